Background: an optimization exercise with open tools, aiming at small area and a short achievable clock period. Do not read the settings as production practice. RTL that was checked went through simulation tests only; none was proved equivalent to the original. The runs stand in the order in which they began. Some may have run side by side, so a run need not build on the results above it, and the first need not be the original design. The series may have gaps, and a smaller design here may also do less where the tests do not look. Function not checked in runs 6, 7, 11, 12, 14, 16 to 18, 23, 28, 30, 35 and 40: the RTL went through the layout flow alone. Power figures rest on the tool's default switching activity, not on a simulated workload.

--- run.sh ---
#!/bin/bash
# synth_recipe.tcl (not shown) runs the flow's synth.tcl, then flattens the netlist and writes it again
# the make line also repeats each setting of config.mk as NAME=value (left out here)
make -C /OpenROAD-flow-scripts/flow DESIGN_CONFIG=/design/flow/config.mk WORK_HOME=/design/flow/orfs CLKGATE_MAP_FILE= SYNTH_SCRIPT=/design/flow/synth_recipe.tcl finish
--- config.mk ---
export PLATFORM = sky130hd
export DESIGN_NAME = System
export DESIGN_NICKNAME = System
export VERILOG_FILES = /design/flow/design.v
export SDC_FILE = /design/flow/constraint.sdc
export NUM_CORES = 4
export LEC_CHECK = 0
export CAP_MARGIN = 20
export CORE_MARGIN = 2
export CORE_UTILIZATION = 40
export SLEW_MARGIN = 20
--- constraint.sdc ---
create_clock -name core_clock -period 17.0 [get_ports {CLK}]
set_input_delay 3.4000 -clock core_clock [delete_from_list [all_inputs] [get_ports {CLK}]]
set_output_delay 3.4000 -clock core_clock [all_outputs]
set_load 0.01 [all_outputs]
--- design.v ---
`timescale 1ns / 1ps
module Counter(RESET, CLK, COUNTUP, INIT, END, OUT);
	parameter integer len = 3;
	input RESET;
	input CLK;
	input COUNTUP;
	input [len*8-1:0] INIT;
	output END;
	output [len*8-1:0] OUT;
	reg [len*8-1:0] cnt;
	assign OUT=cnt;
	wire [len*8-1:0] added;
	wire [len:0] carry;
	assign carry [0] = COUNTUP;
	assign END = carry[len];
	generate
		genvar i;
		for(i=0;i<len;i=i+1) begin: loop
			wire [7:0] total = carry[i]+cnt[i*8+7:i*8];
			wire overflow = total == 95;
			assign carry [i+1] = overflow ? 1'b1 : 1'b0;
			assign added [i*8+7:i*8] = overflow ? 8'b0 : total;
		end
	endgenerate
	always @ (posedge CLK) begin
		cnt <=
			RESET ? INIT :
			END ? cnt :
			added;
	end
endmodule
module CharDec(chr1, chr2, decoded);
	parameter [7:0] j=0;
	input [7:0] chr1;
	input [7:0] chr2;
	output [7:0] decoded;
	wire [7:0] total = chr1+j;
	wire flag = chr2 < total;
	wire [7:0] base = total - chr2;
	wire [7:0] nbase =
		base <= (95*1) ? 95 :
		base <= (95*2) ? (95*2) : 95*3;
	wire [7:0] baseK = flag ? nbase : 0;
	assign decoded = baseK + chr2 - total;
endmodule
module Decoder(RESET, CLK, ENC_TAIL, PASSWD_INIT, FOUND, END, PASSWD_OUT);
	parameter integer ENQLEN=10;
	parameter integer PASSLEN=5;
	input RESET;
	input CLK;
	input [0:8*PASSLEN-1] ENC_TAIL;
	input [0:8*PASSLEN-1] PASSWD_INIT;
    output FOUND;
	output END;
    output [0:8*PASSLEN-1] PASSWD_OUT;
	wire [0:8*PASSLEN-1] passwd;
	Counter #(PASSLEN) counter(RESET, CLK, !FOUND, PASSWD_INIT, END, passwd);
	wire [0:8*PASSLEN-1] decoded;
	generate
		genvar i;
		for(i=0;i<PASSLEN;i=i+1) begin: len
			parameter j = PASSLEN-1-((ENQLEN-PASSLEN + i)%PASSLEN);
			CharDec #(.j(j))
				dev(passwd[j*8:j*8+7], ENC_TAIL[i*8:i*8+7], decoded[i*8:i*8+7]);
		end
	endgenerate
	assign FOUND = decoded == passwd;
	assign PASSWD_OUT = passwd;
endmodule
module Serial(RESET, CLK, START, END, SIGNAL, BUFFER);
	parameter integer BUFFLEN=5;
	parameter integer CLOCK=26; 
	input RESET;
	input CLK;
	input START;
	output reg END;
	output SIGNAL;
	input [0:8*BUFFLEN-1] BUFFER;
	reg [9:0] slckcount;
	wire slckp;
	wire [9:0] next_slckcount;
	assign slckp = slckcount == CLOCK;
	assign next_slckcount = slckp ? 10'd0 : slckcount + 10'd1;
	reg [3:0] bitwidecount;
	wire bitwide;
	wire [3:0] next_bitwidecount;
	assign bitwide = bitwidecount == 15;
	assign next_bitwidecount =
		slckp ? ( bitwide ? 4'd0 : bitwidecount + 4'd1 ) :
		bitwidecount;
	reg [3:0] framecount;
	wire framelast;
	wire [3:0] next_framecount;
	assign next_framecount =
		slckp && bitwide ? (framelast ? 4'd0 : framecount + 4'd1 ):
		framecount;
	wire framefirst;
	wire framestart;
	assign framelast = framecount == 4'd10;
	assign framefirst = framecount == 4'd0;
	assign framestart = framecount == 4'd1;
	reg [7:0] charcount;
	wire [7:0] next_charcount;
	assign next_charcount =
		(slckp && bitwide && framelast) ? (END ? 8'd0 : charcount + 8'd1) :
		charcount;
	assign SIGNAL =
		((!sending) || END || framefirst || framelast) ? 1'b1 :  
		framestart ? 1'b0 :  
		charcount == 0 ? 1'b1 :
		BUFFER[8*(charcount-1)+9-framecount];
	reg sending;
	always @(posedge CLK) begin
		if (RESET) begin
			sending <= 0;
			slckcount <= 0;
			bitwidecount <= 0;
			framecount <= 0;
			charcount <= 0;
			END <= 0;
		end else if (END && !START) begin
			END <= 0;
			sending <= 0;
		end else if (!END && START && !sending) begin
			sending <= 1;
			slckcount <= 0;
			bitwidecount <= 0;
			framecount <= 0;
			charcount <= 0;
		end else if (sending) begin
			slckcount <= next_slckcount;
			bitwidecount <= next_bitwidecount;
			framecount <= next_framecount;
			charcount <= next_charcount;
			END <= next_charcount ==  (BUFFLEN+1);
			sending <= next_charcount != (BUFFLEN+1);
		end
	end
endmodule
module System(RESET, CLK, ENCRYPTED, PASSWD_INIT, FLAG, FOUND, TXD);
	parameter integer ENQLEN=17;
	parameter integer PASSLEN=5;
	input RESET;
	input CLK;
	input [0:8*PASSLEN-1] ENCRYPTED;
	input [0:8*PASSLEN-1] PASSWD_INIT;
	output FLAG;
	output FOUND;
	output TXD;
	wire [0:8*PASSLEN-1] PASSWD_OUT;
	wire SerEND;
	wire DecoderEND;
	wire SerSEND = FOUND | DecoderEND;
	reg [0:8*PASSLEN-1] ENC_REG;
	reg [15:0] DecoderCount;
	assign FLAG=DecoderEND ? 1'b1 : DecoderCount[15];
	Decoder #(ENQLEN, PASSLEN) dec(RESET, CLK, ENC_REG, PASSWD_INIT, FOUND, DecoderEND, PASSWD_OUT);
	Serial #(PASSLEN) ser(RESET, CLK, SerSEND, SerEND, TXD, PASSWD_OUT);
	always @(posedge CLK) begin
		DecoderCount <= RESET ? 16'd0 : DecoderCount+16'd1;
	end
	always @(posedge CLK) begin
		if (RESET) ENC_REG <= ENCRYPTED;
	end
endmodule
==> summary.txt, run 1 <==
min-delay worst type=flip-flop to flip-flop; Yosys reg bits=124; Data required, critical path=13.60 ns; fill count=2942; via count=10.5k; Post-Route WL=32.1 mm; number of synthesized flops with an enable pin=80; crit path to=FLAG; I/O pin cnt=85; R2R cell count=66; final instance area=0.0147 sq mm; setup slack, reg-to-reg=3.61 ns; clk slew on worst S/H paths=0.08 ns; overall power=1.68 mW; Startpoint Class=flip-flop; syn_area_per_cell=8.76 sq um; H-tree levels=4; post-DP HPWL=24.2 mm; Post-DP Area=0.0136 sq mm; Synth warnings=3; Fin. Hold Viols=0; pre-CTS setup slack=0.235 ns; die height=180 um; share of cells above drive strength 1=10.9%; Finished Core Util=48.1%; grt ovf=0; ys flop type=edfxtp_1; Vias/cell=5.49; Critical Path Max Stage Delay=0.56 ns; Nets=1739; initial core utilization=40.5%; P per Cell Area=115 mW/mm^2; Async SR Flop Fraction=0%; type of element capturing the critical path=output port; CTS Buf Count=17; Antenna Violating Nets Remaining=0; status=complete, no violations; Pins Over Slew Limit=0; routed length per instance=16.8 um; clk sink count=124; VDD IR-drop max=0.0757 mV; max cap viols=0; Area Growth Syn to Fin=18.6%; Final period util=95.0%; Max Fanout on Critical Path=6; CTS Root Cell=clkbuf_16; first-pass GRT wire length=51.5 mm; syn nets=1646; synthesized area=0.0124 sq mm; Seq/Total Area, Yosys=26.6%; GRT Total Usage=19.7%; Clock Skew=0.0200 ns; largest net degree at the start of global routing=91; die area=0.0323 sq mm; Static Leakage=5.98 nW; Reg-to-Reg Start=dec.counter.cnt[10]; Die X=180 um; CP Launch Point=dec.counter.cnt[10]; WP depth=62; Post-Synthesis Cells=1411; TritonCTS clock tree=done; hold buffers post-CTS=0; num rows=64; Finish-stage setup viols=0; gpl congestion=0.860; clock tree buffer depth=2; core box area=0.0305 sq mm; fin crit period=16.15 ns; clock latency (worst-skew pair)=0.44 ns; slowest cell on the critical path=or4_4; Netlist cell types=88; Slew HR=28.4%; Worst Hold Slack=0.478 ns; Arr. time, crit path=12.75 ns; Top cell by count, worst path=ha_2; Critical path buffers and inverters=8; initial DRC count=678; Max Freq=61.9 MHz; IO buf count=84; vias in the first global route=10.1k; family with the most delay on the worst path=simple AND/OR/NAND/NOR gates; Final Worst Setup Slack=0.853 ns; critical path class=flip-flop to output port; reg-to-reg critical path endpoint=ser.charcount[0]; slew of the pin with the lowest slew margin=1.07 ns; DRC Markers=0; diodes inserted=0; antenna violations before repair=0; Pre-antenna DRT Iters=5
[stage by stage]
stage          cells  TNS (ns)
2_1_floorplan   1411         0
3_3_place_gp    1848         0
3_5_place_dp    1848         0
4_1_cts         1885         0
5_1_grt         1913    -0.106
6_report        1913         0
[cell type report]
cell class	count	area, sq um	share of cell area, %
Clock buffer	18	450	3.07
Timing Repair Buffer	130	1180	8.03
Multi-Input combinational cell	1095	8610	58.7
Inverter	136	510	3.48
Clock inverter	14	143	0.972
Sequential cell	124	3280	22.4
Tap cell	396	495	3.38
[metal layers]
layer | track usage [%] | part of all wire (%) | vias up
met2 | 33.3 | 48 | 241
met1 | 26.2 | 47 | 5015
li1 | - | - | 5223
met3 | 3.16 | 4.3 | 31
met4 | 5.11 | 1.4 | 0
met5 | 0 | 0 | -
[report_power, final]
group / leakage [nW] / switching, mW / internal (mW)
logic: 4.50 / 0.520 / 0.414
clock network: 0.293 / 0.173 / 0.204
registers: 1.18 / 0.0280 / 0.342
total: 5.98 / 0.721 / 0.960
[worst reg2reg max path, delay by kind of cell (launching register included)]
family	cells	cell delay [ns]
DFF	1	0.46
buffers and inverters	8	1.04
and+or+nand+nor	33	6.36
adders and majority gates	13	3.10
xor gates and xnor gates	5	0.89
AOI/OAI and AO/OA	7	1.38
[flip-flops by register name, indices dropped and copies added (netlist names)]
register	cells
ENC_REG	40
dec.counter.cnt	40
DecoderCount	16
ser.slckcount	10
ser.charcount	8
ser.bitwidecount	4
ser.framecount	4
ser.END	1
ser.sending	1
[cells by family after synthesis]
logic type      share of synthesized area (%)
mux                                      2.95
compound gates                           16.0
fa+ha+maj                                18.0
xor+xnor                                 11.5
flops                                    26.6
simple gates                             19.1
buf+inv                                  5.92
[cell usage in the layout (no fill, tap or decap), types with 8 or more instances in the layout]
master	synthesis	layout
o21a_1	10	10
buf_4	0	47
o31ai_1	21	21
o21ai_0	63	59
dfxtp_1	44	44
nand2_1	133	131
nor2_1	103	103
o2111ai_1	9	9
clkbuf_16	0	18
nand3_1	49	49
nor2b_1	19	18
a31oi_1	8	8
nor4_1	15	14
a21o_1	25	25
nand3b_1	9	9
nand2b_1	15	15
nand4_1	32	32
ha_2	0	10
xor2_1	65	63
and3_1	19	18
ha_1	113	98
fa_1	40	40
clkdlybuf4s50_1	0	82
inv_1	136	134
or3_1	8	8
mux4_2	11	11
a211oi_1	11	9
a21oi_1	49	47
edfxtp_1	80	80
nor3_1	26	24
xnor2_1	97	90
and2_1	10	10
[what timing repair did]
action                                  4_1_cts  5_1_grt
setup buffers                                 5       28
gates cloned                                  0        0
endpoints found under the setup margin        1        1
pin swaps                                     0       22
resized for setup                             8       53
[synth_stat cells (5+ instances only)]
master / instances / share of area [%]
a2111oi_0: 7 / 0.50
a211o_1: 6 / 0.42
a211oi_1: 11 / 0.67
a21o_1: 25 / 1.5
a21oi_1: 49 / 2.0
a311oi_1: 5 / 0.35
a31oi_1: 8 / 0.40
and2_1: 10 / 0.51
and3_1: 19 / 0.96
buf_2: 9 / 0.36
clkbuf_1: 45 / 1.4
dfxtp_1: 44 / 7.1
edfxtp_1: 80 / 19
fa_1: 40 / 6.5
ha_1: 113 / 11
inv_1: 136 / 4.1
mux2_2: 6 / 0.55
mux2i_1: 5 / 0.40
mux4_2: 11 / 2.0
nand2_1: 133 / 4.0
nand2b_1: 15 / 0.76
nand3_1: 49 / 2.0
nand3b_1: 9 / 0.55
nand4_1: 32 / 1.6
nor2_1: 103 / 3.1
nor2b_1: 19 / 0.96
nor3_1: 26 / 1.1
nor3b_1: 7 / 0.42
nor4_1: 15 / 0.76
o2111ai_1: 9 / 0.64
o211ai_1: 7 / 0.42
o21a_1: 10 / 0.61
o21ai_0: 63 / 2.5
o22ai_1: 5 / 0.25
o31ai_1: 21 / 1.3
or2_2: 6 / 0.30
or3_1: 8 / 0.40
or4_1: 5 / 0.30
xnor2_1: 97 / 6.9
xor2_1: 65 / 4.6
[worst min-delay path by stage]
stage                           to  cells after the start  slack [ns]           startpoint
2_1_floorplan      DecoderCount[0]                      1        0.43      DecoderCount[0]
3_3_place_gp       DecoderCount[0]                      1        0.45      DecoderCount[0]
3_5_place_dp   ser.bitwidecount[1]                      2        0.47  ser.bitwidecount[1]
4_1_cts            DecoderCount[0]                      1        0.49      DecoderCount[0]
5_1_grt            DecoderCount[0]                      1        0.53      DecoderCount[0]
6_report           DecoderCount[0]                      1        0.48      DecoderCount[0]
==> run 2: changes to the inputs <==
==> design.v (replaced) <==
`timescale 1ns / 1ps
module System(RESET, CLK, ENCRYPTED, PASSWD_INIT, FLAG, FOUND, TXD);
	input RESET;
	input CLK;
	input [0:39] ENCRYPTED;
	input [0:39] PASSWD_INIT;
	output FLAG;
	output FOUND;
	output TXD;
	wire [6:0] e0 = ENCRYPTED[1:7];
	wire [6:0] e1 = ENCRYPTED[9:15];
	wire [6:0] e2 = ENCRYPTED[17:23];
	wire [6:0] e3 = ENCRYPTED[25:31];
	wire [6:0] e4 = ENCRYPTED[33:39];
	reg [6:0] p0, p1, p2, p3, p4;
	reg found;
	reg [15:0] hb;
	wire top = (p0 == 7'd94) & (p1 == 7'd94) & (p2 == 7'd94) & (p3 == 7'd94) & (p4 == 7'd94);
	wire stop = found | top;
	wire w4 = p4 == 7'd94;
	wire w3 = p3 == 7'd94;
	wire w2 = p2 == 7'd94;
	wire w1 = p1 == 7'd94;
	wire c4 = !stop;
	wire c3 = c4 & w4;
	wire c2 = c3 & w3;
	wire c1 = c2 & w2;
	wire c0 = c1 & w1;
	wire [6:0] i4 = c4 ? (w4 ? 7'd0 : p4 + 7'd1) : p4;
	wire [6:0] i3 = c3 ? (w3 ? 7'd0 : p3 + 7'd1) : p3;
	wire [6:0] i2 = c2 ? (w2 ? 7'd0 : p2 + 7'd1) : p2;
	wire [6:0] i1 = c1 ? (w1 ? 7'd0 : p1 + 7'd1) : p1;
	wire [6:0] i0 = c0 ? p0 + 7'd1 : p0;
	wire [6:0] n0 = RESET ? PASSWD_INIT[1:7]   : i0;
	wire [6:0] n1 = RESET ? PASSWD_INIT[9:15]  : i1;
	wire [6:0] n2 = RESET ? PASSWD_INIT[17:23] : i2;
	wire [6:0] n3 = RESET ? PASSWD_INIT[25:31] : i3;
	wire [6:0] n4 = RESET ? PASSWD_INIT[33:39] : i4;
	wire [7:0] s02 = n0 + n2;
	wire [7:0] m02 = (s02 >= 8'd95) ? s02 - 8'd95 : s02;
	wire [7:0] s34 = n3 + n4 + 8'd3;
	wire [7:0] m34 = (s34 >= 8'd190) ? s34 - 8'd190 : (s34 >= 8'd95) ? s34 - 8'd95 : s34;
	wire [6:0] h1 = e1[0] ? {1'b0, e1[6:1]} : {1'b0, e1[6:1]} + 7'd47;
	wire [7:0] e2p = e2 + 8'd2;
	wire [7:0] e4p = e4 + 8'd1;
	wire v0 = (e2p == {1'b0, e0}) | (e2p == {1'b0, e0} + 8'd95);
	wire v3 = (e4p == {1'b0, e3}) | (e4p == {1'b0, e3} + 8'd95);
	wire pass = v0 & v3 & (m02 == {1'b0, e2}) & (m34 == {1'b0, e4}) & (n1 == h1);
	always @(posedge CLK) begin
		p0 <= n0; p1 <= n1; p2 <= n2; p3 <= n3; p4 <= n4;
		found <= pass;
		hb <= RESET ? 16'd0 : hb + 16'd1;
	end
	assign FOUND = found;
	assign FLAG = (top & !found) | hb[15];
	reg [8:0] ph;
	reg [3:0] j;
	reg [2:0] b;
	reg txd;
	wire slot_end = ph == 9'd431;
	wire done = b == 3'd6;
	always @(posedge CLK) begin
		if (RESET) begin
			ph <= 9'd0;
			j <= 4'd6;
			b <= 3'd0;
		end else if (stop) begin
			ph <= slot_end ? 9'd0 : ph + 9'd1;
			if (slot_end) begin
				j <= (j == 4'd0) ? 4'd6 : j + 4'd1;
				if (j == 4'd0 && !done) b <= b + 3'd1;
			end
		end
	end
	reg dbit;
	always @(*) begin
		case (b)
			3'd1: dbit = j[2:0] == 3'd7 ? 1'b0 : p0[j[2:0]];
			3'd2: dbit = j[2:0] == 3'd7 ? 1'b0 : p1[j[2:0]];
			3'd3: dbit = j[2:0] == 3'd7 ? 1'b0 : p2[j[2:0]];
			3'd4: dbit = j[2:0] == 3'd7 ? 1'b0 : p3[j[2:0]];
			3'd5: dbit = j[2:0] == 3'd7 ? 1'b0 : p4[j[2:0]];
			default: dbit = 1'b1;
		endcase
	end
	wire low = !done & ((j == 4'd7) | (j[3] & !dbit));
	always @(posedge CLK) txd <= RESET | !low;
	assign TXD = txd;
endmodule
==> run 2 against run 1 <==
Effect of this change:
- largest cell class unchanged
- non-clock buffer count is 54 lower
- clock skew is 0.014 ns lower
- critical path depth is 40 lower
- sequential cell count is 55 lower
- still clean
- die area is 45% lower
- final cell count is 41% lower
- clock-buffer cell count is 5 lower
- clock power is 56% lower
- routed wire length is 49% lower
- register-to-register slack better by 6.6 ns
- combinational power is about 70% lower
- highest routed layer unchanged
==> summary.txt, run 2 <==
Final period util=50.6% (-44 points); VDD IR-drop max=0.0403 mV (-47%); Post-Synthesis Cells=849 (-40%); CTS Buf Count=9 (-8); first-pass GRT wire length=27.8 mm (-46%); Arr. time, crit path=8.85 ns (-3.90 ns); I/O pin cnt=85 (unchanged); fin crit period=8.61 ns (-7.54 ns); Met1 Routed Length=7.97 mm (-47%); Finished Core Util=47.7% (-0.41 points); Netlist cell types=90 (+2.3%); clk sink count=69 (-44%); post-CTS sizing=0 (-8); diodes inserted=0 (unchanged); Seq/Total Area, Yosys=20.9% (-5.6 points); antenna violations before repair=0 (unchanged); Biggest register=hb; top layer in use=met4; slew of the pin with the lowest slew margin=1.08 ns (+0.00472 ns); Slew HR=27.6% (-0.77 points); initial DRC count=284 (-58%); commonest non-fill, non-tap cells in the layout=nor2_1 (88), nand2_1 (80), clkdlybuf4s50_1 (73); Max Fanout on Critical Path=52 (+46); Finish-stage setup viols=0 (unchanged); Max Freq=116 MHz (+88%); type of element capturing the critical path=flip-flop; Top cell by count, worst path=inv_1; WL met2=7.55 mm (-51%); sw power=0.236 mW (-67%); clock tree buffer depth=2 (unchanged); number of synthesized flops with an enable pin=2 (-98%); Comb power frac=44.7% (-11 points); most common cell after layout, fill and taps aside=nor2_1; max cap viols=0 (unchanged); Yosys top cell area share=20.0% (+0.60 points); vias in the first global route=5710 (-44%); max reg flops=16; Synth warnings=1 (-2); die area=0.0178 sq mm (-45%); GRT Total Usage=18.9% (-0.78 points); CP Launch Point=RESET; Area contributors post-synth=dfxtp_1 (20%), ha_1 (9.2%), xnor2_1 (8.4%); Die X=133 um (-26%); Pre-antenna DRT Iters=5 (unchanged); core box area=0.0165 sq mm (-46%); Area Growth Syn to Fin=17.2%; Regs by FF count=hb (16), ph (9); internal power=0.393 mW (-59%); TNS Setup=0 ns (unchanged); RSZ-0062 raised after global routing=false; status=complete, no violations; Critical Path Max Stage Delay=0.58 ns (+0.02 ns); Vias/cell=5.46 (-0.55%); syn nets=982 (-40%); syn_area_per_cell=7.89 sq um (-10%); P per Cell Area=80.1 mW/mm^2 (-30%); ys flop type=dfxtp_1; largest net degree at the start of global routing=53 (-42%); clock latency (worst-skew pair)=0.33 ns (-0.11 ns); Async SR Flop Fraction=0% (unchanged); Antenna Violating Nets Remaining=0 (unchanged); Cell Chain, Critical Path=buf_2 > buf_4 > nor2_1 > a22o_1 > inv_1 > ha_1 > inv_1 > ha_1 > inv_1 > fa_1 > nor2b_1 > o22ai_1 > xor2_1 > o21ai_0 > a211o_1 > a211oi_1 > a31oi_1 > xor2_1 > a2111o_1 > a2111oi_2 > o2111ai_1 > nor4_2; Post-Route WL=16.3 mm (-49%); overall power=0.629 mW (-63%); Data required, critical path=17.25 ns (+3.65 ns); switching fraction of total power=37.5% (-5.4 points); routed length per instance=14.4 um (-14%); family with the most delay on the worst path=compound AO/OA/AOI/OAI gates; initial core utilization=40.7% (+0.14 points); hold path startpoint=hb[0]; most frequent cell after synthesis=nor2_1; most frequent cells after synthesis=nor2_1 (88), nand2_1 (80), dfxtp_1 (67), xnor2_1 (64), ha_1 (49); Pins Over Slew Limit=0 (unchanged); synthesized area=0.00670 sq mm (-46%); final instance area=0.00785 sq mm (-46%); Yosys reg bits=69 (-44%); min-delay worst type=flip-flop to flip-flop; Nets=1038 (-40%); grt ovf=0 (unchanged); die height=133 um (-26%); post-DP HPWL=12.8 mm (-47%); Critical path buffers and inverters=5 (-3); Startpoint Class=input pin; hold buffers post-CTS=0 (unchanged); clock power share=26.0% (+3.6 points); clk slew on worst S/H paths=0.05 ns (-0.03 ns); TritonCTS clock tree=done; Synth area leader=dfxtp_1; Static Leakage=3.03 nW (-49%); share of cells above drive strength 1=5.60% (-5.3 points); IO buf count=74 (-12%); gpl congestion=0.839 (-2.4%); number of setup buffers added after CTS=0 (-5); num rows=47 (-27%); Fin. Hold Viols=0 (unchanged); Clock Skew=0.00646 ns (-0.0136 ns); slowest cell on the critical path=buf_4; Reg-to-Reg Start=p0[0]; via count=6174 (-41%); register share of total power=29.3% (+7.3 points); met3 wire length=617 um (-55%); critical path class=input pin to flip-flop; H-tree levels=3 (-1); DRC Markers=0 (unchanged); Final Non-Filler Cells=1130 (-41%); placed insts=1114 (-40%); CTS Root Cell=clkbuf_16; Post-DP Area=0.00760 sq mm (-44%)
## run 2: cell count changes in the layout (fill, tap and decap cells not counted), sizes merged, moves of 13 or more
cell    previous run  this run
a21o              25         5
dfxtp             44        67
xor2              65        46
o21ai             66        44
nor2             104        88
fa                40         2
nand2            134        81
o31ai             22         9
xnor2             97        66
buf               47         3
ha               113        49
inv              145        42
edfxtp            80         2
## run 2: worst paths after layout
kind / end / slack, ns / cells after the start
setup / recovery: found / 8.39 / 22
hold / removal: hb[0] / 0.44 / 1
setup reg to reg: found / 10.17 / 24
hold reg to reg: hb[0] / 0.44 / 1
## run 2: stage by stage
| step | hold slack [ns] | setup WS [ns] |
|---|---|---|
| 6_report | 0.438 | 8.39 |
| 5_1_grt | 0.493 | 7.82 |
| 4_1_cts | 0.432 | 8.39 |
| 3_5_place_dp | 0.418 | 8.06 |
| 3_3_place_gp | 0.413 | 8.08 |
| 2_1_floorplan | 0.398 | 8.76 |
## run 2: cell families (layout without fill, tap and decap cells)
logic type | Yosys count | count (layout) | share of synthesized area [%]
multiplexers | 24 | 24 | 4.62
AO/OA/AOI/OAI | 183 | 183 | 19.5
adder cells (fa/ha/maj) | 51 | 51 | 9.75
buffers and inverters | 73 | 134 | 4.22
XOR/XNOR | 113 | 113 | 15.4
flip-flops | 69 | 69 | 20.9
AND/OR/NAND/NOR | 336 | 336 | 25.6
## run 2: worst reg2reg max path, cell delays in order (launching register included)
cell	delay, ns
dfxtp_1	0.39
inv_1	0.10
ha_1	0.19
and4b_1	0.19
nand3_1	0.27
nor3_1	0.18
a21o_1	0.32
nor3_1	0.86
nand4_1	0.23
xnor2_1	0.17
a22o_1	0.22
ha_1	0.29
ha_1	0.25
or2_2	0.32
o22ai_1	0.23
xor2_1	0.36
o21ai_0	0.22
a211o_1	0.39
a211oi_1	0.26
a31oi_1	0.09
xor2_1	0.17
a2111o_1	0.31
a2111oi_2	0.28
o2111ai_1	0.19
nor4_2	0.29
## run 2: layout make-up
cell class              instances  area [sq um]
well taps                     220           275
clock inverters                 3          12.5
fillers                      1698          8620
clock buffers                  13           240
multi-input cells             707          5010
inverters                      42           158
repair buffers                 76           751
flip-flops and latches         69          1400
## run 2: power by group through the flow
stage	combinational (mW)	sequential (mW)	clock [mW]
2_1_floorplan	0.214	0.184	0
3_3_place_gp	0.278	0.188	0
3_5_place_dp	0.279	0.188	0
4_1_cts	0.281	0.184	0.168
5_1_grt	0.314	0.186	0.175
6_report	0.281	0.185	0.164
## run 2: routing by layer
metal	GRT usage (%)	vias to the layer above
li1	-	3181
met4	5.02	0
met3	2.85	14
met2	30.5	118
met5	0	-
met1	26.4	2861
==> run 3: changes to the inputs <==
==> design.v (replaced) <==
`timescale 1ns / 1ps
module System(RESET, CLK, ENCRYPTED, PASSWD_INIT, FLAG, FOUND, TXD);
	input RESET;
	input CLK;
	input [0:39] ENCRYPTED;
	input [0:39] PASSWD_INIT;
	output FLAG;
	output FOUND;
	output TXD;
	function eqsum8;
		input [7:0] x, y, z;
		reg [7:0] k;
		begin
			k = (x & y) | ((x ^ y) & ~z);
			eqsum8 = (x ^ y ^ z) == {k[6:0], 1'b0};
		end
	endfunction
	function eqsum3;
		input [7:0] x, y, c, z;
		reg [7:0] s, k;
		begin
			s = x ^ y ^ c;
			k = (x & y) | (x & c) | (y & c);
			eqsum3 = eqsum8(s, {k[6:0], 1'b0}, z);
		end
	endfunction
	function [6:0] mod95;
		input [7:0] s;
		mod95 = (s >= 8'd95) ? s - 8'd95 : s[6:0];
	endfunction
	wire [6:0] e0 = ENCRYPTED[1:7];
	wire [6:0] e1 = ENCRYPTED[9:15];
	wire [6:0] e2 = ENCRYPTED[17:23];
	wire [6:0] e3 = ENCRYPTED[25:31];
	wire [6:0] e4 = ENCRYPTED[33:39];
	wire [6:0] I0 = PASSWD_INIT[1:7];
	wire [6:0] I1 = PASSWD_INIT[9:15];
	wire [6:0] I2 = PASSWD_INIT[17:23];
	wire [6:0] I3 = PASSWD_INIT[25:31];
	wire [6:0] I4 = PASSWD_INIT[33:39];
	reg rst_q;
	always @(posedge CLK) rst_q <= RESET;
	reg [6:0] p0, p1, p2, p3, p4;
	reg fv, f1, f02, f34;
	wire found = fv & f1 & f02 & f34;
	wire w4 = p4 == 7'd94;
	wire w3 = p3 == 7'd94;
	wire w2 = p2 == 7'd94;
	wire w1 = p1 == 7'd94;
	wire top = w4 & w3 & w2 & w1 & (p0 == 7'd94);
	wire stop = found | top;
	wire c4 = !stop;
	wire c3 = c4 & w4;
	wire c2 = c3 & w3;
	wire c1 = c2 & w2;
	wire c0 = c1 & w1;
	wire [6:0] i4 = c4 ? (w4 ? 7'd0 : p4 + 7'd1) : p4;
	wire [6:0] i3 = c3 ? (w3 ? 7'd0 : p3 + 7'd1) : p3;
	wire [6:0] i2 = c2 ? (w2 ? 7'd0 : p2 + 7'd1) : p2;
	wire [6:0] i1 = c1 ? (w1 ? 7'd0 : p1 + 7'd1) : p1;
	wire [6:0] i0 = c0 ? p0 + 7'd1 : p0;
	wire topn = (i0 == 7'd94) & (i1 == 7'd94) & (i2 == 7'd94) & (i3 == 7'd94) & (i4 == 7'd94);
	wire [7:0] e2p = e2 + 8'd2;
	wire [7:0] e4p = e4 + 8'd1;
	wire v = (e0 == mod95(e2p)) & (e3 == mod95(e4p));
	wire [6:0] h1 = e1[0] ? {1'b0, e1[6:1]} : {1'b0, e1[6:1]} + 7'd47;
	wire ptop = (e0 == 7'd0) & (e1 == 7'd94) & (e2 == 7'd93) & (e3 == 7'd2) & (e4 == 7'd1);
	wire r02 = eqsum8({1'b0, I0}, {1'b0, I2}, {1'b0, e2}) | eqsum3({1'b0, I0}, {1'b0, I2}, 8'd161, {1'b0, e2});
	wire r34 = eqsum3({1'b0, I3}, {1'b0, I4}, 8'd3, {1'b0, e4}) | eqsum3({1'b0, I3}, {1'b0, I4}, 8'd164, {1'b0, e4}) |
		((e4 == 7'd0) & (((I3 == 7'd93) & (I4 == 7'd94)) | ((I3 == 7'd94) & (I4 == 7'd93)))) |
		((e4 == 7'd1) & (I3 == 7'd94) & (I4 == 7'd94));
	wire topI = (I0 == 7'd94) & (I1 == 7'd94) & (I2 == 7'd94) & (I3 == 7'd94) & (I4 == 7'd94);
	wire [7:0] s02 = i0 + i2;
	wire [7:0] s34 = i3 + i4 + 8'd3;
	wire [6:0] w02 = mod95(s02);
	wire [6:0] w34 = (s34 >= 8'd190) ? s34 - 8'd190 : mod95(s34);
	reg [15:0] hb;    
	reg fl;
	always @(posedge CLK) begin
		if (RESET) begin
			p0 <= I0; p1 <= I1; p2 <= I2; p3 <= I3; p4 <= I4;
		end else begin
			p0 <= i0; p1 <= i1; p2 <= i2; p3 <= i3; p4 <= i4;
		end
		fv <= v;
		f1 <= (RESET ? I1 : i1) == h1;
		f02 <= RESET ? r02 : (w02 == e2);
		f34 <= RESET ? r34 : (w34 == e4);
		hb <= rst_q ? 16'd2 : hb + 16'd1;
		fl <= ((RESET ? topI : topn) & !ptop) | (hb[15] & !rst_q & !RESET);
	end
	assign FOUND = found;
	assign FLAG = fl;
	reg [8:0] ph;
	reg [3:0] j;
	reg [2:0] b;
	reg txd;
	wire [8:0] phe = rst_q ? 9'd0 : ph;
	wire slot_end = ph == 9'd431;
	wire done = b == 3'd6;
	always @(posedge CLK) begin
		ph <= stop ? ((phe == 9'd431) ? 9'd0 : phe + 9'd1) : 9'd0;
		if (rst_q) begin
			j <= 4'd6;
			b <= 3'd0;
		end else if (stop && slot_end) begin
			j <= (j == 4'd0) ? 4'd6 : j + 4'd1;
			if (j == 4'd0 && !done) b <= b + 3'd1;
		end
	end
	reg dbit;
	always @(*) begin
		case (b)
			3'd1: dbit = j[2:0] == 3'd7 ? 1'b0 : p0[j[2:0]];
			3'd2: dbit = j[2:0] == 3'd7 ? 1'b0 : p1[j[2:0]];
			3'd3: dbit = j[2:0] == 3'd7 ? 1'b0 : p2[j[2:0]];
			3'd4: dbit = j[2:0] == 3'd7 ? 1'b0 : p3[j[2:0]];
			3'd5: dbit = j[2:0] == 3'd7 ? 1'b0 : p4[j[2:0]];
			default: dbit = 1'b1;
		endcase
	end
	wire low = !done & ((j == 4'd7) | (j[3] & !dbit));
	always @(posedge CLK) txd <= RESET | rst_q | !low;
	assign TXD = txd;
endmodule
==> run 3 against run 2 <==
Effect of this change:
- still clean
- worst setup slack improved by 1.9 ns
- final area up 16%
- area after synthesis grew 16%
- critical path type unchanged
- largest power group unchanged
==> summary.txt, run 3 <==
status=complete, no violations; number of synthesized flops with an enable pin=1 (-1); type of element capturing the critical path=flip-flop; number of setup buffers added after CTS=0 (unchanged); H-tree levels=3 (unchanged); Max Freq=149 MHz (+28%); Antenna Violating Nets Remaining=0 (unchanged); Cell Chain, Critical Path=clkdlybuf4s50_1 > inv_1 > ha_1 > or4b_2 > a21oi_1 > a31oi_1 > nand2b_1 > nor3b_1 > a211oi_1 > a211oi_1 > a21oi_1 > a2111oi_0; hold buffers post-CTS=0 (unchanged); commonest non-fill, non-tap cells in the layout=inv_1 (89), xnor2_1 (89), nand2_1 (83); clk sink count=74 (+7.2%); clock tree buffer depth=2 (unchanged); min-delay worst type=flip-flop to flip-flop; Yosys reg bits=74 (+7.2%); num rows=51 (+8.5%); Biggest register=hb; Post-DP Area=0.00876 sq mm (+15%); Critical Path Max Stage Delay=0.68 ns (+0.10 ns); grt ovf=0 (unchanged); Synth area leader=dfxtp_1; clk slew on worst S/H paths=0.06 ns (about the same); Vias/cell=5.31 (-2.8%); first-pass GRT wire length=33.3 mm (+20%); syn nets=1137 (+16%); Die X=144 um (+7.6%); Area Growth Syn to Fin=16.5%; max cap viols=0 (unchanged); Pre-antenna DRT Iters=4 (-1); die height=144 um (+7.6%); initial core utilization=40.4% (-0.25 points); Regs by FF count=hb (16), ph (9); Finish-stage setup viols=0 (unchanged); Startpoint Class=input pin; Post-Synthesis Cells=954 (+12%); routed length per instance=15.8 um (+9.2%); fin crit period=6.70 ns (-1.90 ns); RSZ-0062 raised after global routing=false; die area=0.0206 sq mm (+16%); Max Fanout on Critical Path=6 (-88%); max reg flops=16 (unchanged); syn_area_per_cell=8.16 sq um (+3.5%); antenna violations before repair=0 (unchanged); TNS Setup=0 ns (unchanged); clock latency (worst-skew pair)=0.34 ns (about the same); Netlist cell types=76 (-16%); pre-CTS setup slack=10.01 ns (+1.96 ns); DRC Markers=0 (unchanged); Post-Route WL=20.2 mm (+24%); gpl congestion=0.914 (+8.9%); Data required, critical path=17.20 ns (-0.05 ns); CTS Buf Count=9 (unchanged); via count=6811 (+10%); Final Worst Setup Slack=10.30 ns (+1.90 ns); final instance area=0.00907 sq mm (+16%); slowest cell on the critical path=or4b_2; post-CTS sizing=0 (unchanged); Fin. Hold Viols=0 (unchanged); most frequent cells after synthesis=inv_1 (89), xnor2_1 (89), nand2_1 (83), nor2_1 (79), ha_1 (75); overall power=0.727 mW (+16%); CTS Root Cell=clkbuf_16; Final period util=39.4% (-11 points); Seq/Total Area, Yosys=19.1% (-1.8 points); P per Cell Area=80.1 mW/mm^2 (about the same); Pins Over Slew Limit=0 (unchanged); Nets=1196 (+15%); Synth warnings=1 (unchanged); critical path class=input pin to flip-flop; post-DP HPWL=16.2 mm (+27%); Slew HR=33.3% (+5.7 points); diodes inserted=0 (unchanged); Static Leakage=3.66 nW (+21%); GRT Total Usage=20.3% (+1.4 points); share of cells above drive strength 1=5.11% (-0.50 points); Async SR Flop Fraction=0% (unchanged); Clock Skew=0.0101 ns (+0.00367 ns); IO buf count=74 (unchanged); VDD IR-drop max=0.0411 mV (+1.9%); initial DRC count=354 (+25%); slew of the pin with the lowest slew margin=0.999 ns (-0.0784 ns); Worst Hold Slack=0.442 ns (+0.00355 ns); ys flop type=dfxtp_1; I/O pin cnt=85 (unchanged); vias in the first global route=6541 (+15%); Area contributors post-synth=dfxtp_1 (19%), ha_1 (12%), xnor2_1 (10%); largest net degree at the start of global routing=69 (+30%); TritonCTS clock tree=done; synthesized area=0.00779 sq mm (+16%); Arr. time, crit path=6.90 ns (-1.95 ns); Yosys top cell area share=18.8% (-1.3 points); core box area=0.0193 sq mm (+17%)
==> run 3: final cells by class <==
cell class	instances	area, sq um
flip-flops and latches	74	1490
multi-input cells	763	5860
fillers	1991	10200
clock inverters	2	35.0
repair buffers	76	751
well taps	265	332
inverters	89	334
clock buffers	14	264
==> run 3: final timing paths <==
| path | slack (ns) | end | startpoint | cells past startpoint |
|---|---|---|---|---|
| worst min register to register | 0.44 | hb[0] | hb[0] | 1 |
| worst max-delay path | 10.30 | fv | ENCRYPTED[22] | 12 |
| worst min-delay path | 0.44 | hb[0] | hb[0] | 1 |
| worst max register to register | 11.54 | f34 | p1[0] | 22 |
==> run 3: metal layers <==
metal	vias to the layer above	track usage [%]	part of all wire (%)
li1	3441	-	-
met1	3218	28.4	49
met2	125	33.1	46
met3	27	2.37	3.2
met4	0	5.57	1.7
met5	-	0	0
==> run 3: power by group <==
part | internal [mW] | switching, mW | total (mW) | leakage (nW)
clock | 0.122 | 0.0706 | 0.192 | 0.147
combinational | 0.155 | 0.179 | 0.333 | 2.90
sequential | 0.184 | 0.0169 | 0.201 | 0.612
total | 0.460 | 0.266 | 0.727 | 3.66
==> run 3: kinds of logic after synthesis <==
logic type / Yosys count / share of synthesized area (%)
buffers and inverters: 117 / 5.80
and+or+nand+nor: 353 / 23.4
adders and majority gates: 101 / 18.7
muxes: 35 / 5.56
DFF: 74 / 19.1
xor gates and xnor gates: 135 / 15.6
AOI/OAI and AO/OA: 139 / 11.7
==> run 3: worst max-delay path, delay by kind of cell <==
| family | cells | cell delay (ns) |
|---|---|---|
| adders and majority gates | 1 | 0.39 |
| buffers and inverters | 2 | 0.82 |
| AOI/OAI and AO/OA | 6 | 1.08 |
| and+or+nand+nor | 3 | 1.19 |
==> run 3: through the flow <==
stage	std cells	util, %
floorplan	954	-
global placement	1267	45.5
detailed placement	1267	45.5
CTS	1283	47.0
global route	1283	47.1
finish	1283	47.1
==> run 4: changes to the inputs <==
--- a/config.mk
+++ b/config.mk
@@ -7,5 +7,5 @@
 export LEC_CHECK = 0
-export CAP_MARGIN = 20
+export CAP_MARGIN = 60
 export CORE_MARGIN = 2
 export CORE_UTILIZATION = 40
-export SLEW_MARGIN = 20
+export SLEW_MARGIN = 80
==> run 4 against run 3 <==
Effect of this change:
- still clean on timing, DRC and antenna
- critical path depth unchanged
- area after synthesis did not move
- clock-buffer cell count shrank 1
- sequential power is essentially flat
- largest power group unchanged
==> summary.txt, run 4 <==
status=complete, no violations; first-pass GRT wire length=34.0 mm (+2.2%); Post-Synthesis Cells=954 (unchanged); Regs by FF count=hb (16), ph (9); most frequent cells after synthesis=inv_1 (89), xnor2_1 (89), nand2_1 (83), nor2_1 (79), ha_1 (75); fin crit period=5.84 ns (-0.864 ns); type of element capturing the critical path=flip-flop; pre-CTS setup slack=10.32 ns (+0.309 ns); clock power share=22.9% (-3.5 points); RSZ-0062 raised after global routing=false; initial core utilization=40.4% (unchanged); commonest non-fill, non-tap cells in the layout=inv_1 (84), nand2_1 (82), xnor2_1 (74); Seq/Total Area, Yosys=19.1% (unchanged); Yosys reg bits=74 (unchanged); P per Cell Area=77.3 mW/mm^2 (-3.6%); Async SR Flop Fraction=0% (unchanged); Max Freq=171 MHz (+15%); post-CTS sizing=0 (unchanged); Area Growth Syn to Fin=26.1%; clk sink count=74 (unchanged); most common cell after layout, fill and taps aside=inv_1; Pins Over Slew Limit=0 (unchanged); clock tree buffer depth=2 (unchanged); TritonCTS clock tree=done; die height=144 um (unchanged); Data required, critical path=17.25 ns (+0.05 ns); Slew HR=78.8% (+46 points); VDD IR-drop max=0.0456 mV (+11%); sw power=0.293 mW (+10%); clk slew on worst S/H paths=0.06 ns (about the same); hold buffers post-CTS=0 (unchanged); Final Worst Setup Slack=11.16 ns (+0.864 ns); H-tree levels=3 (unchanged); CTS Buf Count=9 (unchanged); Post-Route WL=21.1 mm (+4.3%); post-DP HPWL=16.9 mm (+4.3%); largest net degree at the start of global routing=25 (-64%); max cap viols=0 (unchanged); ys flop type=dfxtp_1; Clock Skew=0.00642 ns (-0.00371 ns); IO buf count=74 (unchanged); switching fraction of total power=38.6% (+2.0 points); vias in the first global route=6714 (+2.6%); antenna violations before repair=0 (unchanged); internal power=0.466 mW (+1.1%); Max Fanout on Critical Path=6 (unchanged); Biggest register=hb; core box area=0.0193 sq mm (unchanged); Comb power frac=50.5% (+4.6 points); Area contributors post-synth=dfxtp_1 (19%), ha_1 (12%), xnor2_1 (10%); Finish-stage setup viols=0 (unchanged); Die X=144 um (unchanged); num rows=51 (unchanged); Antenna Violating Nets Remaining=0 (unchanged); max reg flops=16 (unchanged); Yosys top cell area share=18.8% (unchanged); grt ovf=0 (unchanged); Synth warnings=1 (unchanged); Arr. time, crit path=6.08 ns (-0.82 ns); min-delay worst type=flip-flop to flip-flop; DRC Markers=0 (unchanged); critical path class=input pin to flip-flop; Synth area leader=dfxtp_1; Netlist cell types=76 (unchanged); slew of the pin with the lowest slew margin=0.317 ns (-0.683 ns); register share of total power=26.6% (-1.1 points); routed length per instance=16.2 um (+2.4%); die area=0.0206 sq mm (unchanged); initial DRC count=334 (-5.6%); CTS Root Cell=clkbuf_16; GRT Total Usage=21.0% (+0.65 points); Startpoint Class=input pin; Pre-antenna DRT Iters=4 (unchanged); gpl congestion=0.914 (unchanged); Static Leakage=3.85 nW (+5.4%); clock latency (worst-skew pair)=0.35 ns (about the same); fill count=1903 (-4.4%); syn_area_per_cell=8.16 sq um (unchanged); Final period util=34.3% (-5.1 points); diodes inserted=0 (unchanged); Nets=1219 (+1.9%); number of synthesized flops with an enable pin=1 (unchanged); syn nets=1137 (unchanged); TNS Setup=0 ns (unchanged); via count=6939 (+1.9%); number of setup buffers added after CTS=0 (unchanged); Vias/cell=5.31 (about the same); I/O pin cnt=85 (unchanged); share of cells above drive strength 1=15.4% (+10 points); synthesized area=0.00779 sq mm (unchanged); Fin. Hold Viols=0 (unchanged)
## run 4: cell types whose count changed in the layout (fill, tap and decap cells not counted), sizes merged
cell           before  now
bufinv              1    0
buf                 3   36
clkdlybuf4s25       0    1
inv                89   87
clkdlybuf4s50      73   61
clkinv              1    5
## run 4: stage by stage
| stage | area [sq um] | power (mW) | instances | util (%) | hold slack (ns) |
|---|---|---|---|---|---|
| floorplan | 7790 | 0.454 | 954 | - | 0.413 |
| global route | 9820 | 0.811 | 1306 | 51.0 | 0.477 |
| CTS | 9580 | 0.747 | 1305 | 49.7 | 0.441 |
| finish | 9820 | 0.759 | 1306 | 51.0 | 0.440 |
| global placement | 8760 | 0.533 | 1267 | 45.5 | 0.426 |
| detailed placement | 9320 | 0.571 | 1289 | 48.3 | 0.433 |
## run 4: path summary, 6_finish.rpt
path | start | to | slack [ns] | cells past startpoint
hold / removal | hb[0] | hb[0] | 0.44 | 1
setup / recovery | ENCRYPTED[22] | fv | 11.16 | 12
hold reg to reg | hb[0] | hb[0] | 0.44 | 1
setup reg to reg | p1[0] | f34 | 11.41 | 25
## run 4: power by group through the flow
stage                     Sequential, mW  Combinational [mW]  Clock (mW)
after floorplan                    0.197               0.257           0
after global placement             0.204               0.329           0
after detailed placement           0.205               0.366           0
after CTS                          0.201               0.370       0.177
after global routing               0.203               0.422       0.186
final                              0.202               0.383       0.174
## run 4: routing by layer
layer	global-route usage, %	vias to the layer above	part of all wire [%]
li1	-	3490	-
met1	28.8	3248	47
met2	33.4	168	47
met3	3.40	33	3.8
met4	7.17	0	2.0
met5	0	-	0
## run 4: layout make-up
type	instances	area [sq um]	area share, %
Sequential cell	74	1510	15.4
Tap cell	265	332	3.38
Clock inverter	3	15.0	0.153
Clock buffer	13	250	2.55
Inverter	89	334	3.40
Timing Repair Buffer	99	860	8.75
Multi-Input combinational cell	763	6520	66.3
## run 4: kinds of logic (layout without fill, tap and decap cells)
logic type      count (synthesis)  count (layout)  synth area share [%]
buf+inv                       117             204                  5.80
simple gates                  353             353                  23.4
fa+ha+maj                     101             101                  18.7
mux                            35              35                  5.56
flops                          74              74                  19.1
xor+xnor                      135             135                  15.6
compound gates                139             139                  11.7
## run 4: worst max-delay path, cell delays in order
cell       delay [ns]
buf_2            0.16
inv_2            0.11
ha_1             0.37
or4b_2           0.71
a21oi_2          0.24
a31oi_4          0.08
nand2b_1         0.24
nor3b_1          0.23
a211oi_1         0.08
a211oi_1         0.17
a21oi_1          0.09
a2111oi_4        0.20
==> run 5: changes to the inputs <==
==> flow/run.sh (new file) <==
#!/bin/bash
export BUFFER_PORTS_ARGS="-buffer_cell sky130_fd_sc_hd__buf_2"
bash standard.sh > standard.log 2>&1
==> standard.sh (new file) <==
#!/bin/bash
# synth_recipe.tcl (not shown) runs the flow's synth.tcl, then flattens the netlist and writes it again
# the make line also repeats each setting of config.mk as NAME=value (left out here)
make -C /OpenROAD-flow-scripts/flow DESIGN_CONFIG=/design/flow/config.mk WORK_HOME=/design/flow/orfs CLKGATE_MAP_FILE= SYNTH_SCRIPT=/design/flow/synth_recipe.tcl "${@:-finish}"
--- a/config.mk
+++ b/config.mk
@@ -7,5 +7,5 @@
 export LEC_CHECK = 0
-export CAP_MARGIN = 60
+export CAP_MARGIN = 20
 export CORE_MARGIN = 2
 export CORE_UTILIZATION = 40
-export SLEW_MARGIN = 80
+export SLEW_MARGIN = 20
removed: run.sh
==> run 5 against run 4 <==
Effect of this change:
- still clean on timing, DRC and antenna
- first-iteration DRC count rose by 25%
- register-to-register slack got worse by 0.29 ns
- global-route usage fell by 1.2 points
- hold slack improved by 0.0043 ns
- largest power group unchanged
- highest routed layer unchanged
==> summary.txt, run 5 <==
status=complete, no violations; Yosys top cell area share=18.8% (unchanged); syn_area_per_cell=8.16 sq um (unchanged); Post-Synth XOR/XNOR Area=15.6% (unchanged); clock latency (worst-skew pair)=0.34 ns (about the same); complex-gate fraction of the synthesized area=11.7% (unchanged); Seq/Total Area, Yosys=19.1% (unchanged); TNS Setup=0 ns (unchanged); core box area=0.0193 sq mm (unchanged); P per Cell Area=81.0 mW/mm^2 (+4.8%); largest net degree at the start of global routing=69 (+180%); Area contributors post-synth=dfxtp_1 (19%), ha_1 (12%), xnor2_1 (10%); DRC Markers=0 (unchanged); post-CTS sizing=0 (unchanged); IO buf count=74 (unchanged); H-tree levels=3 (unchanged); Post-Synth Simple-Gate Area=23.4% (unchanged); CTS Root Cell=clkbuf_16; grt ovf=0 (unchanged); critical path class=input pin to flip-flop; Hold Crit Depth=1 (unchanged); largest family of logic cells by synthesized area=simple AND/OR/NAND/NOR gates; Pre-antenna DRT Iters=4 (unchanged); vias in the first global route=6459 (-3.8%); RSZ-0062 raised after global routing=false; Die X=144 um (unchanged); syn nets=1137 (unchanged); R2R cell count=22 (-12%); Finished Core Util=45.0% (-5.9 points); Finish-stage setup viols=0 (unchanged); Yosys reg bits=74 (unchanged); share of cells above drive strength 1=12.5% (-2.9 points); via count=6717 (-3.2%); slew of the pin with the lowest slew margin=1.14 ns (+0.827 ns); synthesized area=0.00779 sq mm (unchanged); GR Layer Usage met3=2.73% (-0.67 points); Fin. Hold Viols=0 (unchanged); number of synthesized flops with an enable pin=1 (unchanged); die area=0.0206 sq mm (unchanged); min-delay worst type=flip-flop to flip-flop; hold path startpoint=hb[0]; gr busiest metal=met2; VDD IR-drop max=0.0445 mV (-2.5%); grt met1 use=27.9% (-0.87 points); Startpoint Class=input pin; post-DP HPWL=15.8 mm (-6.8%); Post-Synthesis Cells=954 (unchanged); type of element capturing the critical path=flip-flop; CTS Buf Count=9 (unchanged); hold buffers post-CTS=0 (unchanged); gpl congestion=0.893 (-2.3%); commonest non-fill, non-tap cells in the layout=inv_1 (89), xnor2_1 (89), nand2_1 (83); num rows=51 (unchanged); most frequent cells after synthesis=inv_1 (89), xnor2_1 (89), nand2_1 (83), nor2_1 (79), ha_1 (75); Reg-to-Reg Start=p1[0]; Static Leakage=3.65 nW (-5.2%); Antenna Violating Nets Remaining=0 (unchanged); Nets=1196 (-1.9%); number of setup buffers added after CTS=0 (unchanged); ys flop type=dfxtp_1; Clock Skew=0.00658 ns (+0.000156 ns); clock tree buffer depth=2 (unchanged); Synth area leader=dfxtp_1; fin crit period=6.22 ns (+0.385 ns); clk slew on worst S/H paths=0.06 ns (about the same); I/O pin cnt=85 (unchanged); Max Fanout on Critical Path=6 (unchanged); GRT Total Usage=19.8% (-1.2 points); max reg flops=16 (unchanged); antenna violations before repair=0 (unchanged); Max Freq=161 MHz (-6.2%); Post-Route WL=19.6 mm (-7.3%); CP Launch Point=ENCRYPTED[22]; post-synthesis mux area share=5.56% (unchanged); Synth warnings=1 (unchanged); Netlist cell types=76 (unchanged); met2 usage=31.6% (-1.8 points); Data required, critical path=17.18 ns (-0.07 ns); clk sink count=74 (unchanged); Slew HR=23.6% (-55 points); Async SR Flop Fraction=0% (unchanged); first-pass GRT wire length=32.8 mm (-3.6%); initial core utilization=40.4% (unchanged); TritonCTS clock tree=done; Vias/cell=5.24 (-1.5%); initial DRC count=416 (+25%); diodes inserted=0 (unchanged); Final period util=36.6% (+2.3 points); Biggest register=hb; Pins Over Slew Limit=0 (unchanged); Arr. time, crit path=6.40 ns (+0.32 ns); Regs by FF count=hb (16), ph (9); routed length per instance=15.3 um (-5.6%); Area Growth Syn to Fin=11.4%; max cap viols=0 (unchanged); die height=144 um (unchanged); Synth Area in Adders=18.7% (unchanged)
==> run 5: final timing paths <==
check	to	slack, ns
hold / removal	hb[0]	0.44
setup reg to reg	f34	11.12
hold reg to reg	hb[0]	0.44
setup / recovery	fv	10.78
==> run 5: worst max-delay path, cell delays in order <==
cell and delay, ns:
buf_2 0.15, inv_1 0.16, ha_1 0.37, or4b_2 0.67, a21oi_1 0.21, a31oi_1 0.15, nand2b_1 0.29, nor3b_1 0.23
a211oi_1 0.07, a211oi_1 0.17, a21oi_1 0.07, a2111oi_0 0.45
==> run 5: metal layers <==
layer,vias to the layer above,part of all wire [%]
li1,3429,-
met2,137,46
met1,3126,49
met5,-,0
met3,25,3.6
met4,0,1.6
==> run 5: power breakdown <==
part           switching (mW)  internal (mW)  leakage, nW  total, mW
Clock                  0.0726          0.106        0.139      0.179
Combinational           0.178          0.146         2.90      0.324
Sequential             0.0155          0.184        0.612      0.200
==> run 5: final cells by class <==
| cell class | instances | area, sq um |
|---|---|---|
| multi-input cells | 763 | 5850 |
| inverters | 89 | 334 |
| repair buffers | 76 | 385 |
| clock buffers | 12 | 256 |
| fillers | 1975 | 10600 |
| clock inverters | 4 | 26.3 |
| well taps | 265 | 332 |
| flip-flops and latches | 74 | 1490 |
==> run 5: kinds of logic (layout without fill, tap and decap cells) <==
kind of cell,after synthesis,count (layout)
flops,74,74
xor+xnor,135,135
mux,35,35
simple gates,353,353
buf+inv,117,181
compound gates,139,139
fa+ha+maj,101,101
==> run 5: metrics by stage <==
stage,std cells,hold slack [ns],cell area (sq um),power [mW],setup slack [ns]
finish,1283,0.445,8680,0.703,10.78
global route,1283,0.467,8680,0.758,10.56
CTS,1283,0.451,8680,0.705,10.83
detailed placement,1267,0.440,8390,0.524,10.48
global placement,1267,0.427,8390,0.523,10.54
floorplan,954,0.413,7790,0.454,11.13
==> run 6: changes to the inputs <==
--- a/design.v
+++ b/design.v
@@ -9,2 +9,15 @@
 	output TXD;
+	function [7:0] add8;
+		input [7:0] x, y;
+		input ci;
+		integer k;
+		reg c;
+		begin
+			c = ci;
+			for (k = 0; k < 8; k = k + 1) begin
+				add8[k] = x[k] ^ y[k] ^ c;
+				c = (x[k] & y[k]) | (c & (x[k] ^ y[k]));
+			end
+		end
+	endfunction
 	function eqsum8;
@@ -26,5 +39,14 @@
 	endfunction
-	function [6:0] mod95;
-		input [7:0] s;
-		mod95 = (s >= 8'd95) ? s - 8'd95 : s[6:0];
+	function [6:0] inc7;
+		input [6:0] x;
+		input c;
+		integer k;
+		reg t;
+		begin
+			t = c;
+			for (k = 0; k < 7; k = k + 1) begin
+				inc7[k] = x[k] ^ t;
+				t = t & x[k];
+			end
+		end
 	endfunction
@@ -56,13 +78,12 @@
 	wire c0 = c1 & w1;
-	wire [6:0] i4 = c4 ? (w4 ? 7'd0 : p4 + 7'd1) : p4;
-	wire [6:0] i3 = c3 ? (w3 ? 7'd0 : p3 + 7'd1) : p3;
-	wire [6:0] i2 = c2 ? (w2 ? 7'd0 : p2 + 7'd1) : p2;
-	wire [6:0] i1 = c1 ? (w1 ? 7'd0 : p1 + 7'd1) : p1;
-	wire [6:0] i0 = c0 ? p0 + 7'd1 : p0;
-	wire topn = (i0 == 7'd94) & (i1 == 7'd94) & (i2 == 7'd94) & (i3 == 7'd94) & (i4 == 7'd94);
-	wire [7:0] e2p = e2 + 8'd2;
-	wire [7:0] e4p = e4 + 8'd1;
-	wire v = (e0 == mod95(e2p)) & (e3 == mod95(e4p));
-	wire [6:0] h1 = e1[0] ? {1'b0, e1[6:1]} : {1'b0, e1[6:1]} + 7'd47;
+	wire [6:0] i4 = (c3) ? 7'd0 : inc7(p4, c4);
+	wire [6:0] i3 = (c2) ? 7'd0 : inc7(p3, c3);
+	wire [6:0] i2 = (c1) ? 7'd0 : inc7(p2, c2);
+	wire [6:0] i1 = (c0) ? 7'd0 : inc7(p1, c1);
+	wire [6:0] i0 = inc7(p0, c0);
+	wire topn = top | (c4 & (p4 == 7'd93) & w3 & w2 & w1 & (p0 == 7'd94));
+	wire v = (eqsum8({1'b0, e2}, 8'd2, {1'b0, e0}) | eqsum8({1'b0, e2}, 8'd163, {1'b0, e0})) &
+	         (eqsum8({1'b0, e4}, 8'd1, {1'b0, e3}) | eqsum8({1'b0, e4}, 8'd162, {1'b0, e3}));
 	wire ptop = (e0 == 7'd0) & (e1 == 7'd94) & (e2 == 7'd93) & (e3 == 7'd2) & (e4 == 7'd1);
+	wire r1 = ((I1 == e1[6:1]) & e1[0]) | eqsum8({I1, 1'b1}, 8'd161, {1'b0, e1});
 	wire r02 = eqsum8({1'b0, I0}, {1'b0, I2}, {1'b0, e2}) | eqsum3({1'b0, I0}, {1'b0, I2}, 8'd161, {1'b0, e2});
@@ -72,7 +93,15 @@
 	wire topI = (I0 == 7'd94) & (I1 == 7'd94) & (I2 == 7'd94) & (I3 == 7'd94) & (I4 == 7'd94);
-	wire [7:0] s02 = i0 + i2;
-	wire [7:0] s34 = i3 + i4 + 8'd3;
-	wire [6:0] w02 = mod95(s02);
-	wire [6:0] w34 = (s34 >= 8'd190) ? s34 - 8'd190 : mod95(s34);
-	reg [15:0] hb;    
+	wire [7:0] u1 = add8({i1, 1'b1}, 8'd161, 1'b0);
+	wire q1 = ((i1 == e1[6:1]) & e1[0]) | (u1 == {1'b0, e1});
+	wire [7:0] s02 = add8({1'b0, i0}, {1'b0, i2}, 1'b0);
+	wire [7:0] s02b = add8(s02, 8'd161, 1'b0);
+	wire q02 = (s02 == {1'b0, e2}) | (s02b == {1'b0, e2});
+	wire [7:0] s34 = add8({1'b0, i3}, {1'b0, i4}, 1'b1);    
+	wire [7:0] s34a = add8(s34, 8'd2, 1'b0);               
+	wire [7:0] s34b = add8(s34, 8'd163, 1'b0);             
+	wire q34 = (s34a == {1'b0, e4}) | (s34b == {1'b0, e4}) |
+		((e4 == 7'd0) & (s34a == 8'd190)) | ((e4 == 7'd1) & (s34a == 8'd191));
+	reg [14:0] hx;
+	reg hb15;
+	wire hz = hx[13:0] == 14'd0;
 	reg fl;
@@ -85,7 +114,8 @@
 		fv <= v;
-		f1 <= (RESET ? I1 : i1) == h1;
-		f02 <= RESET ? r02 : (w02 == e2);
-		f34 <= RESET ? r34 : (w34 == e4);
-		hb <= rst_q ? 16'd2 : hb + 16'd1;
-		fl <= ((RESET ? topI : topn) & !ptop) | (hb[15] & !rst_q & !RESET);
+		f1 <= RESET ? r1 : q1;
+		f02 <= RESET ? r02 : q02;
+		f34 <= RESET ? r34 : q34;
+		hx <= rst_q ? 15'd4 : {hx[13:0], hx[14] ^ hx[13] ^ hz};
+		hb15 <= rst_q ? 1'b0 : hb15 ^ (hz & !hx[14]);
+		fl <= ((RESET ? topI : topn) & !ptop) | (hb15 & !rst_q & !RESET);
 	end
@@ -101,3 +131,3 @@
 	always @(posedge CLK) begin
-		ph <= stop ? ((phe == 9'd431) ? 9'd0 : phe + 9'd1) : 9'd0;
+		ph <= (stop && phe != 9'd431) ? {phe[8:1] ^ {(&phe[7:0]), (&phe[6:0]), (&phe[5:0]), (&phe[4:0]), (&phe[3:0]), (&phe[2:0]), (&phe[1:0]), phe[0]}, ~phe[0]} : 9'd0;
 		if (rst_q) begin
@@ -106,4 +136,4 @@
 		end else if (stop && slot_end) begin
-			j <= (j == 4'd0) ? 4'd6 : j + 4'd1;
-			if (j == 4'd0 && !done) b <= b + 3'd1;
+			j <= (j == 4'd0) ? 4'd6 : {j[3] ^ (&j[2:0]), j[2] ^ (&j[1:0]), j[1] ^ j[0], ~j[0]};
+			if (j == 4'd0 && !done) b <= {b[2] ^ (&b[1:0]), b[1] ^ b[0], ~b[0]};
 		end
==> run 6 against run 5 <==
Effect of this change:
- clock power up about 30%
- worst setup slack got worse by 0.22 ns
- synthesized cell count is 17% lower
- clock-buffer cell count decreased by 1
- non-clock buffer count stayed put
- final cell count is 15% lower
- sequential share of layout area up 1.2 points
- die area down 8.5%
- first-iteration DRC count fell by 31%
- utilization rose by 1.3 points
- routed wire length fell by 15%
- critical path type is now flip-flop to flip-flop
- largest cell class unchanged
==> summary.txt, run 6 <==
Final Worst Setup Slack=10.55 ns (-0.224 ns); WP depth=22 (+10); first-pass GRT wire length=27.9 mm (-15%); reg-to-reg critical path endpoint=f02; share of cells above drive strength 1=13.9% (+1.4 points); slew of the pin with the lowest slew margin=0.743 ns (-0.401 ns); Post-DP Area=0.00768 sq mm (-8.5%); Post-Synth XOR/XNOR Area=12.2% (-3.4 points); max cap viols=0 (unchanged); Max Fanout on Critical Path=8 (+2); CP Launch Point=p1[5]; TNS Setup=0 ns (unchanged); vias in the first global route=5535 (-14%); post-CTS sizing=0 (unchanged); VDD IR-drop max=0.0634 mV (+43%); syn nets=1023 (-10%); DRC Markers=0 (unchanged); TritonCTS clock tree=done; Data required, critical path=17.18 ns (about the same); Final period util=37.9% (+1.3 points); via count=5542 (-17%); Critical Path Max Stage Delay=0.63 ns (-0.04 ns); R2R cell count=22 (unchanged); Arr. time, crit path=6.63 ns (+0.23 ns); Pre-antenna DRT Iters=5 (+1); largest net degree at the start of global routing=74 (+7.2%); slowest cell on the critical path=or4_4; hold buffers post-CTS=0 (unchanged); Max Freq=155 MHz (-3.5%); crit path to=f02; setup slack, reg-to-reg=10.55 ns (-0.57 ns); critical path class=flip-flop to flip-flop; Synth warnings=1 (unchanged); H-tree levels=3 (unchanged); Vias/cell=5.08 (-3.0%); fin crit period=6.45 ns (+0.224 ns); Die X=137 um (-4.3%); Clock Skew=0.00666 ns (+0.0000812 ns); Startpoint Class=flip-flop; number of setup buffers added after CTS=0 (unchanged); diodes inserted=0 (unchanged); Post-Synthesis Cells=793 (-17%); P per Cell Area=83.1 mW/mm^2 (+2.6%); Slew HR=50.4% (+27 points); die area=0.0189 sq mm (-8.5%); routed length per instance=15.3 um (+0.13%); largest family of logic cells by synthesized area=adder cells; initial core utilization=41.0% (+0.55 points); Synth area leader=dfxtp_1; Reg-to-Reg Start=p1[5]; Antenna Violating Nets Remaining=0 (unchanged); gpl congestion=0.864 (-3.2%); GRT Total Usage=19.0% (-0.78 points); final instance area=0.00805 sq mm (-7.3%); Yosys reg bits=74 (unchanged); Area Growth Syn to Fin=13.1%; number of synthesized flops with an enable pin=0 (-1); post-DP HPWL=13.8 mm (-13%); Critical path buffers and inverters=3 (+1); complex-gate fraction of the synthesized area=7.36% (-4.4 points); post-synthesis mux area share=3.98% (-1.6 points); clock latency (worst-skew pair)=0.34 ns (about the same); Static Leakage=3.75 nW (+2.7%); clock tree buffer depth=2 (unchanged); clk slew on worst S/H paths=0.06 ns (about the same); Top cell by count, worst path=fa_1; family with the most delay on the worst path=adder cells; Async SR Flop Fraction=0% (unchanged); CTS Root Cell=clkbuf_16; Biggest register=hx; Synth Area in Adders=29.8% (+11 points); Post-Route WL=16.7 mm (-15%); Finish-stage setup viols=0 (unchanged); syn_area_per_cell=8.97 sq um (+9.8%); Fin. Hold Viols=0 (unchanged); Seq/Total Area, Yosys=20.8% (+1.7 points); Post-Synth Simple-Gate Area=18.5% (-4.9 points); most common cell after layout, fill and taps aside=ha_1; CTS Buf Count=9 (unchanged); Netlist cell types=63 (-17%); max reg flops=15 (-1); num rows=48 (-5.9%); most frequent cells after synthesis=ha_1 (112), inv_1 (110), dfxtp_1 (74), nand2_1 (63), xnor2_1 (58); Area contributors post-synth=dfxtp_1 (21%), ha_1 (20%), fa_1 (10%); Regs by FF count=hx (15), ph (9); Finished Core Util=46.4% (+1.3 points); die height=137 um (-4.3%); IO buf count=74 (unchanged); Yosys top cell area share=20.8% (+2.1 points); grt ovf=0 (unchanged); Pins Over Slew Limit=0 (unchanged); core box area=0.0174 sq mm (-9.9%); RSZ-0062 raised after global routing=false; status=complete, no violations; min-delay worst type=flip-flop to flip-flop; most frequent cell after synthesis=ha_1; clk sink count=74 (unchanged); I/O pin cnt=85 (unchanged); pre-CTS setup slack=10.57 ns (+0.0878 ns); Cell Chain, Critical Path=nand4bb_1 > or4_4 > o21bai_4 > or3_1 > inv_2 > ha_1 > and2_1 > ha_1 > inv_1 > fa_1 > fa_1 > fa_1 > fa_1 > fa_1 > fa_1 > inv_1 > ha_1 > xnor2_1 > nand4_1 > nor2_1 > nor3_1 > a31oi_1; synthesized area=0.00711 sq mm (-8.7%); initial DRC count=288 (-31%); type of element capturing the critical path=flip-flop; commonest non-fill, non-tap cells in the layout=ha_1 (112), inv_1 (110), dfxtp_1 (74), buf_2 (74), nand2_1 (63); Nets=1091 (-8.8%); ys flop type=dfxtp_1; antenna violations before repair=0 (unchanged)
[run 6: layout make-up]
type	instances	area, sq um
fill	1709	9310
multi-input combinational	589	5110
sequential	74	1480
inverter	111	417
timing repair buffer	76	385
tap	225	282
clock buffer	11	243
clock inverter	5	125
[run 6: cells by family (layout without fill, tap and decap cells)]
kind of cell,count (synthesis),after routing
AOI/OAI and AO/OA,80,80
xor gates and xnor gates,98,98
buffers and inverters,130,203
adders and majority gates,148,148
DFF,74,74
muxes,21,21
and+or+nand+nor,242,242
[run 6: routing by layer]
metal / vias up / wire, um / track usage, %
li1: 2819 / - / -
met4: 0 / 194 / 4.12
met5: - / 0 / 0
met1: 2597 / 8190 / 26.6
met3: 16 / 598 / 3.13
met2: 110 / 7670 / 30.7
[run 6: how the worst min path moves through the flow]
stage | from | end | slack [ns] | cells after the start
final | hx[1] | hx[2] | 0.45 | 1
after global routing | hx[0] | hx[1] | 0.48 | 1
after CTS | hx[1] | hx[2] | 0.45 | 1
after detailed placement | hx[1] | hx[2] | 0.44 | 1
after global placement | hx[1] | hx[2] | 0.43 | 1
after floorplan | hx[1] | hx[2] | 0.42 | 1
[run 6: where the power goes]
part	switching, mW	leakage, nW	internal [mW]	total [mW]
Combinational	0.127	2.96	0.116	0.243
Sequential	0.00853	0.611	0.184	0.193
Clock	0.0711	0.180	0.162	0.233
[run 6: through the flow]
| step | hold slack [ns] | instances | total power, mW |
|---|---|---|---|
| after floorplan | 0.415 | 793 | 0.378 |
| after global placement | 0.434 | 1075 | 0.437 |
| after detailed placement | 0.442 | 1075 | 0.439 |
| after CTS | 0.454 | 1091 | 0.678 |
| after global routing | 0.477 | 1091 | 0.718 |
| final | 0.453 | 1091 | 0.669 |
==> run 7: changes to the inputs <==
==> flow/run.sh (replaced) <==
#!/bin/bash
export BUFFER_PORTS_ARGS="-buffer_cell sky130_fd_sc_hd__buf_2"
bash standard.sh SETUP_SLACK_MARGIN=12.3 finish > standard.log 2>&1
==> run 7 against run 6 <==
Effect of this change:
- critical path depth is 1 higher
- clock-buffer cell count is 1 higher
- sequential share of layout area is 0.69 points lower
- clock power is about 20% lower
- largest power group unchanged
- critical endpoint unchanged
- synthesized cell count stayed put
- die area stayed put
- still clean on timing, DRC and antenna
- area after synthesis stayed put
- critical path type unchanged
- via count is 2.7% higher
==> summary.txt, run 7 <==
status=complete, no violations; share of cells above drive strength 1=21.1% (+7.3 points); most frequent cells after synthesis=ha_1 (112), inv_1 (110), dfxtp_1 (74), nand2_1 (63), xnor2_1 (58); setup slack, reg-to-reg=11.58 ns (+1.02 ns); syn_area_per_cell=8.97 sq um (unchanged); min-delay worst type=flip-flop to flip-flop; number of synthesized flops with an enable pin=0 (unchanged); P per Cell Area=76.6 mW/mm^2 (-7.9%); Post-Synthesis Cells=793 (unchanged); Worst Hold Slack=0.442 ns (-0.0111 ns); Cell Chain, Critical Path=nand4bb_4 > or4_4 > o21bai_4 > buf_6 > or3_4 > inv_4 > ha_4 > and2_4 > ha_4 > inv_2 > fa_2 > fa_2 > fa_2 > fa_2 > fa_2 > fa_1 > inv_1 > ha_1 > xnor2_1 > nand4_1 > nor2_1 > nor3_1 > a31oi_1; clock latency (worst-skew pair)=0.34 ns (about the same); Finish-stage setup viols=0 (unchanged); Pre-antenna DRT Iters=4 (-1); R2R cell count=23 (+4.5%); Pins Over Slew Limit=0 (unchanged); Post-Route WL=17.3 mm (+4.1%); Seq/Total Area, Yosys=20.8% (unchanged); RSZ-0062 raised after global routing=true; synthesized area=0.00711 sq mm (unchanged); Sequential Area=0.00149 sq mm (+0.42%); Critical path buffers and inverters=4 (+1); Nets=1112 (+1.9%); die height=137 um (unchanged); reg-to-reg critical path endpoint=f02; gpl congestion=0.922 (+6.8%); slew of the pin with the lowest slew margin=0.713 ns (-0.0303 ns); most frequent cell after synthesis=ha_1; initial DRC count=244 (-15%); Vias/cell=5.13 (+0.90%); fin crit period=5.42 ns (-1.02 ns); Antenna Violating Nets Remaining=0 (unchanged); clock tree buffer depth=2 (unchanged); family with the most delay on the worst path=adder cells; Final period util=31.9% (-6.0 points); crit path to=f02; Yosys reg bits=74 (unchanged); hold buffers post-CTS=0 (unchanged); grt ovf=0 (unchanged); Arr. time, crit path=5.69 ns (-0.94 ns); Top cell by count, worst path=fa_2; max reg flops=15 (unchanged); Startpoint Class=flip-flop; area of the multi-input gates=0.00534 sq mm (+4.5%); Data required, critical path=17.26 ns (+0.08 ns); most common cell after layout, fill and taps aside=inv_1; Max Fanout on Critical Path=3 (-5); TNS Setup=0 ns (unchanged); fill count=1634 (-4.4%); type of element capturing the critical path=flip-flop; initial core utilization=41.0% (unchanged); DRC Markers=0 (unchanged); critical path class=flip-flop to flip-flop; Clock Skew=0.00981 ns (+0.00315 ns); CTS Buf Count=9 (unchanged); VDD IR-drop max=0.0534 mV (-16%); ys flop type=dfxtp_1; Area Growth Syn to Fin=18.1%; CP Launch Point=p0[0]; WP depth=23 (+4.5%); max cap viols=0 (unchanged); clk sink count=74 (unchanged); Yosys top cell area share=20.8% (unchanged); Async SR Flop Fraction=0% (unchanged); syn nets=1023 (unchanged); Synth area leader=dfxtp_1; CTS Root Cell=clkbuf_16; Fin. Hold Viols=0 (unchanged); core box area=0.0174 sq mm (unchanged); Static Leakage=3.82 nW (+1.8%); Reg-to-Reg Start=p0[0]; GRT Total Usage=19.5% (+0.51 points); Synth warnings=1 (unchanged); first-pass GRT wire length=28.3 mm (+1.4%); Slew HR=52.5% (+2.0 points); post-DP HPWL=14.1 mm (+2.4%); die area=0.0189 sq mm (unchanged); IO buf count=74 (unchanged); Area contributors post-synth=dfxtp_1 (21%), ha_1 (20%), fa_1 (10%); commonest non-fill, non-tap cells in the layout=inv_1 (104), ha_1 (103), buf_2 (72); routed length per instance=15.6 um (+2.3%); Netlist cell types=63 (unchanged); slowest cell on the critical path=or4_4; antenna violations before repair=0 (unchanged); via count=5689 (+2.7%); Regs by FF count=hx (15), ph (9); largest net degree at the start of global routing=73 (-1.4%); Biggest register=hx; num rows=48 (unchanged); vias in the first global route=5646 (+2.0%); clk slew on worst S/H paths=0.06 ns (about the same); Max Freq=184 MHz (+19%); Die X=137 um (unchanged); H-tree levels=3 (unchanged); Critical Path Max Stage Delay=0.54 ns (-0.09 ns); TritonCTS clock tree=done; I/O pin cnt=85 (unchanged); diodes inserted=0 (unchanged)
-- run 7: cell counts after synthesis --
No cell type changed its count.
-- run 7: timing repair --
action | 4_1_cts | 5_1_grt
setup endpoints to repair | 3 | 5
gates resized for setup | 26 | 15
buffers inserted | 14 | 7
pin swaps | 19 | 14
gates cloned | 0 | 0
-- run 7: logic make-up (layout without fill, tap and decap cells) --
logic type                 Yosys count  count (layout)  share of synthesized area (%)
AOI/OAI and AO/OA                   80              80                           7.36
adders and majority gates          148             148                           29.8
muxes                               21              21                           3.98
and+or+nand+nor                    242             242                           18.5
DFF                                 74              74                           20.8
buffers and inverters              130             222                           7.27
xor gates and xnor gates            98              98                           12.2
-- run 7: cell type report --
cell class              count  share of cell area (%)
clock buffers              12                    2.94
clock inverters             2                   0.462
inverters                 111                    5.08
multi-input cells         589                    63.6
flip-flops and latches     74                    17.7
well taps                 225                    3.35
repair buffers             97                    6.81
-- run 7: through the flow --
step           power (mW)  utilization, %  instance area (sq um)  std cells  setup WS (ns)
6_report            0.643            48.4                   8400       1110          11.58
5_1_grt             0.691            48.4                   8400       1110          11.32
4_1_cts             0.638            47.5                   8250       1103          11.50
3_5_place_dp        0.444            44.8                   7770       1075          11.30
3_3_place_gp        0.441            44.8                   7770       1075          11.26
2_1_floorplan       0.382               -                   7210        793          11.85
-- run 7: per-layer routing --
layer / GRT usage, % / wire [um]
met3: 2.28 / 556
met2: 32.2 / 8120
met4: 7.16 / 412
met1: 26.2 / 8250
met5: 0 / 0
-- run 7: worst min-delay path by stage --
| stage | startpoint | endpoint | slack (ns) | depth (start not counted) |
|---|---|---|---|---|
| 4_1_cts | hx[1] | hx[2] | 0.45 | 1 |
| 6_report | hx[1] | hx[2] | 0.44 | 1 |
| 5_1_grt | hx[1] | hx[2] | 0.46 | 1 |
| 3_5_place_dp | hx[1] | hx[2] | 0.44 | 1 |
| 2_1_floorplan | hx[1] | hx[2] | 0.42 | 1 |
| 3_3_place_gp | hx[1] | hx[2] | 0.44 | 1 |
-- run 7: where the power goes --
| part | internal, mW | total (mW) | switching (mW) |
|---|---|---|---|
| clock network | 0.116 | 0.186 | 0.0702 |
| logic | 0.127 | 0.262 | 0.135 |
| registers | 0.184 | 0.194 | 0.00983 |
==> run 8: changes to the inputs <==
--- a/design.v
+++ b/design.v
@@ -83,3 +83,10 @@
 	wire [6:0] i0 = inc7(p0, c0);
-	wire topn = top | (c4 & (p4 == 7'd93) & w3 & w2 & w1 & (p0 == 7'd94));
+	function eqk9;
+		input [8:0] x, y, kc;
+		reg [8:0] c;
+		begin
+			c = (x & y) | ((x | y) & ~kc);
+			eqk9 = (x ^ y ^ kc) == {c[7:0], 1'b0};
+		end
+	endfunction
 	wire v = (eqsum8({1'b0, e2}, 8'd2, {1'b0, e0}) | eqsum8({1'b0, e2}, 8'd163, {1'b0, e0})) &
@@ -87,18 +94,20 @@
 	wire ptop = (e0 == 7'd0) & (e1 == 7'd94) & (e2 == 7'd93) & (e3 == 7'd2) & (e4 == 7'd1);
-	wire r1 = ((I1 == e1[6:1]) & e1[0]) | eqsum8({I1, 1'b1}, 8'd161, {1'b0, e1});
-	wire r02 = eqsum8({1'b0, I0}, {1'b0, I2}, {1'b0, e2}) | eqsum3({1'b0, I0}, {1'b0, I2}, 8'd161, {1'b0, e2});
-	wire r34 = eqsum3({1'b0, I3}, {1'b0, I4}, 8'd3, {1'b0, e4}) | eqsum3({1'b0, I3}, {1'b0, I4}, 8'd164, {1'b0, e4}) |
-		((e4 == 7'd0) & (((I3 == 7'd93) & (I4 == 7'd94)) | ((I3 == 7'd94) & (I4 == 7'd93)))) |
-		((e4 == 7'd1) & (I3 == 7'd94) & (I4 == 7'd94));
-	wire topI = (I0 == 7'd94) & (I1 == 7'd94) & (I2 == 7'd94) & (I3 == 7'd94) & (I4 == 7'd94);
-	wire [7:0] u1 = add8({i1, 1'b1}, 8'd161, 1'b0);
-	wire q1 = ((i1 == e1[6:1]) & e1[0]) | (u1 == {1'b0, e1});
-	wire [7:0] s02 = add8({1'b0, i0}, {1'b0, i2}, 1'b0);
-	wire [7:0] s02b = add8(s02, 8'd161, 1'b0);
-	wire q02 = (s02 == {1'b0, e2}) | (s02b == {1'b0, e2});
-	wire [7:0] s34 = add8({1'b0, i3}, {1'b0, i4}, 1'b1);    
-	wire [7:0] s34a = add8(s34, 8'd2, 1'b0);               
-	wire [7:0] s34b = add8(s34, 8'd163, 1'b0);             
-	wire q34 = (s34a == {1'b0, e4}) | (s34b == {1'b0, e4}) |
-		((e4 == 7'd0) & (s34a == 8'd190)) | ((e4 == 7'd1) & (s34a == 8'd191));
+	wire [6:0] h1a = {1'b0, e1[6:1]};
+	wire [6:0] h1b = {1'b0, e1[6:1]} + 7'd47;
+	wire [6:0] n0 = RESET ? I0 : i0;
+	wire [6:0] n1 = RESET ? I1 : i1;
+	wire [6:0] n2 = RESET ? I2 : i2;
+	wire [6:0] n3 = RESET ? I3 : i3;
+	wire [6:0] n4 = RESET ? I4 : i4;
+	wire [6:0] ne2 = ~e2;
+	wire [6:0] a02 = n0 ^ n2 ^ ne2;
+	wire [6:0] b02 = (n0 & n2) | (n0 & ne2) | (n2 & ne2);
+	wire q02 = eqk9({2'b0, a02}, {1'b0, b02, 1'b0}, 9'd127) | eqk9({2'b0, a02}, {1'b0, b02, 1'b0}, 9'd222);
+	wire [6:0] ne4 = ~e4;
+	wire [6:0] a34 = n3 ^ n4 ^ ne4;
+	wire [6:0] b34 = (n3 & n4) | (n3 & ne4) | (n4 & ne4);
+	wire q34 = eqk9({2'b0, a34}, {1'b0, b34, 1'b0}, 9'd124) | eqk9({2'b0, a34}, {1'b0, b34, 1'b0}, 9'd219) |
+	           eqk9({2'b0, a34}, {1'b0, b34, 1'b0}, 9'd314);
+	wire q1 = e1[0] ? (n1 == h1a) : (n1 == h1b);
+	wire topN = (n0 == 7'd94) & (n1 == 7'd94) & (n2 == 7'd94) & (n3 == 7'd94) & (n4 == 7'd94);
 	reg [14:0] hx;
@@ -108,14 +117,10 @@
 	always @(posedge CLK) begin
-		if (RESET) begin
-			p0 <= I0; p1 <= I1; p2 <= I2; p3 <= I3; p4 <= I4;
-		end else begin
-			p0 <= i0; p1 <= i1; p2 <= i2; p3 <= i3; p4 <= i4;
-		end
+		p0 <= n0; p1 <= n1; p2 <= n2; p3 <= n3; p4 <= n4;
 		fv <= v;
-		f1 <= RESET ? r1 : q1;
-		f02 <= RESET ? r02 : q02;
-		f34 <= RESET ? r34 : q34;
+		f1 <= q1;
+		f02 <= q02;
+		f34 <= q34;
 		hx <= rst_q ? 15'd4 : {hx[13:0], hx[14] ^ hx[13] ^ hz};
 		hb15 <= rst_q ? 1'b0 : hb15 ^ (hz & !hx[14]);
-		fl <= ((RESET ? topI : topn) & !ptop) | (hb15 & !rst_q & !RESET);
+		fl <= (topN & !ptop) | (hb15 & !rst_q & !RESET);
 	end
==> flow/run.sh (replaced) <==
#!/bin/bash
export BUFFER_PORTS_ARGS="-buffer_cell sky130_fd_sc_hd__buf_2"
bash standard.sh > standard.log 2>&1
==> run 8 against run 7 <==
Effect of this change:
- largest power group is now clock
- sequential power about the same
- largest cell class unchanged
- utilization shrank 1.4 points
- clock-buffer cell count unchanged
- clock skew fell by 0.00054 ns
- critical endpoint unchanged
==> summary.txt, run 8 <==
die height=122 um (-11%); routed length per instance=15.1 um (-3.3%); switching fraction of total power=28.0% (-5.4 points); Synth area leader=dfxtp_1; syn_area_per_cell=8.98 sq um (+0.19%); internal power=0.386 mW (-9.9%); VDD IR-drop max=0.0477 mV (-11%); Post-Synthesis Cells=622 (-22%); most frequent cells after synthesis=ha_1 (79), inv_1 (75), dfxtp_1 (74), nand2_1 (47), nor2_1 (32); number of synthesized flops with an enable pin=0 (unchanged); slew of the pin with the lowest slew margin=0.756 ns (+0.0434 ns); Netlist cell types=66 (+4.8%); RSZ-0062 raised after global routing=false; Finish-stage setup viols=0 (unchanged); num rows=43 (-10%); Pre-antenna DRT Iters=5 (+1); IO buf count=74 (unchanged); Startpoint Class=input pin; Die X=122 um (-11%); most frequent cell after synthesis=ha_1; CTS Root Cell=clkbuf_16; max reg flops=15 (unchanged); first-pass GRT wire length=22.1 mm (-22%); syn nets=796 (-22%); Seq/Total Area, Yosys=26.5% (+5.7 points); Post-Route WL=13.3 mm (-23%); post-CTS sizing=0 (-100%); fin crit period=6.42 ns (+1.00 ns); Antenna Violating Nets Remaining=0 (unchanged); register share of total power=36.0% (+5.8 points); placed insts=862 (-20%); GRT Total Usage=18.9% (-0.58 points); Async SR Flop Fraction=0% (unchanged); Reg-to-Reg Start=p3[5]; Pins Over Slew Limit=0 (unchanged); Hold Crit Depth=1 (unchanged); Synth warnings=1 (unchanged); antenna violations before repair=0 (unchanged); P per Cell Area=82.8 mW/mm^2 (+8.2%); core box area=0.0138 sq mm (-21%); Max Fanout on Critical Path=68 (+65); pre-CTS setup slack=10.16 ns (-1.14 ns); most common cell after layout, fill and taps aside=ha_1; die area=0.0149 sq mm (-21%); grt ovf=0 (unchanged); post-DP HPWL=10.9 mm (-23%); Worst Hold Slack=0.443 ns (+0.00100 ns); WHS Endpoint=hx[2]; clock tree buffer depth=2 (unchanged); Area Growth Syn to Fin=15.9%; Max Freq=156 MHz (-16%); Slew HR=48.8% (-3.7 points); setup slack, reg-to-reg=12.09 ns (+0.51 ns); clk slew on worst S/H paths=0.05 ns (about the same); via count=4542 (-20%); clock power share=39.8% (+11 points); Comb power frac=24.2% (-17 points); diodes inserted=0 (unchanged); Data required, critical path=17.25 ns (about the same); status=complete, no violations; initial DRC count=155 (-36%); sw power=0.150 mW (-30%); Final period util=37.8% (+5.9 points); reg-to-reg critical path endpoint=f02; Final Non-Filler Cells=878 (-21%); vias in the first global route=4664 (-17%); Yosys top cell area share=26.5% (+5.7 points); Biggest register=hx; synthesized area=0.00559 sq mm (-21%); largest net degree at the start of global routing=69 (-5.5%); number of setup buffers added after CTS=0 (-14); clk sink count=74 (unchanged); Area contributors post-synth=dfxtp_1 (27%), ha_1 (18%), inv_1 (5.0%); TNS Setup=0 ns (unchanged); hold path startpoint=hx[1]; critical path class=input pin to flip-flop; I/O pin cnt=85 (unchanged); type of element capturing the critical path=flip-flop; Regs by FF count=hx (15), ph (9); ys flop type=dfxtp_1; R2R cell count=20 (-13%); DRC Markers=0 (unchanged); fill count=1411 (-14%); share of cells above drive strength 1=17.2% (-3.9 points); Nets=867 (-22%); Vias/cell=5.17 (+0.93%); Arr. time, crit path=6.67 ns (+0.98 ns); CTS Buf Count=9 (unchanged); Fin. Hold Viols=0 (unchanged); gpl congestion=0.892 (-3.3%); Static Leakage=3.08 nW (-19%); TritonCTS clock tree=done; Final Worst Setup Slack=10.58 ns (-1.00 ns); min-delay worst type=flip-flop to flip-flop; Yosys reg bits=74 (unchanged); clock latency (worst-skew pair)=0.34 ns (about the same); hold buffers post-CTS=0 (unchanged); Clock Skew=0.00927 ns (-0.000542 ns); commonest non-fill, non-tap cells in the layout=ha_1 (79), inv_1 (75), dfxtp_1 (74), buf_2 (74), nand2_1 (47); H-tree levels=3 (unchanged); initial core utilization=40.6% (-0.40 points); max cap viols=0 (unchanged)
==> run 8: cell count changes after synthesis, moves of 20 or more <==
cell,change
inv_1,-35
ha_1,-33
xnor2_1,-27
fa_1,-23
o21ai_0,-20
==> run 8: power by group through the flow <==
stage,clock network [mW],logic (mW),registers [mW]
after global placement,0,0.127,0.196
final,0.213,0.130,0.193
after detailed placement,0,0.130,0.197
after global routing,0.224,0.150,0.194
after floorplan,0,0.0967,0.193
after CTS,0.218,0.131,0.193
==> run 8: logic make-up after synthesis <==
logic type | after synthesis | synth area share (%)
AO/OA/AOI/OAI | 79 | 9.85
buffers and inverters | 92 | 6.25
AND/OR/NAND/NOR | 206 | 20.8
multiplexers | 25 | 5.75
XOR/XNOR | 54 | 8.46
adder cells (fa/ha/maj) | 92 | 22.3
flip-flops | 74 | 26.5
==> run 8: routing by layer <==
metal,vias up,GRT usage (%),part of all wire [%]
met5,-,0,0
met4,0,7.18,2.6
met3,31,4.45,4.6
met2,81,31.8,47
met1,2124,23.5,46
li1,2306,-,-
==> run 8: how the worst max path moves through the flow <==
stage                     start  end  cells past startpoint
after global placement    RESET   fl                      9
after global routing      RESET  f02                     11
after detailed placement  RESET  f02                     11
after CTS                 RESET  f02                     11
after floorplan           RESET  f02                     14
final                     RESET  f02                     11
==> run 8: layout make-up <==
cell class	instances	area [sq um]	area share (%)
multi-input cells	456	3760	58.0
clock buffers	12	267	4.12
well taps	180	225	3.48
clock inverters	4	72.6	1.12
repair buffers	76	385	5.95
flip-flops and latches	74	1480	22.9
inverters	76	285	4.41
==> run 8: stage by stage <==
step / util (%) / instance area (sq um) / power [mW]
after floorplan: - / 5590 / 0.290
after global placement: 44.5 / 6130 / 0.324
after detailed placement: 44.5 / 6130 / 0.326
after CTS: 47.0 / 6470 / 0.542
after global routing: 47.0 / 6470 / 0.568
final: 47.0 / 6470 / 0.536
==> run 8: critical path, cell delays in order <==
cell      delay, ns
buf_2          0.07
buf_4          0.53
clkinv_1       0.53
a31oi_1        0.55
fa_1           0.53
inv_1          0.07
ha_1           0.23
xor2_1         0.16
nor3_1         0.21
a221oi_1       0.13
a211oi_1       0.24
==> run 9: changes to the inputs <==
==> flow/run.sh (replaced) <==
#!/bin/bash
export BUFFER_PORTS_ARGS="-buffer_cell sky130_fd_sc_hd__buf_2"
bash standard.sh SETUP_SLACK_MARGIN=11.6 finish > standard.log 2>&1
==> run 9 against run 8 <==
Effect of this change:
- die area unchanged
- hold slack better by 0.012 ns
- sequential power is essentially flat
- maximum frequency up 20%
- register-to-register slack got worse by 0.12 ns
- sequential cell count did not move
- critical path type unchanged
==> summary.txt, run 9 <==
status=complete, no violations; Data required, critical path=17.25 ns (about the same); type of element capturing the critical path=flip-flop; synthesized area=0.00559 sq mm (unchanged); met2 usage=33.9% (+2.2 points); GRT Total Usage=20.0% (+1.0 points); RSZ-0062 raised after global routing=true; Vias/cell=5.29 (+2.4%); VDD IR-drop max=0.0551 mV (+16%); core box area=0.0138 sq mm (unchanged); slew of the pin with the lowest slew margin=0.864 ns (+0.108 ns); Cell Chain, Critical Path=buf_8 > buf_12 > buf_6 > inv_8 > a31oi_4 > fa_1 > inv_1 > ha_4 > xor2_2 > nor3_2 > a221oi_2 > a211oi_2; Synth area leader=dfxtp_1; pre-CTS setup slack=10.11 ns (-0.0532 ns); Post-Route WL=14.7 mm (+11%); Finished Core Util=49.7% (+2.7 points); DRC Markers=0 (unchanged); diodes inserted=0 (unchanged); grt ovf=0 (unchanged); syn_area_per_cell=8.98 sq um (unchanged); internal power=0.405 mW (+4.9%); Yosys reg bits=74 (unchanged); Post-DP Area=0.00615 sq mm (+0.20%); Nets=879 (+1.4%); initial DRC count=250 (+61%); clock power share=38.6% (-1.2 points); overall power=0.567 mW (+5.8%); most frequent cells after synthesis=ha_1 (79), inv_1 (75), dfxtp_1 (74), nand2_1 (47), nor2_1 (32); Clock Skew=0.00689 ns (-0.00238 ns); die height=122 um (unchanged); Seq/Total Area, Yosys=26.5% (unchanged); share of cells above drive strength 1=21.7% (+4.5 points); Pins Over Slew Limit=0 (unchanged); placed insts=862 (unchanged); clk sink count=74 (unchanged); CTS Root Cell=clkbuf_16; slowest cell on the critical path=fa_1; largest net degree at the start of global routing=35 (-49%); Max Fanout on Critical Path=9 (-87%); Synth warnings=1 (unchanged); H-tree levels=3 (unchanged); final instance area=0.00684 sq mm (+5.6%); Regs by FF count=hx (15), ph (9); IO buf count=74 (unchanged); Critical Path Max Stage Delay=0.47 ns (-0.08 ns); number of synthesized flops with an enable pin=0 (unchanged); first-pass GRT wire length=23.1 mm (+4.5%); P per Cell Area=82.9 mW/mm^2 (+0.16%); switching fraction of total power=28.6% (+0.59 points); min-delay worst type=flip-flop to flip-flop; syn nets=796 (unchanged); sw power=0.162 mW (+8.0%); Biggest register=hx; Startpoint Class=input pin; Netlist cell types=66 (unchanged); fin crit period=5.37 ns (-1.05 ns); max reg flops=15 (unchanged); gpl congestion=0.842 (-5.6%); Async SR Flop Fraction=0% (unchanged); Final Non-Filler Cells=889 (+1.3%); grt met1 use=24.9% (+1.4 points); clk slew on worst S/H paths=0.06 ns (about the same); Die X=122 um (unchanged); Fin. Hold Viols=0 (unchanged); most frequent cell after synthesis=ha_1; antenna violations before repair=0 (unchanged); initial core utilization=40.6% (unchanged); GR Layer Usage met3=4.03% (-0.42 points); clock latency (worst-skew pair)=0.34 ns (about the same); gr busiest metal=met2; Max Freq=186 MHz (+20%); num rows=43 (unchanged); Post-Synthesis Cells=622 (unchanged); most common cell after layout, fill and taps aside=ha_1; ys flop type=dfxtp_1; Comb power frac=27.3% (+3.1 points); CTS Buf Count=9 (unchanged); TNS Setup=0 ns (unchanged); Finish-stage setup viols=0 (unchanged); commonest non-fill, non-tap cells in the layout=ha_1 (76), inv_1 (74), dfxtp_1 (74); Yosys top cell area share=26.5% (unchanged); Final Worst Setup Slack=11.63 ns (+1.05 ns); post-DP HPWL=11.1 mm (+1.7%); TritonCTS clock tree=done; Pre-antenna DRT Iters=4 (-1); via count=4707 (+3.6%); Worst Hold Slack=0.456 ns (+0.0125 ns); critical path class=input pin to flip-flop; Final period util=31.6% (-6.2 points); Arr. time, crit path=5.63 ns (-1.04 ns); fill count=1336 (-5.3%); Static Leakage=3.21 nW (+4.3%); I/O pin cnt=85 (unchanged); Area Growth Syn to Fin=22.4%; setup slack, reg-to-reg=11.97 ns (-0.12 ns); register share of total power=34.1% (-1.9 points); die area=0.0149 sq mm (unchanged); Area contributors post-synth=dfxtp_1 (27%), ha_1 (18%), inv_1 (5.0%); clock tree buffer depth=2 (unchanged); max cap viols=0 (unchanged); routed length per instance=16.6 um (+9.6%); Slew HR=41.5% (-7.3 points); vias in the first global route=4828 (+3.5%); Antenna Violating Nets Remaining=0 (unchanged)
## run 9: worst max-delay path, delay by kind of cell
family	cells	cell delay [ns]
compound gates	3	0.54
simple gates	1	0.26
fa+ha+maj	2	0.68
buf+inv	5	0.56
xor+xnor	1	0.19
## run 9: cell type report
cell class	count	area, sq um	area share, %
tap	180	225	3.29
multi-input combinational	456	3930	57.4
sequential	74	1480	21.7
inverter	76	293	4.28
clock buffer	10	239	3.49
timing repair buffer	88	572	8.36
clock inverter	5	103	1.50
## run 9: power by group through the flow
stage,combinational [mW],sequential [mW],clock [mW]
2_1_floorplan,0.0994,0.193,0
3_3_place_gp,0.128,0.196,0
3_5_place_dp,0.132,0.197,0
4_1_cts,0.137,0.193,0.222
5_1_grt,0.172,0.194,0.229
6_report,0.155,0.193,0.219
## run 9: path summary, 6_finish.rpt
check,from,endpoint,depth (start not counted)
setup / recovery,RESET,f02,12
hold / removal,hx[1],hx[2],1
setup reg to reg,p3[5],f02,20
hold reg to reg,hx[1],hx[2],1
## run 9: routing by layer
layer,up-vias,wire (um)
li1,2330,-
met3,26,602
met5,-,0
met1,2243,6650
met2,108,7120
met4,0,357
## run 9: timing repair
| action | 4_1_cts | 5_1_grt |
|---|---|---|
| endpoints found under the setup margin | 3 | 3 |
| resized for setup | 11 | 36 |
| hold buffers | 0 | 0 |
| setup buffers | 0 | 10 |
| pin swaps | 0 | 14 |
| cloned | 2 | 0 |
## run 9: cell families (layout without fill, tap and decap cells)
logic type,count (synthesis),in the layout,synth area share [%]
mux,25,25,5.75
xor+xnor,54,54,8.46
flops,74,74,26.5
compound gates,79,79,9.85
simple gates,206,206,20.8
fa+ha+maj,92,92,22.3
buf+inv,92,179,6.25
==> run 10: changes to the inputs <==
==> flow/run.sh (replaced) <==
#!/bin/bash
export BUFFER_PORTS_ARGS="-buffer_cell sky130_fd_sc_hd__buf_2"
bash standard.sh SETUP_SLACK_MARGIN=12.8 finish > standard.log 2>&1
==> run 10 against run 9 <==
Effect of this change:
- critical path type unchanged
- routed wire length increased by 2.2%
- via count is 0.13% higher
- still clean on timing, DRC and antenna
- clock skew is 0.00055 ns higher
- highest routed layer unchanged
- die area unchanged
==> summary.txt, run 10 <==
status=complete, no violations; gpl congestion=0.857 (+1.7%); grt ovf=0 (unchanged); H-tree levels=3 (unchanged); clock power share=34.5% (-4.1 points); pre-CTS setup slack=10.37 ns (+0.265 ns); slowest cell on the critical path=fa_1; Regs by FF count=hx (15), ph (9); max cap viols=0 (unchanged); Yosys reg bits=74 (unchanged); P per Cell Area=78.1 mW/mm^2 (-5.9%); syn nets=796 (unchanged); Final Worst Setup Slack=11.78 ns (+0.153 ns); initial DRC count=202 (-19%); internal power=0.382 mW (-5.6%); clk sink count=74 (unchanged); family with the most delay on the worst path=adder cells; Die X=122 um (unchanged); routed length per instance=16.9 um (+1.8%); Synth area leader=dfxtp_1; Fin. Hold Viols=0 (unchanged); die height=122 um (unchanged); clock tree buffer depth=2 (unchanged); IO buf count=74 (unchanged); GRT Total Usage=21.7% (+1.7 points); Netlist cell types=66 (unchanged); Vias/cell=5.28 (-0.21%); Critical Path Max Stage Delay=0.45 ns (-0.02 ns); Pins Over Slew Limit=0 (unchanged); Critical path buffers and inverters=5 (unchanged); Area Growth Syn to Fin=27.5%; most frequent cells after synthesis=ha_1 (79), inv_1 (75), dfxtp_1 (74), nand2_1 (47), nor2_1 (32); switching fraction of total power=31.3% (+2.6 points); CTS Buf Count=9 (unchanged); Nets=881 (+0.23%); Max Freq=192 MHz (+2.9%); type of element capturing the critical path=flip-flop; reg-to-reg critical path endpoint=f02; critical path class=input pin to flip-flop; Yosys top cell area share=26.5% (unchanged); slew of the pin with the lowest slew margin=0.772 ns (-0.0925 ns); post-DP HPWL=11.3 mm (+1.4%); setup slack, reg-to-reg=12.10 ns (+0.13 ns); first-pass GRT wire length=24.7 mm (+6.9%); num rows=43 (unchanged); hold path startpoint=hx[1]; largest net degree at the start of global routing=35 (unchanged); R2R cell count=20 (unchanged); via count=4713 (+0.13%); fin crit period=5.22 ns (-0.153 ns); Final period util=30.7% (-0.90 points); Hold Crit Depth=1 (unchanged); TritonCTS clock tree=done; vias in the first global route=4873 (+0.93%); clock latency (worst-skew pair)=0.35 ns (about the same); Biggest register=hx; Async SR Flop Fraction=0% (unchanged); most frequent cell after synthesis=ha_1; Reg-to-Reg Start=p3[5]; Arr. time, crit path=5.43 ns (-0.20 ns); Synth warnings=1 (unchanged); antenna violations before repair=0 (unchanged); Seq/Total Area, Yosys=26.5% (unchanged); Area contributors post-synth=dfxtp_1 (27%), ha_1 (18%), inv_1 (5.0%); initial core utilization=40.6% (unchanged); DRC Markers=0 (unchanged); Max Fanout on Critical Path=7 (-2); syn_area_per_cell=8.98 sq um (unchanged); synthesized area=0.00559 sq mm (unchanged); VDD IR-drop max=0.0453 mV (-18%); Finish-stage setup viols=0 (unchanged); commonest non-fill, non-tap cells in the layout=dfxtp_1 (72), ha_1 (69), buf_2 (67); most common cell after layout, fill and taps aside=dfxtp_1; I/O pin cnt=85 (unchanged); Startpoint Class=input pin; CTS Root Cell=clkbuf_16; min-delay worst type=flip-flop to flip-flop; TNS Setup=0 ns (unchanged); WHS Endpoint=hx[2]; share of cells above drive strength 1=27.1% (+5.4 points); Post-Synthesis Cells=622 (unchanged); ys flop type=dfxtp_1; Comb power frac=30.7% (+3.4 points); core box area=0.0138 sq mm (unchanged); register share of total power=34.8% (+0.7 points); clk slew on worst S/H paths=0.06 ns (about the same); Pre-antenna DRT Iters=5 (+1); diodes inserted=0 (unchanged); die area=0.0149 sq mm (unchanged); max reg flops=15 (unchanged); number of synthesized flops with an enable pin=0 (unchanged); Antenna Violating Nets Remaining=0 (unchanged); Slew HR=47.7% (+6.3 points); Data required, critical path=17.21 ns (-0.04 ns); Static Leakage=3.24 nW (+0.91%); RSZ-0062 raised after global routing=true; Cell Chain, Critical Path=buf_12 > buf_12 > mux2_4 > inv_2 > fa_1 > inv_2 > ha_4 > xor2_4 > buf_4 > a221oi_2 > a211oi_2; sw power=0.174 mW (+7.0%); Clock Skew=0.00744 ns (+0.000551 ns); Post-Route WL=15.0 mm (+2.2%)
run 10: metrics by stage:
stage / total power, mW / area (sq um) / util [%] / instances / hold slack [ns]
global placement: 0.330 / 6280 / 45.6 / 862 / 0.422
global route: 0.588 / 7120 / 51.7 / 892 / 0.466
floorplan: 0.297 / 5790 / - / 622 / 0.415
CTS: 0.554 / 7060 / 51.3 / 892 / 0.454
detailed placement: 0.334 / 6280 / 45.6 / 862 / 0.439
finish: 0.556 / 7120 / 51.7 / 892 / 0.449
run 10: layer usage:
layer	global-route usage [%]	part of all wire [%]
met1	26.8	45
met2	37.7	50
met3	4.49	4.0
met4	6.54	1.8
met5	0	0
run 10: final cells by class:
type,count,area [sq um]
multi-input combinational,456,4170
tap,180,225
timing repair buffer,90,637
fill,1327,6650
clock inverter,6,67.6
sequential,74,1480
inverter,76,315
clock buffer,10,229
run 10: logic make-up (layout without fill, tap and decap cells):
kind of cell    after synthesis  in the layout  share of synthesized area, %
flops                        74             74                          26.5
buf+inv                      92            182                          6.25
compound gates               79             79                          9.85
mux                          25             25                          5.75
xor+xnor                     54             54                          8.46
simple gates                206            206                          20.8
fa+ha+maj                    92             92                          22.3
run 10: worst max path at each step:
stage	start	endpoint	slack, ns	depth (start not counted)
3_5_place_dp	RESET	f02	10.37	11
4_1_cts	RESET	f02	11.80	11
3_3_place_gp	RESET	f02	10.45	11
6_report	RESET	f02	11.78	11
2_1_floorplan	RESET	f34	11.28	15
5_1_grt	RESET	f34	11.68	10
run 10: timing repair:
action | 4_1_cts | 5_1_grt
endpoints found under the setup margin | 30 | 10
pin swaps | 22 | 12
setup buffers | 11 | 0
gates cloned | 3 | 0
hold buffers | 0 | 0
resized for setup | 69 | 13
run 10: power groups by stage:
stage          Combinational (mW)  Clock (mW)  Sequential (mW)
4_1_cts                     0.165       0.196            0.193
3_3_place_gp                0.134           0            0.196
3_5_place_dp                0.137           0            0.197
6_report                    0.171       0.192            0.193
5_1_grt                     0.190       0.204            0.194
2_1_floorplan               0.104           0            0.193
==> run 11: changes to the inputs <==
==> design.v (replaced) <==
`timescale 1ns / 1ps
module NextMux(S, A, B, Y);
	input S;
	input [34:0] A, B;
	output [34:0] Y;
	assign Y = S ? A : B;
endmodule
module Check(n0, n1, n2, n3, n4, e0, e1, e2, e3, e4, q02a, q02b, q34a, q34b, q34c, q1, top, ptop);
	input [6:0] n0, n1, n2, n3, n4, e0, e1, e2, e3, e4;
	output q02a, q02b, q34a, q34b, q34c, q1, top, ptop;
	function eqk9;
		input [8:0] x, y, kc;
		reg [8:0] c;
		begin
			c = (x & y) | ((x | y) & ~kc);
			eqk9 = (x ^ y ^ kc) == {c[7:0], 1'b0};
		end
	endfunction
	wire [6:0] e2p = (e2 == 7'd93) ? 7'd0 : (e2 == 7'd94) ? 7'd1 : e2 + 7'd2;
	wire [6:0] e4p = (e4 == 7'd94) ? 7'd0 : e4 + 7'd1;
	wire v = (e0 == e2p) & (e3 == e4p);
	assign ptop = (e0 == 7'd0) & (e1 == 7'd94) & (e2 == 7'd93) & (e3 == 7'd2) & (e4 == 7'd1);
	wire [6:0] h1a = {1'b0, e1[6:1]};
	wire [6:0] h1b = {1'b0, e1[6:1]} + 7'd47;
	wire [6:0] ne2 = ~e2;
	wire [6:0] a02 = n0 ^ n2 ^ ne2;
	wire [6:0] b02 = (n0 & n2) | (n0 & ne2) | (n2 & ne2);
	assign q02a = eqk9({2'b0, a02}, {1'b0, b02, 1'b0}, 9'd127);
	assign q02b = eqk9({2'b0, a02}, {1'b0, b02, 1'b0}, 9'd222);
	wire [6:0] ne4 = ~e4;
	wire [6:0] a34 = n3 ^ n4 ^ ne4;
	wire [6:0] b34 = (n3 & n4) | (n3 & ne4) | (n4 & ne4);
	assign q34a = eqk9({2'b0, a34}, {1'b0, b34, 1'b0}, 9'd124);
	assign q34b = eqk9({2'b0, a34}, {1'b0, b34, 1'b0}, 9'd219);
	assign q34c = eqk9({2'b0, a34}, {1'b0, b34, 1'b0}, 9'd314);
	assign q1 = v & (e1[0] ? (n1 == h1a) : (n1 == h1b));
	assign top = (n0 == 7'd94) & (n1 == 7'd94) & (n2 == 7'd94) & (n3 == 7'd94) & (n4 == 7'd94);
endmodule
module System(RESET, CLK, ENCRYPTED, PASSWD_INIT, FLAG, FOUND, TXD);
	input RESET;
	input CLK;
	input [0:39] ENCRYPTED;
	input [0:39] PASSWD_INIT;
	output FLAG;
	output FOUND;
	output TXD;
	function [6:0] inc7;
		input [6:0] x;
		input c;
		integer k;
		reg t;
		begin
			t = c;
			for (k = 0; k < 7; k = k + 1) begin
				inc7[k] = x[k] ^ t;
				t = t & x[k];
			end
		end
	endfunction
	wire [6:0] e0 = ENCRYPTED[1:7];
	wire [6:0] e1 = ENCRYPTED[9:15];
	wire [6:0] e2 = ENCRYPTED[17:23];
	wire [6:0] e3 = ENCRYPTED[25:31];
	wire [6:0] e4 = ENCRYPTED[33:39];
	wire [34:0] init = {PASSWD_INIT[1:7], PASSWD_INIT[9:15], PASSWD_INIT[17:23], PASSWD_INIT[25:31], PASSWD_INIT[33:39]};
	reg rst_q;
	always @(posedge CLK) rst_q <= RESET;
	reg [6:0] p0, p1, p2, p3, p4;
	reg f02a, f02b, f34a, f34b, f34c, f1;
	wire found = (f02a | f02b) & (f34a | f34b | f34c) & f1;
	wire w4 = p4 == 7'd94;
	wire w3 = p3 == 7'd94;
	wire w2 = p2 == 7'd94;
	wire w1 = p1 == 7'd94;
	wire top = w4 & w3 & w2 & w1 & (p0 == 7'd94);
	wire stop = found | top;
	wire c4 = !stop;
	wire c3 = c4 & w4;
	wire c2 = c3 & w3;
	wire c1 = c2 & w2;
	wire c0 = c1 & w1;
	wire [6:0] i4 = (c3) ? 7'd0 : inc7(p4, c4);
	wire [6:0] i3 = (c2) ? 7'd0 : inc7(p3, c3);
	wire [6:0] i2 = (c1) ? 7'd0 : inc7(p2, c2);
	wire [6:0] i1 = (c0) ? 7'd0 : inc7(p1, c1);
	wire [6:0] i0 = inc7(p0, c0);
	wire [34:0] n;
	NextMux nm(.S(RESET), .A(init), .B({i0, i1, i2, i3, i4}), .Y(n));
	wire [6:0] n0 = n[34:28];
	wire [6:0] n1 = n[27:21];
	wire [6:0] n2 = n[20:14];
	wire [6:0] n3 = n[13:7];
	wire [6:0] n4 = n[6:0];
	wire q02a, q02b, q34a, q34b, q34c, q1, topN, ptop;
	Check ck(.n0(n0), .n1(n1), .n2(n2), .n3(n3), .n4(n4), .e0(e0), .e1(e1), .e2(e2), .e3(e3), .e4(e4),
		.q02a(q02a), .q02b(q02b), .q34a(q34a), .q34b(q34b), .q34c(q34c), .q1(q1), .top(topN), .ptop(ptop));
	reg [14:0] hx;
	reg hb15;
	wire hz = hx[13:0] == 14'd0;
	reg fle, flh;
	always @(posedge CLK) begin
		p0 <= n0; p1 <= n1; p2 <= n2; p3 <= n3; p4 <= n4;
		f02a <= q02a; f02b <= q02b;
		f34a <= q34a; f34b <= q34b; f34c <= q34c;
		f1 <= q1;
		hx <= rst_q ? 15'd4 : {hx[13:0], hx[14] ^ hx[13] ^ hz};
		hb15 <= rst_q ? 1'b0 : hb15 ^ (hz & !hx[14]);
		fle <= topN & !ptop;
		flh <= hb15 & !rst_q & !RESET;
	end
	assign FOUND = found;
	assign FLAG = fle | flh;
	reg [8:0] ph;     
	reg [3:0] j;
	reg [2:0] b;
	reg txd;
	wire slot_end = ph == 9'd118;
	wire done = b == 3'd6;
	wire [8:0] phn = {ph[7:0], ph[8] ^ ph[4]};
	always @(posedge CLK) begin
		ph <= !stop ? 9'd1 : rst_q ? 9'd2 : slot_end ? 9'd1 : phn;
		if (rst_q) begin
			j <= 4'd6;
			b <= 3'd0;
		end else if (stop && slot_end) begin
			j <= (j == 4'd0) ? 4'd6 : {j[3] ^ (&j[2:0]), j[2] ^ (&j[1:0]), j[1] ^ j[0], ~j[0]};
			if (j == 4'd0 && !done) b <= {b[2] ^ (&b[1:0]), b[1] ^ b[0], ~b[0]};
		end
	end
	reg dbit;
	always @(*) begin
		case (b)
			3'd1: dbit = j[2:0] == 3'd7 ? 1'b0 : p0[j[2:0]];
			3'd2: dbit = j[2:0] == 3'd7 ? 1'b0 : p1[j[2:0]];
			3'd3: dbit = j[2:0] == 3'd7 ? 1'b0 : p2[j[2:0]];
			3'd4: dbit = j[2:0] == 3'd7 ? 1'b0 : p3[j[2:0]];
			3'd5: dbit = j[2:0] == 3'd7 ? 1'b0 : p4[j[2:0]];
			default: dbit = 1'b1;
		endcase
	end
	wire low = !done & ((j == 4'd7) | (j[3] & !dbit));
	always @(posedge CLK) txd <= RESET | rst_q | !low;
	assign TXD = txd;
endmodule
==> flow/run.sh (replaced) <==
#!/bin/bash
export BUFFER_PORTS_ARGS="-buffer_cell sky130_fd_sc_hd__buf_2"
bash standard.sh SETUP_SLACK_MARGIN=12.3 finish > standard.log 2>&1
--- a/config.mk
+++ b/config.mk
@@ -11 +11,3 @@
 export SLEW_MARGIN = 20
+export SYNTH_HIERARCHICAL = 1
+export SYNTH_MINIMUM_KEEP_SIZE = 0
==> run 11 against run 10 <==
Effect of this change:
- via count shrank 0.85%
- total power is 3.8% higher
- sequential share of layout area grew 1.3 points
- die area grew 4.0%
- global-route usage down 2.9 points
- area after synthesis up 4.1%
==> summary.txt, run 11 <==
status=complete, no violations; clk slew on worst S/H paths=0.06 ns (about the same); slew of the pin with the lowest slew margin=0.877 ns (+0.105 ns); Final Worst Setup Slack=11.60 ns (-0.185 ns); Arr. time, crit path=5.65 ns (+0.22 ns); grt ovf=0 (unchanged); min-delay worst type=flip-flop to flip-flop; Data required, critical path=17.24 ns (+0.03 ns); CTS Buf Count=9 (unchanged); Worst Hold Slack=0.443 ns (-0.00576 ns); Slew HR=41.1% (-6.7 points); initial DRC count=255 (+26%); Cell Chain, Critical Path=buf_12 > buf_4 > buf_8 > buf_16 > buf_4 > mux2_4 > xnor2_2 > xnor2_1 > or4b_1 > and4bb_1 > nand4_1 > nor4_2; clock tree buffer depth=2 (unchanged); CP Launch Point=RESET; Antenna Violating Nets Remaining=0 (unchanged); hold buffers post-CTS=0 (unchanged); antenna violations before repair=0 (unchanged); CTS Root Cell=clkbuf_16; Die X=125 um (+2.0%); clk sink count=77 (+4.1%); Clock Skew=0.00815 ns (+0.000705 ns); Max Fanout on Critical Path=4 (-3); Synth warnings=8 (+7); Regs by FF count=hx (15), ph (9); Area Growth Syn to Fin=19.9%; critical path class=input pin to flip-flop; Vias/cell=5.37 (+1.7%); synthesized area=0.00582 sq mm (+4.1%); most frequent cell after synthesis=dfxtp_1; Critical Path Max Stage Delay=0.50 ns (+0.05 ns); die height=125 um (+2.0%); H-tree levels=3 (unchanged); IO buf count=74 (unchanged); pre-CTS setup slack=10.75 ns (+0.372 ns); max reg flops=15 (unchanged); Finish-stage setup viols=0 (unchanged); Fin. Hold Viols=0 (unchanged); initial core utilization=40.5% (-0.079 points); TritonCTS clock tree=done; commonest non-fill, non-tap cells in the layout=dfxtp_1 (77), buf_2 (73), ha_1 (56); Sequential Area=0.00154 sq mm (+3.9%); max cap viols=0 (unchanged); Seq/Total Area, Yosys=26.5% (about the same); num rows=44 (+2.3%); core box area=0.0144 sq mm (+4.3%); ys flop type=dfxtp_1; final instance area=0.00698 sq mm (-2.0%); type of element capturing the critical path=flip-flop; Nets=840 (-4.7%); Top cell by count, worst path=buf_4; grt met1 use=23.8% (-3.1 points); syn nets=752 (-5.5%); Area contributors post-synth=dfxtp_1 (26%), ha_1 (13%), mux2_4 (7.7%); fin crit period=5.40 ns (+0.185 ns); Static Leakage=3.11 nW (-4.0%); share of cells above drive strength 1=27.4% (+0.30 points); met2 usage=33.5% (-4.2 points); Async SR Flop Fraction=0% (unchanged); Synth area leader=dfxtp_1; Yosys top cell area share=26.5% (about the same); Post-DP Area=0.00636 sq mm (+1.2%); fill count=1332 (+0.38%); most frequent cells after synthesis=dfxtp_1 (77), ha_1 (61), inv_1 (49), nor2b_1 (40); slowest cell on the critical path=or4b_1; Yosys reg bits=77 (+4.1%); VDD IR-drop max=0.0356 mV (-22%); gr busiest metal=met2; I/O pin cnt=85 (unchanged); post-DP HPWL=11.1 mm (-1.1%); gpl congestion=0.897 (+4.7%); vias in the first global route=4715 (-3.2%); P per Cell Area=82.7 mW/mm^2 (+6.0%); routed length per instance=16.9 um (about the same); Pins Over Slew Limit=0 (unchanged); via count=4673 (-0.85%); area of the multi-input gates=0.00411 sq mm (-1.2%); number of synthesized flops with an enable pin=0 (unchanged); RSZ-0062 raised after global routing=true; DRC Markers=0 (unchanged); Post-Route WL=14.7 mm (-2.5%); largest net degree at the start of global routing=27 (-23%); diodes inserted=0 (unchanged); Post-Synthesis Cells=595 (-4.3%); Final period util=31.8% (+1.1 points); syn_area_per_cell=9.78 sq um (+8.8%); most common cell after layout, fill and taps aside=dfxtp_1; TNS Setup=0 ns (unchanged); Biggest register=hx; Startpoint Class=input pin; first-pass GRT wire length=23.6 mm (-4.6%); Reg-to-Reg Start=p4[5]; die area=0.0155 sq mm (+4.0%); GR Layer Usage met3=2.92% (-1.6 points); clock latency (worst-skew pair)=0.33 ns (-0.02 ns); GRT Total Usage=18.8% (-2.9 points); Netlist cell types=66 (unchanged); Pre-antenna DRT Iters=5 (unchanged); hold path startpoint=ph[5]; Max Freq=185 MHz (-3.4%)
-- run 11: cell count changes after synthesis, sizes merged, moves of 5 or more --
cell / previous run / this run
nor2: 32 / 23
and2: 5 / 17
inv: 75 / 50
o21a: 7 / 0
or4: 2 / 7
nand3: 10 / 17
nand2b: 2 / 7
nor2b: 25 / 40
mux2: 7 / 38
xor2: 23 / 17
nand2: 47 / 15
ha: 79 / 61
nor3: 18 / 10
-- run 11: final timing paths --
| kind | endpoint | slack, ns | cells after the start |
|---|---|---|---|
| setup reg to reg | f34c | 11.89 | 19 |
| hold reg to reg | ph[6] | 0.44 | 1 |
| hold / removal | ph[6] | 0.44 | 1 |
| setup / recovery | f1 | 11.60 | 12 |
-- run 11: cell families (layout without fill, tap and decap cells) --
group                      after synthesis  count (layout)  share of synthesized area [%]
AOI/OAI and AO/OA                       66              66                           7.57
xor gates and xnor gates                47              47                           7.08
adders and majority gates               75              75                           17.9
buffers and inverters                   68             159                           5.48
DFF                                     77              77                           26.5
muxes                                   54              54                           13.1
and+or+nand+nor                        208             208                           22.3
-- run 11: cell type report --
type                    count  share of cell area (%)
repair buffers             95                    8.93
flip-flops and latches     77                    22.1
clock buffers              12                    3.53
clock inverters             2                   0.502
multi-input cells         450                    59.0
inverters                  50                    2.69
well taps                 184                    3.30
-- run 11: worst max-delay path, delay by kind of cell --
| family | cells | cell delay (ns) |
|---|---|---|
| buffers and inverters | 5 | 0.62 |
| multiplexers | 1 | 0.31 |
| AND/OR/NAND/NOR | 4 | 1.03 |
| XOR/XNOR | 2 | 0.28 |
-- run 11: per-stage QoR --
stage	power, mW	util (%)	std cells
2_1_floorplan	0.334	-	595
5_1_grt	0.612	48.6	870
4_1_cts	0.579	47.8	863
3_3_place_gp	0.372	44.3	837
3_5_place_dp	0.378	44.3	837
6_report	0.577	48.6	870
-- run 11: metal layers --
metal,vias to the layer above,part of all wire [%]
li1,2285,-
met1,2269,44
met2,101,51
met3,18,4.2
met4,0,1.4
met5,-,0
-- run 11: Yosys stat by module, one instance, submodules excluded --
| module | flip-flops and latches | cell area (sq um) |
|---|---|---|
| System | 77 | 3290 |
| Check | 0 | 1950 |
| NextMux | 0 | 578 |
-- run 11: power by group --
group	internal [mW]	switching, mW
clock network	0.116	0.0693
logic	0.0969	0.0917
registers	0.193	0.0106
-- run 11: what timing repair did --
action	in CTS	in global routing
pin swaps	10	19
buffers inserted	10	7
resized for setup	21	12
cloned	2	0
endpoints found under the setup margin	7	8
==> run 12: changes to the inputs <==
--- a/config.mk
+++ b/config.mk
@@ -11,3 +11 @@
 export SLEW_MARGIN = 20
-export SYNTH_HIERARCHICAL = 1
-export SYNTH_MINIMUM_KEEP_SIZE = 0
==> run 12 against run 11 <==
Effect of this change:
- routed wire length is 6.4% higher
- worst setup slack lost 0.040 ns
- maximum frequency decreased by 0.73%
- sequential cell count unchanged
- first-iteration DRC count is 68% higher
- via count grew 3.9%
- utilization rose by 4.1 points
- global-route usage grew 3.1 points
- still clean
==> summary.txt, run 12 <==
Synth Area in Adders=18.9% (+1.0 points); Data required, critical path=17.28 ns (+0.04 ns); most frequent cell after synthesis=dfxtp_1; largest net degree at the start of global routing=33 (+22%); share of cells above drive strength 1=26.3% (-1.1 points); Final Non-Filler Cells=892 (+2.5%); clock latency (worst-skew pair)=0.34 ns (about the same); Async SR Flop Fraction=0% (unchanged); number of synthesized flops with an enable pin=0 (unchanged); first-pass GRT wire length=24.9 mm (+5.5%); DRC Markers=0 (unchanged); Post-DP Area=0.00608 sq mm (-4.4%); VDD IR-drop max=0.0520 mV (+46%); Pins Over Slew Limit=0 (unchanged); Post-Synthesis Cells=613 (+3.0%); CTS Root Cell=clkbuf_16; complex-gate fraction of the synthesized area=11.9% (+4.3 points); Antenna Violating Nets Remaining=0 (unchanged); TNS Setup=0 ns (unchanged); initial core utilization=41.0% (+0.54 points); Static Leakage=3.08 nW (-0.97%); synthesized area=0.00546 sq mm (-6.2%); die height=121 um (-3.1%); Final period util=32.0% (+0.23 points); final instance area=0.00701 sq mm (+0.39%); most frequent cells after synthesis=dfxtp_1 (77), ha_1 (61), inv_1 (53), nand2_1 (52), nor2_1 (35); min-delay worst type=flip-flop to flip-flop; Area Growth Syn to Fin=28.4%; GRT Total Usage=21.9% (+3.1 points); status=complete, no violations; die area=0.0146 sq mm (-6.0%); syn nets=769 (+2.3%); critical path class=input pin to flip-flop; Max Fanout on Critical Path=8 (+4); Fin. Hold Viols=0 (unchanged); fin crit period=5.44 ns (+0.0396 ns); most common cell after layout, fill and taps aside=dfxtp_1; TritonCTS clock tree=done; Vias/cell=5.44 (+1.4%); Biggest register=hx; ys flop type=dfxtp_1; post-synthesis mux area share=5.92% (-7.2 points); via count=4856 (+3.9%); grt ovf=0 (unchanged); RSZ-0062 raised after global routing=true; Arr. time, crit path=5.72 ns (+0.07 ns); Max Freq=184 MHz (-0.73%); hold buffers post-CTS=0 (unchanged); Die X=121 um (-3.1%); num rows=42 (-4.5%); Cell Chain, Critical Path=buf_12 > buf_12 > clkinvlp_4 > nand2_1 > o21ai_2 > fa_1 > ha_1 > xor2_1 > nand4_1 > or4_1 > nor2_1; post-DP HPWL=11.6 mm (+4.2%); vias in the first global route=4884 (+3.6%); max cap viols=0 (unchanged); Yosys top cell area share=28.3% (+1.8 points); slowest cell on the critical path=or4_1; Worst Hold Slack=0.446 ns (+0.00262 ns); max reg flops=15 (unchanged); Finish-stage setup viols=0 (unchanged); Area contributors post-synth=dfxtp_1 (28%), ha_1 (14%), fa_1 (4.8%); type of element capturing the critical path=flip-flop; Startpoint Class=input pin; family with the most delay on the worst path=simple AND/OR/NAND/NOR gates; Synth warnings=2 (-6); Yosys reg bits=77 (unchanged); Top cell by count, worst path=buf_12; Nets=867 (+3.2%); H-tree levels=3 (unchanged); clk sink count=77 (unchanged); gpl congestion=0.851 (-5.1%); routed length per instance=17.5 um (+3.8%); largest family of logic cells by synthesized area=simple AND/OR/NAND/NOR gates; Clock Skew=0.00670 ns (-0.00145 ns); CTS Buf Count=9 (unchanged); P per Cell Area=78.0 mW/mm^2 (-5.7%); initial DRC count=428 (+68%); core box area=0.0133 sq mm (-7.5%); clk slew on worst S/H paths=0.06 ns (about the same); Netlist cell types=64 (-3.0%); diodes inserted=0 (unchanged); antenna violations before repair=0 (unchanged); placed insts=848 (+1.3%); slew of the pin with the lowest slew margin=0.962 ns (+0.0846 ns); Post-Synth Simple-Gate Area=22.7% (+0.41 points); Finished Core Util=52.7% (+4.1 points); clock tree buffer depth=2 (unchanged); Critical path buffers and inverters=3 (-2); Seq/Total Area, Yosys=28.3% (+1.8 points); commonest non-fill, non-tap cells in the layout=dfxtp_1 (77), buf_2 (68), ha_1 (56); Critical Path Max Stage Delay=0.51 ns (about the same); I/O pin cnt=85 (unchanged); Synth area leader=dfxtp_1; Slew HR=35.8% (-5.3 points); syn_area_per_cell=8.90 sq um (-9.0%); Regs by FF count=hx (15), ph (9); IO buf count=74 (unchanged); Post-Synth XOR/XNOR Area=7.39% (+0.31 points); Pre-antenna DRT Iters=5 (unchanged); Post-Route WL=15.6 mm (+6.4%)
## run 12: cell types whose count changed after synthesis, sizes merged, moves of 5 or more
cell,delta
nand2,+37
mux2,-30
nor2b,-20
nor2,+13
a22oi,+7
and2,-6
or4,-6
a31oi,-5
o21a,+5
or3,+5
## run 12: kinds of logic (layout without fill, tap and decap cells)
logic type | Yosys count | count (layout)
AO/OA/AOI/OAI | 93 | 93
XOR/XNOR | 46 | 46
adder cells (fa/ha/maj) | 75 | 75
buffers and inverters | 69 | 172
flip-flops | 77 | 77
multiplexers | 25 | 25
AND/OR/NAND/NOR | 228 | 228
## run 12: cell type report
type / count / area (sq um)
clock inverters: 5 / 42.5
flip-flops and latches: 77 / 1540
fillers: 1247 / 6290
multi-input cells: 467 / 3980
well taps: 176 / 220
repair buffers: 103 / 737
inverters: 53 / 228
clock buffers: 11 / 253
## run 12: metal layers
layer,GRT usage (%),wire (um),up-vias
met2,36.5,7330,136
met1,28.8,7270,2331
met3,3.54,725,17
met4,7.27,277,0
li1,-,-,2372
met5,0,0,-
## run 12: power breakdown
part | leakage, nW | switching [mW] | internal, mW | total (mW)
clock | 0.142 | 0.0793 | 0.108 | 0.187
combinational | 2.30 | 0.0829 | 0.0762 | 0.159
sequential | 0.635 | 0.00912 | 0.191 | 0.200
## run 12: timing repair
item | 4_1_cts | 5_1_grt
setup endpoints to repair | 8 | 9
buffers inserted | 8 | 15
pin swaps | 21 | 28
gates cloned | 3 | 1
gates resized for setup | 43 | 34
## run 12: worst register-to-register path, cell delays in order, from the launching register on
cell and delay (ns):
dfxtp_1 0.30, or3_4 0.40, a2111o_1 0.46, a211oi_4 0.40, nor2b_1 0.34, and2_1 0.18
ha_1 0.16, ha_1 0.14, ha_1 0.14, ha_1 0.14, ha_1 0.14, ha_1 0.22
mux2_2 0.27, inv_1 0.11, fa_1 0.47, inv_1 0.08, ha_1 0.23, xor2_1 0.16
or4_1 0.46, nor2_1 0.09
## run 12: path summary, 6_finish.rpt
path,slack (ns),startpoint,cells after the start,to
worst min register to register,0.45,ph[1],1,ph[2]
worst max register to register,12.07,f34b,19,f02b
worst min-delay path,0.45,ph[1],1,ph[2]
worst max-delay path,11.56,RESET,11,f02b
## run 12: metrics by stage
step | setup slack [ns] | power [mW]
2_1_floorplan | 11.05 | 0.300
5_1_grt | 11.45 | 0.574
3_5_place_dp | 10.50 | 0.339
4_1_cts | 11.56 | 0.542
6_report | 11.56 | 0.546
3_3_place_gp | 10.51 | 0.335
==> run 13: changes to the inputs <==
==> design.v: back to that of run 8 <==
==> run 13 against run 12 <==
Effect of this change:
- combinational power is 8% higher
- die area is 2.4% higher
- register-to-register slack better by 0.02 ns
- critical endpoint is now f02
- sequential power is 3% lower
- utilization is 0.75 points lower
- via count is 4.0% lower
- final cell count is 0.45% higher
- sequential cell count is 3 lower
- critical path depth stayed put
- global-route usage is 1.2 points lower
- hold slack better by 0.012 ns
==> summary.txt, run 13 <==
status=complete, no violations; VDD IR-drop max=0.0451 mV (-13%); Async SR Flop Fraction=0% (unchanged); met3 wire length=627 um (-14%); Synth area leader=dfxtp_1; Regs by FF count=hx (15), ph (9); Post-DP Area=0.00623 sq mm (+2.5%); min-delay worst type=flip-flop to flip-flop; critical path class=input pin to flip-flop; CTS Root Cell=clkbuf_16; syn nets=796 (+3.5%); diodes inserted=0 (unchanged); Pins Over Slew Limit=0 (unchanged); Clock Skew=0.0110 ns (+0.00429 ns); Vias/cell=5.20 (-4.5%); Reg-to-Reg Start=p3[0]; synthesized area=0.00559 sq mm (+2.4%); Yosys top cell area share=26.5% (-1.7 points); Seq/Total Area, Yosys=26.5% (-1.7 points); most common cell after layout, fill and taps aside=dfxtp_1; top layer in use=met4; slew of the pin with the lowest slew margin=0.879 ns (-0.0823 ns); WL met2=7.26 mm (-0.97%); via count=4660 (-4.0%); hold buffers post-CTS=0 (unchanged); fin crit period=5.19 ns (-0.256 ns); vias in the first global route=4845 (-0.80%); Nets=885 (+2.1%); Pre-antenna DRT Iters=4 (-1); Met1 Routed Length=6.68 mm (-8.0%); Netlist cell types=66 (+3.1%); clk slew on worst S/H paths=0.06 ns (about the same); IO buf count=74 (unchanged); Finished Core Util=51.9% (-0.75 points); grt ovf=0 (unchanged); Critical Path Max Stage Delay=0.34 ns (-0.17 ns); share of cells above drive strength 1=27.8% (+1.5 points); P per Cell Area=80.3 mW/mm^2 (+3.0%); Final period util=30.5% (-1.5 points); I/O pin cnt=85 (unchanged); ys flop type=dfxtp_1; Startpoint Class=input pin; fill count=1289 (+3.4%); Yosys reg bits=74 (-3.9%); gpl congestion=0.865 (+1.6%); Fin. Hold Viols=0 (unchanged); reg-to-reg critical path endpoint=f02; max cap viols=0 (unchanged); Finish-stage setup viols=0 (unchanged); Die X=122 um (+1.2%); post-DP HPWL=11.0 mm (-5.2%); Synth warnings=1 (-1); H-tree levels=3 (unchanged); Biggest register=hx; TNS Setup=0 ns (unchanged); Max Fanout on Critical Path=5 (-3); die area=0.0149 sq mm (+2.4%); CTS Buf Count=9 (unchanged); Hold Crit Depth=1 (unchanged); routed length per instance=16.5 um (-5.8%); core box area=0.0138 sq mm (+3.6%); first-pass GRT wire length=23.9 mm (-3.7%); Post-Synthesis Cells=622 (+1.5%); most frequent cells after synthesis=ha_1 (79), inv_1 (75), dfxtp_1 (74), nand2_1 (47), nor2_1 (32); GRT Total Usage=20.7% (-1.2 points); clk sink count=74 (-3.9%); DRC Markers=0 (unchanged); clock tree buffer depth=2 (unchanged); WHS Endpoint=hx[2]; antenna violations before repair=0 (unchanged); overall power=0.575 mW (+5.2%); Post-Route WL=14.8 mm (-5.3%); slowest cell on the critical path=a311oi_4; commonest non-fill, non-tap cells in the layout=dfxtp_1 (74), buf_2 (71), ha_1 (68); R2R cell count=20 (+1); most frequent cell after synthesis=ha_1; Data required, critical path=17.26 ns (-0.02 ns); largest net degree at the start of global routing=35 (+6.1%); Static Leakage=3.27 nW (+6.1%); Slew HR=40.4% (+4.6 points); clock latency (worst-skew pair)=0.34 ns (about the same); Cell Chain, Critical Path=buf_12 > buf_16 > buf_4 > a311oi_4 > or2_4 > xor2_2 > ha_1 > xor2_1 > nor3_2 > nand2b_1 > a211oi_2; number of synthesized flops with an enable pin=0 (unchanged); CP Launch Point=RESET; die height=122 um (+1.2%); Max Freq=193 MHz (+4.9%); num rows=43 (+2.4%); type of element capturing the critical path=flip-flop; RSZ-0062 raised after global routing=true; syn_area_per_cell=8.98 sq um (+0.95%); Area contributors post-synth=dfxtp_1 (27%), ha_1 (18%), inv_1 (5.0%); setup slack, reg-to-reg=12.09 ns (+0.02 ns); max reg flops=15 (unchanged); TritonCTS clock tree=done; initial core utilization=40.6% (-0.46 points); Antenna Violating Nets Remaining=0 (unchanged); Area Growth Syn to Fin=28.0%; final instance area=0.00715 sq mm (+2.1%); hold path startpoint=hx[1]; initial DRC count=167 (-61%); Arr. time, crit path=5.45 ns (-0.27 ns)
[run 13: cell types whose count changed in the layout (fill, tap and decap cells not counted), sizes merged, moves of 7 or more]
cell,change
a22oi,-10
buf,-7
ha,+18
inv,+25
nand3,-8
or3,-7
[run 13: area by class of cell]
class	count	area, sq um	share of cell area [%]
clock inverter	5	85.1	1.19
timing repair buffer	94	637	8.90
clock buffer	11	243	3.39
inverter	76	303	4.23
multi-input combinational	456	4180	58.4
sequential	74	1480	20.7
tap	180	225	3.15
[run 13: power by group]
part           switching (mW)  internal [mW]
registers             0.00939          0.184
clock network          0.0758          0.133
logic                  0.0871         0.0850
total                   0.172          0.402
[run 13: critical path, delay by kind of cell]
family | cells | cell delay (ns)
fa+ha+maj | 1 | 0.34
simple gates | 3 | 0.52
compound gates | 2 | 0.53
buf+inv | 3 | 0.41
xor+xnor | 2 | 0.24
[run 13: worst max-delay path by stage]
stage / end / slack (ns) / cells after the start
4_1_cts: f02 / 11.80 / 11
2_1_floorplan: f34 / 11.28 / 15
3_5_place_dp: f02 / 10.36 / 11
5_1_grt: f34 / 11.74 / 12
3_3_place_gp: f02 / 10.40 / 11
6_report: f02 / 11.81 / 11
[run 13: per-layer routing]
metal	vias to the layer above	GRT usage, %
met1	2203	27.3
met5	-	0
met2	103	35.5
met3	16	3.75
li1	2338	-
met4	0	4.17
[run 13: timing repair]
action / in CTS / in global routing
setup endpoints to repair: 7 / 5
pin swaps: 15 / 22
resized for setup: 50 / 42
buffers inserted: 13 / 2
gates cloned: 3 / 0
[run 13: through the flow]
stage	cells	hold slack [ns]	worst slack [ns]
4_1_cts	894	0.462	11.80
5_1_grt	896	0.480	11.74
3_3_place_gp	862	0.431	10.40
6_report	896	0.458	11.81
3_5_place_dp	862	0.440	10.36
2_1_floorplan	622	0.415	11.28
[run 13: logic make-up (layout without fill, tap and decap cells)]
group	Yosys count	count (layout)	synth area share, %
and+or+nand+nor	206	206	20.8
xor gates and xnor gates	54	54	8.46
AOI/OAI and AO/OA	79	79	9.85
adders and majority gates	92	92	22.3
muxes	25	25	5.75
buffers and inverters	92	186	6.25
DFF	74	74	26.5
==> run 14: changes to the inputs <==
==> design.v (replaced) <==
`timescale 1ns / 1ps
module NextMux(S, A, B, Y);
	input S;
	input [34:0] A, B;
	output [34:0] Y;
	assign Y = S ? A : B;
endmodule
module Check(n0, n1, n2, n3, n4, e0, e1, e2, e3, e4, q02a, q02b, q34a, q34b, q1, top, ptop);
	input [6:0] n0, n1, n2, n3, n4, e0, e1, e2, e3, e4;
	output q02a, q02b, q34a, q34b, q1, top, ptop;
	function eqsum8;
		input [7:0] x, y, z;
		reg [7:0] k;
		begin
			k = (x & y) | ((x ^ y) & ~z);
			eqsum8 = (x ^ y ^ z) == {k[6:0], 1'b0};
		end
	endfunction
	wire [6:0] e2p = (e2 == 7'd93) ? 7'd0 : (e2 == 7'd94) ? 7'd1 : e2 + 7'd2;
	wire [6:0] e4p = (e4 == 7'd94) ? 7'd0 : e4 + 7'd1;
	wire v = (e0 == e2p) & (e3 == e4p);
	assign ptop = (e0 == 7'd0) & (e1 == 7'd94) & (e2 == 7'd93) & (e3 == 7'd2) & (e4 == 7'd1);
	wire [6:0] h1 = e1[0] ? {1'b0, e1[6:1]} : {1'b0, e1[6:1]} + 7'd47;
	wire [7:0] e2b = {1'b0, e2} + 8'd95;
	assign q02a = eqsum8({1'b0, n0}, {1'b0, n2}, {1'b0, e2});
	assign q02b = eqsum8({1'b0, n0}, {1'b0, n2}, e2b);
	wire [6:0] d4 = (e4 >= 7'd3) ? e4 - 7'd3 : e4 + 7'd92;
	wire [7:0] d4b = {1'b0, d4} + 8'd95;
	assign q34a = eqsum8({1'b0, n3}, {1'b0, n4}, {1'b0, d4});
	assign q34b = eqsum8({1'b0, n3}, {1'b0, n4}, d4b);
	assign q1 = v & (n1 == h1);
	assign top = (n0 == 7'd94) & (n1 == 7'd94) & (n2 == 7'd94) & (n3 == 7'd94) & (n4 == 7'd94);
endmodule
module System(RESET, CLK, ENCRYPTED, PASSWD_INIT, FLAG, FOUND, TXD);
	input RESET;
	input CLK;
	input [0:39] ENCRYPTED;
	input [0:39] PASSWD_INIT;
	output FLAG;
	output FOUND;
	output TXD;
	function [6:0] inc7;
		input [6:0] x;
		input c;
		integer k;
		reg t;
		begin
			t = c;
			for (k = 0; k < 7; k = k + 1) begin
				inc7[k] = x[k] ^ t;
				t = t & x[k];
			end
		end
	endfunction
	wire [6:0] e0 = ENCRYPTED[1:7];
	wire [6:0] e1 = ENCRYPTED[9:15];
	wire [6:0] e2 = ENCRYPTED[17:23];
	wire [6:0] e3 = ENCRYPTED[25:31];
	wire [6:0] e4 = ENCRYPTED[33:39];
	wire [34:0] init = {PASSWD_INIT[1:7], PASSWD_INIT[9:15], PASSWD_INIT[17:23], PASSWD_INIT[25:31], PASSWD_INIT[33:39]};
	reg rst_q;
	always @(posedge CLK) rst_q <= RESET;
	reg [6:0] p0, p1, p2, p3, p4;
	reg f02a, f02b, f34a, f34b, f1;
	wire found = (f02a | f02b) & (f34a | f34b) & f1;
	wire w4 = p4 == 7'd94;
	wire w3 = p3 == 7'd94;
	wire w2 = p2 == 7'd94;
	wire w1 = p1 == 7'd94;
	wire top = w4 & w3 & w2 & w1 & (p0 == 7'd94);
	wire stop = found | top;
	wire c4 = !stop;
	wire c3 = c4 & w4;
	wire c2 = c3 & w3;
	wire c1 = c2 & w2;
	wire c0 = c1 & w1;
	wire [6:0] i4 = (c3) ? 7'd0 : inc7(p4, c4);
	wire [6:0] i3 = (c2) ? 7'd0 : inc7(p3, c3);
	wire [6:0] i2 = (c1) ? 7'd0 : inc7(p2, c2);
	wire [6:0] i1 = (c0) ? 7'd0 : inc7(p1, c1);
	wire [6:0] i0 = inc7(p0, c0);
	wire [34:0] n;
	NextMux nm(.S(RESET), .A(init), .B({i0, i1, i2, i3, i4}), .Y(n));
	wire [6:0] n0 = n[34:28];
	wire [6:0] n1 = n[27:21];
	wire [6:0] n2 = n[20:14];
	wire [6:0] n3 = n[13:7];
	wire [6:0] n4 = n[6:0];
	wire q02a, q02b, q34a, q34b, q1, topN, ptop;
	Check ck(.n0(n0), .n1(n1), .n2(n2), .n3(n3), .n4(n4), .e0(e0), .e1(e1), .e2(e2), .e3(e3), .e4(e4),
		.q02a(q02a), .q02b(q02b), .q34a(q34a), .q34b(q34b), .q1(q1), .top(topN), .ptop(ptop));
	reg [14:0] hx;
	reg hb15;
	wire hz = hx[13:0] == 14'd0;
	reg fle, flh;
	always @(posedge CLK) begin
		p0 <= n0; p1 <= n1; p2 <= n2; p3 <= n3; p4 <= n4;
		f02a <= q02a; f02b <= q02b;
		f34a <= q34a; f34b <= q34b;
		f1 <= q1;
		hx <= rst_q ? 15'd4 : {hx[13:0], hx[14] ^ hx[13] ^ hz};
		hb15 <= rst_q ? 1'b0 : hb15 ^ (hz & !hx[14]);
		fle <= topN & !ptop;
		flh <= hb15 & !rst_q & !RESET;
	end
	assign FOUND = found;
	assign FLAG = fle | flh;
	reg [8:0] ph;     
	reg [3:0] j;
	reg [2:0] b;
	reg txd;
	wire slot_end = ph == 9'd118;
	wire done = b == 3'd6;
	wire [8:0] phn = {ph[7:0], ph[8] ^ ph[4]};
	always @(posedge CLK) begin
		ph <= !stop ? 9'd1 : rst_q ? 9'd2 : slot_end ? 9'd1 : phn;
		if (rst_q) begin
			j <= 4'd6;
			b <= 3'd0;
		end else if (stop && slot_end) begin
			j <= (j == 4'd0) ? 4'd6 : {j[3] ^ (&j[2:0]), j[2] ^ (&j[1:0]), j[1] ^ j[0], ~j[0]};
			if (j == 4'd0 && !done) b <= {b[2] ^ (&b[1:0]), b[1] ^ b[0], ~b[0]};
		end
	end
	reg dbit;
	always @(*) begin
		case (b)
			3'd1: dbit = j[2:0] == 3'd7 ? 1'b0 : p0[j[2:0]];
			3'd2: dbit = j[2:0] == 3'd7 ? 1'b0 : p1[j[2:0]];
			3'd3: dbit = j[2:0] == 3'd7 ? 1'b0 : p2[j[2:0]];
			3'd4: dbit = j[2:0] == 3'd7 ? 1'b0 : p3[j[2:0]];
			3'd5: dbit = j[2:0] == 3'd7 ? 1'b0 : p4[j[2:0]];
			default: dbit = 1'b1;
		endcase
	end
	wire low = !done & ((j == 4'd7) | (j[3] & !dbit));
	always @(posedge CLK) txd <= RESET | rst_q | !low;
	assign TXD = txd;
endmodule
==> run 14 against run 13 <==
Effect of this change:
- final area increased by 10%
- sequential share of layout area decreased by 1.4 points
- utilization decreased by 0.24 points
- synthesized cell count increased by 15%
- area after synthesis increased by 12%
- final cell count increased by 14%
- via count increased by 18%
==> summary.txt, run 14 <==
routed length per instance=16.9 um (+2.8%); min-delay worst type=flip-flop to flip-flop; Regs by FF count=hx (15), ph (9); Antenna Violating Nets Remaining=0 (unchanged); diodes inserted=0 (unchanged); RSZ-0062 raised after global routing=true; die area=0.0167 sq mm (+12%); largest net degree at the start of global routing=29 (-17%); Finished Core Util=51.7% (-0.24 points); num rows=45 (+4.7%); placed insts=970 (+13%); number of synthesized flops with an enable pin=0 (unchanged); Yosys reg bits=76 (+2.7%); critical path class=input pin to flip-flop; Nets=968 (+9.4%); IO buf count=74 (unchanged); Post-DP Area=0.00690 sq mm (+11%); DRC Markers=0 (unchanged); Met1 Routed Length=7.07 mm (+5.8%); WL met2=8.74 mm (+20%); VDD IR-drop max=0.0384 mV (-15%); fin crit period=5.69 ns (+0.505 ns); Finish-stage setup viols=0 (unchanged); Yosys top cell area share=24.3% (-2.2 points); ys flop type=dfxtp_1; type of element capturing the critical path=flip-flop; met3 wire length=862 um (+37%); Startpoint Class=input pin; Vias/cell=5.38 (+3.4%); initial DRC count=271 (+62%); via count=5477 (+18%); antenna violations before repair=0 (unchanged); Die X=129 um (+5.6%); syn_area_per_cell=8.77 sq um (-2.4%); most frequent cell after synthesis=dfxtp_1; Biggest register=hx; die height=129 um (+5.6%); max cap viols=0 (unchanged); Area Growth Syn to Fin=26.0%; Final Non-Filler Cells=1018 (+14%); I/O pin cnt=85 (unchanged); Seq/Total Area, Yosys=24.3% (-2.2 points); first-pass GRT wire length=28.0 mm (+17%); H-tree levels=3 (unchanged); commonest non-fill, non-tap cells in the layout=dfxtp_1 (76), nand2_1 (70), buf_2 (66); top layer in use=met4; Netlist cell types=72 (+9.1%); Slew HR=39.8% (-0.67 points); Pins Over Slew Limit=0 (unchanged); synthesized area=0.00626 sq mm (+12%); status=complete, no violations; gpl congestion=0.834 (-3.6%); share of cells above drive strength 1=25.3% (-2.5 points); clock tree buffer depth=2 (unchanged); Clock Skew=0.00472 ns (-0.00627 ns); most frequent cells after synthesis=dfxtp_1 (76), nand2_1 (73), inv_1 (58), ha_1 (54), xnor2_1 (53); post-DP HPWL=13.0 mm (+18%); clock latency (worst-skew pair)=0.34 ns (about the same); Async SR Flop Fraction=0% (unchanged); P per Cell Area=71.2 mW/mm^2 (-11%); Static Leakage=3.39 nW (+3.7%); Area contributors post-synth=dfxtp_1 (24%), ha_1 (11%), fa_1 (9.0%); Post-Route WL=17.2 mm (+17%); Synth warnings=2 (+1); vias in the first global route=5685 (+17%); Max Freq=176 MHz (-8.9%); clk sink count=76 (+2.7%); GRT Total Usage=21.7% (+1.0 points); Final period util=33.5% (+3.0 points); Pre-antenna DRT Iters=5 (+1); Fin. Hold Viols=0 (unchanged); Synth area leader=dfxtp_1; grt ovf=0 (unchanged); Data required, critical path=17.27 ns (about the same); TritonCTS clock tree=done; CTS Buf Count=9 (unchanged); hold buffers post-CTS=0 (unchanged); most common cell after layout, fill and taps aside=dfxtp_1; max reg flops=15 (unchanged); Arr. time, crit path=5.96 ns (+0.51 ns); Post-Synthesis Cells=714 (+15%); slew of the pin with the lowest slew margin=0.902 ns (+0.0227 ns); final instance area=0.00789 sq mm (+10%); initial core utilization=41.0% (+0.45 points); syn nets=878 (+10%); core box area=0.0153 sq mm (+11%); clk slew on worst S/H paths=0.06 ns (about the same); TNS Setup=0 ns (unchanged); CTS Root Cell=clkbuf_16; Max Fanout on Critical Path=4 (-1)
[run 14: changes by cell type in the layout (fill, tap and decap cells not counted), moves of 11 or more]
cell | previous run | this run
buf_4 | 14 | 26
fa_1 | 11 | 27
ha_1 | 68 | 48
inv_1 | 64 | 47
nand2_1 | 43 | 70
nand3_1 | 10 | 32
o21a_1 | 2 | 13
xnor2_1 | 29 | 48
[run 14: metal layers]
metal	vias up	global-route usage, %
met3	34	4.38
li1	2681	-
met4	0	8.57
met5	-	0
met2	165	39.5
met1	2597	25.0
[run 14: critical path, cell delays in order]
cell,delay (ns)
buf_12,0.09
inv_8,0.03
ha_4,0.15
a2111oi_4,0.39
nand2_2,0.17
xnor2_2,0.19
inv_2,0.07
ha_4,0.16
nand2_2,0.06
o21bai_1,0.07
xnor2_1,0.19
fa_1,0.48
xnor2_2,0.17
nand4_1,0.16
nor3_2,0.17
[run 14: repair_timing]
| action | CTS | global route |
|---|---|---|
| setup endpoints to repair | 7 | 6 |
| pin swaps | 24 | 14 |
| cloned | 4 | 0 |
| setup buffers | 26 | 4 |
| resized for setup | 79 | 10 |
[run 14: cells by family (layout without fill, tap and decap cells)]
| group | after synthesis | in the layout | synth area share [%] |
|---|---|---|---|
| DFF | 76 | 76 | 24.3 |
| and+or+nand+nor | 252 | 252 | 21.5 |
| buffers and inverters | 88 | 181 | 5.50 |
| AOI/OAI and AO/OA | 122 | 122 | 14.2 |
| xor gates and xnor gates | 71 | 71 | 9.93 |
| muxes | 23 | 23 | 4.76 |
| adders and majority gates | 82 | 82 | 19.7 |
[run 14: stage by stage]
step	total power, mW	hold slack (ns)	setup WS, ns
2_1_floorplan	0.315	0.415	10.99
4_1_cts	0.561	0.440	11.29
5_1_grt	0.595	0.455	11.05
3_3_place_gp	0.351	0.429	10.40
3_5_place_dp	0.355	0.431	10.38
6_report	0.561	0.437	11.31
[run 14: final cells by class]
type / instances / area (sq um)
Tap cell: 211 / 264
Fill cell: 1468 / 7370
Timing Repair Buffer: 109 / 843
Sequential cell: 76 / 1520
Inverter: 58 / 240
Clock inverter: 3 / 40.0
Clock buffer: 11 / 233
Multi-Input combinational cell: 550 / 4750
[run 14: final timing paths]
path / end / depth (start not counted) / startpoint / slack [ns]
worst min-delay path: hx[2] / 1 / hx[1] / 0.44
worst max-delay path: f34b / 15 / ENCRYPTED[36] / 11.31
worst max register to register: f34a / 18 / p0[5] / 12.08
worst min register to register: hx[2] / 1 / hx[1] / 0.44
[run 14: report_power, final]
group | internal (mW) | switching (mW) | total (mW)
Combinational | 0.0870 | 0.0951 | 0.182
Sequential | 0.188 | 0.00960 | 0.198
Clock | 0.111 | 0.0698 | 0.181
==> run 15: changes to the inputs <==
==> design.v: back to that of run 8 <==
--- a/config.mk
+++ b/config.mk
@@ -9,3 +9,3 @@
 export CORE_MARGIN = 2
-export CORE_UTILIZATION = 40
+export CORE_UTILIZATION = 65
 export SLEW_MARGIN = 20
==> run 15 against run 14 <==
Effect of this change:
- global-route usage up 10 points
- still clean
- clock power fell by 14%
- routed wire length down 16%
- final area decreased by 13%
- sequential share of layout area grew 2.4 points
- sequential power down 3%
- die area shrank 44%
- critical endpoint is now f02
- worst setup slack improved by 0.40 ns
- utilization up 31 points
- non-clock buffer count fell by 20
- clock skew grew 0.0080 ns
- maximum frequency rose by 7.5%
==> summary.txt, run 15 <==
Netlist cell types=66 (-8.3%); clock latency (worst-skew pair)=0.37 ns (+0.03 ns); Area contributors post-synth=dfxtp_1 (27%), ha_1 (18%), inv_1 (5.0%); Cell Chain, Critical Path=buf_8 > buf_12 > buf_8 > and2_4 > a31oi_4 > fa_1 > inv_2 > ha_4 > xor2_4 > nor3_4 > nand2b_1 > a211oi_1; CTS Root Cell=clkbuf_8; initial DRC count=247 (-8.9%); status=complete, no violations; H-tree levels=3 (unchanged); ys flop type=dfxtp_1; Pins Over Slew Limit=0 (unchanged); grt ovf=0 (unchanged); DRC Markers=0 (unchanged); Reg-to-Reg Start=p3[5]; Post-Synth Simple-Gate Area=20.8% (-0.70 points); IO buf count=74 (unchanged); Synth warnings=1 (-1); Die X=96.7 um (-25%); slowest cell on the critical path=fa_1; CTS Buf Count=9 (unchanged); Worst Hold Slack=0.462 ns (+0.0255 ns); Pre-antenna DRT Iters=6 (+1); largest family of logic cells by synthesized area=adder cells; TritonCTS clock tree=done; Data required, critical path=17.28 ns (about the same); vias in the first global route=5002 (-12%); complex-gate fraction of the synthesized area=9.85% (-4.4 points); Yosys reg bits=74 (-2.6%); hold buffers post-CTS=0 (unchanged); first-pass GRT wire length=24.1 mm (-14%); Slew HR=38.3% (-1.5 points); Max Fanout on Critical Path=6 (+2); clk slew on worst S/H paths=0.08 ns (+0.02 ns); critical path class=input pin to flip-flop; Finish-stage setup viols=0 (unchanged); most frequent cells after synthesis=ha_1 (79), inv_1 (75), dfxtp_1 (74), nand2_1 (47), nor2_1 (32); Static Leakage=3.20 nW (-5.8%); share of cells above drive strength 1=25.2% (-0.10 points); max reg flops=15 (unchanged); clk sink count=74 (-2.6%); synthesized area=0.00559 sq mm (-11%); Final period util=31.2% (-2.3 points); Area Growth Syn to Fin=22.3%; clock tree buffer depth=2 (unchanged); Synth area leader=dfxtp_1; Seq/Total Area, Yosys=26.5% (+2.2 points); Critical Path Max Stage Delay=0.49 ns (about the same); Post-Synthesis Cells=622 (-13%); Arr. time, crit path=5.58 ns (-0.38 ns); number of synthesized flops with an enable pin=0 (unchanged); post-DP HPWL=10.5 mm (-19%); core box area=0.00826 sq mm (-46%); most common cell after layout, fill and taps aside=dfxtp_1; Biggest register=hx; die height=96.7 um (-25%); Nets=880 (-9.1%); via count=4902 (-10%); Post-Synth XOR/XNOR Area=8.46% (-1.5 points); die area=0.00935 sq mm (-44%); Max Freq=189 MHz (+7.5%); fin crit period=5.30 ns (-0.396 ns); antenna violations before repair=0 (unchanged); diodes inserted=0 (unchanged); Antenna Violating Nets Remaining=0 (unchanged); Startpoint Class=input pin; slew of the pin with the lowest slew margin=0.912 ns (+0.00956 ns); Regs by FF count=hx (15), ph (9); Yosys top cell area share=26.5% (+2.2 points); VDD IR-drop max=0.0371 mV (-3.5%); I/O pin cnt=85 (unchanged); largest net degree at the start of global routing=35 (+21%); Post-Route WL=14.5 mm (-16%); most frequent cell after synthesis=ha_1; min-delay worst type=flip-flop to flip-flop; gpl congestion=0.863 (+3.5%); Fin. Hold Viols=0 (unchanged); RSZ-0062 raised after global routing=true; max cap viols=0 (unchanged); Top cell by count, worst path=buf_8; CP Launch Point=RESET; num rows=33 (-27%); GRT Total Usage=32.0% (+10 points); hold path startpoint=hx[1]; TNS Setup=0 ns (unchanged); syn_area_per_cell=8.98 sq um (+2.5%); initial core utilization=67.7% (+27 points); Vias/cell=6.01 (+12%); Synth Area in Adders=22.3% (+2.6 points); post-synthesis mux area share=5.75% (+1.0 points); Async SR Flop Fraction=0% (unchanged); commonest non-fill, non-tap cells in the layout=dfxtp_1 (74), buf_2 (71), ha_1 (70); Clock Skew=0.0127 ns (+0.00796 ns); type of element capturing the critical path=flip-flop; syn nets=796 (-9.3%); P per Cell Area=76.0 mW/mm^2 (+6.7%); routed length per instance=17.7 um (+4.7%)
## run 15: cell count changes in the layout (fill, tap and decap cells not counted), moves of 8 or more
cell and change:
a21oi_1 -10, buf_4 -15, clkbuf_16 -9, clkbuf_8 +9
fa_1 -16, ha_1 +22, inv_1 +21, nand2_1 -24
nand3_1 -22, nor3_1 +8, o21ai_0 -9, xnor2_1 -18
## run 15: layer usage
metal | GRT usage [%] | up-vias | part of all wire [%]
met5 | 0 | - | 0
met1 | 38.7 | 2355 | 42
met3 | 5.42 | 44 | 4.1
li1 | - | 2345 | -
met2 | 56.4 | 158 | 50
met4 | 12.6 | 0 | 3.4
## run 15: cell type report
type	instances	area, sq um
Fill cell	515	1420
Sequential cell	74	1480
Clock buffer	9	124
Inverter	76	298
Tap cell	105	131
Clock inverter	7	101
Timing Repair Buffer	89	576
Multi-Input combinational cell	456	4120
## run 15: final timing paths
check                              to  slack [ns]  depth (start not counted)
worst max-delay path              f02       11.70                         12
worst min-delay path            hx[2]        0.46                          1
worst max register to register    f02       12.01                         20
worst min register to register  hx[2]        0.46                          1
## run 15: logic make-up after synthesis
family                   after synthesis
AO/OA/AOI/OAI                         79
XOR/XNOR                              54
AND/OR/NAND/NOR                      206
adder cells (fa/ha/maj)               92
flip-flops                            74
multiplexers                          25
buffers and inverters                 92
## run 15: where the power goes
group | total (mW) | internal (mW) | switching (mW)
registers | 0.193 | 0.184 | 0.00954
logic | 0.170 | 0.0816 | 0.0881
clock network | 0.156 | 0.0841 | 0.0720
total | 0.519 | 0.349 | 0.170
## run 15: through the flow
stage	cells	utilization (%)	area, sq um	worst slack (ns)	power [mW]
6_report	816	82.8	6840	11.70	0.519
3_3_place_gp	787	74.3	6140	10.65	0.325
4_1_cts	814	81.1	6700	11.77	0.502
5_1_grt	816	82.8	6840	11.61	0.546
2_1_floorplan	622	-	5740	11.28	0.295
3_5_place_dp	787	74.3	6140	10.62	0.332
## run 15: timing repair
action                     CTS  global route
pin swaps                   20            18
setup buffers                9             2
setup endpoints to repair    6             6
gates cloned                 2             0
gates resized for setup     48            22
## run 15: critical path: cells and delay by family
kind,cells,cell delay (ns)
adders and majority gates,2,0.70
buffers and inverters,4,0.46
AOI/OAI and AO/OA,2,0.41
and+or+nand+nor,3,0.40
xor gates and xnor gates,1,0.19
==> run 16: changes to the inputs <==
==> design.v (replaced) <==
`timescale 1ns / 1ps
module NextMux(S, A, B, Y);
	input S;
	input [34:0] A, B;
	output [34:0] Y;
	assign Y = S ? A : B;
endmodule
module Check(n0, n1, n2, n3, n4, e0, e1, e2, e3, e4, q02, q34, q1, top, ptop);
	input [6:0] n0, n1, n2, n3, n4, e0, e1, e2, e3, e4;
	output q02, q34, q1, top, ptop;
	function eqk9;
		input [8:0] x, y, kc;
		reg [8:0] c;
		begin
			c = (x & y) | ((x | y) & ~kc);
			eqk9 = (x ^ y ^ kc) == {c[7:0], 1'b0};
		end
	endfunction
	function [6:0] addk7;
		input [6:0] x, kc;
		integer k;
		reg c;
		begin
			c = 1'b0;
			for (k = 0; k < 7; k = k + 1) begin
				addk7[k] = x[k] ^ kc[k] ^ c;
				c = (x[k] & kc[k]) | (c & (x[k] | kc[k]));
			end
		end
	endfunction
	wire hi2 = (e2[6:2] == 5'b10111) & (e2[1] ^ e2[0]);           
	wire [6:0] e2p = hi2 ? {6'b0, e2[1]} : addk7(e2, 7'd2);
	wire [6:0] e4p = (e4 == 7'd94) ? 7'd0 : addk7(e4, 7'd1);
	wire lo4 = (e4[6:2] == 5'b0) & ~(e4[1] & e4[0]);               
	wire [6:0] d4 = lo4 ? {5'b10111, e4[1:0]} : addk7(e4, 7'd125);
	wire v = (e0 == e2p) & (e3 == e4p);
	assign ptop = (e0 == 7'd0) & (e1 == 7'd94) & (e2 == 7'd93) & (e3 == 7'd2) & (e4 == 7'd1);
	wire [6:0] h1 = e1[0] ? {1'b0, e1[6:1]} : addk7({1'b0, e1[6:1]}, 7'd47);
	wire [6:0] ne2 = ~e2;
	wire [6:0] a02 = n0 ^ n2 ^ ne2;
	wire [6:0] b02 = (n0 & n2) | (n0 & ne2) | (n2 & ne2);
	assign q02 = eqk9({2'b0, a02}, {1'b0, b02, 1'b0}, {1'b0, ~a02[0], 1'b1, a02[0], 4'b1111, a02[0]});
	wire [6:0] nd4 = ~d4;
	wire [6:0] a34 = n3 ^ n4 ^ nd4;
	wire [6:0] b34 = (n3 & n4) | (n3 & nd4) | (n4 & nd4);
	assign q34 = eqk9({2'b0, a34}, {1'b0, b34, 1'b0}, {1'b0, ~a34[0], 1'b1, a34[0], 4'b1111, a34[0]});
	assign q1 = v & (n1 == h1);
	assign top = (n0 == 7'd94) & (n1 == 7'd94) & (n2 == 7'd94) & (n3 == 7'd94) & (n4 == 7'd94);
endmodule
module System(RESET, CLK, ENCRYPTED, PASSWD_INIT, FLAG, FOUND, TXD);
	input RESET;
	input CLK;
	input [0:39] ENCRYPTED;
	input [0:39] PASSWD_INIT;
	output FLAG;
	output FOUND;
	output TXD;
	function [6:0] inc7;
		input [6:0] x;
		input c;
		integer k;
		reg t;
		begin
			t = c;
			for (k = 0; k < 7; k = k + 1) begin
				inc7[k] = x[k] ^ t;
				t = t & x[k];
			end
		end
	endfunction
	wire [6:0] e0 = ENCRYPTED[1:7];
	wire [6:0] e1 = ENCRYPTED[9:15];
	wire [6:0] e2 = ENCRYPTED[17:23];
	wire [6:0] e3 = ENCRYPTED[25:31];
	wire [6:0] e4 = ENCRYPTED[33:39];
	wire [34:0] init = {PASSWD_INIT[1:7], PASSWD_INIT[9:15], PASSWD_INIT[17:23], PASSWD_INIT[25:31], PASSWD_INIT[33:39]};
	reg rst_q;
	always @(posedge CLK) rst_q <= RESET;
	reg [6:0] p0, p1, p2, p3, p4;
	reg f02, f34, f1;
	wire found = f02 & f34 & f1;
	wire w4 = p4 == 7'd94;
	wire w3 = p3 == 7'd94;
	wire w2 = p2 == 7'd94;
	wire w1 = p1 == 7'd94;
	wire top = w4 & w3 & w2 & w1 & (p0 == 7'd94);
	wire stop = found | top;
	wire c4 = !stop;
	wire c3 = c4 & w4;
	wire c2 = c3 & w3;
	wire c1 = c2 & w2;
	wire c0 = c1 & w1;
	wire [6:0] i4 = (c3) ? 7'd0 : inc7(p4, c4);
	wire [6:0] i3 = (c2) ? 7'd0 : inc7(p3, c3);
	wire [6:0] i2 = (c1) ? 7'd0 : inc7(p2, c2);
	wire [6:0] i1 = (c0) ? 7'd0 : inc7(p1, c1);
	wire [6:0] i0 = inc7(p0, c0);
	wire [34:0] n;
	NextMux nm(.S(RESET), .A(init), .B({i0, i1, i2, i3, i4}), .Y(n));
	wire [6:0] n0 = n[34:28];
	wire [6:0] n1 = n[27:21];
	wire [6:0] n2 = n[20:14];
	wire [6:0] n3 = n[13:7];
	wire [6:0] n4 = n[6:0];
	wire q02, q34, q1, topN, ptop;
	Check ck(.n0(n0), .n1(n1), .n2(n2), .n3(n3), .n4(n4), .e0(e0), .e1(e1), .e2(e2), .e3(e3), .e4(e4),
		.q02(q02), .q34(q34), .q1(q1), .top(topN), .ptop(ptop));
	reg [14:0] hx;
	reg hb15;
	wire hz = hx[13:0] == 14'd0;
	reg fle, flh;
	always @(posedge CLK) begin
		p0 <= n0; p1 <= n1; p2 <= n2; p3 <= n3; p4 <= n4;
		f02 <= q02; f34 <= q34;
		f1 <= q1;
		hx <= rst_q ? 15'd4 : {hx[13:0], hx[14] ^ hx[13] ^ hz};
		hb15 <= rst_q ? 1'b0 : hb15 ^ (hz & !hx[14]);
		fle <= topN & !ptop;
		flh <= hb15 & !rst_q & !RESET;
	end
	assign FOUND = found;
	assign FLAG = fle | flh;
	reg [8:0] ph;     
	reg [3:0] j;
	reg [2:0] b;
	reg txd;
	wire slot_end = ph == 9'd118;
	wire done = b == 3'd6;
	wire [8:0] phn = {ph[7:0], ph[8] ^ ph[4]};
	always @(posedge CLK) begin
		ph <= !stop ? 9'd1 : rst_q ? 9'd2 : slot_end ? 9'd1 : phn;
		if (rst_q) begin
			j <= 4'd6;
			b <= 3'd0;
		end else if (stop && slot_end) begin
			j <= (j == 4'd0) ? 4'd6 : {j[3] ^ (&j[2:0]), j[2] ^ (&j[1:0]), j[1] ^ j[0], ~j[0]};
			if (j == 4'd0 && !done) b <= {b[2] ^ (&b[1:0]), b[1] ^ b[0], ~b[0]};
		end
	end
	reg dbit;
	always @(*) begin
		case (b)
			3'd1: dbit = j[2:0] == 3'd7 ? 1'b0 : p0[j[2:0]];
			3'd2: dbit = j[2:0] == 3'd7 ? 1'b0 : p1[j[2:0]];
			3'd3: dbit = j[2:0] == 3'd7 ? 1'b0 : p2[j[2:0]];
			3'd4: dbit = j[2:0] == 3'd7 ? 1'b0 : p3[j[2:0]];
			3'd5: dbit = j[2:0] == 3'd7 ? 1'b0 : p4[j[2:0]];
			default: dbit = 1'b1;
		endcase
	end
	wire low = !done & ((j == 4'd7) | (j[3] & !dbit));
	always @(posedge CLK) txd <= RESET | rst_q | !low;
	assign TXD = txd;
endmodule
--- a/config.mk
+++ b/config.mk
@@ -9,3 +9,3 @@
 export CORE_MARGIN = 2
-export CORE_UTILIZATION = 65
+export CORE_UTILIZATION = 40
 export SLEW_MARGIN = 20
==> run 16 against run 15 <==
Effect of this change:
- sequential share of layout area decreased by 0.88 points
- clock skew decreased by 0.0072 ns
- die area increased by 60%
- final area increased by 4.2%
- clock power increased by 43%
- non-clock buffer count increased by 7
- global-route usage decreased by 11 points
- routed wire length increased by 6.5%
- largest power group is now clock
==> summary.txt, run 16 <==
Biggest register=hx; P per Cell Area=80.0 mW/mm^2 (+5.3%); initial DRC count=247 (unchanged); grt ovf=0 (unchanged); share of cells above drive strength 1=26.6% (+1.5 points); Pins Over Slew Limit=0 (unchanged); Yosys reg bits=74 (unchanged); Regs by FF count=hx (15), ph (9); most common cell after layout, fill and taps aside=dfxtp_1; commonest non-fill, non-tap cells in the layout=dfxtp_1 (74), buf_2 (69), ha_1 (57); syn_area_per_cell=9.07 sq um (+0.93%); sw power=0.161 mW (-5.2%); post-DP HPWL=11.4 mm (+8.4%); Nets=876 (-0.45%); R2R cell count=17 (-15%); number of synthesized flops with an enable pin=0 (unchanged); Max Freq=174 MHz (-7.6%); die height=122 um (+27%); type of element capturing the critical path=flip-flop; num rows=43 (+30%); die area=0.0150 sq mm (+60%); critical path class=input pin to flip-flop; fin crit period=5.73 ns (+0.435 ns); core box area=0.0138 sq mm (+67%); setup slack, reg-to-reg=11.48 ns (-0.53 ns); Yosys top cell area share=26.4% (-0.12 points); Hold Crit Depth=1 (unchanged); clock power share=39.2% (+9.1 points); Post-Synthesis Cells=619 (-0.48%); TNS Setup=0 ns (unchanged); I/O pin cnt=85 (unchanged); Die X=122 um (+27%); via count=4914 (+0.24%); Arr. time, crit path=5.96 ns (+0.38 ns); Antenna Violating Nets Remaining=0 (unchanged); first-pass GRT wire length=24.4 mm (+1.2%); Post-Route WL=15.4 mm (+6.5%); largest net degree at the start of global routing=38 (+8.6%); clk sink count=74 (unchanged); internal power=0.409 mW (+17%); syn nets=787 (-1.1%); Area contributors post-synth=dfxtp_1 (26%), ha_1 (16%), fa_1 (5.0%); min-delay worst type=flip-flop to flip-flop; H-tree levels=3 (unchanged); DRC Markers=0 (unchanged); Seq/Total Area, Yosys=26.4% (-0.12 points); Startpoint Class=input pin; antenna violations before repair=0 (unchanged); pre-CTS setup slack=10.67 ns (+0.0449 ns); clock latency (worst-skew pair)=0.33 ns (-0.04 ns); Data required, critical path=17.23 ns (-0.05 ns); max reg flops=15 (unchanged); RSZ-0062 raised after global routing=true; initial core utilization=40.8% (-27 points); Async SR Flop Fraction=0% (unchanged); Max Fanout on Critical Path=6 (unchanged); CTS Root Cell=clkbuf_16; slew of the pin with the lowest slew margin=0.955 ns (+0.0434 ns); IO buf count=74 (unchanged); Final period util=33.7% (+2.6 points); gpl congestion=0.881 (+2.0%); most frequent cells after synthesis=dfxtp_1 (74), ha_1 (72), inv_1 (62), nand2_1 (52), nor2_1 (36); Finish-stage setup viols=0 (unchanged); status=complete, no violations; register share of total power=33.9% (-3.3 points); clk slew on worst S/H paths=0.06 ns (-0.02 ns); synthesized area=0.00561 sq mm (+0.45%); TritonCTS clock tree=done; hold buffers post-CTS=0 (unchanged); Area Growth Syn to Fin=27.0%; vias in the first global route=5040 (+0.76%); Comb power frac=26.9% (-5.8 points); Vias/cell=5.50 (-8.4%); diodes inserted=0 (unchanged); Slew HR=34.7% (-3.6 points); max cap viols=0 (unchanged); ys flop type=dfxtp_1; Netlist cell types=71 (+7.6%); GRT Total Usage=20.9% (-11 points); Pre-antenna DRT Iters=4 (-2); most frequent cell after synthesis=dfxtp_1; CTS Buf Count=9 (unchanged); clock tree buffer depth=2 (unchanged); switching fraction of total power=28.2% (-4.5 points); Clock Skew=0.00544 ns (-0.00723 ns); Synth warnings=2 (+1); Static Leakage=3.21 nW (+0.45%); Final Worst Setup Slack=11.27 ns (-0.435 ns); Fin. Hold Viols=0 (unchanged); Synth area leader=dfxtp_1; VDD IR-drop max=0.0463 mV (+25%); routed length per instance=17.3 um (-2.7%); Worst Hold Slack=0.415 ns (-0.0466 ns)
==> run 16: changes by cell type in the layout (fill, tap and decap cells not counted), sizes merged, moves of 7 or more <==
cell   delta
nor3     -12
xnor2     -7
and2      +7
buf       +7
ha        -7
inv      -15
xor2     -11
==> run 16: timing repair <==
item                                    4_1_cts  5_1_grt
endpoints found under the setup margin        4        4
gates cloned                                  2        0
pin swaps                                    19       16
resized for setup                            44       24
setup buffers                                 6       12
==> run 16: routing by layer <==
metal	GRT usage (%)	up-vias	wire length (um)	share of wire, %
met5	0	-	0	0
met4	8.55	0	490	3.2
met3	3.35	34	607	3.9
met2	38.0	129	7780	50
met1	24.3	2353	6530	42
li1	-	2398	-	-
==> run 16: per-stage QoR <==
stage | power, mW | cell area, sq um | std cells | utilization (%)
finish | 0.570 | 7130 | 893 | 51.7
global route | 0.601 | 7130 | 893 | 51.7
CTS | 0.565 | 6930 | 881 | 50.3
detailed placement | 0.330 | 6230 | 857 | 45.2
floorplan | 0.293 | 5770 | 619 | -
global placement | 0.326 | 6230 | 857 | 45.2
==> run 16: layout make-up <==
cell class / instances / area, sq um
Fill cell: 1291 / 6650
Multi-Input combinational cell: 464 / 4140
Tap cell: 180 / 225
Inverter: 63 / 259
Clock inverter: 5 / 100
Sequential cell: 74 / 1480
Clock buffer: 11 / 253
Timing Repair Buffer: 96 / 664
==> run 16: final timing paths <==
check / to / from
max: f34 / ENCRYPTED[37]
min: flh / rst_q
max reg2reg: f34 / p1[0]
min reg2reg: flh / rst_q
==> run 16: power groups by stage <==
stage,registers (mW),clock network [mW],logic (mW)
2_1_floorplan,0.194,0,0.0990
3_3_place_gp,0.196,0,0.129
3_5_place_dp,0.197,0,0.134
4_1_cts,0.193,0.226,0.146
5_1_grt,0.195,0.234,0.173
6_report,0.193,0.223,0.153
==> run 16: worst max-delay path: stages <==
cell     delay, ns
buf_2         0.14
or4_4         0.55
nor2_4        0.17
nand2_4       0.09
xnor2_2       0.15
fa_1          0.51
inv_2         0.05
fa_1          0.51
xnor2_1       0.12
nand3_1       0.10
nor4_2        0.18
==> run 16: cell families (layout without fill, tap and decap cells) <==
family	Yosys count	in the layout	share of synthesized area, %
AND/OR/NAND/NOR	215	215	21.6
AO/OA/AOI/OAI	97	97	12.2
adder cells (fa/ha/maj)	86	86	21.0
buffers and inverters	81	175	6.35
flip-flops	74	74	26.4
XOR/XNOR	36	36	5.62
multiplexers	30	30	6.78
==> run 17: changes to the inputs <==
--- a/design.v
+++ b/design.v
@@ -33,4 +33,2 @@
 	wire [6:0] e4p = (e4 == 7'd94) ? 7'd0 : addk7(e4, 7'd1);
-	wire lo4 = (e4[6:2] == 5'b0) & ~(e4[1] & e4[0]);               
-	wire [6:0] d4 = lo4 ? {5'b10111, e4[1:0]} : addk7(e4, 7'd125);
 	wire v = (e0 == e2p) & (e3 == e4p);
@@ -42,6 +40,10 @@
 	assign q02 = eqk9({2'b0, a02}, {1'b0, b02, 1'b0}, {1'b0, ~a02[0], 1'b1, a02[0], 4'b1111, a02[0]});
-	wire [6:0] nd4 = ~d4;
-	wire [6:0] a34 = n3 ^ n4 ^ nd4;
-	wire [6:0] b34 = (n3 & n4) | (n3 & nd4) | (n4 & nd4);
-	assign q34 = eqk9({2'b0, a34}, {1'b0, b34, 1'b0}, {1'b0, ~a34[0], 1'b1, a34[0], 4'b1111, a34[0]});
+	wire [6:0] ne4 = ~e4;
+	wire [6:0] a34 = n3 ^ n4 ^ ne4;
+	wire [6:0] b34 = (n3 & n4) | (n3 & ne4) | (n4 & ne4);
+	wire s34 = a34[0];
+	wire hi3 = (n3[6:2] == 5'b10111) & (n3[1] ^ n3[0]);
+	wire hi4 = (n4[6:2] == 5'b10111) & (n4[1] ^ n4[0]);
+	wire x34 = hi3 & hi4 & (e4[6:1] == 6'd0) & (e4[0] ? (n3[1] & n4[1]) : (n3[1] ^ n4[1]));
+	assign q34 = eqk9({2'b0, a34}, {1'b0, b34, 1'b0}, {1'b0, s34, 1'b1, ~s34, 2'b11, ~s34, s34, s34}) | x34;
 	assign q1 = v & (n1 == h1);
==> run 17 against run 16 <==
Effect of this change:
- worst setup slack improved by 0.22 ns
- synthesized cell count is 5.7% lower
- combinational power fell by 4%
- register-to-register slack improved by 0.72 ns
- maximum frequency increased by 4.0%
- critical path depth increased by 4
- via count fell by 5.8%
- highest routed layer unchanged
- first-iteration DRC count decreased by 22%
- clock-buffer cell count grew 2
- global-route usage down 0.78 points
- clock skew fell by 0.00068 ns
- sequential power is essentially flat
==> summary.txt, run 17 <==
status=complete, no violations; Clock Skew=0.00477 ns (-0.000676 ns); Netlist cell types=78 (+9.9%); Async SR Flop Fraction=0% (unchanged); Final period util=32.4% (-1.3 points); Startpoint Class=input pin; most frequent cell after synthesis=dfxtp_1; Post-DP Area=0.00609 sq mm (-2.1%); clock tree buffer depth=2 (unchanged); Yosys top cell area share=27.3% (+0.89 points); initial core utilization=41.0% (+0.24 points); I/O pin cnt=85 (unchanged); diodes inserted=0 (unchanged); core box area=0.0132 sq mm (-3.9%); IO buf count=74 (unchanged); DRC Markers=0 (unchanged); Synth area leader=dfxtp_1; Max Freq=181 MHz (+4.0%); commonest non-fill, non-tap cells in the layout=dfxtp_1 (74), buf_2 (69), ha_1 (59); vias in the first global route=4736 (-6.0%); TritonCTS clock tree=done; syn nets=751 (-4.6%); syn_area_per_cell=9.30 sq um (+2.5%); Nets=841 (-4.0%); largest net degree at the start of global routing=36 (-5.3%); Comb power frac=27.9% (+1.0 points); min-delay worst type=flip-flop to flip-flop; max reg flops=15 (unchanged); critical path class=input pin to flip-flop; CTS Buf Count=9 (unchanged); sw power=0.151 mW (-6.1%); Slew HR=38.4% (+3.7 points); first-pass GRT wire length=23.0 mm (-5.9%); Arr. time, crit path=5.79 ns (-0.17 ns); type of element capturing the critical path=flip-flop; die area=0.0145 sq mm (-3.2%); clock power share=35.2% (-4.0 points); share of cells above drive strength 1=25.8% (-0.84 points); die height=121 um (-1.6%); Finished Core Util=51.7% (-0.072 points); hold buffers post-CTS=0 (unchanged); grt ovf=0 (unchanged); Area contributors post-synth=dfxtp_1 (27%), ha_1 (16%), fa_1 (5.9%); Seq/Total Area, Yosys=27.3% (+0.89 points); Static Leakage=3.10 nW (-3.5%); register share of total power=36.9% (+3.0 points); P per Cell Area=76.8 mW/mm^2 (-4.0%); Synth warnings=2 (unchanged); Fin. Hold Viols=0 (unchanged); GRT Total Usage=20.1% (-0.78 points); routed length per instance=16.6 um (-4.0%); Area Growth Syn to Fin=26.0%; slew of the pin with the lowest slew margin=0.923 ns (-0.0320 ns); VDD IR-drop max=0.0431 mV (-6.9%); gpl congestion=0.816 (-7.3%); Biggest register=hx; Hold Crit Depth=1 (unchanged); Vias/cell=5.42 (-1.5%); post-DP HPWL=10.7 mm (-6.1%); fin crit period=5.52 ns (-0.218 ns); Data required, critical path=17.27 ns (+0.04 ns); switching fraction of total power=28.7% (+0.52 points); clk slew on worst S/H paths=0.05 ns (about the same); max cap viols=0 (unchanged); num rows=42 (-2.3%); R2R cell count=21 (+4); antenna violations before repair=0 (unchanged); H-tree levels=3 (unchanged); RSZ-0062 raised after global routing=true; initial DRC count=192 (-22%); clock latency (worst-skew pair)=0.33 ns (about the same); most common cell after layout, fill and taps aside=dfxtp_1; Antenna Violating Nets Remaining=0 (unchanged); ys flop type=dfxtp_1; Pre-antenna DRT Iters=5 (+1); clk sink count=74 (unchanged); fill count=1239 (-4.0%); Finish-stage setup viols=0 (unchanged); CTS Root Cell=clkbuf_16; Post-Synthesis Cells=584 (-5.7%); internal power=0.374 mW (-8.5%); synthesized area=0.00543 sq mm (-3.3%); Regs by FF count=hx (15), ph (9); Pins Over Slew Limit=0 (unchanged); Die X=121 um (-1.6%); final instance area=0.00684 sq mm (-4.0%); Post-Route WL=14.1 mm (-8.2%); TNS Setup=0 ns (unchanged); number of synthesized flops with an enable pin=0 (unchanged); Max Fanout on Critical Path=3 (-3); most frequent cells after synthesis=dfxtp_1 (74), ha_1 (69), nand2_1 (53), inv_1 (52), nor2_1 (31); via count=4627 (-5.8%); Yosys reg bits=74 (unchanged)
run 17: changes by cell type in the layout (fill, tap and decap cells not counted), moves of 4 or more:
| cell | previous run | this run |
|---|---|---|
| nand3b_1 | 11 | 5 |
| nand4b_1 | 10 | 4 |
| nor4_2 | 5 | 1 |
| a311o_1 | 0 | 5 |
| a22o_1 | 2 | 6 |
| inv_1 | 56 | 49 |
| a31oi_1 | 8 | 2 |
| xnor2_2 | 4 | 0 |
| ha_4 | 14 | 10 |
| nor2_1 | 35 | 30 |
| o21a_1 | 6 | 1 |
| o21ai_1 | 2 | 6 |
run 17: kinds of logic after synthesis:
logic type / share of synthesized area [%]
XOR/XNOR: 5.32
adder cells (fa/ha/maj): 21.8
buffers and inverters: 5.00
multiplexers: 6.20
AND/OR/NAND/NOR: 21.7
AO/OA/AOI/OAI: 12.7
flip-flops: 27.3
run 17: final cells by class:
type | count | area, sq um | area share [%]
multi-input combinational | 440 | 3950 | 57.7
sequential | 74 | 1480 | 21.7
timing repair buffer | 95 | 676 | 9.88
clock buffer | 13 | 250 | 3.66
inverter | 54 | 228 | 3.33
tap | 176 | 220 | 3.22
clock inverter | 2 | 37.5 | 0.549
run 17: what timing repair did:
action	CTS	global route
endpoints found under the hold margin	0	0
setup endpoints to repair	12	4
pin swaps	16	19
gates resized for setup	31	27
setup buffers	9	8
gates cloned	2	1
run 17: worst max-delay path: stages:
cell	delay (ns)
buf_8	0.10
inv_12	0.03
ha_4	0.15
ha_4	0.16
ha_4	0.15
inv_2	0.06
ha_4	0.12
inv_1	0.03
ha_1	0.26
mux2_4	0.28
a22o_1	0.20
mux2i_1	0.14
o2111ai_1	0.15
nor4_1	0.33
o311a_1	0.23
run 17: path summary, 6_finish.rpt:
kind / end / start / slack, ns
worst min register to register: hx[2] / hx[1] / 0.44
worst min-delay path: hx[2] / hx[1] / 0.44
worst max register to register: f34 / p4[0] / 12.20
worst max-delay path: f1 / ENCRYPTED[13] / 11.48
run 17: power groups by stage:
stage          clock [mW]  sequential, mW  combinational (mW)
2_1_floorplan           0           0.194              0.0968
3_3_place_gp            0           0.197               0.126
3_5_place_dp            0           0.198               0.130
4_1_cts             0.188           0.194               0.139
5_1_grt             0.198           0.195               0.165
6_report            0.185           0.194               0.147
run 17: stage by stage:
step | instances | total power, mW | hold slack, ns | setup WS (ns)
final | 854 | 0.525 | 0.439 | 11.48
after floorplan | 584 | 0.291 | 0.415 | 11.13
after global routing | 854 | 0.558 | 0.458 | 11.42
after detailed placement | 819 | 0.327 | 0.432 | 10.35
after global placement | 819 | 0.323 | 0.428 | 10.38
after CTS | 845 | 0.522 | 0.443 | 11.39
run 17: metal layers:
layer  GRT usage (%)  wire length, um  vias to the layer above
li1                -                -                     2285
met1            24.4             6200                     2211
met2            36.1             7130                      109
met3            2.69              531                       22
met4            7.49              278                        0
met5               0                0                        -
==> run 18: changes to the inputs <==
--- a/config.mk
+++ b/config.mk
@@ -9,3 +9,3 @@
 export CORE_MARGIN = 2
-export CORE_UTILIZATION = 40
+export CORE_UTILIZATION = 60
 export SLEW_MARGIN = 20
==> run 18 against run 17 <==
Effect of this change:
- still clean
- worst setup slack better by 0.14 ns
- register-to-register slack worse by 0.05 ns
- critical path depth down 2
- final cell count down 8.4%
- global-route usage up 8.1 points
- sequential share of layout area up 0.63 points
- combinational power up 3%
- sequential cell count unchanged
- routed wire length down 4.7%
- largest cell class unchanged
- largest power group unchanged
==> summary.txt, run 18 <==
status=complete, no violations; Static Leakage=3.01 nW (-2.8%); max cap viols=0 (unchanged); Data required, critical path=17.30 ns (+0.03 ns); initial DRC count=184 (-4.2%); Post-Synth Simple-Gate Area=21.7% (unchanged); CTS Root Cell=clkbuf_8; Post-Route WL=13.5 mm (-4.7%); clock latency (worst-skew pair)=0.36 ns (+0.03 ns); die area=0.00982 sq mm (-32%); Max Fanout on Critical Path=2 (-1); crit path to=f1; Final Worst Setup Slack=11.62 ns (+0.136 ns); Pins Over Slew Limit=0 (unchanged); Fin. Hold Viols=0 (unchanged); largest family of logic cells by synthesized area=adder cells; H-tree levels=3 (unchanged); Nets=836 (-0.59%); complex-gate fraction of the synthesized area=12.7% (unchanged); die height=99.1 um (-18%); core box area=0.00876 sq mm (-34%); slew of the pin with the lowest slew margin=0.852 ns (-0.0713 ns); Seq/Total Area, Yosys=27.3% (unchanged); Finish-stage setup viols=0 (unchanged); clk sink count=74 (unchanged); IO buf count=74 (unchanged); Area contributors post-synth=dfxtp_1 (27%), ha_1 (16%), fa_1 (5.9%); setup slack, reg-to-reg=12.15 ns (-0.05 ns); Final period util=31.6% (-0.80 points); syn_area_per_cell=9.30 sq um (unchanged); Arr. time, crit path=5.68 ns (-0.11 ns); most frequent cell after synthesis=dfxtp_1; synthesized area=0.00543 sq mm (unchanged); Regs by FF count=hx (15), ph (9); Slew HR=43.1% (+4.8 points); I/O pin cnt=85 (unchanged); most frequent cells after synthesis=dfxtp_1 (74), ha_1 (69), nand2_1 (53), inv_1 (52), nor2_1 (31); first-pass GRT wire length=22.1 mm (-3.8%); met2 usage=49.7% (+14 points); CP Launch Point=ENCRYPTED[38]; Pre-antenna DRT Iters=4 (-1); GR Layer Usage met3=5.97% (+3.3 points); initial core utilization=62.0% (+21 points); fin crit period=5.38 ns (-0.136 ns); CTS Buf Count=9 (unchanged); largest net degree at the start of global routing=36 (unchanged); antenna violations before repair=0 (unchanged); GRT Total Usage=28.2% (+8.1 points); share of cells above drive strength 1=26.7% (+0.90 points); ys flop type=dfxtp_1; TritonCTS clock tree=done; Post-Synth XOR/XNOR Area=5.32% (unchanged); TNS Setup=0 ns (unchanged); Synth warnings=2 (unchanged); critical path class=input pin to flip-flop; clock tree buffer depth=2 (unchanged); VDD IR-drop max=0.0400 mV (-7.2%); reg-to-reg critical path endpoint=f34; grt met1 use=34.8% (+10 points); gpl congestion=0.897 (+9.9%); num rows=34 (-19%); clk slew on worst S/H paths=0.08 ns (+0.03 ns); syn nets=751 (unchanged); grt ovf=0 (unchanged); post-synthesis mux area share=6.20% (unchanged); routed length per instance=17.2 um (+4.1%); Startpoint Class=input pin; Yosys reg bits=74 (unchanged); commonest non-fill, non-tap cells in the layout=dfxtp_1 (74), buf_2 (69), ha_1 (58); P per Cell Area=71.0 mW/mm^2 (-7.6%); DRC Markers=0 (unchanged); Antenna Violating Nets Remaining=0 (unchanged); Synth area leader=dfxtp_1; Clock Skew=0.00792 ns (+0.00315 ns); number of synthesized flops with an enable pin=0 (unchanged); Async SR Flop Fraction=0% (unchanged); Post-DP Area=0.00601 sq mm (-1.4%); Post-Synthesis Cells=584 (unchanged); Biggest register=hx; RSZ-0062 raised after global routing=true; gr busiest metal=met2; post-DP HPWL=10.1 mm (-5.8%); Area Growth Syn to Fin=22.5%; hold path startpoint=hx[1]; max reg flops=15 (unchanged); Netlist cell types=78 (unchanged); diodes inserted=0 (unchanged); fill count=630 (-49%); type of element capturing the critical path=flip-flop; Reg-to-Reg Start=p2[2]; Yosys top cell area share=27.3% (unchanged); final instance area=0.00665 sq mm (-2.8%); overall power=0.472 mW (-10%); most common cell after layout, fill and taps aside=dfxtp_1; Die X=99.1 um (-18%); min-delay worst type=flip-flop to flip-flop; Max Freq=186 MHz (+2.5%); pre-CTS setup slack=10.27 ns (-0.0797 ns); vias in the first global route=4650 (-1.8%); via count=4669 (+0.91%); Synth Area in Adders=21.8% (unchanged); R2R cell count=21 (unchanged); Vias/cell=5.97 (+10%)
run 18: cell count changes in the layout (fill, tap and decap cells not counted), moves of 3 or more:
cell | previous run | this run
clkbuf_16 | 10 | 0
clkbuf_8 | 1 | 9
buf_4 | 14 | 10
o21ai_0 | 18 | 14
buf_16 | 0 | 3
clkbuf_1 | 3 | 0
run 18: cells by family (layout without fill, tap and decap cells):
| family | count (synthesis) | count (layout) |
|---|---|---|
| simple gates | 204 | 204 |
| fa+ha+maj | 85 | 85 |
| compound gates | 92 | 92 |
| buf+inv | 70 | 160 |
| mux | 26 | 26 |
| flops | 74 | 74 |
| xor+xnor | 33 | 33 |
run 18: what timing repair did:
action	4_1_cts	5_1_grt
pin swaps	36	7
endpoints found under the setup margin	12	5
endpoints found under the hold margin	0	0
hold buffers	0	0
cloned	3	0
setup buffers	10	2
gates resized for setup	56	15
run 18: per-stage QoR:
stage | std cells | hold slack, ns | utilization (%)
6_report | 782 | 0.443 | 75.9
5_1_grt | 782 | 0.453 | 75.9
4_1_cts | 780 | 0.446 | 74.9
3_5_place_dp | 751 | 0.427 | 68.6
3_3_place_gp | 751 | 0.421 | 68.6
2_1_floorplan | 584 | 0.415 | -
run 18: worst max-delay path, stage by stage:
cell	delay (ns)
buf_8	0.10
ha_4	0.15
ha_4	0.15
ha_4	0.15
ha_4	0.15
ha_4	0.17
xnor2_4	0.15
a222oi_1	0.27
o2111ai_1	0.18
a211oi_1	0.25
o2111ai_1	0.14
nor4_1	0.19
o311a_1	0.21
run 18: worst min-delay path by stage:
stage,end,slack [ns],depth (start not counted)
after detailed placement,hx[2],0.43,1
after CTS,hx[2],0.45,1
final,hx[2],0.44,1
after global routing,hx[2],0.45,1
after global placement,hx[2],0.42,1
after floorplan,hx[2],0.42,1
run 18: cell type report:
cell class | instances | area (sq um) | area share (%)
inverter | 54 | 233 | 3.50
multi-input combinational | 440 | 3990 | 60.0
tap | 108 | 135 | 2.03
clock inverter | 7 | 61.3 | 0.922
clock buffer | 9 | 124 | 1.86
timing repair buffer | 90 | 627 | 9.43
sequential | 74 | 1480 | 22.3
run 18: per-layer routing:
metal  part of all wire [%]  routed length [um]  vias up
met1                     42                5710     2244
met4                    1.3                 169        0
met5                      0                   0        -
met3                    5.6                 760       14
li1                       -                   -     2275
met2                     51                6840      136
run 18: power breakdown:
group | internal (mW) | total (mW) | leakage, nW | switching (mW)
Combinational | 0.0739 | 0.151 | 2.31 | 0.0768
Sequential | 0.183 | 0.194 | 0.611 | 0.0103
Clock | 0.0554 | 0.128 | 0.0884 | 0.0721
Total | 0.313 | 0.472 | 3.01 | 0.159
==> run 19: changes to the inputs <==
--- a/design.v
+++ b/design.v
@@ -30,6 +30,12 @@
 	endfunction
-	wire hi2 = (e2[6:2] == 5'b10111) & (e2[1] ^ e2[0]);           
-	wire [6:0] e2p = hi2 ? {6'b0, e2[1]} : addk7(e2, 7'd2);
-	wire [6:0] e4p = (e4 == 7'd94) ? 7'd0 : addk7(e4, 7'd1);
-	wire v = (e0 == e2p) & (e3 == e4p);
+	function eqsum8;
+		input [7:0] x, y, z;
+		reg [7:0] k;
+		begin
+			k = (x & y) | ((x ^ y) & ~z);
+			eqsum8 = (x ^ y ^ z) == {k[6:0], 1'b0};
+		end
+	endfunction
+	wire v = (eqsum8({1'b0, e2}, 8'd2, {1'b0, e0}) | eqsum8({1'b0, e2}, 8'd163, {1'b0, e0})) &
+	         (eqsum8({1'b0, e4}, 8'd1, {1'b0, e3}) | eqsum8({1'b0, e4}, 8'd162, {1'b0, e3}));
 	assign ptop = (e0 == 7'd0) & (e1 == 7'd94) & (e2 == 7'd93) & (e3 == 7'd2) & (e4 == 7'd1);
@@ -141,13 +147,4 @@
 	end
-	reg dbit;
-	always @(*) begin
-		case (b)
-			3'd1: dbit = j[2:0] == 3'd7 ? 1'b0 : p0[j[2:0]];
-			3'd2: dbit = j[2:0] == 3'd7 ? 1'b0 : p1[j[2:0]];
-			3'd3: dbit = j[2:0] == 3'd7 ? 1'b0 : p2[j[2:0]];
-			3'd4: dbit = j[2:0] == 3'd7 ? 1'b0 : p3[j[2:0]];
-			3'd5: dbit = j[2:0] == 3'd7 ? 1'b0 : p4[j[2:0]];
-			default: dbit = 1'b1;
-		endcase
-	end
+	wire [7:0] bs = {1'b1, p0[j[2:0]], p1[j[2:0]], p2[j[2:0]], p3[j[2:0]], p4[j[2:0]], 2'b11};
+	wire dbit = (j[2:0] == 3'd7) ? (b == 3'd0 || b >= 3'd6) : bs[3'd7 - b];
 	wire low = !done & ((j == 4'd7) | (j[3] & !dbit));
==> flow/run.sh (replaced) <==
#!/bin/bash
export BUFFER_PORTS_ARGS="-buffer_cell sky130_fd_sc_hd__buf_2"
bash standard.sh ADDER_MAP_FILE= SETUP_SLACK_MARGIN=12.3 finish > standard.log 2>&1
==> run 19 against run 18 <==
Effect of this change:
- still clean on timing, DRC and antenna
- die area up 7.9%
- global-route usage up 4.1 points
- combinational power up 16%
- area after synthesis up 8.3%
- largest cell class unchanged
- largest power group unchanged
==> summary.txt, run 19 <==
Post-Synthesis Cells=731 (+25%); post-synthesis mux area share=6.26% (+0.058 points); core box area=0.00964 sq mm (+10%); fill count=789 (+25%); Nets=892 (+6.7%); P per Cell Area=73.0 mW/mm^2 (+2.9%); Area Growth Syn to Fin=21.8%; largest net degree at the start of global routing=30 (-17%); max reg flops=15 (unchanged); GRT Total Usage=32.3% (+4.1 points); type of element capturing the critical path=flip-flop; critical path class=input pin to flip-flop; die height=103 um (+3.9%); Post-Synth XOR/XNOR Area=9.88% (+4.6 points); Area contributors post-synth=dfxtp_1 (25%), xnor2_1 (5.1%), nand2_1 (4.2%); ys flop type=dfxtp_1; status=complete, no violations; CTS Buf Count=9 (unchanged); clk slew on worst S/H paths=0.09 ns (about the same); num rows=36 (+5.9%); Pins Over Slew Limit=0 (unchanged); area of the multi-input gates=0.00448 sq mm (+12%); Synth area leader=dfxtp_1; syn_area_per_cell=8.04 sq um (-13%); Final period util=31.9% (+0.25 points); Synth warnings=2 (unchanged); Post-Synth Simple-Gate Area=31.8% (+10 points); overall power=0.523 mW (+11%); Data required, critical path=17.32 ns (+0.02 ns); Arr. time, crit path=5.74 ns (+0.06 ns); post-DP HPWL=12.0 mm (+19%); RSZ-0062 raised after global routing=true; IO buf count=74 (unchanged); H-tree levels=3 (unchanged); most common cell after layout, fill and taps aside=dfxtp_1; initial core utilization=61.0% (-0.97 points); Clock Skew=0.0130 ns (+0.00512 ns); Finished Core Util=74.3% (-1.6 points); Final Non-Filler Cells=948 (+21%); most frequent cells after synthesis=dfxtp_1 (74), nand2_1 (65), nor2_1 (55), a21oi_1 (36), xnor2_1 (34); Async SR Flop Fraction=0% (unchanged); VDD IR-drop max=0.0386 mV (-3.5%); Worst Hold Slack=0.457 ns (+0.0146 ns); pre-CTS setup slack=10.11 ns (-0.160 ns); Sequential Area=0.00148 sq mm (unchanged); DRC Markers=0 (unchanged); TNS Setup=0 ns (unchanged); placed insts=907 (+21%); Antenna Violating Nets Remaining=0 (unchanged); diodes inserted=0 (unchanged); Post-Route WL=17.1 mm (+27%); Static Leakage=2.74 nW (-9.1%); Final Worst Setup Slack=11.58 ns (-0.0432 ns); clock latency (worst-skew pair)=0.38 ns (+0.02 ns); grt ovf=0 (unchanged); Finish-stage setup viols=0 (unchanged); commonest non-fill, non-tap cells in the layout=dfxtp_1 (74), buf_2 (71), nand2_1 (62); I/O pin cnt=85 (unchanged); initial DRC count=473 (+160%); vias in the first global route=5606 (+21%); Max Fanout on Critical Path=7 (+5); slew of the pin with the lowest slew margin=0.866 ns (+0.0146 ns); routed length per instance=18.1 um (+4.7%); Yosys top cell area share=25.2% (-2.1 points); Vias/cell=6.39 (+7.1%); number of synthesized flops with an enable pin=0 (unchanged); Regs by FF count=hx (15), ph (9); Startpoint Class=input pin; TritonCTS clock tree=done; min-delay worst type=flip-flop to flip-flop; Die X=103 um (+3.9%); via count=6061 (+30%); Pre-antenna DRT Iters=5 (+1); CTS Root Cell=clkbuf_8; first-pass GRT wire length=26.9 mm (+22%); syn nets=813 (+8.3%); synthesized area=0.00588 sq mm (+8.3%); gpl congestion=0.938 (+4.6%); share of cells above drive strength 1=27.0% (+0.29 points); Max Freq=184 MHz (-0.80%); complex-gate fraction of the synthesized area=21.5% (+8.8 points); Slew HR=42.2% (-0.98 points); final instance area=0.00716 sq mm (+7.7%); Netlist cell types=96 (+23%); fin crit period=5.42 ns (+0.0432 ns); clk sink count=74 (unchanged); Synth Area in Adders=1.06% (-21 points); Biggest register=hx; most frequent cell after synthesis=dfxtp_1; max cap viols=0 (unchanged); antenna violations before repair=0 (unchanged); Fin. Hold Viols=0 (unchanged); largest family of logic cells by synthesized area=simple AND/OR/NAND/NOR gates; die area=0.0106 sq mm (+7.9%); Seq/Total Area, Yosys=25.2% (-2.1 points); Yosys reg bits=74 (unchanged); Post-DP Area=0.00638 sq mm (+6.2%); clock tree buffer depth=2 (unchanged)
-- run 19: worst paths after layout --
check             slack [ns]   from    end  cells after the start
setup / recovery       11.58  RESET    f34                     11
hold / removal          0.46  ph[1]  ph[2]                      1
hold reg to reg         0.46  ph[1]  ph[2]                      1
setup reg to reg       13.09  p1[2]    f34                     11
-- run 19: layout make-up --
| cell class | count | area share [%] |
|---|---|---|
| sequential | 74 | 20.7 |
| tap | 133 | 2.32 |
| clock buffer | 9 | 1.73 |
| inverter | 32 | 1.78 |
| multi-input combinational | 592 | 62.6 |
| timing repair inverter | 1 | 0.105 |
| clock inverter | 7 | 1.17 |
| timing repair buffer | 100 | 9.54 |
-- run 19: report_power, final --
group / total, mW / switching [mW] / internal, mW
Combinational: 0.175 / 0.0928 / 0.0826
Clock: 0.146 / 0.0759 / 0.0705
Sequential: 0.201 / 0.0177 / 0.183
-- run 19: metal layers --
metal | track usage [%] | routed length (um) | vias to the layer above
met5 | 0 | 0 | -
met1 | 42.3 | 7170 | 2873
met4 | 10.6 | 379 | 0
met2 | 55.2 | 8360 | 276
li1 | - | - | 2869
met3 | 4.14 | 1210 | 43
-- run 19: critical path: stages --
cell and delay, ns:
buf_12 0.12, buf_12 0.14, buf_4 0.15, nor4_2 0.31, a221oi_2 0.14, xnor2_2 0.39
maj3_2 0.39, mux2i_4 0.27, a221oi_2 0.08, a21oi_1 0.16, o211a_1 0.19
-- run 19: cell families (layout without fill, tap and decap cells) --
group / count (synthesis) / after routing
DFF: 74 / 74
adders and majority gates: 6 / 6
muxes: 30 / 30
AOI/OAI and AO/OA: 167 / 167
xor gates and xnor gates: 62 / 62
and+or+nand+nor: 327 / 327
buffers and inverters: 65 / 149
-- run 19: repair_timing --
| action | CTS | global route |
|---|---|---|
| pin swaps | 19 | 13 |
| cloned | 4 | 0 |
| buffers inserted | 14 | 7 |
| resized for setup | 40 | 24 |
| hold buffers | 0 | 0 |
| setup endpoints to repair | 22 | 4 |
==> run 20: changes to the inputs <==
==> flow/run.sh (replaced) <==
#!/bin/bash
export BUFFER_PORTS_ARGS="-buffer_cell sky130_fd_sc_hd__buf_2"
bash standard.sh SETUP_SLACK_MARGIN=12.3 finish > standard.log 2>&1
==> run 20 against run 19 <==
Effect of this change:
- still clean on timing, DRC and antenna
- utilization decreased by 1.0 points
- sequential power shrank 4%
- die area decreased by 7.6%
- total power decreased by 12%
- global-route usage shrank 5.3 points
- area after synthesis is 7.9% lower
- register-to-register slack got worse by 1.1 ns
- routed wire length shrank 25%
- largest cell class unchanged
==> summary.txt, run 20 <==
Yosys top cell area share=27.4% (+2.2 points); top layer in use=met4; Sequential Area=0.00148 sq mm (unchanged); type of element capturing the critical path=flip-flop; initial core utilization=62.1% (+1.1 points); placed insts=742 (-18%); Cell Chain, Critical Path=buf_12 > clkbuf_16 > o21a_1 > fa_2 > inv_2 > fa_2 > xnor2_1 > nor3_2 > nand3_1 > nor4_2 > a31o_1; synthesized area=0.00541 sq mm (-7.9%); commonest non-fill, non-tap cells in the layout=dfxtp_1 (74), buf_2 (71), ha_1 (68); area of the multi-input gates=0.00376 sq mm (-16%); Critical path buffers and inverters=3 (unchanged); TNS Setup=0 ns (unchanged); most common cell after layout, fill and taps aside=dfxtp_1; Yosys reg bits=74 (unchanged); Synth warnings=2 (unchanged); H-tree levels=3 (unchanged); Top cell by count, worst path=fa_2; Max Freq=187 MHz (+1.2%); Arr. time, crit path=5.66 ns (-0.08 ns); GRT Total Usage=27.0% (-5.3 points); clk slew on worst S/H paths=0.08 ns (about the same); num rows=34 (-5.6%); Nets=828 (-7.2%); Async SR Flop Fraction=0% (unchanged); RSZ-0062 raised after global routing=true; hold path startpoint=ph[5]; critical path class=input pin to flip-flop; syn_area_per_cell=9.39 sq um (+17%); Clock Skew=0.0142 ns (+0.00117 ns); grt ovf=0 (unchanged); vias in the first global route=4481 (-20%); clock latency (worst-skew pair)=0.36 ns (-0.02 ns); fill count=665 (-16%); family with the most delay on the worst path=adder cells; Met1 Routed Length=5.58 mm (-22%); DRC Markers=0 (unchanged); share of cells above drive strength 1=24.2% (-2.8 points); largest net degree at the start of global routing=38 (+27%); via count=4440 (-27%); gpl congestion=0.903 (-3.8%); TritonCTS clock tree=done; first-pass GRT wire length=21.1 mm (-22%); Slew HR=41.7% (-0.44 points); Reg-to-Reg Start=p2[0]; Antenna Violating Nets Remaining=0 (unchanged); Finish-stage setup viols=0 (unchanged); Max Fanout on Critical Path=9 (+2); post-DP HPWL=9.60 mm (-20%); core box area=0.00872 sq mm (-9.5%); routed length per instance=16.6 um (-7.8%); antenna violations before repair=0 (unchanged); slowest cell on the critical path=fa_2; Area contributors post-synth=dfxtp_1 (27%), ha_1 (17%), fa_1 (5.9%); CTS Buf Count=9 (unchanged); max reg flops=15 (unchanged); Critical Path Max Stage Delay=0.61 ns (+0.22 ns); slew of the pin with the lowest slew margin=0.873 ns (+0.00653 ns); Fin. Hold Viols=0 (unchanged); Pins Over Slew Limit=0 (unchanged); P per Cell Area=71.9 mW/mm^2 (-1.6%); min-delay worst type=flip-flop to flip-flop; Synth area leader=dfxtp_1; Seq/Total Area, Yosys=27.4% (+2.2 points); clk sink count=74 (unchanged); Data required, critical path=17.30 ns (-0.02 ns); WHS Endpoint=ph[6]; WL met2=6.43 mm (-23%); number of synthesized flops with an enable pin=0 (unchanged); clock tree buffer depth=2 (unchanged); Netlist cell types=71 (-26%); die height=99.0 um (-3.9%); R2R cell count=18 (+7); met3 wire length=496 um (-59%); Post-Route WL=12.8 mm (-25%); initial DRC count=205 (-57%); Pre-antenna DRT Iters=5 (unchanged); VDD IR-drop max=0.0319 mV (-17%); Final Non-Filler Cells=769 (-19%); status=complete, no violations; I/O pin cnt=85 (unchanged); diodes inserted=0 (unchanged); overall power=0.459 mW (-12%); max cap viols=0 (unchanged); Die X=99.0 um (-3.9%); CTS Root Cell=clkbuf_8; syn nets=748 (-8.0%); most frequent cells after synthesis=dfxtp_1 (74), ha_1 (74), inv_1 (63), nand2_1 (53), xnor2_1 (29); Area Growth Syn to Fin=18.0%; WP depth=11 (unchanged); Startpoint Class=input pin; Post-Synthesis Cells=576 (-21%); Biggest register=hx; ys flop type=dfxtp_1; Hold Crit Depth=1 (unchanged); fin crit period=5.36 ns (-0.0664 ns); Vias/cell=5.77 (-9.7%); setup slack, reg-to-reg=12.02 ns (-1.07 ns); reg-to-reg critical path endpoint=f34; Final period util=31.5% (-0.39 points); Static Leakage=2.97 nW (+8.7%); Regs by FF count=hx (15), ph (9); hold buffers post-CTS=0 (unchanged); die area=0.00980 sq mm (-7.6%); IO buf count=74 (unchanged)
[run 20: final cells by class]
class	count	area share [%]
Clock buffer	10	2.00
Clock inverter	6	0.666
Inverter	63	3.82
Multi-Input combinational cell	422	58.9
Sequential cell	74	23.2
Tap cell	108	2.12
Timing Repair Buffer	86	9.34
[run 20: worst max-delay path by stage]
| stage | slack [ns] | endpoint | from |
|---|---|---|---|
| 2_1_floorplan | 11.10 | f34 | RESET |
| 3_3_place_gp | 10.62 | f34 | RESET |
| 3_5_place_dp | 10.62 | f34 | RESET |
| 4_1_cts | 11.58 | f34 | RESET |
| 5_1_grt | 11.55 | f02 | RESET |
| 6_report | 11.64 | f34 | RESET |
[run 20: timing repair]
action                     CTS  global route
setup buffers                3             4
setup endpoints to repair    4             5
gates resized for setup     35            23
gates cloned                 2             2
pin swaps                   10            16
[run 20: logic make-up (layout without fill, tap and decap cells)]
logic type	Yosys count	count (layout)	synth area share [%]
buffers and inverters	80	165	6.38
XOR/XNOR	47	47	7.61
flip-flops	74	74	27.4
AO/OA/AOI/OAI	73	73	9.73
multiplexers	24	24	6.31
adder cells (fa/ha/maj)	91	91	23.2
AND/OR/NAND/NOR	187	187	19.4
[run 20: routing by layer]
metal | track usage (%) | vias to the layer above
li1 | - | 2178
met1 | 34.6 | 2114
met2 | 46.4 | 121
met3 | 3.83 | 27
met4 | 9.69 | 0
met5 | 0 | -
[run 20: power breakdown]
group          internal (mW)  switching, mW  leakage [nW]  total [mW]
Clock                 0.0532         0.0695        0.0827       0.123
Sequential             0.183        0.00916         0.611       0.193
Combinational         0.0713         0.0726          2.28       0.144
[run 20: per-stage QoR]
step / area [sq um] / setup slack [ns] / hold slack (ns) / util (%)
4_1_cts: 6220 / 11.58 / 0.455 / 71.4
5_1_grt: 6390 / 11.55 / 0.475 / 73.2
3_3_place_gp: 5830 / 10.62 / 0.432 / 66.8
3_5_place_dp: 5830 / 10.62 / 0.436 / 66.8
2_1_floorplan: 5450 / 11.10 / 0.415 / -
6_report: 6390 / 11.64 / 0.451 / 73.2
==> run 21: changes to the inputs <==
--- a/config.mk
+++ b/config.mk
@@ -11 +11,3 @@
 export SLEW_MARGIN = 20
+export SYNTH_HIERARCHICAL = 1
+export SYNTH_MINIMUM_KEEP_SIZE = 0
==> run 21 against run 20 <==
Effect of this change:
- critical path depth is 2 lower
- utilization decreased by 2.5 points
- worst setup slack lost 0.059 ns
- sequential cell count stayed put
- via count shrank 5.5%
- synthesized cell count decreased by 5.2%
- critical endpoint unchanged
- largest power group unchanged
- sequential share of layout area is 0.20 points lower
- still clean
- area after synthesis increased by 2.9%
- combinational power up 12%
==> summary.txt, run 21 <==
via count=4198 (-5.5%); commonest non-fill, non-tap cells in the layout=dfxtp_1 (74), buf_2 (73), ha_1 (71); largest net degree at the start of global routing=28 (-26%); Final Non-Filler Cells=748 (-2.7%); initial DRC count=107 (-48%); Regs by FF count=hx (15), ph (9); die area=0.0101 sq mm (+2.8%); fin crit period=5.41 ns (+0.0585 ns); vias in the first global route=4323 (-3.5%); overall power=0.483 mW (+5.3%); post-DP HPWL=9.74 mm (+1.5%); clock latency (worst-skew pair)=0.36 ns (about the same); ys flop type=dfxtp_1; Slew HR=40.1% (-1.6 points); Post-Route WL=12.3 mm (-3.5%); WP depth=9 (-2); IO buf count=74 (unchanged); R2R cell count=18 (unchanged); Post-Synthesis Cells=546 (-5.2%); num rows=35 (+2.9%); Worst Hold Slack=0.466 ns (+0.0149 ns); Netlist cell types=61 (-14%); Startpoint Class=input pin; Synth warnings=8 (+6); Biggest register=hx; Static Leakage=3.06 nW (+3.0%); Nets=806 (-2.7%); H-tree levels=3 (unchanged); status=complete, no violations; Top cell by count, worst path=buf_12; Yosys top cell area share=26.6% (-0.78 points); Area contributors post-synth=dfxtp_1 (27%), ha_1 (17%), mux2_4 (8.1%); Reg-to-Reg Start=p4[5]; first-pass GRT wire length=20.4 mm (-3.0%); Synth area leader=dfxtp_1; critical path class=input pin to flip-flop; core box area=0.00911 sq mm (+4.4%); Sequential Area=0.00148 sq mm (unchanged); CTS Buf Count=9 (unchanged); Pins Over Slew Limit=0 (unchanged); Max Freq=185 MHz (-1.1%); syn nets=720 (-3.7%); routed length per instance=16.5 um (-0.82%); setup slack, reg-to-reg=12.03 ns (about the same); VDD IR-drop max=0.0353 mV (+11%); fill count=744 (+12%); initial core utilization=61.2% (-0.90 points); Finish-stage setup viols=0 (unchanged); antenna violations before repair=0 (unchanged); gpl congestion=0.838 (-7.2%); Max Fanout on Critical Path=7 (-2); Cell Chain, Critical Path=buf_12 > buf_12 > mux2_4 > inv_4 > fa_2 > buf_6 > fa_1 > xor2_1 > o41ai_2; slew of the pin with the lowest slew margin=0.897 ns (+0.0244 ns); family with the most delay on the worst path=adder cells; Data required, critical path=17.24 ns (-0.06 ns); Area Growth Syn to Fin=15.7%; type of element capturing the critical path=flip-flop; CP Launch Point=RESET; Critical path buffers and inverters=4 (+1); Seq/Total Area, Yosys=26.6% (-0.78 points); clk sink count=74 (unchanged); clock tree buffer depth=2 (unchanged); clk slew on worst S/H paths=0.08 ns (about the same); share of cells above drive strength 1=28.4% (+4.2 points); Antenna Violating Nets Remaining=0 (unchanged); Die X=100 um (+1.4%); most common cell after layout, fill and taps aside=dfxtp_1; Fin. Hold Viols=0 (unchanged); DRC Markers=0 (unchanged); Vias/cell=5.61 (-2.8%); CTS Root Cell=clkbuf_8; area of the multi-input gates=0.00383 sq mm (+1.9%); Yosys reg bits=74 (unchanged); placed insts=720 (-3.0%); slowest cell on the critical path=fa_2; crit path to=f34; Critical Path Max Stage Delay=0.47 ns (-0.14 ns); most frequent cells after synthesis=dfxtp_1 (74), ha_1 (74), inv_1 (66), mux2_4 (30), and2_1 (25); max reg flops=15 (unchanged); min-delay worst type=flip-flop to flip-flop; TritonCTS clock tree=done; Clock Skew=0.0137 ns (-0.000507 ns); Async SR Flop Fraction=0% (unchanged); synthesized area=0.00557 sq mm (+2.9%); Arr. time, crit path=5.65 ns (about the same); P per Cell Area=75.0 mW/mm^2 (+4.4%); grt ovf=0 (unchanged); TNS Setup=0 ns (unchanged); number of synthesized flops with an enable pin=0 (unchanged); syn_area_per_cell=10.2 sq um (+8.6%); Pre-antenna DRT Iters=4 (-1); RSZ-0062 raised after global routing=true; Final period util=31.8% (+0.34 points); final instance area=0.00644 sq mm (+0.86%); die height=100 um (+1.4%); I/O pin cnt=85 (unchanged); diodes inserted=0 (unchanged); max cap viols=0 (unchanged); GRT Total Usage=26.2% (-0.83 points); reg-to-reg critical path endpoint=f34; Post-DP Area=0.00604 sq mm (+3.7%)
## run 21: worst min path at each step
stage          start  slack [ns]  cells after the start    end
2_1_floorplan  hx[1]        0.42                      1  hx[2]
3_3_place_gp   hx[1]        0.42                      1  hx[2]
3_5_place_dp   ph[1]        0.45                      1  ph[2]
4_1_cts        hx[4]        0.46                      1  hx[5]
5_1_grt        hx[6]        0.49                      1  hx[7]
6_report       hx[4]        0.47                      1  hx[5]
## run 21: area by class of cell
| cell class | instances | area share (%) |
|---|---|---|
| multi-input cells | 393 | 59.4 |
| flip-flops and latches | 74 | 23.0 |
| repair buffers | 87 | 8.37 |
| inverters | 67 | 4.25 |
| clock buffers | 11 | 2.19 |
| well taps | 111 | 2.16 |
| clock inverters | 5 | 0.583 |
## run 21: repair_timing
| item | CTS | global route |
|---|---|---|
| pin swaps | 15 | 5 |
| buffers inserted | 9 | 1 |
| hold buffers | 0 | 0 |
| endpoints found under the setup margin | 5 | 5 |
| cloned | 2 | 0 |
| gates resized for setup | 21 | 5 |
| endpoints found under the hold margin | 0 | 0 |
## run 21: report_power, final
group | total [mW] | switching (mW) | internal (mW) | leakage (nW)
clock network | 0.125 | 0.0674 | 0.0577 | 0.0863
registers | 0.197 | 0.0114 | 0.186 | 0.611
logic | 0.161 | 0.0778 | 0.0834 | 2.37
total | 0.483 | 0.157 | 0.327 | 3.06
## run 21: through the flow
step / worst slack [ns] / utilization, %
finish: 11.59 / 70.7
floorplan: 11.47 / -
detailed placement: 10.79 / 66.3
global route: 11.55 / 70.7
CTS: 11.63 / 70.4
global placement: 10.77 / 66.3
## run 21: per-module statistics from Yosys, one instance, submodules excluded
module   cells inside  flip-flops and latches  cell area [sq um]
System            301                      74               3260
Check             206                       0               1740
NextMux            39                       0                578
## run 21: metal layers
layer / vias up / track usage (%) / wire length (um)
met5: - / 0 / 0
met4: 0 / 8.75 / 282
met3: 21 / 5.85 / 539
met2: 113 / 45.8 / 6200
met1: 1984 / 31.8 / 5330
li1: 2080 / - / -
## run 21: kinds of logic after synthesis
kind of cell	share of synthesized area (%)
AO/OA/AOI/OAI	5.28
buffers and inverters	6.45
XOR/XNOR	6.29
AND/OR/NAND/NOR	18.6
adder cells (fa/ha/maj)	23.1
multiplexers	13.7
flip-flops	26.6
## run 21: worst reg2reg max path, cell delays in order (launching register included)
cell and delay (ns):
dfxtp_1 0.34, nand4b_1 0.26, nor4_4 0.48, nand3_2 0.23, nand3_1 0.26, inv_1 0.07
ha_1 0.18, ha_1 0.18, ha_1 0.18, ha_1 0.18, ha_1 0.18, ha_1 0.26
nor2b_1 0.12, mux2_4 0.30, inv_1 0.12, fa_1 0.47, fa_1 0.48, xor2_1 0.16
o41ai_2 0.40
==> run 22: changes to the inputs <==
==> flow/run.sh (replaced) <==
#!/bin/bash
export BUFFER_PORTS_ARGS="-buffer_cell sky130_fd_sc_hd__buf_2"
bash standard.sh SETUP_SLACK_MARGIN=11.6 finish > standard.log 2>&1
--- a/config.mk
+++ b/config.mk
@@ -11,3 +11 @@
 export SLEW_MARGIN = 20
-export SYNTH_HIERARCHICAL = 1
-export SYNTH_MINIMUM_KEEP_SIZE = 0
==> run 22 against run 21 <==
Effect of this change:
- sequential cell count is the same
- utilization increased by 1.6 points
- maximum frequency rose by 0.77%
- combinational power decreased by 14%
- sequential power decreased by 3%
- clock skew about the same
- area after synthesis fell by 2.9%
- global-route usage rose by 0.44 points
- via count grew 6.7%
- clock-buffer cell count is 1 lower
- critical path type unchanged
- critical endpoint unchanged
- largest power group unchanged
==> summary.txt, run 22 <==
status=complete, no violations; Post-Synthesis Cells=576 (+5.5%); Area Growth Syn to Fin=16.6%; Finished Core Util=72.3% (+1.6 points); Comb power frac=27.2% (-6.2 points); GR Layer Usage met3=4.18% (-1.7 points); Nets=823 (+2.1%); Yosys top cell area share=27.4% (+0.78 points); via count=4479 (+6.7%); Final period util=31.6% (-0.24 points); Slew HR=42.5% (+2.4 points); Vias/cell=5.86 (+4.5%); largest net degree at the start of global routing=38 (+36%); diodes inserted=0 (unchanged); CTS Buf Count=9 (unchanged); antenna violations before repair=0 (unchanged); switching fraction of total power=28.9% (-3.5 points); Antenna Violating Nets Remaining=0 (unchanged); syn_area_per_cell=9.39 sq um (-7.9%); clock tree buffer depth=2 (unchanged); max cap viols=0 (unchanged); I/O pin cnt=85 (unchanged); number of synthesized flops with an enable pin=0 (unchanged); Arr. time, crit path=5.67 ns (+0.02 ns); fin crit period=5.37 ns (-0.0412 ns); most common cell after layout, fill and taps aside=dfxtp_1; Pins Over Slew Limit=0 (unchanged); Netlist cell types=71 (+16%); gr busiest metal=met2; TNS Setup=0 ns (unchanged); crit path to=f34; post-DP HPWL=9.88 mm (+1.4%); die area=0.00980 sq mm (-2.7%); Max Fanout on Critical Path=9 (+2); Yosys reg bits=74 (unchanged); gpl congestion=0.925 (+10%); routed length per instance=16.6 um (+0.63%); min-delay worst type=flip-flop to flip-flop; TritonCTS clock tree=done; share of cells above drive strength 1=22.6% (-5.9 points); CTS Root Cell=clkbuf_8; CP Launch Point=RESET; commonest non-fill, non-tap cells in the layout=dfxtp_1 (74), buf_2 (73), ha_1 (71); reg-to-reg critical path endpoint=f34; clk sink count=74 (unchanged); die height=99.0 um (-1.4%); Reg-to-Reg Start=p2[0]; Pre-antenna DRT Iters=5 (+1); max reg flops=15 (unchanged); type of element capturing the critical path=flip-flop; ys flop type=dfxtp_1; Seq/Total Area, Yosys=27.4% (+0.78 points); Synth warnings=2 (-6); initial core utilization=62.1% (+0.90 points); grt met1 use=32.8% (+1.1 points); Post-Route WL=12.7 mm (+2.8%); R2R cell count=18 (unchanged); first-pass GRT wire length=20.8 mm (+1.7%); met2 usage=48.4% (+2.6 points); internal power=0.364 mW (+12%); Regs by FF count=hx (15), ph (9); Data required, critical path=17.29 ns (+0.05 ns); H-tree levels=3 (unchanged); Clock Skew=0.0135 ns (-0.000221 ns); initial DRC count=272 (+150%); Fin. Hold Viols=0 (unchanged); clock latency (worst-skew pair)=0.35 ns (about the same); Max Freq=186 MHz (+0.77%); Die X=99.0 um (-1.4%); clock power share=35.3% (+9.4 points); Area contributors post-synth=dfxtp_1 (27%), ha_1 (17%), fa_1 (5.9%); register share of total power=37.5% (-3.3 points); Static Leakage=2.97 nW (-3.1%); P per Cell Area=81.3 mW/mm^2 (+8.3%); syn nets=748 (+3.9%); Synth area leader=dfxtp_1; critical path class=input pin to flip-flop; sw power=0.148 mW (-5.3%); IO buf count=74 (unchanged); Async SR Flop Fraction=0% (unchanged); num rows=34 (-2.9%); vias in the first global route=4470 (+3.4%); synthesized area=0.00541 sq mm (-2.9%); Startpoint Class=input pin; hold buffers post-CTS=0 (unchanged); grt ovf=0 (unchanged); core box area=0.00872 sq mm (-4.3%); RSZ-0062 raised after global routing=true; Finish-stage setup viols=0 (unchanged); Biggest register=hx; most frequent cells after synthesis=dfxtp_1 (74), ha_1 (74), inv_1 (63), nand2_1 (53), xnor2_1 (29); slew of the pin with the lowest slew margin=0.861 ns (-0.0365 ns); clk slew on worst S/H paths=0.08 ns (about the same); DRC Markers=0 (unchanged); setup slack, reg-to-reg=11.87 ns (-0.16 ns); GRT Total Usage=26.6% (+0.44 points); VDD IR-drop max=0.0494 mV (+40%)
[run 22: how the worst min path moves through the flow]
| stage | from | to | slack [ns] | cells after the start |
|---|---|---|---|---|
| after floorplan | hx[1] | hx[2] | 0.42 | 1 |
| after global placement | ph[5] | ph[6] | 0.43 | 1 |
| after detailed placement | hx[1] | hx[2] | 0.43 | 1 |
| after CTS | hx[1] | hx[2] | 0.45 | 1 |
| after global routing | hx[1] | hx[2] | 0.49 | 1 |
| final | hx[1] | hx[2] | 0.45 | 1 |
[run 22: timing repair]
action,in CTS,in global routing
pin swaps,5,3
buffers inserted,2,1
hold endpoints to repair,0,0
resized for setup,18,16
setup endpoints to repair,4,3
cloned,3,0
[run 22: cell families (layout without fill, tap and decap cells)]
| logic type | after synthesis | in the layout | share of synthesized area, % |
|---|---|---|---|
| buffers and inverters | 80 | 160 | 6.38 |
| multiplexers | 24 | 24 | 6.31 |
| XOR/XNOR | 47 | 47 | 7.61 |
| AND/OR/NAND/NOR | 187 | 187 | 19.4 |
| adder cells (fa/ha/maj) | 91 | 91 | 23.2 |
| flip-flops | 74 | 74 | 27.4 |
| AO/OA/AOI/OAI | 73 | 73 | 9.73 |
[run 22: layout make-up]
class                      instances  area, sq um
timing repair buffer              81          512
tap                              108          135
sequential                        74         1480
multi-input combinational        422         3680
clock buffer                      10          128
clock inverter                     6          138
fill                             686         2410
inverter                          63          236
[run 22: worst max-delay path, cell delays in order]
cell     delay [ns]
buf_6          0.12
buf_16         0.14
o21a_4         0.20
fa_2           0.62
inv_2          0.07
fa_1           0.53
xor2_1         0.15
nand3_1        0.10
nor4_2         0.18
a31o_1         0.13
[run 22: metrics by stage]
step                      power, mW  hold WS (ns)  setup slack (ns)  instance area, sq um  std cells
after CTS                     0.511         0.453             11.62                  6260        763
after global routing          0.539         0.487             11.50                  6310        764
after floorplan               0.289         0.415             11.10                  5450        576
final                         0.513         0.448             11.63                  6310        764
after detailed placement      0.324         0.431             10.64                  5830        742
after global placement        0.318         0.430             10.65                  5830        742
[run 22: power groups by stage]
stage / logic (mW) / registers (mW) / clock network, mW
after CTS: 0.137 / 0.192 / 0.182
after floorplan: 0.0967 / 0.193 / 0
final: 0.139 / 0.192 / 0.181
after global placement: 0.122 / 0.196 / 0
after detailed placement: 0.128 / 0.196 / 0
after global routing: 0.156 / 0.194 / 0.189
[run 22: metal layers]
| metal | share of wire (%) | vias to the layer above | routed length [um] |
|---|---|---|---|
| li1 | - | 2173 | - |
| met1 | 42 | 2123 | 5350 |
| met2 | 51 | 157 | 6470 |
| met3 | 5.2 | 26 | 657 |
| met4 | 1.7 | 0 | 213 |
| met5 | 0 | - | 0 |
==> run 23: changes to the inputs <==
--- a/design.v
+++ b/design.v
@@ -7,5 +7,5 @@
 endmodule
-module Check(n0, n1, n2, n3, n4, e0, e1, e2, e3, e4, q02, q34, q1, top, ptop);
+module Check(n0, n1, n2, n3, n4, e0, e1, e2, e3, e4, q02, q34, q1);
 	input [6:0] n0, n1, n2, n3, n4, e0, e1, e2, e3, e4;
-	output q02, q34, q1, top, ptop;
+	output q02, q34, q1;
 	function eqk9;
@@ -40,3 +40,2 @@
 	         (eqsum8({1'b0, e4}, 8'd1, {1'b0, e3}) | eqsum8({1'b0, e4}, 8'd162, {1'b0, e3}));
-	assign ptop = (e0 == 7'd0) & (e1 == 7'd94) & (e2 == 7'd93) & (e3 == 7'd2) & (e4 == 7'd1);
 	wire [6:0] h1 = e1[0] ? {1'b0, e1[6:1]} : addk7({1'b0, e1[6:1]}, 7'd47);
@@ -55,3 +54,2 @@
 	assign q1 = v & (n1 == h1);
-	assign top = (n0 == 7'd94) & (n1 == 7'd94) & (n2 == 7'd94) & (n3 == 7'd94) & (n4 == 7'd94);
 endmodule
@@ -112,5 +110,5 @@
 	wire [6:0] n4 = n[6:0];
-	wire q02, q34, q1, topN, ptop;
+	wire q02, q34, q1;
 	Check ck(.n0(n0), .n1(n1), .n2(n2), .n3(n3), .n4(n4), .e0(e0), .e1(e1), .e2(e2), .e3(e3), .e4(e4),
-		.q02(q02), .q34(q34), .q1(q1), .top(topN), .ptop(ptop));
+		.q02(q02), .q34(q34), .q1(q1));
 	reg [14:0] hx;
@@ -118,3 +116,2 @@
 	wire hz = hx[13:0] == 14'd0;
-	reg fle, flh;
 	always @(posedge CLK) begin
@@ -123,9 +120,7 @@
 		f1 <= q1;
-		hx <= rst_q ? 15'd4 : {hx[13:0], hx[14] ^ hx[13] ^ hz};
+		hx <= rst_q ? 15'd2 : {hx[13:0], hx[14] ^ hx[13] ^ hz};
 		hb15 <= rst_q ? 1'b0 : hb15 ^ (hz & !hx[14]);
-		fle <= topN & !ptop;
-		flh <= hb15 & !rst_q & !RESET;
 	end
 	assign FOUND = found;
-	assign FLAG = fle | flh;
+	assign FLAG = (top & !found) | (hb15 & !rst_q);
 	reg [8:0] ph;     
==> flow/run.sh (replaced) <==
#!/bin/bash
export BUFFER_PORTS_ARGS="-buffer_cell sky130_fd_sc_hd__buf_2"
bash standard.sh SETUP_SLACK_MARGIN=12.3 finish > standard.log 2>&1
==> run 23 against run 22 <==
Effect of this change:
- non-clock buffer count rose by 8
- area after synthesis is 3.3% lower
- routed wire length is 4.1% lower
- clock power decreased by 16%
- hold slack improved by 0.0079 ns
- still clean on timing, DRC and antenna
- sequential cell count decreased by 2
- die area decreased by 3.2%
- sequential share of layout area down 1.0 points
- critical path depth down 1
- global-route usage grew 0.38 points
- maximum frequency increased by 0.70%
- combinational power up 6%
==> summary.txt, run 23 <==
status=complete, no violations; Area Growth Syn to Fin=23.5%; top layer in use=met4; via count=4310 (-3.8%); ys flop type=dfxtp_1; die area=0.00949 sq mm (-3.2%); hold path startpoint=hx[0]; Reg-to-Reg Start=p2[0]; Finish-stage setup viols=0 (unchanged); Regs by FF count=hx (15), ph (9); Synth warnings=2 (unchanged); Data required, critical path=17.28 ns (about the same); max cap viols=0 (unchanged); Arr. time, crit path=5.62 ns (-0.05 ns); most frequent cells after synthesis=dfxtp_1 (72), ha_1 (71), inv_1 (65), nand2_1 (51), xor2_1 (29); clock tree buffer depth=2 (unchanged); die height=97.4 um (-1.6%); Met1 Routed Length=5.56 mm (+3.9%); I/O pin cnt=85 (unchanged); Seq/Total Area, Yosys=27.5% (+0.16 points); Slew HR=51.3% (+8.8 points); critical path class=input pin to flip-flop; initial DRC count=178 (-35%); Pins Over Slew Limit=0 (unchanged); type of element capturing the critical path=flip-flop; syn_area_per_cell=9.23 sq um (-1.7%); Pre-antenna DRT Iters=5 (unchanged); TNS Setup=0 ns (unchanged); Synth area leader=dfxtp_1; CP Launch Point=RESET; max reg flops=15 (unchanged); Post-DP Area=0.00575 sq mm (-1.4%); diodes inserted=0 (unchanged); initial core utilization=60.9% (-1.1 points); grt ovf=0 (unchanged); Yosys top cell area share=27.5% (+0.16 points); syn nets=737 (-1.5%); Async SR Flop Fraction=0% (unchanged); Clock Skew=0.00553 ns (-0.00796 ns); commonest non-fill, non-tap cells in the layout=buf_2 (70), dfxtp_1 (62), ha_1 (61); IO buf count=74 (unchanged); antenna violations before repair=0 (unchanged); Final period util=31.4% (-0.22 points); R2R cell count=18 (unchanged); slew of the pin with the lowest slew margin=0.729 ns (-0.132 ns); Yosys reg bits=72 (-2.7%); Antenna Violating Nets Remaining=0 (unchanged); share of cells above drive strength 1=27.0% (+4.5 points); Post-Synthesis Cells=567 (-1.6%); WL met2=5.74 mm (-11%); synthesized area=0.00523 sq mm (-3.3%); Nets=820 (-0.36%); RSZ-0062 raised after global routing=true; met3 wire length=535 um (-19%); Die X=97.4 um (-1.6%); clk sink count=72 (-2.7%); setup slack, reg-to-reg=12.07 ns (+0.20 ns); TritonCTS clock tree=done; GRT Total Usage=27.0% (+0.38 points); most common cell after layout, fill and taps aside=buf_2; min-delay worst type=flip-flop to flip-flop; H-tree levels=3 (unchanged); fin crit period=5.34 ns (-0.0374 ns); Netlist cell types=62 (-13%); num rows=34 (unchanged); first-pass GRT wire length=20.7 mm (-0.16%); Post-Route WL=12.2 mm (-4.1%); CTS Root Cell=clkbuf_8; Max Fanout on Critical Path=6 (-3); Vias/cell=5.65 (-3.6%); Biggest register=hx; Area contributors post-synth=dfxtp_1 (28%), ha_1 (17%), fa_1 (6.5%); VDD IR-drop max=0.0404 mV (-18%); Fin. Hold Viols=0 (unchanged); Startpoint Class=input pin; WHS Endpoint=hx[1]; Hold Crit Depth=1 (unchanged); most frequent cell after synthesis=dfxtp_1; Max Freq=187 MHz (+0.70%); gpl congestion=0.885 (-4.4%); largest net degree at the start of global routing=32 (-16%); number of synthesized flops with an enable pin=0 (unchanged); final instance area=0.00647 sq mm (+2.5%); post-DP HPWL=8.95 mm (-9.4%); P per Cell Area=75.7 mW/mm^2 (-6.8%); DRC Markers=0 (unchanged); core box area=0.00859 sq mm (-1.5%); clk slew on worst S/H paths=0.08 ns (about the same); hold buffers post-CTS=0 (unchanged); routed length per instance=16.0 um (-4.0%); reg-to-reg critical path endpoint=f02; Static Leakage=3.05 nW (+2.9%); clock latency (worst-skew pair)=0.35 ns (about the same); vias in the first global route=4353 (-2.6%); CTS Buf Count=9 (unchanged)
## run 23: timing repair
item                       in CTS  in global routing
pin swaps                      29                  8
gates cloned                    3                  0
gates resized for setup        57                 13
setup endpoints to repair       5                  4
setup buffers                  11                  0
## run 23: logic make-up (layout without fill, tap and decap cells)
family,Yosys count,count (layout),share of synthesized area [%]
fa+ha+maj,89,89,23.7
xor+xnor,53,53,8.87
flops,72,72,27.5
mux,23,23,6.05
simple gates,177,177,18.4
compound gates,70,70,9.37
buf+inv,83,171,6.10
## run 23: layout make-up
type / instances / area (sq um)
multi-input combinational: 412 / 3770
fill: 621 / 2130
sequential: 72 / 1450
timing repair buffer: 89 / 613
inverter: 66 / 275
tap: 108 / 135
clock buffer: 10 / 128
clock inverter: 6 / 92.6
## run 23: worst max path at each step
stage | end | slack [ns] | cells after the start
2_1_floorplan | f34 | 11.29 | 11
3_3_place_gp | f34 | 10.53 | 12
3_5_place_dp | f34 | 10.51 | 12
4_1_cts | f02 | 11.74 | 8
5_1_grt | f34 | 11.63 | 12
6_report | f34 | 11.66 | 9
## run 23: worst max-delay path: stages
cell	delay, ns
buf_12	0.11
bufbuf_16	0.26
o21a_1	0.19
fa_2	0.58
inv_2	0.07
fa_1	0.42
xor2_1	0.23
nand3_1	0.16
o2bb2ai_2	0.19
## run 23: layer usage
metal  track usage, %  vias to the layer above
li1                 -                     2122
met1             36.1                     2031
met2             44.2                      124
met3             4.89                       33
met4             9.08                        0
met5                0                        -
## run 23: power by group
group | switching [mW] | leakage, nW | internal, mW
combinational | 0.0750 | 2.35 | 0.0729
sequential | 0.0110 | 0.596 | 0.179
clock | 0.0681 | 0.103 | 0.0834
## run 23: through the flow
stage / hold slack, ns / std cells / setup slack, ns / utilization, % / power [mW]
detailed placement: 0.435 / 733 / 10.51 / 66.9 / 0.321
global placement: 0.429 / 733 / 10.53 / 66.9 / 0.314
CTS: 0.458 / 763 / 11.74 / 74.6 / 0.486
global route: 0.477 / 763 / 11.63 / 75.2 / 0.517
finish: 0.456 / 763 / 11.66 / 75.2 / 0.489
floorplan: 0.416 / 567 / 11.29 / - / 0.286
==> run 24: changes to the inputs <==
--- a/design.v
+++ b/design.v
@@ -30,12 +30,8 @@
 	endfunction
-	function eqsum8;
-		input [7:0] x, y, z;
-		reg [7:0] k;
-		begin
-			k = (x & y) | ((x ^ y) & ~z);
-			eqsum8 = (x ^ y ^ z) == {k[6:0], 1'b0};
-		end
-	endfunction
-	wire v = (eqsum8({1'b0, e2}, 8'd2, {1'b0, e0}) | eqsum8({1'b0, e2}, 8'd163, {1'b0, e0})) &
-	         (eqsum8({1'b0, e4}, 8'd1, {1'b0, e3}) | eqsum8({1'b0, e4}, 8'd162, {1'b0, e3}));
+	wire [6:0] ne2x = ~e2;
+	wire [6:0] ne4x = ~e4;
+	wire s0 = e0[0] ^ ne2x[0];
+	wire s3 = e3[0] ^ ne4x[0];
+	wire v = eqk9({2'b0, e0}, {2'b0, ne2x}, {1'b0, s0, 1'b0, ~s0, 3'b000, ~s0, s0}) &
+	         eqk9({2'b0, e3}, {2'b0, ne4x}, {1'b0, ~s3, 1'b0, s3, 4'b0000, s3});
 	wire [6:0] h1 = e1[0] ? {1'b0, e1[6:1]} : addk7({1'b0, e1[6:1]}, 7'd47);
==> flow/run.sh (replaced) <==
#!/bin/bash
export BUFFER_PORTS_ARGS="-buffer_cell sky130_fd_sc_hd__buf_2"
bash standard.sh SETUP_SLACK_MARGIN=11.6 finish > standard.log 2>&1
==> run 24 against run 23 <==
Effect of this change:
- total power is 0.68% higher
- largest cell class unchanged
- routed wire length is 3.7% lower
- clock skew is 0.0029 ns higher
- first-iteration DRC count is 19% lower
- die area is 3.4% lower
- combinational power is 9% lower
- hold slack worse by 0.0056 ns
- sequential share of layout area is 1.5 points higher
- area after synthesis is 3.5% lower
==> summary.txt, run 24 <==
Finished Core Util=73.5% (-1.7 points); GRT Total Usage=27.2% (+0.25 points); min-delay worst type=flip-flop to flip-flop; max cap viols=0 (unchanged); via count=4063 (-5.7%); CTS Root Cell=clkbuf_8; Reg-to-Reg Start=p1[0]; Post-Synthesis Cells=538 (-5.1%); Pre-antenna DRT Iters=5 (unchanged); diodes inserted=0 (unchanged); max reg flops=15 (unchanged); Seq/Total Area, Yosys=28.5% (+1.0 points); antenna violations before repair=0 (unchanged); Netlist cell types=57 (-8.1%); Data required, critical path=17.30 ns (+0.02 ns); Final period util=31.9% (+0.55 points); Cell Chain, Critical Path=buf_6 > buf_12 > o21a_4 > fa_2 > inv_2 > fa_1 > xor2_1 > nand3_1 > nor4_2 > a21o_1; I/O pin cnt=85 (unchanged); clock power share=34.5% (+3.5 points); num rows=33 (-2.9%); most frequent cells after synthesis=dfxtp_1 (72), ha_1 (63), inv_1 (60), nand2_1 (49), nor2_1 (32); syn_area_per_cell=9.39 sq um (+1.7%); Pins Over Slew Limit=0 (unchanged); DRC Markers=0 (unchanged); clock tree buffer depth=2 (unchanged); Vias/cell=5.60 (-0.93%); Arr. time, crit path=5.73 ns (+0.11 ns); Nets=782 (-4.6%); Slew HR=39.5% (-12 points); P per Cell Area=82.0 mW/mm^2 (+8.3%); type of element capturing the critical path=flip-flop; synthesized area=0.00505 sq mm (-3.5%); VDD IR-drop max=0.0604 mV (+49%); family with the most delay on the worst path=adder cells; Biggest register=hx; share of cells above drive strength 1=23.8% (-3.2 points); ys flop type=dfxtp_1; vias in the first global route=3979 (-8.6%); number of synthesized flops with an enable pin=0 (unchanged); most frequent cell after synthesis=dfxtp_1; WP depth=10 (+1); fill count=633 (+1.9%); first-pass GRT wire length=18.9 mm (-9.0%); Static Leakage=2.87 nW (-6.1%); syn nets=704 (-4.5%); slew of the pin with the lowest slew margin=0.906 ns (+0.176 ns); Fin. Hold Viols=0 (unchanged); commonest non-fill, non-tap cells in the layout=dfxtp_1 (72), buf_2 (72), ha_1 (61); Async SR Flop Fraction=0% (unchanged); gpl congestion=0.858 (-3.0%); H-tree levels=3 (unchanged); slowest cell on the critical path=fa_2; Finish-stage setup viols=0 (unchanged); status=complete, no violations; fin crit period=5.43 ns (+0.0928 ns); CTS Buf Count=9 (unchanged); clock latency (worst-skew pair)=0.36 ns (about the same); Clock Skew=0.00840 ns (+0.00288 ns); initial DRC count=145 (-19%); sw power=0.149 mW (-3.6%); Die X=95.7 um (-1.7%); Area contributors post-synth=dfxtp_1 (29%), ha_1 (16%), fa_1 (8.3%); core box area=0.00818 sq mm (-4.9%); initial core utilization=61.8% (+0.86 points); Post-Route WL=11.7 mm (-3.7%); register share of total power=38.3% (-0.5 points); reg-to-reg critical path endpoint=f34; TNS Setup=0 ns (unchanged); post-DP HPWL=8.82 mm (-1.4%); grt ovf=0 (unchanged); Critical path buffers and inverters=3 (unchanged); clk slew on worst S/H paths=0.08 ns (about the same); Max Freq=184 MHz (-1.7%); critical path class=input pin to flip-flop; CP Launch Point=RESET; Synth warnings=2 (unchanged); TritonCTS clock tree=done; Critical Path Max Stage Delay=0.59 ns (about the same); Comb power frac=27.2% (-3.0 points); switching fraction of total power=30.2% (-1.3 points); die area=0.00917 sq mm (-3.4%); Synth area leader=dfxtp_1; Startpoint Class=input pin; Area Growth Syn to Fin=19.0%; die height=95.7 um (-1.7%); R2R cell count=19 (+1); routed length per instance=16.2 um (+1.2%); IO buf count=74 (unchanged); Yosys top cell area share=28.5% (+1.0 points); Regs by FF count=hx (15), ph (9); Yosys reg bits=72 (unchanged); internal power=0.344 mW (+2.6%); Antenna Violating Nets Remaining=0 (unchanged); setup slack, reg-to-reg=11.87 ns (-0.20 ns); RSZ-0062 raised after global routing=true; clk sink count=72 (unchanged); Max Fanout on Critical Path=7 (+1); largest net degree at the start of global routing=33 (+3.1%); crit path to=f34
[run 24: layout make-up]
class | instances | area, sq um | share of cell area, %
clock buffers | 9 | 124 | 2.06
well taps | 105 | 131 | 2.19
clock inverters | 7 | 128 | 2.12
repair buffers | 86 | 557 | 9.27
inverters | 60 | 225 | 3.75
multi-input cells | 387 | 3400 | 56.6
flip-flops and latches | 72 | 1440 | 24.0
[run 24: what timing repair did]
item,CTS,global route
setup endpoints to repair,3,3
cloned,2,1
hold buffers,0,0
resized for setup,12,23
buffers inserted,1,7
pin swaps,9,11
[run 24: worst min-delay path by stage]
stage	from	to	slack, ns	cells after the start
after floorplan	hx[0]	hx[1]	0.42	1
after global placement	ph[6]	ph[7]	0.43	1
after detailed placement	hx[0]	hx[1]	0.43	1
after CTS	hx[0]	hx[1]	0.45	1
after global routing	ph[5]	ph[6]	0.48	1
final	hx[0]	hx[1]	0.45	1
[run 24: cell families (layout without fill, tap and decap cells)]
group | Yosys count | in the layout | share of synthesized area, %
XOR/XNOR | 42 | 42 | 7.28
AND/OR/NAND/NOR | 167 | 167 | 17.8
adder cells (fa/ha/maj) | 84 | 84 | 23.9
multiplexers | 30 | 30 | 7.71
AO/OA/AOI/OAI | 64 | 64 | 8.62
buffers and inverters | 79 | 162 | 6.07
flip-flops | 72 | 72 | 28.5
[run 24: power groups by stage]
| stage | sequential, mW | combinational [mW] | clock (mW) |
|---|---|---|---|
| detailed placement | 0.192 | 0.121 | 0 |
| global route | 0.190 | 0.152 | 0.178 |
| finish | 0.189 | 0.134 | 0.170 |
| CTS | 0.188 | 0.127 | 0.173 |
| global placement | 0.192 | 0.117 | 0 |
| floorplan | 0.189 | 0.0925 | 0 |
[run 24: per-layer routing]
layer | up-vias | global-route usage [%] | routed length, um
li1 | 2000 | - | -
met4 | 0 | 6.90 | 118
met1 | 1945 | 35.6 | 5260
met5 | - | 0 | 0
met2 | 107 | 47.0 | 5810
met3 | 11 | 4.46 | 539
[run 24: stage by stage]
stage | hold WS, ns | instance area, sq um | total power [mW] | worst slack [ns] | instances
after floorplan | 0.416 | 5120 | 0.281 | 11.11 | 538
after global placement | 0.433 | 5490 | 0.308 | 10.75 | 699
after detailed placement | 0.432 | 5490 | 0.313 | 10.71 | 699
after CTS | 0.452 | 5870 | 0.488 | 11.61 | 718
after global routing | 0.477 | 6010 | 0.520 | 11.49 | 726
final | 0.450 | 6010 | 0.493 | 11.57 | 726
==> run 25: changes to the inputs <==
==> flow/run.sh (replaced) <==
#!/bin/bash
export BUFFER_PORTS_ARGS="-buffer_cell sky130_fd_sc_hd__buf_2"
bash standard.sh SETUP_SLACK_MARGIN=12.3 finish > standard.log 2>&1
==> run 25 against run 24 <==
Effect of this change:
- still clean on timing, DRC and antenna
- utilization up 2.4 points
- clock skew is 0.0071 ns higher
- clock power is 26% lower
- critical path depth increased by 1
- via count is 0.52% higher
- hold slack got worse by 0.0080 ns
- routed wire length is 0.65% higher
- global-route usage rose by 0.25 points
- non-clock buffer count increased by 9
==> summary.txt, run 25 <==
status=complete, no violations; Clock Skew=0.0155 ns (+0.00714 ns); Final Worst Setup Slack=11.68 ns (+0.108 ns); diodes inserted=0 (unchanged); Max Freq=188 MHz (+2.0%); via count=4084 (+0.52%); Max Fanout on Critical Path=5 (-2); Area contributors post-synth=dfxtp_1 (29%), ha_1 (16%), fa_1 (8.3%); Yosys reg bits=72 (unchanged); most frequent cell after synthesis=dfxtp_1; Cell Chain, Critical Path=buf_12 > buf_12 > buf_6 > o21ai_4 > fa_1 > inv_2 > fa_2 > xor2_1 > nand3_1 > nor4_2 > a21o_1; syn nets=704 (unchanged); antenna violations before repair=0 (unchanged); Seq/Total Area, Yosys=28.5% (unchanged); gpl congestion=0.885 (+3.2%); largest net degree at the start of global routing=33 (unchanged); H-tree levels=3 (unchanged); critical path class=input pin to flip-flop; CTS Buf Count=9 (unchanged); Top cell by count, worst path=buf_12; clk slew on worst S/H paths=0.08 ns (about the same); first-pass GRT wire length=19.0 mm (+0.48%); synthesized area=0.00505 sq mm (unchanged); Arr. time, crit path=5.61 ns (-0.12 ns); most common cell after layout, fill and taps aside=buf_2; Static Leakage=2.91 nW (+1.6%); type of element capturing the critical path=flip-flop; Post-DP Area=0.00550 sq mm (+0.11%); Critical Path Max Stage Delay=0.57 ns (-0.02 ns); clock tree buffer depth=2 (unchanged); Fin. Hold Viols=0 (unchanged); commonest non-fill, non-tap cells in the layout=buf_2 (71), dfxtp_1 (64), ha_1 (60); Pre-antenna DRT Iters=5 (unchanged); vias in the first global route=4079 (+2.5%); VDD IR-drop max=0.0409 mV (-32%); Biggest register=hx; I/O pin cnt=85 (unchanged); Post-Route WL=11.8 mm (+0.65%); fill count=575 (-9.2%); hold buffers post-CTS=0 (unchanged); Netlist cell types=57 (unchanged); ys flop type=dfxtp_1; DRC Markers=0 (unchanged); Antenna Violating Nets Remaining=0 (unchanged); Pins Over Slew Limit=0 (unchanged); slew of the pin with the lowest slew margin=0.727 ns (-0.178 ns); Nets=791 (+1.2%); grt ovf=0 (unchanged); die height=95.7 um (unchanged); IO buf count=74 (unchanged); Synth warnings=2 (unchanged); Area Growth Syn to Fin=22.9%; syn_area_per_cell=9.39 sq um (unchanged); Die X=95.7 um (unchanged); die area=0.00917 sq mm (unchanged); Yosys top cell area share=28.5% (unchanged); max reg flops=15 (unchanged); routed length per instance=16.1 um (-0.58%); pre-CTS setup slack=10.72 ns (+0.0100 ns); final instance area=0.00621 sq mm (+3.3%); Finish-stage setup viols=0 (unchanged); post-DP HPWL=8.68 mm (-1.6%); CTS Root Cell=clkbuf_8; slowest cell on the critical path=fa_2; Post-Synthesis Cells=538 (unchanged); Startpoint Class=input pin; RSZ-0062 raised after global routing=true; fin crit period=5.32 ns (-0.108 ns); GRT Total Usage=27.5% (+0.25 points); TritonCTS clock tree=done; most frequent cells after synthesis=dfxtp_1 (72), ha_1 (63), inv_1 (60), nand2_1 (49), nor2_1 (32); number of synthesized flops with an enable pin=0 (unchanged); Slew HR=51.4% (+12 points); Regs by FF count=hx (15), ph (9); min-delay worst type=flip-flop to flip-flop; TNS Setup=0 ns (unchanged); Hold Crit Depth=1 (unchanged); Synth area leader=dfxtp_1; initial DRC count=161 (+11%); clk sink count=72 (unchanged); Data required, critical path=17.29 ns (about the same); max cap viols=0 (unchanged); Vias/cell=5.56 (-0.71%); clock latency (worst-skew pair)=0.36 ns (about the same); P per Cell Area=74.5 mW/mm^2 (-9.1%); share of cells above drive strength 1=29.5% (+5.7 points); Final period util=31.3% (-0.64 points); Finished Core Util=75.9% (+2.4 points); R2R cell count=21 (+2); Async SR Flop Fraction=0% (unchanged); initial core utilization=61.8% (unchanged); num rows=33 (unchanged); core box area=0.00818 sq mm (unchanged)
[run 25: cell counts after synthesis]
No cell type changed its count.
[run 25: kinds of logic (layout without fill, tap and decap cells)]
family                   Yosys count  after routing  synth area share [%]
AO/OA/AOI/OAI                     64             64                  8.62
XOR/XNOR                          42             42                  7.28
adder cells (fa/ha/maj)           84             84                  23.9
buffers and inverters             79            171                  6.07
flip-flops                        72             72                  28.5
multiplexers                      30             30                  7.71
AND/OR/NAND/NOR                  167            167                  17.8
[run 25: power by group]
group          internal [mW]  switching, mW
clock                 0.0580         0.0668
combinational         0.0745         0.0745
sequential             0.179        0.00963
[run 25: critical path, delay by kind of cell]
kind | cells | cell delay, ns
compound gates | 2 | 0.18
xor+xnor | 1 | 0.17
fa+ha+maj | 2 | 1.13
buf+inv | 4 | 0.39
simple gates | 2 | 0.33
[run 25: final cells by class]
| cell class | count | area [sq um] | share of cell area (%) |
|---|---|---|---|
| Tap cell | 105 | 131 | 2.12 |
| Multi-Input combinational cell | 387 | 3550 | 57.2 |
| Inverter | 60 | 229 | 3.69 |
| Clock inverter | 5 | 38.8 | 0.625 |
| Timing Repair Buffer | 95 | 664 | 10.7 |
| Sequential cell | 72 | 1450 | 23.4 |
| Clock buffer | 11 | 141 | 2.28 |
[run 25: repair_timing]
action | in CTS | in global routing
buffers inserted | 11 | 5
pin swaps | 22 | 24
setup endpoints to repair | 9 | 4
gates resized for setup | 47 | 33
cloned | 4 | 0
[run 25: worst paths after layout]
path,from,end,slack [ns]
setup / recovery,RESET,f34,11.68
setup reg to reg,p1[0],f34,12.13
hold reg to reg,ph[1],ph[2],0.44
hold / removal,ph[1],ph[2],0.44
[run 25: stage by stage]
| step | power [mW] | hold WS [ns] | instances |
|---|---|---|---|
| 2_1_floorplan | 0.281 | 0.416 | 538 |
| 3_3_place_gp | 0.309 | 0.429 | 699 |
| 4_1_cts | 0.453 | 0.444 | 730 |
| 6_report | 0.463 | 0.442 | 735 |
| 5_1_grt | 0.491 | 0.447 | 735 |
| 3_5_place_dp | 0.313 | 0.432 | 699 |
[run 25: per-layer routing]
layer | vias to the layer above | part of all wire, % | global-route usage, % | wire (um)
met5 | - | 0 | 0 | 0
met4 | 0 | 3.0 | 12.9 | 358
met3 | 26 | 4.9 | 4.39 | 574
met2 | 128 | 48 | 45.2 | 5680
met1 | 1908 | 44 | 35.4 | 5180
li1 | 2022 | - | - | -
==> run 26: changes to the inputs <==
==> flow/run.sh (replaced) <==
#!/bin/bash
export BUFFER_PORTS_ARGS="-buffer_cell sky130_fd_sc_hd__buf_2"
bash standard.sh SETUP_SLACK_MARGIN=11.0 finish > standard.log 2>&1
==> run 26 against run 25 <==
Effect of this change:
- first-iteration DRC count shrank 3.1%
- final area is 7.5% lower
- final cell count is 2.6% lower
- clock power increased by 36%
- non-clock buffer count down 19
- clock skew is 0.0041 ns lower
- combinational power down 19%
- via count down 5.0%
- critical path depth stayed put
- maximum frequency fell by 7.6%
- critical endpoint unchanged
- highest routed layer unchanged
==> summary.txt, run 26 <==
TritonCTS clock tree=done; Vias/cell=5.42 (-2.5%); syn nets=704 (unchanged); Antenna Violating Nets Remaining=0 (unchanged); largest family of logic cells by synthesized area=adder cells; largest net degree at the start of global routing=66 (+100%); die height=95.7 um (unchanged); VDD IR-drop max=0.0418 mV (+2.3%); Netlist cell types=57 (unchanged); share of cells above drive strength 1=19.1% (-10 points); synthesized area=0.00505 sq mm (unchanged); CTS Root Cell=clkbuf_8; Pre-antenna DRT Iters=5 (unchanged); Max Fanout on Critical Path=65 (+60); Synth Area in Adders=23.9% (unchanged); clk sink count=72 (unchanged); clk slew on worst S/H paths=0.08 ns (about the same); number of synthesized flops with an enable pin=0 (unchanged); Startpoint Class=input pin; Area contributors post-synth=dfxtp_1 (29%), ha_1 (16%), fa_1 (8.3%); clock tree buffer depth=2 (unchanged); Post-Synth XOR/XNOR Area=7.28% (unchanged); slowest cell on the critical path=fa_1; Nets=772 (-2.4%); Critical Path Max Stage Delay=0.59 ns (+0.02 ns); Synth warnings=2 (unchanged); via count=3880 (-5.0%); Regs by FF count=hx (15), ph (9); num rows=33 (unchanged); initial core utilization=61.8% (unchanged); DRC Markers=0 (unchanged); post-CTS sizing=0 (-100%); clock latency (worst-skew pair)=0.36 ns (about the same); max reg flops=15 (unchanged); Data required, critical path=17.30 ns (about the same); Final Worst Setup Slack=11.24 ns (-0.435 ns); Async SR Flop Fraction=0% (unchanged); Die X=95.7 um (unchanged); Finish-stage setup viols=0 (unchanged); CTS Buf Count=9 (unchanged); Post-Route WL=10.5 mm (-11%); die area=0.00917 sq mm (unchanged); first-pass GRT wire length=17.6 mm (-7.1%); Final period util=33.9% (+2.6 points); Top cell by count, worst path=fa_1; gpl congestion=0.818 (-7.6%); Post-Synthesis Cells=538 (unchanged); grt ovf=0 (unchanged); slew of the pin with the lowest slew margin=0.743 ns (+0.0153 ns); most common cell after layout, fill and taps aside=buf_2; P per Cell Area=83.2 mW/mm^2 (+12%); diodes inserted=0 (unchanged); critical path class=input pin to flip-flop; Slew HR=50.4% (-1.1 points); pre-CTS setup slack=10.74 ns (+0.0218 ns); ys flop type=dfxtp_1; Pins Over Slew Limit=0 (unchanged); initial DRC count=156 (-3.1%); I/O pin cnt=85 (unchanged); hold buffers post-CTS=0 (unchanged); most frequent cell after synthesis=dfxtp_1; antenna violations before repair=0 (unchanged); commonest non-fill, non-tap cells in the layout=buf_2 (74), dfxtp_1 (72), ha_1 (63); syn_area_per_cell=9.39 sq um (unchanged); min-delay worst type=flip-flop to flip-flop; Synth area leader=dfxtp_1; complex-gate fraction of the synthesized area=8.62% (unchanged); status=complete, no violations; number of setup buffers added after CTS=0 (-11); Static Leakage=2.76 nW (-5.2%); core box area=0.00818 sq mm (unchanged); routed length per instance=14.6 um (-9.0%); GRT Total Usage=25.3% (-2.2 points); Cell Chain, Critical Path=buf_2 > buf_6 > nand2_1 > o21a_1 > fa_1 > inv_1 > fa_1 > nor3_1 > nand3_1 > nor4_1 > a21o_1; post-synthesis mux area share=7.71% (unchanged); post-DP HPWL=8.63 mm (-0.64%); vias in the first global route=3805 (-6.7%); most frequent cells after synthesis=dfxtp_1 (72), ha_1 (63), inv_1 (60), nand2_1 (49), nor2_1 (32); type of element capturing the critical path=flip-flop; Post-DP Area=0.00549 sq mm (-0.27%); Area Growth Syn to Fin=13.6%; Seq/Total Area, Yosys=28.5% (unchanged); TNS Setup=0 ns (unchanged); Yosys top cell area share=28.5% (unchanged); Final Non-Filler Cells=716 (-2.6%); Post-Synth Simple-Gate Area=17.8% (unchanged); Arr. time, crit path=6.05 ns (+0.44 ns); RSZ-0062 raised after global routing=false; Max Freq=174 MHz (-7.6%); Fin. Hold Viols=0 (unchanged); final instance area=0.00574 sq mm (-7.5%); placed insts=700 (+0.14%); Yosys reg bits=72 (unchanged); Clock Skew=0.0114 ns (-0.00414 ns); fin crit period=5.76 ns (+0.435 ns); Biggest register=hx; max cap viols=0 (unchanged); fill count=650 (+13%); H-tree levels=3 (unchanged); IO buf count=74 (unchanged)
## run 26: changes by cell type in the layout (fill, tap and decap cells not counted), moves of 6 or more
cell	previous run	this run
dfxtp_1	64	72
o21ai_0	8	19
dfxtp_2	8	0
fa_1	15	21
buf_4	14	1
inv_1	54	60
fa_2	6	0
## run 26: path summary, 6_finish.rpt
kind,startpoint,endpoint,slack (ns),depth (start not counted)
hold / removal,hx[0],hx[1],0.44,1
hold reg to reg,hx[0],hx[1],0.44,1
setup reg to reg,p1[0],f34,11.90,19
setup / recovery,RESET,f34,11.24,11
## run 26: logic make-up after synthesis
| logic type | after synthesis |
|---|---|
| and+or+nand+nor | 167 |
| adders and majority gates | 84 |
| buffers and inverters | 79 |
| DFF | 72 |
| AOI/OAI and AO/OA | 64 |
| xor gates and xnor gates | 42 |
| muxes | 30 |
## run 26: power breakdown
group | internal (mW) | leakage, nW | switching [mW] | total (mW)
sequential | 0.179 | 0.595 | 0.00835 | 0.187
combinational | 0.0584 | 2.04 | 0.0620 | 0.120
clock | 0.0993 | 0.125 | 0.0708 | 0.170
total | 0.336 | 2.76 | 0.141 | 0.478
## run 26: per-stage QoR
| stage | hold WS [ns] | util [%] | total power, mW |
|---|---|---|---|
| 2_1_floorplan | 0.416 | - | 0.280 |
| 3_3_place_gp | 0.428 | 67.1 | 0.308 |
| 3_5_place_dp | 0.427 | 67.1 | 0.313 |
| 4_1_cts | 0.446 | 70.1 | 0.482 |
| 5_1_grt | 0.470 | 70.2 | 0.508 |
| 6_report | 0.443 | 70.2 | 0.478 |
## run 26: layout make-up
class / count / area (sq um) / share of cell area [%]
clock buffer: 9 / 124 / 2.16
tap: 105 / 131 / 2.29
timing repair buffer: 76 / 389 / 6.78
sequential: 72 / 1440 / 25.1
multi-input combinational: 387 / 3300 / 57.5
inverter: 60 / 225 / 3.92
clock inverter: 7 / 125 / 2.18
## run 26: metal layers
metal	up-vias	share of wire, %	track usage (%)
met1	1806	46	33.5
met2	87	49	41.8
li1	1981	-	-
met4	0	0.74	8.21
met3	6	4.6	4.54
met5	-	0	0
## run 26: worst max-delay path, delay by kind of cell
family | cells | cell delay, ns
AO/OA/AOI/OAI | 2 | 0.32
adder cells (fa/ha/maj) | 2 | 1.08
buffers and inverters | 3 | 0.57
AND/OR/NAND/NOR | 4 | 0.66
==> run 27: changes to the inputs <==
==> flow/run.sh (replaced) <==
#!/bin/bash
export BUFFER_PORTS_ARGS="-buffer_cell sky130_fd_sc_hd__buf_1"
bash standard.sh SETUP_SLACK_MARGIN=11.6 finish > standard.log 2>&1
==> run 27 against run 26 <==
Effect of this change:
- still clean
- sequential share of layout area down 0.23 points
- utilization up 0.64 points
- sequential cell count unchanged
- highest routed layer unchanged
==> summary.txt, run 27 <==
Data required, critical path=17.29 ns (about the same); share of cells above drive strength 1=10.3% (-8.9 points); Arr. time, crit path=5.66 ns (-0.39 ns); hold path startpoint=ph[6]; I/O pin cnt=85 (unchanged); DRC Markers=0 (unchanged); IO buf count=74 (unchanged); vias in the first global route=3896 (+2.4%); Synth warnings=2 (unchanged); routed length per instance=15.7 um (+7.2%); slew of the pin with the lowest slew margin=0.904 ns (+0.161 ns); hold buffers post-CTS=0 (unchanged); max reg flops=15 (unchanged); slowest cell on the critical path=fa_2; min-delay worst type=flip-flop to flip-flop; initial core utilization=61.8% (unchanged); register share of total power=40.0% (+0.8 points); Pins Over Slew Limit=0 (unchanged); CTS Buf Count=9 (unchanged); final instance area=0.00579 sq mm (+0.92%); via count=4028 (+3.8%); Fin. Hold Viols=0 (unchanged); RSZ-0062 raised after global routing=true; critical path class=input pin to flip-flop; met3 wire length=513 um (+7.5%); Async SR Flop Fraction=0% (unchanged); max cap viols=0 (unchanged); sw power=0.147 mW (+4.1%); Met1 Routed Length=5.14 mm (+6.5%); Max Fanout on Critical Path=17 (-74%); Yosys top cell area share=28.5% (unchanged); status=complete, no violations; Final period util=31.6% (-2.2 points); WL met2=5.44 mm (+6.9%); clock power share=33.2% (-2.4 points); Regs by FF count=hx (15), ph (9); Area contributors post-synth=dfxtp_1 (29%), ha_1 (16%), fa_1 (8.3%); Yosys reg bits=72 (unchanged); Biggest register=hx; Finish-stage setup viols=0 (unchanged); top layer in use=met4; clock tree buffer depth=2 (unchanged); most frequent cell after synthesis=dfxtp_1; Area Growth Syn to Fin=14.7%; Critical Path Max Stage Delay=0.60 ns (about the same); Post-DP Area=0.00540 sq mm (-1.5%); first-pass GRT wire length=18.2 mm (+3.4%); antenna violations before repair=0 (unchanged); Pre-antenna DRT Iters=7 (+2); CTS Root Cell=clkbuf_8; syn nets=704 (unchanged); fin crit period=5.38 ns (-0.378 ns); internal power=0.324 mW (-3.8%); die height=95.7 um (unchanged); post-DP HPWL=8.75 mm (+1.4%); TritonCTS clock tree=done; Max Freq=186 MHz (+7.0%); type of element capturing the critical path=flip-flop; gpl congestion=0.858 (+4.9%); VDD IR-drop max=0.0490 mV (+17%); clock latency (worst-skew pair)=0.35 ns (about the same); TNS Setup=0 ns (unchanged); clk slew on worst S/H paths=0.08 ns (about the same); Seq/Total Area, Yosys=28.5% (unchanged); Slew HR=39.7% (-11 points); P per Cell Area=81.3 mW/mm^2 (-2.4%); commonest non-fill, non-tap cells in the layout=dfxtp_1 (72), buf_1 (72), ha_1 (61); Nets=775 (+0.39%); num rows=33 (unchanged); Startpoint Class=input pin; CP Launch Point=RESET; Post-Synthesis Cells=538 (unchanged); Cell Chain, Critical Path=clkbuf_4 > buf_12 > nand2_1 > o21a_1 > fa_2 > inv_2 > fa_1 > xor2_1 > nand3_1 > nor4_2 > a21o_1; Static Leakage=2.61 nW (-5.6%); Reg-to-Reg Start=p4[0]; Synth area leader=dfxtp_1; clk sink count=72 (unchanged); diodes inserted=0 (unchanged); most frequent cells after synthesis=dfxtp_1 (72), ha_1 (63), inv_1 (60), nand2_1 (49), nor2_1 (32); die area=0.00917 sq mm (unchanged); Post-Route WL=11.3 mm (+7.7%); largest net degree at the start of global routing=33 (-50%); synthesized area=0.00505 sq mm (unchanged); initial DRC count=189 (+21%); Comb power frac=26.9% (+1.7 points); grt ovf=0 (unchanged); Antenna Violating Nets Remaining=0 (unchanged); Netlist cell types=57 (unchanged); H-tree levels=3 (unchanged); GRT Total Usage=26.1% (+0.89 points); core box area=0.00818 sq mm (unchanged); switching fraction of total power=31.2% (+1.7 points); ys flop type=dfxtp_1; number of synthesized flops with an enable pin=0 (unchanged); syn_area_per_cell=9.39 sq um (unchanged); Die X=95.7 um (unchanged); Vias/cell=5.60 (+3.4%); Clock Skew=0.0141 ns (+0.00268 ns)
run 27: cell counts after synthesis:
Identical to the previous run, type by type.
run 27: cell families (layout without fill, tap and decap cells):
kind of cell,after synthesis,count (layout),synth area share [%]
flip-flops,72,72,28.5
multiplexers,30,30,7.71
adder cells (fa/ha/maj),84,84,23.9
AO/OA/AOI/OAI,64,64,8.62
AND/OR/NAND/NOR,167,167,17.8
buffers and inverters,79,155,6.07
XOR/XNOR,42,42,7.28
run 27: final timing paths:
kind	endpoint	slack, ns	cells past startpoint
max	f34	11.62	11
min	ph[7]	0.46	1
max reg2reg	f02	12.03	19
min reg2reg	ph[7]	0.46	1
run 27: layer usage:
layer | vias to the layer above | global-route usage [%]
met5 | - | 0
met4 | 0 | 8.81
met3 | 17 | 3.84
met2 | 109 | 44.0
met1 | 1909 | 34.5
li1 | 1993 | -
run 27: power groups by stage:
stage	clock, mW	sequential [mW]	combinational (mW)
after CTS	0.158	0.188	0.125
final	0.156	0.188	0.126
after global placement	0	0.192	0.115
after floorplan	0	0.189	0.0925
after global routing	0.165	0.190	0.143
after detailed placement	0	0.192	0.119
run 27: worst max-delay path: cells and delay by family:
family                     cells  cell delay [ns]
adders and majority gates      2             1.10
AOI/OAI and AO/OA              2             0.28
xor gates and xnor gates       1             0.15
and+or+nand+nor                3             0.32
buffers and inverters          3             0.40
run 27: area by class of cell:
type / count / area [sq um]
timing repair buffer: 79 / 384
fill: 645 / 2380
tap: 105 / 131
inverter: 60 / 225
clock inverter: 7 / 103
multi-input combinational: 387 / 3380
sequential: 72 / 1440
clock buffer: 9 / 124
run 27: repair_timing:
action                     4_1_cts  5_1_grt
gates cloned                     2        0
pin swaps                       10        7
gates resized for setup         12       15
setup endpoints to repair        3        4
buffers inserted                 2        0
run 27: per-stage QoR:
| stage | hold slack (ns) | utilization (%) | cells | worst slack, ns | total power [mW] |
|---|---|---|---|---|---|
| 2_1_floorplan | 0.416 | - | 538 | 11.11 | 0.281 |
| 3_3_place_gp | 0.429 | 66.1 | 699 | 10.74 | 0.306 |
| 3_5_place_dp | 0.438 | 66.1 | 699 | 10.74 | 0.311 |
| 4_1_cts | 0.464 | 70.5 | 719 | 11.59 | 0.471 |
| 5_1_grt | 0.473 | 70.8 | 719 | 11.56 | 0.498 |
| 6_report | 0.459 | 70.8 | 719 | 11.62 | 0.471 |
==> run 28: changes to the inputs <==
--- a/design.v
+++ b/design.v
@@ -40,3 +40,3 @@
 	wire [6:0] b02 = (n0 & n2) | (n0 & ne2) | (n2 & ne2);
-	assign q02 = eqk9({2'b0, a02}, {1'b0, b02, 1'b0}, {1'b0, ~a02[0], 1'b1, a02[0], 4'b1111, a02[0]});
+	assign q02 = eqk9({2'b0, a02}, {1'b0, b02, 1'b0}, 9'd127) | eqk9({2'b0, a02}, {1'b0, b02, 1'b0}, 9'd222);
 	wire [6:0] ne4 = ~e4;
@@ -44,3 +44,2 @@
 	wire [6:0] b34 = (n3 & n4) | (n3 & ne4) | (n4 & ne4);
-	wire s34 = a34[0];
 	wire hi3 = (n3[6:2] == 5'b10111) & (n3[1] ^ n3[0]);
@@ -48,3 +47,3 @@
 	wire x34 = hi3 & hi4 & (e4[6:1] == 6'd0) & (e4[0] ? (n3[1] & n4[1]) : (n3[1] ^ n4[1]));
-	assign q34 = eqk9({2'b0, a34}, {1'b0, b34, 1'b0}, {1'b0, s34, 1'b1, ~s34, 2'b11, ~s34, s34, s34}) | x34;
+	assign q34 = eqk9({2'b0, a34}, {1'b0, b34, 1'b0}, 9'd124) | eqk9({2'b0, a34}, {1'b0, b34, 1'b0}, 9'd219) | x34;
 	assign q1 = v & (n1 == h1);
--- a/config.mk
+++ b/config.mk
@@ -9,3 +9,3 @@
 export CORE_MARGIN = 2
-export CORE_UTILIZATION = 60
+export CORE_UTILIZATION = 70
 export SLEW_MARGIN = 20
==> run 28 against run 27 <==
Effect of this change:
- area after synthesis grew 2.5%
- total power grew 2.1%
- utilization grew 12 points
- final area grew 3.6%
- via count grew 4.3%
==> summary.txt, run 28 <==
via count=4203 (+4.3%); slew of the pin with the lowest slew margin=0.755 ns (-0.149 ns); complex-gate fraction of the synthesized area=8.51% (-0.11 points); Comb power frac=29.1% (+2.2 points); gpl congestion=0.903 (+5.3%); diodes inserted=0 (unchanged); max reg flops=15 (unchanged); min-delay worst type=flip-flop to flip-flop; Finish-stage setup viols=0 (unchanged); Post-Synth Simple-Gate Area=18.4% (+0.58 points); Post-Route WL=12.1 mm (+7.2%); Hold Crit Depth=1 (unchanged); Antenna Violating Nets Remaining=0 (unchanged); clk sink count=72 (unchanged); TritonCTS clock tree=done; Netlist cell types=60 (+5.3%); ys flop type=dfxtp_1; first-pass GRT wire length=19.2 mm (+5.7%); sw power=0.151 mW (+2.7%); num rows=31 (-6.1%); Startpoint Class=input pin; Yosys reg bits=72 (unchanged); die area=0.00810 sq mm (-12%); Clock Skew=0.0148 ns (+0.000718 ns); Static Leakage=2.78 nW (+6.6%); initial DRC count=211 (+12%); Yosys top cell area share=27.9% (-0.69 points); hold path startpoint=hx[0]; largest family of logic cells by synthesized area=adder cells; largest net degree at the start of global routing=34 (+3.0%); Arr. time, crit path=5.62 ns (-0.04 ns); Max Freq=186 MHz (about the same); clock power share=31.6% (-1.6 points); reg-to-reg critical path endpoint=f02; overall power=0.480 mW (+2.1%); status=complete, no violations; Pins Over Slew Limit=0 (unchanged); R2R cell count=20 (+1); CP Launch Point=RESET; Reg-to-Reg Start=p1[0]; switching fraction of total power=31.4% (+0.20 points); share of cells above drive strength 1=12.0% (+1.7 points); Synth warnings=2 (unchanged); type of element capturing the critical path=flip-flop; Post-Synth XOR/XNOR Area=8.29% (+1.0 points); Slew HR=49.6% (+9.9 points); hold buffers post-CTS=0 (unchanged); routed length per instance=16.5 um (+5.1%); fin crit period=5.38 ns (+0.00450 ns); max cap viols=0 (unchanged); clk slew on worst S/H paths=0.08 ns (about the same); Pre-antenna DRT Iters=5 (-2); Area contributors post-synth=dfxtp_1 (28%), ha_1 (17%), fa_1 (6.6%); clock tree buffer depth=2 (unchanged); post-DP HPWL=8.72 mm (-0.41%); IO buf count=74 (unchanged); most common cell after layout, fill and taps aside=buf_1; Synth area leader=dfxtp_1; most frequent cells after synthesis=dfxtp_1 (72), inv_1 (70), ha_1 (69), nand2_1 (45), xnor2_1 (27); Data required, critical path=17.24 ns (-0.05 ns); Async SR Flop Fraction=0% (unchanged); syn_area_per_cell=9.41 sq um (+0.24%); P per Cell Area=80.1 mW/mm^2 (-1.5%); grt ovf=0 (unchanged); Vias/cell=5.73 (+2.4%); most frequent cell after synthesis=dfxtp_1; Biggest register=hx; internal power=0.329 mW (+1.8%); GRT Total Usage=29.6% (+3.4 points); TNS Setup=0 ns (unchanged); VDD IR-drop max=0.0638 mV (+30%); die height=90.0 um (-6.0%); RSZ-0062 raised after global routing=true; Fin. Hold Viols=0 (unchanged); Post-Synthesis Cells=550 (+2.2%); CTS Buf Count=9 (unchanged); vias in the first global route=4251 (+9.1%); Die X=90.0 um (-6.0%); core box area=0.00721 sq mm (-12%); post-synthesis mux area share=6.70% (-1.0 points); antenna violations before repair=0 (unchanged); register share of total power=39.3% (-0.7 points); H-tree levels=3 (unchanged); critical path class=input pin to flip-flop; CTS Root Cell=clkbuf_8; syn nets=718 (+2.0%); Final period util=31.7% (about the same); number of synthesized flops with an enable pin=0 (unchanged); setup slack, reg-to-reg=11.97 ns (-0.06 ns); Nets=797 (+2.8%); Regs by FF count=hx (15), ph (9); DRC Markers=0 (unchanged); synthesized area=0.00517 sq mm (+2.5%); clock latency (worst-skew pair)=0.35 ns (about the same); Area Growth Syn to Fin=15.9%; Max Fanout on Critical Path=7 (-10); Synth Area in Adders=23.3% (-0.68 points); Seq/Total Area, Yosys=27.9% (-0.69 points); I/O pin cnt=85 (unchanged); commonest non-fill, non-tap cells in the layout=buf_1 (73), dfxtp_1 (72), inv_1 (70); initial core utilization=71.7% (+10 points); WHS Endpoint=hx[1]
run 28: cell count changes after synthesis, sizes merged, moves of 4 or more:
cell   before  now
fa         21   17
nor4       13    8
o21ai      19   26
ha         63   69
nand4       6   11
xor2       16   22
a22oi       0    4
nor2       32   22
inv        60   70
a31o        0    5
nand3       8   19
run 28: worst max path at each step:
stage | endpoint | slack, ns | cells after the start
2_1_floorplan | f34 | 11.28 | 12
3_3_place_gp | f34 | 10.83 | 12
3_5_place_dp | f34 | 10.81 | 12
4_1_cts | f34 | 11.57 | 13
5_1_grt | f02 | 11.53 | 12
6_report | f02 | 11.62 | 12
run 28: kinds of logic (layout without fill, tap and decap cells):
logic type / Yosys count / after routing
AO/OA/AOI/OAI: 64 / 64
XOR/XNOR: 49 / 49
adder cells (fa/ha/maj): 86 / 86
buffers and inverters: 90 / 174
flip-flops: 72 / 72
multiplexers: 26 / 26
AND/OR/NAND/NOR: 163 / 163
run 28: critical path, stage by stage:
cell and delay [ns]:
buf_6 0.13, buf_12 0.14, buf_4 0.14, o21ai_1 0.19, inv_1 0.10, fa_1 0.59, inv_1 0.06, ha_1 0.33
xor2_2 0.19, o21ai_1 0.10, a21oi_1 0.19, nor3_2 0.07
run 28: final cells by class:
cell class | count | area (sq um)
clock buffers | 9 | 124
clock inverters | 7 | 103
fillers | 453 | 1220
inverters | 71 | 267
multi-input cells | 388 | 3480
flip-flops and latches | 72 | 1440
well taps | 99 | 124
repair buffers | 87 | 455
run 28: power groups by stage:
stage,clock network [mW],registers [mW],logic (mW)
3_3_place_gp,0,0.191,0.118
5_1_grt,0.160,0.190,0.157
3_5_place_dp,0,0.192,0.125
4_1_cts,0.154,0.188,0.128
6_report,0.152,0.189,0.140
2_1_floorplan,0,0.189,0.0970
run 28: layer usage:
| metal | vias up | share of wire [%] | track usage, % |
|---|---|---|---|
| met1 | 1973 | 41 | 34.5 |
| met2 | 167 | 51 | 52.3 |
| met5 | - | 0 | 0 |
| li1 | 2028 | - | - |
| met3 | 35 | 5.2 | 6.87 |
| met4 | 0 | 2.8 | 12.3 |
run 28: repair_timing:
action,CTS,global route
cloned,1,2
hold endpoints to repair,0,0
setup buffers,0,8
gates resized for setup,5,20
pin swaps,0,12
endpoints found under the setup margin,3,4
run 28: per-stage QoR:
step | cells | setup WS [ns] | utilization, % | cell area (sq um) | hold WS [ns]
final | 733 | 11.62 | 83.1 | 6000 | 0.446
after global placement | 706 | 10.83 | 76.4 | 5520 | 0.427
after CTS | 723 | 11.57 | 80.4 | 5800 | 0.449
after global routing | 733 | 11.53 | 83.1 | 6000 | 0.468
after detailed placement | 706 | 10.81 | 76.4 | 5520 | 0.430
after floorplan | 550 | 11.28 | - | 5250 | 0.416
==> run 29: changes to the inputs <==
--- a/design.v
+++ b/design.v
@@ -40,3 +40,3 @@
 	wire [6:0] b02 = (n0 & n2) | (n0 & ne2) | (n2 & ne2);
-	assign q02 = eqk9({2'b0, a02}, {1'b0, b02, 1'b0}, 9'd127) | eqk9({2'b0, a02}, {1'b0, b02, 1'b0}, 9'd222);
+	assign q02 = eqk9({2'b0, a02}, {1'b0, b02, 1'b0}, {1'b0, ~a02[0], 1'b1, a02[0], 4'b1111, a02[0]});
 	wire [6:0] ne4 = ~e4;
@@ -44,2 +44,3 @@
 	wire [6:0] b34 = (n3 & n4) | (n3 & ne4) | (n4 & ne4);
+	wire s34 = a34[0];
 	wire hi3 = (n3[6:2] == 5'b10111) & (n3[1] ^ n3[0]);
@@ -47,3 +48,3 @@
 	wire x34 = hi3 & hi4 & (e4[6:1] == 6'd0) & (e4[0] ? (n3[1] & n4[1]) : (n3[1] ^ n4[1]));
-	assign q34 = eqk9({2'b0, a34}, {1'b0, b34, 1'b0}, 9'd124) | eqk9({2'b0, a34}, {1'b0, b34, 1'b0}, 9'd219) | x34;
+	assign q34 = eqk9({2'b0, a34}, {1'b0, b34, 1'b0}, {1'b0, s34, 1'b1, ~s34, 2'b11, ~s34, s34, s34}) | x34;
 	assign q1 = v & (n1 == h1);
==> flow/run.sh (replaced) <==
#!/bin/bash
export BUFFER_PORTS_ARGS="-buffer_cell sky130_fd_sc_hd__buf_1"
bash standard.sh SETUP_SLACK_MARGIN=11.8 finish > standard.log 2>&1
==> run 29 against run 28 <==
Effect of this change:
- non-clock buffer count grew 1
- final cell count fell by 1.9%
- synthesized cell count fell by 2.2%
- clock skew up 0.0017 ns
- sequential share of layout area hardly changed
- sequential cell count did not move
- total power is 3.7% lower
- clock power is 18% lower
- via count grew 3.2%
- global-route usage rose by 1.9 points
- largest cell class unchanged
- highest routed layer unchanged
==> summary.txt, run 29 <==
status=complete, no violations; diodes inserted=0 (unchanged); Vias/cell=6.03 (+5.2%); Fin. Hold Viols=0 (unchanged); Sequential Area=0.00144 sq mm (+0.17%); Arr. time, crit path=5.66 ns (+0.04 ns); Startpoint Class=input pin; slew of the pin with the lowest slew margin=0.913 ns (+0.158 ns); Biggest register=hx; syn nets=704 (-1.9%); Max Freq=186 MHz (+0.32%); register share of total power=40.9% (+1.6 points); Slew HR=39.0% (-11 points); Finish-stage setup viols=0 (unchanged); type of element capturing the critical path=flip-flop; switching fraction of total power=33.5% (+2.1 points); TNS Setup=0 ns (unchanged); most frequent cells after synthesis=dfxtp_1 (72), ha_1 (63), inv_1 (60), nand2_1 (49), nor2_1 (32); share of cells above drive strength 1=16.2% (+4.2 points); GR Layer Usage met3=5.26% (-1.6 points); VDD IR-drop max=0.0420 mV (-34%); synthesized area=0.00505 sq mm (-2.4%); Max Fanout on Critical Path=8 (+1); Area contributors post-synth=dfxtp_1 (29%), ha_1 (16%), fa_1 (8.3%); area of the multi-input gates=0.00352 sq mm (+1.0%); vias in the first global route=4106 (-3.4%); RSZ-0062 raised after global routing=true; initial core utilization=73.5% (+1.8 points); max reg flops=15 (unchanged); Die X=88.9 um (-1.2%); Yosys top cell area share=28.5% (+0.69 points); Antenna Violating Nets Remaining=0 (unchanged); Worst Hold Slack=0.459 ns (+0.0128 ns); core box area=0.00687 sq mm (-4.8%); Post-DP Area=0.00540 sq mm (-2.1%); Seq/Total Area, Yosys=28.5% (+0.69 points); Post-Synthesis Cells=538 (-2.2%); most frequent cell after synthesis=dfxtp_1; I/O pin cnt=85 (unchanged); internal power=0.308 mW (-6.6%); H-tree levels=3 (unchanged); clk sink count=72 (unchanged); gpl congestion=0.900 (-0.34%); final instance area=0.00602 sq mm (+0.29%); post-DP HPWL=8.33 mm (-4.5%); die height=88.9 um (-1.2%); critical path class=input pin to flip-flop; first-pass GRT wire length=18.8 mm (-2.1%); Clock Skew=0.0165 ns (+0.00165 ns); IO buf count=74 (unchanged); CTS Buf Count=9 (unchanged); gr busiest metal=met2; initial DRC count=382 (+81%); Regs by FF count=hx (15), ph (9); clock latency (worst-skew pair)=0.36 ns (about the same); max cap viols=0 (unchanged); Synth warnings=2 (unchanged); clock power share=26.9% (-4.7 points); number of synthesized flops with an enable pin=0 (unchanged); num rows=30 (-3.2%); syn_area_per_cell=9.39 sq um (-0.24%); clk slew on worst S/H paths=0.08 ns (about the same); most common cell after layout, fill and taps aside=dfxtp_1; fill count=344 (-24%); die area=0.00791 sq mm (-2.3%); Static Leakage=2.68 nW (-3.6%); DRC Markers=0 (unchanged); largest net degree at the start of global routing=33 (-2.9%); met2 usage=54.9% (+2.6 points); Comb power frac=32.3% (+3.2 points); antenna violations before repair=0 (unchanged); commonest non-fill, non-tap cells in the layout=dfxtp_1 (70), buf_1 (67), ha_1 (55); Pins Over Slew Limit=0 (unchanged); R2R cell count=18 (-10%); Pre-antenna DRT Iters=6 (+1); Post-Route WL=12.7 mm (+5.4%); grt ovf=0 (unchanged); Area Growth Syn to Fin=19.1%; Async SR Flop Fraction=0% (unchanged); routed length per instance=17.7 um (+7.4%); P per Cell Area=76.9 mW/mm^2 (-4.0%); min-delay worst type=flip-flop to flip-flop; Final period util=31.6% (-0.10 points); clock tree buffer depth=2 (unchanged); Hold Crit Depth=1 (unchanged); GRT Total Usage=31.4% (+1.9 points); sw power=0.155 mW (+2.6%); fin crit period=5.37 ns (-0.0170 ns); Yosys reg bits=72 (unchanged); ys flop type=dfxtp_1; via count=4337 (+3.2%); Data required, critical path=17.29 ns (+0.05 ns); TritonCTS clock tree=done; Nets=784 (-1.6%); Netlist cell types=57 (-5.0%); grt met1 use=39.7% (+5.2 points); CTS Root Cell=clkbuf_8; Synth area leader=dfxtp_1
## run 29: worst paths after layout
path	endpoint	startpoint	slack [ns]
min	hx[1]	hx[0]	0.46
max	f34	RESET	11.63
max reg2reg	f02	p3[6]	11.96
min reg2reg	hx[1]	hx[0]	0.46
## run 29: power groups by stage
stage / clock network, mW / logic, mW / registers [mW]
floorplan: 0 / 0.0926 / 0.189
global placement: 0 / 0.113 / 0.191
detailed placement: 0 / 0.118 / 0.192
CTS: 0.124 / 0.132 / 0.188
global route: 0.131 / 0.165 / 0.190
finish: 0.124 / 0.149 / 0.189
## run 29: kinds of logic (layout without fill, tap and decap cells)
kind of cell               after synthesis  in the layout  share of synthesized area, %
xor gates and xnor gates                42             42                          7.28
adders and majority gates               84             84                          23.9
and+or+nand+nor                        167            167                          17.8
muxes                                   30             30                          7.71
buffers and inverters                   79            164                          6.07
AOI/OAI and AO/OA                       64             64                          8.62
DFF                                     72             72                          28.5
## run 29: layout make-up
cell class              instances  share of cell area [%]
multi-input cells             387                    58.5
clock inverters                 6                   0.686
inverters                      60                    3.85
well taps                      96                    2.00
repair buffers                 88                    8.67
flip-flops and latches         72                    24.0
clock buffers                  10                    2.29
## run 29: critical path, stage by stage
cell and delay, ns:
clkbuf_16 0.15, buf_16 0.15, o21a_4 0.23, fa_2 0.55, inv_2 0.06, fa_1 0.54
xor2_1 0.17, nand3_1 0.12, nor4_2 0.16, a21o_1 0.12
## run 29: what timing repair did
item | in CTS | in global routing
resized for setup | 40 | 34
hold endpoints to repair | 0 | 0
setup buffers | 7 | 2
setup endpoints to repair | 4 | 4
pin swaps | 19 | 17
hold buffers | 0 | 0
gates cloned | 3 | 1
## run 29: through the flow
step	cells	util (%)	total power, mW	setup WS [ns]
CTS	716	85.3	0.445	11.70
floorplan	538	-	0.281	11.11
global route	719	87.6	0.486	11.55
detailed placement	690	78.6	0.310	10.72
global placement	690	78.6	0.305	10.80
finish	719	87.6	0.463	11.63
## run 29: per-layer routing
layer	up-vias	share of wire, %	wire length [um]
met5	-	0	0
met4	0	2.3	296
met3	34	7.1	908
met2	222	50	6420
met1	2073	40	5110
li1	2008	-	-
==> run 30: changes to the inputs <==
--- a/design.v
+++ b/design.v
@@ -7,5 +7,5 @@
 endmodule
-module Check(n0, n1, n2, n3, n4, e0, e1, e2, e3, e4, q02, q34, q1);
+module Check(n0, n1, n2, n3, n4, e0, e1, e2, e3, e4, q02a, q02b, q34a, q34b, q34x, q1);
 	input [6:0] n0, n1, n2, n3, n4, e0, e1, e2, e3, e4;
-	output q02, q34, q1;
+	output q02a, q02b, q34a, q34b, q34x, q1;
 	function eqk9;
@@ -18,12 +18,9 @@
 	endfunction
-	function [6:0] addk7;
-		input [6:0] x, kc;
-		integer k;
-		reg c;
+	function [1:0] eqk9h;
+		input [8:0] x, y, kc;
+		reg [8:0] c, t;
 		begin
-			c = 1'b0;
-			for (k = 0; k < 7; k = k + 1) begin
-				addk7[k] = x[k] ^ kc[k] ^ c;
-				c = (x[k] & kc[k]) | (c & (x[k] | kc[k]));
-			end
+			c = (x & y) | ((x | y) & ~kc);
+			t = (x ^ y ^ kc) ^ {c[7:0], 1'b0};
+			eqk9h = {t[8:4] == 5'd0, t[3:0] == 4'd0};
 		end
@@ -36,3 +33,2 @@
 	         eqk9({2'b0, e3}, {2'b0, ne4x}, {1'b0, ~s3, 1'b0, s3, 4'b0000, s3});
-	wire [6:0] h1 = e1[0] ? {1'b0, e1[6:1]} : addk7({1'b0, e1[6:1]}, 7'd47);
 	wire [6:0] ne2 = ~e2;
@@ -40,3 +36,3 @@
 	wire [6:0] b02 = (n0 & n2) | (n0 & ne2) | (n2 & ne2);
-	assign q02 = eqk9({2'b0, a02}, {1'b0, b02, 1'b0}, {1'b0, ~a02[0], 1'b1, a02[0], 4'b1111, a02[0]});
+	assign {q02b, q02a} = eqk9h({2'b0, a02}, {1'b0, b02, 1'b0}, {1'b0, ~a02[0], 1'b1, a02[0], 4'b1111, a02[0]});
 	wire [6:0] ne4 = ~e4;
@@ -47,5 +43,5 @@
 	wire hi4 = (n4[6:2] == 5'b10111) & (n4[1] ^ n4[0]);
-	wire x34 = hi3 & hi4 & (e4[6:1] == 6'd0) & (e4[0] ? (n3[1] & n4[1]) : (n3[1] ^ n4[1]));
-	assign q34 = eqk9({2'b0, a34}, {1'b0, b34, 1'b0}, {1'b0, s34, 1'b1, ~s34, 2'b11, ~s34, s34, s34}) | x34;
-	assign q1 = v & (n1 == h1);
+	assign q34x = hi3 & hi4 & (e4[6:1] == 6'd0) & (e4[0] ? (n3[1] & n4[1]) : (n3[1] ^ n4[1]));
+	assign {q34b, q34a} = eqk9h({2'b0, a34}, {1'b0, b34, 1'b0}, {1'b0, s34, 1'b1, ~s34, 2'b11, ~s34, s34, s34});
+	assign q1 = v & eqk9({1'b0, n1, 1'b1}, {2'b0, ~e1}, {1'b0, ~e1[0], 1'b1, e1[0], 4'b1111, e1[0]});
 endmodule
@@ -81,4 +77,4 @@
 	reg [6:0] p0, p1, p2, p3, p4;
-	reg f02, f34, f1;
-	wire found = f02 & f34 & f1;
+	reg f02a, f02b, f34a, f34b, f34x, f1;
+	wire found = f02a & f02b & ((f34a & f34b) | f34x) & f1;
 	wire w4 = p4 == 7'd94;
@@ -106,5 +102,5 @@
 	wire [6:0] n4 = n[6:0];
-	wire q02, q34, q1;
+	wire q02a, q02b, q34a, q34b, q34x, q1;
 	Check ck(.n0(n0), .n1(n1), .n2(n2), .n3(n3), .n4(n4), .e0(e0), .e1(e1), .e2(e2), .e3(e3), .e4(e4),
-		.q02(q02), .q34(q34), .q1(q1));
+		.q02a(q02a), .q02b(q02b), .q34a(q34a), .q34b(q34b), .q34x(q34x), .q1(q1));
 	reg [14:0] hx;
@@ -114,3 +110,3 @@
 		p0 <= n0; p1 <= n1; p2 <= n2; p3 <= n3; p4 <= n4;
-		f02 <= q02; f34 <= q34;
+		f02a <= q02a; f02b <= q02b; f34a <= q34a; f34b <= q34b; f34x <= q34x;
 		f1 <= q1;
==> flow/run.sh (replaced) <==
#!/bin/bash
export BUFFER_PORTS_ARGS="-buffer_cell sky130_fd_sc_hd__buf_1"
bash standard.sh SETUP_SLACK_MARGIN=11.6 finish > standard.log 2>&1
==> run 30 against run 29 <==
Effect of this change:
- still clean
- register-to-register slack improved by 0.30 ns
- worst setup slack better by 0.040 ns
- routed wire length fell by 14%
- sequential power increased by 5%
- highest routed layer unchanged
==> summary.txt, run 30 <==
clock power share=29.8% (+2.9 points); ys flop type=dfxtp_1; clk sink count=75 (+4.2%); VDD IR-drop max=0.0535 mV (+28%); Synth area leader=dfxtp_1; Post-DP Area=0.00546 sq mm (+1.2%); Synth warnings=2 (unchanged); Comb power frac=28.2% (-4.1 points); initial DRC count=213 (-44%); Antenna Violating Nets Remaining=0 (unchanged); syn nets=693 (-1.6%); DRC Markers=0 (unchanged); complex-gate fraction of the synthesized area=7.48% (-1.1 points); slew of the pin with the lowest slew margin=0.721 ns (-0.192 ns); Yosys top cell area share=29.2% (+0.70 points); GRT Total Usage=29.2% (-2.2 points); Max Freq=188 MHz (+0.75%); Post-Route WL=10.9 mm (-14%); synthesized area=0.00513 sq mm (+1.7%); clk slew on worst S/H paths=0.08 ns (about the same); TritonCTS clock tree=done; grt ovf=0 (unchanged); type of element capturing the critical path=flip-flop; die height=89.7 um (+0.80%); Finish-stage setup viols=0 (unchanged); clock latency (worst-skew pair)=0.36 ns (about the same); hold path startpoint=ph[6]; H-tree levels=3 (unchanged); most common cell after layout, fill and taps aside=dfxtp_1; post-synthesis mux area share=7.31% (-0.40 points); Area contributors post-synth=dfxtp_1 (29%), ha_1 (16%), fa_1 (8.2%); Finished Core Util=81.0% (-6.6 points); Startpoint Class=input pin; vias in the first global route=3859 (-6.0%); critical path class=input pin to flip-flop; most frequent cell after synthesis=dfxtp_1; Async SR Flop Fraction=0% (unchanged); CTS Root Cell=clkbuf_8; WHS Endpoint=ph[7]; RSZ-0062 raised after global routing=false; hold buffers post-CTS=0 (unchanged); clock tree buffer depth=2 (unchanged); Pins Over Slew Limit=0 (unchanged); die area=0.00804 sq mm (+1.6%); syn_area_per_cell=9.76 sq um (+4.0%); Post-Synthesis Cells=526 (-2.2%); largest family of logic cells by synthesized area=adder cells; IO buf count=74 (unchanged); R2R cell count=18 (unchanged); CTS Buf Count=9 (unchanged); Nets=770 (-1.8%); TNS Setup=0 ns (unchanged); Seq/Total Area, Yosys=29.2% (+0.70 points); gpl congestion=0.884 (-1.8%); routed length per instance=15.4 um (-13%); antenna violations before repair=0 (unchanged); Arr. time, crit path=5.61 ns (-0.05 ns); Synth Area in Adders=24.0% (+0.042 points); status=complete, no violations; Netlist cell types=61 (+7.0%); Biggest register=hx; fin crit period=5.32 ns (-0.0402 ns); Die X=89.7 um (+0.80%); Post-Synth Simple-Gate Area=17.9% (+0.070 points); Regs by FF count=hx (15), ph (9); Post-Synth XOR/XNOR Area=7.68% (+0.39 points); Pre-antenna DRT Iters=4 (-2); register share of total power=42.1% (+1.2 points); P per Cell Area=81.2 mW/mm^2 (+5.7%); Reg-to-Reg Start=p1[2]; share of cells above drive strength 1=10.0% (-6.2 points); Final period util=31.3% (-0.24 points); min-delay worst type=flip-flop to flip-flop; largest net degree at the start of global routing=32 (-3.0%); most frequent cells after synthesis=dfxtp_1 (75), ha_1 (64), inv_1 (63), nand2_1 (47), xnor2_1 (29); Clock Skew=0.00872 ns (-0.00773 ns); sw power=0.146 mW (-5.7%); Yosys reg bits=75 (+4.2%); Area Growth Syn to Fin=13.1%; Max Fanout on Critical Path=10 (+2); post-DP HPWL=8.47 mm (+1.7%); diodes inserted=0 (unchanged); Static Leakage=2.70 nW (+0.75%); Data required, critical path=17.28 ns (about the same); setup slack, reg-to-reg=12.26 ns (+0.30 ns); internal power=0.326 mW (+6.0%); max reg flops=15 (unchanged); Slew HR=51.8% (+13 points); max cap viols=0 (unchanged); Hold Crit Depth=1 (unchanged); Fin. Hold Viols=0 (unchanged); initial core utilization=71.6% (-2.0 points); first-pass GRT wire length=17.4 mm (-7.5%); commonest non-fill, non-tap cells in the layout=dfxtp_1 (75), buf_1 (73), ha_1 (64); Vias/cell=5.48 (-9.1%); switching fraction of total power=30.9% (-2.6 points); via count=3875 (-11%); final instance area=0.00581 sq mm (-3.4%); core box area=0.00718 sq mm (+4.5%); number of synthesized flops with an enable pin=0 (unchanged); I/O pin cnt=85 (unchanged); reg-to-reg critical path endpoint=f02b; num rows=31 (+3.3%)
[run 30: power groups by stage]
stage / clock (mW) / combinational, mW / sequential [mW]
finish: 0.141 / 0.133 / 0.198
global route: 0.148 / 0.149 / 0.200
CTS: 0.141 / 0.131 / 0.198
detailed placement: 0 / 0.124 / 0.202
global placement: 0 / 0.118 / 0.202
floorplan: 0 / 0.0952 / 0.199
[run 30: kinds of logic (layout without fill, tap and decap cells)]
logic type | Yosys count | count (layout)
XOR/XNOR | 45 | 45
adder cells (fa/ha/maj) | 86 | 86
AND/OR/NAND/NOR | 160 | 160
AO/OA/AOI/OAI | 51 | 51
flip-flops | 75 | 75
multiplexers | 29 | 29
buffers and inverters | 80 | 162
[run 30: layer usage]
metal | wire (um) | part of all wire (%) | GRT usage, %
met1 | 4880 | 45 | 36.3
met2 | 5190 | 48 | 49.5
met3 | 550 | 5.1 | 5.76
met4 | 267 | 2.5 | 12.2
met5 | 0 | 0 | 0
[run 30: area by class of cell]
type,count,area (sq um)
inverter,64,240
clock buffer,11,141
fill,473,1370
clock inverter,5,61.3
multi-input combinational,371,3340
sequential,75,1500
timing repair buffer,82,404
tap,99,124
[run 30: critical path, cell delays in order]
cell,delay (ns)
clkbuf_4,0.15
buf_12,0.15
mux2i_2,0.16
or2_4,0.24
fa_1,0.56
inv_2,0.08
buf_4,0.14
fa_2,0.37
xor2_1,0.15
nor3_1,0.19
[run 30: through the flow]
stage / cells / power [mW] / hold slack (ns) / setup WS, ns
after detailed placement: 685 / 0.327 / 0.439 / 10.83
final: 707 / 0.472 / 0.454 / 11.68
after CTS: 707 / 0.471 / 0.453 / 11.60
after floorplan: 526 / 0.294 / 0.416 / 11.41
after global placement: 685 / 0.320 / 0.424 / 10.86
after global routing: 707 / 0.496 / 0.466 / 11.60
[run 30: how the worst max path moves through the flow]
stage	from	end	slack (ns)
floorplan	RESET	f34b	11.41
global placement	RESET	f34b	10.86
detailed placement	RESET	f34b	10.83
CTS	RESET	f34b	11.60
global route	RESET	f02b	11.60
finish	RESET	f34a	11.68
[run 30: timing repair]
action / CTS / global route
pin swaps: 2 / 5
cloned: 2 / 0
setup endpoints to repair: 4 / 4
resized for setup: 7 / 6
setup buffers: 4 / 0
==> run 31: changes to the inputs <==
==> design.v: back to that of run 24 <==
==> run 31 against run 30 <==
Effect of this change:
- hold slack got worse by 0.0066 ns
- final cell count is 0.42% higher
- maximum frequency fell by 0.55%
- utilization grew 2.8 points
- global-route usage up 2.6 points
- still clean
- critical path type unchanged
- critical path depth grew 1
- routed wire length grew 9.1%
- register-to-register slack got worse by 0.18 ns
==> summary.txt, run 31 <==
Yosys top cell area share=28.5% (-0.70 points); Synth warnings=2 (unchanged); hold path startpoint=hx[0]; Post-Synthesis Cells=538 (+2.3%); share of cells above drive strength 1=10.4% (+0.39 points); initial core utilization=73.5% (+2.0 points); TNS Setup=0 ns (unchanged); gpl congestion=0.893 (+1.0%); die height=88.9 um (-0.80%); number of synthesized flops with an enable pin=0 (unchanged); min-delay worst type=flip-flop to flip-flop; Pins Over Slew Limit=0 (unchanged); Synth area leader=dfxtp_1; RSZ-0062 raised after global routing=true; largest net degree at the start of global routing=33 (+3.1%); fill count=404 (-15%); I/O pin cnt=85 (unchanged); placed insts=691 (+0.88%); commonest non-fill, non-tap cells in the layout=dfxtp_1 (72), buf_1 (72), ha_1 (61); TritonCTS clock tree=done; clk sink count=72 (-4.0%); Worst Hold Slack=0.447 ns (-0.00660 ns); Sequential Area=0.00144 sq mm (-4.0%); core box area=0.00687 sq mm (-4.3%); first-pass GRT wire length=19.2 mm (+10%); Final Worst Setup Slack=11.65 ns (-0.0293 ns); clk slew on worst S/H paths=0.09 ns (about the same); Async SR Flop Fraction=0% (unchanged); Die X=88.9 um (-0.80%); Regs by FF count=hx (15), ph (9); area of the multi-input gates=0.00339 sq mm (+1.7%); Post-Route WL=11.9 mm (+9.1%); Final period util=31.5% (+0.17 points); WHS Endpoint=hx[1]; slew of the pin with the lowest slew margin=0.764 ns (+0.0421 ns); Vias/cell=5.78 (+5.5%); Reg-to-Reg Start=p4[2]; syn_area_per_cell=9.39 sq um (-3.9%); pre-CTS setup slack=10.72 ns (-0.106 ns); Slew HR=49.0% (-2.8 points); routed length per instance=16.7 um (+8.6%); Fin. Hold Viols=0 (unchanged); most frequent cells after synthesis=dfxtp_1 (72), ha_1 (63), inv_1 (60), nand2_1 (49), nor2_1 (32); Finished Core Util=83.7% (+2.8 points); Hold Crit Depth=1 (unchanged); initial DRC count=280 (+31%); max reg flops=15 (unchanged); DRC Markers=0 (unchanged); clock latency (worst-skew pair)=0.36 ns (about the same); Antenna Violating Nets Remaining=0 (unchanged); max cap viols=0 (unchanged); P per Cell Area=77.9 mW/mm^2 (-4.1%); H-tree levels=3 (unchanged); type of element capturing the critical path=flip-flop; Clock Skew=0.0150 ns (+0.00633 ns); setup slack, reg-to-reg=12.08 ns (-0.18 ns); grt ovf=0 (unchanged); Post-DP Area=0.00540 sq mm (-1.2%); Arr. time, crit path=5.65 ns (+0.04 ns); Max Freq=187 MHz (-0.55%); critical path class=input pin to flip-flop; reg-to-reg critical path endpoint=f02; Yosys reg bits=72 (-4.0%); die area=0.00791 sq mm (-1.6%); Netlist cell types=57 (-6.6%); final instance area=0.00575 sq mm (-1.0%); IO buf count=74 (unchanged); syn nets=704 (+1.6%); Static Leakage=2.58 nW (-4.4%); Finish-stage setup viols=0 (unchanged); GRT Total Usage=31.8% (+2.6 points); antenna violations before repair=0 (unchanged); CTS Root Cell=clkbuf_8; Seq/Total Area, Yosys=28.5% (-0.70 points); Area contributors post-synth=dfxtp_1 (29%), ha_1 (16%), fa_1 (8.3%); most frequent cell after synthesis=dfxtp_1; VDD IR-drop max=0.0386 mV (-28%); Final Non-Filler Cells=710 (+0.42%); Data required, critical path=17.30 ns (+0.02 ns); status=complete, no violations; R2R cell count=18 (unchanged); vias in the first global route=4146 (+7.4%); via count=4105 (+5.9%); post-DP HPWL=8.86 mm (+4.6%); Area Growth Syn to Fin=13.9%; ys flop type=dfxtp_1; num rows=30 (-3.2%); Biggest register=hx; fin crit period=5.35 ns (+0.0293 ns); Pre-antenna DRT Iters=5 (+1); diodes inserted=0 (unchanged); clock tree buffer depth=2 (unchanged); Nets=775 (+0.65%); Max Fanout on Critical Path=17 (+7); synthesized area=0.00505 sq mm (-1.7%); hold buffers post-CTS=0 (unchanged); overall power=0.448 mW (-5.1%); CTS Buf Count=9 (unchanged); Startpoint Class=input pin
## run 31: layout make-up
class                   count  share of cell area (%)
inverters                  60                    3.92
well taps                  96                    2.09
clock buffers               9                    2.15
repair buffers             79                    6.72
multi-input cells         387                    59.0
flip-flops and latches     72                    25.1
clock inverters             7                    1.04
## run 31: logic make-up (layout without fill, tap and decap cells)
kind of cell / after synthesis / count (layout) / synth area share (%)
buffers and inverters: 79 / 155 / 6.07
XOR/XNOR: 42 / 42 / 7.28
multiplexers: 30 / 30 / 7.71
AND/OR/NAND/NOR: 167 / 167 / 17.8
adder cells (fa/ha/maj): 84 / 84 / 23.9
flip-flops: 72 / 72 / 28.5
AO/OA/AOI/OAI: 64 / 64 / 8.62
## run 31: worst max-delay path, stage by stage
cell and delay, ns:
clkbuf_2 0.15, buf_12 0.17, nand2_1 0.07, o21a_1 0.16, fa_2 0.61, inv_2 0.07, fa_1 0.50, xor2_1 0.16
nand3_1 0.11, nor4_2 0.14, a21o_1 0.12
## run 31: timing repair
action                                  4_1_cts  5_1_grt
resized for setup                            15       12
setup buffers                                 0        1
endpoints found under the setup margin        3        4
endpoints found under the hold margin         0        0
cloned                                        2        0
pin swaps                                     8        5
## run 31: layer usage
layer	vias up	wire (um)	GRT usage [%]
met1	1945	5040	39.8
met2	142	5930	55.1
met5	-	0	0
li1	1994	-	-
met3	24	601	5.26
met4	0	311	12.6
## run 31: how the worst max path moves through the flow
stage,cells past startpoint,slack [ns],end,start
finish,11,11.65,f34,RESET
global route,11,11.53,f34,RESET
CTS,11,11.60,f1,ENCRYPTED[39]
detailed placement,11,10.72,f34,RESET
global placement,10,10.79,f34,RESET
floorplan,12,11.11,f34,RESET
## run 31: power breakdown
group          switching (mW)  internal, mW
sequential            0.00917         0.179
clock                  0.0727        0.0554
combinational          0.0701        0.0618
total                   0.152         0.296
==> run 32: changes to the inputs <==
--- a/config.mk
+++ b/config.mk
@@ -7,2 +7,3 @@
 export LEC_CHECK = 0
+export ABC_AREA = 1
 export CAP_MARGIN = 20
==> run 32 against run 31 <==
Effect of this change:
- clock skew is 0.0056 ns lower
- largest cell class unchanged
- critical endpoint is now f02
- die area is 3.4% higher
- sequential power hardly changed
- clock-buffer cell count stayed put
- hold slack worse by 0.015 ns
- worst setup slack better by 0.0035 ns
- maximum frequency hardly changed
- utilization is 0.72 points higher
==> summary.txt, run 32 <==
Pre-antenna DRT Iters=5 (unchanged); ys flop type=dfxtp_1; overall power=0.485 mW (+8.4%); post-DP HPWL=9.64 mm (+8.8%); Reg-to-Reg Start=p1[2]; VDD IR-drop max=0.0542 mV (+40%); I/O pin cnt=85 (unchanged); routed length per instance=15.6 um (-6.8%); Arr. time, crit path=5.59 ns (-0.06 ns); met3 wire length=991 um (+65%); Slew HR=47.8% (-1.2 points); Worst Hold Slack=0.432 ns (-0.0149 ns); max cap viols=0 (unchanged); slowest cell on the critical path=fa_1; H-tree levels=3 (unchanged); Nets=953 (+23%); grt ovf=0 (unchanged); Fin. Hold Viols=0 (unchanged); P per Cell Area=79.3 mW/mm^2 (+1.7%); Biggest register=hx; Regs by FF count=hx (15), ph (9); DRC Markers=0 (unchanged); Async SR Flop Fraction=0% (unchanged); synthesized area=0.00523 sq mm (+3.6%); Area Growth Syn to Fin=17.1%; initial core utilization=72.1% (-1.4 points); most common cell after layout, fill and taps aside=nand2_1; internal power=0.333 mW (+12%); Data required, critical path=17.24 ns (-0.06 ns); num rows=31 (+3.3%); Yosys reg bits=72 (unchanged); Max Freq=187 MHz (about the same); Post-Synthesis Cells=704 (+31%); initial DRC count=454 (+62%); Synth area leader=dfxtp_1; register share of total power=38.6% (-3.4 points); RSZ-0062 raised after global routing=false; CTS Root Cell=clkbuf_8; number of synthesized flops with an enable pin=0 (unchanged); Static Leakage=3.10 nW (+20%); syn_area_per_cell=7.43 sq um (-21%); core box area=0.00725 sq mm (+5.6%); share of cells above drive strength 1=9.97% (-0.45 points); status=complete, no violations; Yosys top cell area share=27.6% (-0.98 points); Seq/Total Area, Yosys=27.6% (-0.98 points); vias in the first global route=4925 (+19%); gpl congestion=0.949 (+6.3%); Top cell by count, worst path=nand2_1; sw power=0.153 mW (+0.38%); die height=90.4 um (+1.7%); GRT Total Usage=34.8% (+3.0 points); max reg flops=15 (unchanged); clk sink count=72 (unchanged); switching fraction of total power=31.4% (-2.5 points); TritonCTS clock tree=done; Post-Route WL=13.9 mm (+17%); Final Non-Filler Cells=891 (+25%); antenna violations before repair=0 (unchanged); clock power share=34.4% (+5.8 points); Finish-stage setup viols=0 (unchanged); fin crit period=5.35 ns (-0.00350 ns); commonest non-fill, non-tap cells in the layout=nand2_1 (148), inv_1 (123), buf_1 (73); Die X=90.4 um (+1.7%); type of element capturing the critical path=flip-flop; WL met2=6.68 mm (+13%); Critical Path Max Stage Delay=0.41 ns (-0.20 ns); syn nets=870 (+24%); via count=5046 (+23%); top layer in use=met4; fill count=482 (+19%); clk slew on worst S/H paths=0.08 ns (about the same); Area contributors post-synth=dfxtp_1 (28%), ha_1 (15%), nand2_1 (11%); Pins Over Slew Limit=0 (unchanged); die area=0.00818 sq mm (+3.4%); Vias/cell=5.66 (-2.0%); CP Launch Point=RESET; slew of the pin with the lowest slew margin=0.782 ns (+0.0187 ns); largest net degree at the start of global routing=24 (-27%); diodes inserted=0 (unchanged); IO buf count=74 (unchanged); clock latency (worst-skew pair)=0.36 ns (about the same); most frequent cell after synthesis=nand2_1; placed insts=866 (+25%); Clock Skew=0.00946 ns (-0.00559 ns); critical path class=input pin to flip-flop; TNS Setup=0 ns (unchanged); hold buffers post-CTS=0 (unchanged); Netlist cell types=44 (-23%); Synth warnings=2 (unchanged); Cell Chain, Critical Path=buf_8 > bufbuf_16 > clkinv_8 > nand2_1 > nand2_1 > fa_1 > ha_1 > a211oi_1 > o2111ai_2 > a2111oi_2; Met1 Routed Length=5.60 mm (+11%); Comb power frac=27.0% (-2.4 points); most frequent cells after synthesis=nand2_1 (160), inv_1 (126), dfxtp_1 (72), ha_1 (63), nor2_1 (63); clock tree buffer depth=2 (unchanged); CTS Buf Count=9 (unchanged); min-delay worst type=flip-flop to flip-flop; Max Fanout on Critical Path=13 (-4); first-pass GRT wire length=22.5 mm (+17%); Final period util=31.5% (about the same); hold path startpoint=hx[11]; Antenna Violating Nets Remaining=0 (unchanged); Startpoint Class=input pin
## run 32: cell count changes after synthesis, moves of 9 or more
cell / delta
xnor2_1: -14
nand3_1: +38
a21oi_1: +11
nand2_2: +10
nand2_1: +111
inv_1: +66
mux2i_1: -16
nor2_1: +31
nor2b_1: -17
and2_1: -9
## run 32: cell type report
class                           count  area [sq um]  area share (%)
Clock buffer                        9           124            2.02
Clock inverter                      7           120            1.96
Inverter                          132           524            8.56
Multi-Input combinational cell    488          3330            54.3
Sequential cell                    72          1440            23.5
Tap cell                           99           124            2.02
Timing Repair Buffer               83           448            7.31
Timing Repair inverter              1          16.3           0.266
## run 32: critical path: cells and delay by family
family,cells,cell delay (ns)
and+or+nand+nor,2,0.18
buffers and inverters,3,0.46
AOI/OAI and AO/OA,3,0.81
adders and majority gates,2,0.74
## run 32: final timing paths
| check | endpoint | slack, ns | cells after the start |
|---|---|---|---|
| min reg2reg | hx[12] | 0.43 | 2 |
| min | hx[12] | 0.43 | 2 |
| max | f02 | 11.65 | 10 |
| max reg2reg | f02 | 12.51 | 23 |
## run 32: cell families after synthesis
group                    Yosys count  share of synthesized area [%]
XOR/XNOR                          20                           3.35
flip-flops                        72                           27.6
AO/OA/AOI/OAI                     67                           7.66
AND/OR/NAND/NOR                  317                           28.0
buffers and inverters            144                           10.4
adder cells (fa/ha/maj)           84                           23.1
## run 32: power by group through the flow
stage / Sequential, mW / Clock, mW / Combinational, mW
2_1_floorplan: 0.188 / 0 / 0.0876
3_3_place_gp: 0.190 / 0 / 0.108
3_5_place_dp: 0.190 / 0 / 0.114
4_1_cts: 0.186 / 0.166 / 0.125
5_1_grt: 0.188 / 0.173 / 0.148
6_report: 0.187 / 0.167 / 0.131
## run 32: per-stage QoR
stage          instance area [sq um]  setup slack, ns  utilization (%)
2_1_floorplan                   5310            11.54                -
3_3_place_gp                    5610            10.88             77.3
3_5_place_dp                    5610            10.82             77.3
4_1_cts                         6060            11.61             83.5
5_1_grt                         6120            11.60             84.4
6_report                        6120            11.65             84.4
## run 32: layer usage
metal	up-vias	track usage, %
met5	-	0
li1	2405	-
met4	0	18.1
met3	53	5.43
met2	240	60.2
met1	2348	41.8
## run 32: repair_timing
action,4_1_cts,5_1_grt
gates resized for setup,19,18
pin swaps,5,11
buffers inserted,3,2
setup endpoints to repair,2,2
gates cloned,4,0
==> run 33: changes to the inputs <==
--- a/design.v
+++ b/design.v
@@ -18,14 +18,2 @@
 	endfunction
-	function [6:0] addk7;
-		input [6:0] x, kc;
-		integer k;
-		reg c;
-		begin
-			c = 1'b0;
-			for (k = 0; k < 7; k = k + 1) begin
-				addk7[k] = x[k] ^ kc[k] ^ c;
-				c = (x[k] & kc[k]) | (c & (x[k] | kc[k]));
-			end
-		end
-	endfunction
 	wire [6:0] ne2x = ~e2;
@@ -36,3 +24,2 @@
 	         eqk9({2'b0, e3}, {2'b0, ne4x}, {1'b0, ~s3, 1'b0, s3, 4'b0000, s3});
-	wire [6:0] h1 = e1[0] ? {1'b0, e1[6:1]} : addk7({1'b0, e1[6:1]}, 7'd47);
 	wire [6:0] ne2 = ~e2;
@@ -49,3 +36,3 @@
 	assign q34 = eqk9({2'b0, a34}, {1'b0, b34, 1'b0}, {1'b0, s34, 1'b1, ~s34, 2'b11, ~s34, s34, s34}) | x34;
-	assign q1 = v & (n1 == h1);
+	assign q1 = v & eqk9({1'b0, n1, 1'b1}, {2'b0, ~e1}, {1'b0, ~e1[0], 1'b1, e1[0], 4'b1111, e1[0]});
 endmodule
@@ -133,3 +120,3 @@
 			b <= 3'd0;
-		end else if (stop && slot_end) begin
+		end else if (slot_end) begin    
 			j <= (j == 4'd0) ? 4'd6 : {j[3] ^ (&j[2:0]), j[2] ^ (&j[1:0]), j[1] ^ j[0], ~j[0]};
--- a/config.mk
+++ b/config.mk
@@ -7,6 +7,5 @@
 export LEC_CHECK = 0
-export ABC_AREA = 1
 export CAP_MARGIN = 20
 export CORE_MARGIN = 2
-export CORE_UTILIZATION = 70
+export CORE_UTILIZATION = 80
 export SLEW_MARGIN = 20
==> run 33 against run 32 <==
Effect of this change:
- the run now fails in 5_1_grt
- area after synthesis is 6.0% lower
- synthesized cell count shrank 29%
==> summary.txt, run 33 <==
num rows=28 (-9.7%); most frequent cell after synthesis=dfxtp_1; IO buf count=74 (unchanged); Die X=82.4 um (-8.9%); Worst EP post-GRT repair=f34$_DFF_P_/D; status=did not finish; GRT Total Usage=75.9%; ys flop type=dfxtp_1; I/O pin cnt=85 (unchanged); clk sink count=72 (unchanged); CTS Root Cell=clkbuf_8; placed insts=636 (-27%); Async SR Flop Fraction=0% (unchanged); Post-Synthesis Cells=501 (-29%); synthesized area=0.00492 sq mm (-6.0%); gpl congestion=0.940 (-0.91%); number of synthesized flops with an enable pin=0 (unchanged); largest net degree at the start of global routing=31; most frequent cells after synthesis=dfxtp_1 (72), ha_1 (64), inv_1 (56), nand2_1 (32), xnor2_1 (31); Yosys top cell area share=29.3% (+1.8 points); clock tree buffer depth=2 (unchanged); Area contributors post-synth=dfxtp_1 (29%), ha_1 (16%), fa_1 (8.5%); post-DP HPWL=8.95 mm (-7.1%); Yosys reg bits=72 (unchanged); worst endpoint pin kind=register input; H-tree levels=3 (unchanged); initial core utilization=83.1% (+11 points); syn nets=668 (-23%); Synth area leader=dfxtp_1; Err=[ERROR GRT-0232] Routing congestion too high. Check the congestion heatmap in the GUI.; syn_area_per_cell=9.81 sq um (+32%); Synth warnings=2 (unchanged); grt ovf=75; Seq/Total Area, Yosys=29.3% (+1.8 points); die height=82.4 um (-8.9%); CTS Buf Count=9 (unchanged); Exit stage=5_1_grt; Netlist cell types=62 (+41%); hold buffers post-CTS=0 (unchanged)
-- run 33: cell count changes after synthesis, sizes merged, moves of 9 or more --
cell and change:
a21oi -11, nor2 -48, nand2 -138, nor2b +18, mux2i +9, a22o +15
xnor2 +19, nand3 -44, xor2 +9, o21ai -10, inv -73
-- run 33: per-stage QoR --
| step | area [sq um] | setup WS [ns] | hold slack (ns) |
|---|---|---|---|
| 2_1_floorplan | 4970 | 11.40 | 0.416 |
| 3_3_place_gp | 5240 | 10.91 | 0.426 |
| 3_5_place_dp | 5240 | 10.87 | 0.431 |
| 4_1_cts | 5680 | 11.59 | 0.465 |
-- run 33: power groups by stage --
| stage | combinational [mW] | clock [mW] | sequential (mW) |
|---|---|---|---|
| after detailed placement | 0.122 | 0 | 0.191 |
| after CTS | 0.137 | 0.170 | 0.188 |
| after floorplan | 0.0926 | 0 | 0.188 |
| after global placement | 0.113 | 0 | 0.190 |
-- run 33: what timing repair did --
action | in CTS
pin swaps | 14
endpoints found under the setup margin | 4
buffers inserted | 2
resized for setup | 23
gates cloned | 3
-- run 33: routing by layer --
metal  GRT overflow  global-route usage, %
met4             27                   90.7
met3              1                   52.0
met1              0                   73.3
met2             47                   96.4
met5              0                   5.00
-- run 33: cells by family after synthesis --
| logic type | synth area share [%] |
|---|---|
| buffers and inverters | 5.93 |
| adder cells (fa/ha/maj) | 25.1 |
| AO/OA/AOI/OAI | 9.64 |
| XOR/XNOR | 8.55 |
| flip-flops | 29.3 |
| multiplexers | 5.50 |
| AND/OR/NAND/NOR | 16.0 |
-- run 33: worst max-delay path by stage --
stage | start | to | slack, ns | cells after the start
after floorplan | RESET | f34 | 11.40 | 11
after global placement | RESET | f34 | 10.91 | 12
after detailed placement | RESET | f34 | 10.87 | 11
after CTS | RESET | f34 | 11.59 | 12
==> run 34: changes to the inputs <==
--- a/config.mk
+++ b/config.mk
@@ -9,3 +9,3 @@
 export CORE_MARGIN = 2
-export CORE_UTILIZATION = 80
+export CORE_UTILIZATION = 70
 export SLEW_MARGIN = 20
==> run 34 against run 33 <==
Effect of this change:
- the run now finishes clean
- area after synthesis is the same
- synthesized cell count is the same
==> summary.txt, run 34 <==
RSZ-0062 raised after global routing=false; Nets=744; commonest non-fill, non-tap cells in the layout=buf_1 (73), dfxtp_1 (72), ha_1 (64); slew of the pin with the lowest slew margin=1.01 ns; die area=0.00771 sq mm; diodes inserted=0; Critical path buffers and inverters=2; status=complete, no violations; Biggest register=hx; grt met1 use=38.8%; Die X=87.8 um (+6.6%); most frequent cell after synthesis=dfxtp_1; Area Growth Syn to Fin=14.5%; Max Fanout on Critical Path=8; Seq/Total Area, Yosys=29.3% (unchanged); clk slew on worst S/H paths=0.08 ns; Cell Chain, Critical Path=buf_6 > buf_12 > mux2_2 > fa_1 > fa_1 > xnor2_1 > nand3_1 > nor4_2; P per Cell Area=82.6 mW/mm^2; ys flop type=dfxtp_1; Clock Skew=0.00796 ns; via count=3842; Startpoint Class=input pin; Post-Route WL=10.7 mm; gpl congestion=0.862 (-8.3%); H-tree levels=3 (unchanged); Yosys top cell area share=29.3% (unchanged); final instance area=0.00563 sq mm; clock latency (worst-skew pair)=0.35 ns; initial core utilization=72.4% (-11 points); most common cell after layout, fill and taps aside=buf_1; GR Layer Usage met3=6.69%; Finished Core Util=82.9%; fill count=433; number of synthesized flops with an enable pin=0 (unchanged); DRC Markers=0; grt ovf=0; GRT Total Usage=30.0%; Antenna Violating Nets Remaining=0; VDD IR-drop max=0.0425 mV; Final period util=31.5%; Finish-stage setup viols=0; Post-Synthesis Cells=501 (unchanged); syn_area_per_cell=9.81 sq um (unchanged); synthesized area=0.00492 sq mm (unchanged); initial DRC count=209; fin crit period=5.35 ns; Vias/cell=5.67; Pre-antenna DRT Iters=5; Arr. time, crit path=5.58 ns; Synth warnings=2 (unchanged); TNS Setup=0 ns; gr busiest metal=met2; I/O pin cnt=85 (unchanged); Synth area leader=dfxtp_1; type of element capturing the critical path=flip-flop; Area contributors post-synth=dfxtp_1 (29%), ha_1 (16%), fa_1 (8.5%); family with the most delay on the worst path=adder cells; CTS Buf Count=9 (unchanged); syn nets=668 (unchanged); Async SR Flop Fraction=0% (unchanged); post-DP HPWL=8.16 mm (-8.9%); Regs by FF count=hx (15), ph (9); clk sink count=72 (unchanged); slowest cell on the critical path=fa_1; antenna violations before repair=0; Max Freq=187 MHz; Fin. Hold Viols=0; Critical Path Max Stage Delay=0.56 ns; TritonCTS clock tree=done; CTS Root Cell=clkbuf_8; max reg flops=15; Post-DP Area=0.00526 sq mm (+0.36%); Netlist cell types=62 (unchanged); clock tree buffer depth=2 (unchanged); first-pass GRT wire length=17.6 mm; met2 usage=48.4%; Yosys reg bits=72 (unchanged); IO buf count=74 (unchanged); critical path class=input pin to flip-flop; Worst Hold Slack=0.453 ns; Slew HR=32.9%; share of cells above drive strength 1=9.45%; Top cell by count, worst path=fa_1; Data required, critical path=17.23 ns; min-delay worst type=flip-flop to flip-flop; Static Leakage=2.55 nW; Pins Over Slew Limit=0; die height=87.8 um (+6.6%); most frequent cells after synthesis=dfxtp_1 (72), ha_1 (64), inv_1 (56), nand2_1 (32), xnor2_1 (31); vias in the first global route=3840; largest net degree at the start of global routing=31; max cap viols=0; overall power=0.465 mW; core box area=0.00679 sq mm; num rows=30 (+7.1%); routed length per instance=15.7 um; hold buffers post-CTS=0 (unchanged)
[run 34: cell type report]
cell class	count	area (sq um)	area share, %
inverter	57	219	3.89
clock buffer	10	128	2.27
clock inverter	6	93.8	1.67
timing repair buffer	81	413	7.33
sequential	72	1440	25.6
tap	96	120	2.13
multi-input combinational	356	3210	57.1
[run 34: per-layer routing]
metal  wire length [um]  vias up
met1               4690     1769
met2               4970      150
li1                   -     1890
met4                361        0
met5                  0        -
met3                640       33
[run 34: power breakdown]
| part | leakage [nW] | total, mW | switching (mW) | internal [mW] |
|---|---|---|---|---|
| clock network | 0.107 | 0.149 | 0.0652 | 0.0833 |
| registers | 0.595 | 0.188 | 0.00985 | 0.179 |
| logic | 1.85 | 0.128 | 0.0634 | 0.0644 |
[run 34: final timing paths]
path,start,to,slack [ns],cells after the start
setup / recovery,RESET,f02,11.65,8
hold / removal,ph[5],ph[6],0.45,1
setup reg to reg,p0[1],f02,12.28,19
hold reg to reg,ph[5],ph[6],0.45,1
[run 34: what timing repair did]
action	4_1_cts	5_1_grt
endpoints found under the setup margin	3	3
cloned	2	1
buffers inserted	2	1
pin swaps	5	1
gates resized for setup	12	4
endpoints found under the hold margin	0	0
[run 34: metrics by stage]
stage | setup WS [ns] | std cells
2_1_floorplan | 11.40 | 501
3_3_place_gp | 10.80 | 656
3_5_place_dp | 10.75 | 656
4_1_cts | 11.62 | 676
5_1_grt | 11.62 | 678
6_report | 11.65 | 678
[run 34: kinds of logic (layout without fill, tap and decap cells)]
| logic type | count (synthesis) | count (layout) | share of synthesized area, % |
|---|---|---|---|
| adders and majority gates | 86 | 86 | 25.1 |
| muxes | 21 | 21 | 5.50 |
| buffers and inverters | 73 | 154 | 5.93 |
| and+or+nand+nor | 139 | 139 | 16.0 |
| xor gates and xnor gates | 48 | 48 | 8.55 |
| DFF | 72 | 72 | 29.3 |
| AOI/OAI and AO/OA | 62 | 62 | 9.64 |
[run 34: worst register-to-register path, delay by kind of cell, from the launching register on]
kind | cells | cell delay, ns
adder cells (fa/ha/maj) | 8 | 1.95
AND/OR/NAND/NOR | 7 | 1.49
XOR/XNOR | 2 | 0.26
flip-flops | 1 | 0.35
buffers and inverters | 1 | 0.12
AO/OA/AOI/OAI | 1 | 0.43
==> run 35: changes to the inputs <==
--- a/design.v
+++ b/design.v
@@ -7,4 +7,4 @@
 endmodule
-module Check(n0, n1, n2, n3, n4, e0, e1, e2, e3, e4, q02, q34, q1);
-	input [6:0] n0, n1, n2, n3, n4, e0, e1, e2, e3, e4;
+module Check(n1, n3, n4, a02, b02, a34, b34, e0, e1, e2, e3, e4, q02, q34, q1);
+	input [6:0] n1, n3, n4, a02, b02, a34, b34, e0, e1, e2, e3, e4;
 	output q02, q34, q1;
@@ -24,9 +24,3 @@
 	         eqk9({2'b0, e3}, {2'b0, ne4x}, {1'b0, ~s3, 1'b0, s3, 4'b0000, s3});
-	wire [6:0] ne2 = ~e2;
-	wire [6:0] a02 = n0 ^ n2 ^ ne2;
-	wire [6:0] b02 = (n0 & n2) | (n0 & ne2) | (n2 & ne2);
 	assign q02 = eqk9({2'b0, a02}, {1'b0, b02, 1'b0}, {1'b0, ~a02[0], 1'b1, a02[0], 4'b1111, a02[0]});
-	wire [6:0] ne4 = ~e4;
-	wire [6:0] a34 = n3 ^ n4 ^ ne4;
-	wire [6:0] b34 = (n3 & n4) | (n3 & ne4) | (n4 & ne4);
 	wire s34 = a34[0];
@@ -86,2 +80,12 @@
 	wire [6:0] i0 = inc7(p0, c0);
+	function [13:0] csa7;
+		input [6:0] x, y, z;
+		csa7 = {x ^ y ^ z, (x & y) | (x & z) | (y & z)};
+	endfunction
+	wire [13:0] cI02 = csa7(init[34:28], init[20:14], ~e2);
+	wire [13:0] ci02 = csa7(i0, i2, ~e2);
+	wire [13:0] cI34 = csa7(init[13:7], init[6:0], ~e4);
+	wire [13:0] ci34 = csa7(i3, i4, ~e4);
+	wire [13:0] c02 = RESET ? cI02 : ci02;
+	wire [13:0] c34 = RESET ? cI34 : ci34;
 	wire [34:0] n;
@@ -94,4 +98,4 @@
 	wire q02, q34, q1;
-	Check ck(.n0(n0), .n1(n1), .n2(n2), .n3(n3), .n4(n4), .e0(e0), .e1(e1), .e2(e2), .e3(e3), .e4(e4),
-		.q02(q02), .q34(q34), .q1(q1));
+	Check ck(.n1(n1), .n3(n3), .n4(n4), .a02(c02[13:7]), .b02(c02[6:0]), .a34(c34[13:7]), .b34(c34[6:0]),
+		.e0(e0), .e1(e1), .e2(e2), .e3(e3), .e4(e4), .q02(q02), .q34(q34), .q1(q1));
 	reg [14:0] hx;
==> run 35 against run 34 <==
Effect of this change:
- largest power group unchanged
- clock power decreased by 6%
- still clean
- maximum frequency is 1.0% higher
- sequential power about the same
- combinational power rose by 19%
- clock-buffer cell count down 1
- synthesized cell count up 26%
- die area is 16% higher
==> summary.txt, run 35 <==
Synth area leader=dfxtp_1; Pins Over Slew Limit=0 (unchanged); clock power share=29.2% (-2.8 points); Pre-antenna DRT Iters=5 (unchanged); post-DP HPWL=10.3 mm (+26%); CP Launch Point=RESET; Synth warnings=2 (unchanged); Max Freq=189 MHz (+1.0%); initial core utilization=73.3% (+0.91 points); syn nets=815 (+22%); Final Non-Filler Cells=809 (+19%); Post-Synthesis Cells=633 (+26%); Post-Route WL=13.1 mm (+23%); Final period util=31.2% (-0.32 points); VDD IR-drop max=0.0427 mV (+0.59%); reg-to-reg critical path endpoint=f02; synthesized area=0.00572 sq mm (+16%); Seq/Total Area, Yosys=25.2% (-4.1 points); most frequent cells after synthesis=ha_1 (92), dfxtp_1 (72), nor2_1 (55), inv_1 (54), nand2_1 (48); core box area=0.00781 sq mm (+15%); Yosys reg bits=72 (unchanged); Die X=94.4 um (+7.5%); Biggest register=hx; I/O pin cnt=85 (unchanged); Comb power frac=31.6% (+4.1 points); share of cells above drive strength 1=7.92% (-1.5 points); CTS Buf Count=9 (unchanged); fill count=543 (+25%); slowest cell on the critical path=fa_1; placed insts=792 (+21%); type of element capturing the critical path=flip-flop; number of setup buffers added after CTS=0 (-2); most common cell after layout, fill and taps aside=ha_1; num rows=32 (+6.7%); die area=0.00891 sq mm (+16%); TritonCTS clock tree=done; slew of the pin with the lowest slew margin=0.726 ns (-0.279 ns); Hold Crit Depth=1 (unchanged); Startpoint Class=input pin; Data required, critical path=17.24 ns (about the same); die height=94.4 um (+7.5%); register share of total power=39.2% (-1.4 points); hold path startpoint=ph[5]; vias in the first global route=4711 (+23%); Vias/cell=5.91 (+4.2%); switching fraction of total power=33.4% (+3.6 points); CTS Root Cell=clkbuf_8; Critical Path Max Stage Delay=0.46 ns (-0.10 ns); Area Growth Syn to Fin=10.8%; min-delay worst type=flip-flop to flip-flop; RSZ-0062 raised after global routing=true; commonest non-fill, non-tap cells in the layout=ha_1 (92), buf_1 (73), dfxtp_1 (72); clock latency (worst-skew pair)=0.35 ns (about the same); H-tree levels=3 (unchanged); Async SR Flop Fraction=0% (unchanged); internal power=0.319 mW (-2.1%); WHS Endpoint=ph[6]; clk sink count=72 (unchanged); critical path class=input pin to flip-flop; IO buf count=74 (unchanged); most frequent cell after synthesis=ha_1; Slew HR=51.5% (+19 points); TNS Setup=0 ns (unchanged); antenna violations before repair=0 (unchanged); sw power=0.160 mW (+16%); max cap viols=0 (unchanged); Antenna Violating Nets Remaining=0 (unchanged); Yosys top cell area share=25.2% (-4.1 points); Static Leakage=2.91 nW (+14%); Area contributors post-synth=dfxtp_1 (25%), ha_1 (20%), xnor2_1 (4.7%); ys flop type=dfxtp_1; Cell Chain, Critical Path=clkbuf_4 > buf_16 > nand2_1 > o31ai_4 > fa_1 > xnor2_1 > nor4_1 > nand4_1 > nor4_2; status=complete, no violations; gpl congestion=0.865 (+0.35%); Critical path buffers and inverters=2 (unchanged); GRT Total Usage=31.3% (+1.3 points); Fin. Hold Viols=0 (unchanged); largest net degree at the start of global routing=47 (+52%); initial DRC count=230 (+10%); number of synthesized flops with an enable pin=0 (unchanged); clk slew on worst S/H paths=0.08 ns (about the same); family with the most delay on the worst path=simple AND/OR/NAND/NOR gates; Worst Hold Slack=0.460 ns (+0.00712 ns); Arr. time, crit path=5.54 ns (-0.04 ns); max reg flops=15 (unchanged); Max Fanout on Critical Path=46 (+38); Finish-stage setup viols=0 (unchanged); first-pass GRT wire length=21.8 mm (+24%); Nets=884 (+19%); Finished Core Util=81.2% (-1.6 points); P per Cell Area=75.6 mW/mm^2 (-8.4%); Netlist cell types=63 (+1.6%); syn_area_per_cell=9.04 sq um (-7.9%); fin crit period=5.30 ns (-0.0549 ns); setup slack, reg-to-reg=12.19 ns (-0.09 ns); clock tree buffer depth=2 (unchanged); routed length per instance=16.2 um (+2.9%); grt ovf=0 (unchanged); Clock Skew=0.0113 ns (+0.00336 ns); R2R cell count=17 (-2); Reg-to-Reg Start=p2[0]; DRC Markers=0 (unchanged); Regs by FF count=hx (15), ph (9); via count=4778 (+24%); diodes inserted=0 (unchanged)
==> run 35: per-stage QoR <==
stage	cell area, sq um	worst slack [ns]	power, mW
final	6340	11.70	0.480
after global routing	6340	11.57	0.510
after CTS	6330	11.69	0.479
after global placement	6070	10.72	0.332
after floorplan	5760	11.62	0.301
after detailed placement	6070	10.75	0.339
==> run 35: area by class of cell <==
type | count | area [sq um] | share of cell area [%]
sequential | 72 | 1440 | 22.7
timing repair buffer | 77 | 349 | 5.50
multi-input combinational | 487 | 4010 | 63.3
clock inverter | 7 | 77.6 | 1.22
inverter | 55 | 209 | 3.29
clock buffer | 9 | 124 | 1.95
tap | 102 | 128 | 2.01
==> run 35: power groups by stage <==
| stage | sequential, mW | clock (mW) | combinational [mW] |
|---|---|---|---|
| after global routing | 0.189 | 0.150 | 0.171 |
| after global placement | 0.191 | 0 | 0.141 |
| final | 0.188 | 0.140 | 0.152 |
| after floorplan | 0.188 | 0 | 0.113 |
| after detailed placement | 0.191 | 0 | 0.148 |
| after CTS | 0.187 | 0.141 | 0.151 |
==> run 35: layer usage <==
metal  track usage, %  share of wire (%)
met1             41.3                 45
met5                0                  0
met3             6.30                6.2
met4             10.4                2.2
met2             51.7                 47
==> run 35: cells by family after synthesis <==
| family | share of synthesized area (%) |
|---|---|
| AND/OR/NAND/NOR | 19.0 |
| AO/OA/AOI/OAI | 9.71 |
| adder cells (fa/ha/maj) | 22.9 |
| multiplexers | 8.79 |
| flip-flops | 25.2 |
| XOR/XNOR | 9.18 |
| buffers and inverters | 5.16 |
==> run 35: repair_timing <==
item | in CTS | in global routing
gates resized for setup | 4 | 3
setup endpoints to repair | 3 | 2
gates cloned | 1 | 0
hold buffers | 0 | 0
==> run 35: worst max path at each step <==
stage          slack [ns]   to  depth (start not counted)
5_1_grt             11.57  f34                          9
6_report            11.70   f1                          9
4_1_cts             11.69   f1                          9
3_3_place_gp        10.72   f1                          9
3_5_place_dp        10.75   f1                          9
2_1_floorplan       11.62   f1                          9
==> run 36: changes to the inputs <==
--- a/design.v
+++ b/design.v
@@ -7,4 +7,4 @@
 endmodule
-module Check(n1, n3, n4, a02, b02, a34, b34, e0, e1, e2, e3, e4, q02, q34, q1);
-	input [6:0] n1, n3, n4, a02, b02, a34, b34, e0, e1, e2, e3, e4;
+module Check(n0, n1, n2, n3, n4, e0, e1, e2, e3, e4, q02, q34, q1);
+	input [6:0] n0, n1, n2, n3, n4, e0, e1, e2, e3, e4;
 	output q02, q34, q1;
@@ -24,3 +24,9 @@
 	         eqk9({2'b0, e3}, {2'b0, ne4x}, {1'b0, ~s3, 1'b0, s3, 4'b0000, s3});
+	wire [6:0] ne2 = ~e2;
+	wire [6:0] a02 = n0 ^ n2 ^ ne2;
+	wire [6:0] b02 = (n0 & n2) | (n0 & ne2) | (n2 & ne2);
 	assign q02 = eqk9({2'b0, a02}, {1'b0, b02, 1'b0}, {1'b0, ~a02[0], 1'b1, a02[0], 4'b1111, a02[0]});
+	wire [6:0] ne4 = ~e4;
+	wire [6:0] a34 = n3 ^ n4 ^ ne4;
+	wire [6:0] b34 = (n3 & n4) | (n3 & ne4) | (n4 & ne4);
 	wire s34 = a34[0];
@@ -80,12 +86,2 @@
 	wire [6:0] i0 = inc7(p0, c0);
-	function [13:0] csa7;
-		input [6:0] x, y, z;
-		csa7 = {x ^ y ^ z, (x & y) | (x & z) | (y & z)};
-	endfunction
-	wire [13:0] cI02 = csa7(init[34:28], init[20:14], ~e2);
-	wire [13:0] ci02 = csa7(i0, i2, ~e2);
-	wire [13:0] cI34 = csa7(init[13:7], init[6:0], ~e4);
-	wire [13:0] ci34 = csa7(i3, i4, ~e4);
-	wire [13:0] c02 = RESET ? cI02 : ci02;
-	wire [13:0] c34 = RESET ? cI34 : ci34;
 	wire [34:0] n;
@@ -98,4 +94,4 @@
 	wire q02, q34, q1;
-	Check ck(.n1(n1), .n3(n3), .n4(n4), .a02(c02[13:7]), .b02(c02[6:0]), .a34(c34[13:7]), .b34(c34[6:0]),
-		.e0(e0), .e1(e1), .e2(e2), .e3(e3), .e4(e4), .q02(q02), .q34(q34), .q1(q1));
+	Check ck(.n0(n0), .n1(n1), .n2(n2), .n3(n3), .n4(n4), .e0(e0), .e1(e1), .e2(e2), .e3(e3), .e4(e4),
+		.q02(q02), .q34(q34), .q1(q1));
 	reg [14:0] hx;
==> flow/run.sh (replaced) <==
#!/bin/bash
export BUFFER_PORTS_ARGS="-buffer_cell sky130_fd_sc_hd__buf_1"
bash standard.sh SETUP_SLACK_MARGIN=11.7 finish > standard.log 2>&1
==> run 36 against run 35 <==
Effect of this change:
- still clean
- final cell count fell by 15%
- global-route usage up 0.57 points
- synthesized cell count is 21% lower
- hold slack got worse by 0.0065 ns
- combinational power fell by 7%
- critical path type unchanged
- final area is 8.4% lower
- clock skew increased by 0.00089 ns
- sequential power about the same
==> summary.txt, run 36 <==
status=complete, no violations; RSZ-0062 raised after global routing=true; die area=0.00771 sq mm (-13%); min-delay worst type=flip-flop to flip-flop; setup slack, reg-to-reg=12.09 ns (-0.10 ns); antenna violations before repair=0 (unchanged); Cell Chain, Critical Path=buf_12 > buf_12 > a21oi_4 > a22o_1 > fa_2 > fa_1 > xnor2_1 > nand3_1 > nor4_4; core box area=0.00679 sq mm (-13%); VDD IR-drop max=0.0501 mV (+17%); TNS Setup=0 ns (unchanged); initial core utilization=72.4% (-0.91 points); commonest non-fill, non-tap cells in the layout=buf_1 (72), dfxtp_1 (70), ha_1 (64); Synth warnings=2 (unchanged); syn_area_per_cell=9.81 sq um (+8.6%); Async SR Flop Fraction=0% (unchanged); Vias/cell=5.94 (+0.56%); vias in the first global route=3998 (-15%); P per Cell Area=82.5 mW/mm^2 (+9.2%); Regs by FF count=hx (15), ph (9); H-tree levels=3 (unchanged); Reg-to-Reg Start=p0[2]; type of element capturing the critical path=flip-flop; hold path startpoint=ph[5]; Area contributors post-synth=dfxtp_1 (29%), ha_1 (16%), fa_1 (8.5%); fill count=377 (-31%); overall power=0.480 mW (about the same); syn nets=668 (-18%); Synth area leader=dfxtp_1; Critical Path Max Stage Delay=0.52 ns (+0.06 ns); family with the most delay on the worst path=adder cells; R2R cell count=20 (+3); Yosys top cell area share=29.3% (+4.1 points); max cap viols=0 (unchanged); Biggest register=hx; die height=87.8 um (-7.0%); Antenna Violating Nets Remaining=0 (unchanged); slew of the pin with the lowest slew margin=0.963 ns (+0.237 ns); Pre-antenna DRT Iters=6 (+1); fin crit period=5.36 ns (+0.0649 ns); Fin. Hold Viols=0 (unchanged); gpl congestion=0.862 (-0.35%); Area Growth Syn to Fin=18.2%; final instance area=0.00581 sq mm (-8.4%); ys flop type=dfxtp_1; Finish-stage setup viols=0 (unchanged); CTS Buf Count=9 (unchanged); clk sink count=72 (unchanged); Startpoint Class=input pin; post-DP HPWL=8.16 mm (-20%); Die X=87.8 um (-7.0%); largest net degree at the start of global routing=31 (-34%); clock latency (worst-skew pair)=0.36 ns (about the same); Post-DP Area=0.00526 sq mm (-13%); Data required, critical path=17.25 ns (about the same); most common cell after layout, fill and taps aside=buf_1; Arr. time, crit path=5.62 ns (+0.08 ns); number of synthesized flops with an enable pin=0 (unchanged); slowest cell on the critical path=fa_1; share of cells above drive strength 1=13.5% (+5.6 points); Clock Skew=0.0122 ns (+0.000887 ns); initial DRC count=258 (+12%); Static Leakage=2.65 nW (-9.1%); Final period util=31.5% (+0.38 points); I/O pin cnt=85 (unchanged); Seq/Total Area, Yosys=29.3% (+4.1 points); Critical path buffers and inverters=2 (unchanged); Yosys reg bits=72 (unchanged); pre-CTS setup slack=10.75 ns (+0.00780 ns); Max Fanout on Critical Path=8 (-83%); Slew HR=35.7% (-16 points); first-pass GRT wire length=18.6 mm (-15%); Max Freq=187 MHz (-1.2%); grt ovf=0 (unchanged); Hold Crit Depth=1 (unchanged); WHS Endpoint=ph[6]; diodes inserted=0 (unchanged); CTS Root Cell=clkbuf_8; num rows=30 (-6.3%); reg-to-reg critical path endpoint=f34; clock tree buffer depth=2 (unchanged); Pins Over Slew Limit=0 (unchanged); most frequent cell after synthesis=dfxtp_1; Post-Synthesis Cells=501 (-21%); max reg flops=15 (unchanged); Netlist cell types=62 (-1.6%); Post-Route WL=11.9 mm (-9.5%); most frequent cells after synthesis=dfxtp_1 (72), ha_1 (64), inv_1 (56), nand2_1 (32), xnor2_1 (31); via count=4086 (-14%); synthesized area=0.00492 sq mm (-14%); Nets=754 (-15%); clk slew on worst S/H paths=0.08 ns (about the same); GRT Total Usage=31.9% (+0.57 points); IO buf count=74 (unchanged); critical path class=input pin to flip-flop; TritonCTS clock tree=done; Final Worst Setup Slack=11.64 ns (-0.0649 ns); DRC Markers=0 (unchanged); Top cell by count, worst path=buf_12; routed length per instance=17.2 um (+6.5%)
run 36: cell types whose count changed after synthesis, moves of 13 or more:
cell and change:
a22o_1 +14, fa_1 +13, ha_1 -28, nand2_1 -16, nor2_1 -38, o21ai_0 -17
run 36: cell families (layout without fill, tap and decap cells):
family	Yosys count	count (layout)	share of synthesized area (%)
AOI/OAI and AO/OA	62	62	9.64
DFF	72	72	29.3
muxes	21	21	5.50
xor gates and xnor gates	48	48	8.55
adders and majority gates	86	86	25.1
buffers and inverters	73	164	5.93
and+or+nand+nor	139	139	16.0
run 36: how the worst max path moves through the flow:
stage	slack [ns]	cells past startpoint	start	end
after floorplan	11.40	11	RESET	f34
after global routing	11.59	9	RESET	f02
after CTS	11.68	10	RESET	f34
after global placement	10.80	8	RESET	f02
final	11.64	9	RESET	f02
after detailed placement	10.75	8	RESET	f02
run 36: repair_timing:
action	CTS	global route
hold buffers	0	0
gates resized for setup	21	20
setup endpoints to repair	4	4
gates cloned	3	0
pin swaps	12	12
buffers inserted	9	4
run 36: report_power, final:
part           total (mW)  leakage [nW]  switching (mW)  internal, mW
registers           0.189         0.595          0.0103         0.179
logic               0.141          1.95          0.0705        0.0703
clock network       0.150         0.107          0.0663        0.0833
total               0.480          2.65           0.147         0.332
run 36: layer usage:
layer	vias up	part of all wire [%]	track usage, %
met3	65	8.5	8.58
met2	222	47	50.7
met4	0	4.9	16.6
met5	-	0	0
met1	1888	40	39.8
li1	1911	-	-
run 36: metrics by stage:
step / util [%] / hold WS [ns] / cells
2_1_floorplan: - / 0.416 / 501
3_3_place_gp: 77.4 / 0.426 / 656
3_5_place_dp: 77.4 / 0.437 / 656
4_1_cts: 84.1 / 0.456 / 684
5_1_grt: 85.5 / 0.464 / 688
6_report: 85.5 / 0.454 / 688
run 36: worst register-to-register path, cell delays in order, from the launching register on:
cell and delay, ns:
dfxtp_2 0.34, nor4bb_1 0.29, and4_2 0.31, buf_4 0.12, nand4_1 0.14, nand2b_1 0.39
inv_1 0.09, ha_1 0.20, ha_1 0.19, ha_1 0.20, ha_1 0.19, ha_1 0.18
ha_1 0.27, inv_1 0.06, o31ai_2 0.31, fa_1 0.50, fa_1 0.49, xnor2_1 0.14
nor3_1 0.13, nand4_1 0.15, o31ai_1 0.11
run 36: area by class of cell:
cell class / count / area [sq um] / area share (%)
inverter: 57 / 219 / 3.77
timing repair buffer: 91 / 517 / 8.89
clock buffer: 10 / 128 / 2.20
sequential: 72 / 1440 / 24.8
tap: 96 / 120 / 2.07
clock inverter: 6 / 93.8 / 1.61
multi-input combinational: 356 / 3290 / 56.6
==> run 37: changes to the inputs <==
==> flow/run.sh (replaced) <==
#!/bin/bash
export BUFFER_PORTS_ARGS="-buffer_cell sky130_fd_sc_hd__buf_1"
bash standard.sh SETUP_SLACK_MARGIN=11.5 finish > standard.log 2>&1
==> run 37 against run 36 <==
Effect of this change:
- routed wire length fell by 6.4%
- worst setup slack got worse by 0.085 ns
- sequential share of layout area grew 0.86 points
- non-clock buffer count shrank 12
- sequential cell count stayed put
- still clean on timing, DRC and antenna
- register-to-register slack better by 0.14 ns
==> summary.txt, run 37 <==
clock latency (worst-skew pair)=0.36 ns (about the same); initial core utilization=72.4% (unchanged); Critical Path Max Stage Delay=0.57 ns (+0.05 ns); CTS Root Cell=clkbuf_8; Pins Over Slew Limit=0 (unchanged); ys flop type=dfxtp_1; first-pass GRT wire length=18.3 mm (-1.6%); Nets=742 (-1.6%); synthesized area=0.00492 sq mm (unchanged); TritonCTS clock tree=done; Worst Hold Slack=0.450 ns (-0.00349 ns); syn nets=668 (unchanged); Final Worst Setup Slack=11.55 ns (-0.0854 ns); Netlist cell types=62 (unchanged); Area Growth Syn to Fin=14.0%; die area=0.00771 sq mm (unchanged); Post-Synthesis Cells=501 (unchanged); setup slack, reg-to-reg=12.23 ns (+0.14 ns); Final period util=32.0% (+0.50 points); clock tree buffer depth=2 (unchanged); Area contributors post-synth=dfxtp_1 (29%), ha_1 (16%), fa_1 (8.5%); grt ovf=0 (unchanged); share of cells above drive strength 1=9.14% (-4.4 points); syn_area_per_cell=9.81 sq um (unchanged); RSZ-0062 raised after global routing=true; Data required, critical path=17.25 ns (about the same); switching fraction of total power=30.3% (-0.39 points); Static Leakage=2.54 nW (-4.0%); Critical path buffers and inverters=2 (unchanged); antenna violations before repair=0 (unchanged); number of synthesized flops with an enable pin=0 (unchanged); hold buffers post-CTS=0 (unchanged); Reg-to-Reg Start=p0[1]; WHS Endpoint=ph[2]; clk slew on worst S/H paths=0.08 ns (about the same); clk sink count=72 (unchanged); Comb power frac=27.3% (-2.1 points); H-tree levels=3 (unchanged); VDD IR-drop max=0.0423 mV (-16%); Synth area leader=dfxtp_1; largest net degree at the start of global routing=31 (unchanged); initial DRC count=272 (+5.4%); CTS Buf Count=9 (unchanged); fin crit period=5.45 ns (+0.0854 ns); Max Fanout on Critical Path=16 (+8); Arr. time, crit path=5.70 ns (+0.08 ns); Cell Chain, Critical Path=clkbuf_2 > buf_12 > mux2_2 > fa_2 > fa_1 > xnor2_1 > nand3_1 > nor4_4; GR Layer Usage met3=4.71% (-3.9 points); met2 usage=51.6% (+0.90 points); hold path startpoint=ph[1]; Vias/cell=5.71 (-3.9%); type of element capturing the critical path=flip-flop; IO buf count=74 (unchanged); Synth warnings=2 (unchanged); Yosys reg bits=72 (unchanged); DRC Markers=0 (unchanged); family with the most delay on the worst path=adder cells; num rows=30 (unchanged); register share of total power=40.1% (+0.7 points); grt met1 use=39.3% (-0.56 points); Slew HR=34.0% (-1.7 points); slowest cell on the critical path=fa_2; sw power=0.143 mW (-2.9%); Regs by FF count=hx (15), ph (9); status=complete, no violations; gr busiest metal=met2; Antenna Violating Nets Remaining=0 (unchanged); Seq/Total Area, Yosys=29.3% (unchanged); Startpoint Class=input pin; Finish-stage setup viols=0 (unchanged); reg-to-reg critical path endpoint=f02; Die X=87.8 um (unchanged); internal power=0.329 mW (-1.1%); post-DP HPWL=8.27 mm (+1.4%); Fin. Hold Viols=0 (unchanged); Finished Core Util=82.5% (-3.0 points); Max Freq=184 MHz (-1.6%); Hold Crit Depth=1 (unchanged); TNS Setup=0 ns (unchanged); Final Non-Filler Cells=676 (-1.7%); most common cell after layout, fill and taps aside=buf_1; Yosys top cell area share=29.3% (unchanged); placed insts=656 (unchanged); Biggest register=hx; core box area=0.00679 sq mm (unchanged); gpl congestion=0.904 (+5.0%); critical path class=input pin to flip-flop; overall power=0.471 mW (-1.7%); Pre-antenna DRT Iters=4 (-2); P per Cell Area=84.1 mW/mm^2 (+1.9%); vias in the first global route=3955 (-1.1%); diodes inserted=0 (unchanged); clock power share=32.7% (+1.5 points); max reg flops=15 (unchanged); final instance area=0.00561 sq mm (-3.5%); via count=3859 (-5.6%); routed length per instance=16.4 um (-4.7%); max cap viols=0 (unchanged); most frequent cells after synthesis=dfxtp_1 (72), ha_1 (64), inv_1 (56), nand2_1 (32), xnor2_1 (31); Async SR Flop Fraction=0% (unchanged); I/O pin cnt=85 (unchanged); Clock Skew=0.00582 ns (-0.00638 ns); die height=87.8 um (unchanged); Post-DP Area=0.00526 sq mm (unchanged); pre-CTS setup slack=10.71 ns (-0.0467 ns); commonest non-fill, non-tap cells in the layout=buf_1 (73), dfxtp_1 (72), ha_1 (64); Post-Route WL=11.1 mm (-6.4%); GRT Total Usage=30.9% (-1.0 points); slew of the pin with the lowest slew margin=0.989 ns (+0.0258 ns); R2R cell count=19 (-5.0%); min-delay worst type=flip-flop to flip-flop; most frequent cell after synthesis=dfxtp_1
[run 37: area by class of cell]
cell class	instances	area, sq um
clock buffers	10	138
clock inverters	6	91.3
fillers	437	1190
well taps	96	120
multi-input cells	356	3220
inverters	57	219
flip-flops and latches	72	1440
repair buffers	79	379
[run 37: worst max-delay path by stage]
stage,start,endpoint,slack [ns],depth (start not counted)
2_1_floorplan,RESET,f34,11.40,11
3_3_place_gp,RESET,f02,10.80,8
3_5_place_dp,RESET,f02,10.71,8
4_1_cts,RESET,f02,11.54,8
5_1_grt,RESET,f34,11.45,12
6_report,RESET,f02,11.55,8
[run 37: kinds of logic after synthesis]
kind of cell / synth area share [%]
AO/OA/AOI/OAI: 9.64
multiplexers: 5.50
flip-flops: 29.3
AND/OR/NAND/NOR: 16.0
adder cells (fa/ha/maj): 25.1
XOR/XNOR: 8.55
buffers and inverters: 5.93
[run 37: power groups by stage]
| stage | Clock [mW] | Sequential, mW | Combinational [mW] |
|---|---|---|---|
| after global routing | 0.162 | 0.189 | 0.144 |
| after CTS | 0.154 | 0.188 | 0.127 |
| after floorplan | 0 | 0.188 | 0.0926 |
| final | 0.154 | 0.189 | 0.129 |
| after global placement | 0 | 0.191 | 0.113 |
| after detailed placement | 0 | 0.192 | 0.120 |
[run 37: layer usage]
| layer | share of wire (%) | up-vias | wire length (um) |
|---|---|---|---|
| li1 | - | 1885 | - |
| met1 | 43 | 1801 | 4760 |
| met2 | 49 | 140 | 5410 |
| met3 | 5.3 | 33 | 590 |
| met4 | 3.1 | 0 | 348 |
| met5 | 0 | - | 0 |
[run 37: worst register-to-register path: cells and delay by family (launching register included)]
family                   cells  cell delay, ns
buffers and inverters        1            0.13
AO/OA/AOI/OAI                1            0.42
XOR/XNOR                     2            0.28
AND/OR/NAND/NOR              7            1.54
flip-flops                   1            0.36
adder cells (fa/ha/maj)      8            1.94
[run 37: repair_timing]
item / in CTS / in global routing
setup endpoints to repair: 2 / 2
gates resized for setup: 5 / 5
setup buffers: 0 / 2
pin swaps: 0 / 1
gates cloned: 2 / 0
==> run 38: changes to the inputs <==
--- a/design.v
+++ b/design.v
@@ -65,4 +65,2 @@
 	wire [34:0] init = {PASSWD_INIT[1:7], PASSWD_INIT[9:15], PASSWD_INIT[17:23], PASSWD_INIT[25:31], PASSWD_INIT[33:39]};
-	reg rst_q;
-	always @(posedge CLK) rst_q <= RESET;
 	reg [6:0] p0, p1, p2, p3, p4;
@@ -103,7 +101,7 @@
 		f1 <= q1;
-		hx <= rst_q ? 15'd2 : {hx[13:0], hx[14] ^ hx[13] ^ hz};
-		hb15 <= rst_q ? 1'b0 : hb15 ^ (hz & !hx[14]);
+		hx <= RESET ? 15'd1 : {hx[13:0], hx[14] ^ hx[13] ^ hz};
+		hb15 <= RESET ? 1'b0 : hb15 ^ (hz & !hx[14]);
 	end
 	assign FOUND = found;
-	assign FLAG = (top & !found) | (hb15 & !rst_q);
+	assign FLAG = (top & !found) | hb15;
 	reg [8:0] ph;     
@@ -116,4 +114,4 @@
 	always @(posedge CLK) begin
-		ph <= !stop ? 9'd1 : rst_q ? 9'd2 : slot_end ? 9'd1 : phn;
-		if (rst_q) begin
+		ph <= (RESET || !stop || slot_end) ? 9'd1 : phn;
+		if (RESET) begin
 			j <= 4'd6;
@@ -128,3 +126,3 @@
 	wire low = !done & ((j == 4'd7) | (j[3] & !dbit));
-	always @(posedge CLK) txd <= RESET | rst_q | !low;
+	always @(posedge CLK) txd <= RESET | !low;
 	assign TXD = txd;
==> flow/run.sh (replaced) <==
#!/bin/bash
export BUFFER_PORTS_ARGS="-buffer_cell sky130_fd_sc_hd__buf_1"
bash standard.sh SETUP_SLACK_MARGIN=11.6 finish > standard.log 2>&1
==> run 38 against run 37 <==
Effect of this change:
- die area hardly changed
- worst setup slack better by 0.13 ns
- sequential power is 2% lower
==> summary.txt, run 38 <==
status=complete, no violations; Fin. Hold Viols=0 (unchanged); critical path class=input pin to flip-flop; Startpoint Class=input pin; core box area=0.00679 sq mm (unchanged); Comb power frac=30.1% (+2.8 points); clock latency (worst-skew pair)=0.34 ns (-0.02 ns); number of synthesized flops with an enable pin=0 (unchanged); routed length per instance=16.4 um (-0.14%); most frequent cells after synthesis=dfxtp_1 (71), ha_1 (64), inv_1 (54), nand2_1 (47), xnor2_1 (34); first-pass GRT wire length=18.4 mm (+0.49%); internal power=0.297 mW (-9.6%); fin crit period=5.31 ns (-0.135 ns); most frequent cell after synthesis=dfxtp_1; commonest non-fill, non-tap cells in the layout=buf_1 (73), dfxtp_1 (71), ha_1 (64); largest net degree at the start of global routing=51 (+65%); RSZ-0062 raised after global routing=false; die area=0.00771 sq mm (about the same); Seq/Total Area, Yosys=28.9% (-0.39 points); slew of the pin with the lowest slew margin=0.693 ns (-0.295 ns); slowest cell on the critical path=fa_1; Async SR Flop Fraction=0% (unchanged); clk slew on worst S/H paths=0.08 ns (about the same); post-synthesis mux area share=5.81% (+0.31 points); Finish-stage setup viols=0 (unchanged); I/O pin cnt=85 (unchanged); Post-Synth Simple-Gate Area=16.8% (+0.75 points); largest family of logic cells by synthesized area=adder cells; synthesized area=0.00491 sq mm (about the same); Arr. time, crit path=5.56 ns (-0.14 ns); TNS Setup=0 ns (unchanged); Die X=87.8 um (about the same); Pre-antenna DRT Iters=4 (unchanged); syn nets=679 (+1.6%); Final period util=31.3% (-0.79 points); ys flop type=dfxtp_1; Synth Area in Adders=25.1% (about the same); max reg flops=15 (unchanged); Static Leakage=2.53 nW (-0.34%); type of element capturing the critical path=flip-flop; Post-Route WL=11.3 mm (+1.6%); Synth area leader=dfxtp_1; initial DRC count=205 (-25%); Pins Over Slew Limit=0 (unchanged); num rows=30 (unchanged); clock power share=28.5% (-4.2 points); CTS Buf Count=9 (unchanged); Critical Path Max Stage Delay=0.57 ns (about the same); Area Growth Syn to Fin=14.2%; clk sink count=71 (-1.4%); die height=87.8 um (about the same); register share of total power=41.4% (+1.3 points); Slew HR=53.4% (+19 points); Synth warnings=2 (unchanged); antenna violations before repair=0 (unchanged); Clock Skew=0.00403 ns (-0.00180 ns); Yosys reg bits=71 (-1.4%); Netlist cell types=60 (-3.2%); Antenna Violating Nets Remaining=0 (unchanged); vias in the first global route=3987 (+0.81%); VDD IR-drop max=0.0505 mV (+19%); Area contributors post-synth=dfxtp_1 (29%), ha_1 (16%), fa_1 (8.6%); Regs by FF count=hx (15), ph (9); GRT Total Usage=30.9% (about the same); initial core utilization=72.3% (about the same); syn_area_per_cell=9.60 sq um (-2.2%); complex-gate fraction of the synthesized area=8.96% (-0.68 points); pre-CTS setup slack=10.66 ns (-0.0451 ns); grt ovf=0 (unchanged); most common cell after layout, fill and taps aside=buf_1; max cap viols=0 (unchanged); min-delay worst type=flip-flop to flip-flop; post-DP HPWL=8.29 mm (+0.20%); P per Cell Area=79.4 mW/mm^2 (-5.6%); H-tree levels=3 (unchanged); Post-Synthesis Cells=512 (+2.2%); switching fraction of total power=33.3% (+3.0 points); Data required, critical path=17.25 ns (about the same); Max Fanout on Critical Path=12 (-4); sw power=0.148 mW (+3.9%); Final Worst Setup Slack=11.69 ns (+0.135 ns); diodes inserted=0 (unchanged); Max Freq=188 MHz (+2.5%); share of cells above drive strength 1=9.97% (+0.83 points); gpl congestion=0.898 (-0.66%); CTS Root Cell=clkbuf_8; Yosys top cell area share=28.9% (-0.39 points); Biggest register=hx; Cell Chain, Critical Path=buf_8 > buf_16 > mux2_4 > fa_1 > fa_2 > xnor2_2 > nand3b_1 > nor4_4; Nets=754 (+1.6%); IO buf count=74 (unchanged); Post-Synth XOR/XNOR Area=8.73% (+0.18 points); DRC Markers=0 (unchanged); via count=3906 (+1.2%); clock tree buffer depth=2 (unchanged); Vias/cell=5.68 (-0.55%); TritonCTS clock tree=done
==> run 38: cell type report <==
| type | instances | area (sq um) |
|---|---|---|
| Inverter | 56 | 211 |
| Clock buffer | 9 | 124 |
| Sequential cell | 71 | 1420 |
| Clock inverter | 7 | 61.3 |
| Multi-Input combinational cell | 369 | 3260 |
| Timing Repair Buffer | 80 | 412 |
| Fill cell | 428 | 1180 |
| Tap cell | 96 | 120 |
==> run 38: what timing repair did <==
| item | 4_1_cts | 5_1_grt |
|---|---|---|
| pin swaps | 2 | 2 |
| setup buffers | 0 | 2 |
| hold endpoints to repair | 0 | 0 |
| gates cloned | 2 | 1 |
| gates resized for setup | 8 | 15 |
| setup endpoints to repair | 3 | 2 |
| hold buffers | 0 | 0 |
==> run 38: worst paths after layout <==
path / from / to / slack (ns) / depth (start not counted)
min: ph[6] / ph[7] / 0.46 / 1
max reg2reg: p2[0] / f02 / 11.95 / 20
max: RESET / f02 / 11.69 / 8
min reg2reg: ph[6] / ph[7] / 0.46 / 1
==> run 38: power by group through the flow <==
| stage | Clock [mW] | Combinational [mW] | Sequential, mW |
|---|---|---|---|
| after floorplan | 0 | 0.0938 | 0.185 |
| after global placement | 0 | 0.115 | 0.188 |
| after detailed placement | 0 | 0.120 | 0.188 |
| after CTS | 0.128 | 0.126 | 0.184 |
| after global routing | 0.135 | 0.150 | 0.186 |
| final | 0.127 | 0.134 | 0.185 |
==> run 38: metrics by stage <==
step                      instances  cell area [sq um]  power (mW)  util [%]  hold slack [ns]
after detailed placement        667               5260       0.308      77.4            0.446
after global routing            688               5610       0.470      82.6            0.478
final                           688               5610       0.446      82.6            0.464
after floorplan                 512               5010       0.279         -            0.420
after global placement          667               5260       0.302      77.4            0.433
after CTS                       685               5540       0.438      81.5            0.466
==> run 38: cell families after synthesis <==
| group | after synthesis |
|---|---|
| and+or+nand+nor | 151 |
| adders and majority gates | 86 |
| buffers and inverters | 72 |
| DFF | 71 |
| AOI/OAI and AO/OA | 63 |
| xor gates and xnor gates | 49 |
| muxes | 20 |
==> run 38: critical path, delay by kind of cell <==
kind          cells  cell delay [ns]
simple gates      2             0.32
buf+inv           2             0.30
xor+xnor          1             0.17
fa+ha+maj         2             1.05
mux               1             0.33
==> run 38: metal layers <==
layer,share of wire [%],vias up,GRT usage [%]
met1,42,1859,39.4
met2,50,126,53.4
met3,6.5,17,6.97
li1,-,1904,-
met5,0,-,0
met4,1.1,0,7.27
==> run 39: changes to the inputs <==
--- a/config.mk
+++ b/config.mk
@@ -10,2 +10,3 @@
 export CORE_UTILIZATION = 70
+export CTS_CLUSTER_SIZE = 50
 export SLEW_MARGIN = 20
==> run 39 against run 38 <==
Effect of this change:
- still clean on timing, DRC and antenna
- total power is the same
- combinational power is essentially flat
- maximum frequency is the same
- largest cell class unchanged
- largest power group unchanged
==> summary.txt, run 39 <==
Regs by FF count=hx (15), ph (9); via count=3906 (unchanged); H-tree levels=3 (unchanged); GRT Total Usage=30.9% (unchanged); initial DRC count=205 (unchanged); Startpoint Class=input pin; die area=0.00771 sq mm (unchanged); Area contributors post-synth=dfxtp_1 (29%), ha_1 (16%), fa_1 (8.6%); Pre-antenna DRT Iters=4 (unchanged); overall power=0.446 mW (unchanged); DRC Markers=0 (unchanged); initial core utilization=72.3% (unchanged); largest net degree at the start of global routing=51 (unchanged); status=complete, no violations; complex-gate fraction of the synthesized area=8.96% (unchanged); gpl congestion=0.898 (unchanged); most frequent cells after synthesis=dfxtp_1 (71), ha_1 (64), inv_1 (54), nand2_1 (47), xnor2_1 (34); grt ovf=0 (unchanged); Post-Synthesis Cells=512 (unchanged); TritonCTS clock tree=done; Seq/Total Area, Yosys=28.9% (unchanged); type of element capturing the critical path=flip-flop; most common cell after layout, fill and taps aside=buf_1; Pins Over Slew Limit=0 (unchanged); Arr. time, crit path=5.56 ns (about the same); I/O pin cnt=85 (unchanged); Max Freq=188 MHz (unchanged); Fin. Hold Viols=0 (unchanged); min-delay worst type=flip-flop to flip-flop; post-synthesis mux area share=5.81% (unchanged); num rows=30 (unchanged); Yosys reg bits=71 (unchanged); Finish-stage setup viols=0 (unchanged); placed insts=667 (unchanged); Netlist cell types=60 (unchanged); P per Cell Area=79.4 mW/mm^2 (unchanged); Area Growth Syn to Fin=14.2% (unchanged); clk sink count=71 (unchanged); Final Non-Filler Cells=688 (unchanged); Die X=87.8 um (unchanged); largest family of logic cells by synthesized area=adder cells; CTS Buf Count=9 (unchanged); RSZ-0062 raised after global routing=false; VDD IR-drop max=0.0505 mV (unchanged); Yosys top cell area share=28.9% (unchanged); slew of the pin with the lowest slew margin=0.693 ns (unchanged); critical path class=input pin to flip-flop; IO buf count=74 (unchanged); clk slew on worst S/H paths=0.08 ns (about the same); vias in the first global route=3987 (unchanged); antenna violations before repair=0 (unchanged); Slew HR=53.4% (unchanged); Post-Route WL=11.3 mm (unchanged); clock latency (worst-skew pair)=0.34 ns (about the same); Clock Skew=0.00403 ns (unchanged); hold buffers post-CTS=0 (unchanged); number of synthesized flops with an enable pin=0 (unchanged); Synth Area in Adders=25.1% (unchanged); syn_area_per_cell=9.60 sq um (unchanged); first-pass GRT wire length=18.4 mm (unchanged); Antenna Violating Nets Remaining=0 (unchanged); Async SR Flop Fraction=0% (unchanged); most frequent cell after synthesis=dfxtp_1; Nets=754 (unchanged); post-DP HPWL=8.29 mm (unchanged); die height=87.8 um (unchanged); CTS Root Cell=clkbuf_8; clock tree buffer depth=2 (unchanged); Post-Synth Simple-Gate Area=16.8% (unchanged); Synth warnings=2 (unchanged); TNS Setup=0 ns (unchanged); Final period util=31.3% (unchanged); Static Leakage=2.53 nW (unchanged); commonest non-fill, non-tap cells in the layout=buf_1 (73), dfxtp_1 (71), ha_1 (64); routed length per instance=16.4 um (unchanged); synthesized area=0.00491 sq mm (unchanged); Biggest register=hx; fin crit period=5.31 ns (unchanged); Max Fanout on Critical Path=12 (unchanged); Finished Core Util=82.6% (unchanged); Data required, critical path=17.25 ns (about the same); ys flop type=dfxtp_1; max cap viols=0 (unchanged); Vias/cell=5.68 (unchanged); Post-Synth XOR/XNOR Area=8.73% (unchanged); Synth area leader=dfxtp_1; diodes inserted=0 (unchanged); Worst Hold Slack=0.464 ns (unchanged); setup slack, reg-to-reg=11.95 ns (about the same); core box area=0.00679 sq mm (unchanged); share of cells above drive strength 1=9.97% (unchanged); syn nets=679 (unchanged); max reg flops=15 (unchanged)
## run 39: cell counts after synthesis
Identical to the previous run, type by type.
## run 39: final timing paths
path | startpoint | end | cells after the start
setup / recovery | RESET | f02 | 8
hold / removal | ph[6] | ph[7] | 1
setup reg to reg | p2[0] | f02 | 20
hold reg to reg | ph[6] | ph[7] | 1
## run 39: what timing repair did
action | 4_1_cts | 5_1_grt
setup endpoints to repair | 3 | 2
setup buffers | 0 | 2
cloned | 2 | 1
gates resized for setup | 8 | 15
pin swaps | 2 | 2
## run 39: layout make-up
cell class	instances	area, sq um
fill	428	1180
sequential	71	1420
clock buffer	9	124
tap	96	120
multi-input combinational	369	3260
clock inverter	7	61.3
timing repair buffer	80	412
inverter	56	211
## run 39: power breakdown
group / switching [mW] / internal (mW) / total (mW)
logic: 0.0688 / 0.0651 / 0.134
clock network: 0.0711 / 0.0560 / 0.127
registers: 0.00846 / 0.176 / 0.185
total: 0.148 / 0.297 / 0.446
## run 39: routing by layer
| metal | up-vias | wire (um) | part of all wire (%) | GRT usage, % |
|---|---|---|---|---|
| li1 | 1904 | - | - | - |
| met1 | 1859 | 4770 | 42 | 39.4 |
| met2 | 126 | 5660 | 50 | 53.4 |
| met3 | 17 | 734 | 6.5 | 6.97 |
| met4 | 0 | 123 | 1.1 | 7.27 |
| met5 | - | 0 | 0 | 0 |
## run 39: critical path, cell delays in order
cell      delay, ns
buf_8          0.14
buf_16         0.16
mux2_4         0.33
fa_1           0.57
fa_2           0.48
xnor2_2        0.17
nand3b_1       0.14
nor4_4         0.18
## run 39: through the flow
stage	instance area [sq um]	setup WS [ns]
floorplan	5010	11.40
global placement	5260	10.62
detailed placement	5260	10.66
CTS	5540	11.59
global route	5610	11.59
finish	5610	11.69
## run 39: cells by family after synthesis
| kind of cell | after synthesis |
|---|---|
| muxes | 20 |
| and+or+nand+nor | 151 |
| buffers and inverters | 72 |
| AOI/OAI and AO/OA | 63 |
| adders and majority gates | 86 |
| DFF | 71 |
| xor gates and xnor gates | 49 |
==> run 40: changes to the inputs <==
--- a/design.v
+++ b/design.v
@@ -109,3 +109,2 @@
 	reg [2:0] b;
-	reg txd;
 	wire slot_end = ph == 9'd118;
@@ -114,3 +113,3 @@
 	always @(posedge CLK) begin
-		ph <= (RESET || !stop || slot_end) ? 9'd1 : phn;
+		ph <= (RESET || !stop) ? 9'd256 : slot_end ? 9'd1 : phn;
 		if (RESET) begin
@@ -126,4 +125,3 @@
 	wire low = !done & ((j == 4'd7) | (j[3] & !dbit));
-	always @(posedge CLK) txd <= RESET | !low;
-	assign TXD = txd;
+	assign TXD = !low;
 endmodule
--- a/config.mk
+++ b/config.mk
@@ -10,3 +10,2 @@
 export CORE_UTILIZATION = 70
-export CTS_CLUSTER_SIZE = 50
 export SLEW_MARGIN = 20
==> run 40 against run 39 <==
Effect of this change:
- still clean
- area after synthesis down 1.3%
- sequential cell count down 1
- hold slack worse by 0.015 ns
- final area down 0.16%
- total power down 1.3%
- clock power about the same
- maximum frequency down 6.1%
- clock-buffer cell count unchanged
- register-to-register slack better by 0.43 ns
- critical endpoint is now TXD
==> summary.txt, run 40 <==
Seq/Total Area, Yosys=28.9% (-0.032 points); routed length per instance=16.9 um (+3.3%); Reg-to-Reg Start=p2[6]; Static Leakage=2.59 nW (+2.4%); gpl congestion=0.856 (-4.7%); die height=87.2 um (-0.62%); Synth warnings=2 (unchanged); TritonCTS clock tree=done; CTS Root Cell=clkbuf_8; vias in the first global route=4006 (+0.48%); Yosys top cell area share=28.9% (-0.032 points); status=complete, no violations; Cell Chain, Critical Path=mux4_2 > mux4_2 > a21oi_2 > nor2_1 > a2bb2oi_1 > buf_2; type of element capturing the critical path=output port; I/O pin cnt=85 (unchanged); max reg flops=15 (unchanged); CTS Buf Count=9 (unchanged); min-delay worst type=flip-flop to flip-flop; TNS Setup=0 ns (unchanged); Pre-antenna DRT Iters=4 (unchanged); critical path class=flip-flop to output port; clock tree buffer depth=2 (unchanged); Top cell by count, worst path=mux4_2; Post-Route WL=11.1 mm (-1.8%); Data required, critical path=13.60 ns (-3.65 ns); Post-Synthesis Cells=487 (-4.9%); setup slack, reg-to-reg=12.38 ns (+0.43 ns); number of synthesized flops with an enable pin=0 (unchanged); fin crit period=5.66 ns (+0.345 ns); post-DP HPWL=8.08 mm (-2.5%); Regs by FF count=hx (15), ph (9); Nets=736 (-2.4%); RSZ-0062 raised after global routing=true; commonest non-fill, non-tap cells in the layout=buf_1 (72), dfxtp_1 (68), ha_1 (64); slowest cell on the critical path=mux4_2; Finish-stage setup viols=0 (unchanged); H-tree levels=3 (unchanged); Biggest register=hx; ys flop type=dfxtp_1; Clock Skew=0.00623 ns (+0.00221 ns); Hold Crit Depth=1 (unchanged); Finished Core Util=82.9% (+0.33 points); WHS Endpoint=ph[8]; Critical path buffers and inverters=1 (-1); Synth Area in Adders=25.4% (+0.33 points); Critical Path Max Stage Delay=0.53 ns (-0.04 ns); share of cells above drive strength 1=11.7% (+1.7 points); DRC Markers=0 (unchanged); Pins Over Slew Limit=0 (unchanged); die area=0.00761 sq mm (-1.2%); slew of the pin with the lowest slew margin=0.562 ns (-0.131 ns); Post-Synth XOR/XNOR Area=8.85% (+0.11 points); Max Freq=177 MHz (-6.1%); largest family of logic cells by synthesized area=adder cells; Die X=87.2 um (-0.62%); Area Growth Syn to Fin=15.6%; clk sink count=70 (-1.4%); Final period util=33.3% (+2.0 points); Startpoint Class=flip-flop; antenna violations before repair=0 (unchanged); most common cell after layout, fill and taps aside=buf_1; family with the most delay on the worst path=multiplexers; complex-gate fraction of the synthesized area=9.08% (+0.12 points); Antenna Violating Nets Remaining=0 (unchanged); Netlist cell types=58 (-3.3%); Fin. Hold Viols=0 (unchanged); most frequent cell after synthesis=dfxtp_1; reg-to-reg critical path endpoint=f34; hold path startpoint=ph[7]; Async SR Flop Fraction=0% (unchanged); Yosys reg bits=70 (-1.4%); Slew HR=62.4% (+9.0 points); fill count=424 (-0.93%); first-pass GRT wire length=18.7 mm (+1.8%); synthesized area=0.00485 sq mm (-1.3%); Post-Synth Simple-Gate Area=16.1% (-0.63 points); syn nets=654 (-3.7%); Synth area leader=dfxtp_1; max cap viols=0 (unchanged); most frequent cells after synthesis=dfxtp_1 (70), ha_1 (64), inv_1 (54), nand2_1 (32), xnor2_1 (28); clk slew on worst S/H paths=0.09 ns (about the same); diodes inserted=0 (unchanged); num rows=30 (unchanged); P per Cell Area=78.4 mW/mm^2 (-1.2%); Vias/cell=5.81 (+2.4%); initial DRC count=170 (-17%); post-synthesis mux area share=6.27% (+0.46 points); initial core utilization=71.8% (-0.54 points); GRT Total Usage=32.2% (+1.4 points); Max Fanout on Critical Path=6 (-6); IO buf count=74 (unchanged); hold buffers post-CTS=0 (unchanged); core box area=0.00676 sq mm (-0.55%); VDD IR-drop max=0.0553 mV (+9.7%); Area contributors post-synth=dfxtp_1 (29%), ha_1 (17%), fa_1 (8.7%); via count=3802 (-2.7%); Arr. time, crit path=2.26 ns (-3.30 ns); R2R cell count=19 (-5.0%); largest net degree at the start of global routing=44 (-14%); clock latency (worst-skew pair)=0.35 ns (about the same); syn_area_per_cell=9.96 sq um (+3.8%); grt ovf=0 (unchanged)
run 40: final cells by class:
cell class                 instances  area, sq um  share of cell area (%)
clock buffer                       9          124                    2.21
clock inverter                     7         61.3                    1.09
inverter                          55          209                    3.73
multi-input combinational        348         3250                    58.0
sequential                        70         1410                    25.1
tap                               80          100                    1.79
timing repair buffer              85          450                    8.04
run 40: per-stage QoR:
| stage | cells | power, mW | hold WS (ns) | area (sq um) | setup WS [ns] |
|---|---|---|---|---|---|
| 2_1_floorplan | 487 | 0.278 | 0.415 | 4920 | 11.32 |
| 3_3_place_gp | 628 | 0.301 | 0.423 | 5190 | 10.75 |
| 3_5_place_dp | 628 | 0.306 | 0.436 | 5190 | 10.72 |
| 4_1_cts | 652 | 0.440 | 0.454 | 5570 | 11.36 |
| 5_1_grt | 654 | 0.468 | 0.461 | 5600 | 11.25 |
| 6_report | 654 | 0.440 | 0.450 | 5600 | 11.34 |
run 40: power breakdown:
part,total [mW],leakage [nW],internal [mW],switching (mW)
clock,0.130,0.0892,0.0560,0.0737
sequential,0.182,0.579,0.173,0.00887
combinational,0.128,1.93,0.0637,0.0638
run 40: worst max path at each step:
stage | startpoint | to | slack [ns] | cells past startpoint
detailed placement | RESET | f34 | 10.72 | 11
finish | j[0] | TXD | 11.34 | 6
floorplan | RESET | f34 | 11.32 | 11
global route | j[0] | TXD | 11.25 | 6
global placement | RESET | f02 | 10.75 | 8
CTS | j[0] | TXD | 11.36 | 6
run 40: per-layer routing:
metal | global-route usage (%) | wire (um) | vias to the layer above
met2 | 54.5 | 5570 | 135
met3 | 7.96 | 694 | 12
met1 | 40.3 | 4700 | 1809
li1 | - | - | 1846
met5 | 0 | 0 | -
met4 | 11.0 | 112 | 0
run 40: cells by family (layout without fill, tap and decap cells):
logic type | Yosys count | count (layout)
AND/OR/NAND/NOR | 136 | 136
buffers and inverters | 69 | 156
AO/OA/AOI/OAI | 56 | 56
XOR/XNOR | 49 | 49
multiplexers | 21 | 21
adder cells (fa/ha/maj) | 86 | 86
flip-flops | 70 | 70
run 40: what timing repair did:
action / CTS / global route
buffers inserted: 5 / 2
endpoints found under the setup margin: 4 / 4
pin swaps: 7 / 6
gates resized for setup: 21 / 5
cloned: 3 / 0

==> re-timing with driven ports <==
No port has a modelled driver above. Below, the same layouts with a new extraction and two added sets of constraints.
Step 1 sets driving cells, clkbuf_16 on the clock port and buf_2 on the other inputs (assumed; they add their load-dependent delay and slew).
Step 2 adds t to the input delays and takes it off the output delays; t is the mean of the earliest and latest rising clock arrival at the registers after step 1. Input paths then give back, and output paths get back, about the clock's delay inside the block.
a / b / c = ideal ports / drivers / drivers and shift; a / b = the first two.
run	shift t [ns]	setup WS [ns]	hold WS [ns]	slew at the worst register clock pin (ns)
run 1	0.483	0.853 / 0.804 / 1.287	0.478 / 0.478 / 0.478	0.08 / 0.08
run 2	0.368	8.394 / 8.401 / 8.033	0.438 / 0.438 / 0.438	0.05 / 0.05
run 3	0.378	10.298 / 10.305 / 9.927	0.442 / 0.442 / 0.442	0.06 / 0.06
run 4	0.384	11.162 / 11.169 / 10.786	0.440 / 0.440 / 0.440	0.06 / 0.06
run 5	0.378	10.777 / 10.792 / 10.415	0.445 / 0.445 / 0.445	0.06 / 0.06
run 6	0.374	10.553 / 10.553 / 10.553	0.453 / 0.453 / 0.453	0.06 / 0.06
run 7	0.375	11.577 / 11.577 / 11.518	0.442 / 0.442 / 0.442	0.06 / 0.06
run 8	0.374	10.576 / 10.590 / 10.216	0.443 / 0.443 / 0.443	0.06 / 0.06
run 9	0.369	11.628 / 11.616 / 11.246	0.456 / 0.456 / 0.456	0.06 / 0.06
run 10	0.383	11.781 / 11.759 / 11.376	0.449 / 0.449 / 0.449	0.06 / 0.06
run 11	0.364	11.595 / 11.573 / 11.209	0.443 / 0.443 / 0.443	0.06 / 0.06
run 12	0.378	11.556 / 11.547 / 11.169	0.446 / 0.446 / 0.446	0.06 / 0.06
run 13	0.376	11.811 / 11.803 / 11.428	0.458 / 0.458 / 0.458	0.06 / 0.06
run 14	0.376	11.306 / 11.285 / 10.909	0.437 / 0.437 / 0.437	0.06 / 0.06
run 15	0.403	11.702 / 11.696 / 11.293	0.462 / 0.462 / 0.462	0.09 / 0.09
run 16	0.366	11.267 / 11.280 / 10.914	0.415 / 0.415 / 0.415	0.06 / 0.06
run 17	0.369	11.485 / 11.470 / 11.100	0.439 / 0.439 / 0.439	0.06 / 0.06
run 18	0.377	11.621 / 11.595 / 11.218	0.443 / 0.443 / 0.443	0.09 / 0.09
run 19	0.401	11.578 / 11.565 / 11.163	0.457 / 0.457 / 0.457	0.09 / 0.09
run 20	0.385	11.644 / 11.627 / 11.242	0.451 / 0.451 / 0.451	0.09 / 0.09
run 21	0.381	11.586 / 11.564 / 11.183	0.466 / 0.466 / 0.466	0.09 / 0.09
run 22	0.371	11.627 / 11.607 / 11.235	0.448 / 0.448 / 0.448	0.09 / 0.09
run 23	0.380	11.664 / 11.644 / 11.264	0.456 / 0.456 / 0.456	0.08 / 0.08
run 24	0.383	11.571 / 11.570 / 11.188	0.450 / 0.450 / 0.450	0.09 / 0.09
run 25	0.380	11.680 / 11.643 / 11.263	0.442 / 0.442 / 0.442	0.09 / 0.09
run 26	0.383	11.244 / 11.254 / 10.871	0.443 / 0.443 / 0.443	0.09 / 0.09
run 27	0.374	11.622 / 11.631 / 11.257	0.459 / 0.459 / 0.459	0.09 / 0.09
run 28	0.377	11.618 / 11.616 / 11.239	0.446 / 0.446 / 0.446	0.09 / 0.09
run 29	0.378	11.635 / 11.622 / 11.244	0.459 / 0.459 / 0.459	0.09 / 0.09
run 30	0.386	11.675 / 11.684 / 11.298	0.454 / 0.454 / 0.454	0.08 / 0.08
run 31	0.384	11.646 / 11.649 / 11.265	0.447 / 0.447 / 0.447	0.09 / 0.09
run 32	0.391	11.649 / 11.631 / 11.241	0.432 / 0.432 / 0.432	0.08 / 0.08
run 34	0.376	11.648 / 11.632 / 11.256	0.453 / 0.453 / 0.453	0.08 / 0.08
run 35	0.383	11.703 / 11.712 / 11.330	0.460 / 0.460 / 0.460	0.09 / 0.09
run 36	0.384	11.638 / 11.618 / 11.234	0.454 / 0.454 / 0.454	0.08 / 0.08
run 37	0.384	11.553 / 11.559 / 11.175	0.450 / 0.450 / 0.450	0.08 / 0.08
run 38	0.376	11.688 / 11.669 / 11.293	0.464 / 0.464 / 0.464	0.08 / 0.08
run 39	0.376	11.688 / 11.669 / 11.293	0.464 / 0.464 / 0.464	0.08 / 0.08
run 40	0.383	11.343 / 11.310 / 11.221	0.450 / 0.450 / 0.450	0.09 / 0.09
After both steps setup and hold are still met in every run listed. The setup slack of run 25, which loses most, moves by -0.037 ns with the drivers and by -0.417 ns with both steps.
